Context: an optimization exercise on an open-source flow, tuned for small area. The choices shown serve that exercise and are no tape-out recipe. RTL that was checked went through simulation tests only; none was proved equivalent to the original. The runs stand in the order in which they began. Some may have run side by side, so a run need not build on the results above it, and the first need not be the original design. The series may have gaps, and a smaller design here may also do less where the tests do not look. Function not checked in runs 2 to 6 and 10: the RTL went through the layout flow alone. Power and IR drop assume default switching activity.

[flow/config.mk]
export PLATFORM = sky130hd
export DESIGN_NAME = ldiv
export DESIGN_NICKNAME = ldiv
export VERILOG_FILES = /design/flow/design.v
export SDC_FILE = /design/flow/constraint.sdc
export NUM_CORES = 4
export LEC_CHECK = 0
export CAP_MARGIN = 20
export CORE_MARGIN = 2
export CORE_UTILIZATION = 45
export PLACE_DENSITY = 0.6
export SLEW_MARGIN = 20
[flow/constraint.sdc]
create_clock -name core_clock -period 7.0 [get_ports {clk}]
set_input_delay 1.4000 -clock core_clock [delete_from_list [all_inputs] [get_ports {clk}]]
set_output_delay 1.4000 -clock core_clock [all_outputs]
set_load 0.01 [all_outputs]
[flow/design.v]
module ldiv #
  (
   parameter 	NUMERATOR_WIDTH = 32,
   parameter 	DENOMINATOR_WIDTH = 32,
   parameter 	QUOTIENT_WIDTH = 32 
   )
   (
    input 				      clk,
    input 				      reset,
    input signed [NUMERATOR_WIDTH - 1:0]      numerator_in,
    input [DENOMINATOR_WIDTH - 1:0] 	      denominator_in,
    input 				      valid_in,
    output signed [QUOTIENT_WIDTH - 1:0]      quotient_out,
    output signed [NUMERATOR_WIDTH - 1:0]     remainder_out,
    output 				      valid_out,
    output signed [NUMERATOR_WIDTH - 1 + 1:0] numerator_out,
    output [DENOMINATOR_WIDTH - 1:0] 	      denominator_out
    );
   localparam LATENCY = NUMERATOR_WIDTH;
   reg signed [LATENCY - 1 + 1:0] 	      numerator [LATENCY - 1:0];
   reg [DENOMINATOR_WIDTH - 1:0] 	      denominator [LATENCY - 1:0];
   reg [QUOTIENT_WIDTH - 1:0] 		      quotient [LATENCY - 1:0];
   reg [NUMERATOR_WIDTH - 1:0] 		      remainder [LATENCY - 1:0];
   reg 					      valid [LATENCY - 1:0];
   reg [LATENCY - 1:0] 			      numerator_negative;
   wire [LATENCY - 1:0] 		      remainder_next [LATENCY - 1:0];
   assign quotient_out = numerator_negative[LATENCY - 1] ? -quotient[LATENCY - 1] : quotient[LATENCY - 1];
   assign remainder_out = numerator_negative[LATENCY - 1] ? -remainder[LATENCY - 1] : remainder[LATENCY - 1];
   assign valid_out = valid[LATENCY - 1];
   assign numerator_out = numerator_negative[LATENCY - 1] ? -numerator[LATENCY - 1] : numerator[LATENCY - 1];
   assign denominator_out = denominator[LATENCY - 1];
   genvar 				      i;
   generate
      for (i = 0; i < LATENCY; i = i + 1)
	begin
	   assign remainder_next[i] = i > 0 ? (remainder[i - 1] << 1) | numerator[i - 1][LATENCY - i - 1] : 0;
	   always @(posedge clk)
	     if (i == 0)
	       begin
		  quotient[i] <= 0;
		  remainder[i] <= 0;
		  denominator[i] <= denominator_in;
		  numerator[i] <= numerator_in < 0 ? -numerator_in : numerator_in;
		  numerator_negative[i] <= numerator_in < 0;
		  valid[i] <= reset ? 1'b0 : valid_in;
	       end
	     else
	       begin
		  if (remainder_next[i] >= denominator[i - 1])
		    begin
		       remainder[i] <= remainder_next[i] - denominator[i - 1];
		       quotient[i] <= quotient[i - 1] | (1 << LATENCY - i - 1);
		    end
		  else
		    begin
		       remainder[i] <= remainder_next[i];
		       quotient[i] <= quotient[i - 1];
		    end
		  denominator[i] <= denominator[i - 1];
		  numerator[i] <= numerator[i - 1];
		  numerator_negative[i] <= numerator_negative[i - 1];
		  valid[i] <= reset ? 1'b0 : valid[i - 1];
	       end
	end
   endgenerate
endmodule
[flow/run.sh]
#!/bin/bash
# synth_recipe.tcl (not shown) runs the flow's synth.tcl, then flattens the netlist and writes it again
# the make line also repeats each setting of config.mk as NAME=value (left out here)
make -C /OpenROAD-flow-scripts/flow DESIGN_CONFIG=/design/flow/config.mk WORK_HOME=/design/flow/orfs CLKGATE_MAP_FILE= SYNTH_SCRIPT=/design/flow/synth_recipe.tcl finish
==> impl_metrics.json, run 1 <==
{
  "fin_skew_ns": 0.0462,
  "worstSetupStartpointType": "flop",
  "cts_num_sinks": 3602,
  "ios": 197,
  "final.period_utilization": 0.918,
  "crit_type": "reg2out",
  "final-hold-violation-count": 0,
  "ys_dominant_reg_cell": "dfxtp_1",
  "synth_most_common_cell": "dfxtp_1",
  "tightestPinTransition_ns": 1.25,
  "row_count": 201,
  "critical_path_required_time_ns": 5.60,
  "synth.cells.most_frequent": "dfxtp_1 (3,602), inv_1 (1,214), a21oi_1 (1,087), ha_1 (966), nand2_1 (850)",
  "vdd.ir_drop.worst_uv": 234,
  "grt_pass1_vias": 86500,
  "synthesis.area_per_instance_um2": 10.1,
  "global_route_congestion_overflow_total": 0,
  "globalRouteTotalUtil": 0.194,
  "vias_per_cell": 5.05,
  "ant_nets": 0,
  "cts_tree": "yes",
  "cts.root.buffer_cell": "clkbuf_16",
  "arrival_ns": 5.02,
  "yosys.area.top_type": "dfxtp_1",
  "die_area_um2": 305000,
  "ys_seq_elements": 3602,
  "cts_made_buffers": 358,
  "fin_setup_tns_ns": 0,
  "netlist_instances": 13400,
  "synth.cell_area_um2": 135000,
  "syn_nets": 14400,
  "fmaxAchievable_mhz": 156,
  "max-cap-violations": 0,
  "cts_resized": 0,
  "slew_headroom": 0.153,
  "power.density_cell_area_nw_per_um2": 329,
  "status": "timing/DRC/antenna clean",
  "final_critical_delay_including_setup_and_external_delays_ns": 6.42,
  "maximum_net_fanout_on_the_critical_path": 4,
  "synth.yosys.seq_area_share": 0.534,
  "number_of_buffers_inserted_for_hold_repair_after_clock_tree_synthesis": 0,
  "holdCritPathClass": "reg2reg",
  "io_buffers": 196,
  "worstSkewPairLatency_ns": 0.91,
  "drt_iter0_markers": 5838,
  "grt_setup_unrepaired": "false",
  "crit_path_end_kind": "output pin",
  "antenna_found_initial": 20,
  "initial_core_util": 0.452,
  "cts.path.max_buffers": 4,
  "detail_route.wirelength_um": 305000,
  "total_leakage_power_nw": 70.7,
  "layout-drive-gt1-share": 0.0731,
  "drt-pass1-iter-count": 6,
  "synthToLayoutAreaGrowth_pct": 14.1,
  "synth_top_area_frac": 0.534,
  "slew_viol_final": 0,
  "htree_num_levels": 5,
  "wire_per_inst_um": 17.0,
  "grt_pass1_wl_um": 477000,
  "yosys.cell_types.count": 86,
  "fillerInstances": 27100,
  "dp_hpwl_um": 236000,
  "die_h_um": 552,
  "yosys-top-cells-area": "dfxtp_1 (53%), ha_1 (8.9%), a21oi_1 (4.0%)",
  "gpl.final_weighted_congestion": 0.884,
  "async_flop_share": 0,
  "routed-via-count": 90800,
  "grt_max_degree": 77,
  "fp.coreArea_um2": 299000,
  "p_total_mw": 50.8,
  "setup_violations": 0,
  "die_width_um": 552,
  "post-cts-setup-buffers": 0,
  "detail_route.drc_violations": 0,
  "synth_enable_flop_cells": 0,
  "finalNetCount": 14700,
  "clk_transition_reported_paths_ns": 0.06,
  "place_worst_setup_slack_ns": 1.29,
  "finalWorstSetupSlack_ns": 0.575,
  "synth-warning-count": 6
}
layout make-up:
| class | instances | area [µm²] | area share |
|---|---|---|---|
| clock buffers | 498 | 10300 | 0.0668 |
| clock inverters | 156 | 2230 | 0.0145 |
| diodes | 47 | 118 | 0.000763 |
| multi-input cells | 8239 | 57600 | 0.374 |
| inverters | 1216 | 4560 | 0.0296 |
| repair buffers | 241 | 2310 | 0.0150 |
| well taps | 3958 | 4950 | 0.0321 |
| flip-flops and latches | 3602 | 72100 | 0.468 |
path summary, 6_finish.rpt:
check,cells past startpoint,slack (ns),endpoint,from
worst min-delay path,0,0.30,quotient[27][15],quotient[26][15]
worst max-delay path,11,0.58,numerator_out[32],numerator[31][7]
worst max register to register,13,2.35,remainder[19][3],numerator[18][12]
worst min register to register,0,0.30,quotient[27][15],quotient[26][15]
state kept, by name, indices dropped and copies added, names as in the netlist:
name / cells
numerator_negative: 32
quotient: 496
remainder: 962
valid: 32
denominator: 1024
numerator: 1056
cells in the final DEF, fill, tap and decap left out, types with 37 or more instances in the layout:
cell type / netlist / routed
and2_1: 49 / 49
bufinv_16: 0 / 37
o21a_1: 122 / 122
xor2_1: 354 / 354
a21o_1: 487 / 487
inv_1: 1214 / 1214
xnor2_1: 567 / 567
nor4_1: 46 / 45
a21boi_0: 56 / 55
or4_1: 37 / 37
dfxtp_1: 3602 / 3601
clkbuf_8: 0 / 79
o31ai_1: 93 / 92
clkinv_2: 0 / 51
o211ai_1: 44 / 44
mux2_2: 253 / 253
a211oi_1: 59 / 59
o21bai_1: 118 / 118
buf_4: 3 / 44
nand2b_1: 128 / 128
a21oi_1: 1087 / 1086
clkbuf_1: 266 / 60
nor3_1: 120 / 118
or3_1: 42 / 42
or2_2: 41 / 41
ha_1: 966 / 966
and3_1: 90 / 90
nand4_1: 149 / 149
clkdlybuf4s50_1: 0 / 194
diode_2: 0 / 47
nor2b_1: 143 / 143
nor2_1: 741 / 740
o21ai_0: 792 / 791
clkbuf_16: 0 / 359
a31oi_1: 116 / 113
nand2_1: 850 / 848
nand3_1: 200 / 199
power breakdown:
group | internal, mW | switching [mW]
combinational | 3.49 | 4.37
sequential | 22.1 | 0.967
clock | 11.8 | 8.09
total | 37.3 | 13.4
critical path, cell delays in order, from the launching register on:
cell and delay (ns):
dfxtp_1 0.34, or4_1 0.54, nor2_1 0.17, nand3_1 0.11, or4_1 0.48, or4_4 0.50
inv_1 0.13, nand2_1 0.10, or4_4 0.45, o31ai_1 0.49, xnor2_1 0.18, clkdlybuf4s50_1 0.61
through the flow:
stage / instance area, µm² / hold WS [ns] / util / instances
after floorplan: 135000 / 0.310 / - / 13400
after global placement: 142000 / 0.309 / 0.473 / 17300
after detailed placement: 142000 / 0.312 / 0.473 / 17300
after CTS: 154000 / 0.287 / 0.515 / 17900
after global routing: 154000 / 0.303 / 0.515 / 18000
final: 154000 / 0.298 / 0.515 / 18000
cell families (layout without fill, tap and decap cells):
kind of cell               count (synthesis)  in the layout  synth area share
DFF                                     3602           3602             0.534
AOI/OAI and AO/OA                       3324           3324             0.152
and+or+nand+nor                         2725           2725            0.0957
buffers and inverters                   1513           2111            0.0422
adders and majority gates                996            996            0.0939
xor gates and xnor gates                 921            921            0.0597
muxes                                    272            272            0.0225
other                                      1             48         0.0000277
metal layers:
layer / wire length, µm / track usage / part of all wire
met4: 8800 / 0.0582 / 0.029
met3: 14900 / 0.0301 / 0.049
met1: 143000 / 0.263 / 0.47
met2: 138000 / 0.317 / 0.45
met5: 0 / 0 / 0
==> run 2: too many edits to list; what changed since run 1 <==
flow/design.v: 66 -> 2946 lines; modules unchanged: 0
  ldiv: edited, 66 -> 2946 lines, shown in part
==> module ldiv, changes in run 2, first 42 of 2983 lines <==
@@ -3,5 +3,5 @@
    parameter 	NUMERATOR_WIDTH = 32,
    parameter 	DENOMINATOR_WIDTH = 32,
-   parameter 	QUOTIENT_WIDTH = 32 
+   parameter 	QUOTIENT_WIDTH = 32
    )
    (
@@ -17,50 +17,2930 @@
     output [DENOMINATOR_WIDTH - 1:0] 	      denominator_out
     );
-   localparam LATENCY = NUMERATOR_WIDTH;
-   reg signed [LATENCY - 1 + 1:0] 	      numerator [LATENCY - 1:0];
-   reg [DENOMINATOR_WIDTH - 1:0] 	      denominator [LATENCY - 1:0];
-   reg [QUOTIENT_WIDTH - 1:0] 		      quotient [LATENCY - 1:0];
-   reg [NUMERATOR_WIDTH - 1:0] 		      remainder [LATENCY - 1:0];
-   reg 					      valid [LATENCY - 1:0];
-   reg [LATENCY - 1:0] 			      numerator_negative;
-   wire [LATENCY - 1:0] 		      remainder_next [LATENCY - 1:0];
-   assign quotient_out = numerator_negative[LATENCY - 1] ? -quotient[LATENCY - 1] : quotient[LATENCY - 1];
-   assign remainder_out = numerator_negative[LATENCY - 1] ? -remainder[LATENCY - 1] : remainder[LATENCY - 1];
-   assign valid_out = valid[LATENCY - 1];
-   assign numerator_out = numerator_negative[LATENCY - 1] ? -numerator[LATENCY - 1] : numerator[LATENCY - 1];
-   assign denominator_out = denominator[LATENCY - 1];
-   genvar 				      i;
+   wire [31:0] n0 = numerator_in;
+   wire [31:0] d0 = denominator_in;
+   wire v0 = valid_in;
+   wire [0:0] t1 = {n0[30] ^ n0[31]};
+   wire [1:0] b1;
+   wire [0:0] x1 = t1 ^ d0[0:0];
+   assign b1[0] = 1'b0;
+   wire [0:0] b1_g0 = ~t1 & d0[0:0];
+   wire [0:0] b1_p0 = ~t1 | d0[0:0];
+   assign b1[1] = b1_g0[0];
+   wire g1 = ~b1[1] & ~(|d0[31:1]);
+   wire [0:0] r1 = t1 ^ ({1{g1}} & (d0[0:0] ^ b1[0:0]));
+   wire [0:0] q1 = g1;
+   wire [1:0] t2 = {r1, n0[29] ^ n0[31]};
+   wire [2:0] b2;
+   wire [1:0] x2 = t2 ^ d0[1:0];
+   assign b2[0] = 1'b0;
+   wire [1:0] b2_g0 = ~t2 & d0[1:0];
--- a/flow/config.mk
+++ b/flow/config.mk
@@ -9,4 +9,5 @@
 export CORE_MARGIN = 2
 export CORE_UTILIZATION = 45
+export GPL_TIMING_DRIVEN = 0
 export PLACE_DENSITY = 0.6
 export SLEW_MARGIN = 20
==> run 2 against run 1 <==
  * Now fails the layout checks on setup timing
  * Final cell count decreased by 54%
  * Global-route usage increased by 1.5 points
  * Largest cell class is now multi-input gates
  * Sequential power decreased by 65%
  * Clock power decreased by 63%
==> impl_metrics.json, run 2 <==
{
  "cts.path.max_buffers": 3,
  "p_total_mw": 19.5,
  "crit_chain": "nor4_4, nand2_2, or4_4, or4_4, or4_4, nor2_4, xor2_1, nor2_1, a21oi_2, a21oi_2, nand4_1, or2_4, ha_4, nand3_2, or4_4, or3_4, or4_4, or4_4, nand2_2, xnor2_2, buf_2",
  "vias_per_cell": 5.29,
  "final_critical_delay_including_setup_and_external_delays_ns": 7.44,
  "yosys.area.top_type": "dfxtp_1",
  "crit_path_end_kind": "output pin",
  "cts_made_buffers": 134,
  "finish.cell_count_without_fillers": 8217,
  "finalWorstSetupSlack_ns": -0.443,
  "most_common_cell_after_layout_fill_and_taps_aside": "dfxtp_1",
  "ant_nets": 0,
  "synth.cell_area_um2": 55500,
  "worstHoldPathCells": 0,
  "synth_most_common_cell": "dfxtp_1",
  "grt_pass1_wl_um": 216000,
  "critPathMaxStageDelay_ns": 0.49,
  "detail_route.wirelength_um": 135000,
  "die_area_um2": 126000,
  "ys_seq_elements": 1240,
  "worstSetupStartpointType": "flop",
  "tightestPinTransition_ns": 1.01,
  "synth.yosys.seq_area_share": 0.448,
  "globalRouteTotalUtil": 0.208,
  "clk_transition_reported_paths_ns": 0.06,
  "row_count": 128,
  "worst_path_most_repeated_cell": "or4_4",
  "global_route_congestion_overflow_total": 0,
  "so.violations": "setup timing",
  "cts.root.buffer_cell": "clkbuf_16",
  "ys_dominant_reg_cell": "dfxtp_1",
  "setup_violations": 5,
  "slew_viol_final": 0,
  "place_worst_setup_slack_ns": -1.60,
  "worst-r2r-cell-count": 25,
  "ios": 197,
  "crit_type": "reg2out",
  "worstPathBufferInverterCount": 1,
  "detail_route.drc_violations": 0,
  "crit_cells": 21,
  "post_dp_cell_area_um2": 59500,
  "routed-via-count": 43500,
  "synth_enable_flop_cells": 0,
  "grt_max_degree": 17,
  "maximum_net_fanout_on_the_critical_path": 6,
  "fmaxAchievable_mhz": 134,
  "status": "finished with violations",
  "synth_top_area_frac": 0.448,
  "vdd.ir_drop.worst_uv": 271,
  "die_width_um": 355,
  "syn_nets": 6164,
  "total_leakage_power_nw": 25.0,
  "timing.critical_path.max_delay_family": "simple AND/OR/NAND/NOR gates",
  "drt_iter0_markers": 2429,
  "fp.coreArea_um2": 122000,
  "grt_setup_unrepaired": "true",
  "htree_num_levels": 4,
  "arrival_ns": 6.04,
  "final.period_utilization": 1.06,
  "cts_tree": "yes",
  "design_area_um2": 66900,
  "fin_setup_tns_ns": -1.69,
  "grt_pass1_vias": 41400,
  "fillerInstances": 11100,
  "wire_per_inst_um": 16.4,
  "fin_skew_ns": 0.0626,
  "synthToLayoutAreaGrowth_pct": 20.5,
  "drt-pass1-iter-count": 5,
  "synth.cells.most_frequent": "dfxtp_1 (1,240), xnor2_1 (663), nand2_1 (535), nor2_1 (467), inv_1 (277)",
  "synth-warning-count": 1,
  "yosys.cell_types.count": 111,
  "cts_num_sinks": 1240,
  "gpl.final_weighted_congestion": 0.893,
  "power.density_cell_area_nw_per_um2": 292,
  "dp_hpwl_um": 102000,
  "layout-drive-gt1-share": 0.124,
  "antenna_found_initial": 2,
  "slew_headroom": 0.325,
  "async_flop_share": 0,
  "final-hold-violation-count": 0,
  "io_buffers": 196,
  "synthesis.area_per_instance_um2": 9.11,
  "holdCritPathClass": "reg2reg",
  "critical_path_required_time_ns": 5.60,
  "number_of_buffers_inserted_for_hold_repair_after_clock_tree_synthesis": 0,
  "worstSkewPairLatency_ns": 0.77,
  "yosys-top-cells-area": "dfxtp_1 (45%), xnor2_1 (10%), xor2_1 (4.2%)",
  "die_h_um": 355,
  "netlist_instances": 6090,
  "max-cap-violations": 0,
  "dpl.cell_count": 7912,
  "initial_core_util": 0.454,
  "most-common-layout-cells": "dfxtp_1 (1,221), xnor2_1 (626), nand2_1 (523)",
  "finalNetCount": 6563,
  "crit_slowest_cell": "or4_4"
}
-- run 2: cell type report --
type / count / area [µm²] / area share
repair buffers: 282 / 2570 / 0.0384
clock buffers: 161 / 3600 / 0.0538
inverters: 292 / 1110 / 0.0167
multi-input cells: 4331 / 30600 / 0.458
well taps: 1625 / 2030 / 0.0304
clock inverters: 77 / 1090 / 0.0163
diodes: 1 / 2.50 / 0.0000374
flip-flops and latches: 1240 / 24900 / 0.372
plain buffers: 208 / 965 / 0.0144
-- run 2: through the flow --
stage | utilization | hold slack [ns]
2_1_floorplan | - | 0.310
3_5_place_dp | 0.487 | 0.312
4_1_cts | 0.535 | 0.293
3_3_place_gp | 0.487 | 0.310
5_1_grt | 0.548 | 0.308
6_report | 0.548 | 0.299
-- run 2: repair_timing --
item                                    in CTS  in global routing
gates cloned                                 0                  2
pin swaps                                   37                 85
resized for setup                          293                309
setup buffers                               35                 50
endpoints found under the setup margin     291                290
-- run 2: cell families after synthesis --
| kind of cell | count (synthesis) | share of synthesized area |
|---|---|---|
| AO/OA/AOI/OAI | 1211 | 0.149 |
| XOR/XNOR | 929 | 0.147 |
| adder cells (fa/ha/maj) | 217 | 0.0397 |
| buffers and inverters | 520 | 0.0363 |
| flip-flops | 1240 | 0.448 |
| multiplexers | 68 | 0.0125 |
| AND/OR/NAND/NOR | 1905 | 0.167 |
-- run 2: final timing paths --
check / start / endpoint / slack [ns]
max: d12[2] / quotient_out[30] / -0.44
min reg2reg: Q11[1] / Q12[3] / 0.30
max reg2reg: d7[12] / R8[22] / 0.19
min: Q11[1] / Q12[3] / 0.30
-- run 2: worst register-to-register path, cell delays in order, from the launching register on --
cell	delay, ns
dfxtp_1	0.34
clkbuf_1	0.23
nor2b_1	0.20
maj3_1	0.35
maj3_1	0.44
or3_1	0.41
o41ai_2	0.10
a211oi_2	0.12
buf_4	0.17
o31a_1	0.27
maj3_1	0.51
a211oi_1	0.36
o211ai_1	0.20
a21boi_1	0.17
o2bb2ai_1	0.17
a211oi_2	0.32
o21ai_1	0.14
a21oi_2	0.29
o21ai_1	0.18
a311oi_2	0.28
o2111ai_2	0.28
a31oi_4	0.28
a41oi_4	0.23
buf_4	0.21
a311o_1	0.33
nor3_1	0.13
-- run 2: where the power goes --
part | total [mW] | internal [mW] | switching, mW
clock network | 7.30 | 4.30 | 2.99
logic | 4.22 | 1.92 | 2.31
registers | 8.00 | 7.54 | 0.458
-- run 2: metal layers --
metal  routed length [µm]  part of all wire  global-route usage  vias up
met4                 3470             0.026              0.0631        0
met2                65500              0.48               0.364      856
met1                60400              0.45               0.264    20500
met5                    0                 0                   0        -
met3                 5700             0.042              0.0317      230
li1                     -                 -                   -    21900
==> run 3, diff against run 2 <==
--- a/flow/config.mk
+++ b/flow/config.mk
@@ -9,5 +9,4 @@
 export CORE_MARGIN = 2
 export CORE_UTILIZATION = 45
-export GPL_TIMING_DRIVEN = 0
 export PLACE_DENSITY = 0.6
 export SLEW_MARGIN = 20
==> run 3 against run 2 <==
  * Flip-flop and latch count unchanged
  * Critical path type unchanged
  * Routed wire length down 4.3%
  * Core utilization down 0.32 points
  * Non-clock buffer count up 61
  * Clock power down 3.2%
  * Largest power group unchanged
  * The layout still fails its checks (setup timing)
==> impl_metrics.json, run 3 <==
{
  "cts.path.max_buffers": 3,
  "detail_route.drc_violations": 0,
  "async_flop_share": 0,
  "globalRouteTotalUtil": 0.202,
  "post_synth_mux_area_share": 0.0125,
  "setup_slack_of_the_worst_register_to_register_path_ns": 0.26,
  "worst_path_most_repeated_cell": "or4_4",
  "area.sequential_um2": 24800,
  "synthesis.area_per_instance_um2": 9.11,
  "synth_fa_ha_area_frac": 0.0397,
  "power_switching_mw": 5.51,
  "power.density_cell_area_nw_per_um2": 288,
  "finish.cell_count_without_fillers": 8268,
  "die_h_um": 355,
  "design_area_um2": 66500,
  "fmaxAchievable_mhz": 138,
  "io_buffers": 196,
  "vdd.ir_drop.worst_uv": 245,
  "so.violations": "setup timing",
  "drt_iter0_markers": 2468,
  "final-hold-violation-count": 0,
  "most-common-layout-cells": "dfxtp_1 (1,225), xnor2_1 (652), nand2_1 (533)",
  "cts.root.buffer_cell": "clkbuf_16",
  "switching_share": 0.288,
  "fp.coreArea_um2": 122000,
  "post_synth_and_or_nand_nor_area_fraction": 0.167,
  "crit_chain": "nor4_4, nand2_1, or4_4, or4_4, or4_4, buf_6, nor3_4, xnor2_1, nand3_1, nor4_2, nand4_1, or2_4, ha_4, nand3_2, or4_4, or3_4, or4_4, or4_4, nand2_2, xnor2_2, buf_2",
  "status": "finished with violations",
  "yosys.cell_types.count": 111,
  "synthXorXnorAreaFrac": 0.147,
  "antenna_found_initial": 2,
  "global_route_congestion_overflow_total": 0,
  "ys_dominant_reg_cell": "dfxtp_1",
  "setup_violations": 5,
  "finalWorstSetupSlack_ns": -0.235,
  "post_dp_cell_area_um2": 61200,
  "share_seq_of_total_power": 0.421,
  "worstSkewPairLatency_ns": 0.76,
  "crit_type": "reg2out",
  "internal-power_mw": 13.7,
  "cts_tree": "yes",
  "final_critical_delay_including_setup_and_external_delays_ns": 7.23,
  "row_count": 128,
  "holdCritPathClass": "reg2reg",
  "synth_most_common_cell": "dfxtp_1",
  "synthToLayoutAreaGrowth_pct": 19.8,
  "synth.cell_area_um2": 55500,
  "p_total_mw": 19.2,
  "die_width_um": 355,
  "netlist_instances": 6090,
  "syn_nets": 6164,
  "most_common_cell_after_layout_fill_and_taps_aside": "dfxtp_1",
  "finalNetCount": 6620,
  "vias_per_cell": 5.28,
  "worstSetupStartpointType": "flop",
  "multi_input_area_um2": 29200,
  "synth-warning-count": 1,
  "slew_viol_final": 0,
  "yosys-top-cells-area": "dfxtp_1 (45%), xnor2_1 (10%), xor2_1 (4.2%)",
  "die_area_um2": 126000,
  "gpl.final_weighted_congestion": 0.893,
  "ant_nets": 0,
  "number_of_inserted_diodes": 0,
  "grt_pass1_wl_um": 213000,
  "grt_setup_unrepaired": "true",
  "crit_slowest_cell": "or4_4",
  "wire_per_inst_um": 15.6,
  "initial_core_util": 0.454,
  "clk_transition_reported_paths_ns": 0.06,
  "total_leakage_power_nw": 25.7,
  "dpl.cell_count": 8028,
  "synth_top_family_by_area": "simple AND/OR/NAND/NOR gates",
  "maximum_net_fanout_on_the_critical_path": 3,
  "cts_num_sinks": 1240,
  "synth_enable_flop_cells": 0,
  "critPathMaxStageDelay_ns": 0.48,
  "grt_pass1_vias": 41700,
  "utilization": 0.545,
  "critical_path_required_time_ns": 5.60,
  "htree_num_levels": 4,
  "synth-compound-area-share": 0.149,
  "layout-drive-gt1-share": 0.120,
  "arrival_ns": 5.83,
  "cts_made_buffers": 131,
  "ios": 197,
  "detail_route.wirelength_um": 129000,
  "synth.cells.most_frequent": "dfxtp_1 (1,240), xnor2_1 (663), nand2_1 (535), nor2_1 (467), inv_1 (277)",
  "slew_headroom": 0.323,
  "whs_ns": 0.316,
  "synth.yosys.seq_area_share": 0.448,
  "grt_max_degree": 48,
  "tightestPinTransition_ns": 1.01,
  "fin_skew_ns": 0.0309,
  "crit_path_end_kind": "output pin",
  "fillerInstances": 11100,
  "ys_seq_elements": 1240,
  "routed-via-count": 43600,
  "drt-pass1-iter-count": 5,
  "max-cap-violations": 0,
  "yosys.area.top_type": "dfxtp_1",
  "final.period_utilization": 1.03,
  "clock_network_power_share": 0.369,
  "p_comb_frac": 0.211,
  "dp_hpwl_um": 98600,
  "synth_top_area_frac": 0.448
}
## run 3: cell counts after synthesis
No cell type changed its count.
## run 3: path summary, 6_finish.rpt
kind / startpoint / to / cells after the start
max: d12[4] / quotient_out[30] / 21
min: n7[3] / n8[3] / 0
max reg2reg: R6[15] / R7[1] / 24
min reg2reg: n7[3] / n8[3] / 0
## run 3: critical path: cells and delay by family (launching register included)
kind,cells,cell delay [ns]
flip-flops,1,0.34
XOR/XNOR,2,0.19
AND/OR/NAND/NOR,16,4.13
buffers and inverters,2,0.30
adder cells (fa/ha/maj),1,0.14
## run 3: timing repair
action	4_1_cts	5_1_grt
endpoints found under the setup margin	40	229
buffers inserted	4	6
endpoints found under the hold margin	0	0
hold buffers	0	0
gates resized for setup	46	128
pin swaps	4	16
## run 3: area by class of cell
class,count,area share
timing repair buffer,551,0.0717
sequential,1240,0.374
clock inverter,62,0.0137
multi-input combinational,4330,0.439
inverter,292,0.0165
tap,1625,0.0306
clock buffer,168,0.0546
## run 3: through the flow
step                      TNS (ns)  setup WS [ns]
after floorplan                  0          0.167
after global placement      -0.921         -0.213
after detailed placement     -1.48         -0.291
after CTS                    -1.60         -0.256
after global routing         -1.94         -0.434
final                       -0.829         -0.235
## run 3: routing by layer
metal	vias up	global-route usage	wire (µm)
met3	178	0.0323	5420
met4	0	0.0553	2620
met5	-	0	0
met1	20600	0.260	58900
li1	22000	-	-
met2	816	0.351	62200
## run 3: cell families (layout without fill, tap and decap cells)
family | Yosys count | count (layout)
XOR/XNOR | 929 | 929
multiplexers | 68 | 68
AO/OA/AOI/OAI | 1211 | 1211
buffers and inverters | 520 | 1073
flip-flops | 1240 | 1240
AND/OR/NAND/NOR | 1905 | 1905
adder cells (fa/ha/maj) | 217 | 217
## run 3: power by group through the flow
stage	registers, mW	clock network, mW	logic (mW)
final	8.06	7.07	4.04
after floorplan	7.98	0	2.94
after detailed placement	8.22	0	3.93
after global routing	8.14	7.60	4.47
after CTS	8.07	7.30	3.98
after global placement	8.21	0	3.88
==> run 4, diff against run 3 <==
--- a/flow/design.v
+++ b/flow/design.v
@@ -2911,4 +2911,9 @@
    wire [30:0] r31 = t31 ^ ({31{g31}} & (d11[30:0] ^ b31[30:0]));
    wire [30:0] q31 = {q30, g31};
+   wire [31:0] dm1_12 = d11 - 32'd1;
+   wire e1 = t31[0] & ({2'b00, t31[30:1]} == dm1_12);
+   wire e0 = ({1'b0, t31} == dm1_12);
+   wire eq31 = g31 ? e1 : e0;
+   reg E12;
    reg [31:0] n12;
    reg [31:0] d12;
@@ -2921,4 +2926,5 @@
       Q12 <= q31;
       R12 <= r31;
+      E12 <= eq31;
       v12 <= reset ? 1'b0 : v11;
    end
@@ -2926,6 +2932,5 @@
    wire [31:0] Qx = {1'b0, Q12};
    wire [31:0] Rx = {1'b0, R12};
-   wire [31:0] dm1 = d12 - 32'd1;
-   wire eq = (Rx == dm1);       
+   wire eq = E12;
    wire [31:0] qo;              
    assign qo[1:0] = 2'b00;
==> run 4 against run 3 <==
  * Still fails the layout checks on setup timing
  * Routed wire length is 1.6% higher
  * Worst hold slack worse by 0.045 ns
  * Die area is 3.0% lower
  * Area after synthesis is 3.0% lower
  * Non-clock buffer count is 712 higher
  * Sequential power is 2% lower
  * Maximum frequency is 5.7% lower
  * Critical endpoint is now R8[2]
  * Highest routed layer unchanged
==> impl_metrics.json, run 4 <==
{
  "finalWorstSetupSlack_ns": -0.675,
  "max-cap-violations": 0,
  "maximum_net_fanout_on_the_critical_path": 5,
  "yosys-top-cells-area": "dfxtp_1 (46%), xnor2_1 (12%), xor2_1 (4.7%)",
  "die_h_um": 350,
  "critPathMaxStageDelay_ns": 0.55,
  "final_critical_delay_including_setup_and_external_delays_ns": 7.67,
  "syn_nets": 5822,
  "worstSetupStartpointType": "flop",
  "ant_nets": 0,
  "ys_seq_elements": 1241,
  "dpl.cell_count": 8151,
  "place_worst_setup_slack_ns": -0.744,
  "final-hold-violation-count": 0,
  "synth_enable_flop_cells": 0,
  "vias_per_cell": 5.01,
  "row_count": 126,
  "critical_path_required_time_ns": 7.60,
  "cts_tree": "yes",
  "io_buffers": 196,
  "yosys.area.top_type": "dfxtp_1",
  "area.sequential_um2": 24900,
  "grt_max_degree": 56,
  "power.density_cell_area_nw_per_um2": 269,
  "drt_iter0_markers": 2086,
  "post_dp_cell_area_um2": 64000,
  "synth.cell_area_um2": 53800,
  "slew_headroom": 0.397,
  "met3_usage": 0.0365,
  "fillerInstances": 9941,
  "fin_setup_tns_ns": -19.12,
  "grt_pass1_wl_um": 209000,
  "design_area_um2": 72400,
  "status": "finished with violations",
  "final.period_utilization": 1.10,
  "grt_setup_unrepaired": "true",
  "routed-via-count": 42800,
  "finalNetCount": 6984,
  "synth.yosys.seq_area_share": 0.462,
  "fp.coreArea_um2": 118000,
  "fin_skew_ns": 0.0855,
  "worst_path_most_repeated_cell": "maj3_2",
  "holdCritPathClass": "reg2reg",
  "cts.path.max_buffers": 3,
  "timing.critical_path.max_delay_family": "adder cells",
  "synth.cells.most_frequent": "dfxtp_1 (1,241), xnor2_1 (730), nand2_1 (502), nor2_1 (475), xor2_1 (289)",
  "clk_transition_reported_paths_ns": 0.06,
  "p_total_mw": 19.5,
  "ios": 197,
  "synthToLayoutAreaGrowth_pct": 34.7,
  "synth_most_common_cell": "dfxtp_1",
  "cts_made_buffers": 120,
  "total_leakage_power_nw": 28.9,
  "vdd.ir_drop.worst_uv": 263,
  "worstPathBufferInverterCount": 1,
  "setup_slack_of_the_worst_register_to_register_path_ns": -0.67,
  "grt_pass1_vias": 41400,
  "gpl.final_weighted_congestion": 0.911,
  "detail_route.drc_violations": 0,
  "ys_dominant_reg_cell": "dfxtp_1",
  "slew_viol_final": 0,
  "utilization": 0.613,
  "synth-warning-count": 1,
  "finish.cell_count_without_fillers": 8549,
  "cts_num_sinks": 1241,
  "layout-drive-gt1-share": 0.269,
  "fmaxAchievable_mhz": 130,
  "synthesis.area_per_instance_um2": 9.36,
  "most-common-layout-cells": "dfxtp_1 (1,216), buf_4 (1,001), xnor2_1 (699)",
  "dp_hpwl_um": 97600,
  "tightestPinTransition_ns": 0.894,
  "drt-pass1-iter-count": 5,
  "arrival_ns": 8.27,
  "met2_usage": 0.366,
  "so.violations": "setup timing",
  "global_route_congestion_overflow_total": 0,
  "wire_per_inst_um": 15.3,
  "async_flop_share": 0,
  "yosys.cell_types.count": 122,
  "whs_ns": 0.271,
  "setup_violations": 49,
  "crit_path_end_kind": "flop",
  "htree_num_levels": 3,
  "number_of_buffers_inserted_for_hold_repair_after_clock_tree_synthesis": 0,
  "die_width_um": 350,
  "globalRouteTotalUtil": 0.207,
  "synth_top_area_frac": 0.462,
  "most_common_cell_after_layout_fill_and_taps_aside": "dfxtp_1",
  "die_area_um2": 122000,
  "grt_busiest_layer": "met2",
  "initial_core_util": 0.455,
  "antenna_found_initial": 0,
  "detail_route.wirelength_um": 131000,
  "multi_input_area_um2": 29800,
  "crit_slowest_cell": "or4_4",
  "crit_type": "reg2reg",
  "use_met1": 0.253,
  "worstSkewPairLatency_ns": 0.76,
  "netlist_instances": 5747,
  "cts.root.buffer_cell": "clkbuf_16"
}
## run 4: worst reg2reg max path, delay by kind of cell (launching register included)
kind / cells / cell delay, ns
fa+ha+maj: 11 / 3.56
compound gates: 11 / 2.25
simple gates: 5 / 1.09
flops: 1 / 0.32
buf+inv: 1 / 0.18
xor+xnor: 1 / 0.14
## run 4: cells by family (layout without fill, tap and decap cells)
kind of cell	after synthesis	in the layout	synth area share
fa+ha+maj	252	252	0.0481
simple gates	1720	1721	0.154
xor+xnor	1022	1022	0.167
compound gates	958	960	0.121
buf+inv	505	1767	0.0389
flops	1241	1241	0.462
mux	49	49	0.00919
other cells	0	1	0
## run 4: final timing paths
path	startpoint	to	cells after the start
max	d7[6]	R8[2]	29
min	n6[2]	n7[2]	0
max reg2reg	d7[6]	R8[2]	29
min reg2reg	n6[2]	n7[2]	0
## run 4: timing repair
| action | CTS | global route |
|---|---|---|
| gates cloned | 3 | 4 |
| pin swaps | 122 | 302 |
| resized for setup | 162 | 434 |
| endpoints found under the setup margin | 217 | 238 |
| buffers inserted | 78 | 95 |
## run 4: final cells by class
class,count,share of cell area
timing repair buffer,1263,0.144
inverter,279,0.0147
clock buffer,166,0.0483
sequential,1241,0.344
antenna,1,0.0000345
multi-input combinational,4004,0.412
clock inverter,59,0.0115
tap,1536,0.0265
## run 4: report_power, final
group	internal, mW	switching (mW)
combinational	2.51	2.34
clock	3.98	2.80
sequential	7.54	0.339
total	14.0	5.48
## run 4: layer usage
layer  up-vias  routed length [µm]
li1      21800                   -
met2       702               64900
met1     20100               57600
met5         -                   0
met3       202                5100
met4         0                3610
==> run 5, diff against run 4 <==
--- a/flow/config.mk
+++ b/flow/config.mk
@@ -9,4 +9,6 @@
 export CORE_MARGIN = 2
 export CORE_UTILIZATION = 45
+export CTS_BUF_LIST = sky130_fd_sc_hd__clkbuf_8
+export CTS_CLUSTER_SIZE = 20
 export PLACE_DENSITY = 0.6
 export SLEW_MARGIN = 20
==> run 5 against run 4 <==
  * Still fails the layout checks on setup timing
  * First-iteration DRC count shrank 7.7%
  * Register-to-register slack better by 0.03 ns
  * Via count grew 0.92%
  * Non-clock buffer count stayed put
  * Die area unchanged
  * Clock skew down 0.012 ns
  * Critical endpoint is now R8[7]
==> impl_metrics.json, run 5 <==
{
  "crit_slowest_cell": "or4_4",
  "detail_route.wirelength_um": 132000,
  "utilization": 0.615,
  "async_flop_share": 0,
  "globalRouteTotalUtil": 0.209,
  "cts_made_buffers": 194,
  "area.sequential_um2": 24900,
  "worstSkewPairLatency_ns": 0.91,
  "fin_skew_ns": 0.0738,
  "synth.cells.most_frequent": "dfxtp_1 (1,241), xnor2_1 (730), nand2_1 (502), nor2_1 (475), xor2_1 (289)",
  "antenna_found_initial": 2,
  "power.density_cell_area_nw_per_um2": 265,
  "die_h_um": 350,
  "grt_pass1_wl_um": 210000,
  "slew_viol_final": 0,
  "synth_enable_flop_cells": 0,
  "layout-drive-gt1-share": 0.280,
  "final-hold-violation-count": 0,
  "synth_top_area_frac": 0.462,
  "grt_setup_unrepaired": "true",
  "worst_path_most_repeated_cell": "maj3_2",
  "wire_per_inst_um": 15.2,
  "synth_most_common_cell": "dfxtp_1",
  "synthToLayoutAreaGrowth_pct": 35.2,
  "slew_headroom": 0.165,
  "fp.coreArea_um2": 118000,
  "total_leakage_power_nw": 29.3,
  "internal-power_mw": 13.7,
  "final_critical_delay_including_setup_and_external_delays_ns": 7.64,
  "cp-startpoint": "d7[6]",
  "most_common_cell_after_layout_fill_and_taps_aside": "dfxtp_1",
  "whs_ns": 0.291,
  "drt_iter0_markers": 1926,
  "share_seq_of_total_power": 0.408,
  "global_route_congestion_overflow_total": 0,
  "yosys-top-cells-area": "dfxtp_1 (46%), xnor2_1 (12%), xor2_1 (4.7%)",
  "grt_max_degree": 56,
  "ys_seq_elements": 1241,
  "synth-warning-count": 1,
  "io_buffers": 196,
  "setup_violations": 56,
  "design_area_um2": 72700,
  "crit_type": "reg2reg",
  "yosys.area.top_type": "dfxtp_1",
  "fmaxAchievable_mhz": 131,
  "htree_num_levels": 4,
  "ys_dominant_reg_cell": "dfxtp_1",
  "critical_path.reg2reg.startpoint": "d7[6]",
  "cts_tree": "yes",
  "gpl.final_weighted_congestion": 0.911,
  "final.period_utilization": 1.09,
  "critical_path_required_time_ns": 7.82,
  "fillerInstances": 9963,
  "dp_hpwl_um": 97600,
  "row_count": 126,
  "ios": 197,
  "finalNetCount": 7058,
  "routed-via-count": 43200,
  "synth.cell_area_um2": 53800,
  "critPathMaxStageDelay_ns": 0.56,
  "vias_per_cell": 4.98,
  "so.violations": "setup timing",
  "crit_path_end_kind": "flop",
  "clock_network_power_share": 0.339,
  "cts_num_sinks": 1241,
  "min_from": "n5[15]",
  "detail_route.drc_violations": 0,
  "number_of_buffers_inserted_for_hold_repair_after_clock_tree_synthesis": 0,
  "die_area_um2": 122000,
  "switching_share": 0.289,
  "p_comb_frac": 0.253,
  "worstSetupStartpointType": "flop",
  "cts.path.max_buffers": 3,
  "clk_transition_reported_paths_ns": 0.06,
  "netlist_instances": 5747,
  "cts.root.buffer_cell": "clkbuf_8",
  "die_width_um": 350,
  "synthesis.area_per_instance_um2": 9.36,
  "arrival_ns": 8.46,
  "yosys.cell_types.count": 122,
  "holdCritPathClass": "reg2reg",
  "synth.yosys.seq_area_share": 0.462,
  "initial_core_util": 0.455,
  "syn_nets": 5822,
  "ant_nets": 0,
  "p_total_mw": 19.3,
  "max-cap-violations": 0,
  "grt_pass1_vias": 42300,
  "status": "finished with violations",
  "fin_setup_tns_ns": -18.17,
  "setup_slack_of_the_worst_register_to_register_path_ns": -0.64,
  "vdd.ir_drop.worst_uv": 213,
  "drt-pass1-iter-count": 5,
  "multi_input_area_um2": 30100,
  "power_switching_mw": 5.57,
  "post_dp_cell_area_um2": 64000,
  "maximum_net_fanout_on_the_critical_path": 6,
  "tightestPinTransition_ns": 1.24,
  "finalWorstSetupSlack_ns": -0.643,
  "most-common-layout-cells": "dfxtp_1 (1,217), buf_4 (1,003), xnor2_1 (689)"
}
run 5: cell counts after synthesis:
Identical to the previous run, type by type.
run 5: repair_timing:
action / 4_1_cts / 5_1_grt
setup endpoints to repair: 216 / 240
gates cloned: 2 / 5
buffers inserted: 92 / 83
pin swaps: 153 / 306
resized for setup: 180 / 443
run 5: worst paths after layout:
kind | endpoint | cells after the start
setup reg to reg | R8[7] | 30
hold reg to reg | n6[15] | 0
setup / recovery | R8[7] | 30
hold / removal | n6[15] | 0
run 5: power by group through the flow:
stage / clock (mW) / combinational (mW) / sequential [mW]
floorplan: 0 / 2.81 / 7.93
global placement: 0 / 4.30 / 8.02
detailed placement: 0 / 4.35 / 8.03
CTS: 6.78 / 4.56 / 7.88
global route: 7.11 / 5.31 / 7.94
finish: 6.54 / 4.88 / 7.88
run 5: critical path, delay by kind of cell (launching register included):
kind / cells / cell delay [ns]
adder cells (fa/ha/maj): 11 / 3.54
AO/OA/AOI/OAI: 11 / 2.26
AND/OR/NAND/NOR: 5 / 1.04
flip-flops: 1 / 0.32
buffers and inverters: 2 / 0.29
XOR/XNOR: 1 / 0.12
run 5: through the flow:
step,worst slack (ns),instances
after floorplan,-0.282,5747
after CTS,-0.663,8587
after global placement,-0.577,8151
after global routing,-0.898,8669
final,-0.643,8670
after detailed placement,-0.744,8151
run 5: per-layer routing:
metal	track usage	part of all wire	up-vias
met5	0	0	-
met4	0.0752	0.026	0
met3	0.0415	0.040	239
met2	0.370	0.50	746
met1	0.250	0.44	20300
li1	-	-	22000
run 5: cell families after synthesis:
kind of cell,Yosys count,synth area share
xor gates and xnor gates,1022,0.167
adders and majority gates,252,0.0481
DFF,1241,0.462
and+or+nand+nor,1720,0.154
muxes,49,0.00919
buffers and inverters,505,0.0389
AOI/OAI and AO/OA,958,0.121
run 5: final cells by class:
class / instances / share of cell area
clock buffer: 234 / 0.0443
antenna: 4 / 0.000138
timing repair buffer: 1263 / 0.143
tap: 1536 / 0.0264
multi-input combinational: 4004 / 0.413
sequential: 1241 / 0.342
clock inverter: 109 / 0.0162
inverter: 279 / 0.0147
--- run 6: outline of the changes from run 5 ---
flow/design.v: 2951 -> 2993 lines; modules unchanged: 0
  ldiv: edited, 2951 -> 212 lines
  ldiv_rows_1_5: new, 83 lines
  ldiv_rows_6_8: new, 105 lines
  ldiv_rows_9_11: new, 148 lines
  ldiv_rows_12_14: new, 201 lines
  ldiv_rows_15_17: new, 262 lines, not shown
  ldiv_rows_18_19: new, 201 lines, not shown
  ldiv_rows_20_21: new, 225 lines, not shown
  ldiv_rows_22_23: new, 251 lines, not shown
  ldiv_rows_24_25: new, 281 lines, not shown
  ldiv_rows_26_27: new, 307 lines, not shown
  ldiv_rows_28_29: new, 339 lines, not shown
  ldiv_rows_30_31: new, 378 lines, shown in part
==> module ldiv as of run 6 <==
module ldiv #
  (
   parameter 	NUMERATOR_WIDTH = 32,
   parameter 	DENOMINATOR_WIDTH = 32,
   parameter 	QUOTIENT_WIDTH = 32
   )
   (
    input 				      clk,
    input 				      reset,
    input signed [NUMERATOR_WIDTH - 1:0]      numerator_in,
    input [DENOMINATOR_WIDTH - 1:0] 	      denominator_in,
    input 				      valid_in,
    output signed [QUOTIENT_WIDTH - 1:0]      quotient_out,
    output signed [NUMERATOR_WIDTH - 1:0]     remainder_out,
    output 				      valid_out,
    output signed [NUMERATOR_WIDTH - 1 + 1:0] numerator_out,
    output [DENOMINATOR_WIDTH - 1:0] 	      denominator_out
    );
   wire [31:0] n0 = numerator_in;
   wire [31:0] d0 = denominator_in;
   wire v0 = valid_in;
   wire [4:0] q5, r5;
   ldiv_rows_1_5 u_rows_1 (.n(n0), .d(d0), .qo(q5), .ro(r5));
   reg [31:0] n1;
   reg [31:0] d1;
   reg v1;
   reg [4:0] Q1;
   reg [4:0] R1;
   always @(posedge clk) begin
      n1 <= n0;
      d1 <= d0;
      Q1 <= q5;
      R1 <= r5;
      v1 <= reset ? 1'b0 : v0;
   end
   wire [7:0] q8, r8;
   ldiv_rows_6_8 u_rows_2 (.n(n1), .d(d1), .qi(Q1), .ri(R1), .qo(q8), .ro(r8));
   reg [31:0] n2;
   reg [31:0] d2;
   reg v2;
   reg [7:0] Q2;
   reg [7:0] R2;
   always @(posedge clk) begin
      n2 <= n1;
      d2 <= d1;
      Q2 <= q8;
      R2 <= r8;
      v2 <= reset ? 1'b0 : v1;
   end
   wire [10:0] q11, r11;
   ldiv_rows_9_11 u_rows_3 (.n(n2), .d(d2), .qi(Q2), .ri(R2), .qo(q11), .ro(r11));
   reg [31:0] n3;
   reg [31:0] d3;
   reg v3;
   reg [10:0] Q3;
   reg [10:0] R3;
   always @(posedge clk) begin
      n3 <= n2;
      d3 <= d2;
      Q3 <= q11;
      R3 <= r11;
      v3 <= reset ? 1'b0 : v2;
   end
   wire [13:0] q14, r14;
   ldiv_rows_12_14 u_rows_4 (.n(n3), .d(d3), .qi(Q3), .ri(R3), .qo(q14), .ro(r14));
   reg [31:0] n4;
   reg [31:0] d4;
   reg v4;
   reg [13:0] Q4;
   reg [13:0] R4;
   always @(posedge clk) begin
      n4 <= n3;
      d4 <= d3;
      Q4 <= q14;
      R4 <= r14;
      v4 <= reset ? 1'b0 : v3;
   end
   wire [16:0] q17, r17;
   ldiv_rows_15_17 u_rows_5 (.n(n4), .d(d4), .qi(Q4), .ri(R4), .qo(q17), .ro(r17));
   reg [31:0] n5;
   reg [31:0] d5;
   reg v5;
   reg [16:0] Q5;
   reg [16:0] R5;
   always @(posedge clk) begin
      n5 <= n4;
      d5 <= d4;
      Q5 <= q17;
      R5 <= r17;
      v5 <= reset ? 1'b0 : v4;
   end
   wire [18:0] q19, r19;
   ldiv_rows_18_19 u_rows_6 (.n(n5), .d(d5), .qi(Q5), .ri(R5), .qo(q19), .ro(r19));
   reg [31:0] n6;
   reg [31:0] d6;
   reg v6;
   reg [18:0] Q6;
   reg [18:0] R6;
   always @(posedge clk) begin
      n6 <= n5;
      d6 <= d5;
      Q6 <= q19;
      R6 <= r19;
      v6 <= reset ? 1'b0 : v5;
   end
   wire [20:0] q21, r21;
   ldiv_rows_20_21 u_rows_7 (.n(n6), .d(d6), .qi(Q6), .ri(R6), .qo(q21), .ro(r21));
   reg [31:0] n7;
   reg [31:0] d7;
   reg v7;
   reg [20:0] Q7;
   reg [20:0] R7;
   always @(posedge clk) begin
      n7 <= n6;
      d7 <= d6;
      Q7 <= q21;
      R7 <= r21;
      v7 <= reset ? 1'b0 : v6;
   end
   wire [22:0] q23, r23;
   ldiv_rows_22_23 u_rows_8 (.n(n7), .d(d7), .qi(Q7), .ri(R7), .qo(q23), .ro(r23));
   reg [31:0] n8;
   reg [31:0] d8;
   reg v8;
   reg [22:0] Q8;
   reg [22:0] R8;
   always @(posedge clk) begin
      n8 <= n7;
      d8 <= d7;
      Q8 <= q23;
      R8 <= r23;
      v8 <= reset ? 1'b0 : v7;
   end
   wire [24:0] q25, r25;
   ldiv_rows_24_25 u_rows_9 (.n(n8), .d(d8), .qi(Q8), .ri(R8), .qo(q25), .ro(r25));
   reg [31:0] n9;
   reg [31:0] d9;
   reg v9;
   reg [24:0] Q9;
   reg [24:0] R9;
   always @(posedge clk) begin
      n9 <= n8;
      d9 <= d8;
      Q9 <= q25;
      R9 <= r25;
      v9 <= reset ? 1'b0 : v8;
   end
   wire [26:0] q27, r27;
   ldiv_rows_26_27 u_rows_10 (.n(n9), .d(d9), .qi(Q9), .ri(R9), .qo(q27), .ro(r27));
   reg [31:0] n10;
   reg [31:0] d10;
   reg v10;
   reg [26:0] Q10;
   reg [26:0] R10;
   always @(posedge clk) begin
      n10 <= n9;
      d10 <= d9;
      Q10 <= q27;
      R10 <= r27;
      v10 <= reset ? 1'b0 : v9;
   end
   wire [28:0] q29, r29;
   ldiv_rows_28_29 u_rows_11 (.n(n10), .d(d10), .qi(Q10), .ri(R10), .qo(q29), .ro(r29));
   reg [31:0] n11;
   reg [31:0] d11;
   reg v11;
   reg [28:0] Q11;
   reg [28:0] R11;
   always @(posedge clk) begin
      n11 <= n10;
      d11 <= d10;
      Q11 <= q29;
      R11 <= r29;
      v11 <= reset ? 1'b0 : v10;
   end
   wire [30:0] q31, r31;
   wire eq;
   ldiv_rows_30_31 u_rows_12 (.n(n11), .d(d11), .qi(Q11), .ri(R11), .qo(q31), .ro(r31), .eqo(eq));
   reg [31:0] n12;
   reg [31:0] d12;
   reg v12;
   reg [30:0] Q12;
   reg [30:0] R12;
   reg E12;
   always @(posedge clk) begin
      n12 <= n11;
      d12 <= d11;
      Q12 <= q31;
      R12 <= r31;
      E12 <= eq;
      v12 <= reset ? 1'b0 : v11;
   end
   wire s = n12[31];
   wire [31:0] Qx = {1'b0, Q12};
   wire [31:0] Rx = {1'b0, R12};
   wire eqr = E12;
   wire [31:0] qo;              
   assign qo[1:0] = 2'b00;
   genvar k;
   generate
      for (k = 2; k < 32; k = k + 1) begin : qor
         assign qo[k] = |Qx[k-1:1];
      end
   endgenerate
   wire [31:0] nq = Qx ^ qo;    
   wire sel = eqr | Qx[0];
   assign quotient_out = s ? {sel ? ~Qx[31:1] : nq[31:1], Qx[0] ^ eqr} : Qx;
   assign remainder_out = s ? (eqr ? 32'd0 : ~Rx) : Rx;
   assign numerator_out = {n12[31], n12};
   assign denominator_out = d12;
   assign valid_out = v12;
endmodule
==> module ldiv_rows_1_5 as of run 6 <==
module ldiv_rows_1_5 (input [31:0] n, input [31:0] d, output [4:0] qo, output [4:0] ro);
   wire [0:0] t1 = {n[30] ^ n[31]};
   wire [0:0] b1_g = ~t1 & d[0:0];
   wire [0:0] b1_p = ~t1 | d[0:0];
   wire [1:0] b1;
   assign b1[0] = 1'b0;
   assign b1[1] = b1_g[0];
   wire g1 = ~b1[1] & ~(|d[31:1]);
   wire [0:0] r1 = t1 ^ ({1{g1}} & (d[0:0] ^ b1[0:0]));
   wire [0:0] q1 = g1;
   wire [1:0] t2 = {r1, n[29] ^ n[31]};
   wire [1:0] b2_g = ~t2 & d[1:0];
   wire [1:0] b2_p = ~t2 | d[1:0];
   wire b2_G0 = b2_g[1] | (b2_p[1] & b2_g[0]);
   wire b2_P0 = b2_p[1] & b2_p[0];
   wire [2:0] b2;
   assign b2[0] = 1'b0;
   assign b2[1] = b2_g[0];
   assign b2[2] = b2_G0;
   wire g2 = ~b2[2] & ~(|d[31:2]);
   wire [1:0] r2 = t2 ^ ({2{g2}} & (d[1:0] ^ b2[1:0]));
   wire [1:0] q2 = {q1, g2};
   wire [2:0] t3 = {r2, n[28] ^ n[31]};
   wire [2:0] b3_g = ~t3 & d[2:0];
   wire [2:0] b3_p = ~t3 | d[2:0];
   wire b3_G0 = b3_g[1] | (b3_p[1] & b3_g[0]);
   wire b3_P0 = b3_p[1] & b3_p[0];
   wire b3_G1 = b3_g[2] | (b3_p[2] & b3_G0);
   wire b3_P1 = b3_p[2] & b3_P0;
   wire [3:0] b3;
   assign b3[0] = 1'b0;
   assign b3[1] = b3_g[0];
   assign b3[2] = b3_G0;
   assign b3[3] = b3_G1;
   wire g3 = ~b3[3] & ~(|d[31:3]);
   wire [2:0] r3 = t3 ^ ({3{g3}} & (d[2:0] ^ b3[2:0]));
   wire [2:0] q3 = {q2, g3};
   wire [3:0] t4 = {r3, n[27] ^ n[31]};
   wire [3:0] b4_g = ~t4 & d[3:0];
   wire [3:0] b4_p = ~t4 | d[3:0];
   wire b4_G0 = b4_g[1] | (b4_p[1] & b4_g[0]);
   wire b4_P0 = b4_p[1] & b4_p[0];
   wire b4_G1 = b4_g[3] | (b4_p[3] & b4_g[2]);
   wire b4_P1 = b4_p[3] & b4_p[2];
   wire b4_G2 = b4_g[2] | (b4_p[2] & b4_G0);
   wire b4_P2 = b4_p[2] & b4_P0;
   wire b4_G3 = b4_G1 | (b4_P1 & b4_G0);
   wire b4_P3 = b4_P1 & b4_P0;
   wire [4:0] b4;
   assign b4[0] = 1'b0;
   assign b4[1] = b4_g[0];
   assign b4[2] = b4_G0;
   assign b4[3] = b4_G2;
   assign b4[4] = b4_G3;
   wire g4 = ~b4[4] & ~(|d[31:4]);
   wire [3:0] r4 = t4 ^ ({4{g4}} & (d[3:0] ^ b4[3:0]));
   wire [3:0] q4 = {q3, g4};
   wire [4:0] t5 = {r4, n[26] ^ n[31]};
   wire [4:0] b5_g = ~t5 & d[4:0];
   wire [4:0] b5_p = ~t5 | d[4:0];
   wire b5_G0 = b5_g[1] | (b5_p[1] & b5_g[0]);
   wire b5_P0 = b5_p[1] & b5_p[0];
   wire b5_G1 = b5_g[3] | (b5_p[3] & b5_g[2]);
   wire b5_P1 = b5_p[3] & b5_p[2];
   wire b5_G2 = b5_g[2] | (b5_p[2] & b5_G0);
   wire b5_P2 = b5_p[2] & b5_P0;
   wire b5_G3 = b5_G1 | (b5_P1 & b5_G0);
   wire b5_P3 = b5_P1 & b5_P0;
   wire b5_G4 = b5_g[4] | (b5_p[4] & b5_G3);
   wire b5_P4 = b5_p[4] & b5_P3;
   wire [5:0] b5;
   assign b5[0] = 1'b0;
   assign b5[1] = b5_g[0];
   assign b5[2] = b5_G0;
   assign b5[3] = b5_G2;
   assign b5[4] = b5_G3;
   assign b5[5] = b5_G4;
   wire g5 = ~b5[5] & ~(|d[31:5]);
   wire [4:0] r5 = t5 ^ ({5{g5}} & (d[4:0] ^ b5[4:0]));
   wire [4:0] q5 = {q4, g5};
   assign qo = q5;
   assign ro = r5;
endmodule
==> module ldiv_rows_6_8 as of run 6 <==
module ldiv_rows_6_8 (input [31:0] n, input [31:0] d, input [4:0] qi, input [4:0] ri, output [7:0] qo, output [7:0] ro);
   wire [5:0] t6 = {ri, n[25] ^ n[31]};
   wire [5:0] b6_g = ~t6 & d[5:0];
   wire [5:0] b6_p = ~t6 | d[5:0];
   wire b6_G0 = b6_g[1] | (b6_p[1] & b6_g[0]);
   wire b6_P0 = b6_p[1] & b6_p[0];
   wire b6_G1 = b6_g[3] | (b6_p[3] & b6_g[2]);
   wire b6_P1 = b6_p[3] & b6_p[2];
   wire b6_G2 = b6_g[5] | (b6_p[5] & b6_g[4]);
   wire b6_P2 = b6_p[5] & b6_p[4];
   wire b6_G3 = b6_g[2] | (b6_p[2] & b6_G0);
   wire b6_P3 = b6_p[2] & b6_P0;
   wire b6_G4 = b6_G1 | (b6_P1 & b6_G0);
   wire b6_P4 = b6_P1 & b6_P0;
   wire b6_G5 = b6_g[4] | (b6_p[4] & b6_G4);
   wire b6_P5 = b6_p[4] & b6_P4;
   wire b6_G6 = b6_G2 | (b6_P2 & b6_G4);
   wire b6_P6 = b6_P2 & b6_P4;
   wire [6:0] b6;
   assign b6[0] = 1'b0;
   assign b6[1] = b6_g[0];
   assign b6[2] = b6_G0;
   assign b6[3] = b6_G3;
   assign b6[4] = b6_G4;
   assign b6[5] = b6_G5;
   assign b6[6] = b6_G6;
   wire g6 = ~b6[6] & ~(|d[31:6]);
   wire [5:0] r6 = t6 ^ ({6{g6}} & (d[5:0] ^ b6[5:0]));
   wire [5:0] q6 = {qi, g6};
   wire [6:0] t7 = {r6, n[24] ^ n[31]};
   wire [6:0] b7_g = ~t7 & d[6:0];
   wire [6:0] b7_p = ~t7 | d[6:0];
   wire b7_G0 = b7_g[1] | (b7_p[1] & b7_g[0]);
   wire b7_P0 = b7_p[1] & b7_p[0];
   wire b7_G1 = b7_g[3] | (b7_p[3] & b7_g[2]);
   wire b7_P1 = b7_p[3] & b7_p[2];
   wire b7_G2 = b7_g[5] | (b7_p[5] & b7_g[4]);
   wire b7_P2 = b7_p[5] & b7_p[4];
   wire b7_G3 = b7_g[2] | (b7_p[2] & b7_G0);
   wire b7_P3 = b7_p[2] & b7_P0;
   wire b7_G4 = b7_G1 | (b7_P1 & b7_G0);
   wire b7_P4 = b7_P1 & b7_P0;
   wire b7_G5 = b7_g[6] | (b7_p[6] & b7_G2);
   wire b7_P5 = b7_p[6] & b7_P2;
   wire b7_G6 = b7_g[4] | (b7_p[4] & b7_G4);
   wire b7_P6 = b7_p[4] & b7_P4;
   wire b7_G7 = b7_G2 | (b7_P2 & b7_G4);
   wire b7_P7 = b7_P2 & b7_P4;
   wire b7_G8 = b7_G5 | (b7_P5 & b7_G4);
   wire b7_P8 = b7_P5 & b7_P4;
   wire [7:0] b7;
   assign b7[0] = 1'b0;
   assign b7[1] = b7_g[0];
   assign b7[2] = b7_G0;
   assign b7[3] = b7_G3;
   assign b7[4] = b7_G4;
   assign b7[5] = b7_G6;
   assign b7[6] = b7_G7;
   assign b7[7] = b7_G8;
   wire g7 = ~b7[7] & ~(|d[31:7]);
   wire [6:0] r7 = t7 ^ ({7{g7}} & (d[6:0] ^ b7[6:0]));
   wire [6:0] q7 = {q6, g7};
   wire [7:0] t8 = {r7, n[23] ^ n[31]};
   wire [7:0] b8_g = ~t8 & d[7:0];
   wire [7:0] b8_p = ~t8 | d[7:0];
   wire b8_G0 = b8_g[1] | (b8_p[1] & b8_g[0]);
   wire b8_P0 = b8_p[1] & b8_p[0];
   wire b8_G1 = b8_g[3] | (b8_p[3] & b8_g[2]);
   wire b8_P1 = b8_p[3] & b8_p[2];
   wire b8_G2 = b8_g[5] | (b8_p[5] & b8_g[4]);
   wire b8_P2 = b8_p[5] & b8_p[4];
   wire b8_G3 = b8_g[7] | (b8_p[7] & b8_g[6]);
   wire b8_P3 = b8_p[7] & b8_p[6];
   wire b8_G4 = b8_g[2] | (b8_p[2] & b8_G0);
   wire b8_P4 = b8_p[2] & b8_P0;
   wire b8_G5 = b8_G1 | (b8_P1 & b8_G0);
   wire b8_P5 = b8_P1 & b8_P0;
   wire b8_G6 = b8_g[6] | (b8_p[6] & b8_G2);
   wire b8_P6 = b8_p[6] & b8_P2;
   wire b8_G7 = b8_G3 | (b8_P3 & b8_G2);
   wire b8_P7 = b8_P3 & b8_P2;
   wire b8_G8 = b8_g[4] | (b8_p[4] & b8_G5);
   wire b8_P8 = b8_p[4] & b8_P5;
   wire b8_G9 = b8_G2 | (b8_P2 & b8_G5);
   wire b8_P9 = b8_P2 & b8_P5;
   wire b8_G10 = b8_G6 | (b8_P6 & b8_G5);
   wire b8_P10 = b8_P6 & b8_P5;
   wire b8_G11 = b8_G7 | (b8_P7 & b8_G5);
   wire b8_P11 = b8_P7 & b8_P5;
   wire [8:0] b8;
   assign b8[0] = 1'b0;
   assign b8[1] = b8_g[0];
   assign b8[2] = b8_G0;
   assign b8[3] = b8_G4;
   assign b8[4] = b8_G5;
   assign b8[5] = b8_G8;
   assign b8[6] = b8_G9;
   assign b8[7] = b8_G10;
   assign b8[8] = b8_G11;
   wire g8 = ~b8[8] & ~(|d[31:8]);
   wire [7:0] r8 = t8 ^ ({8{g8}} & (d[7:0] ^ b8[7:0]));
   wire [7:0] q8 = {q7, g8};
   assign qo = q8;
   assign ro = r8;
endmodule
==> module ldiv_rows_9_11 as of run 6 <==
module ldiv_rows_9_11 (input [31:0] n, input [31:0] d, input [7:0] qi, input [7:0] ri, output [10:0] qo, output [10:0] ro);
   wire [8:0] t9 = {ri, n[22] ^ n[31]};
   wire [8:0] b9_g = ~t9 & d[8:0];
   wire [8:0] b9_p = ~t9 | d[8:0];
   wire b9_G0 = b9_g[1] | (b9_p[1] & b9_g[0]);
   wire b9_P0 = b9_p[1] & b9_p[0];
   wire b9_G1 = b9_g[3] | (b9_p[3] & b9_g[2]);
   wire b9_P1 = b9_p[3] & b9_p[2];
   wire b9_G2 = b9_g[5] | (b9_p[5] & b9_g[4]);
   wire b9_P2 = b9_p[5] & b9_p[4];
   wire b9_G3 = b9_g[7] | (b9_p[7] & b9_g[6]);
   wire b9_P3 = b9_p[7] & b9_p[6];
   wire b9_G4 = b9_g[2] | (b9_p[2] & b9_G0);
   wire b9_P4 = b9_p[2] & b9_P0;
   wire b9_G5 = b9_G1 | (b9_P1 & b9_G0);
   wire b9_P5 = b9_P1 & b9_P0;
   wire b9_G6 = b9_g[6] | (b9_p[6] & b9_G2);
   wire b9_P6 = b9_p[6] & b9_P2;
   wire b9_G7 = b9_G3 | (b9_P3 & b9_G2);
   wire b9_P7 = b9_P3 & b9_P2;
   wire b9_G8 = b9_g[4] | (b9_p[4] & b9_G5);
   wire b9_P8 = b9_p[4] & b9_P5;
   wire b9_G9 = b9_G2 | (b9_P2 & b9_G5);
   wire b9_P9 = b9_P2 & b9_P5;
   wire b9_G10 = b9_G6 | (b9_P6 & b9_G5);
   wire b9_P10 = b9_P6 & b9_P5;
   wire b9_G11 = b9_G7 | (b9_P7 & b9_G5);
   wire b9_P11 = b9_P7 & b9_P5;
   wire b9_G12 = b9_g[8] | (b9_p[8] & b9_G11);
   wire b9_P12 = b9_p[8] & b9_P11;
   wire [9:0] b9;
   assign b9[0] = 1'b0;
   assign b9[1] = b9_g[0];
   assign b9[2] = b9_G0;
   assign b9[3] = b9_G4;
   assign b9[4] = b9_G5;
   assign b9[5] = b9_G8;
   assign b9[6] = b9_G9;
   assign b9[7] = b9_G10;
   assign b9[8] = b9_G11;
   assign b9[9] = b9_G12;
   wire g9 = ~b9[9] & ~(|d[31:9]);
   wire [8:0] r9 = t9 ^ ({9{g9}} & (d[8:0] ^ b9[8:0]));
   wire [8:0] q9 = {qi, g9};
   wire [9:0] t10 = {r9, n[21] ^ n[31]};
   wire [9:0] b10_g = ~t10 & d[9:0];
   wire [9:0] b10_p = ~t10 | d[9:0];
   wire b10_G0 = b10_g[1] | (b10_p[1] & b10_g[0]);
   wire b10_P0 = b10_p[1] & b10_p[0];
   wire b10_G1 = b10_g[3] | (b10_p[3] & b10_g[2]);
   wire b10_P1 = b10_p[3] & b10_p[2];
   wire b10_G2 = b10_g[5] | (b10_p[5] & b10_g[4]);
   wire b10_P2 = b10_p[5] & b10_p[4];
   wire b10_G3 = b10_g[7] | (b10_p[7] & b10_g[6]);
   wire b10_P3 = b10_p[7] & b10_p[6];
   wire b10_G4 = b10_g[9] | (b10_p[9] & b10_g[8]);
   wire b10_P4 = b10_p[9] & b10_p[8];
   wire b10_G5 = b10_g[2] | (b10_p[2] & b10_G0);
   wire b10_P5 = b10_p[2] & b10_P0;
   wire b10_G6 = b10_G1 | (b10_P1 & b10_G0);
   wire b10_P6 = b10_P1 & b10_P0;
   wire b10_G7 = b10_g[6] | (b10_p[6] & b10_G2);
   wire b10_P7 = b10_p[6] & b10_P2;
   wire b10_G8 = b10_G3 | (b10_P3 & b10_G2);
   wire b10_P8 = b10_P3 & b10_P2;
   wire b10_G9 = b10_g[4] | (b10_p[4] & b10_G6);
   wire b10_P9 = b10_p[4] & b10_P6;
   wire b10_G10 = b10_G2 | (b10_P2 & b10_G6);
   wire b10_P10 = b10_P2 & b10_P6;
   wire b10_G11 = b10_G7 | (b10_P7 & b10_G6);
   wire b10_P11 = b10_P7 & b10_P6;
   wire b10_G12 = b10_G8 | (b10_P8 & b10_G6);
   wire b10_P12 = b10_P8 & b10_P6;
   wire b10_G13 = b10_g[8] | (b10_p[8] & b10_G12);
   wire b10_P13 = b10_p[8] & b10_P12;
   wire b10_G14 = b10_G4 | (b10_P4 & b10_G12);
   wire b10_P14 = b10_P4 & b10_P12;
   wire [10:0] b10;
   assign b10[0] = 1'b0;
   assign b10[1] = b10_g[0];
   assign b10[2] = b10_G0;
   assign b10[3] = b10_G5;
   assign b10[4] = b10_G6;
   assign b10[5] = b10_G9;
   assign b10[6] = b10_G10;
   assign b10[7] = b10_G11;
   assign b10[8] = b10_G12;
   assign b10[9] = b10_G13;
   assign b10[10] = b10_G14;
   wire g10 = ~b10[10] & ~(|d[31:10]);
   wire [9:0] r10 = t10 ^ ({10{g10}} & (d[9:0] ^ b10[9:0]));
   wire [9:0] q10 = {q9, g10};
   wire [10:0] t11 = {r10, n[20] ^ n[31]};
   wire [10:0] b11_g = ~t11 & d[10:0];
   wire [10:0] b11_p = ~t11 | d[10:0];
   wire b11_G0 = b11_g[1] | (b11_p[1] & b11_g[0]);
   wire b11_P0 = b11_p[1] & b11_p[0];
   wire b11_G1 = b11_g[3] | (b11_p[3] & b11_g[2]);
   wire b11_P1 = b11_p[3] & b11_p[2];
   wire b11_G2 = b11_g[5] | (b11_p[5] & b11_g[4]);
   wire b11_P2 = b11_p[5] & b11_p[4];
   wire b11_G3 = b11_g[7] | (b11_p[7] & b11_g[6]);
   wire b11_P3 = b11_p[7] & b11_p[6];
   wire b11_G4 = b11_g[9] | (b11_p[9] & b11_g[8]);
   wire b11_P4 = b11_p[9] & b11_p[8];
   wire b11_G5 = b11_g[2] | (b11_p[2] & b11_G0);
   wire b11_P5 = b11_p[2] & b11_P0;
   wire b11_G6 = b11_G1 | (b11_P1 & b11_G0);
   wire b11_P6 = b11_P1 & b11_P0;
   wire b11_G7 = b11_g[6] | (b11_p[6] & b11_G2);
   wire b11_P7 = b11_p[6] & b11_P2;
   wire b11_G8 = b11_G3 | (b11_P3 & b11_G2);
   wire b11_P8 = b11_P3 & b11_P2;
   wire b11_G9 = b11_g[10] | (b11_p[10] & b11_G4);
   wire b11_P9 = b11_p[10] & b11_P4;
   wire b11_G10 = b11_g[4] | (b11_p[4] & b11_G6);
   wire b11_P10 = b11_p[4] & b11_P6;
   wire b11_G11 = b11_G2 | (b11_P2 & b11_G6);
   wire b11_P11 = b11_P2 & b11_P6;
   wire b11_G12 = b11_G7 | (b11_P7 & b11_G6);
   wire b11_P12 = b11_P7 & b11_P6;
   wire b11_G13 = b11_G8 | (b11_P8 & b11_G6);
   wire b11_P13 = b11_P8 & b11_P6;
   wire b11_G14 = b11_g[8] | (b11_p[8] & b11_G13);
   wire b11_P14 = b11_p[8] & b11_P13;
   wire b11_G15 = b11_G4 | (b11_P4 & b11_G13);
   wire b11_P15 = b11_P4 & b11_P13;
   wire b11_G16 = b11_G9 | (b11_P9 & b11_G13);
   wire b11_P16 = b11_P9 & b11_P13;
   wire [11:0] b11;
   assign b11[0] = 1'b0;
   assign b11[1] = b11_g[0];
   assign b11[2] = b11_G0;
   assign b11[3] = b11_G5;
   assign b11[4] = b11_G6;
   assign b11[5] = b11_G10;
   assign b11[6] = b11_G11;
   assign b11[7] = b11_G12;
   assign b11[8] = b11_G13;
   assign b11[9] = b11_G14;
   assign b11[10] = b11_G15;
   assign b11[11] = b11_G16;
   wire g11 = ~b11[11] & ~(|d[31:11]);
   wire [10:0] r11 = t11 ^ ({11{g11}} & (d[10:0] ^ b11[10:0]));
   wire [10:0] q11 = {q10, g11};
   assign qo = q11;
   assign ro = r11;
endmodule
==> module ldiv_rows_12_14 as of run 6 <==
module ldiv_rows_12_14 (input [31:0] n, input [31:0] d, input [10:0] qi, input [10:0] ri, output [13:0] qo, output [13:0] ro);
   wire [11:0] t12 = {ri, n[19] ^ n[31]};
   wire [11:0] b12_g = ~t12 & d[11:0];
   wire [11:0] b12_p = ~t12 | d[11:0];
   wire b12_G0 = b12_g[1] | (b12_p[1] & b12_g[0]);
   wire b12_P0 = b12_p[1] & b12_p[0];
   wire b12_G1 = b12_g[3] | (b12_p[3] & b12_g[2]);
   wire b12_P1 = b12_p[3] & b12_p[2];
   wire b12_G2 = b12_g[5] | (b12_p[5] & b12_g[4]);
   wire b12_P2 = b12_p[5] & b12_p[4];
   wire b12_G3 = b12_g[7] | (b12_p[7] & b12_g[6]);
   wire b12_P3 = b12_p[7] & b12_p[6];
   wire b12_G4 = b12_g[9] | (b12_p[9] & b12_g[8]);
   wire b12_P4 = b12_p[9] & b12_p[8];
   wire b12_G5 = b12_g[11] | (b12_p[11] & b12_g[10]);
   wire b12_P5 = b12_p[11] & b12_p[10];
   wire b12_G6 = b12_g[2] | (b12_p[2] & b12_G0);
   wire b12_P6 = b12_p[2] & b12_P0;
   wire b12_G7 = b12_G1 | (b12_P1 & b12_G0);
   wire b12_P7 = b12_P1 & b12_P0;
   wire b12_G8 = b12_g[6] | (b12_p[6] & b12_G2);
   wire b12_P8 = b12_p[6] & b12_P2;
   wire b12_G9 = b12_G3 | (b12_P3 & b12_G2);
   wire b12_P9 = b12_P3 & b12_P2;
   wire b12_G10 = b12_g[10] | (b12_p[10] & b12_G4);
   wire b12_P10 = b12_p[10] & b12_P4;
   wire b12_G11 = b12_G5 | (b12_P5 & b12_G4);
   wire b12_P11 = b12_P5 & b12_P4;
   wire b12_G12 = b12_g[4] | (b12_p[4] & b12_G7);
   wire b12_P12 = b12_p[4] & b12_P7;
   wire b12_G13 = b12_G2 | (b12_P2 & b12_G7);
   wire b12_P13 = b12_P2 & b12_P7;
   wire b12_G14 = b12_G8 | (b12_P8 & b12_G7);
   wire b12_P14 = b12_P8 & b12_P7;
   wire b12_G15 = b12_G9 | (b12_P9 & b12_G7);
   wire b12_P15 = b12_P9 & b12_P7;
   wire b12_G16 = b12_g[8] | (b12_p[8] & b12_G15);
   wire b12_P16 = b12_p[8] & b12_P15;
   wire b12_G17 = b12_G4 | (b12_P4 & b12_G15);
   wire b12_P17 = b12_P4 & b12_P15;
   wire b12_G18 = b12_G10 | (b12_P10 & b12_G15);
   wire b12_P18 = b12_P10 & b12_P15;
   wire b12_G19 = b12_G11 | (b12_P11 & b12_G15);
   wire b12_P19 = b12_P11 & b12_P15;
   wire [12:0] b12;
   assign b12[0] = 1'b0;
   assign b12[1] = b12_g[0];
   assign b12[2] = b12_G0;
   assign b12[3] = b12_G6;
   assign b12[4] = b12_G7;
   assign b12[5] = b12_G12;
   assign b12[6] = b12_G13;
   assign b12[7] = b12_G14;
   assign b12[8] = b12_G15;
   assign b12[9] = b12_G16;
   assign b12[10] = b12_G17;
   assign b12[11] = b12_G18;
   assign b12[12] = b12_G19;
   wire g12 = ~b12[12] & ~(|d[31:12]);
   wire [11:0] r12 = t12 ^ ({12{g12}} & (d[11:0] ^ b12[11:0]));
   wire [11:0] q12 = {qi, g12};
   wire [12:0] t13 = {r12, n[18] ^ n[31]};
   wire [12:0] b13_g = ~t13 & d[12:0];
   wire [12:0] b13_p = ~t13 | d[12:0];
   wire b13_G0 = b13_g[1] | (b13_p[1] & b13_g[0]);
   wire b13_P0 = b13_p[1] & b13_p[0];
   wire b13_G1 = b13_g[3] | (b13_p[3] & b13_g[2]);
   wire b13_P1 = b13_p[3] & b13_p[2];
   wire b13_G2 = b13_g[5] | (b13_p[5] & b13_g[4]);
   wire b13_P2 = b13_p[5] & b13_p[4];
   wire b13_G3 = b13_g[7] | (b13_p[7] & b13_g[6]);
   wire b13_P3 = b13_p[7] & b13_p[6];
   wire b13_G4 = b13_g[9] | (b13_p[9] & b13_g[8]);
   wire b13_P4 = b13_p[9] & b13_p[8];
   wire b13_G5 = b13_g[11] | (b13_p[11] & b13_g[10]);
   wire b13_P5 = b13_p[11] & b13_p[10];
   wire b13_G6 = b13_g[2] | (b13_p[2] & b13_G0);
   wire b13_P6 = b13_p[2] & b13_P0;
   wire b13_G7 = b13_G1 | (b13_P1 & b13_G0);
   wire b13_P7 = b13_P1 & b13_P0;
   wire b13_G8 = b13_g[6] | (b13_p[6] & b13_G2);
   wire b13_P8 = b13_p[6] & b13_P2;
   wire b13_G9 = b13_G3 | (b13_P3 & b13_G2);
   wire b13_P9 = b13_P3 & b13_P2;
   wire b13_G10 = b13_g[10] | (b13_p[10] & b13_G4);
   wire b13_P10 = b13_p[10] & b13_P4;
   wire b13_G11 = b13_G5 | (b13_P5 & b13_G4);
   wire b13_P11 = b13_P5 & b13_P4;
   wire b13_G12 = b13_g[4] | (b13_p[4] & b13_G7);
   wire b13_P12 = b13_p[4] & b13_P7;
   wire b13_G13 = b13_G2 | (b13_P2 & b13_G7);
   wire b13_P13 = b13_P2 & b13_P7;
   wire b13_G14 = b13_G8 | (b13_P8 & b13_G7);
   wire b13_P14 = b13_P8 & b13_P7;
   wire b13_G15 = b13_G9 | (b13_P9 & b13_G7);
   wire b13_P15 = b13_P9 & b13_P7;
   wire b13_G16 = b13_g[12] | (b13_p[12] & b13_G11);
   wire b13_P16 = b13_p[12] & b13_P11;
   wire b13_G17 = b13_g[8] | (b13_p[8] & b13_G15);
   wire b13_P17 = b13_p[8] & b13_P15;
   wire b13_G18 = b13_G4 | (b13_P4 & b13_G15);
   wire b13_P18 = b13_P4 & b13_P15;
   wire b13_G19 = b13_G10 | (b13_P10 & b13_G15);
   wire b13_P19 = b13_P10 & b13_P15;
   wire b13_G20 = b13_G11 | (b13_P11 & b13_G15);
   wire b13_P20 = b13_P11 & b13_P15;
   wire b13_G21 = b13_G16 | (b13_P16 & b13_G15);
   wire b13_P21 = b13_P16 & b13_P15;
   wire [13:0] b13;
   assign b13[0] = 1'b0;
   assign b13[1] = b13_g[0];
   assign b13[2] = b13_G0;
   assign b13[3] = b13_G6;
   assign b13[4] = b13_G7;
   assign b13[5] = b13_G12;
   assign b13[6] = b13_G13;
   assign b13[7] = b13_G14;
   assign b13[8] = b13_G15;
   assign b13[9] = b13_G17;
   assign b13[10] = b13_G18;
   assign b13[11] = b13_G19;
   assign b13[12] = b13_G20;
   assign b13[13] = b13_G21;
   wire g13 = ~b13[13] & ~(|d[31:13]);
   wire [12:0] r13 = t13 ^ ({13{g13}} & (d[12:0] ^ b13[12:0]));
   wire [12:0] q13 = {q12, g13};
   wire [13:0] t14 = {r13, n[17] ^ n[31]};
   wire [13:0] b14_g = ~t14 & d[13:0];
   wire [13:0] b14_p = ~t14 | d[13:0];
   wire b14_G0 = b14_g[1] | (b14_p[1] & b14_g[0]);
   wire b14_P0 = b14_p[1] & b14_p[0];
   wire b14_G1 = b14_g[3] | (b14_p[3] & b14_g[2]);
   wire b14_P1 = b14_p[3] & b14_p[2];
   wire b14_G2 = b14_g[5] | (b14_p[5] & b14_g[4]);
   wire b14_P2 = b14_p[5] & b14_p[4];
   wire b14_G3 = b14_g[7] | (b14_p[7] & b14_g[6]);
   wire b14_P3 = b14_p[7] & b14_p[6];
   wire b14_G4 = b14_g[9] | (b14_p[9] & b14_g[8]);
   wire b14_P4 = b14_p[9] & b14_p[8];
   wire b14_G5 = b14_g[11] | (b14_p[11] & b14_g[10]);
   wire b14_P5 = b14_p[11] & b14_p[10];
   wire b14_G6 = b14_g[13] | (b14_p[13] & b14_g[12]);
   wire b14_P6 = b14_p[13] & b14_p[12];
   wire b14_G7 = b14_g[2] | (b14_p[2] & b14_G0);
   wire b14_P7 = b14_p[2] & b14_P0;
   wire b14_G8 = b14_G1 | (b14_P1 & b14_G0);
   wire b14_P8 = b14_P1 & b14_P0;
   wire b14_G9 = b14_g[6] | (b14_p[6] & b14_G2);
   wire b14_P9 = b14_p[6] & b14_P2;
   wire b14_G10 = b14_G3 | (b14_P3 & b14_G2);
   wire b14_P10 = b14_P3 & b14_P2;
   wire b14_G11 = b14_g[10] | (b14_p[10] & b14_G4);
   wire b14_P11 = b14_p[10] & b14_P4;
   wire b14_G12 = b14_G5 | (b14_P5 & b14_G4);
   wire b14_P12 = b14_P5 & b14_P4;
   wire b14_G13 = b14_g[4] | (b14_p[4] & b14_G8);
   wire b14_P13 = b14_p[4] & b14_P8;
   wire b14_G14 = b14_G2 | (b14_P2 & b14_G8);
   wire b14_P14 = b14_P2 & b14_P8;
   wire b14_G15 = b14_G9 | (b14_P9 & b14_G8);
   wire b14_P15 = b14_P9 & b14_P8;
   wire b14_G16 = b14_G10 | (b14_P10 & b14_G8);
   wire b14_P16 = b14_P10 & b14_P8;
   wire b14_G17 = b14_g[12] | (b14_p[12] & b14_G12);
   wire b14_P17 = b14_p[12] & b14_P12;
   wire b14_G18 = b14_G6 | (b14_P6 & b14_G12);
   wire b14_P18 = b14_P6 & b14_P12;
   wire b14_G19 = b14_g[8] | (b14_p[8] & b14_G16);
   wire b14_P19 = b14_p[8] & b14_P16;
   wire b14_G20 = b14_G4 | (b14_P4 & b14_G16);
   wire b14_P20 = b14_P4 & b14_P16;
   wire b14_G21 = b14_G11 | (b14_P11 & b14_G16);
   wire b14_P21 = b14_P11 & b14_P16;
   wire b14_G22 = b14_G12 | (b14_P12 & b14_G16);
   wire b14_P22 = b14_P12 & b14_P16;
   wire b14_G23 = b14_G17 | (b14_P17 & b14_G16);
   wire b14_P23 = b14_P17 & b14_P16;
   wire b14_G24 = b14_G18 | (b14_P18 & b14_G16);
   wire b14_P24 = b14_P18 & b14_P16;
   wire [14:0] b14;
   assign b14[0] = 1'b0;
   assign b14[1] = b14_g[0];
   assign b14[2] = b14_G0;
   assign b14[3] = b14_G7;
   assign b14[4] = b14_G8;
   assign b14[5] = b14_G13;
   assign b14[6] = b14_G14;
   assign b14[7] = b14_G15;
   assign b14[8] = b14_G16;
   assign b14[9] = b14_G19;
   assign b14[10] = b14_G20;
   assign b14[11] = b14_G21;
   assign b14[12] = b14_G22;
   assign b14[13] = b14_G23;
   assign b14[14] = b14_G24;
   wire g14 = ~b14[14] & ~(|d[31:14]);
   wire [13:0] r14 = t14 ^ ({14{g14}} & (d[13:0] ^ b14[13:0]));
   wire [13:0] q14 = {q13, g14};
   assign qo = q14;
   assign ro = r14;
endmodule
==> module ldiv_rows_30_31 as of run 6, first 37 of 378 lines <==
module ldiv_rows_30_31 (input [31:0] n, input [31:0] d, input [28:0] qi, input [28:0] ri, output [30:0] qo, output [30:0] ro, output eqo);
   wire [29:0] t30 = {ri, n[1] ^ n[31]};
   wire [29:0] b30_g = ~t30 & d[29:0];
   wire [29:0] b30_p = ~t30 | d[29:0];
   wire b30_G0 = b30_g[1] | (b30_p[1] & b30_g[0]);
   wire b30_P0 = b30_p[1] & b30_p[0];
   wire b30_G1 = b30_g[3] | (b30_p[3] & b30_g[2]);
   wire b30_P1 = b30_p[3] & b30_p[2];
   wire b30_G2 = b30_g[5] | (b30_p[5] & b30_g[4]);
   wire b30_P2 = b30_p[5] & b30_p[4];
   wire b30_G3 = b30_g[7] | (b30_p[7] & b30_g[6]);
   wire b30_P3 = b30_p[7] & b30_p[6];
   wire b30_G4 = b30_g[9] | (b30_p[9] & b30_g[8]);
   wire b30_P4 = b30_p[9] & b30_p[8];
   wire b30_G5 = b30_g[11] | (b30_p[11] & b30_g[10]);
   wire b30_P5 = b30_p[11] & b30_p[10];
   wire b30_G6 = b30_g[13] | (b30_p[13] & b30_g[12]);
   wire b30_P6 = b30_p[13] & b30_p[12];
   wire b30_G7 = b30_g[15] | (b30_p[15] & b30_g[14]);
   wire b30_P7 = b30_p[15] & b30_p[14];
   wire b30_G8 = b30_g[17] | (b30_p[17] & b30_g[16]);
   wire b30_P8 = b30_p[17] & b30_p[16];
   wire b30_G9 = b30_g[19] | (b30_p[19] & b30_g[18]);
   wire b30_P9 = b30_p[19] & b30_p[18];
   wire b30_G10 = b30_g[21] | (b30_p[21] & b30_g[20]);
   wire b30_P10 = b30_p[21] & b30_p[20];
   wire b30_G11 = b30_g[23] | (b30_p[23] & b30_g[22]);
   wire b30_P11 = b30_p[23] & b30_p[22];
   wire b30_G12 = b30_g[25] | (b30_p[25] & b30_g[24]);
   wire b30_P12 = b30_p[25] & b30_p[24];
   wire b30_G13 = b30_g[27] | (b30_p[27] & b30_g[26]);
   wire b30_P13 = b30_p[27] & b30_p[26];
   wire b30_G14 = b30_g[29] | (b30_p[29] & b30_g[28]);
   wire b30_P14 = b30_p[29] & b30_p[28];
   wire b30_G15 = b30_g[2] | (b30_p[2] & b30_G0);
   wire b30_P15 = b30_p[2] & b30_P0;
   wire b30_G16 = b30_G1 | (b30_P1 & b30_G0);
--- a/flow/config.mk
+++ b/flow/config.mk
@@ -9,6 +9,5 @@
 export CORE_MARGIN = 2
 export CORE_UTILIZATION = 45
-export CTS_BUF_LIST = sky130_fd_sc_hd__clkbuf_8
-export CTS_CLUSTER_SIZE = 20
 export PLACE_DENSITY = 0.6
 export SLEW_MARGIN = 20
+export SYNTH_HIERARCHICAL = 1
==> run 6 against run 5 <==
  * The run now finishes clean
  * Register-to-register slack improved by 1.1 ns
  * Global-route usage decreased by 0.26 points
  * Sequential power increased by 2.8%
  * Maximum frequency increased by 17%
  * Area after synthesis increased by 19%
  * Clock-buffer cell count decreased by 63
  * Critical path depth decreased by 5
  * Core utilization decreased by 11 points
  * Design area decreased by 2.2%
  * Sequential share of layout area increased by 0.71 points
  * Highest routed layer unchanged
==> impl_metrics.json, run 6 <==
{
  "cts.path.max_buffers": 3,
  "syn_nets": 7083,
  "synth_most_common_cell": "dfxtp_1",
  "grt_pass1_vias": 46600,
  "global_route_congestion_overflow_total": 0,
  "netlist_instances": 7008,
  "yosys-top-cells-area": "dfxtp_1 (39%), xnor2_1 (8.5%), xor2_1 (3.9%)",
  "ant_nets": 0,
  "initial_core_util": 0.452,
  "synth_enable_flop_cells": 0,
  "fillerInstances": 13100,
  "p_comb_frac": 0.248,
  "die_h_um": 380,
  "tightestPinTransition_ns": 1.08,
  "drt-pass1-iter-count": 6,
  "yosys.cell_types.count": 182,
  "clock_network_power_share": 0.362,
  "max-cap-violations": 0,
  "detail_route.wirelength_um": 153000,
  "finalNetCount": 7049,
  "drt_iter0_markers": 3077,
  "crit_path_end_kind": "flop",
  "ys_dominant_reg_cell": "dfxtp_1",
  "wire_per_inst_um": 17.1,
  "clk_transition_reported_paths_ns": 0.06,
  "critical_path_required_time_ns": 7.63,
  "worstSkewPairLatency_ns": 0.79,
  "grt_pass1_wl_um": 248000,
  "post_dp_cell_area_um2": 66100,
  "cts_made_buffers": 133,
  "row_count": 138,
  "grt_max_degree": 54,
  "yosys.area.top_type": "dfxtp_1",
  "die_area_um2": 145000,
  "arrival_ns": 7.18,
  "fmaxAchievable_mhz": 153,
  "switching_share": 0.310,
  "slew_viol_final": 0,
  "worstSetupStartpointType": "flop",
  "synthesis.area_per_instance_um2": 9.10,
  "synth.cells.most_frequent": "dfxtp_1 (1,241), xnor2_1 (616), nand2_1 (555), nor2_1 (443), xor2_1 (283)",
  "final-hold-violation-count": 0,
  "whs_ns": 0.300,
  "most-common-layout-cells": "dfxtp_1 (1,239), xnor2_1 (613), nand2_1 (554)",
  "maximum_net_fanout_on_the_critical_path": 17,
  "total_leakage_power_nw": 26.6,
  "globalRouteTotalUtil": 0.206,
  "power.density_cell_area_nw_per_um2": 292,
  "power_switching_mw": 6.44,
  "async_flop_share": 0,
  "htree_num_levels": 4,
  "number_of_inserted_diodes": 0,
  "dp_hpwl_um": 118000,
  "number_of_buffers_inserted_for_hold_repair_after_clock_tree_synthesis": 0,
  "cts.root.buffer_cell": "clkbuf_16",
  "final.period_utilization": 0.935,
  "routed-via-count": 48800,
  "gpl.final_weighted_congestion": 0.916,
  "ys_seq_elements": 1241,
  "io_buffers": 196,
  "synth-warning-count": 7,
  "antenna_found_initial": 2,
  "p_total_mw": 20.8,
  "crit_type": "reg2reg",
  "design_area_um2": 71100,
  "detail_route.drc_violations": 0,
  "setup_violations": 0,
  "die_width_um": 380,
  "synthToLayoutAreaGrowth_pct": 11.5,
  "cts_num_sinks": 1241,
  "cts_tree": "yes",
  "layout-drive-gt1-share": 0.114,
  "holdCritPathClass": "reg2reg",
  "fp.coreArea_um2": 141000,
  "ios": 197,
  "synth_top_area_frac": 0.390,
  "vias_per_cell": 5.44,
  "slew_headroom": 0.272,
  "fin_skew_ns": 0.0597,
  "share_seq_of_total_power": 0.391,
  "vdd.ir_drop.worst_uv": 233,
  "status": "timing/DRC/antenna clean",
  "internal-power_mw": 14.3,
  "synth.cell_area_um2": 63800,
  "synth.yosys.seq_area_share": 0.390,
  "final_critical_delay_including_setup_and_external_delays_ns": 6.54,
  "most_common_cell_after_layout_fill_and_taps_aside": "dfxtp_1"
}
[run 6: per-module statistics from Yosys (local to each module, per instance), excerpt]
module           cells  flip-flops and latches  times used  area (µm²)
ldiv_rows_30_31    806                       0           1        5460
ldiv_rows_15_17    609                       0           1        3990
ldiv_rows_26_27    522                       0           1        3490
ldiv_rows_12_14    463                       0           1        3120
ldiv              1418                    1241           1       26100
ldiv_rows_6_8      252                       0           1        1750
ldiv_rows_20_21    463                       0           1        3150
ldiv_rows_22_23    480                       0           1        3240
ldiv_rows_9_11     331                       0           1        2320
[run 6: cells by family after synthesis]
group                      Yosys count  synth area share
xor gates and xnor gates           919             0.129
AOI/OAI and AO/OA                 1498             0.185
buffers and inverters              824            0.0698
adders and majority gates          184            0.0297
muxes                               77            0.0122
DFF                               1241             0.390
and+or+nand+nor                   2265             0.184
[run 6: routing by layer]
metal,up-vias,GRT usage,wire length [µm]
met5,-,0,0
met4,0,0.0620,3640
met3,227,0.0377,7780
met2,1046,0.347,71600
met1,23100,0.268,70100
li1,24500,-,-
[run 6: path summary, 6_finish.rpt]
path / from / cells past startpoint / slack (ns) / endpoint
max: R4[7] / 25 / 0.46 / R5[14]
min: n7[6] / 0 / 0.30 / n8[6]
min reg2reg: n7[6] / 0 / 0.30 / n8[6]
max reg2reg: R4[7] / 25 / 0.46 / R5[14]
[run 6: layout make-up]
class	instances	area [µm²]	area share
clock inverters	71	1180	0.0166
clock buffers	171	3710	0.0522
inverters	288	1090	0.0153
multi-input cells	4944	34700	0.487
flip-flops and latches	1241	24800	0.349
well taps	1890	2360	0.0332
repair buffers	366	3280	0.0461
[run 6: worst max-delay path, cell delays in order, from the launching register on]
cell and delay, ns:
dfxtp_1 0.40, nor2b_1 0.20, a21oi_1 0.37, and3_1 0.31, nand2b_2 0.18, o211ai_4 0.38, inv_2 0.26, a21boi_1 0.21
o211ai_1 0.10, o311a_1 0.37, o41a_1 0.52, a211oi_4 0.35, o31ai_4 0.14, inv_2 0.19, buf_4 0.19, nand3_1 0.09
xnor2_1 0.16, and2_1 0.19, or3_1 0.43, a2111oi_0 0.45, a21oi_1 0.10, a31oi_1 0.28, maj3_1 0.24, xnor2_1 0.11
nand2_1 0.08, xor2_1 0.13
[run 6: timing repair]
| item | in CTS | in global routing |
|---|---|---|
| endpoints found under the setup margin | 0 | 55 |
| buffers inserted | 0 | 1 |
| gates resized for setup | 0 | 25 |
[run 6: per-stage QoR]
step | setup WS [ns] | cells | utilization | setup TNS (ns)
3_3_place_gp | 0.345 | 8727 | 0.468 | 0
2_1_floorplan | 0.985 | 7008 | - | 0
6_report | 0.457 | 8971 | 0.504 | 0
5_1_grt | -0.000978 | 8971 | 0.504 | -0.000978
4_1_cts | 0.158 | 8969 | 0.503 | 0
3_5_place_dp | 0.219 | 8727 | 0.468 | 0
[run 6: power groups by stage]
| stage | Sequential (mW) | Combinational [mW] | Clock [mW] |
|---|---|---|---|
| 3_3_place_gp | 8.26 | 5.02 | 0 |
| 6_report | 8.10 | 5.14 | 7.51 |
| 3_5_place_dp | 8.26 | 5.07 | 0 |
| 2_1_floorplan | 7.99 | 3.95 | 0 |
| 4_1_cts | 8.11 | 5.10 | 7.76 |
| 5_1_grt | 8.18 | 5.64 | 8.05 |
==> run 7, diff against run 6 <==
--- a/flow/design.v
+++ b/flow/design.v
@@ -20,208 +20,16 @@
    wire [31:0] d0 = denominator_in;
    wire v0 = valid_in;
-   wire [4:0] q5, r5;
-   ldiv_rows_1_5 u_rows_1 (.n(n0), .d(d0), .qo(q5), .ro(r5));
-   reg [31:0] n1;
-   reg [31:0] d1;
-   reg v1;
-   reg [4:0] Q1;
-   reg [4:0] R1;
-   always @(posedge clk) begin
-      n1 <= n0;
-      d1 <= d0;
-      Q1 <= q5;
-      R1 <= r5;
-      v1 <= reset ? 1'b0 : v0;
-   end
-   wire [7:0] q8, r8;
-   ldiv_rows_6_8 u_rows_2 (.n(n1), .d(d1), .qi(Q1), .ri(R1), .qo(q8), .ro(r8));
-   reg [31:0] n2;
-   reg [31:0] d2;
-   reg v2;
-   reg [7:0] Q2;
-   reg [7:0] R2;
-   always @(posedge clk) begin
-      n2 <= n1;
-      d2 <= d1;
-      Q2 <= q8;
-      R2 <= r8;
-      v2 <= reset ? 1'b0 : v1;
-   end
-   wire [10:0] q11, r11;
-   ldiv_rows_9_11 u_rows_3 (.n(n2), .d(d2), .qi(Q2), .ri(R2), .qo(q11), .ro(r11));
-   reg [31:0] n3;
-   reg [31:0] d3;
-   reg v3;
-   reg [10:0] Q3;
-   reg [10:0] R3;
-   always @(posedge clk) begin
-      n3 <= n2;
-      d3 <= d2;
-      Q3 <= q11;
-      R3 <= r11;
-      v3 <= reset ? 1'b0 : v2;
-   end
-   wire [13:0] q14, r14;
-   ldiv_rows_12_14 u_rows_4 (.n(n3), .d(d3), .qi(Q3), .ri(R3), .qo(q14), .ro(r14));
-   reg [31:0] n4;
-   reg [31:0] d4;
-   reg v4;
-   reg [13:0] Q4;
-   reg [13:0] R4;
-   always @(posedge clk) begin
-      n4 <= n3;
-      d4 <= d3;
-      Q4 <= q14;
-      R4 <= r14;
-      v4 <= reset ? 1'b0 : v3;
-   end
-   wire [16:0] q17, r17;
-   ldiv_rows_15_17 u_rows_5 (.n(n4), .d(d4), .qi(Q4), .ri(R4), .qo(q17), .ro(r17));
-   reg [31:0] n5;
-   reg [31:0] d5;
-   reg v5;
-   reg [16:0] Q5;
-   reg [16:0] R5;
-   always @(posedge clk) begin
-      n5 <= n4;
-      d5 <= d4;
-      Q5 <= q17;
-      R5 <= r17;
-      v5 <= reset ? 1'b0 : v4;
-   end
-   wire [18:0] q19, r19;
-   ldiv_rows_18_19 u_rows_6 (.n(n5), .d(d5), .qi(Q5), .ri(R5), .qo(q19), .ro(r19));
-   reg [31:0] n6;
-   reg [31:0] d6;
-   reg v6;
-   reg [18:0] Q6;
-   reg [18:0] R6;
-   always @(posedge clk) begin
-      n6 <= n5;
-      d6 <= d5;
-      Q6 <= q19;
-      R6 <= r19;
-      v6 <= reset ? 1'b0 : v5;
-   end
-   wire [20:0] q21, r21;
-   ldiv_rows_20_21 u_rows_7 (.n(n6), .d(d6), .qi(Q6), .ri(R6), .qo(q21), .ro(r21));
-   reg [31:0] n7;
-   reg [31:0] d7;
-   reg v7;
-   reg [20:0] Q7;
-   reg [20:0] R7;
-   always @(posedge clk) begin
-      n7 <= n6;
-      d7 <= d6;
-      Q7 <= q21;
-      R7 <= r21;
-      v7 <= reset ? 1'b0 : v6;
-   end
-   wire [22:0] q23, r23;
-   ldiv_rows_22_23 u_rows_8 (.n(n7), .d(d7), .qi(Q7), .ri(R7), .qo(q23), .ro(r23));
-   reg [31:0] n8;
-   reg [31:0] d8;
-   reg v8;
-   reg [22:0] Q8;
-   reg [22:0] R8;
-   always @(posedge clk) begin
-      n8 <= n7;
-      d8 <= d7;
-      Q8 <= q23;
-      R8 <= r23;
-      v8 <= reset ? 1'b0 : v7;
-   end
-   wire [24:0] q25, r25;
-   ldiv_rows_24_25 u_rows_9 (.n(n8), .d(d8), .qi(Q8), .ri(R8), .qo(q25), .ro(r25));
-   reg [31:0] n9;
-   reg [31:0] d9;
-   reg v9;
-   reg [24:0] Q9;
-   reg [24:0] R9;
-   always @(posedge clk) begin
-      n9 <= n8;
-      d9 <= d8;
-      Q9 <= q25;
-      R9 <= r25;
-      v9 <= reset ? 1'b0 : v8;
-   end
-   wire [26:0] q27, r27;
-   ldiv_rows_26_27 u_rows_10 (.n(n9), .d(d9), .qi(Q9), .ri(R9), .qo(q27), .ro(r27));
-   reg [31:0] n10;
-   reg [31:0] d10;
-   reg v10;
-   reg [26:0] Q10;
-   reg [26:0] R10;
-   always @(posedge clk) begin
-      n10 <= n9;
-      d10 <= d9;
-      Q10 <= q27;
-      R10 <= r27;
-      v10 <= reset ? 1'b0 : v9;
-   end
-   wire [28:0] q29, r29;
-   ldiv_rows_28_29 u_rows_11 (.n(n10), .d(d10), .qi(Q10), .ri(R10), .qo(q29), .ro(r29));
-   reg [31:0] n11;
-   reg [31:0] d11;
-   reg v11;
-   reg [28:0] Q11;
-   reg [28:0] R11;
-   always @(posedge clk) begin
-      n11 <= n10;
-      d11 <= d10;
-      Q11 <= q29;
-      R11 <= r29;
-      v11 <= reset ? 1'b0 : v10;
-   end
-   wire [30:0] q31, r31;
-   wire eq;
-   ldiv_rows_30_31 u_rows_12 (.n(n11), .d(d11), .qi(Q11), .ri(R11), .qo(q31), .ro(r31), .eqo(eq));
-   reg [31:0] n12;
-   reg [31:0] d12;
-   reg v12;
-   reg [30:0] Q12;
-   reg [30:0] R12;
-   reg E12;
-   always @(posedge clk) begin
-      n12 <= n11;
-      d12 <= d11;
-      Q12 <= q31;
-      R12 <= r31;
-      E12 <= eq;
-      v12 <= reset ? 1'b0 : v11;
-   end
-   wire s = n12[31];
-   wire [31:0] Qx = {1'b0, Q12};
-   wire [31:0] Rx = {1'b0, R12};
-   wire eqr = E12;
-   wire [31:0] qo;              
-   assign qo[1:0] = 2'b00;
-   genvar k;
-   generate
-      for (k = 2; k < 32; k = k + 1) begin : qor
-         assign qo[k] = |Qx[k-1:1];
-      end
-   endgenerate
-   wire [31:0] nq = Qx ^ qo;    
-   wire sel = eqr | Qx[0];
-   assign quotient_out = s ? {sel ? ~Qx[31:1] : nq[31:1], Qx[0] ^ eqr} : Qx;
-   assign remainder_out = s ? (eqr ? 32'd0 : ~Rx) : Rx;
-   assign numerator_out = {n12[31], n12};
-   assign denominator_out = d12;
-   assign valid_out = v12;
-endmodule
-module ldiv_rows_1_5 (input [31:0] n, input [31:0] d, output [4:0] qo, output [4:0] ro);
-   wire [0:0] t1 = {n[30] ^ n[31]};
-   wire [0:0] b1_g = ~t1 & d[0:0];
-   wire [0:0] b1_p = ~t1 | d[0:0];
+   wire [0:0] t1 = {n0[30] ^ n0[31]};
+   wire [0:0] b1_g = ~t1 & d0[0:0];
+   wire [0:0] b1_p = ~t1 | d0[0:0];
    wire [1:0] b1;
    assign b1[0] = 1'b0;
    assign b1[1] = b1_g[0];
-   wire g1 = ~b1[1] & ~(|d[31:1]);
-   wire [0:0] r1 = t1 ^ ({1{g1}} & (d[0:0] ^ b1[0:0]));
+   wire g1 = ~b1[1] & ~(|d0[31:1]);
+   wire [0:0] r1 = t1 ^ ({1{g1}} & (d0[0:0] ^ b1[0:0]));
    wire [0:0] q1 = g1;
-   wire [1:0] t2 = {r1, n[29] ^ n[31]};
-   wire [1:0] b2_g = ~t2 & d[1:0];
-   wire [1:0] b2_p = ~t2 | d[1:0];
+   wire [1:0] t2 = {r1, n0[29] ^ n0[31]};
+   wire [1:0] b2_g = ~t2 & d0[1:0];
+   wire [1:0] b2_p = ~t2 | d0[1:0];
    wire b2_G0 = b2_g[1] | (b2_p[1] & b2_g[0]);
    wire b2_P0 = b2_p[1] & b2_p[0];
@@ -230,10 +38,10 @@
    assign b2[1] = b2_g[0];
    assign b2[2] = b2_G0;
-   wire g2 = ~b2[2] & ~(|d[31:2]);
-   wire [1:0] r2 = t2 ^ ({2{g2}} & (d[1:0] ^ b2[1:0]));
+   wire g2 = ~b2[2] & ~(|d0[31:2]);
+   wire [1:0] r2 = t2 ^ ({2{g2}} & (d0[1:0] ^ b2[1:0]));
    wire [1:0] q2 = {q1, g2};
-   wire [2:0] t3 = {r2, n[28] ^ n[31]};
-   wire [2:0] b3_g = ~t3 & d[2:0];
-   wire [2:0] b3_p = ~t3 | d[2:0];
+   wire [2:0] t3 = {r2, n0[28] ^ n0[31]};
+   wire [2:0] b3_g = ~t3 & d0[2:0];
+   wire [2:0] b3_p = ~t3 | d0[2:0];
    wire b3_G0 = b3_g[1] | (b3_p[1] & b3_g[0]);
    wire b3_P0 = b3_p[1] & b3_p[0];
@@ -245,10 +53,10 @@
    assign b3[2] = b3_G0;
    assign b3[3] = b3_G1;
-   wire g3 = ~b3[3] & ~(|d[31:3]);
-   wire [2:0] r3 = t3 ^ ({3{g3}} & (d[2:0] ^ b3[2:0]));
+   wire g3 = ~b3[3] & ~(|d0[31:3]);
+   wire [2:0] r3 = t3 ^ ({3{g3}} & (d0[2:0] ^ b3[2:0]));
    wire [2:0] q3 = {q2, g3};
-   wire [3:0] t4 = {r3, n[27] ^ n[31]};
-   wire [3:0] b4_g = ~t4 & d[3:0];
-   wire [3:0] b4_p = ~t4 | d[3:0];
+   wire [3:0] t4 = {r3, n0[27] ^ n0[31]};
+   wire [3:0] b4_g = ~t4 & d0[3:0];
+   wire [3:0] b4_p = ~t4 | d0[3:0];
    wire b4_G0 = b4_g[1] | (b4_p[1] & b4_g[0]);
    wire b4_P0 = b4_p[1] & b4_p[0];
@@ -265,10 +73,10 @@
    assign b4[3] = b4_G2;
    assign b4[4] = b4_G3;
-   wire g4 = ~b4[4] & ~(|d[31:4]);
-   wire [3:0] r4 = t4 ^ ({4{g4}} & (d[3:0] ^ b4[3:0]));
+   wire g4 = ~b4[4] & ~(|d0[31:4]);
+   wire [3:0] r4 = t4 ^ ({4{g4}} & (d0[3:0] ^ b4[3:0]));
    wire [3:0] q4 = {q3, g4};
-   wire [4:0] t5 = {r4, n[26] ^ n[31]};
-   wire [4:0] b5_g = ~t5 & d[4:0];
-   wire [4:0] b5_p = ~t5 | d[4:0];
+   wire [4:0] t5 = {r4, n0[26] ^ n0[31]};
+   wire [4:0] b5_g = ~t5 & d0[4:0];
+   wire [4:0] b5_p = ~t5 | d0[4:0];
    wire b5_G0 = b5_g[1] | (b5_p[1] & b5_g[0]);
    wire b5_P0 = b5_p[1] & b5_p[0];
@@ -288,14 +96,22 @@
    assign b5[4] = b5_G3;
    assign b5[5] = b5_G4;
-   wire g5 = ~b5[5] & ~(|d[31:5]);
-   wire [4:0] r5 = t5 ^ ({5{g5}} & (d[4:0] ^ b5[4:0]));
+   wire g5 = ~b5[5] & ~(|d0[31:5]);
+   wire [4:0] r5 = t5 ^ ({5{g5}} & (d0[4:0] ^ b5[4:0]));
    wire [4:0] q5 = {q4, g5};
-   assign qo = q5;
-   assign ro = r5;
-endmodule
-module ldiv_rows_6_8 (input [31:0] n, input [31:0] d, input [4:0] qi, input [4:0] ri, output [7:0] qo, output [7:0] ro);
-   wire [5:0] t6 = {ri, n[25] ^ n[31]};
-   wire [5:0] b6_g = ~t6 & d[5:0];
-   wire [5:0] b6_p = ~t6 | d[5:0];
+   reg [31:0] n1;
+   reg [31:0] d1;
+   reg v1;
+   reg [4:0] Q1;
+   reg [4:0] R1;
+   always @(posedge clk) begin
+      n1 <= n0;
+      d1 <= d0;
+      Q1 <= q5;
+      R1 <= r5;
+      v1 <= reset ? 1'b0 : v0;
+   end
+   wire [5:0] t6 = {R1, n1[25] ^ n1[31]};
+   wire [5:0] b6_g = ~t6 & d1[5:0];
+   wire [5:0] b6_p = ~t6 | d1[5:0];
    wire b6_G0 = b6_g[1] | (b6_p[1] & b6_g[0]);
    wire b6_P0 = b6_p[1] & b6_p[0];
@@ -320,10 +136,10 @@
    assign b6[5] = b6_G5;
    assign b6[6] = b6_G6;
-   wire g6 = ~b6[6] & ~(|d[31:6]);
-   wire [5:0] r6 = t6 ^ ({6{g6}} & (d[5:0] ^ b6[5:0]));
-   wire [5:0] q6 = {qi, g6};
-   wire [6:0] t7 = {r6, n[24] ^ n[31]};
-   wire [6:0] b7_g = ~t7 & d[6:0];
-   wire [6:0] b7_p = ~t7 | d[6:0];
+   wire g6 = ~b6[6] & ~(|d1[31:6]);
+   wire [5:0] r6 = t6 ^ ({6{g6}} & (d1[5:0] ^ b6[5:0]));
+   wire [5:0] q6 = {Q1, g6};
+   wire [6:0] t7 = {r6, n1[24] ^ n1[31]};
+   wire [6:0] b7_g = ~t7 & d1[6:0];
+   wire [6:0] b7_p = ~t7 | d1[6:0];
    wire b7_G0 = b7_g[1] | (b7_p[1] & b7_g[0]);
    wire b7_P0 = b7_p[1] & b7_p[0];
@@ -353,10 +169,10 @@
    assign b7[6] = b7_G7;
    assign b7[7] = b7_G8;
-   wire g7 = ~b7[7] & ~(|d[31:7]);
-   wire [6:0] r7 = t7 ^ ({7{g7}} & (d[6:0] ^ b7[6:0]));
+   wire g7 = ~b7[7] & ~(|d1[31:7]);
+   wire [6:0] r7 = t7 ^ ({7{g7}} & (d1[6:0] ^ b7[6:0]));
    wire [6:0] q7 = {q6, g7};
-   wire [7:0] t8 = {r7, n[23] ^ n[31]};
-   wire [7:0] b8_g = ~t8 & d[7:0];
-   wire [7:0] b8_p = ~t8 | d[7:0];
+   wire [7:0] t8 = {r7, n1[23] ^ n1[31]};
+   wire [7:0] b8_g = ~t8 & d1[7:0];
+   wire [7:0] b8_p = ~t8 | d1[7:0];
    wire b8_G0 = b8_g[1] | (b8_p[1] & b8_g[0]);
    wire b8_P0 = b8_p[1] & b8_p[0];
@@ -393,14 +209,22 @@
    assign b8[7] = b8_G10;
    assign b8[8] = b8_G11;
-   wire g8 = ~b8[8] & ~(|d[31:8]);
-   wire [7:0] r8 = t8 ^ ({8{g8}} & (d[7:0] ^ b8[7:0]));
+   wire g8 = ~b8[8] & ~(|d1[31:8]);
+   wire [7:0] r8 = t8 ^ ({8{g8}} & (d1[7:0] ^ b8[7:0]));
    wire [7:0] q8 = {q7, g8};
-   assign qo = q8;
-   assign ro = r8;
-endmodule
-module ldiv_rows_9_11 (input [31:0] n, input [31:0] d, input [7:0] qi, input [7:0] ri, output [10:0] qo, output [10:0] ro);
-   wire [8:0] t9 = {ri, n[22] ^ n[31]};
-   wire [8:0] b9_g = ~t9 & d[8:0];
-   wire [8:0] b9_p = ~t9 | d[8:0];
+   reg [31:0] n2;
+   reg [31:0] d2;
+   reg v2;
+   reg [7:0] Q2;
+   reg [7:0] R2;
+   always @(posedge clk) begin
+      n2 <= n1;
+      d2 <= d1;
+      Q2 <= q8;
+      R2 <= r8;
+      v2 <= reset ? 1'b0 : v1;
+   end
+   wire [8:0] t9 = {R2, n2[22] ^ n2[31]};
+   wire [8:0] b9_g = ~t9 & d2[8:0];
+   wire [8:0] b9_p = ~t9 | d2[8:0];
    wire b9_G0 = b9_g[1] | (b9_p[1] & b9_g[0]);
    wire b9_P0 = b9_p[1] & b9_p[0];
@@ -440,10 +264,10 @@
    assign b9[8] = b9_G11;
    assign b9[9] = b9_G12;
-   wire g9 = ~b9[9] & ~(|d[31:9]);
-   wire [8:0] r9 = t9 ^ ({9{g9}} & (d[8:0] ^ b9[8:0]));
-   wire [8:0] q9 = {qi, g9};
-   wire [9:0] t10 = {r9, n[21] ^ n[31]};
-   wire [9:0] b10_g = ~t10 & d[9:0];
-   wire [9:0] b10_p = ~t10 | d[9:0];
+   wire g9 = ~b9[9] & ~(|d2[31:9]);
+   wire [8:0] r9 = t9 ^ ({9{g9}} & (d2[8:0] ^ b9[8:0]));
+   wire [8:0] q9 = {Q2, g9};
+   wire [9:0] t10 = {r9, n2[21] ^ n2[31]};
+   wire [9:0] b10_g = ~t10 & d2[9:0];
+   wire [9:0] b10_p = ~t10 | d2[9:0];
    wire b10_G0 = b10_g[1] | (b10_p[1] & b10_g[0]);
    wire b10_P0 = b10_p[1] & b10_p[0];
@@ -488,10 +312,10 @@
    assign b10[9] = b10_G13;
    assign b10[10] = b10_G14;
-   wire g10 = ~b10[10] & ~(|d[31:10]);
-   wire [9:0] r10 = t10 ^ ({10{g10}} & (d[9:0] ^ b10[9:0]));
+   wire g10 = ~b10[10] & ~(|d2[31:10]);
+   wire [9:0] r10 = t10 ^ ({10{g10}} & (d2[9:0] ^ b10[9:0]));
    wire [9:0] q10 = {q9, g10};
-   wire [10:0] t11 = {r10, n[20] ^ n[31]};
-   wire [10:0] b11_g = ~t11 & d[10:0];
-   wire [10:0] b11_p = ~t11 | d[10:0];
+   wire [10:0] t11 = {r10, n2[20] ^ n2[31]};
+   wire [10:0] b11_g = ~t11 & d2[10:0];
+   wire [10:0] b11_p = ~t11 | d2[10:0];
    wire b11_G0 = b11_g[1] | (b11_p[1] & b11_g[0]);
    wire b11_P0 = b11_p[1] & b11_p[0];
@@ -541,14 +365,22 @@
    assign b11[10] = b11_G15;
    assign b11[11] = b11_G16;
-   wire g11 = ~b11[11] & ~(|d[31:11]);
-   wire [10:0] r11 = t11 ^ ({11{g11}} & (d[10:0] ^ b11[10:0]));
+   wire g11 = ~b11[11] & ~(|d2[31:11]);
+   wire [10:0] r11 = t11 ^ ({11{g11}} & (d2[10:0] ^ b11[10:0]));
    wire [10:0] q11 = {q10, g11};
-   assign qo = q11;
-   assign ro = r11;
-endmodule
-module ldiv_rows_12_14 (input [31:0] n, input [31:0] d, input [10:0] qi, input [10:0] ri, output [13:0] qo, output [13:0] ro);
-   wire [11:0] t12 = {ri, n[19] ^ n[31]};
-   wire [11:0] b12_g = ~t12 & d[11:0];
-   wire [11:0] b12_p = ~t12 | d[11:0];
+   reg [31:0] n3;
+   reg [31:0] d3;
+   reg v3;
+   reg [10:0] Q3;
+   reg [10:0] R3;
+   always @(posedge clk) begin
+      n3 <= n2;
+      d3 <= d2;
+      Q3 <= q11;
+      R3 <= r11;
+      v3 <= reset ? 1'b0 : v2;
+   end
+   wire [11:0] t12 = {R3, n3[19] ^ n3[31]};
+   wire [11:0] b12_g = ~t12 & d3[11:0];
+   wire [11:0] b12_p = ~t12 | d3[11:0];
    wire b12_G0 = b12_g[1] | (b12_p[1] & b12_g[0]);
    wire b12_P0 = b12_p[1] & b12_p[0];
@@ -605,10 +437,10 @@
    assign b12[11] = b12_G18;
    assign b12[12] = b12_G19;
-   wire g12 = ~b12[12] & ~(|d[31:12]);
-   wire [11:0] r12 = t12 ^ ({12{g12}} & (d[11:0] ^ b12[11:0]));
-   wire [11:0] q12 = {qi, g12};
-   wire [12:0] t13 = {r12, n[18] ^ n[31]};
-   wire [12:0] b13_g = ~t13 & d[12:0];
-   wire [12:0] b13_p = ~t13 | d[12:0];
+   wire g12 = ~b12[12] & ~(|d3[31:12]);
+   wire [11:0] r12 = t12 ^ ({12{g12}} & (d3[11:0] ^ b12[11:0]));
+   wire [11:0] q12 = {Q3, g12};
+   wire [12:0] t13 = {r12, n3[18] ^ n3[31]};
+   wire [12:0] b13_g = ~t13 & d3[12:0];
+   wire [12:0] b13_p = ~t13 | d3[12:0];
    wire b13_G0 = b13_g[1] | (b13_p[1] & b13_g[0]);
    wire b13_P0 = b13_p[1] & b13_p[0];
@@ -670,10 +502,10 @@
    assign b13[12] = b13_G20;
    assign b13[13] = b13_G21;
-   wire g13 = ~b13[13] & ~(|d[31:13]);
-   wire [12:0] r13 = t13 ^ ({13{g13}} & (d[12:0] ^ b13[12:0]));
+   wire g13 = ~b13[13] & ~(|d3[31:13]);
+   wire [12:0] r13 = t13 ^ ({13{g13}} & (d3[12:0] ^ b13[12:0]));
    wire [12:0] q13 = {q12, g13};
-   wire [13:0] t14 = {r13, n[17] ^ n[31]};
-   wire [13:0] b14_g = ~t14 & d[13:0];
-   wire [13:0] b14_p = ~t14 | d[13:0];
+   wire [13:0] t14 = {r13, n3[17] ^ n3[31]};
+   wire [13:0] b14_g = ~t14 & d3[13:0];
+   wire [13:0] b14_p = ~t14 | d3[13:0];
    wire b14_G0 = b14_g[1] | (b14_p[1] & b14_g[0]);
    wire b14_P0 = b14_p[1] & b14_p[0];
@@ -742,14 +574,22 @@
    assign b14[13] = b14_G23;
    assign b14[14] = b14_G24;
-   wire g14 = ~b14[14] & ~(|d[31:14]);
-   wire [13:0] r14 = t14 ^ ({14{g14}} & (d[13:0] ^ b14[13:0]));
+   wire g14 = ~b14[14] & ~(|d3[31:14]);
+   wire [13:0] r14 = t14 ^ ({14{g14}} & (d3[13:0] ^ b14[13:0]));
    wire [13:0] q14 = {q13, g14};
-   assign qo = q14;
-   assign ro = r14;
-endmodule
-module ldiv_rows_15_17 (input [31:0] n, input [31:0] d, input [13:0] qi, input [13:0] ri, output [16:0] qo, output [16:0] ro);
-   wire [14:0] t15 = {ri, n[16] ^ n[31]};
-   wire [14:0] b15_g = ~t15 & d[14:0];
-   wire [14:0] b15_p = ~t15 | d[14:0];
+   reg [31:0] n4;
+   reg [31:0] d4;
+   reg v4;
+   reg [13:0] Q4;
+   reg [13:0] R4;
+   always @(posedge clk) begin
+      n4 <= n3;
+      d4 <= d3;
+      Q4 <= q14;
+      R4 <= r14;
+      v4 <= reset ? 1'b0 : v3;
+   end
+   wire [14:0] t15 = {R4, n4[16] ^ n4[31]};
+   wire [14:0] b15_g = ~t15 & d4[14:0];
+   wire [14:0] b15_p = ~t15 | d4[14:0];
    wire b15_G0 = b15_g[1] | (b15_p[1] & b15_g[0]);
    wire b15_P0 = b15_p[1] & b15_p[0];
@@ -825,10 +665,10 @@
    assign b15[14] = b15_G26;
    assign b15[15] = b15_G27;
-   wire g15 = ~b15[15] & ~(|d[31:15]);
-   wire [14:0] r15 = t15 ^ ({15{g15}} & (d[14:0] ^ b15[14:0]));
-   wire [14:0] q15 = {qi, g15};
-   wire [15:0] t16 = {r15, n[15] ^ n[31]};
-   wire [15:0] b16_g = ~t16 & d[15:0];
-   wire [15:0] b16_p = ~t16 | d[15:0];
+   wire g15 = ~b15[15] & ~(|d4[31:15]);
+   wire [14:0] r15 = t15 ^ ({15{g15}} & (d4[14:0] ^ b15[14:0]));
+   wire [14:0] q15 = {Q4, g15};
+   wire [15:0] t16 = {r15, n4[15] ^ n4[31]};
+   wire [15:0] b16_g = ~t16 & d4[15:0];
+   wire [15:0] b16_p = ~t16 | d4[15:0];
    wire b16_G0 = b16_g[1] | (b16_p[1] & b16_g[0]);
    wire b16_P0 = b16_p[1] & b16_p[0];
@@ -913,10 +753,10 @@
    assign b16[15] = b16_G30;
    assign b16[16] = b16_G31;
-   wire g16 = ~b16[16] & ~(|d[31:16]);
-   wire [15:0] r16 = t16 ^ ({16{g16}} & (d[15:0] ^ b16[15:0]));
+   wire g16 = ~b16[16] & ~(|d4[31:16]);
+   wire [15:0] r16 = t16 ^ ({16{g16}} & (d4[15:0] ^ b16[15:0]));
    wire [15:0] q16 = {q15, g16};
-   wire [16:0] t17 = {r16, n[14] ^ n[31]};
-   wire [16:0] b17_g = ~t17 & d[16:0];
-   wire [16:0] b17_p = ~t17 | d[16:0];
+   wire [16:0] t17 = {r16, n4[14] ^ n4[31]};
+   wire [16:0] b17_g = ~t17 & d4[16:0];
+   wire [16:0] b17_p = ~t17 | d4[16:0];
    wire b17_G0 = b17_g[1] | (b17_p[1] & b17_g[0]);
    wire b17_P0 = b17_p[1] & b17_p[0];
@@ -1004,14 +844,22 @@
    assign b17[16] = b17_G31;
    assign b17[17] = b17_G32;
-   wire g17 = ~b17[17] & ~(|d[31:17]);
-   wire [16:0] r17 = t17 ^ ({17{g17}} & (d[16:0] ^ b17[16:0]));
+   wire g17 = ~b17[17] & ~(|d4[31:17]);
+   wire [16:0] r17 = t17 ^ ({17{g17}} & (d4[16:0] ^ b17[16:0]));
    wire [16:0] q17 = {q16, g17};
-   assign qo = q17;
-   assign ro = r17;
-endmodule
-module ldiv_rows_18_19 (input [31:0] n, input [31:0] d, input [16:0] qi, input [16:0] ri, output [18:0] qo, output [18:0] ro);
-   wire [17:0] t18 = {ri, n[13] ^ n[31]};
-   wire [17:0] b18_g = ~t18 & d[17:0];
-   wire [17:0] b18_p = ~t18 | d[17:0];
+   reg [31:0] n5;
+   reg [31:0] d5;
+   reg v5;
+   reg [16:0] Q5;
+   reg [16:0] R5;
+   always @(posedge clk) begin
+      n5 <= n4;
+      d5 <= d4;
+      Q5 <= q17;
+      R5 <= r17;
+      v5 <= reset ? 1'b0 : v4;
+   end
+   wire [17:0] t18 = {R5, n5[13] ^ n5[31]};
+   wire [17:0] b18_g = ~t18 & d5[17:0];
+   wire [17:0] b18_p = ~t18 | d5[17:0];
    wire b18_G0 = b18_g[1] | (b18_p[1] & b18_g[0]);
    wire b18_P0 = b18_p[1] & b18_p[0];
@@ -1104,10 +952,10 @@
    assign b18[17] = b18_G33;
    assign b18[18] = b18_G34;
-   wire g18 = ~b18[18] & ~(|d[31:18]);
-   wire [17:0] r18 = t18 ^ ({18{g18}} & (d[17:0] ^ b18[17:0]));
-   wire [17:0] q18 = {qi, g18};
-   wire [18:0] t19 = {r18, n[12] ^ n[31]};
-   wire [18:0] b19_g = ~t19 & d[18:0];
-   wire [18:0] b19_p = ~t19 | d[18:0];
+   wire g18 = ~b18[18] & ~(|d5[31:18]);
+   wire [17:0] r18 = t18 ^ ({18{g18}} & (d5[17:0] ^ b18[17:0]));
+   wire [17:0] q18 = {Q5, g18};
+   wire [18:0] t19 = {r18, n5[12] ^ n5[31]};
+   wire [18:0] b19_g = ~t19 & d5[18:0];
+   wire [18:0] b19_p = ~t19 | d5[18:0];
    wire b19_G0 = b19_g[1] | (b19_p[1] & b19_g[0]);
    wire b19_P0 = b19_p[1] & b19_p[0];
@@ -1205,14 +1053,22 @@
    assign b19[18] = b19_G35;
    assign b19[19] = b19_G36;
-   wire g19 = ~b19[19] & ~(|d[31:19]);
-   wire [18:0] r19 = t19 ^ ({19{g19}} & (d[18:0] ^ b19[18:0]));
+   wire g19 = ~b19[19] & ~(|d5[31:19]);
+   wire [18:0] r19 = t19 ^ ({19{g19}} & (d5[18:0] ^ b19[18:0]));
    wire [18:0] q19 = {q18, g19};
-   assign qo = q19;
-   assign ro = r19;
-endmodule
-module ldiv_rows_20_21 (input [31:0] n, input [31:0] d, input [18:0] qi, input [18:0] ri, output [20:0] qo, output [20:0] ro);
-   wire [19:0] t20 = {ri, n[11] ^ n[31]};
-   wire [19:0] b20_g = ~t20 & d[19:0];
-   wire [19:0] b20_p = ~t20 | d[19:0];
+   reg [31:0] n6;
+   reg [31:0] d6;
+   reg v6;
+   reg [18:0] Q6;
+   reg [18:0] R6;
+   always @(posedge clk) begin
+      n6 <= n5;
+      d6 <= d5;
+      Q6 <= q19;
+      R6 <= r19;
+      v6 <= reset ? 1'b0 : v5;
+   end
+   wire [19:0] t20 = {R6, n6[11] ^ n6[31]};
+   wire [19:0] b20_g = ~t20 & d6[19:0];
+   wire [19:0] b20_p = ~t20 | d6[19:0];
    wire b20_G0 = b20_g[1] | (b20_p[1] & b20_g[0]);
    wire b20_P0 = b20_p[1] & b20_p[0];
@@ -1317,10 +1173,10 @@
    assign b20[19] = b20_G38;
    assign b20[20] = b20_G39;
-   wire g20 = ~b20[20] & ~(|d[31:20]);
-   wire [19:0] r20 = t20 ^ ({20{g20}} & (d[19:0] ^ b20[19:0]));
-   wire [19:0] q20 = {qi, g20};
-   wire [20:0] t21 = {r20, n[10] ^ n[31]};
-   wire [20:0] b21_g = ~t21 & d[20:0];
-   wire [20:0] b21_p = ~t21 | d[20:0];
+   wire g20 = ~b20[20] & ~(|d6[31:20]);
+   wire [19:0] r20 = t20 ^ ({20{g20}} & (d6[19:0] ^ b20[19:0]));
+   wire [19:0] q20 = {Q6, g20};
+   wire [20:0] t21 = {r20, n6[10] ^ n6[31]};
+   wire [20:0] b21_g = ~t21 & d6[20:0];
+   wire [20:0] b21_p = ~t21 | d6[20:0];
    wire b21_G0 = b21_g[1] | (b21_p[1] & b21_g[0]);
    wire b21_P0 = b21_p[1] & b21_p[0];
@@ -1430,14 +1286,22 @@
    assign b21[20] = b21_G40;
    assign b21[21] = b21_G41;
-   wire g21 = ~b21[21] & ~(|d[31:21]);
-   wire [20:0] r21 = t21 ^ ({21{g21}} & (d[20:0] ^ b21[20:0]));
+   wire g21 = ~b21[21] & ~(|d6[31:21]);
+   wire [20:0] r21 = t21 ^ ({21{g21}} & (d6[20:0] ^ b21[20:0]));
    wire [20:0] q21 = {q20, g21};
-   assign qo = q21;
-   assign ro = r21;
-endmodule
-module ldiv_rows_22_23 (input [31:0] n, input [31:0] d, input [20:0] qi, input [20:0] ri, output [22:0] qo, output [22:0] ro);
-   wire [21:0] t22 = {ri, n[9] ^ n[31]};
-   wire [21:0] b22_g = ~t22 & d[21:0];
-   wire [21:0] b22_p = ~t22 | d[21:0];
+   reg [31:0] n7;
+   reg [31:0] d7;
+   reg v7;
+   reg [20:0] Q7;
+   reg [20:0] R7;
+   always @(posedge clk) begin
+      n7 <= n6;
+      d7 <= d6;
+      Q7 <= q21;
+      R7 <= r21;
+      v7 <= reset ? 1'b0 : v6;
+   end
+   wire [21:0] t22 = {R7, n7[9] ^ n7[31]};
+   wire [21:0] b22_g = ~t22 & d7[21:0];
+   wire [21:0] b22_p = ~t22 | d7[21:0];
    wire b22_G0 = b22_g[1] | (b22_p[1] & b22_g[0]);
    wire b22_P0 = b22_p[1] & b22_p[0];
@@ -1554,10 +1418,10 @@
    assign b22[21] = b22_G43;
    assign b22[22] = b22_G44;
-   wire g22 = ~b22[22] & ~(|d[31:22]);
-   wire [21:0] r22 = t22 ^ ({22{g22}} & (d[21:0] ^ b22[21:0]));
-   wire [21:0] q22 = {qi, g22};
-   wire [22:0] t23 = {r22, n[8] ^ n[31]};
-   wire [22:0] b23_g = ~t23 & d[22:0];
-   wire [22:0] b23_p = ~t23 | d[22:0];
+   wire g22 = ~b22[22] & ~(|d7[31:22]);
+   wire [21:0] r22 = t22 ^ ({22{g22}} & (d7[21:0] ^ b22[21:0]));
+   wire [21:0] q22 = {Q7, g22};
+   wire [22:0] t23 = {r22, n7[8] ^ n7[31]};
+   wire [22:0] b23_g = ~t23 & d7[22:0];
+   wire [22:0] b23_p = ~t23 | d7[22:0];
    wire b23_G0 = b23_g[1] | (b23_p[1] & b23_g[0]);
    wire b23_P0 = b23_p[1] & b23_p[0];
@@ -1681,14 +1545,22 @@
    assign b23[22] = b23_G46;
    assign b23[23] = b23_G47;
-   wire g23 = ~b23[23] & ~(|d[31:23]);
-   wire [22:0] r23 = t23 ^ ({23{g23}} & (d[22:0] ^ b23[22:0]));
+   wire g23 = ~b23[23] & ~(|d7[31:23]);
+   wire [22:0] r23 = t23 ^ ({23{g23}} & (d7[22:0] ^ b23[22:0]));
    wire [22:0] q23 = {q22, g23};
-   assign qo = q23;
-   assign ro = r23;
-endmodule
-module ldiv_rows_24_25 (input [31:0] n, input [31:0] d, input [22:0] qi, input [22:0] ri, output [24:0] qo, output [24:0] ro);
-   wire [23:0] t24 = {ri, n[7] ^ n[31]};
-   wire [23:0] b24_g = ~t24 & d[23:0];
-   wire [23:0] b24_p = ~t24 | d[23:0];
+   reg [31:0] n8;
+   reg [31:0] d8;
+   reg v8;
+   reg [22:0] Q8;
+   reg [22:0] R8;
+   always @(posedge clk) begin
+      n8 <= n7;
+      d8 <= d7;
+      Q8 <= q23;
+      R8 <= r23;
+      v8 <= reset ? 1'b0 : v7;
+   end
+   wire [23:0] t24 = {R8, n8[7] ^ n8[31]};
+   wire [23:0] b24_g = ~t24 & d8[23:0];
+   wire [23:0] b24_p = ~t24 | d8[23:0];
    wire b24_G0 = b24_g[1] | (b24_p[1] & b24_g[0]);
    wire b24_P0 = b24_p[1] & b24_p[0];
@@ -1821,10 +1693,10 @@
    assign b24[23] = b24_G50;
    assign b24[24] = b24_G51;
-   wire g24 = ~b24[24] & ~(|d[31:24]);
-   wire [23:0] r24 = t24 ^ ({24{g24}} & (d[23:0] ^ b24[23:0]));
-   wire [23:0] q24 = {qi, g24};
-   wire [24:0] t25 = {r24, n[6] ^ n[31]};
-   wire [24:0] b25_g = ~t25 & d[24:0];
-   wire [24:0] b25_p = ~t25 | d[24:0];
+   wire g24 = ~b24[24] & ~(|d8[31:24]);
+   wire [23:0] r24 = t24 ^ ({24{g24}} & (d8[23:0] ^ b24[23:0]));
+   wire [23:0] q24 = {Q8, g24};
+   wire [24:0] t25 = {r24, n8[6] ^ n8[31]};
+   wire [24:0] b25_g = ~t25 & d8[24:0];
+   wire [24:0] b25_p = ~t25 | d8[24:0];
    wire b25_G0 = b25_g[1] | (b25_p[1] & b25_g[0]);
    wire b25_P0 = b25_p[1] & b25_p[0];
@@ -1962,14 +1834,22 @@
    assign b25[24] = b25_G52;
    assign b25[25] = b25_G53;
-   wire g25 = ~b25[25] & ~(|d[31:25]);
-   wire [24:0] r25 = t25 ^ ({25{g25}} & (d[24:0] ^ b25[24:0]));
+   wire g25 = ~b25[25] & ~(|d8[31:25]);
+   wire [24:0] r25 = t25 ^ ({25{g25}} & (d8[24:0] ^ b25[24:0]));
    wire [24:0] q25 = {q24, g25};
-   assign qo = q25;
-   assign ro = r25;
-endmodule
-module ldiv_rows_26_27 (input [31:0] n, input [31:0] d, input [24:0] qi, input [24:0] ri, output [26:0] qo, output [26:0] ro);
-   wire [25:0] t26 = {ri, n[5] ^ n[31]};
-   wire [25:0] b26_g = ~t26 & d[25:0];
-   wire [25:0] b26_p = ~t26 | d[25:0];
+   reg [31:0] n9;
+   reg [31:0] d9;
+   reg v9;
+   reg [24:0] Q9;
+   reg [24:0] R9;
+   always @(posedge clk) begin
+      n9 <= n8;
+      d9 <= d8;
+      Q9 <= q25;
+      R9 <= r25;
+      v9 <= reset ? 1'b0 : v8;
+   end
+   wire [25:0] t26 = {R9, n9[5] ^ n9[31]};
+   wire [25:0] b26_g = ~t26 & d9[25:0];
+   wire [25:0] b26_p = ~t26 | d9[25:0];
    wire b26_G0 = b26_g[1] | (b26_p[1] & b26_g[0]);
    wire b26_P0 = b26_p[1] & b26_p[0];
@@ -2114,10 +1994,10 @@
    assign b26[25] = b26_G55;
    assign b26[26] = b26_G56;
-   wire g26 = ~b26[26] & ~(|d[31:26]);
-   wire [25:0] r26 = t26 ^ ({26{g26}} & (d[25:0] ^ b26[25:0]));
-   wire [25:0] q26 = {qi, g26};
-   wire [26:0] t27 = {r26, n[4] ^ n[31]};
-   wire [26:0] b27_g = ~t27 & d[26:0];
-   wire [26:0] b27_p = ~t27 | d[26:0];
+   wire g26 = ~b26[26] & ~(|d9[31:26]);
+   wire [25:0] r26 = t26 ^ ({26{g26}} & (d9[25:0] ^ b26[25:0]));
+   wire [25:0] q26 = {Q9, g26};
+   wire [26:0] t27 = {r26, n9[4] ^ n9[31]};
+   wire [26:0] b27_g = ~t27 & d9[26:0];
+   wire [26:0] b27_p = ~t27 | d9[26:0];
    wire b27_G0 = b27_g[1] | (b27_p[1] & b27_g[0]);
    wire b27_P0 = b27_p[1] & b27_p[0];
@@ -2269,14 +2149,22 @@
    assign b27[26] = b27_G58;
    assign b27[27] = b27_G59;
-   wire g27 = ~b27[27] & ~(|d[31:27]);
-   wire [26:0] r27 = t27 ^ ({27{g27}} & (d[26:0] ^ b27[26:0]));
+   wire g27 = ~b27[27] & ~(|d9[31:27]);
+   wire [26:0] r27 = t27 ^ ({27{g27}} & (d9[26:0] ^ b27[26:0]));
    wire [26:0] q27 = {q26, g27};
-   assign qo = q27;
-   assign ro = r27;
-endmodule
-module ldiv_rows_28_29 (input [31:0] n, input [31:0] d, input [26:0] qi, input [26:0] ri, output [28:0] qo, output [28:0] ro);
-   wire [27:0] t28 = {ri, n[3] ^ n[31]};
-   wire [27:0] b28_g = ~t28 & d[27:0];
-   wire [27:0] b28_p = ~t28 | d[27:0];
+   reg [31:0] n10;
+   reg [31:0] d10;
+   reg v10;
+   reg [26:0] Q10;
+   reg [26:0] R10;
+   always @(posedge clk) begin
+      n10 <= n9;
+      d10 <= d9;
+      Q10 <= q27;
+      R10 <= r27;
+      v10 <= reset ? 1'b0 : v9;
+   end
+   wire [27:0] t28 = {R10, n10[3] ^ n10[31]};
+   wire [27:0] b28_g = ~t28 & d10[27:0];
+   wire [27:0] b28_p = ~t28 | d10[27:0];
    wire b28_G0 = b28_g[1] | (b28_p[1] & b28_g[0]);
    wire b28_P0 = b28_p[1] & b28_p[0];
@@ -2437,10 +2325,10 @@
    assign b28[27] = b28_G62;
    assign b28[28] = b28_G63;
-   wire g28 = ~b28[28] & ~(|d[31:28]);
-   wire [27:0] r28 = t28 ^ ({28{g28}} & (d[27:0] ^ b28[27:0]));
-   wire [27:0] q28 = {qi, g28};
-   wire [28:0] t29 = {r28, n[2] ^ n[31]};
-   wire [28:0] b29_g = ~t29 & d[28:0];
-   wire [28:0] b29_p = ~t29 | d[28:0];
+   wire g28 = ~b28[28] & ~(|d10[31:28]);
+   wire [27:0] r28 = t28 ^ ({28{g28}} & (d10[27:0] ^ b28[27:0]));
+   wire [27:0] q28 = {Q10, g28};
+   wire [28:0] t29 = {r28, n10[2] ^ n10[31]};
+   wire [28:0] b29_g = ~t29 & d10[28:0];
+   wire [28:0] b29_p = ~t29 | d10[28:0];
    wire b29_G0 = b29_g[1] | (b29_p[1] & b29_g[0]);
    wire b29_P0 = b29_p[1] & b29_p[0];
@@ -2608,14 +2496,22 @@
    assign b29[28] = b29_G65;
    assign b29[29] = b29_G66;
-   wire g29 = ~b29[29] & ~(|d[31:29]);
-   wire [28:0] r29 = t29 ^ ({29{g29}} & (d[28:0] ^ b29[28:0]));
+   wire g29 = ~b29[29] & ~(|d10[31:29]);
+   wire [28:0] r29 = t29 ^ ({29{g29}} & (d10[28:0] ^ b29[28:0]));
    wire [28:0] q29 = {q28, g29};
-   assign qo = q29;
-   assign ro = r29;
-endmodule
-module ldiv_rows_30_31 (input [31:0] n, input [31:0] d, input [28:0] qi, input [28:0] ri, output [30:0] qo, output [30:0] ro, output eqo);
-   wire [29:0] t30 = {ri, n[1] ^ n[31]};
-   wire [29:0] b30_g = ~t30 & d[29:0];
-   wire [29:0] b30_p = ~t30 | d[29:0];
+   reg [31:0] n11;
+   reg [31:0] d11;
+   reg v11;
+   reg [28:0] Q11;
+   reg [28:0] R11;
+   always @(posedge clk) begin
+      n11 <= n10;
+      d11 <= d10;
+      Q11 <= q29;
+      R11 <= r29;
+      v11 <= reset ? 1'b0 : v10;
+   end
+   wire [29:0] t30 = {R11, n11[1] ^ n11[31]};
+   wire [29:0] b30_g = ~t30 & d11[29:0];
+   wire [29:0] b30_p = ~t30 | d11[29:0];
    wire b30_G0 = b30_g[1] | (b30_p[1] & b30_g[0]);
    wire b30_P0 = b30_p[1] & b30_p[0];
@@ -2792,10 +2688,10 @@
    assign b30[29] = b30_G69;
    assign b30[30] = b30_G70;
-   wire g30 = ~b30[30] & ~(|d[31:30]);
-   wire [29:0] r30 = t30 ^ ({30{g30}} & (d[29:0] ^ b30[29:0]));
-   wire [29:0] q30 = {qi, g30};
-   wire [30:0] t31 = {r30, n[0] ^ n[31]};
-   wire [30:0] b31_g = ~t31 & d[30:0];
-   wire [30:0] b31_p = ~t31 | d[30:0];
+   wire g30 = ~b30[30] & ~(|d11[31:30]);
+   wire [29:0] r30 = t30 ^ ({30{g30}} & (d11[29:0] ^ b30[29:0]));
+   wire [29:0] q30 = {Q11, g30};
+   wire [30:0] t31 = {r30, n11[0] ^ n11[31]};
+   wire [30:0] b31_g = ~t31 & d11[30:0];
+   wire [30:0] b31_p = ~t31 | d11[30:0];
    wire b31_G0 = b31_g[1] | (b31_p[1] & b31_g[0]);
    wire b31_P0 = b31_p[1] & b31_p[0];
@@ -2981,13 +2877,43 @@
    assign b31[30] = b31_G73;
    assign b31[31] = b31_G74;
-   wire g31 = ~b31[31] & ~(|d[31:31]);
-   wire [30:0] r31 = t31 ^ ({31{g31}} & (d[30:0] ^ b31[30:0]));
+   wire g31 = ~b31[31] & ~(|d11[31:31]);
+   wire [30:0] r31 = t31 ^ ({31{g31}} & (d11[30:0] ^ b31[30:0]));
    wire [30:0] q31 = {q30, g31};
-   wire [31:0] dm1 = d - 32'd1;
+   wire [31:0] dm1 = d11 - 32'd1;
    wire e1 = t31[0] & ({2'b00, t31[30:1]} == dm1);
    wire e0 = ({1'b0, t31} == dm1);
    wire eq = g31 ? e1 : e0;
-   assign qo = q31;
-   assign ro = r31;
-   assign eqo = eq;
+   reg [31:0] n12;
+   reg [31:0] d12;
+   reg v12;
+   reg [30:0] Q12;
+   reg [30:0] R12;
+   reg E12;
+   always @(posedge clk) begin
+      n12 <= n11;
+      d12 <= d11;
+      Q12 <= q31;
+      R12 <= r31;
+      E12 <= eq;
+      v12 <= reset ? 1'b0 : v11;
+   end
+   wire s = n12[31];
+   wire [31:0] Qx = {1'b0, Q12};
+   wire [31:0] Rx = {1'b0, R12};
+   wire eqr = E12;
+   wire [31:0] qo;              
+   assign qo[1:0] = 2'b00;
+   genvar k;
+   generate
+      for (k = 2; k < 32; k = k + 1) begin : qor
+         assign qo[k] = |Qx[k-1:1];
+      end
+   endgenerate
+   wire [31:0] nq = Qx ^ qo;    
+   wire sel = eqr | Qx[0];
+   assign quotient_out = s ? {sel ? ~Qx[31:1] : nq[31:1], Qx[0] ^ eqr} : Qx;
+   assign remainder_out = s ? (eqr ? 32'd0 : ~Rx) : Rx;
+   assign numerator_out = {n12[31], n12};
+   assign denominator_out = d12;
+   assign valid_out = v12;
 endmodule
--- a/flow/config.mk
+++ b/flow/config.mk
@@ -11,3 +11,2 @@
 export PLACE_DENSITY = 0.6
 export SLEW_MARGIN = 20
-export SYNTH_HIERARCHICAL = 1
==> run 7 against run 6 <==
  * Critical endpoint is now R5[1]
  * Maximum frequency down 5.0%
  * Largest cell class unchanged
  * Still clean on timing, DRC and antenna
  * Total power down 7.7%
  * Synthesized cell count is 15% lower
==> impl_metrics.json, run 7 <==
{
  "die_width_um": 353,
  "crit_path_end_kind": "flop",
  "drt-pass1-iter-count": 5,
  "critical_path_required_time_ns": 7.64,
  "vdd.ir_drop.worst_uv": 247,
  "yosys-top-cells-area": "dfxtp_1 (45%), xnor2_1 (11%), xor2_1 (4.9%)",
  "ys_dominant_reg_cell": "dfxtp_1",
  "synth.cell_area_um2": 54900,
  "layout-drive-gt1-share": 0.156,
  "grt_setup_unrepaired": "true",
  "fp.coreArea_um2": 121000,
  "most_common_cell_after_layout_fill_and_taps_aside": "dfxtp_1",
  "cts.root.buffer_cell": "clkbuf_16",
  "final_critical_delay_including_setup_and_external_delays_ns": 6.89,
  "async_flop_share": 0,
  "fmaxAchievable_mhz": 145,
  "finalNetCount": 6635,
  "die_area_um2": 125000,
  "crit_type": "reg2reg",
  "max-cap-violations": 0,
  "ant_nets": 0,
  "row_count": 128,
  "top_layer": "met5",
  "grt_max_degree": 55,
  "status": "timing/DRC/antenna clean",
  "met2_wirelength_um": 62200,
  "synth.yosys.seq_area_share": 0.453,
  "synthToLayoutAreaGrowth_pct": 23.1,
  "yosys.area.top_type": "dfxtp_1",
  "grt_pass1_wl_um": 207000,
  "synth.cells.most_frequent": "dfxtp_1 (1,241), xnor2_1 (668), nand2_1 (568), nor2_1 (373), xor2_1 (309)",
  "routed-via-count": 42600,
  "global_route_congestion_overflow_total": 0,
  "utilization": 0.557,
  "cts_made_buffers": 130,
  "wl_met1_um": 57200,
  "die_h_um": 353,
  "detail_route.wirelength_um": 128000,
  "htree_num_levels": 4,
  "power.density_cell_area_nw_per_um2": 283,
  "vias_per_cell": 5.14,
  "cts_tree": "yes",
  "fin_skew_ns": 0.0419,
  "total_leakage_power_nw": 26.2,
  "worstSkewPairLatency_ns": 0.77,
  "clk_transition_reported_paths_ns": 0.06,
  "cts.path.max_buffers": 3,
  "netlist_instances": 5926,
  "cts_num_sinks": 1241,
  "ys_seq_elements": 1241,
  "number_of_buffers_inserted_for_hold_repair_after_clock_tree_synthesis": 0,
  "worst_path_most_repeated_cell": "maj3_2",
  "synth_top_area_frac": 0.453,
  "initial_core_util": 0.452,
  "worstSetupStartpointType": "flop",
  "drt_iter0_markers": 2171,
  "yosys.cell_types.count": 108,
  "arrival_ns": 7.53,
  "dp_hpwl_um": 97800,
  "slew_headroom": 0.361,
  "ios": 197,
  "fin_setup_tns_ns": 0,
  "wire_per_inst_um": 15.4,
  "final-hold-violation-count": 0,
  "synth_enable_flop_cells": 0,
  "slew_viol_final": 0,
  "gpl.final_weighted_congestion": 0.920,
  "holdCritPathClass": "reg2reg",
  "globalRouteTotalUtil": 0.199,
  "synth_most_common_cell": "dfxtp_1",
  "tightestPinTransition_ns": 0.947,
  "maximum_net_fanout_on_the_critical_path": 6,
  "setup_violations": 0,
  "wire_length_on_met3_um": 5490,
  "detail_route.drc_violations": 0,
  "synth-warning-count": 1,
  "syn_nets": 6001,
  "io_buffers": 196,
  "grt_pass1_vias": 41000,
  "synthesis.area_per_instance_um2": 9.26,
  "final.period_utilization": 0.984,
  "antenna_found_initial": 8,
  "crit_slowest_cell": "maj3_2",
  "critPathMaxStageDelay_ns": 0.38,
  "most-common-layout-cells": "dfxtp_1 (1,225), xnor2_1 (660), nand2_1 (556)"
}
run 7: changes by cell type in the layout (fill, tap and decap cells not counted), moves of 47 or more:
cell | previous run | this run
nor3_1 | 166 | 109
buf_4 | 167 | 518
nand2b_1 | 171 | 106
maj3_1 | 149 | 237
nand3_1 | 209 | 96
nor2_1 | 442 | 369
xnor2_1 | 613 | 660
run 7: kinds of logic after synthesis:
logic type      after synthesis  synth area share
buf+inv                     537            0.0379
fa+ha+maj                   269            0.0497
xor+xnor                    978             0.156
flops                      1241             0.453
simple gates               1795             0.160
compound gates             1050             0.133
mux                          56            0.0104
run 7: through the flow:
step / hold slack, ns / cells / cell area, µm² / setup slack, ns / power (mW)
global placement: 0.310 / 8019 / 61800 / -0.167 / 12.2
finish: 0.286 / 8284 / 67600 / 0.114 / 19.1
detailed placement: 0.312 / 8019 / 61800 / -0.205 / 12.2
CTS: 0.283 / 8248 / 66400 / 0.00158 / 19.2
floorplan: 0.310 / 5926 / 54900 / 0.248 / 10.9
global route: 0.296 / 8282 / 67600 / -0.221 / 20.2
run 7: critical path, delay by kind of cell, from the launching register on:
family,cells,cell delay [ns]
buf+inv,2,0.35
flops,1,0.32
fa+ha+maj,6,1.98
simple gates,5,1.20
compound gates,11,2.59
xor+xnor,2,0.29
run 7: final cells by class:
| cell class | instances | area (µm²) |
|---|---|---|
| diodes | 2 | 5.00 |
| clock buffers | 167 | 3590 |
| clock inverters | 62 | 883 |
| fillers | 10900 | 53800 |
| inverters | 303 | 1140 |
| multi-input cells | 4148 | 28900 |
| flip-flops and latches | 1241 | 24900 |
| well taps | 1625 | 2030 |
| repair buffers | 736 | 6230 |
run 7: power breakdown:
part	leakage [nW]	switching [mW]	internal, mW	total (mW)
logic	13.7	2.18	2.10	4.28
registers	10.4	0.394	7.56	7.95
clock network	2.13	2.91	4.00	6.91
run 7: routing by layer:
| layer | up-vias | track usage |
|---|---|---|
| met2 | 750 | 0.351 |
| li1 | 21600 | - |
| met1 | 20000 | 0.246 |
| met5 | - | 0 |
| met3 | 186 | 0.0375 |
| met4 | 6 | 0.0599 |
run 7: final timing paths:
path,startpoint,end,slack (ns),depth (start not counted)
setup / recovery,d4[18],R5[1],0.11,26
hold / removal,n6[9],n7[9],0.29,0
hold reg to reg,n6[9],n7[9],0.29,0
setup reg to reg,d4[18],R5[1],0.11,26
run 7: repair_timing:
item                       in CTS  in global routing
pin swaps                       6                 68
setup endpoints to repair      74                219
resized for setup              19                204
setup buffers                   0                 30
gates cloned                    0                  5
==> run 8, diff against run 7 <==
--- a/flow/config.mk
+++ b/flow/config.mk
@@ -9,4 +9,5 @@
 export CORE_MARGIN = 2
 export CORE_UTILIZATION = 45
+export CTS_BUF_LIST = sky130_fd_sc_hd__clkbuf_4
 export PLACE_DENSITY = 0.6
 export SLEW_MARGIN = 20
==> run 8 against run 7 <==
  * Still clean
  * Sequential power about the same
  * Flip-flop and latch count unchanged
  * Clock-buffer cell count increased by 284
  * Core utilization decreased by 0.48 points
  * Die area unchanged
  * Routed wire length increased by 1.7%
  * Final cell count increased by 3.8%
  * Design area decreased by 0.85%
  * Clock power decreased by 14%
  * Worst hold slack improved by 0.017 ns
  * First-iteration DRC count decreased by 2.4%
  * Area after synthesis unchanged
  * Largest cell class unchanged
==> impl_metrics.json, run 8 <==
{
  "die_h_um": 353,
  "slew_viol_final": 0,
  "worst-r2r-cell-count": 25,
  "final_critical_delay_including_setup_and_external_delays_ns": 6.90,
  "layout-drive-gt1-share": 0.188,
  "synthToLayoutAreaGrowth_pct": 22.1,
  "vias_per_cell": 5.09,
  "grt_pass1_vias": 42700,
  "netlist_instances": 5926,
  "maximum_net_fanout_on_the_critical_path": 9,
  "detail_route.drc_violations": 0,
  "most-common-layout-cells": "dfxtp_1 (1,224), xnor2_1 (663), nand2_1 (566)",
  "synth-warning-count": 1,
  "antenna_found_initial": 11,
  "fin_setup_tns_ns": 0,
  "timing.critical_path.max_delay_family": "compound AO/OA/AOI/OAI gates",
  "critPathMaxStageDelay_ns": 0.37,
  "ys_seq_elements": 1241,
  "tightestPinTransition_ns": 0.962,
  "fp.coreArea_um2": 121000,
  "grt_setup_unrepaired": "true",
  "min_to": "Q12[13]",
  "detail_route.wirelength_um": 130000,
  "yosys.cell_types.count": 108,
  "worstSetupStartpointType": "flop",
  "worstPathBufferInverterCount": 1,
  "critical_path_required_time_ns": 8.05,
  "arrival_ns": 7.94,
  "worstSkewPairLatency_ns": 1.24,
  "finalNetCount": 6838,
  "synth.yosys.seq_area_share": 0.453,
  "crit_slowest_cell": "or3_1",
  "holdCritPathClass": "reg2reg",
  "synth.cell_area_um2": 54900,
  "status": "timing/DRC/antenna clean",
  "drt_iter0_markers": 2119,
  "area.sequential_um2": 24900,
  "critical_path.reg2reg.startpoint": "d4[23]",
  "globalRouteTotalUtil": 0.203,
  "fin_skew_ns": 0.0970,
  "syn_nets": 6001,
  "ant_nets": 0,
  "worst_r2r_endpoint": "R5[1]",
  "yosys-top-cells-area": "dfxtp_1 (45%), xnor2_1 (11%), xor2_1 (4.9%)",
  "synthesis.area_per_instance_um2": 9.26,
  "synth_enable_flop_cells": 0,
  "worstHoldPathCells": 0,
  "yosys.area.top_type": "dfxtp_1",
  "cts_tree": "yes",
  "dp_hpwl_um": 97800,
  "grt_max_degree": 55,
  "power.density_cell_area_nw_per_um2": 271,
  "global_route_congestion_overflow_total": 0,
  "setup_violations": 0,
  "whs_ns": 0.303,
  "fillerInstances": 11300,
  "max-cap-violations": 0,
  "finish.cell_count_without_fillers": 8602,
  "gpl.final_weighted_congestion": 0.920,
  "worst_path_most_repeated_cell": "maj3_2",
  "min_from": "Q11[11]",
  "synth_top_area_frac": 0.453,
  "routed-via-count": 43800,
  "htree_num_levels": 5,
  "p_total_mw": 18.2,
  "io_buffers": 196,
  "ys_dominant_reg_cell": "dfxtp_1",
  "fmaxAchievable_mhz": 145,
  "crit_path_end_kind": "flop",
  "most_common_cell_after_layout_fill_and_taps_aside": "dfxtp_1",
  "final-hold-violation-count": 0,
  "cts_num_sinks": 1241,
  "multi_input_area_um2": 28800,
  "die_area_um2": 125000,
  "total_leakage_power_nw": 26.4,
  "crit_type": "reg2reg",
  "vdd.ir_drop.worst_uv": 189,
  "drt-pass1-iter-count": 7,
  "synth_most_common_cell": "dfxtp_1",
  "die_width_um": 353,
  "cts_made_buffers": 329,
  "number_of_buffers_inserted_for_hold_repair_after_clock_tree_synthesis": 0,
  "ios": 197,
  "cp-startpoint": "d4[23]",
  "cts.root.buffer_cell": "clkbuf_4",
  "async_flop_share": 0,
  "row_count": 128,
  "dpl.cell_count": 8019,
  "final.period_utilization": 0.985,
  "clk_transition_reported_paths_ns": 0.06,
  "cts.path.max_buffers": 4,
  "synth.cells.most_frequent": "dfxtp_1 (1,241), xnor2_1 (668), nand2_1 (568), nor2_1 (373), xor2_1 (309)",
  "setup_slack_of_the_worst_register_to_register_path_ns": 0.10,
  "grt_pass1_wl_um": 211000,
  "initial_core_util": 0.452,
  "wire_per_inst_um": 15.1,
  "slew_headroom": 0.351
}
run 8: cell counts after synthesis:
No cell type changed its count.
run 8: worst max-delay path by stage:
stage / endpoint / slack [ns] / cells after the start
2_1_floorplan: R3[9] / 0.25 / 27
3_3_place_gp: R8[1] / -0.17 / 25
3_5_place_dp: R8[1] / -0.20 / 25
4_1_cts: R5[1] / 0.01 / 25
5_1_grt: R5[1] / -0.18 / 26
6_report: R5[1] / 0.10 / 25
run 8: layout make-up:
cell class	instances	area share
clock buffers	451	0.0505
well taps	1625	0.0303
repair buffers	740	0.0932
clock inverters	88	0.00736
inverters	303	0.0170
flip-flops and latches	1241	0.371
multi-input cells	4148	0.430
diodes	6	0.000224
run 8: cell families after synthesis:
logic type / count (synthesis) / synth area share
AOI/OAI and AO/OA: 1050 / 0.133
xor gates and xnor gates: 978 / 0.156
adders and majority gates: 269 / 0.0497
buffers and inverters: 537 / 0.0379
DFF: 1241 / 0.453
muxes: 56 / 0.0104
and+or+nand+nor: 1795 / 0.160
run 8: timing repair:
item | 4_1_cts | 5_1_grt
gates resized for setup | 27 | 180
pin swaps | 12 | 76
endpoints found under the hold margin | 0 | 0
cloned | 0 | 5
setup endpoints to repair | 82 | 219
setup buffers | 6 | 27
run 8: layer usage:
layer / track usage / wire [µm]
met5: 0 / 27
met4: 0.0787 / 3390
met1: 0.244 / 57300
met3: 0.0427 / 5880
met2: 0.354 / 63100
run 8: metrics by stage:
stage | instance area (µm²) | worst slack [ns] | utilization
floorplan | 54900 | 0.248 | -
global placement | 61800 | -0.167 | 0.509
detailed placement | 61800 | -0.205 | 0.509
CTS | 65900 | 0.0101 | 0.543
global route | 67000 | -0.185 | 0.552
finish | 67000 | 0.105 | 0.552
run 8: power breakdown:
| group | switching [mW] | internal (mW) | leakage, nW | total [mW] |
|---|---|---|---|---|
| clock network | 2.77 | 3.15 | 2.33 | 5.92 |
| logic | 2.18 | 2.11 | 13.7 | 4.30 |
| registers | 0.395 | 7.56 | 10.4 | 7.95 |
| total | 5.35 | 12.8 | 26.4 | 18.2 |
==> run 9, diff against run 8 <==
--- a/flow/config.mk
+++ b/flow/config.mk
@@ -8,6 +8,7 @@
 export CAP_MARGIN = 20
 export CORE_MARGIN = 2
-export CORE_UTILIZATION = 45
+export CORE_UTILIZATION = 60
 export CTS_BUF_LIST = sky130_fd_sc_hd__clkbuf_4
-export PLACE_DENSITY = 0.6
+export GPL_TIMING_DRIVEN = 0
+export PLACE_DENSITY = 0.75
 export SLEW_MARGIN = 20
==> run 9 against run 8 <==
  * The layout now fails its checks (setup timing)
  * Highest routed layer is now met4
  * First-iteration DRC count up 16%
  * Largest cell class unchanged
  * Via count about the same
  * Largest power group unchanged
  * Combinational power down 3%
  * Total power down 2.4%
  * Clock power down 5.6%
  * Clock-buffer cell count down 23
  * Global-route usage up 6.7 points
  * Critical endpoint unchanged
  * Register-to-register slack worse by 0.29 ns
==> impl_metrics.json, run 9 <==
{
  "fin_skew_ns": 0.163,
  "cts_made_buffers": 311,
  "cts_num_sinks": 1241,
  "netlist_instances": 5926,
  "yosys-top-cells-area": "dfxtp_1 (45%), xnor2_1 (11%), xor2_1 (4.9%)",
  "dpl.cell_count": 7301,
  "synth.cell_area_um2": 54900,
  "cts.path.max_buffers": 4,
  "synth_top_area_frac": 0.453,
  "slew_headroom": 0.341,
  "so.violations": "setup timing",
  "detail_route.drc_violations": 0,
  "antenna_found_initial": 2,
  "die_area_um2": 93900,
  "worstPathBufferInverterCount": 3,
  "worstSkewPairLatency_ns": 1.21,
  "most-common-layout-cells": "dfxtp_1 (1,202), xnor2_1 (644), nand2_1 (553)",
  "setup_slack_of_the_worst_register_to_register_path_ns": -0.18,
  "gpl.final_weighted_congestion": 0.909,
  "initial_core_util": 0.608,
  "io_buffers": 196,
  "grt_pass1_vias": 42700,
  "worstSetupStartpointType": "flop",
  "cp-startpoint": "d4[8]",
  "met2_wirelength_um": 66600,
  "finish.cell_count_without_fillers": 7935,
  "routed-via-count": 43800,
  "critical_path_required_time_ns": 8.03,
  "die_h_um": 306,
  "grt_max_degree": 20,
  "fmaxAchievable_mhz": 139,
  "critPathMaxStageDelay_ns": 0.52,
  "most_common_cell_after_layout_fill_and_taps_aside": "dfxtp_1",
  "cts.root.buffer_cell": "clkbuf_4",
  "setup_violations": 14,
  "async_flop_share": 0,
  "vias_per_cell": 5.52,
  "grt_setup_unrepaired": "true",
  "dp_hpwl_um": 95500,
  "ant_nets": 0,
  "total_leakage_power_nw": 25.1,
  "ios": 197,
  "worst-r2r-cell-count": 27,
  "synthToLayoutAreaGrowth_pct": 19.1,
  "vdd.ir_drop.worst_uv": 228,
  "synth.yosys.seq_area_share": 0.453,
  "status": "finished with violations",
  "utilization": 0.724,
  "wire_length_on_met3_um": 5160,
  "crit_path_end_kind": "flop",
  "fin_setup_tns_ns": -1.01,
  "synthesis.area_per_instance_um2": 9.26,
  "ys_seq_elements": 1241,
  "layout-drive-gt1-share": 0.166,
  "maximum_net_fanout_on_the_critical_path": 7,
  "holdCritPathClass": "reg2reg",
  "syn_nets": 6001,
  "min_from": "Q3[1]",
  "synth.cells.most_frequent": "dfxtp_1 (1,241), xnor2_1 (668), nand2_1 (568), nor2_1 (373), xor2_1 (309)",
  "wire_per_inst_um": 16.5,
  "die_width_um": 306,
  "global_route_congestion_overflow_total": 0,
  "crit_slowest_cell": "a2111o_1",
  "row_count": 110,
  "ys_dominant_reg_cell": "dfxtp_1",
  "final-hold-violation-count": 0,
  "drt-pass1-iter-count": 5,
  "synth_enable_flop_cells": 0,
  "yosys.area.top_type": "dfxtp_1",
  "crit_cells": 27,
  "max-cap-violations": 0,
  "wl_met1_um": 53400,
  "top_layer": "met4",
  "detail_route.wirelength_um": 131000,
  "clk_transition_reported_paths_ns": 0.07,
  "finalNetCount": 6634,
  "final.period_utilization": 1.03,
  "yosys.cell_types.count": 108,
  "power.density_cell_area_nw_per_um2": 271,
  "finalWorstSetupSlack_ns": -0.182,
  "synth-warning-count": 1,
  "grt_pass1_wl_um": 209000,
  "tightestPinTransition_ns": 0.988,
  "slew_viol_final": 0,
  "htree_num_levels": 5,
  "drt_iter0_markers": 2464,
  "globalRouteTotalUtil": 0.270,
  "crit_type": "reg2reg",
  "critical_path.reg2reg.startpoint": "d4[8]",
  "cts_tree": "yes",
  "timing.critical_path.max_delay_family": "compound AO/OA/AOI/OAI gates",
  "synth_most_common_cell": "dfxtp_1",
  "arrival_ns": 8.22,
  "worstHoldPathCells": 0,
  "final_critical_delay_including_setup_and_external_delays_ns": 7.18,
  "fp.coreArea_um2": 90300
}
-- run 9: cell counts after synthesis --
Identical to the previous run, type by type.
-- run 9: final timing paths --
path,endpoint
worst max-delay path,R5[1]
worst min-delay path,Q4[4]
worst max register to register,R5[1]
worst min register to register,Q4[4]
-- run 9: cell families (layout without fill, tap and decap cells) --
family,after synthesis,after routing,share of synthesized area
and+or+nand+nor,1795,1795,0.160
other,0,2,0
AOI/OAI and AO/OA,1050,1050,0.133
xor gates and xnor gates,978,978,0.156
adders and majority gates,269,269,0.0497
buffers and inverters,537,1368,0.0379
muxes,56,56,0.0104
DFF,1241,1241,0.453
-- run 9: power by group --
part | total, mW | internal (mW) | switching [mW] | leakage (nW)
clock | 5.59 | 2.93 | 2.66 | 2.19
combinational | 4.18 | 1.93 | 2.26 | 12.5
sequential | 7.95 | 7.55 | 0.400 | 10.4
total | 17.7 | 12.4 | 5.32 | 25.1
-- run 9: through the flow --
stage | hold slack (ns) | power [mW] | cell area [µm²] | setup slack [ns]
after CTS | 0.209 | 17.7 | 63700 | -0.0619
final | 0.239 | 17.7 | 65400 | -0.182
after global placement | 0.310 | 11.7 | 58300 | -1.74
after floorplan | 0.310 | 10.9 | 54900 | 0.248
after global routing | 0.219 | 18.7 | 65400 | -0.421
after detailed placement | 0.312 | 11.8 | 58300 | -1.81
-- run 9: metal layers --
metal / vias up / global-route usage
met2: 1110 / 0.490
met3: 308 / 0.0414
met5: - / 0
met1: 20600 / 0.303
met4: 0 / 0.144
li1: 21800 / -
-- run 9: area by class of cell --
class                   instances  area, µm²
flip-flops and latches       1241      24900
clock inverters                83        417
clock buffers                 428       3210
diodes                          2       5.00
plain buffers                 218       1140
well taps                    1176       1470
fillers                      6853      24900
multi-input cells            4148      30000
repair buffers                336       3080
inverters                     303       1160
-- run 9: timing repair --
item	4_1_cts	5_1_grt
gates cloned	0	4
endpoints found under the hold margin	0	0
resized for setup	291	331
setup endpoints to repair	236	230
buffers inserted	71	62
pin swaps	74	111
hold buffers	0	0
==> run 10, diff against run 9 <==
--- a/flow/design.v
+++ b/flow/design.v
@@ -20,16 +20,180 @@
    wire [31:0] d0 = denominator_in;
    wire v0 = valid_in;
-   wire [0:0] t1 = {n0[30] ^ n0[31]};
-   wire [0:0] b1_g = ~t1 & d0[0:0];
-   wire [0:0] b1_p = ~t1 | d0[0:0];
+   wire [5:0] q6, r6;
+   ldiv_rows_1_6 u_rows_1 (.n(n0), .d(d0), .qo(q6), .ro(r6));
+   reg [31:0] n1;
+   reg [31:0] d1;
+   reg v1;
+   reg [5:0] Q1;
+   reg [5:0] R1;
+   always @(posedge clk) begin
+      n1 <= n0;
+      d1 <= d0;
+      Q1 <= q6;
+      R1 <= r6;
+      v1 <= reset ? 1'b0 : v0;
+   end
+   wire [8:0] q9, r9;
+   ldiv_rows_7_9 u_rows_2 (.n(n1), .d(d1), .qi(Q1), .ri(R1), .qo(q9), .ro(r9));
+   reg [31:0] n2;
+   reg [31:0] d2;
+   reg v2;
+   reg [8:0] Q2;
+   reg [8:0] R2;
+   always @(posedge clk) begin
+      n2 <= n1;
+      d2 <= d1;
+      Q2 <= q9;
+      R2 <= r9;
+      v2 <= reset ? 1'b0 : v1;
+   end
+   wire [11:0] q12, r12;
+   ldiv_rows_10_12 u_rows_3 (.n(n2), .d(d2), .qi(Q2), .ri(R2), .qo(q12), .ro(r12));
+   reg [31:0] n3;
+   reg [31:0] d3;
+   reg v3;
+   reg [11:0] Q3;
+   reg [11:0] R3;
+   always @(posedge clk) begin
+      n3 <= n2;
+      d3 <= d2;
+      Q3 <= q12;
+      R3 <= r12;
+      v3 <= reset ? 1'b0 : v2;
+   end
+   wire [14:0] q15, r15;
+   ldiv_rows_13_15 u_rows_4 (.n(n3), .d(d3), .qi(Q3), .ri(R3), .qo(q15), .ro(r15));
+   reg [31:0] n4;
+   reg [31:0] d4;
+   reg v4;
+   reg [14:0] Q4;
+   reg [14:0] R4;
+   always @(posedge clk) begin
+      n4 <= n3;
+      d4 <= d3;
+      Q4 <= q15;
+      R4 <= r15;
+      v4 <= reset ? 1'b0 : v3;
+   end
+   wire [17:0] q18, r18;
+   ldiv_rows_16_18 u_rows_5 (.n(n4), .d(d4), .qi(Q4), .ri(R4), .qo(q18), .ro(r18));
+   reg [31:0] n5;
+   reg [31:0] d5;
+   reg v5;
+   reg [17:0] Q5;
+   reg [17:0] R5;
+   always @(posedge clk) begin
+      n5 <= n4;
+      d5 <= d4;
+      Q5 <= q18;
+      R5 <= r18;
+      v5 <= reset ? 1'b0 : v4;
+   end
+   wire [20:0] q21, r21;
+   ldiv_rows_19_21 u_rows_6 (.n(n5), .d(d5), .qi(Q5), .ri(R5), .qo(q21), .ro(r21));
+   reg [31:0] n6;
+   reg [31:0] d6;
+   reg v6;
+   reg [20:0] Q6;
+   reg [20:0] R6;
+   always @(posedge clk) begin
+      n6 <= n5;
+      d6 <= d5;
+      Q6 <= q21;
+      R6 <= r21;
+      v6 <= reset ? 1'b0 : v5;
+   end
+   wire [23:0] q24, r24;
+   ldiv_rows_22_24 u_rows_7 (.n(n6), .d(d6), .qi(Q6), .ri(R6), .qo(q24), .ro(r24));
+   reg [31:0] n7;
+   reg [31:0] d7;
+   reg v7;
+   reg [23:0] Q7;
+   reg [23:0] R7;
+   always @(posedge clk) begin
+      n7 <= n6;
+      d7 <= d6;
+      Q7 <= q24;
+      R7 <= r24;
+      v7 <= reset ? 1'b0 : v6;
+   end
+   wire [26:0] q27, r27;
+   ldiv_rows_25_27 u_rows_8 (.n(n7), .d(d7), .qi(Q7), .ri(R7), .qo(q27), .ro(r27));
+   reg [31:0] n8;
+   reg [31:0] d8;
+   reg v8;
+   reg [26:0] Q8;
+   reg [26:0] R8;
+   always @(posedge clk) begin
+      n8 <= n7;
+      d8 <= d7;
+      Q8 <= q27;
+      R8 <= r27;
+      v8 <= reset ? 1'b0 : v7;
+   end
+   wire [28:0] q29, r29;
+   ldiv_rows_28_29 u_rows_9 (.n(n8), .d(d8), .qi(Q8), .ri(R8), .qo(q29), .ro(r29));
+   reg [31:0] n9;
+   reg [31:0] d9;
+   reg v9;
+   reg [28:0] Q9;
+   reg [28:0] R9;
+   always @(posedge clk) begin
+      n9 <= n8;
+      d9 <= d8;
+      Q9 <= q29;
+      R9 <= r29;
+      v9 <= reset ? 1'b0 : v8;
+   end
+   wire [30:0] q31, r31;
+   wire eq;
+   ldiv_rows_30_31 u_rows_10 (.n(n9), .d(d9), .qi(Q9), .ri(R9), .qo(q31), .ro(r31), .eqo(eq));
+   reg [31:0] n10;
+   reg [31:0] d10;
+   reg v10;
+   reg [30:0] Q10;
+   reg [30:0] R10;
+   reg E10;
+   always @(posedge clk) begin
+      n10 <= n9;
+      d10 <= d9;
+      Q10 <= q31;
+      R10 <= r31;
+      E10 <= eq;
+      v10 <= reset ? 1'b0 : v9;
+   end
+   wire s = n10[31];
+   wire [31:0] Qx = {1'b0, Q10};
+   wire [31:0] Rx = {1'b0, R10};
+   wire eqr = E10;
+   wire [31:0] qo;              
+   assign qo[1:0] = 2'b00;
+   genvar k;
+   generate
+      for (k = 2; k < 32; k = k + 1) begin : qor
+         assign qo[k] = |Qx[k-1:1];
+      end
+   endgenerate
+   wire [31:0] nq = Qx ^ qo;    
+   wire sel = eqr | Qx[0];
+   assign quotient_out = s ? {sel ? ~Qx[31:1] : nq[31:1], Qx[0] ^ eqr} : Qx;
+   assign remainder_out = s ? (eqr ? 32'd0 : ~Rx) : Rx;
+   assign numerator_out = {n10[31], n10};
+   assign denominator_out = d10;
+   assign valid_out = v10;
+endmodule
+module ldiv_rows_1_6 (input [31:0] n, input [31:0] d, output [5:0] qo, output [5:0] ro);
+   wire [0:0] t1 = {n[30] ^ n[31]};
+   wire [0:0] b1_g = ~t1 & d[0:0];
+   wire [0:0] b1_p = ~t1 | d[0:0];
    wire [1:0] b1;
    assign b1[0] = 1'b0;
    assign b1[1] = b1_g[0];
-   wire g1 = ~b1[1] & ~(|d0[31:1]);
-   wire [0:0] r1 = t1 ^ ({1{g1}} & (d0[0:0] ^ b1[0:0]));
+   wire g1 = ~b1[1] & ~(|d[31:1]);
+   wire [0:0] r1 = t1 ^ ({1{g1}} & (d[0:0] ^ b1[0:0]));
    wire [0:0] q1 = g1;
-   wire [1:0] t2 = {r1, n0[29] ^ n0[31]};
-   wire [1:0] b2_g = ~t2 & d0[1:0];
-   wire [1:0] b2_p = ~t2 | d0[1:0];
+   wire [1:0] t2 = {r1, n[29] ^ n[31]};
+   wire [1:0] b2_g = ~t2 & d[1:0];
+   wire [1:0] b2_p = ~t2 | d[1:0];
    wire b2_G0 = b2_g[1] | (b2_p[1] & b2_g[0]);
    wire b2_P0 = b2_p[1] & b2_p[0];
@@ -38,10 +202,10 @@
    assign b2[1] = b2_g[0];
    assign b2[2] = b2_G0;
-   wire g2 = ~b2[2] & ~(|d0[31:2]);
-   wire [1:0] r2 = t2 ^ ({2{g2}} & (d0[1:0] ^ b2[1:0]));
+   wire g2 = ~b2[2] & ~(|d[31:2]);
+   wire [1:0] r2 = t2 ^ ({2{g2}} & (d[1:0] ^ b2[1:0]));
    wire [1:0] q2 = {q1, g2};
-   wire [2:0] t3 = {r2, n0[28] ^ n0[31]};
-   wire [2:0] b3_g = ~t3 & d0[2:0];
-   wire [2:0] b3_p = ~t3 | d0[2:0];
+   wire [2:0] t3 = {r2, n[28] ^ n[31]};
+   wire [2:0] b3_g = ~t3 & d[2:0];
+   wire [2:0] b3_p = ~t3 | d[2:0];
    wire b3_G0 = b3_g[1] | (b3_p[1] & b3_g[0]);
    wire b3_P0 = b3_p[1] & b3_p[0];
@@ -53,10 +217,10 @@
    assign b3[2] = b3_G0;
    assign b3[3] = b3_G1;
-   wire g3 = ~b3[3] & ~(|d0[31:3]);
-   wire [2:0] r3 = t3 ^ ({3{g3}} & (d0[2:0] ^ b3[2:0]));
+   wire g3 = ~b3[3] & ~(|d[31:3]);
+   wire [2:0] r3 = t3 ^ ({3{g3}} & (d[2:0] ^ b3[2:0]));
    wire [2:0] q3 = {q2, g3};
-   wire [3:0] t4 = {r3, n0[27] ^ n0[31]};
-   wire [3:0] b4_g = ~t4 & d0[3:0];
-   wire [3:0] b4_p = ~t4 | d0[3:0];
+   wire [3:0] t4 = {r3, n[27] ^ n[31]};
+   wire [3:0] b4_g = ~t4 & d[3:0];
+   wire [3:0] b4_p = ~t4 | d[3:0];
    wire b4_G0 = b4_g[1] | (b4_p[1] & b4_g[0]);
    wire b4_P0 = b4_p[1] & b4_p[0];
@@ -73,10 +237,10 @@
    assign b4[3] = b4_G2;
    assign b4[4] = b4_G3;
-   wire g4 = ~b4[4] & ~(|d0[31:4]);
-   wire [3:0] r4 = t4 ^ ({4{g4}} & (d0[3:0] ^ b4[3:0]));
+   wire g4 = ~b4[4] & ~(|d[31:4]);
+   wire [3:0] r4 = t4 ^ ({4{g4}} & (d[3:0] ^ b4[3:0]));
    wire [3:0] q4 = {q3, g4};
-   wire [4:0] t5 = {r4, n0[26] ^ n0[31]};
-   wire [4:0] b5_g = ~t5 & d0[4:0];
-   wire [4:0] b5_p = ~t5 | d0[4:0];
+   wire [4:0] t5 = {r4, n[26] ^ n[31]};
+   wire [4:0] b5_g = ~t5 & d[4:0];
+   wire [4:0] b5_p = ~t5 | d[4:0];
    wire b5_G0 = b5_g[1] | (b5_p[1] & b5_g[0]);
    wire b5_P0 = b5_p[1] & b5_p[0];
@@ -96,22 +260,10 @@
    assign b5[4] = b5_G3;
    assign b5[5] = b5_G4;
-   wire g5 = ~b5[5] & ~(|d0[31:5]);
-   wire [4:0] r5 = t5 ^ ({5{g5}} & (d0[4:0] ^ b5[4:0]));
+   wire g5 = ~b5[5] & ~(|d[31:5]);
+   wire [4:0] r5 = t5 ^ ({5{g5}} & (d[4:0] ^ b5[4:0]));
    wire [4:0] q5 = {q4, g5};
-   reg [31:0] n1;
-   reg [31:0] d1;
-   reg v1;
-   reg [4:0] Q1;
-   reg [4:0] R1;
-   always @(posedge clk) begin
-      n1 <= n0;
-      d1 <= d0;
-      Q1 <= q5;
-      R1 <= r5;
-      v1 <= reset ? 1'b0 : v0;
-   end
-   wire [5:0] t6 = {R1, n1[25] ^ n1[31]};
-   wire [5:0] b6_g = ~t6 & d1[5:0];
-   wire [5:0] b6_p = ~t6 | d1[5:0];
+   wire [5:0] t6 = {r5, n[25] ^ n[31]};
+   wire [5:0] b6_g = ~t6 & d[5:0];
+   wire [5:0] b6_p = ~t6 | d[5:0];
    wire b6_G0 = b6_g[1] | (b6_p[1] & b6_g[0]);
    wire b6_P0 = b6_p[1] & b6_p[0];
@@ -136,10 +288,14 @@
    assign b6[5] = b6_G5;
    assign b6[6] = b6_G6;
-   wire g6 = ~b6[6] & ~(|d1[31:6]);
-   wire [5:0] r6 = t6 ^ ({6{g6}} & (d1[5:0] ^ b6[5:0]));
-   wire [5:0] q6 = {Q1, g6};
-   wire [6:0] t7 = {r6, n1[24] ^ n1[31]};
-   wire [6:0] b7_g = ~t7 & d1[6:0];
-   wire [6:0] b7_p = ~t7 | d1[6:0];
+   wire g6 = ~b6[6] & ~(|d[31:6]);
+   wire [5:0] r6 = t6 ^ ({6{g6}} & (d[5:0] ^ b6[5:0]));
+   wire [5:0] q6 = {q5, g6};
+   assign qo = q6;
+   assign ro = r6;
+endmodule
+module ldiv_rows_7_9 (input [31:0] n, input [31:0] d, input [5:0] qi, input [5:0] ri, output [8:0] qo, output [8:0] ro);
+   wire [6:0] t7 = {ri, n[24] ^ n[31]};
+   wire [6:0] b7_g = ~t7 & d[6:0];
+   wire [6:0] b7_p = ~t7 | d[6:0];
    wire b7_G0 = b7_g[1] | (b7_p[1] & b7_g[0]);
    wire b7_P0 = b7_p[1] & b7_p[0];
@@ -169,10 +325,10 @@
    assign b7[6] = b7_G7;
    assign b7[7] = b7_G8;
-   wire g7 = ~b7[7] & ~(|d1[31:7]);
-   wire [6:0] r7 = t7 ^ ({7{g7}} & (d1[6:0] ^ b7[6:0]));
-   wire [6:0] q7 = {q6, g7};
-   wire [7:0] t8 = {r7, n1[23] ^ n1[31]};
-   wire [7:0] b8_g = ~t8 & d1[7:0];
-   wire [7:0] b8_p = ~t8 | d1[7:0];
+   wire g7 = ~b7[7] & ~(|d[31:7]);
+   wire [6:0] r7 = t7 ^ ({7{g7}} & (d[6:0] ^ b7[6:0]));
+   wire [6:0] q7 = {qi, g7};
+   wire [7:0] t8 = {r7, n[23] ^ n[31]};
+   wire [7:0] b8_g = ~t8 & d[7:0];
+   wire [7:0] b8_p = ~t8 | d[7:0];
    wire b8_G0 = b8_g[1] | (b8_p[1] & b8_g[0]);
    wire b8_P0 = b8_p[1] & b8_p[0];
@@ -209,22 +365,10 @@
    assign b8[7] = b8_G10;
    assign b8[8] = b8_G11;
-   wire g8 = ~b8[8] & ~(|d1[31:8]);
-   wire [7:0] r8 = t8 ^ ({8{g8}} & (d1[7:0] ^ b8[7:0]));
+   wire g8 = ~b8[8] & ~(|d[31:8]);
+   wire [7:0] r8 = t8 ^ ({8{g8}} & (d[7:0] ^ b8[7:0]));
    wire [7:0] q8 = {q7, g8};
-   reg [31:0] n2;
-   reg [31:0] d2;
-   reg v2;
-   reg [7:0] Q2;
-   reg [7:0] R2;
-   always @(posedge clk) begin
-      n2 <= n1;
-      d2 <= d1;
-      Q2 <= q8;
-      R2 <= r8;
-      v2 <= reset ? 1'b0 : v1;
-   end
-   wire [8:0] t9 = {R2, n2[22] ^ n2[31]};
-   wire [8:0] b9_g = ~t9 & d2[8:0];
-   wire [8:0] b9_p = ~t9 | d2[8:0];
+   wire [8:0] t9 = {r8, n[22] ^ n[31]};
+   wire [8:0] b9_g = ~t9 & d[8:0];
+   wire [8:0] b9_p = ~t9 | d[8:0];
    wire b9_G0 = b9_g[1] | (b9_p[1] & b9_g[0]);
    wire b9_P0 = b9_p[1] & b9_p[0];
@@ -264,10 +408,14 @@
    assign b9[8] = b9_G11;
    assign b9[9] = b9_G12;
-   wire g9 = ~b9[9] & ~(|d2[31:9]);
-   wire [8:0] r9 = t9 ^ ({9{g9}} & (d2[8:0] ^ b9[8:0]));
-   wire [8:0] q9 = {Q2, g9};
-   wire [9:0] t10 = {r9, n2[21] ^ n2[31]};
-   wire [9:0] b10_g = ~t10 & d2[9:0];
-   wire [9:0] b10_p = ~t10 | d2[9:0];
+   wire g9 = ~b9[9] & ~(|d[31:9]);
+   wire [8:0] r9 = t9 ^ ({9{g9}} & (d[8:0] ^ b9[8:0]));
+   wire [8:0] q9 = {q8, g9};
+   assign qo = q9;
+   assign ro = r9;
+endmodule
+module ldiv_rows_10_12 (input [31:0] n, input [31:0] d, input [8:0] qi, input [8:0] ri, output [11:0] qo, output [11:0] ro);
+   wire [9:0] t10 = {ri, n[21] ^ n[31]};
+   wire [9:0] b10_g = ~t10 & d[9:0];
+   wire [9:0] b10_p = ~t10 | d[9:0];
    wire b10_G0 = b10_g[1] | (b10_p[1] & b10_g[0]);
    wire b10_P0 = b10_p[1] & b10_p[0];
@@ -312,10 +460,10 @@
    assign b10[9] = b10_G13;
    assign b10[10] = b10_G14;
-   wire g10 = ~b10[10] & ~(|d2[31:10]);
-   wire [9:0] r10 = t10 ^ ({10{g10}} & (d2[9:0] ^ b10[9:0]));
-   wire [9:0] q10 = {q9, g10};
-   wire [10:0] t11 = {r10, n2[20] ^ n2[31]};
-   wire [10:0] b11_g = ~t11 & d2[10:0];
-   wire [10:0] b11_p = ~t11 | d2[10:0];
+   wire g10 = ~b10[10] & ~(|d[31:10]);
+   wire [9:0] r10 = t10 ^ ({10{g10}} & (d[9:0] ^ b10[9:0]));
+   wire [9:0] q10 = {qi, g10};
+   wire [10:0] t11 = {r10, n[20] ^ n[31]};
+   wire [10:0] b11_g = ~t11 & d[10:0];
+   wire [10:0] b11_p = ~t11 | d[10:0];
    wire b11_G0 = b11_g[1] | (b11_p[1] & b11_g[0]);
    wire b11_P0 = b11_p[1] & b11_p[0];
@@ -365,22 +513,10 @@
    assign b11[10] = b11_G15;
    assign b11[11] = b11_G16;
-   wire g11 = ~b11[11] & ~(|d2[31:11]);
-   wire [10:0] r11 = t11 ^ ({11{g11}} & (d2[10:0] ^ b11[10:0]));
+   wire g11 = ~b11[11] & ~(|d[31:11]);
+   wire [10:0] r11 = t11 ^ ({11{g11}} & (d[10:0] ^ b11[10:0]));
    wire [10:0] q11 = {q10, g11};
-   reg [31:0] n3;
-   reg [31:0] d3;
-   reg v3;
-   reg [10:0] Q3;
-   reg [10:0] R3;
-   always @(posedge clk) begin
-      n3 <= n2;
-      d3 <= d2;
-      Q3 <= q11;
-      R3 <= r11;
-      v3 <= reset ? 1'b0 : v2;
-   end
-   wire [11:0] t12 = {R3, n3[19] ^ n3[31]};
-   wire [11:0] b12_g = ~t12 & d3[11:0];
-   wire [11:0] b12_p = ~t12 | d3[11:0];
+   wire [11:0] t12 = {r11, n[19] ^ n[31]};
+   wire [11:0] b12_g = ~t12 & d[11:0];
+   wire [11:0] b12_p = ~t12 | d[11:0];
    wire b12_G0 = b12_g[1] | (b12_p[1] & b12_g[0]);
    wire b12_P0 = b12_p[1] & b12_p[0];
@@ -437,10 +573,14 @@
    assign b12[11] = b12_G18;
    assign b12[12] = b12_G19;
-   wire g12 = ~b12[12] & ~(|d3[31:12]);
-   wire [11:0] r12 = t12 ^ ({12{g12}} & (d3[11:0] ^ b12[11:0]));
-   wire [11:0] q12 = {Q3, g12};
-   wire [12:0] t13 = {r12, n3[18] ^ n3[31]};
-   wire [12:0] b13_g = ~t13 & d3[12:0];
-   wire [12:0] b13_p = ~t13 | d3[12:0];
+   wire g12 = ~b12[12] & ~(|d[31:12]);
+   wire [11:0] r12 = t12 ^ ({12{g12}} & (d[11:0] ^ b12[11:0]));
+   wire [11:0] q12 = {q11, g12};
+   assign qo = q12;
+   assign ro = r12;
+endmodule
+module ldiv_rows_13_15 (input [31:0] n, input [31:0] d, input [11:0] qi, input [11:0] ri, output [14:0] qo, output [14:0] ro);
+   wire [12:0] t13 = {ri, n[18] ^ n[31]};
+   wire [12:0] b13_g = ~t13 & d[12:0];
+   wire [12:0] b13_p = ~t13 | d[12:0];
    wire b13_G0 = b13_g[1] | (b13_p[1] & b13_g[0]);
    wire b13_P0 = b13_p[1] & b13_p[0];
@@ -502,10 +642,10 @@
    assign b13[12] = b13_G20;
    assign b13[13] = b13_G21;
-   wire g13 = ~b13[13] & ~(|d3[31:13]);
-   wire [12:0] r13 = t13 ^ ({13{g13}} & (d3[12:0] ^ b13[12:0]));
-   wire [12:0] q13 = {q12, g13};
-   wire [13:0] t14 = {r13, n3[17] ^ n3[31]};
-   wire [13:0] b14_g = ~t14 & d3[13:0];
-   wire [13:0] b14_p = ~t14 | d3[13:0];
+   wire g13 = ~b13[13] & ~(|d[31:13]);
+   wire [12:0] r13 = t13 ^ ({13{g13}} & (d[12:0] ^ b13[12:0]));
+   wire [12:0] q13 = {qi, g13};
+   wire [13:0] t14 = {r13, n[17] ^ n[31]};
+   wire [13:0] b14_g = ~t14 & d[13:0];
+   wire [13:0] b14_p = ~t14 | d[13:0];
    wire b14_G0 = b14_g[1] | (b14_p[1] & b14_g[0]);
    wire b14_P0 = b14_p[1] & b14_p[0];
@@ -574,22 +714,10 @@
    assign b14[13] = b14_G23;
    assign b14[14] = b14_G24;
-   wire g14 = ~b14[14] & ~(|d3[31:14]);
-   wire [13:0] r14 = t14 ^ ({14{g14}} & (d3[13:0] ^ b14[13:0]));
+   wire g14 = ~b14[14] & ~(|d[31:14]);
+   wire [13:0] r14 = t14 ^ ({14{g14}} & (d[13:0] ^ b14[13:0]));
    wire [13:0] q14 = {q13, g14};
-   reg [31:0] n4;
-   reg [31:0] d4;
-   reg v4;
-   reg [13:0] Q4;
-   reg [13:0] R4;
-   always @(posedge clk) begin
-      n4 <= n3;
-      d4 <= d3;
-      Q4 <= q14;
-      R4 <= r14;
-      v4 <= reset ? 1'b0 : v3;
-   end
-   wire [14:0] t15 = {R4, n4[16] ^ n4[31]};
-   wire [14:0] b15_g = ~t15 & d4[14:0];
-   wire [14:0] b15_p = ~t15 | d4[14:0];
+   wire [14:0] t15 = {r14, n[16] ^ n[31]};
+   wire [14:0] b15_g = ~t15 & d[14:0];
+   wire [14:0] b15_p = ~t15 | d[14:0];
    wire b15_G0 = b15_g[1] | (b15_p[1] & b15_g[0]);
    wire b15_P0 = b15_p[1] & b15_p[0];
@@ -665,10 +793,14 @@
    assign b15[14] = b15_G26;
    assign b15[15] = b15_G27;
-   wire g15 = ~b15[15] & ~(|d4[31:15]);
-   wire [14:0] r15 = t15 ^ ({15{g15}} & (d4[14:0] ^ b15[14:0]));
-   wire [14:0] q15 = {Q4, g15};
-   wire [15:0] t16 = {r15, n4[15] ^ n4[31]};
-   wire [15:0] b16_g = ~t16 & d4[15:0];
-   wire [15:0] b16_p = ~t16 | d4[15:0];
+   wire g15 = ~b15[15] & ~(|d[31:15]);
+   wire [14:0] r15 = t15 ^ ({15{g15}} & (d[14:0] ^ b15[14:0]));
+   wire [14:0] q15 = {q14, g15};
+   assign qo = q15;
+   assign ro = r15;
+endmodule
+module ldiv_rows_16_18 (input [31:0] n, input [31:0] d, input [14:0] qi, input [14:0] ri, output [17:0] qo, output [17:0] ro);
+   wire [15:0] t16 = {ri, n[15] ^ n[31]};
+   wire [15:0] b16_g = ~t16 & d[15:0];
+   wire [15:0] b16_p = ~t16 | d[15:0];
    wire b16_G0 = b16_g[1] | (b16_p[1] & b16_g[0]);
    wire b16_P0 = b16_p[1] & b16_p[0];
@@ -753,10 +885,10 @@
    assign b16[15] = b16_G30;
    assign b16[16] = b16_G31;
-   wire g16 = ~b16[16] & ~(|d4[31:16]);
-   wire [15:0] r16 = t16 ^ ({16{g16}} & (d4[15:0] ^ b16[15:0]));
-   wire [15:0] q16 = {q15, g16};
-   wire [16:0] t17 = {r16, n4[14] ^ n4[31]};
-   wire [16:0] b17_g = ~t17 & d4[16:0];
-   wire [16:0] b17_p = ~t17 | d4[16:0];
+   wire g16 = ~b16[16] & ~(|d[31:16]);
+   wire [15:0] r16 = t16 ^ ({16{g16}} & (d[15:0] ^ b16[15:0]));
+   wire [15:0] q16 = {qi, g16};
+   wire [16:0] t17 = {r16, n[14] ^ n[31]};
+   wire [16:0] b17_g = ~t17 & d[16:0];
+   wire [16:0] b17_p = ~t17 | d[16:0];
    wire b17_G0 = b17_g[1] | (b17_p[1] & b17_g[0]);
    wire b17_P0 = b17_p[1] & b17_p[0];
@@ -844,22 +976,10 @@
    assign b17[16] = b17_G31;
    assign b17[17] = b17_G32;
-   wire g17 = ~b17[17] & ~(|d4[31:17]);
-   wire [16:0] r17 = t17 ^ ({17{g17}} & (d4[16:0] ^ b17[16:0]));
+   wire g17 = ~b17[17] & ~(|d[31:17]);
+   wire [16:0] r17 = t17 ^ ({17{g17}} & (d[16:0] ^ b17[16:0]));
    wire [16:0] q17 = {q16, g17};
-   reg [31:0] n5;
-   reg [31:0] d5;
-   reg v5;
-   reg [16:0] Q5;
-   reg [16:0] R5;
-   always @(posedge clk) begin
-      n5 <= n4;
-      d5 <= d4;
-      Q5 <= q17;
-      R5 <= r17;
-      v5 <= reset ? 1'b0 : v4;
-   end
-   wire [17:0] t18 = {R5, n5[13] ^ n5[31]};
-   wire [17:0] b18_g = ~t18 & d5[17:0];
-   wire [17:0] b18_p = ~t18 | d5[17:0];
+   wire [17:0] t18 = {r17, n[13] ^ n[31]};
+   wire [17:0] b18_g = ~t18 & d[17:0];
+   wire [17:0] b18_p = ~t18 | d[17:0];
    wire b18_G0 = b18_g[1] | (b18_p[1] & b18_g[0]);
    wire b18_P0 = b18_p[1] & b18_p[0];
@@ -952,10 +1072,14 @@
    assign b18[17] = b18_G33;
    assign b18[18] = b18_G34;
-   wire g18 = ~b18[18] & ~(|d5[31:18]);
-   wire [17:0] r18 = t18 ^ ({18{g18}} & (d5[17:0] ^ b18[17:0]));
-   wire [17:0] q18 = {Q5, g18};
-   wire [18:0] t19 = {r18, n5[12] ^ n5[31]};
-   wire [18:0] b19_g = ~t19 & d5[18:0];
-   wire [18:0] b19_p = ~t19 | d5[18:0];
+   wire g18 = ~b18[18] & ~(|d[31:18]);
+   wire [17:0] r18 = t18 ^ ({18{g18}} & (d[17:0] ^ b18[17:0]));
+   wire [17:0] q18 = {q17, g18};
+   assign qo = q18;
+   assign ro = r18;
+endmodule
+module ldiv_rows_19_21 (input [31:0] n, input [31:0] d, input [17:0] qi, input [17:0] ri, output [20:0] qo, output [20:0] ro);
+   wire [18:0] t19 = {ri, n[12] ^ n[31]};
+   wire [18:0] b19_g = ~t19 & d[18:0];
+   wire [18:0] b19_p = ~t19 | d[18:0];
    wire b19_G0 = b19_g[1] | (b19_p[1] & b19_g[0]);
    wire b19_P0 = b19_p[1] & b19_p[0];
@@ -1053,22 +1177,10 @@
    assign b19[18] = b19_G35;
    assign b19[19] = b19_G36;
-   wire g19 = ~b19[19] & ~(|d5[31:19]);
-   wire [18:0] r19 = t19 ^ ({19{g19}} & (d5[18:0] ^ b19[18:0]));
-   wire [18:0] q19 = {q18, g19};
-   reg [31:0] n6;
-   reg [31:0] d6;
-   reg v6;
-   reg [18:0] Q6;
-   reg [18:0] R6;
-   always @(posedge clk) begin
-      n6 <= n5;
-      d6 <= d5;
-      Q6 <= q19;
-      R6 <= r19;
-      v6 <= reset ? 1'b0 : v5;
-   end
-   wire [19:0] t20 = {R6, n6[11] ^ n6[31]};
-   wire [19:0] b20_g = ~t20 & d6[19:0];
-   wire [19:0] b20_p = ~t20 | d6[19:0];
+   wire g19 = ~b19[19] & ~(|d[31:19]);
+   wire [18:0] r19 = t19 ^ ({19{g19}} & (d[18:0] ^ b19[18:0]));
+   wire [18:0] q19 = {qi, g19};
+   wire [19:0] t20 = {r19, n[11] ^ n[31]};
+   wire [19:0] b20_g = ~t20 & d[19:0];
+   wire [19:0] b20_p = ~t20 | d[19:0];
    wire b20_G0 = b20_g[1] | (b20_p[1] & b20_g[0]);
    wire b20_P0 = b20_p[1] & b20_p[0];
@@ -1173,10 +1285,10 @@
    assign b20[19] = b20_G38;
    assign b20[20] = b20_G39;
-   wire g20 = ~b20[20] & ~(|d6[31:20]);
-   wire [19:0] r20 = t20 ^ ({20{g20}} & (d6[19:0] ^ b20[19:0]));
-   wire [19:0] q20 = {Q6, g20};
-   wire [20:0] t21 = {r20, n6[10] ^ n6[31]};
-   wire [20:0] b21_g = ~t21 & d6[20:0];
-   wire [20:0] b21_p = ~t21 | d6[20:0];
+   wire g20 = ~b20[20] & ~(|d[31:20]);
+   wire [19:0] r20 = t20 ^ ({20{g20}} & (d[19:0] ^ b20[19:0]));
+   wire [19:0] q20 = {q19, g20};
+   wire [20:0] t21 = {r20, n[10] ^ n[31]};
+   wire [20:0] b21_g = ~t21 & d[20:0];
+   wire [20:0] b21_p = ~t21 | d[20:0];
    wire b21_G0 = b21_g[1] | (b21_p[1] & b21_g[0]);
    wire b21_P0 = b21_p[1] & b21_p[0];
@@ -1286,22 +1398,14 @@
    assign b21[20] = b21_G40;
    assign b21[21] = b21_G41;
-   wire g21 = ~b21[21] & ~(|d6[31:21]);
-   wire [20:0] r21 = t21 ^ ({21{g21}} & (d6[20:0] ^ b21[20:0]));
+   wire g21 = ~b21[21] & ~(|d[31:21]);
+   wire [20:0] r21 = t21 ^ ({21{g21}} & (d[20:0] ^ b21[20:0]));
    wire [20:0] q21 = {q20, g21};
-   reg [31:0] n7;
-   reg [31:0] d7;
-   reg v7;
-   reg [20:0] Q7;
-   reg [20:0] R7;
-   always @(posedge clk) begin
-      n7 <= n6;
-      d7 <= d6;
-      Q7 <= q21;
-      R7 <= r21;
-      v7 <= reset ? 1'b0 : v6;
-   end
-   wire [21:0] t22 = {R7, n7[9] ^ n7[31]};
-   wire [21:0] b22_g = ~t22 & d7[21:0];
-   wire [21:0] b22_p = ~t22 | d7[21:0];
+   assign qo = q21;
+   assign ro = r21;
+endmodule
+module ldiv_rows_22_24 (input [31:0] n, input [31:0] d, input [20:0] qi, input [20:0] ri, output [23:0] qo, output [23:0] ro);
+   wire [21:0] t22 = {ri, n[9] ^ n[31]};
+   wire [21:0] b22_g = ~t22 & d[21:0];
+   wire [21:0] b22_p = ~t22 | d[21:0];
    wire b22_G0 = b22_g[1] | (b22_p[1] & b22_g[0]);
    wire b22_P0 = b22_p[1] & b22_p[0];
@@ -1418,10 +1522,10 @@
    assign b22[21] = b22_G43;
    assign b22[22] = b22_G44;
-   wire g22 = ~b22[22] & ~(|d7[31:22]);
-   wire [21:0] r22 = t22 ^ ({22{g22}} & (d7[21:0] ^ b22[21:0]));
-   wire [21:0] q22 = {Q7, g22};
-   wire [22:0] t23 = {r22, n7[8] ^ n7[31]};
-   wire [22:0] b23_g = ~t23 & d7[22:0];
-   wire [22:0] b23_p = ~t23 | d7[22:0];
+   wire g22 = ~b22[22] & ~(|d[31:22]);
+   wire [21:0] r22 = t22 ^ ({22{g22}} & (d[21:0] ^ b22[21:0]));
+   wire [21:0] q22 = {qi, g22};
+   wire [22:0] t23 = {r22, n[8] ^ n[31]};
+   wire [22:0] b23_g = ~t23 & d[22:0];
+   wire [22:0] b23_p = ~t23 | d[22:0];
    wire b23_G0 = b23_g[1] | (b23_p[1] & b23_g[0]);
    wire b23_P0 = b23_p[1] & b23_p[0];
@@ -1545,22 +1649,10 @@
    assign b23[22] = b23_G46;
    assign b23[23] = b23_G47;
-   wire g23 = ~b23[23] & ~(|d7[31:23]);
-   wire [22:0] r23 = t23 ^ ({23{g23}} & (d7[22:0] ^ b23[22:0]));
+   wire g23 = ~b23[23] & ~(|d[31:23]);
+   wire [22:0] r23 = t23 ^ ({23{g23}} & (d[22:0] ^ b23[22:0]));
    wire [22:0] q23 = {q22, g23};
-   reg [31:0] n8;
-   reg [31:0] d8;
-   reg v8;
-   reg [22:0] Q8;
-   reg [22:0] R8;
-   always @(posedge clk) begin
-      n8 <= n7;
-      d8 <= d7;
-      Q8 <= q23;
-      R8 <= r23;
-      v8 <= reset ? 1'b0 : v7;
-   end
-   wire [23:0] t24 = {R8, n8[7] ^ n8[31]};
-   wire [23:0] b24_g = ~t24 & d8[23:0];
-   wire [23:0] b24_p = ~t24 | d8[23:0];
+   wire [23:0] t24 = {r23, n[7] ^ n[31]};
+   wire [23:0] b24_g = ~t24 & d[23:0];
+   wire [23:0] b24_p = ~t24 | d[23:0];
    wire b24_G0 = b24_g[1] | (b24_p[1] & b24_g[0]);
    wire b24_P0 = b24_p[1] & b24_p[0];
@@ -1693,10 +1785,14 @@
    assign b24[23] = b24_G50;
    assign b24[24] = b24_G51;
-   wire g24 = ~b24[24] & ~(|d8[31:24]);
-   wire [23:0] r24 = t24 ^ ({24{g24}} & (d8[23:0] ^ b24[23:0]));
-   wire [23:0] q24 = {Q8, g24};
-   wire [24:0] t25 = {r24, n8[6] ^ n8[31]};
-   wire [24:0] b25_g = ~t25 & d8[24:0];
-   wire [24:0] b25_p = ~t25 | d8[24:0];
+   wire g24 = ~b24[24] & ~(|d[31:24]);
+   wire [23:0] r24 = t24 ^ ({24{g24}} & (d[23:0] ^ b24[23:0]));
+   wire [23:0] q24 = {q23, g24};
+   assign qo = q24;
+   assign ro = r24;
+endmodule
+module ldiv_rows_25_27 (input [31:0] n, input [31:0] d, input [23:0] qi, input [23:0] ri, output [26:0] qo, output [26:0] ro);
+   wire [24:0] t25 = {ri, n[6] ^ n[31]};
+   wire [24:0] b25_g = ~t25 & d[24:0];
+   wire [24:0] b25_p = ~t25 | d[24:0];
    wire b25_G0 = b25_g[1] | (b25_p[1] & b25_g[0]);
    wire b25_P0 = b25_p[1] & b25_p[0];
@@ -1834,22 +1930,10 @@
    assign b25[24] = b25_G52;
    assign b25[25] = b25_G53;
-   wire g25 = ~b25[25] & ~(|d8[31:25]);
-   wire [24:0] r25 = t25 ^ ({25{g25}} & (d8[24:0] ^ b25[24:0]));
-   wire [24:0] q25 = {q24, g25};
-   reg [31:0] n9;
-   reg [31:0] d9;
-   reg v9;
-   reg [24:0] Q9;
-   reg [24:0] R9;
-   always @(posedge clk) begin
-      n9 <= n8;
-      d9 <= d8;
-      Q9 <= q25;
-      R9 <= r25;
-      v9 <= reset ? 1'b0 : v8;
-   end
-   wire [25:0] t26 = {R9, n9[5] ^ n9[31]};
-   wire [25:0] b26_g = ~t26 & d9[25:0];
-   wire [25:0] b26_p = ~t26 | d9[25:0];
+   wire g25 = ~b25[25] & ~(|d[31:25]);
+   wire [24:0] r25 = t25 ^ ({25{g25}} & (d[24:0] ^ b25[24:0]));
+   wire [24:0] q25 = {qi, g25};
+   wire [25:0] t26 = {r25, n[5] ^ n[31]};
+   wire [25:0] b26_g = ~t26 & d[25:0];
+   wire [25:0] b26_p = ~t26 | d[25:0];
    wire b26_G0 = b26_g[1] | (b26_p[1] & b26_g[0]);
    wire b26_P0 = b26_p[1] & b26_p[0];
@@ -1994,10 +2078,10 @@
    assign b26[25] = b26_G55;
    assign b26[26] = b26_G56;
-   wire g26 = ~b26[26] & ~(|d9[31:26]);
-   wire [25:0] r26 = t26 ^ ({26{g26}} & (d9[25:0] ^ b26[25:0]));
-   wire [25:0] q26 = {Q9, g26};
-   wire [26:0] t27 = {r26, n9[4] ^ n9[31]};
-   wire [26:0] b27_g = ~t27 & d9[26:0];
-   wire [26:0] b27_p = ~t27 | d9[26:0];
+   wire g26 = ~b26[26] & ~(|d[31:26]);
+   wire [25:0] r26 = t26 ^ ({26{g26}} & (d[25:0] ^ b26[25:0]));
+   wire [25:0] q26 = {q25, g26};
+   wire [26:0] t27 = {r26, n[4] ^ n[31]};
+   wire [26:0] b27_g = ~t27 & d[26:0];
+   wire [26:0] b27_p = ~t27 | d[26:0];
    wire b27_G0 = b27_g[1] | (b27_p[1] & b27_g[0]);
    wire b27_P0 = b27_p[1] & b27_p[0];
@@ -2149,22 +2233,14 @@
    assign b27[26] = b27_G58;
    assign b27[27] = b27_G59;
-   wire g27 = ~b27[27] & ~(|d9[31:27]);
-   wire [26:0] r27 = t27 ^ ({27{g27}} & (d9[26:0] ^ b27[26:0]));
+   wire g27 = ~b27[27] & ~(|d[31:27]);
+   wire [26:0] r27 = t27 ^ ({27{g27}} & (d[26:0] ^ b27[26:0]));
    wire [26:0] q27 = {q26, g27};
-   reg [31:0] n10;
-   reg [31:0] d10;
-   reg v10;
-   reg [26:0] Q10;
-   reg [26:0] R10;
-   always @(posedge clk) begin
-      n10 <= n9;
-      d10 <= d9;
-      Q10 <= q27;
-      R10 <= r27;
-      v10 <= reset ? 1'b0 : v9;
-   end
-   wire [27:0] t28 = {R10, n10[3] ^ n10[31]};
-   wire [27:0] b28_g = ~t28 & d10[27:0];
-   wire [27:0] b28_p = ~t28 | d10[27:0];
+   assign qo = q27;
+   assign ro = r27;
+endmodule
+module ldiv_rows_28_29 (input [31:0] n, input [31:0] d, input [26:0] qi, input [26:0] ri, output [28:0] qo, output [28:0] ro);
+   wire [27:0] t28 = {ri, n[3] ^ n[31]};
+   wire [27:0] b28_g = ~t28 & d[27:0];
+   wire [27:0] b28_p = ~t28 | d[27:0];
    wire b28_G0 = b28_g[1] | (b28_p[1] & b28_g[0]);
    wire b28_P0 = b28_p[1] & b28_p[0];
@@ -2325,10 +2401,10 @@
    assign b28[27] = b28_G62;
    assign b28[28] = b28_G63;
-   wire g28 = ~b28[28] & ~(|d10[31:28]);
-   wire [27:0] r28 = t28 ^ ({28{g28}} & (d10[27:0] ^ b28[27:0]));
-   wire [27:0] q28 = {Q10, g28};
-   wire [28:0] t29 = {r28, n10[2] ^ n10[31]};
-   wire [28:0] b29_g = ~t29 & d10[28:0];
-   wire [28:0] b29_p = ~t29 | d10[28:0];
+   wire g28 = ~b28[28] & ~(|d[31:28]);
+   wire [27:0] r28 = t28 ^ ({28{g28}} & (d[27:0] ^ b28[27:0]));
+   wire [27:0] q28 = {qi, g28};
+   wire [28:0] t29 = {r28, n[2] ^ n[31]};
+   wire [28:0] b29_g = ~t29 & d[28:0];
+   wire [28:0] b29_p = ~t29 | d[28:0];
    wire b29_G0 = b29_g[1] | (b29_p[1] & b29_g[0]);
    wire b29_P0 = b29_p[1] & b29_p[0];
@@ -2496,22 +2572,14 @@
    assign b29[28] = b29_G65;
    assign b29[29] = b29_G66;
-   wire g29 = ~b29[29] & ~(|d10[31:29]);
-   wire [28:0] r29 = t29 ^ ({29{g29}} & (d10[28:0] ^ b29[28:0]));
+   wire g29 = ~b29[29] & ~(|d[31:29]);
+   wire [28:0] r29 = t29 ^ ({29{g29}} & (d[28:0] ^ b29[28:0]));
    wire [28:0] q29 = {q28, g29};
-   reg [31:0] n11;
-   reg [31:0] d11;
-   reg v11;
-   reg [28:0] Q11;
-   reg [28:0] R11;
-   always @(posedge clk) begin
-      n11 <= n10;
-      d11 <= d10;
-      Q11 <= q29;
-      R11 <= r29;
-      v11 <= reset ? 1'b0 : v10;
-   end
-   wire [29:0] t30 = {R11, n11[1] ^ n11[31]};
-   wire [29:0] b30_g = ~t30 & d11[29:0];
-   wire [29:0] b30_p = ~t30 | d11[29:0];
+   assign qo = q29;
+   assign ro = r29;
+endmodule
+module ldiv_rows_30_31 (input [31:0] n, input [31:0] d, input [28:0] qi, input [28:0] ri, output [30:0] qo, output [30:0] ro, output eqo);
+   wire [29:0] t30 = {ri, n[1] ^ n[31]};
+   wire [29:0] b30_g = ~t30 & d[29:0];
+   wire [29:0] b30_p = ~t30 | d[29:0];
    wire b30_G0 = b30_g[1] | (b30_p[1] & b30_g[0]);
    wire b30_P0 = b30_p[1] & b30_p[0];
@@ -2688,10 +2756,10 @@
    assign b30[29] = b30_G69;
    assign b30[30] = b30_G70;
-   wire g30 = ~b30[30] & ~(|d11[31:30]);
-   wire [29:0] r30 = t30 ^ ({30{g30}} & (d11[29:0] ^ b30[29:0]));
-   wire [29:0] q30 = {Q11, g30};
-   wire [30:0] t31 = {r30, n11[0] ^ n11[31]};
-   wire [30:0] b31_g = ~t31 & d11[30:0];
-   wire [30:0] b31_p = ~t31 | d11[30:0];
+   wire g30 = ~b30[30] & ~(|d[31:30]);
+   wire [29:0] r30 = t30 ^ ({30{g30}} & (d[29:0] ^ b30[29:0]));
+   wire [29:0] q30 = {qi, g30};
+   wire [30:0] t31 = {r30, n[0] ^ n[31]};
+   wire [30:0] b31_g = ~t31 & d[30:0];
+   wire [30:0] b31_p = ~t31 | d[30:0];
    wire b31_G0 = b31_g[1] | (b31_p[1] & b31_g[0]);
    wire b31_P0 = b31_p[1] & b31_p[0];
@@ -2877,43 +2945,13 @@
    assign b31[30] = b31_G73;
    assign b31[31] = b31_G74;
-   wire g31 = ~b31[31] & ~(|d11[31:31]);
-   wire [30:0] r31 = t31 ^ ({31{g31}} & (d11[30:0] ^ b31[30:0]));
+   wire g31 = ~b31[31] & ~(|d[31:31]);
+   wire [30:0] r31 = t31 ^ ({31{g31}} & (d[30:0] ^ b31[30:0]));
    wire [30:0] q31 = {q30, g31};
-   wire [31:0] dm1 = d11 - 32'd1;
+   wire [31:0] dm1 = d - 32'd1;
    wire e1 = t31[0] & ({2'b00, t31[30:1]} == dm1);
    wire e0 = ({1'b0, t31} == dm1);
    wire eq = g31 ? e1 : e0;
-   reg [31:0] n12;
-   reg [31:0] d12;
-   reg v12;
-   reg [30:0] Q12;
-   reg [30:0] R12;
-   reg E12;
-   always @(posedge clk) begin
-      n12 <= n11;
-      d12 <= d11;
-      Q12 <= q31;
-      R12 <= r31;
-      E12 <= eq;
-      v12 <= reset ? 1'b0 : v11;
-   end
-   wire s = n12[31];
-   wire [31:0] Qx = {1'b0, Q12};
-   wire [31:0] Rx = {1'b0, R12};
-   wire eqr = E12;
-   wire [31:0] qo;              
-   assign qo[1:0] = 2'b00;
-   genvar k;
-   generate
-      for (k = 2; k < 32; k = k + 1) begin : qor
-         assign qo[k] = |Qx[k-1:1];
-      end
-   endgenerate
-   wire [31:0] nq = Qx ^ qo;    
-   wire sel = eqr | Qx[0];
-   assign quotient_out = s ? {sel ? ~Qx[31:1] : nq[31:1], Qx[0] ^ eqr} : Qx;
-   assign remainder_out = s ? (eqr ? 32'd0 : ~Rx) : Rx;
-   assign numerator_out = {n12[31], n12};
-   assign denominator_out = d12;
-   assign valid_out = v12;
+   assign qo = q31;
+   assign ro = r31;
+   assign eqo = eq;
 endmodule
--- a/flow/config.mk
+++ b/flow/config.mk
@@ -10,5 +10,5 @@
 export CORE_UTILIZATION = 60
 export CTS_BUF_LIST = sky130_fd_sc_hd__clkbuf_4
-export GPL_TIMING_DRIVEN = 0
 export PLACE_DENSITY = 0.75
 export SLEW_MARGIN = 20
+export SYNTH_HIERARCHICAL = 1
==> run 10 against run 9 <==
  * Still fails the layout checks on setup timing
  * Non-clock buffer count increased by 704
  * Die area is 9.3% higher
  * Design area rose by 14%
  * Critical endpoint is now R6[1]
  * Largest cell class unchanged
  * Largest power group unchanged
==> impl_metrics.json, run 10 <==
{
  "vdd.ir_drop.worst_uv": 229,
  "globalRouteTotalUtil": 0.322,
  "slew_headroom": 0.125,
  "worstPathBufferInverterCount": 4,
  "synth.cell_area_um2": 60100,
  "setup_violations": 37,
  "layout-drive-gt1-share": 0.268,
  "worstHoldPathCells": 0,
  "critical_path_required_time_ns": 7.95,
  "finalWorstSetupSlack_ns": -0.324,
  "synth-warning-count": 7,
  "max-cap-violations": 0,
  "cts.path.max_buffers": 4,
  "yosys.area.top_type": "dfxtp_1",
  "grt_setup_unrepaired": "true",
  "critical_path.reg2reg.startpoint": "R5[0]",
  "min_to": "n9[9]",
  "fillerInstances": 7097,
  "routed-via-count": 56600,
  "dpl.cell_count": 8836,
  "row_count": 116,
  "critPathMaxStageDelay_ns": 0.55,
  "gpl.final_weighted_congestion": 0.985,
  "yosys-top-cells-area": "dfxtp_1 (34%), xnor2_1 (8.8%), xor2_1 (3.8%)",
  "slew_viol_final": 0,
  "crit_path_end_kind": "flop",
  "initial_core_util": 0.603,
  "grt_max_degree": 73,
  "synthToLayoutAreaGrowth_pct": 24.5,
  "synth_most_common_cell": "dfxtp_1",
  "synth.cells.most_frequent": "dfxtp_1 (1,035), xnor2_1 (606), nand2_1 (553), nor2_1 (475), a21oi_1 (265)",
  "cts_num_sinks": 1035,
  "syn_nets": 6989,
  "yosys.cell_types.count": 172,
  "timing.critical_path.max_delay_family": "compound AO/OA/AOI/OAI gates",
  "worst_r2r_endpoint": "R6[1]",
  "detail_route.drc_violations": 0,
  "crit_type": "reg2reg",
  "setup_slack_of_the_worst_register_to_register_path_ns": -0.32,
  "status": "finished with violations",
  "grt_pass1_vias": 53300,
  "grt_pass1_wl_um": 271000,
  "final.period_utilization": 1.05,
  "drt-pass1-iter-count": 6,
  "worstSetupStartpointType": "flop",
  "htree_num_levels": 5,
  "arrival_ns": 8.28,
  "die_width_um": 320,
  "ys_seq_elements": 1035,
  "holdCritPathClass": "reg2reg",
  "post_dp_cell_area_um2": 67700,
  "dp_hpwl_um": 130000,
  "ys_dominant_reg_cell": "dfxtp_1",
  "so.violations": "setup timing",
  "worstSkewPairLatency_ns": 1.18,
  "design_area_um2": 74800,
  "die_area_um2": 103000,
  "vias_per_cell": 6.00,
  "most-common-layout-cells": "dfxtp_1 (1,013), buf_4 (998), xnor2_1 (569)",
  "ant_nets": 0,
  "fin_skew_ns": 0.0931,
  "wire_per_inst_um": 18.8,
  "finalNetCount": 8026,
  "final-hold-violation-count": 0,
  "place_worst_setup_slack_ns": -0.464,
  "drt_iter0_markers": 4901,
  "ios": 197,
  "async_flop_share": 0,
  "worst-r2r-cell-count": 30,
  "maximum_net_fanout_on_the_critical_path": 6,
  "fp.coreArea_um2": 99700,
  "cts_made_buffers": 276,
  "synth_enable_flop_cells": 0,
  "detail_route.wirelength_um": 177000,
  "min_from": "n8[9]",
  "finish.cell_count_without_fillers": 9429,
  "total_leakage_power_nw": 29.7,
  "fmaxAchievable_mhz": 137,
  "synth_top_area_frac": 0.345,
  "tightestPinTransition_ns": 1.30,
  "io_buffers": 196,
  "clk_transition_reported_paths_ns": 0.07,
  "final_critical_delay_including_setup_and_external_delays_ns": 7.32,
  "cts.root.buffer_cell": "clkbuf_4",
  "worst_path_most_repeated_cell": "buf_4",
  "power.density_cell_area_nw_per_um2": 248,
  "netlist_instances": 6914,
  "whs_ns": 0.246,
  "synthesis.area_per_instance_um2": 8.69,
  "die_h_um": 320,
  "crit_slowest_cell": "or4_1",
  "fin_setup_tns_ns": -4.98,
  "cts_tree": "yes",
  "synth.yosys.seq_area_share": 0.345,
  "antenna_found_initial": 6,
  "global_route_congestion_overflow_total": 0,
  "most_common_cell_after_layout_fill_and_taps_aside": "dfxtp_1"
}
==> run 10: layout make-up <==
type / count / area, µm² / area share
repair buffers: 1258 / 10300 / 0.138
clock inverters: 70 / 551 / 0.00736
diodes: 4 / 10.0 / 0.000134
clock buffers: 384 / 2880 / 0.0385
flip-flops and latches: 1035 / 20800 / 0.277
well taps: 1298 / 1620 / 0.0217
inverters: 276 / 1050 / 0.0141
multi-input cells: 5104 / 37600 / 0.503
==> run 10: modules after synthesis (local to each module, per instance), a selection <==
module | flops+latches | cell area (µm²) | times used
ldiv_rows_10_12 | 0 | 2860 | 1
ldiv_rows_22_24 | 0 | 4710 | 1
ldiv_rows_25_27 | 0 | 6060 | 1
ldiv_rows_1_6 | 0 | 2140 | 1
ldiv_rows_7_9 | 0 | 1750 | 1
ldiv_rows_13_15 | 0 | 3480 | 1
ldiv_rows_16_18 | 0 | 3590 | 1
ldiv_rows_28_29 | 0 | 3740 | 1
==> run 10: how the worst max path moves through the flow <==
stage                       from      to  slack (ns)  depth (start not counted)
after global routing      R5[13]   R6[1]       -0.69                         30
after global placement    d6[24]  R7[22]       -0.44                         30
after CTS                 d6[28]   R7[0]       -0.05                         33
after detailed placement  d5[28]  R6[15]       -0.46                         30
final                      R5[0]   R6[1]       -0.32                         30
after floorplan           n6[31]  R7[13]        0.01                         31
==> run 10: routing by layer <==
layer / global-route usage / routed length, µm / up-vias
met4: 0.161 / 8630 / 6
met3: 0.0545 / 12000 / 592
met2: 0.554 / 86000 / 2352
met1: 0.386 / 70800 / 26800
li1: - / - / 26900
met5: 0 / 44 / -
==> run 10: stage by stage <==
step	utilization	power, mW
after global placement	0.679	12.6
final	0.750	18.6
after detailed placement	0.679	12.8
after CTS	0.724	18.2
after floorplan	-	10.7
after global routing	0.750	19.6
==> run 10: cells by family (layout without fill, tap and decap cells) <==
group,after synthesis,count (layout),synth area share
xor gates and xnor gates,880,880,0.130
adders and majority gates,174,174,0.0299
other,0,4,0
and+or+nand+nor,2341,2341,0.204
DFF,1035,1035,0.345
muxes,77,77,0.0129
buffers and inverters,776,1988,0.0679
AOI/OAI and AO/OA,1631,1632,0.210
==> run 10: power breakdown <==
group,leakage (nW),switching [mW],internal (mW),total [mW]
clock,2.06,2.41,2.89,5.31
sequential,8.66,0.405,6.33,6.73
combinational,19.0,3.48,3.04,6.52
==> run 10: timing repair <==
action | in CTS | in global routing
setup buffers | 41 | 96
endpoints found under the setup margin | 74 | 114
pin swaps | 86 | 192
resized for setup | 137 | 387
cloned | 5 | 4
hold buffers | 0 | 0
==> run 11, diff against run 10 <==
==> flow/design.v: back to that of run 7 <==
--- a/flow/config.mk
+++ b/flow/config.mk
@@ -9,6 +9,9 @@
 export CORE_MARGIN = 2
 export CORE_UTILIZATION = 60
-export CTS_BUF_LIST = sky130_fd_sc_hd__clkbuf_4
+export CTS_BUF_LIST = sky130_fd_sc_hd__clkbuf_16
+export CTS_CLUSTER_DIAMETER = 120
+export CTS_CLUSTER_SIZE = 30
+export GPL_TIMING_DRIVEN = 0
 export PLACE_DENSITY = 0.75
+export SETUP_SLACK_MARGIN = 0.2
 export SLEW_MARGIN = 20
-export SYNTH_HIERARCHICAL = 1
==> run 11 against run 10 <==
  * Non-clock buffer count shrank 637
  * Routed wire length down 27%
  * Still fails the layout checks on setup timing
  * Largest power group unchanged
  * Combinational power is 33% lower
  * Design area fell by 14%
  * Sequential power increased by 18%
  * Worst setup slack better by 0.071 ns
  * Final cell count fell by 20%
  * Maximum frequency increased by 0.98%
==> impl_metrics.json, run 11 <==
{
  "status": "finished with violations",
  "so.violations": "setup timing",
  "tightestPinTransition_ns": 0.966,
  "fin_skew_ns": 0.0454,
  "synth.yosys.seq_area_share": 0.453,
  "post_synth_mux_area_share": 0.0104,
  "drt-pass1-iter-count": 6,
  "max-cap-violations": 0,
  "whs_ns": 0.307,
  "timing.critical_path.max_delay_family": "compound AO/OA/AOI/OAI gates",
  "worst_setup_path_endpoint": "R5[1]",
  "ant_nets": 0,
  "most-common-layout-cells": "dfxtp_1 (1,206), xnor2_1 (632), nand2_1 (539)",
  "synth.cells.most_frequent": "dfxtp_1 (1,241), xnor2_1 (668), nand2_1 (568), nor2_1 (373), xor2_1 (309)",
  "worstSkewPairLatency_ns": 0.67,
  "cts.path.max_buffers": 3,
  "dpl.cell_count": 7301,
  "async_flop_share": 0,
  "syn_nets": 6001,
  "synth_fa_ha_area_frac": 0.0497,
  "synth_top_area_frac": 0.453,
  "grt_pass1_wl_um": 204000,
  "io_buffers": 196,
  "synth.cell_area_um2": 54900,
  "die_area_um2": 93900,
  "synth_most_common_cell": "dfxtp_1",
  "synth-warning-count": 1,
  "post_synth_and_or_nand_nor_area_fraction": 0.160,
  "ios": 197,
  "synth_top_family_by_area": "simple AND/OR/NAND/NOR gates",
  "crit_type": "reg2reg",
  "slew_headroom": 0.356,
  "setup_slack_of_the_worst_register_to_register_path_ns": -0.25,
  "die_h_um": 306,
  "ys_dominant_reg_cell": "dfxtp_1",
  "fmaxAchievable_mhz": 138,
  "detail_route.drc_violations": 0,
  "clk_transition_reported_paths_ns": 0.10,
  "crit_slowest_cell": "or4_1",
  "critical_path_required_time_ns": 7.57,
  "worstPathBufferInverterCount": 3,
  "gpl.final_weighted_congestion": 0.909,
  "worst_r2r_endpoint": "R5[1]",
  "min_from": "n8[13]",
  "slew_viol_final": 0,
  "holdCritPathClass": "reg2reg",
  "routed-via-count": 42500,
  "fp.coreArea_um2": 90300,
  "final.period_utilization": 1.04,
  "globalRouteTotalUtil": 0.262,
  "vdd.ir_drop.worst_uv": 227,
  "p_total_mw": 15.6,
  "finalWorstSetupSlack_ns": -0.253,
  "synthToLayoutAreaGrowth_pct": 17.2,
  "grt_max_degree": 31,
  "crit_path_end_kind": "flop",
  "drt_iter0_markers": 2740,
  "maximum_net_fanout_on_the_critical_path": 10,
  "synth-compound-area-share": 0.133,
  "finalNetCount": 6437,
  "worst-r2r-cell-count": 27,
  "yosys-top-cells-area": "dfxtp_1 (45%), xnor2_1 (11%), xor2_1 (4.9%)",
  "cts.root.buffer_cell": "clkbuf_16",
  "synthesis.area_per_instance_um2": 9.26,
  "initial_core_util": 0.608,
  "critical_path.reg2reg.startpoint": "d4[9]",
  "power.density_cell_area_nw_per_um2": 243,
  "ys_seq_elements": 1241,
  "final-hold-violation-count": 0,
  "number_of_buffers_inserted_for_hold_repair_after_clock_tree_synthesis": 0,
  "layout-drive-gt1-share": 0.139,
  "vias_per_cell": 5.64,
  "wire_per_inst_um": 17.1,
  "post_dp_cell_area_um2": 58300,
  "total_leakage_power_nw": 24.2,
  "arrival_ns": 7.82,
  "fin_setup_tns_ns": -2.03,
  "worstSetupStartpointType": "flop",
  "synthXorXnorAreaFrac": 0.156,
  "grt_pass1_vias": 40400,
  "dp_hpwl_um": 95500,
  "most_common_cell_after_layout_fill_and_taps_aside": "dfxtp_1",
  "setup_violations": 21,
  "cp-startpoint": "d4[9]",
  "design_area_um2": 64300,
  "final_critical_delay_including_setup_and_external_delays_ns": 7.25,
  "cts_num_sinks": 1241,
  "die_width_um": 306,
  "synth_enable_flop_cells": 0,
  "finish.cell_count_without_fillers": 7544,
  "critPathMaxStageDelay_ns": 0.53,
  "antenna_found_initial": 1,
  "worst_path_most_repeated_cell": "maj3_2",
  "global_route_congestion_overflow_total": 0,
  "htree_num_levels": 2,
  "grt_setup_unrepaired": "true",
  "yosys.area.top_type": "dfxtp_1",
  "netlist_instances": 5926,
  "crit_cells": 27,
  "detail_route.wirelength_um": 129000,
  "cts_tree": "yes",
  "yosys.cell_types.count": 108,
  "cts_made_buffers": 47,
  "row_count": 110
}
==> run 11: timing repair <==
action	4_1_cts	5_1_grt
gates cloned	3	5
setup endpoints to repair	242	237
setup buffers	88	92
gates resized for setup	398	404
pin swaps	105	170
==> run 11: cell families after synthesis <==
kind of cell    after synthesis
fa+ha+maj                   269
xor+xnor                    978
mux                          56
compound gates             1050
buf+inv                     537
flops                      1241
simple gates               1795
==> run 11: routing by layer <==
metal | track usage | up-vias | part of all wire
li1 | - | 21100 | -
met3 | 0.0243 | 263 | 0.035
met4 | 0.0971 | 0 | 0.040
met1 | 0.310 | 20100 | 0.42
met2 | 0.488 | 999 | 0.51
met5 | 0 | - | 0
==> run 11: layout make-up <==
type | count | area, µm²
sequential | 1241 | 24900
tap | 1176 | 1470
clock inverter | 6 | 140
multi-input combinational | 4148 | 30600
timing repair buffer | 387 | 3570
fill | 6866 | 26000
antenna | 2 | 5.00
inverter | 303 | 1160
buffer | 234 | 1310
clock buffer | 47 | 1180
==> run 11: metrics by stage <==
stage	util	setup WS (ns)
3_3_place_gp	0.646	-1.74
2_1_floorplan	-	0.248
3_5_place_dp	0.646	-1.81
4_1_cts	0.688	-0.189
6_report	0.713	-0.253
5_1_grt	0.713	-0.458
==> run 11: how the worst min path moves through the flow <==
stage                         end  slack [ns]  cells after the start
after CTS                  n9[13]        0.30                      0
final                      n9[13]        0.31                      0
after detailed placement    n9[4]        0.31                      0
after global placement    Q12[29]        0.31                      0
after global routing       n7[12]        0.32                      0
after floorplan           Q10[10]        0.31                      0
==> run 11: power breakdown <==
| group | total [mW] | switching (mW) | leakage [nW] | internal, mW |
|---|---|---|---|---|
| clock network | 3.31 | 2.03 | 0.638 | 1.28 |
| registers | 7.94 | 0.392 | 10.4 | 7.55 |
| logic | 4.36 | 2.34 | 13.2 | 2.02 |
| total | 15.6 | 4.77 | 24.2 | 10.8 |
==> run 11: worst register-to-register path: cells and delay by family, from the launching register on <==
family,cells,cell delay [ns]
XOR/XNOR,1,0.14
AND/OR/NAND/NOR,4,1.29
buffers and inverters,3,0.48
AO/OA/AOI/OAI,14,3.14
adder cells (fa/ha/maj),5,1.80
flip-flops,1,0.34
==> run 12, diff against run 11 <==
==> flow/config.mk (replaced) <==
export PLATFORM = sky130hd
export DESIGN_NAME = ldiv
export DESIGN_NICKNAME = ldiv
export VERILOG_FILES = /design/flow/design.v
export SDC_FILE = /design/flow/constraint.sdc
export NUM_CORES = 4
export LEC_CHECK = 0
export CAP_MARGIN = 20
export CORE_MARGIN = 2
export CORE_UTILIZATION = 60
export CTS_BUF_LIST = sky130_fd_sc_hd__clkbuf_4
export PLACE_DENSITY = 0.75
export SLEW_MARGIN = 20
==> run 12 against run 11 <==
  * Now clean on timing, DRC and antenna
  * Area after synthesis did not move
  * Largest power group unchanged
  * Non-clock buffer count rose by 77
  * Maximum frequency rose by 5.8%
  * Critical path depth did not move
  * Clock power rose by 73%
  * Critical path type unchanged
  * Sequential power barely moved
  * Clock-buffer cell count rose by 381
  * Largest cell class unchanged
==> impl_metrics.json, run 12 <==
{
  "status": "timing/DRC/antenna clean",
  "fp.coreArea_um2": 90300,
  "power.density_cell_area_nw_per_um2": 272,
  "dp_hpwl_um": 94200,
  "ys_seq_elements": 1241,
  "initial_core_util": 0.608,
  "detail_route.drc_violations": 0,
  "wire_per_inst_um": 15.8,
  "synth_top_area_frac": 0.453,
  "power_switching_mw": 5.31,
  "worst_r2r_endpoint": "R5[1]",
  "detail_route.wirelength_um": 127000,
  "netlist_instances": 5926,
  "ys_dominant_reg_cell": "dfxtp_1",
  "worstPathBufferInverterCount": 3,
  "crit_path_end_kind": "flop",
  "global_route_congestion_overflow_total": 0,
  "row_count": 110,
  "die_area_um2": 93900,
  "share_seq_of_total_power": 0.443,
  "internal-power_mw": 12.6,
  "worstSkewPairLatency_ns": 1.22,
  "antenna_found_initial": 3,
  "crit_cells": 27,
  "arrival_ns": 7.83,
  "synth.cell_area_um2": 54900,
  "maximum_net_fanout_on_the_critical_path": 7,
  "io_buffers": 196,
  "ant_nets": 0,
  "synth.cells.most_frequent": "dfxtp_1 (1,241), xnor2_1 (668), nand2_1 (568), nor2_1 (373), xor2_1 (309)",
  "globalRouteTotalUtil": 0.263,
  "synth-warning-count": 1,
  "yosys.area.top_type": "dfxtp_1",
  "place_worst_setup_slack_ns": -0.227,
  "p_comb_frac": 0.238,
  "grt_pass1_vias": 42800,
  "routed-via-count": 44000,
  "total_leakage_power_nw": 26.1,
  "drt-pass1-iter-count": 6,
  "htree_num_levels": 5,
  "setup_violations": 0,
  "switching_share": 0.296,
  "synthToLayoutAreaGrowth_pct": 20.3,
  "clock_network_power_share": 0.319,
  "cp-startpoint": "d4[24]",
  "holdCritPathClass": "reg2reg",
  "crit_slowest_cell": "maj3_2",
  "p_total_mw": 17.9,
  "cts_num_sinks": 1241,
  "die_h_um": 306,
  "worst_path_most_repeated_cell": "maj3_2",
  "dpl.cell_count": 7538,
  "vdd.ir_drop.worst_uv": 268,
  "die_width_um": 306,
  "worstSetupStartpointType": "flop",
  "timing.critical_path.max_delay_family": "compound AO/OA/AOI/OAI gates",
  "worst-r2r-cell-count": 27,
  "layout-drive-gt1-share": 0.181,
  "gpl.final_weighted_congestion": 0.923,
  "critical_path_required_time_ns": 7.97,
  "synth.yosys.seq_area_share": 0.453,
  "critical_path.reg2reg.startpoint": "d4[24]",
  "cts_made_buffers": 318,
  "critPathMaxStageDelay_ns": 0.38,
  "synth_enable_flop_cells": 0,
  "crit_type": "reg2reg",
  "max-cap-violations": 0,
  "yosys-top-cells-area": "dfxtp_1 (45%), xnor2_1 (11%), xor2_1 (4.9%)",
  "worst_setup_path_endpoint": "R5[1]",
  "fin_setup_tns_ns": 0,
  "cts_tree": "yes",
  "fin_skew_ns": 0.192,
  "drt_iter0_markers": 2795,
  "synth_most_common_cell": "dfxtp_1",
  "finalWorstSetupSlack_ns": 0.146,
  "tightestPinTransition_ns": 0.994,
  "fmaxAchievable_mhz": 146,
  "most-common-layout-cells": "dfxtp_1 (1,224), xnor2_1 (661), nand2_1 (566)",
  "slew_headroom": 0.335,
  "final.period_utilization": 0.979,
  "syn_nets": 6001,
  "synthesis.area_per_instance_um2": 9.26,
  "cts.root.buffer_cell": "clkbuf_4",
  "async_flop_share": 0,
  "cts.path.max_buffers": 4,
  "most_common_cell_after_layout_fill_and_taps_aside": "dfxtp_1",
  "slew_viol_final": 0,
  "yosys.cell_types.count": 108,
  "finalNetCount": 6786,
  "grt_max_degree": 45,
  "vias_per_cell": 5.44,
  "setup_slack_of_the_worst_register_to_register_path_ns": 0.15,
  "final_critical_delay_including_setup_and_external_delays_ns": 6.85,
  "finish.cell_count_without_fillers": 8082,
  "grt_setup_unrepaired": "true",
  "final-hold-violation-count": 0,
  "grt_pass1_wl_um": 206000,
  "ios": 197,
  "clk_transition_reported_paths_ns": 0.07
}
## run 12: area by class of cell
| class | count | area (µm²) |
|---|---|---|
| Inverter | 303 | 1140 |
| Clock buffer | 428 | 3210 |
| Fill cell | 6758 | 24200 |
| Clock inverter | 79 | 472 |
| Timing Repair Buffer | 698 | 5880 |
| Antenna cell | 8 | 20.0 |
| Sequential cell | 1241 | 24900 |
| Tap cell | 1176 | 1470 |
| Multi-Input combinational cell | 4149 | 29000 |
## run 12: what timing repair did
item / 4_1_cts / 5_1_grt
setup buffers: 2 / 25
hold buffers: 0 / 0
gates cloned: 0 / 3
gates resized for setup: 27 / 186
endpoints found under the setup margin: 44 / 209
pin swaps: 4 / 69
## run 12: cells by family after synthesis
| kind of cell | synth area share |
|---|---|
| buf+inv | 0.0379 |
| simple gates | 0.160 |
| fa+ha+maj | 0.0497 |
| compound gates | 0.133 |
| mux | 0.0104 |
| xor+xnor | 0.156 |
| flops | 0.453 |
## run 12: power by group through the flow
stage	logic, mW	registers (mW)	clock network [mW]
final	4.27	7.95	5.72
after global placement	3.99	8.09	0
after CTS	4.10	7.94	5.94
after detailed placement	4.06	8.10	0
after global routing	4.68	8.01	6.31
after floorplan	2.90	7.95	0
## run 12: how the worst min path moves through the flow
stage | start | to | depth (start not counted) | slack [ns]
floorplan | Q9[8] | Q10[10] | 0 | 0.31
global placement | n10[14] | n11[14] | 0 | 0.31
detailed placement | n5[23] | n6[23] | 0 | 0.31
CTS | Q7[2] | Q8[4] | 0 | 0.18
global route | Q7[2] | Q8[4] | 0 | 0.20
finish | Q7[2] | Q8[4] | 0 | 0.22
## run 12: metal layers
metal / GRT usage / share of wire / up-vias
li1: - / - / 22100
met1: 0.315 / 0.43 / 20600
met2: 0.472 / 0.50 / 1077
met3: 0.0414 / 0.047 / 231
met4: 0.104 / 0.024 / 0
met5: 0 / 0 / -
## run 12: stage by stage
step,area (µm²),utilization,hold WS (ns)
global placement,61000,0.676,0.309
CTS,64800,0.718,0.179
global route,66000,0.732,0.205
floorplan,54900,-,0.310
finish,66000,0.732,0.216
detailed placement,61000,0.676,0.312
==> run 13, diff against run 12 <==
--- a/flow/design.v
+++ b/flow/design.v
@@ -111,105 +111,5 @@
       v1 <= reset ? 1'b0 : v0;
    end
-   wire [5:0] t6 = {R1, n1[25] ^ n1[31]};
-   wire [5:0] b6_g = ~t6 & d1[5:0];
-   wire [5:0] b6_p = ~t6 | d1[5:0];
-   wire b6_G0 = b6_g[1] | (b6_p[1] & b6_g[0]);
-   wire b6_P0 = b6_p[1] & b6_p[0];
-   wire b6_G1 = b6_g[3] | (b6_p[3] & b6_g[2]);
-   wire b6_P1 = b6_p[3] & b6_p[2];
-   wire b6_G2 = b6_g[5] | (b6_p[5] & b6_g[4]);
-   wire b6_P2 = b6_p[5] & b6_p[4];
-   wire b6_G3 = b6_g[2] | (b6_p[2] & b6_G0);
-   wire b6_P3 = b6_p[2] & b6_P0;
-   wire b6_G4 = b6_G1 | (b6_P1 & b6_G0);
-   wire b6_P4 = b6_P1 & b6_P0;
-   wire b6_G5 = b6_g[4] | (b6_p[4] & b6_G4);
-   wire b6_P5 = b6_p[4] & b6_P4;
-   wire b6_G6 = b6_G2 | (b6_P2 & b6_G4);
-   wire b6_P6 = b6_P2 & b6_P4;
-   wire [6:0] b6;
-   assign b6[0] = 1'b0;
-   assign b6[1] = b6_g[0];
-   assign b6[2] = b6_G0;
-   assign b6[3] = b6_G3;
-   assign b6[4] = b6_G4;
-   assign b6[5] = b6_G5;
-   assign b6[6] = b6_G6;
-   wire g6 = ~b6[6] & ~(|d1[31:6]);
-   wire [5:0] r6 = t6 ^ ({6{g6}} & (d1[5:0] ^ b6[5:0]));
-   wire [5:0] q6 = {Q1, g6};
-   wire [6:0] t7 = {r6, n1[24] ^ n1[31]};
-   wire [6:0] b7_g = ~t7 & d1[6:0];
-   wire [6:0] b7_p = ~t7 | d1[6:0];
-   wire b7_G0 = b7_g[1] | (b7_p[1] & b7_g[0]);
-   wire b7_P0 = b7_p[1] & b7_p[0];
-   wire b7_G1 = b7_g[3] | (b7_p[3] & b7_g[2]);
-   wire b7_P1 = b7_p[3] & b7_p[2];
-   wire b7_G2 = b7_g[5] | (b7_p[5] & b7_g[4]);
-   wire b7_P2 = b7_p[5] & b7_p[4];
-   wire b7_G3 = b7_g[2] | (b7_p[2] & b7_G0);
-   wire b7_P3 = b7_p[2] & b7_P0;
-   wire b7_G4 = b7_G1 | (b7_P1 & b7_G0);
-   wire b7_P4 = b7_P1 & b7_P0;
-   wire b7_G5 = b7_g[6] | (b7_p[6] & b7_G2);
-   wire b7_P5 = b7_p[6] & b7_P2;
-   wire b7_G6 = b7_g[4] | (b7_p[4] & b7_G4);
-   wire b7_P6 = b7_p[4] & b7_P4;
-   wire b7_G7 = b7_G2 | (b7_P2 & b7_G4);
-   wire b7_P7 = b7_P2 & b7_P4;
-   wire b7_G8 = b7_G5 | (b7_P5 & b7_G4);
-   wire b7_P8 = b7_P5 & b7_P4;
-   wire [7:0] b7;
-   assign b7[0] = 1'b0;
-   assign b7[1] = b7_g[0];
-   assign b7[2] = b7_G0;
-   assign b7[3] = b7_G3;
-   assign b7[4] = b7_G4;
-   assign b7[5] = b7_G6;
-   assign b7[6] = b7_G7;
-   assign b7[7] = b7_G8;
-   wire g7 = ~b7[7] & ~(|d1[31:7]);
-   wire [6:0] r7 = t7 ^ ({7{g7}} & (d1[6:0] ^ b7[6:0]));
-   wire [6:0] q7 = {q6, g7};
-   wire [7:0] t8 = {r7, n1[23] ^ n1[31]};
-   wire [7:0] b8_g = ~t8 & d1[7:0];
-   wire [7:0] b8_p = ~t8 | d1[7:0];
-   wire b8_G0 = b8_g[1] | (b8_p[1] & b8_g[0]);
-   wire b8_P0 = b8_p[1] & b8_p[0];
-   wire b8_G1 = b8_g[3] | (b8_p[3] & b8_g[2]);
-   wire b8_P1 = b8_p[3] & b8_p[2];
-   wire b8_G2 = b8_g[5] | (b8_p[5] & b8_g[4]);
-   wire b8_P2 = b8_p[5] & b8_p[4];
-   wire b8_G3 = b8_g[7] | (b8_p[7] & b8_g[6]);
-   wire b8_P3 = b8_p[7] & b8_p[6];
-   wire b8_G4 = b8_g[2] | (b8_p[2] & b8_G0);
-   wire b8_P4 = b8_p[2] & b8_P0;
-   wire b8_G5 = b8_G1 | (b8_P1 & b8_G0);
-   wire b8_P5 = b8_P1 & b8_P0;
-   wire b8_G6 = b8_g[6] | (b8_p[6] & b8_G2);
-   wire b8_P6 = b8_p[6] & b8_P2;
-   wire b8_G7 = b8_G3 | (b8_P3 & b8_G2);
-   wire b8_P7 = b8_P3 & b8_P2;
-   wire b8_G8 = b8_g[4] | (b8_p[4] & b8_G5);
-   wire b8_P8 = b8_p[4] & b8_P5;
-   wire b8_G9 = b8_G2 | (b8_P2 & b8_G5);
-   wire b8_P9 = b8_P2 & b8_P5;
-   wire b8_G10 = b8_G6 | (b8_P6 & b8_G5);
-   wire b8_P10 = b8_P6 & b8_P5;
-   wire b8_G11 = b8_G7 | (b8_P7 & b8_G5);
-   wire b8_P11 = b8_P7 & b8_P5;
-   wire [8:0] b8;
-   assign b8[0] = 1'b0;
-   assign b8[1] = b8_g[0];
-   assign b8[2] = b8_G0;
-   assign b8[3] = b8_G4;
-   assign b8[4] = b8_G5;
-   assign b8[5] = b8_G8;
-   assign b8[6] = b8_G9;
-   assign b8[7] = b8_G10;
-   assign b8[8] = b8_G11;
-   wire g8 = ~b8[8] & ~(|d1[31:8]);
-   wire [7:0] r8 = t8 ^ ({8{g8}} & (d1[7:0] ^ b8[7:0]));
-   wire [7:0] q8 = {q7, g8};
+   wire [7:0] q8, r8;
    reg [31:0] n2;
    reg [31:0] d2;
@@ -224,148 +124,5 @@
       v2 <= reset ? 1'b0 : v1;
    end
-   wire [8:0] t9 = {R2, n2[22] ^ n2[31]};
-   wire [8:0] b9_g = ~t9 & d2[8:0];
-   wire [8:0] b9_p = ~t9 | d2[8:0];
-   wire b9_G0 = b9_g[1] | (b9_p[1] & b9_g[0]);
-   wire b9_P0 = b9_p[1] & b9_p[0];
-   wire b9_G1 = b9_g[3] | (b9_p[3] & b9_g[2]);
-   wire b9_P1 = b9_p[3] & b9_p[2];
-   wire b9_G2 = b9_g[5] | (b9_p[5] & b9_g[4]);
-   wire b9_P2 = b9_p[5] & b9_p[4];
-   wire b9_G3 = b9_g[7] | (b9_p[7] & b9_g[6]);
-   wire b9_P3 = b9_p[7] & b9_p[6];
-   wire b9_G4 = b9_g[2] | (b9_p[2] & b9_G0);
-   wire b9_P4 = b9_p[2] & b9_P0;
-   wire b9_G5 = b9_G1 | (b9_P1 & b9_G0);
-   wire b9_P5 = b9_P1 & b9_P0;
-   wire b9_G6 = b9_g[6] | (b9_p[6] & b9_G2);
-   wire b9_P6 = b9_p[6] & b9_P2;
-   wire b9_G7 = b9_G3 | (b9_P3 & b9_G2);
-   wire b9_P7 = b9_P3 & b9_P2;
-   wire b9_G8 = b9_g[4] | (b9_p[4] & b9_G5);
-   wire b9_P8 = b9_p[4] & b9_P5;
-   wire b9_G9 = b9_G2 | (b9_P2 & b9_G5);
-   wire b9_P9 = b9_P2 & b9_P5;
-   wire b9_G10 = b9_G6 | (b9_P6 & b9_G5);
-   wire b9_P10 = b9_P6 & b9_P5;
-   wire b9_G11 = b9_G7 | (b9_P7 & b9_G5);
-   wire b9_P11 = b9_P7 & b9_P5;
-   wire b9_G12 = b9_g[8] | (b9_p[8] & b9_G11);
-   wire b9_P12 = b9_p[8] & b9_P11;
-   wire [9:0] b9;
-   assign b9[0] = 1'b0;
-   assign b9[1] = b9_g[0];
-   assign b9[2] = b9_G0;
-   assign b9[3] = b9_G4;
-   assign b9[4] = b9_G5;
-   assign b9[5] = b9_G8;
-   assign b9[6] = b9_G9;
-   assign b9[7] = b9_G10;
-   assign b9[8] = b9_G11;
-   assign b9[9] = b9_G12;
-   wire g9 = ~b9[9] & ~(|d2[31:9]);
-   wire [8:0] r9 = t9 ^ ({9{g9}} & (d2[8:0] ^ b9[8:0]));
-   wire [8:0] q9 = {Q2, g9};
-   wire [9:0] t10 = {r9, n2[21] ^ n2[31]};
-   wire [9:0] b10_g = ~t10 & d2[9:0];
-   wire [9:0] b10_p = ~t10 | d2[9:0];
-   wire b10_G0 = b10_g[1] | (b10_p[1] & b10_g[0]);
-   wire b10_P0 = b10_p[1] & b10_p[0];
-   wire b10_G1 = b10_g[3] | (b10_p[3] & b10_g[2]);
-   wire b10_P1 = b10_p[3] & b10_p[2];
-   wire b10_G2 = b10_g[5] | (b10_p[5] & b10_g[4]);
-   wire b10_P2 = b10_p[5] & b10_p[4];
-   wire b10_G3 = b10_g[7] | (b10_p[7] & b10_g[6]);
-   wire b10_P3 = b10_p[7] & b10_p[6];
-   wire b10_G4 = b10_g[9] | (b10_p[9] & b10_g[8]);
-   wire b10_P4 = b10_p[9] & b10_p[8];
-   wire b10_G5 = b10_g[2] | (b10_p[2] & b10_G0);
-   wire b10_P5 = b10_p[2] & b10_P0;
-   wire b10_G6 = b10_G1 | (b10_P1 & b10_G0);
-   wire b10_P6 = b10_P1 & b10_P0;
-   wire b10_G7 = b10_g[6] | (b10_p[6] & b10_G2);
-   wire b10_P7 = b10_p[6] & b10_P2;
-   wire b10_G8 = b10_G3 | (b10_P3 & b10_G2);
-   wire b10_P8 = b10_P3 & b10_P2;
-   wire b10_G9 = b10_g[4] | (b10_p[4] & b10_G6);
-   wire b10_P9 = b10_p[4] & b10_P6;
-   wire b10_G10 = b10_G2 | (b10_P2 & b10_G6);
-   wire b10_P10 = b10_P2 & b10_P6;
-   wire b10_G11 = b10_G7 | (b10_P7 & b10_G6);
-   wire b10_P11 = b10_P7 & b10_P6;
-   wire b10_G12 = b10_G8 | (b10_P8 & b10_G6);
-   wire b10_P12 = b10_P8 & b10_P6;
-   wire b10_G13 = b10_g[8] | (b10_p[8] & b10_G12);
-   wire b10_P13 = b10_p[8] & b10_P12;
-   wire b10_G14 = b10_G4 | (b10_P4 & b10_G12);
-   wire b10_P14 = b10_P4 & b10_P12;
-   wire [10:0] b10;
-   assign b10[0] = 1'b0;
-   assign b10[1] = b10_g[0];
-   assign b10[2] = b10_G0;
-   assign b10[3] = b10_G5;
-   assign b10[4] = b10_G6;
-   assign b10[5] = b10_G9;
-   assign b10[6] = b10_G10;
-   assign b10[7] = b10_G11;
-   assign b10[8] = b10_G12;
-   assign b10[9] = b10_G13;
-   assign b10[10] = b10_G14;
-   wire g10 = ~b10[10] & ~(|d2[31:10]);
-   wire [9:0] r10 = t10 ^ ({10{g10}} & (d2[9:0] ^ b10[9:0]));
-   wire [9:0] q10 = {q9, g10};
-   wire [10:0] t11 = {r10, n2[20] ^ n2[31]};
-   wire [10:0] b11_g = ~t11 & d2[10:0];
-   wire [10:0] b11_p = ~t11 | d2[10:0];
-   wire b11_G0 = b11_g[1] | (b11_p[1] & b11_g[0]);
-   wire b11_P0 = b11_p[1] & b11_p[0];
-   wire b11_G1 = b11_g[3] | (b11_p[3] & b11_g[2]);
-   wire b11_P1 = b11_p[3] & b11_p[2];
-   wire b11_G2 = b11_g[5] | (b11_p[5] & b11_g[4]);
-   wire b11_P2 = b11_p[5] & b11_p[4];
-   wire b11_G3 = b11_g[7] | (b11_p[7] & b11_g[6]);
-   wire b11_P3 = b11_p[7] & b11_p[6];
-   wire b11_G4 = b11_g[9] | (b11_p[9] & b11_g[8]);
-   wire b11_P4 = b11_p[9] & b11_p[8];
-   wire b11_G5 = b11_g[2] | (b11_p[2] & b11_G0);
-   wire b11_P5 = b11_p[2] & b11_P0;
-   wire b11_G6 = b11_G1 | (b11_P1 & b11_G0);
-   wire b11_P6 = b11_P1 & b11_P0;
-   wire b11_G7 = b11_g[6] | (b11_p[6] & b11_G2);
-   wire b11_P7 = b11_p[6] & b11_P2;
-   wire b11_G8 = b11_G3 | (b11_P3 & b11_G2);
-   wire b11_P8 = b11_P3 & b11_P2;
-   wire b11_G9 = b11_g[10] | (b11_p[10] & b11_G4);
-   wire b11_P9 = b11_p[10] & b11_P4;
-   wire b11_G10 = b11_g[4] | (b11_p[4] & b11_G6);
-   wire b11_P10 = b11_p[4] & b11_P6;
-   wire b11_G11 = b11_G2 | (b11_P2 & b11_G6);
-   wire b11_P11 = b11_P2 & b11_P6;
-   wire b11_G12 = b11_G7 | (b11_P7 & b11_G6);
-   wire b11_P12 = b11_P7 & b11_P6;
-   wire b11_G13 = b11_G8 | (b11_P8 & b11_G6);
-   wire b11_P13 = b11_P8 & b11_P6;
-   wire b11_G14 = b11_g[8] | (b11_p[8] & b11_G13);
-   wire b11_P14 = b11_p[8] & b11_P13;
-   wire b11_G15 = b11_G4 | (b11_P4 & b11_G13);
-   wire b11_P15 = b11_P4 & b11_P13;
-   wire b11_G16 = b11_G9 | (b11_P9 & b11_G13);
-   wire b11_P16 = b11_P9 & b11_P13;
-   wire [11:0] b11;
-   assign b11[0] = 1'b0;
-   assign b11[1] = b11_g[0];
-   assign b11[2] = b11_G0;
-   assign b11[3] = b11_G5;
-   assign b11[4] = b11_G6;
-   assign b11[5] = b11_G10;
-   assign b11[6] = b11_G11;
-   assign b11[7] = b11_G12;
-   assign b11[8] = b11_G13;
-   assign b11[9] = b11_G14;
-   assign b11[10] = b11_G15;
-   assign b11[11] = b11_G16;
-   wire g11 = ~b11[11] & ~(|d2[31:11]);
-   wire [10:0] r11 = t11 ^ ({11{g11}} & (d2[10:0] ^ b11[10:0]));
-   wire [10:0] q11 = {q10, g11};
+   wire [10:0] q11, r11;
    reg [31:0] n3;
    reg [31:0] d3;
@@ -380,201 +137,5 @@
       v3 <= reset ? 1'b0 : v2;
    end
-   wire [11:0] t12 = {R3, n3[19] ^ n3[31]};
-   wire [11:0] b12_g = ~t12 & d3[11:0];
-   wire [11:0] b12_p = ~t12 | d3[11:0];
-   wire b12_G0 = b12_g[1] | (b12_p[1] & b12_g[0]);
-   wire b12_P0 = b12_p[1] & b12_p[0];
-   wire b12_G1 = b12_g[3] | (b12_p[3] & b12_g[2]);
-   wire b12_P1 = b12_p[3] & b12_p[2];
-   wire b12_G2 = b12_g[5] | (b12_p[5] & b12_g[4]);
-   wire b12_P2 = b12_p[5] & b12_p[4];
-   wire b12_G3 = b12_g[7] | (b12_p[7] & b12_g[6]);
-   wire b12_P3 = b12_p[7] & b12_p[6];
-   wire b12_G4 = b12_g[9] | (b12_p[9] & b12_g[8]);
-   wire b12_P4 = b12_p[9] & b12_p[8];
-   wire b12_G5 = b12_g[11] | (b12_p[11] & b12_g[10]);
-   wire b12_P5 = b12_p[11] & b12_p[10];
-   wire b12_G6 = b12_g[2] | (b12_p[2] & b12_G0);
-   wire b12_P6 = b12_p[2] & b12_P0;
-   wire b12_G7 = b12_G1 | (b12_P1 & b12_G0);
-   wire b12_P7 = b12_P1 & b12_P0;
-   wire b12_G8 = b12_g[6] | (b12_p[6] & b12_G2);
-   wire b12_P8 = b12_p[6] & b12_P2;
-   wire b12_G9 = b12_G3 | (b12_P3 & b12_G2);
-   wire b12_P9 = b12_P3 & b12_P2;
-   wire b12_G10 = b12_g[10] | (b12_p[10] & b12_G4);
-   wire b12_P10 = b12_p[10] & b12_P4;
-   wire b12_G11 = b12_G5 | (b12_P5 & b12_G4);
-   wire b12_P11 = b12_P5 & b12_P4;
-   wire b12_G12 = b12_g[4] | (b12_p[4] & b12_G7);
-   wire b12_P12 = b12_p[4] & b12_P7;
-   wire b12_G13 = b12_G2 | (b12_P2 & b12_G7);
-   wire b12_P13 = b12_P2 & b12_P7;
-   wire b12_G14 = b12_G8 | (b12_P8 & b12_G7);
-   wire b12_P14 = b12_P8 & b12_P7;
-   wire b12_G15 = b12_G9 | (b12_P9 & b12_G7);
-   wire b12_P15 = b12_P9 & b12_P7;
-   wire b12_G16 = b12_g[8] | (b12_p[8] & b12_G15);
-   wire b12_P16 = b12_p[8] & b12_P15;
-   wire b12_G17 = b12_G4 | (b12_P4 & b12_G15);
-   wire b12_P17 = b12_P4 & b12_P15;
-   wire b12_G18 = b12_G10 | (b12_P10 & b12_G15);
-   wire b12_P18 = b12_P10 & b12_P15;
-   wire b12_G19 = b12_G11 | (b12_P11 & b12_G15);
-   wire b12_P19 = b12_P11 & b12_P15;
-   wire [12:0] b12;
-   assign b12[0] = 1'b0;
-   assign b12[1] = b12_g[0];
-   assign b12[2] = b12_G0;
-   assign b12[3] = b12_G6;
-   assign b12[4] = b12_G7;
-   assign b12[5] = b12_G12;
-   assign b12[6] = b12_G13;
-   assign b12[7] = b12_G14;
-   assign b12[8] = b12_G15;
-   assign b12[9] = b12_G16;
-   assign b12[10] = b12_G17;
-   assign b12[11] = b12_G18;
-   assign b12[12] = b12_G19;
-   wire g12 = ~b12[12] & ~(|d3[31:12]);
-   wire [11:0] r12 = t12 ^ ({12{g12}} & (d3[11:0] ^ b12[11:0]));
-   wire [11:0] q12 = {Q3, g12};
-   wire [12:0] t13 = {r12, n3[18] ^ n3[31]};
-   wire [12:0] b13_g = ~t13 & d3[12:0];
-   wire [12:0] b13_p = ~t13 | d3[12:0];
-   wire b13_G0 = b13_g[1] | (b13_p[1] & b13_g[0]);
-   wire b13_P0 = b13_p[1] & b13_p[0];
-   wire b13_G1 = b13_g[3] | (b13_p[3] & b13_g[2]);
-   wire b13_P1 = b13_p[3] & b13_p[2];
-   wire b13_G2 = b13_g[5] | (b13_p[5] & b13_g[4]);
-   wire b13_P2 = b13_p[5] & b13_p[4];
-   wire b13_G3 = b13_g[7] | (b13_p[7] & b13_g[6]);
-   wire b13_P3 = b13_p[7] & b13_p[6];
-   wire b13_G4 = b13_g[9] | (b13_p[9] & b13_g[8]);
-   wire b13_P4 = b13_p[9] & b13_p[8];
-   wire b13_G5 = b13_g[11] | (b13_p[11] & b13_g[10]);
-   wire b13_P5 = b13_p[11] & b13_p[10];
-   wire b13_G6 = b13_g[2] | (b13_p[2] & b13_G0);
-   wire b13_P6 = b13_p[2] & b13_P0;
-   wire b13_G7 = b13_G1 | (b13_P1 & b13_G0);
-   wire b13_P7 = b13_P1 & b13_P0;
-   wire b13_G8 = b13_g[6] | (b13_p[6] & b13_G2);
-   wire b13_P8 = b13_p[6] & b13_P2;
-   wire b13_G9 = b13_G3 | (b13_P3 & b13_G2);
-   wire b13_P9 = b13_P3 & b13_P2;
-   wire b13_G10 = b13_g[10] | (b13_p[10] & b13_G4);
-   wire b13_P10 = b13_p[10] & b13_P4;
-   wire b13_G11 = b13_G5 | (b13_P5 & b13_G4);
-   wire b13_P11 = b13_P5 & b13_P4;
-   wire b13_G12 = b13_g[4] | (b13_p[4] & b13_G7);
-   wire b13_P12 = b13_p[4] & b13_P7;
-   wire b13_G13 = b13_G2 | (b13_P2 & b13_G7);
-   wire b13_P13 = b13_P2 & b13_P7;
-   wire b13_G14 = b13_G8 | (b13_P8 & b13_G7);
-   wire b13_P14 = b13_P8 & b13_P7;
-   wire b13_G15 = b13_G9 | (b13_P9 & b13_G7);
-   wire b13_P15 = b13_P9 & b13_P7;
-   wire b13_G16 = b13_g[12] | (b13_p[12] & b13_G11);
-   wire b13_P16 = b13_p[12] & b13_P11;
-   wire b13_G17 = b13_g[8] | (b13_p[8] & b13_G15);
-   wire b13_P17 = b13_p[8] & b13_P15;
-   wire b13_G18 = b13_G4 | (b13_P4 & b13_G15);
-   wire b13_P18 = b13_P4 & b13_P15;
-   wire b13_G19 = b13_G10 | (b13_P10 & b13_G15);
-   wire b13_P19 = b13_P10 & b13_P15;
-   wire b13_G20 = b13_G11 | (b13_P11 & b13_G15);
-   wire b13_P20 = b13_P11 & b13_P15;
-   wire b13_G21 = b13_G16 | (b13_P16 & b13_G15);
-   wire b13_P21 = b13_P16 & b13_P15;
-   wire [13:0] b13;
-   assign b13[0] = 1'b0;
-   assign b13[1] = b13_g[0];
-   assign b13[2] = b13_G0;
-   assign b13[3] = b13_G6;
-   assign b13[4] = b13_G7;
-   assign b13[5] = b13_G12;
-   assign b13[6] = b13_G13;
-   assign b13[7] = b13_G14;
-   assign b13[8] = b13_G15;
-   assign b13[9] = b13_G17;
-   assign b13[10] = b13_G18;
-   assign b13[11] = b13_G19;
-   assign b13[12] = b13_G20;
-   assign b13[13] = b13_G21;
-   wire g13 = ~b13[13] & ~(|d3[31:13]);
-   wire [12:0] r13 = t13 ^ ({13{g13}} & (d3[12:0] ^ b13[12:0]));
-   wire [12:0] q13 = {q12, g13};
-   wire [13:0] t14 = {r13, n3[17] ^ n3[31]};
-   wire [13:0] b14_g = ~t14 & d3[13:0];
-   wire [13:0] b14_p = ~t14 | d3[13:0];
-   wire b14_G0 = b14_g[1] | (b14_p[1] & b14_g[0]);
-   wire b14_P0 = b14_p[1] & b14_p[0];
-   wire b14_G1 = b14_g[3] | (b14_p[3] & b14_g[2]);
-   wire b14_P1 = b14_p[3] & b14_p[2];
-   wire b14_G2 = b14_g[5] | (b14_p[5] & b14_g[4]);
-   wire b14_P2 = b14_p[5] & b14_p[4];
-   wire b14_G3 = b14_g[7] | (b14_p[7] & b14_g[6]);
-   wire b14_P3 = b14_p[7] & b14_p[6];
-   wire b14_G4 = b14_g[9] | (b14_p[9] & b14_g[8]);
-   wire b14_P4 = b14_p[9] & b14_p[8];
-   wire b14_G5 = b14_g[11] | (b14_p[11] & b14_g[10]);
-   wire b14_P5 = b14_p[11] & b14_p[10];
-   wire b14_G6 = b14_g[13] | (b14_p[13] & b14_g[12]);
-   wire b14_P6 = b14_p[13] & b14_p[12];
-   wire b14_G7 = b14_g[2] | (b14_p[2] & b14_G0);
-   wire b14_P7 = b14_p[2] & b14_P0;
-   wire b14_G8 = b14_G1 | (b14_P1 & b14_G0);
-   wire b14_P8 = b14_P1 & b14_P0;
-   wire b14_G9 = b14_g[6] | (b14_p[6] & b14_G2);
-   wire b14_P9 = b14_p[6] & b14_P2;
-   wire b14_G10 = b14_G3 | (b14_P3 & b14_G2);
-   wire b14_P10 = b14_P3 & b14_P2;
-   wire b14_G11 = b14_g[10] | (b14_p[10] & b14_G4);
-   wire b14_P11 = b14_p[10] & b14_P4;
-   wire b14_G12 = b14_G5 | (b14_P5 & b14_G4);
-   wire b14_P12 = b14_P5 & b14_P4;
-   wire b14_G13 = b14_g[4] | (b14_p[4] & b14_G8);
-   wire b14_P13 = b14_p[4] & b14_P8;
-   wire b14_G14 = b14_G2 | (b14_P2 & b14_G8);
-   wire b14_P14 = b14_P2 & b14_P8;
-   wire b14_G15 = b14_G9 | (b14_P9 & b14_G8);
-   wire b14_P15 = b14_P9 & b14_P8;
-   wire b14_G16 = b14_G10 | (b14_P10 & b14_G8);
-   wire b14_P16 = b14_P10 & b14_P8;
-   wire b14_G17 = b14_g[12] | (b14_p[12] & b14_G12);
-   wire b14_P17 = b14_p[12] & b14_P12;
-   wire b14_G18 = b14_G6 | (b14_P6 & b14_G12);
-   wire b14_P18 = b14_P6 & b14_P12;
-   wire b14_G19 = b14_g[8] | (b14_p[8] & b14_G16);
-   wire b14_P19 = b14_p[8] & b14_P16;
-   wire b14_G20 = b14_G4 | (b14_P4 & b14_G16);
-   wire b14_P20 = b14_P4 & b14_P16;
-   wire b14_G21 = b14_G11 | (b14_P11 & b14_G16);
-   wire b14_P21 = b14_P11 & b14_P16;
-   wire b14_G22 = b14_G12 | (b14_P12 & b14_G16);
-   wire b14_P22 = b14_P12 & b14_P16;
-   wire b14_G23 = b14_G17 | (b14_P17 & b14_G16);
-   wire b14_P23 = b14_P17 & b14_P16;
-   wire b14_G24 = b14_G18 | (b14_P18 & b14_G16);
-   wire b14_P24 = b14_P18 & b14_P16;
-   wire [14:0] b14;
-   assign b14[0] = 1'b0;
-   assign b14[1] = b14_g[0];
-   assign b14[2] = b14_G0;
-   assign b14[3] = b14_G7;
-   assign b14[4] = b14_G8;
-   assign b14[5] = b14_G13;
-   assign b14[6] = b14_G14;
-   assign b14[7] = b14_G15;
-   assign b14[8] = b14_G16;
-   assign b14[9] = b14_G19;
-   assign b14[10] = b14_G20;
-   assign b14[11] = b14_G21;
-   assign b14[12] = b14_G22;
-   assign b14[13] = b14_G23;
-   assign b14[14] = b14_G24;
-   wire g14 = ~b14[14] & ~(|d3[31:14]);
-   wire [13:0] r14 = t14 ^ ({14{g14}} & (d3[13:0] ^ b14[13:0]));
-   wire [13:0] q14 = {q13, g14};
+   wire [13:0] q14, r14;
    reg [31:0] n4;
    reg [31:0] d4;
@@ -589,262 +150,5 @@
       v4 <= reset ? 1'b0 : v3;
    end
-   wire [14:0] t15 = {R4, n4[16] ^ n4[31]};
-   wire [14:0] b15_g = ~t15 & d4[14:0];
-   wire [14:0] b15_p = ~t15 | d4[14:0];
-   wire b15_G0 = b15_g[1] | (b15_p[1] & b15_g[0]);
-   wire b15_P0 = b15_p[1] & b15_p[0];
-   wire b15_G1 = b15_g[3] | (b15_p[3] & b15_g[2]);
-   wire b15_P1 = b15_p[3] & b15_p[2];
-   wire b15_G2 = b15_g[5] | (b15_p[5] & b15_g[4]);
-   wire b15_P2 = b15_p[5] & b15_p[4];
-   wire b15_G3 = b15_g[7] | (b15_p[7] & b15_g[6]);
-   wire b15_P3 = b15_p[7] & b15_p[6];
-   wire b15_G4 = b15_g[9] | (b15_p[9] & b15_g[8]);
-   wire b15_P4 = b15_p[9] & b15_p[8];
-   wire b15_G5 = b15_g[11] | (b15_p[11] & b15_g[10]);
-   wire b15_P5 = b15_p[11] & b15_p[10];
-   wire b15_G6 = b15_g[13] | (b15_p[13] & b15_g[12]);
-   wire b15_P6 = b15_p[13] & b15_p[12];
-   wire b15_G7 = b15_g[2] | (b15_p[2] & b15_G0);
-   wire b15_P7 = b15_p[2] & b15_P0;
-   wire b15_G8 = b15_G1 | (b15_P1 & b15_G0);
-   wire b15_P8 = b15_P1 & b15_P0;
-   wire b15_G9 = b15_g[6] | (b15_p[6] & b15_G2);
-   wire b15_P9 = b15_p[6] & b15_P2;
-   wire b15_G10 = b15_G3 | (b15_P3 & b15_G2);
-   wire b15_P10 = b15_P3 & b15_P2;
-   wire b15_G11 = b15_g[10] | (b15_p[10] & b15_G4);
-   wire b15_P11 = b15_p[10] & b15_P4;
-   wire b15_G12 = b15_G5 | (b15_P5 & b15_G4);
-   wire b15_P12 = b15_P5 & b15_P4;
-   wire b15_G13 = b15_g[14] | (b15_p[14] & b15_G6);
-   wire b15_P13 = b15_p[14] & b15_P6;
-   wire b15_G14 = b15_g[4] | (b15_p[4] & b15_G8);
-   wire b15_P14 = b15_p[4] & b15_P8;
-   wire b15_G15 = b15_G2 | (b15_P2 & b15_G8);
-   wire b15_P15 = b15_P2 & b15_P8;
-   wire b15_G16 = b15_G9 | (b15_P9 & b15_G8);
-   wire b15_P16 = b15_P9 & b15_P8;
-   wire b15_G17 = b15_G10 | (b15_P10 & b15_G8);
-   wire b15_P17 = b15_P10 & b15_P8;
-   wire b15_G18 = b15_g[12] | (b15_p[12] & b15_G12);
-   wire b15_P18 = b15_p[12] & b15_P12;
-   wire b15_G19 = b15_G6 | (b15_P6 & b15_G12);
-   wire b15_P19 = b15_P6 & b15_P12;
-   wire b15_G20 = b15_G13 | (b15_P13 & b15_G12);
-   wire b15_P20 = b15_P13 & b15_P12;
-   wire b15_G21 = b15_g[8] | (b15_p[8] & b15_G17);
-   wire b15_P21 = b15_p[8] & b15_P17;
-   wire b15_G22 = b15_G4 | (b15_P4 & b15_G17);
-   wire b15_P22 = b15_P4 & b15_P17;
-   wire b15_G23 = b15_G11 | (b15_P11 & b15_G17);
-   wire b15_P23 = b15_P11 & b15_P17;
-   wire b15_G24 = b15_G12 | (b15_P12 & b15_G17);
-   wire b15_P24 = b15_P12 & b15_P17;
-   wire b15_G25 = b15_G18 | (b15_P18 & b15_G17);
-   wire b15_P25 = b15_P18 & b15_P17;
-   wire b15_G26 = b15_G19 | (b15_P19 & b15_G17);
-   wire b15_P26 = b15_P19 & b15_P17;
-   wire b15_G27 = b15_G20 | (b15_P20 & b15_G17);
-   wire b15_P27 = b15_P20 & b15_P17;
-   wire [15:0] b15;
-   assign b15[0] = 1'b0;
-   assign b15[1] = b15_g[0];
-   assign b15[2] = b15_G0;
-   assign b15[3] = b15_G7;
-   assign b15[4] = b15_G8;
-   assign b15[5] = b15_G14;
-   assign b15[6] = b15_G15;
-   assign b15[7] = b15_G16;
-   assign b15[8] = b15_G17;
-   assign b15[9] = b15_G21;
-   assign b15[10] = b15_G22;
-   assign b15[11] = b15_G23;
-   assign b15[12] = b15_G24;
-   assign b15[13] = b15_G25;
-   assign b15[14] = b15_G26;
-   assign b15[15] = b15_G27;
-   wire g15 = ~b15[15] & ~(|d4[31:15]);
-   wire [14:0] r15 = t15 ^ ({15{g15}} & (d4[14:0] ^ b15[14:0]));
-   wire [14:0] q15 = {Q4, g15};
-   wire [15:0] t16 = {r15, n4[15] ^ n4[31]};
-   wire [15:0] b16_g = ~t16 & d4[15:0];
-   wire [15:0] b16_p = ~t16 | d4[15:0];
-   wire b16_G0 = b16_g[1] | (b16_p[1] & b16_g[0]);
-   wire b16_P0 = b16_p[1] & b16_p[0];
-   wire b16_G1 = b16_g[3] | (b16_p[3] & b16_g[2]);
-   wire b16_P1 = b16_p[3] & b16_p[2];
-   wire b16_G2 = b16_g[5] | (b16_p[5] & b16_g[4]);
-   wire b16_P2 = b16_p[5] & b16_p[4];
-   wire b16_G3 = b16_g[7] | (b16_p[7] & b16_g[6]);
-   wire b16_P3 = b16_p[7] & b16_p[6];
-   wire b16_G4 = b16_g[9] | (b16_p[9] & b16_g[8]);
-   wire b16_P4 = b16_p[9] & b16_p[8];
-   wire b16_G5 = b16_g[11] | (b16_p[11] & b16_g[10]);
-   wire b16_P5 = b16_p[11] & b16_p[10];
-   wire b16_G6 = b16_g[13] | (b16_p[13] & b16_g[12]);
-   wire b16_P6 = b16_p[13] & b16_p[12];
-   wire b16_G7 = b16_g[15] | (b16_p[15] & b16_g[14]);
-   wire b16_P7 = b16_p[15] & b16_p[14];
-   wire b16_G8 = b16_g[2] | (b16_p[2] & b16_G0);
-   wire b16_P8 = b16_p[2] & b16_P0;
-   wire b16_G9 = b16_G1 | (b16_P1 & b16_G0);
-   wire b16_P9 = b16_P1 & b16_P0;
-   wire b16_G10 = b16_g[6] | (b16_p[6] & b16_G2);
-   wire b16_P10 = b16_p[6] & b16_P2;
-   wire b16_G11 = b16_G3 | (b16_P3 & b16_G2);
-   wire b16_P11 = b16_P3 & b16_P2;
-   wire b16_G12 = b16_g[10] | (b16_p[10] & b16_G4);
-   wire b16_P12 = b16_p[10] & b16_P4;
-   wire b16_G13 = b16_G5 | (b16_P5 & b16_G4);
-   wire b16_P13 = b16_P5 & b16_P4;
-   wire b16_G14 = b16_g[14] | (b16_p[14] & b16_G6);
-   wire b16_P14 = b16_p[14] & b16_P6;
-   wire b16_G15 = b16_G7 | (b16_P7 & b16_G6);
-   wire b16_P15 = b16_P7 & b16_P6;
-   wire b16_G16 = b16_g[4] | (b16_p[4] & b16_G9);
-   wire b16_P16 = b16_p[4] & b16_P9;
-   wire b16_G17 = b16_G2 | (b16_P2 & b16_G9);
-   wire b16_P17 = b16_P2 & b16_P9;
-   wire b16_G18 = b16_G10 | (b16_P10 & b16_G9);
-   wire b16_P18 = b16_P10 & b16_P9;
-   wire b16_G19 = b16_G11 | (b16_P11 & b16_G9);
-   wire b16_P19 = b16_P11 & b16_P9;
-   wire b16_G20 = b16_g[12] | (b16_p[12] & b16_G13);
-   wire b16_P20 = b16_p[12] & b16_P13;
-   wire b16_G21 = b16_G6 | (b16_P6 & b16_G13);
-   wire b16_P21 = b16_P6 & b16_P13;
-   wire b16_G22 = b16_G14 | (b16_P14 & b16_G13);
-   wire b16_P22 = b16_P14 & b16_P13;
-   wire b16_G23 = b16_G15 | (b16_P15 & b16_G13);
-   wire b16_P23 = b16_P15 & b16_P13;
-   wire b16_G24 = b16_g[8] | (b16_p[8] & b16_G19);
-   wire b16_P24 = b16_p[8] & b16_P19;
-   wire b16_G25 = b16_G4 | (b16_P4 & b16_G19);
-   wire b16_P25 = b16_P4 & b16_P19;
-   wire b16_G26 = b16_G12 | (b16_P12 & b16_G19);
-   wire b16_P26 = b16_P12 & b16_P19;
-   wire b16_G27 = b16_G13 | (b16_P13 & b16_G19);
-   wire b16_P27 = b16_P13 & b16_P19;
-   wire b16_G28 = b16_G20 | (b16_P20 & b16_G19);
-   wire b16_P28 = b16_P20 & b16_P19;
-   wire b16_G29 = b16_G21 | (b16_P21 & b16_G19);
-   wire b16_P29 = b16_P21 & b16_P19;
-   wire b16_G30 = b16_G22 | (b16_P22 & b16_G19);
-   wire b16_P30 = b16_P22 & b16_P19;
-   wire b16_G31 = b16_G23 | (b16_P23 & b16_G19);
-   wire b16_P31 = b16_P23 & b16_P19;
-   wire [16:0] b16;
-   assign b16[0] = 1'b0;
-   assign b16[1] = b16_g[0];
-   assign b16[2] = b16_G0;
-   assign b16[3] = b16_G8;
-   assign b16[4] = b16_G9;
-   assign b16[5] = b16_G16;
-   assign b16[6] = b16_G17;
-   assign b16[7] = b16_G18;
-   assign b16[8] = b16_G19;
-   assign b16[9] = b16_G24;
-   assign b16[10] = b16_G25;
-   assign b16[11] = b16_G26;
-   assign b16[12] = b16_G27;
-   assign b16[13] = b16_G28;
-   assign b16[14] = b16_G29;
-   assign b16[15] = b16_G30;
-   assign b16[16] = b16_G31;
-   wire g16 = ~b16[16] & ~(|d4[31:16]);
-   wire [15:0] r16 = t16 ^ ({16{g16}} & (d4[15:0] ^ b16[15:0]));
-   wire [15:0] q16 = {q15, g16};
-   wire [16:0] t17 = {r16, n4[14] ^ n4[31]};
-   wire [16:0] b17_g = ~t17 & d4[16:0];
-   wire [16:0] b17_p = ~t17 | d4[16:0];
-   wire b17_G0 = b17_g[1] | (b17_p[1] & b17_g[0]);
-   wire b17_P0 = b17_p[1] & b17_p[0];
-   wire b17_G1 = b17_g[3] | (b17_p[3] & b17_g[2]);
-   wire b17_P1 = b17_p[3] & b17_p[2];
-   wire b17_G2 = b17_g[5] | (b17_p[5] & b17_g[4]);
-   wire b17_P2 = b17_p[5] & b17_p[4];
-   wire b17_G3 = b17_g[7] | (b17_p[7] & b17_g[6]);
-   wire b17_P3 = b17_p[7] & b17_p[6];
-   wire b17_G4 = b17_g[9] | (b17_p[9] & b17_g[8]);
-   wire b17_P4 = b17_p[9] & b17_p[8];
-   wire b17_G5 = b17_g[11] | (b17_p[11] & b17_g[10]);
-   wire b17_P5 = b17_p[11] & b17_p[10];
-   wire b17_G6 = b17_g[13] | (b17_p[13] & b17_g[12]);
-   wire b17_P6 = b17_p[13] & b17_p[12];
-   wire b17_G7 = b17_g[15] | (b17_p[15] & b17_g[14]);
-   wire b17_P7 = b17_p[15] & b17_p[14];
-   wire b17_G8 = b17_g[2] | (b17_p[2] & b17_G0);
-   wire b17_P8 = b17_p[2] & b17_P0;
-   wire b17_G9 = b17_G1 | (b17_P1 & b17_G0);
-   wire b17_P9 = b17_P1 & b17_P0;
-   wire b17_G10 = b17_g[6] | (b17_p[6] & b17_G2);
-   wire b17_P10 = b17_p[6] & b17_P2;
-   wire b17_G11 = b17_G3 | (b17_P3 & b17_G2);
-   wire b17_P11 = b17_P3 & b17_P2;
-   wire b17_G12 = b17_g[10] | (b17_p[10] & b17_G4);
-   wire b17_P12 = b17_p[10] & b17_P4;
-   wire b17_G13 = b17_G5 | (b17_P5 & b17_G4);
-   wire b17_P13 = b17_P5 & b17_P4;
-   wire b17_G14 = b17_g[14] | (b17_p[14] & b17_G6);
-   wire b17_P14 = b17_p[14] & b17_P6;
-   wire b17_G15 = b17_G7 | (b17_P7 & b17_G6);
-   wire b17_P15 = b17_P7 & b17_P6;
-   wire b17_G16 = b17_g[4] | (b17_p[4] & b17_G9);
-   wire b17_P16 = b17_p[4] & b17_P9;
-   wire b17_G17 = b17_G2 | (b17_P2 & b17_G9);
-   wire b17_P17 = b17_P2 & b17_P9;
-   wire b17_G18 = b17_G10 | (b17_P10 & b17_G9);
-   wire b17_P18 = b17_P10 & b17_P9;
-   wire b17_G19 = b17_G11 | (b17_P11 & b17_G9);
-   wire b17_P19 = b17_P11 & b17_P9;
-   wire b17_G20 = b17_g[12] | (b17_p[12] & b17_G13);
-   wire b17_P20 = b17_p[12] & b17_P13;
-   wire b17_G21 = b17_G6 | (b17_P6 & b17_G13);
-   wire b17_P21 = b17_P6 & b17_P13;
-   wire b17_G22 = b17_G14 | (b17_P14 & b17_G13);
-   wire b17_P22 = b17_P14 & b17_P13;
-   wire b17_G23 = b17_G15 | (b17_P15 & b17_G13);
-   wire b17_P23 = b17_P15 & b17_P13;
-   wire b17_G24 = b17_g[8] | (b17_p[8] & b17_G19);
-   wire b17_P24 = b17_p[8] & b17_P19;
-   wire b17_G25 = b17_G4 | (b17_P4 & b17_G19);
-   wire b17_P25 = b17_P4 & b17_P19;
-   wire b17_G26 = b17_G12 | (b17_P12 & b17_G19);
-   wire b17_P26 = b17_P12 & b17_P19;
-   wire b17_G27 = b17_G13 | (b17_P13 & b17_G19);
-   wire b17_P27 = b17_P13 & b17_P19;
-   wire b17_G28 = b17_G20 | (b17_P20 & b17_G19);
-   wire b17_P28 = b17_P20 & b17_P19;
-   wire b17_G29 = b17_G21 | (b17_P21 & b17_G19);
-   wire b17_P29 = b17_P21 & b17_P19;
-   wire b17_G30 = b17_G22 | (b17_P22 & b17_G19);
-   wire b17_P30 = b17_P22 & b17_P19;
-   wire b17_G31 = b17_G23 | (b17_P23 & b17_G19);
-   wire b17_P31 = b17_P23 & b17_P19;
-   wire b17_G32 = b17_g[16] | (b17_p[16] & b17_G31);
-   wire b17_P32 = b17_p[16] & b17_P31;
-   wire [17:0] b17;
-   assign b17[0] = 1'b0;
-   assign b17[1] = b17_g[0];
-   assign b17[2] = b17_G0;
-   assign b17[3] = b17_G8;
-   assign b17[4] = b17_G9;
-   assign b17[5] = b17_G16;
-   assign b17[6] = b17_G17;
-   assign b17[7] = b17_G18;
-   assign b17[8] = b17_G19;
-   assign b17[9] = b17_G24;
-   assign b17[10] = b17_G25;
-   assign b17[11] = b17_G26;
-   assign b17[12] = b17_G27;
-   assign b17[13] = b17_G28;
-   assign b17[14] = b17_G29;
-   assign b17[15] = b17_G30;
-   assign b17[16] = b17_G31;
-   assign b17[17] = b17_G32;
-   wire g17 = ~b17[17] & ~(|d4[31:17]);
-   wire [16:0] r17 = t17 ^ ({17{g17}} & (d4[16:0] ^ b17[16:0]));
-   wire [16:0] q17 = {q16, g17};
+   wire [16:0] q17, r17;
    reg [31:0] n5;
    reg [31:0] d5;
@@ -2898,4 +2202,5 @@
       v12 <= reset ? 1'b0 : v11;
    end
+   ldiv_group_0 u_group_0 (.n_2(n1), .d_2(d1), .qi_2(Q1), .ri_2(R1), .qo_2(q8), .ro_2(r8), .n_3(n2), .d_3(d2), .qi_3(Q2), .ri_3(R2), .qo_3(q11), .ro_3(r11), .n_4(n3), .d_4(d3), .qi_4(Q3), .ri_4(R3), .qo_4(q14), .ro_4(r14), .n_5(n4), .d_5(d4), .qi_5(Q4), .ri_5(R4), .qo_5(q17), .ro_5(r17));
    wire s = n12[31];
    wire [31:0] Qx = {1'b0, Q12};
@@ -2918,2 +2223,712 @@
    assign valid_out = v12;
 endmodule
+module ldiv_group_0 (input [31:0] n_2, input [31:0] d_2, input [4:0] qi_2, input [4:0] ri_2, output [7:0] qo_2, output [7:0] ro_2, input [31:0] n_3, input [31:0] d_3, input [7:0] qi_3, input [7:0] ri_3, output [10:0] qo_3, output [10:0] ro_3, input [31:0] n_4, input [31:0] d_4, input [10:0] qi_4, input [10:0] ri_4, output [13:0] qo_4, output [13:0] ro_4, input [31:0] n_5, input [31:0] d_5, input [13:0] qi_5, input [13:0] ri_5, output [16:0] qo_5, output [16:0] ro_5);
+   wire [5:0] t6 = {ri_2, n_2[25] ^ n_2[31]};
+   wire [5:0] b6_g = ~t6 & d_2[5:0];
+   wire [5:0] b6_p = ~t6 | d_2[5:0];
+   wire b6_G0 = b6_g[1] | (b6_p[1] & b6_g[0]);
+   wire b6_P0 = b6_p[1] & b6_p[0];
+   wire b6_G1 = b6_g[3] | (b6_p[3] & b6_g[2]);
+   wire b6_P1 = b6_p[3] & b6_p[2];
+   wire b6_G2 = b6_g[5] | (b6_p[5] & b6_g[4]);
+   wire b6_P2 = b6_p[5] & b6_p[4];
+   wire b6_G3 = b6_g[2] | (b6_p[2] & b6_G0);
+   wire b6_P3 = b6_p[2] & b6_P0;
+   wire b6_G4 = b6_G1 | (b6_P1 & b6_G0);
+   wire b6_P4 = b6_P1 & b6_P0;
+   wire b6_G5 = b6_g[4] | (b6_p[4] & b6_G4);
+   wire b6_P5 = b6_p[4] & b6_P4;
+   wire b6_G6 = b6_G2 | (b6_P2 & b6_G4);
+   wire b6_P6 = b6_P2 & b6_P4;
+   wire [6:0] b6;
+   assign b6[0] = 1'b0;
+   assign b6[1] = b6_g[0];
+   assign b6[2] = b6_G0;
+   assign b6[3] = b6_G3;
+   assign b6[4] = b6_G4;
+   assign b6[5] = b6_G5;
+   assign b6[6] = b6_G6;
+   wire g6 = ~b6[6] & ~(|d_2[31:6]);
+   wire [5:0] r6 = t6 ^ ({6{g6}} & (d_2[5:0] ^ b6[5:0]));
+   wire [5:0] q6 = {qi_2, g6};
+   wire [6:0] t7 = {r6, n_2[24] ^ n_2[31]};
+   wire [6:0] b7_g = ~t7 & d_2[6:0];
+   wire [6:0] b7_p = ~t7 | d_2[6:0];
+   wire b7_G0 = b7_g[1] | (b7_p[1] & b7_g[0]);
+   wire b7_P0 = b7_p[1] & b7_p[0];
+   wire b7_G1 = b7_g[3] | (b7_p[3] & b7_g[2]);
+   wire b7_P1 = b7_p[3] & b7_p[2];
+   wire b7_G2 = b7_g[5] | (b7_p[5] & b7_g[4]);
+   wire b7_P2 = b7_p[5] & b7_p[4];
+   wire b7_G3 = b7_g[2] | (b7_p[2] & b7_G0);
+   wire b7_P3 = b7_p[2] & b7_P0;
+   wire b7_G4 = b7_G1 | (b7_P1 & b7_G0);
+   wire b7_P4 = b7_P1 & b7_P0;
+   wire b7_G5 = b7_g[6] | (b7_p[6] & b7_G2);
+   wire b7_P5 = b7_p[6] & b7_P2;
+   wire b7_G6 = b7_g[4] | (b7_p[4] & b7_G4);
+   wire b7_P6 = b7_p[4] & b7_P4;
+   wire b7_G7 = b7_G2 | (b7_P2 & b7_G4);
+   wire b7_P7 = b7_P2 & b7_P4;
+   wire b7_G8 = b7_G5 | (b7_P5 & b7_G4);
+   wire b7_P8 = b7_P5 & b7_P4;
+   wire [7:0] b7;
+   assign b7[0] = 1'b0;
+   assign b7[1] = b7_g[0];
+   assign b7[2] = b7_G0;
+   assign b7[3] = b7_G3;
+   assign b7[4] = b7_G4;
+   assign b7[5] = b7_G6;
+   assign b7[6] = b7_G7;
+   assign b7[7] = b7_G8;
+   wire g7 = ~b7[7] & ~(|d_2[31:7]);
+   wire [6:0] r7 = t7 ^ ({7{g7}} & (d_2[6:0] ^ b7[6:0]));
+   wire [6:0] q7 = {q6, g7};
+   wire [7:0] t8 = {r7, n_2[23] ^ n_2[31]};
+   wire [7:0] b8_g = ~t8 & d_2[7:0];
+   wire [7:0] b8_p = ~t8 | d_2[7:0];
+   wire b8_G0 = b8_g[1] | (b8_p[1] & b8_g[0]);
+   wire b8_P0 = b8_p[1] & b8_p[0];
+   wire b8_G1 = b8_g[3] | (b8_p[3] & b8_g[2]);
+   wire b8_P1 = b8_p[3] & b8_p[2];
+   wire b8_G2 = b8_g[5] | (b8_p[5] & b8_g[4]);
+   wire b8_P2 = b8_p[5] & b8_p[4];
+   wire b8_G3 = b8_g[7] | (b8_p[7] & b8_g[6]);
+   wire b8_P3 = b8_p[7] & b8_p[6];
+   wire b8_G4 = b8_g[2] | (b8_p[2] & b8_G0);
+   wire b8_P4 = b8_p[2] & b8_P0;
+   wire b8_G5 = b8_G1 | (b8_P1 & b8_G0);
+   wire b8_P5 = b8_P1 & b8_P0;
+   wire b8_G6 = b8_g[6] | (b8_p[6] & b8_G2);
+   wire b8_P6 = b8_p[6] & b8_P2;
+   wire b8_G7 = b8_G3 | (b8_P3 & b8_G2);
+   wire b8_P7 = b8_P3 & b8_P2;
+   wire b8_G8 = b8_g[4] | (b8_p[4] & b8_G5);
+   wire b8_P8 = b8_p[4] & b8_P5;
+   wire b8_G9 = b8_G2 | (b8_P2 & b8_G5);
+   wire b8_P9 = b8_P2 & b8_P5;
+   wire b8_G10 = b8_G6 | (b8_P6 & b8_G5);
+   wire b8_P10 = b8_P6 & b8_P5;
+   wire b8_G11 = b8_G7 | (b8_P7 & b8_G5);
+   wire b8_P11 = b8_P7 & b8_P5;
+   wire [8:0] b8;
+   assign b8[0] = 1'b0;
+   assign b8[1] = b8_g[0];
+   assign b8[2] = b8_G0;
+   assign b8[3] = b8_G4;
+   assign b8[4] = b8_G5;
+   assign b8[5] = b8_G8;
+   assign b8[6] = b8_G9;
+   assign b8[7] = b8_G10;
+   assign b8[8] = b8_G11;
+   wire g8 = ~b8[8] & ~(|d_2[31:8]);
+   wire [7:0] r8 = t8 ^ ({8{g8}} & (d_2[7:0] ^ b8[7:0]));
+   wire [7:0] q8 = {q7, g8};
+   assign qo_2 = q8;
+   assign ro_2 = r8;
+   wire [8:0] t9 = {ri_3, n_3[22] ^ n_3[31]};
+   wire [8:0] b9_g = ~t9 & d_3[8:0];
+   wire [8:0] b9_p = ~t9 | d_3[8:0];
+   wire b9_G0 = b9_g[1] | (b9_p[1] & b9_g[0]);
+   wire b9_P0 = b9_p[1] & b9_p[0];
+   wire b9_G1 = b9_g[3] | (b9_p[3] & b9_g[2]);
+   wire b9_P1 = b9_p[3] & b9_p[2];
+   wire b9_G2 = b9_g[5] | (b9_p[5] & b9_g[4]);
+   wire b9_P2 = b9_p[5] & b9_p[4];
+   wire b9_G3 = b9_g[7] | (b9_p[7] & b9_g[6]);
+   wire b9_P3 = b9_p[7] & b9_p[6];
+   wire b9_G4 = b9_g[2] | (b9_p[2] & b9_G0);
+   wire b9_P4 = b9_p[2] & b9_P0;
+   wire b9_G5 = b9_G1 | (b9_P1 & b9_G0);
+   wire b9_P5 = b9_P1 & b9_P0;
+   wire b9_G6 = b9_g[6] | (b9_p[6] & b9_G2);
+   wire b9_P6 = b9_p[6] & b9_P2;
+   wire b9_G7 = b9_G3 | (b9_P3 & b9_G2);
+   wire b9_P7 = b9_P3 & b9_P2;
+   wire b9_G8 = b9_g[4] | (b9_p[4] & b9_G5);
+   wire b9_P8 = b9_p[4] & b9_P5;
+   wire b9_G9 = b9_G2 | (b9_P2 & b9_G5);
+   wire b9_P9 = b9_P2 & b9_P5;
+   wire b9_G10 = b9_G6 | (b9_P6 & b9_G5);
+   wire b9_P10 = b9_P6 & b9_P5;
+   wire b9_G11 = b9_G7 | (b9_P7 & b9_G5);
+   wire b9_P11 = b9_P7 & b9_P5;
+   wire b9_G12 = b9_g[8] | (b9_p[8] & b9_G11);
+   wire b9_P12 = b9_p[8] & b9_P11;
+   wire [9:0] b9;
+   assign b9[0] = 1'b0;
+   assign b9[1] = b9_g[0];
+   assign b9[2] = b9_G0;
+   assign b9[3] = b9_G4;
+   assign b9[4] = b9_G5;
+   assign b9[5] = b9_G8;
+   assign b9[6] = b9_G9;
+   assign b9[7] = b9_G10;
+   assign b9[8] = b9_G11;
+   assign b9[9] = b9_G12;
+   wire g9 = ~b9[9] & ~(|d_3[31:9]);
+   wire [8:0] r9 = t9 ^ ({9{g9}} & (d_3[8:0] ^ b9[8:0]));
+   wire [8:0] q9 = {qi_3, g9};
+   wire [9:0] t10 = {r9, n_3[21] ^ n_3[31]};
+   wire [9:0] b10_g = ~t10 & d_3[9:0];
+   wire [9:0] b10_p = ~t10 | d_3[9:0];
+   wire b10_G0 = b10_g[1] | (b10_p[1] & b10_g[0]);
+   wire b10_P0 = b10_p[1] & b10_p[0];
+   wire b10_G1 = b10_g[3] | (b10_p[3] & b10_g[2]);
+   wire b10_P1 = b10_p[3] & b10_p[2];
+   wire b10_G2 = b10_g[5] | (b10_p[5] & b10_g[4]);
+   wire b10_P2 = b10_p[5] & b10_p[4];
+   wire b10_G3 = b10_g[7] | (b10_p[7] & b10_g[6]);
+   wire b10_P3 = b10_p[7] & b10_p[6];
+   wire b10_G4 = b10_g[9] | (b10_p[9] & b10_g[8]);
+   wire b10_P4 = b10_p[9] & b10_p[8];
+   wire b10_G5 = b10_g[2] | (b10_p[2] & b10_G0);
+   wire b10_P5 = b10_p[2] & b10_P0;
+   wire b10_G6 = b10_G1 | (b10_P1 & b10_G0);
+   wire b10_P6 = b10_P1 & b10_P0;
+   wire b10_G7 = b10_g[6] | (b10_p[6] & b10_G2);
+   wire b10_P7 = b10_p[6] & b10_P2;
+   wire b10_G8 = b10_G3 | (b10_P3 & b10_G2);
+   wire b10_P8 = b10_P3 & b10_P2;
+   wire b10_G9 = b10_g[4] | (b10_p[4] & b10_G6);
+   wire b10_P9 = b10_p[4] & b10_P6;
+   wire b10_G10 = b10_G2 | (b10_P2 & b10_G6);
+   wire b10_P10 = b10_P2 & b10_P6;
+   wire b10_G11 = b10_G7 | (b10_P7 & b10_G6);
+   wire b10_P11 = b10_P7 & b10_P6;
+   wire b10_G12 = b10_G8 | (b10_P8 & b10_G6);
+   wire b10_P12 = b10_P8 & b10_P6;
+   wire b10_G13 = b10_g[8] | (b10_p[8] & b10_G12);
+   wire b10_P13 = b10_p[8] & b10_P12;
+   wire b10_G14 = b10_G4 | (b10_P4 & b10_G12);
+   wire b10_P14 = b10_P4 & b10_P12;
+   wire [10:0] b10;
+   assign b10[0] = 1'b0;
+   assign b10[1] = b10_g[0];
+   assign b10[2] = b10_G0;
+   assign b10[3] = b10_G5;
+   assign b10[4] = b10_G6;
+   assign b10[5] = b10_G9;
+   assign b10[6] = b10_G10;
+   assign b10[7] = b10_G11;
+   assign b10[8] = b10_G12;
+   assign b10[9] = b10_G13;
+   assign b10[10] = b10_G14;
+   wire g10 = ~b10[10] & ~(|d_3[31:10]);
+   wire [9:0] r10 = t10 ^ ({10{g10}} & (d_3[9:0] ^ b10[9:0]));
+   wire [9:0] q10 = {q9, g10};
+   wire [10:0] t11 = {r10, n_3[20] ^ n_3[31]};
+   wire [10:0] b11_g = ~t11 & d_3[10:0];
+   wire [10:0] b11_p = ~t11 | d_3[10:0];
+   wire b11_G0 = b11_g[1] | (b11_p[1] & b11_g[0]);
+   wire b11_P0 = b11_p[1] & b11_p[0];
+   wire b11_G1 = b11_g[3] | (b11_p[3] & b11_g[2]);
+   wire b11_P1 = b11_p[3] & b11_p[2];
+   wire b11_G2 = b11_g[5] | (b11_p[5] & b11_g[4]);
+   wire b11_P2 = b11_p[5] & b11_p[4];
+   wire b11_G3 = b11_g[7] | (b11_p[7] & b11_g[6]);
+   wire b11_P3 = b11_p[7] & b11_p[6];
+   wire b11_G4 = b11_g[9] | (b11_p[9] & b11_g[8]);
+   wire b11_P4 = b11_p[9] & b11_p[8];
+   wire b11_G5 = b11_g[2] | (b11_p[2] & b11_G0);
+   wire b11_P5 = b11_p[2] & b11_P0;
+   wire b11_G6 = b11_G1 | (b11_P1 & b11_G0);
+   wire b11_P6 = b11_P1 & b11_P0;
+   wire b11_G7 = b11_g[6] | (b11_p[6] & b11_G2);
+   wire b11_P7 = b11_p[6] & b11_P2;
+   wire b11_G8 = b11_G3 | (b11_P3 & b11_G2);
+   wire b11_P8 = b11_P3 & b11_P2;
+   wire b11_G9 = b11_g[10] | (b11_p[10] & b11_G4);
+   wire b11_P9 = b11_p[10] & b11_P4;
+   wire b11_G10 = b11_g[4] | (b11_p[4] & b11_G6);
+   wire b11_P10 = b11_p[4] & b11_P6;
+   wire b11_G11 = b11_G2 | (b11_P2 & b11_G6);
+   wire b11_P11 = b11_P2 & b11_P6;
+   wire b11_G12 = b11_G7 | (b11_P7 & b11_G6);
+   wire b11_P12 = b11_P7 & b11_P6;
+   wire b11_G13 = b11_G8 | (b11_P8 & b11_G6);
+   wire b11_P13 = b11_P8 & b11_P6;
+   wire b11_G14 = b11_g[8] | (b11_p[8] & b11_G13);
+   wire b11_P14 = b11_p[8] & b11_P13;
+   wire b11_G15 = b11_G4 | (b11_P4 & b11_G13);
+   wire b11_P15 = b11_P4 & b11_P13;
+   wire b11_G16 = b11_G9 | (b11_P9 & b11_G13);
+   wire b11_P16 = b11_P9 & b11_P13;
+   wire [11:0] b11;
+   assign b11[0] = 1'b0;
+   assign b11[1] = b11_g[0];
+   assign b11[2] = b11_G0;
+   assign b11[3] = b11_G5;
+   assign b11[4] = b11_G6;
+   assign b11[5] = b11_G10;
+   assign b11[6] = b11_G11;
+   assign b11[7] = b11_G12;
+   assign b11[8] = b11_G13;
+   assign b11[9] = b11_G14;
+   assign b11[10] = b11_G15;
+   assign b11[11] = b11_G16;
+   wire g11 = ~b11[11] & ~(|d_3[31:11]);
+   wire [10:0] r11 = t11 ^ ({11{g11}} & (d_3[10:0] ^ b11[10:0]));
+   wire [10:0] q11 = {q10, g11};
+   assign qo_3 = q11;
+   assign ro_3 = r11;
+   wire [11:0] t12 = {ri_4, n_4[19] ^ n_4[31]};
+   wire [11:0] b12_g = ~t12 & d_4[11:0];
+   wire [11:0] b12_p = ~t12 | d_4[11:0];
+   wire b12_G0 = b12_g[1] | (b12_p[1] & b12_g[0]);
+   wire b12_P0 = b12_p[1] & b12_p[0];
+   wire b12_G1 = b12_g[3] | (b12_p[3] & b12_g[2]);
+   wire b12_P1 = b12_p[3] & b12_p[2];
+   wire b12_G2 = b12_g[5] | (b12_p[5] & b12_g[4]);
+   wire b12_P2 = b12_p[5] & b12_p[4];
+   wire b12_G3 = b12_g[7] | (b12_p[7] & b12_g[6]);
+   wire b12_P3 = b12_p[7] & b12_p[6];
+   wire b12_G4 = b12_g[9] | (b12_p[9] & b12_g[8]);
+   wire b12_P4 = b12_p[9] & b12_p[8];
+   wire b12_G5 = b12_g[11] | (b12_p[11] & b12_g[10]);
+   wire b12_P5 = b12_p[11] & b12_p[10];
+   wire b12_G6 = b12_g[2] | (b12_p[2] & b12_G0);
+   wire b12_P6 = b12_p[2] & b12_P0;
+   wire b12_G7 = b12_G1 | (b12_P1 & b12_G0);
+   wire b12_P7 = b12_P1 & b12_P0;
+   wire b12_G8 = b12_g[6] | (b12_p[6] & b12_G2);
+   wire b12_P8 = b12_p[6] & b12_P2;
+   wire b12_G9 = b12_G3 | (b12_P3 & b12_G2);
+   wire b12_P9 = b12_P3 & b12_P2;
+   wire b12_G10 = b12_g[10] | (b12_p[10] & b12_G4);
+   wire b12_P10 = b12_p[10] & b12_P4;
+   wire b12_G11 = b12_G5 | (b12_P5 & b12_G4);
+   wire b12_P11 = b12_P5 & b12_P4;
+   wire b12_G12 = b12_g[4] | (b12_p[4] & b12_G7);
+   wire b12_P12 = b12_p[4] & b12_P7;
+   wire b12_G13 = b12_G2 | (b12_P2 & b12_G7);
+   wire b12_P13 = b12_P2 & b12_P7;
+   wire b12_G14 = b12_G8 | (b12_P8 & b12_G7);
+   wire b12_P14 = b12_P8 & b12_P7;
+   wire b12_G15 = b12_G9 | (b12_P9 & b12_G7);
+   wire b12_P15 = b12_P9 & b12_P7;
+   wire b12_G16 = b12_g[8] | (b12_p[8] & b12_G15);
+   wire b12_P16 = b12_p[8] & b12_P15;
+   wire b12_G17 = b12_G4 | (b12_P4 & b12_G15);
+   wire b12_P17 = b12_P4 & b12_P15;
+   wire b12_G18 = b12_G10 | (b12_P10 & b12_G15);
+   wire b12_P18 = b12_P10 & b12_P15;
+   wire b12_G19 = b12_G11 | (b12_P11 & b12_G15);
+   wire b12_P19 = b12_P11 & b12_P15;
+   wire [12:0] b12;
+   assign b12[0] = 1'b0;
+   assign b12[1] = b12_g[0];
+   assign b12[2] = b12_G0;
+   assign b12[3] = b12_G6;
+   assign b12[4] = b12_G7;
+   assign b12[5] = b12_G12;
+   assign b12[6] = b12_G13;
+   assign b12[7] = b12_G14;
+   assign b12[8] = b12_G15;
+   assign b12[9] = b12_G16;
+   assign b12[10] = b12_G17;
+   assign b12[11] = b12_G18;
+   assign b12[12] = b12_G19;
+   wire g12 = ~b12[12] & ~(|d_4[31:12]);
+   wire [11:0] r12 = t12 ^ ({12{g12}} & (d_4[11:0] ^ b12[11:0]));
+   wire [11:0] q12 = {qi_4, g12};
+   wire [12:0] t13 = {r12, n_4[18] ^ n_4[31]};
+   wire [12:0] b13_g = ~t13 & d_4[12:0];
+   wire [12:0] b13_p = ~t13 | d_4[12:0];
+   wire b13_G0 = b13_g[1] | (b13_p[1] & b13_g[0]);
+   wire b13_P0 = b13_p[1] & b13_p[0];
+   wire b13_G1 = b13_g[3] | (b13_p[3] & b13_g[2]);
+   wire b13_P1 = b13_p[3] & b13_p[2];
+   wire b13_G2 = b13_g[5] | (b13_p[5] & b13_g[4]);
+   wire b13_P2 = b13_p[5] & b13_p[4];
+   wire b13_G3 = b13_g[7] | (b13_p[7] & b13_g[6]);
+   wire b13_P3 = b13_p[7] & b13_p[6];
+   wire b13_G4 = b13_g[9] | (b13_p[9] & b13_g[8]);
+   wire b13_P4 = b13_p[9] & b13_p[8];
+   wire b13_G5 = b13_g[11] | (b13_p[11] & b13_g[10]);
+   wire b13_P5 = b13_p[11] & b13_p[10];
+   wire b13_G6 = b13_g[2] | (b13_p[2] & b13_G0);
+   wire b13_P6 = b13_p[2] & b13_P0;
+   wire b13_G7 = b13_G1 | (b13_P1 & b13_G0);
+   wire b13_P7 = b13_P1 & b13_P0;
+   wire b13_G8 = b13_g[6] | (b13_p[6] & b13_G2);
+   wire b13_P8 = b13_p[6] & b13_P2;
+   wire b13_G9 = b13_G3 | (b13_P3 & b13_G2);
+   wire b13_P9 = b13_P3 & b13_P2;
+   wire b13_G10 = b13_g[10] | (b13_p[10] & b13_G4);
+   wire b13_P10 = b13_p[10] & b13_P4;
+   wire b13_G11 = b13_G5 | (b13_P5 & b13_G4);
+   wire b13_P11 = b13_P5 & b13_P4;
+   wire b13_G12 = b13_g[4] | (b13_p[4] & b13_G7);
+   wire b13_P12 = b13_p[4] & b13_P7;
+   wire b13_G13 = b13_G2 | (b13_P2 & b13_G7);
+   wire b13_P13 = b13_P2 & b13_P7;
+   wire b13_G14 = b13_G8 | (b13_P8 & b13_G7);
+   wire b13_P14 = b13_P8 & b13_P7;
+   wire b13_G15 = b13_G9 | (b13_P9 & b13_G7);
+   wire b13_P15 = b13_P9 & b13_P7;
+   wire b13_G16 = b13_g[12] | (b13_p[12] & b13_G11);
+   wire b13_P16 = b13_p[12] & b13_P11;
+   wire b13_G17 = b13_g[8] | (b13_p[8] & b13_G15);
+   wire b13_P17 = b13_p[8] & b13_P15;
+   wire b13_G18 = b13_G4 | (b13_P4 & b13_G15);
+   wire b13_P18 = b13_P4 & b13_P15;
+   wire b13_G19 = b13_G10 | (b13_P10 & b13_G15);
+   wire b13_P19 = b13_P10 & b13_P15;
+   wire b13_G20 = b13_G11 | (b13_P11 & b13_G15);
+   wire b13_P20 = b13_P11 & b13_P15;
+   wire b13_G21 = b13_G16 | (b13_P16 & b13_G15);
+   wire b13_P21 = b13_P16 & b13_P15;
+   wire [13:0] b13;
+   assign b13[0] = 1'b0;
+   assign b13[1] = b13_g[0];
+   assign b13[2] = b13_G0;
+   assign b13[3] = b13_G6;
+   assign b13[4] = b13_G7;
+   assign b13[5] = b13_G12;
+   assign b13[6] = b13_G13;
+   assign b13[7] = b13_G14;
+   assign b13[8] = b13_G15;
+   assign b13[9] = b13_G17;
+   assign b13[10] = b13_G18;
+   assign b13[11] = b13_G19;
+   assign b13[12] = b13_G20;
+   assign b13[13] = b13_G21;
+   wire g13 = ~b13[13] & ~(|d_4[31:13]);
+   wire [12:0] r13 = t13 ^ ({13{g13}} & (d_4[12:0] ^ b13[12:0]));
+   wire [12:0] q13 = {q12, g13};
+   wire [13:0] t14 = {r13, n_4[17] ^ n_4[31]};
+   wire [13:0] b14_g = ~t14 & d_4[13:0];
+   wire [13:0] b14_p = ~t14 | d_4[13:0];
+   wire b14_G0 = b14_g[1] | (b14_p[1] & b14_g[0]);
+   wire b14_P0 = b14_p[1] & b14_p[0];
+   wire b14_G1 = b14_g[3] | (b14_p[3] & b14_g[2]);
+   wire b14_P1 = b14_p[3] & b14_p[2];
+   wire b14_G2 = b14_g[5] | (b14_p[5] & b14_g[4]);
+   wire b14_P2 = b14_p[5] & b14_p[4];
+   wire b14_G3 = b14_g[7] | (b14_p[7] & b14_g[6]);
+   wire b14_P3 = b14_p[7] & b14_p[6];
+   wire b14_G4 = b14_g[9] | (b14_p[9] & b14_g[8]);
+   wire b14_P4 = b14_p[9] & b14_p[8];
+   wire b14_G5 = b14_g[11] | (b14_p[11] & b14_g[10]);
+   wire b14_P5 = b14_p[11] & b14_p[10];
+   wire b14_G6 = b14_g[13] | (b14_p[13] & b14_g[12]);
+   wire b14_P6 = b14_p[13] & b14_p[12];
+   wire b14_G7 = b14_g[2] | (b14_p[2] & b14_G0);
+   wire b14_P7 = b14_p[2] & b14_P0;
+   wire b14_G8 = b14_G1 | (b14_P1 & b14_G0);
+   wire b14_P8 = b14_P1 & b14_P0;
+   wire b14_G9 = b14_g[6] | (b14_p[6] & b14_G2);
+   wire b14_P9 = b14_p[6] & b14_P2;
+   wire b14_G10 = b14_G3 | (b14_P3 & b14_G2);
+   wire b14_P10 = b14_P3 & b14_P2;
+   wire b14_G11 = b14_g[10] | (b14_p[10] & b14_G4);
+   wire b14_P11 = b14_p[10] & b14_P4;
+   wire b14_G12 = b14_G5 | (b14_P5 & b14_G4);
+   wire b14_P12 = b14_P5 & b14_P4;
+   wire b14_G13 = b14_g[4] | (b14_p[4] & b14_G8);
+   wire b14_P13 = b14_p[4] & b14_P8;
+   wire b14_G14 = b14_G2 | (b14_P2 & b14_G8);
+   wire b14_P14 = b14_P2 & b14_P8;
+   wire b14_G15 = b14_G9 | (b14_P9 & b14_G8);
+   wire b14_P15 = b14_P9 & b14_P8;
+   wire b14_G16 = b14_G10 | (b14_P10 & b14_G8);
+   wire b14_P16 = b14_P10 & b14_P8;
+   wire b14_G17 = b14_g[12] | (b14_p[12] & b14_G12);
+   wire b14_P17 = b14_p[12] & b14_P12;
+   wire b14_G18 = b14_G6 | (b14_P6 & b14_G12);
+   wire b14_P18 = b14_P6 & b14_P12;
+   wire b14_G19 = b14_g[8] | (b14_p[8] & b14_G16);
+   wire b14_P19 = b14_p[8] & b14_P16;
+   wire b14_G20 = b14_G4 | (b14_P4 & b14_G16);
+   wire b14_P20 = b14_P4 & b14_P16;
+   wire b14_G21 = b14_G11 | (b14_P11 & b14_G16);
+   wire b14_P21 = b14_P11 & b14_P16;
+   wire b14_G22 = b14_G12 | (b14_P12 & b14_G16);
+   wire b14_P22 = b14_P12 & b14_P16;
+   wire b14_G23 = b14_G17 | (b14_P17 & b14_G16);
+   wire b14_P23 = b14_P17 & b14_P16;
+   wire b14_G24 = b14_G18 | (b14_P18 & b14_G16);
+   wire b14_P24 = b14_P18 & b14_P16;
+   wire [14:0] b14;
+   assign b14[0] = 1'b0;
+   assign b14[1] = b14_g[0];
+   assign b14[2] = b14_G0;
+   assign b14[3] = b14_G7;
+   assign b14[4] = b14_G8;
+   assign b14[5] = b14_G13;
+   assign b14[6] = b14_G14;
+   assign b14[7] = b14_G15;
+   assign b14[8] = b14_G16;
+   assign b14[9] = b14_G19;
+   assign b14[10] = b14_G20;
+   assign b14[11] = b14_G21;
+   assign b14[12] = b14_G22;
+   assign b14[13] = b14_G23;
+   assign b14[14] = b14_G24;
+   wire g14 = ~b14[14] & ~(|d_4[31:14]);
+   wire [13:0] r14 = t14 ^ ({14{g14}} & (d_4[13:0] ^ b14[13:0]));
+   wire [13:0] q14 = {q13, g14};
+   assign qo_4 = q14;
+   assign ro_4 = r14;
+   wire [14:0] t15 = {ri_5, n_5[16] ^ n_5[31]};
+   wire [14:0] b15_g = ~t15 & d_5[14:0];
+   wire [14:0] b15_p = ~t15 | d_5[14:0];
+   wire b15_G0 = b15_g[1] | (b15_p[1] & b15_g[0]);
+   wire b15_P0 = b15_p[1] & b15_p[0];
+   wire b15_G1 = b15_g[3] | (b15_p[3] & b15_g[2]);
+   wire b15_P1 = b15_p[3] & b15_p[2];
+   wire b15_G2 = b15_g[5] | (b15_p[5] & b15_g[4]);
+   wire b15_P2 = b15_p[5] & b15_p[4];
+   wire b15_G3 = b15_g[7] | (b15_p[7] & b15_g[6]);
+   wire b15_P3 = b15_p[7] & b15_p[6];
+   wire b15_G4 = b15_g[9] | (b15_p[9] & b15_g[8]);
+   wire b15_P4 = b15_p[9] & b15_p[8];
+   wire b15_G5 = b15_g[11] | (b15_p[11] & b15_g[10]);
+   wire b15_P5 = b15_p[11] & b15_p[10];
+   wire b15_G6 = b15_g[13] | (b15_p[13] & b15_g[12]);
+   wire b15_P6 = b15_p[13] & b15_p[12];
+   wire b15_G7 = b15_g[2] | (b15_p[2] & b15_G0);
+   wire b15_P7 = b15_p[2] & b15_P0;
+   wire b15_G8 = b15_G1 | (b15_P1 & b15_G0);
+   wire b15_P8 = b15_P1 & b15_P0;
+   wire b15_G9 = b15_g[6] | (b15_p[6] & b15_G2);
+   wire b15_P9 = b15_p[6] & b15_P2;
+   wire b15_G10 = b15_G3 | (b15_P3 & b15_G2);
+   wire b15_P10 = b15_P3 & b15_P2;
+   wire b15_G11 = b15_g[10] | (b15_p[10] & b15_G4);
+   wire b15_P11 = b15_p[10] & b15_P4;
+   wire b15_G12 = b15_G5 | (b15_P5 & b15_G4);
+   wire b15_P12 = b15_P5 & b15_P4;
+   wire b15_G13 = b15_g[14] | (b15_p[14] & b15_G6);
+   wire b15_P13 = b15_p[14] & b15_P6;
+   wire b15_G14 = b15_g[4] | (b15_p[4] & b15_G8);
+   wire b15_P14 = b15_p[4] & b15_P8;
+   wire b15_G15 = b15_G2 | (b15_P2 & b15_G8);
+   wire b15_P15 = b15_P2 & b15_P8;
+   wire b15_G16 = b15_G9 | (b15_P9 & b15_G8);
+   wire b15_P16 = b15_P9 & b15_P8;
+   wire b15_G17 = b15_G10 | (b15_P10 & b15_G8);
+   wire b15_P17 = b15_P10 & b15_P8;
+   wire b15_G18 = b15_g[12] | (b15_p[12] & b15_G12);
+   wire b15_P18 = b15_p[12] & b15_P12;
+   wire b15_G19 = b15_G6 | (b15_P6 & b15_G12);
+   wire b15_P19 = b15_P6 & b15_P12;
+   wire b15_G20 = b15_G13 | (b15_P13 & b15_G12);
+   wire b15_P20 = b15_P13 & b15_P12;
+   wire b15_G21 = b15_g[8] | (b15_p[8] & b15_G17);
+   wire b15_P21 = b15_p[8] & b15_P17;
+   wire b15_G22 = b15_G4 | (b15_P4 & b15_G17);
+   wire b15_P22 = b15_P4 & b15_P17;
+   wire b15_G23 = b15_G11 | (b15_P11 & b15_G17);
+   wire b15_P23 = b15_P11 & b15_P17;
+   wire b15_G24 = b15_G12 | (b15_P12 & b15_G17);
+   wire b15_P24 = b15_P12 & b15_P17;
+   wire b15_G25 = b15_G18 | (b15_P18 & b15_G17);
+   wire b15_P25 = b15_P18 & b15_P17;
+   wire b15_G26 = b15_G19 | (b15_P19 & b15_G17);
+   wire b15_P26 = b15_P19 & b15_P17;
+   wire b15_G27 = b15_G20 | (b15_P20 & b15_G17);
+   wire b15_P27 = b15_P20 & b15_P17;
+   wire [15:0] b15;
+   assign b15[0] = 1'b0;
+   assign b15[1] = b15_g[0];
+   assign b15[2] = b15_G0;
+   assign b15[3] = b15_G7;
+   assign b15[4] = b15_G8;
+   assign b15[5] = b15_G14;
+   assign b15[6] = b15_G15;
+   assign b15[7] = b15_G16;
+   assign b15[8] = b15_G17;
+   assign b15[9] = b15_G21;
+   assign b15[10] = b15_G22;
+   assign b15[11] = b15_G23;
+   assign b15[12] = b15_G24;
+   assign b15[13] = b15_G25;
+   assign b15[14] = b15_G26;
+   assign b15[15] = b15_G27;
+   wire g15 = ~b15[15] & ~(|d_5[31:15]);
+   wire [14:0] r15 = t15 ^ ({15{g15}} & (d_5[14:0] ^ b15[14:0]));
+   wire [14:0] q15 = {qi_5, g15};
+   wire [15:0] t16 = {r15, n_5[15] ^ n_5[31]};
+   wire [15:0] b16_g = ~t16 & d_5[15:0];
+   wire [15:0] b16_p = ~t16 | d_5[15:0];
+   wire b16_G0 = b16_g[1] | (b16_p[1] & b16_g[0]);
+   wire b16_P0 = b16_p[1] & b16_p[0];
+   wire b16_G1 = b16_g[3] | (b16_p[3] & b16_g[2]);
+   wire b16_P1 = b16_p[3] & b16_p[2];
+   wire b16_G2 = b16_g[5] | (b16_p[5] & b16_g[4]);
+   wire b16_P2 = b16_p[5] & b16_p[4];
+   wire b16_G3 = b16_g[7] | (b16_p[7] & b16_g[6]);
+   wire b16_P3 = b16_p[7] & b16_p[6];
+   wire b16_G4 = b16_g[9] | (b16_p[9] & b16_g[8]);
+   wire b16_P4 = b16_p[9] & b16_p[8];
+   wire b16_G5 = b16_g[11] | (b16_p[11] & b16_g[10]);
+   wire b16_P5 = b16_p[11] & b16_p[10];
+   wire b16_G6 = b16_g[13] | (b16_p[13] & b16_g[12]);
+   wire b16_P6 = b16_p[13] & b16_p[12];
+   wire b16_G7 = b16_g[15] | (b16_p[15] & b16_g[14]);
+   wire b16_P7 = b16_p[15] & b16_p[14];
+   wire b16_G8 = b16_g[2] | (b16_p[2] & b16_G0);
+   wire b16_P8 = b16_p[2] & b16_P0;
+   wire b16_G9 = b16_G1 | (b16_P1 & b16_G0);
+   wire b16_P9 = b16_P1 & b16_P0;
+   wire b16_G10 = b16_g[6] | (b16_p[6] & b16_G2);
+   wire b16_P10 = b16_p[6] & b16_P2;
+   wire b16_G11 = b16_G3 | (b16_P3 & b16_G2);
+   wire b16_P11 = b16_P3 & b16_P2;
+   wire b16_G12 = b16_g[10] | (b16_p[10] & b16_G4);
+   wire b16_P12 = b16_p[10] & b16_P4;
+   wire b16_G13 = b16_G5 | (b16_P5 & b16_G4);
+   wire b16_P13 = b16_P5 & b16_P4;
+   wire b16_G14 = b16_g[14] | (b16_p[14] & b16_G6);
+   wire b16_P14 = b16_p[14] & b16_P6;
+   wire b16_G15 = b16_G7 | (b16_P7 & b16_G6);
+   wire b16_P15 = b16_P7 & b16_P6;
+   wire b16_G16 = b16_g[4] | (b16_p[4] & b16_G9);
+   wire b16_P16 = b16_p[4] & b16_P9;
+   wire b16_G17 = b16_G2 | (b16_P2 & b16_G9);
+   wire b16_P17 = b16_P2 & b16_P9;
+   wire b16_G18 = b16_G10 | (b16_P10 & b16_G9);
+   wire b16_P18 = b16_P10 & b16_P9;
+   wire b16_G19 = b16_G11 | (b16_P11 & b16_G9);
+   wire b16_P19 = b16_P11 & b16_P9;
+   wire b16_G20 = b16_g[12] | (b16_p[12] & b16_G13);
+   wire b16_P20 = b16_p[12] & b16_P13;
+   wire b16_G21 = b16_G6 | (b16_P6 & b16_G13);
+   wire b16_P21 = b16_P6 & b16_P13;
+   wire b16_G22 = b16_G14 | (b16_P14 & b16_G13);
+   wire b16_P22 = b16_P14 & b16_P13;
+   wire b16_G23 = b16_G15 | (b16_P15 & b16_G13);
+   wire b16_P23 = b16_P15 & b16_P13;
+   wire b16_G24 = b16_g[8] | (b16_p[8] & b16_G19);
+   wire b16_P24 = b16_p[8] & b16_P19;
+   wire b16_G25 = b16_G4 | (b16_P4 & b16_G19);
+   wire b16_P25 = b16_P4 & b16_P19;
+   wire b16_G26 = b16_G12 | (b16_P12 & b16_G19);
+   wire b16_P26 = b16_P12 & b16_P19;
+   wire b16_G27 = b16_G13 | (b16_P13 & b16_G19);
+   wire b16_P27 = b16_P13 & b16_P19;
+   wire b16_G28 = b16_G20 | (b16_P20 & b16_G19);
+   wire b16_P28 = b16_P20 & b16_P19;
+   wire b16_G29 = b16_G21 | (b16_P21 & b16_G19);
+   wire b16_P29 = b16_P21 & b16_P19;
+   wire b16_G30 = b16_G22 | (b16_P22 & b16_G19);
+   wire b16_P30 = b16_P22 & b16_P19;
+   wire b16_G31 = b16_G23 | (b16_P23 & b16_G19);
+   wire b16_P31 = b16_P23 & b16_P19;
+   wire [16:0] b16;
+   assign b16[0] = 1'b0;
+   assign b16[1] = b16_g[0];
+   assign b16[2] = b16_G0;
+   assign b16[3] = b16_G8;
+   assign b16[4] = b16_G9;
+   assign b16[5] = b16_G16;
+   assign b16[6] = b16_G17;
+   assign b16[7] = b16_G18;
+   assign b16[8] = b16_G19;
+   assign b16[9] = b16_G24;
+   assign b16[10] = b16_G25;
+   assign b16[11] = b16_G26;
+   assign b16[12] = b16_G27;
+   assign b16[13] = b16_G28;
+   assign b16[14] = b16_G29;
+   assign b16[15] = b16_G30;
+   assign b16[16] = b16_G31;
+   wire g16 = ~b16[16] & ~(|d_5[31:16]);
+   wire [15:0] r16 = t16 ^ ({16{g16}} & (d_5[15:0] ^ b16[15:0]));
+   wire [15:0] q16 = {q15, g16};
+   wire [16:0] t17 = {r16, n_5[14] ^ n_5[31]};
+   wire [16:0] b17_g = ~t17 & d_5[16:0];
+   wire [16:0] b17_p = ~t17 | d_5[16:0];
+   wire b17_G0 = b17_g[1] | (b17_p[1] & b17_g[0]);
+   wire b17_P0 = b17_p[1] & b17_p[0];
+   wire b17_G1 = b17_g[3] | (b17_p[3] & b17_g[2]);
+   wire b17_P1 = b17_p[3] & b17_p[2];
+   wire b17_G2 = b17_g[5] | (b17_p[5] & b17_g[4]);
+   wire b17_P2 = b17_p[5] & b17_p[4];
+   wire b17_G3 = b17_g[7] | (b17_p[7] & b17_g[6]);
+   wire b17_P3 = b17_p[7] & b17_p[6];
+   wire b17_G4 = b17_g[9] | (b17_p[9] & b17_g[8]);
+   wire b17_P4 = b17_p[9] & b17_p[8];
+   wire b17_G5 = b17_g[11] | (b17_p[11] & b17_g[10]);
+   wire b17_P5 = b17_p[11] & b17_p[10];
+   wire b17_G6 = b17_g[13] | (b17_p[13] & b17_g[12]);
+   wire b17_P6 = b17_p[13] & b17_p[12];
+   wire b17_G7 = b17_g[15] | (b17_p[15] & b17_g[14]);
+   wire b17_P7 = b17_p[15] & b17_p[14];
+   wire b17_G8 = b17_g[2] | (b17_p[2] & b17_G0);
+   wire b17_P8 = b17_p[2] & b17_P0;
+   wire b17_G9 = b17_G1 | (b17_P1 & b17_G0);
+   wire b17_P9 = b17_P1 & b17_P0;
+   wire b17_G10 = b17_g[6] | (b17_p[6] & b17_G2);
+   wire b17_P10 = b17_p[6] & b17_P2;
+   wire b17_G11 = b17_G3 | (b17_P3 & b17_G2);
+   wire b17_P11 = b17_P3 & b17_P2;
+   wire b17_G12 = b17_g[10] | (b17_p[10] & b17_G4);
+   wire b17_P12 = b17_p[10] & b17_P4;
+   wire b17_G13 = b17_G5 | (b17_P5 & b17_G4);
+   wire b17_P13 = b17_P5 & b17_P4;
+   wire b17_G14 = b17_g[14] | (b17_p[14] & b17_G6);
+   wire b17_P14 = b17_p[14] & b17_P6;
+   wire b17_G15 = b17_G7 | (b17_P7 & b17_G6);
+   wire b17_P15 = b17_P7 & b17_P6;
+   wire b17_G16 = b17_g[4] | (b17_p[4] & b17_G9);
+   wire b17_P16 = b17_p[4] & b17_P9;
+   wire b17_G17 = b17_G2 | (b17_P2 & b17_G9);
+   wire b17_P17 = b17_P2 & b17_P9;
+   wire b17_G18 = b17_G10 | (b17_P10 & b17_G9);
+   wire b17_P18 = b17_P10 & b17_P9;
+   wire b17_G19 = b17_G11 | (b17_P11 & b17_G9);
+   wire b17_P19 = b17_P11 & b17_P9;
+   wire b17_G20 = b17_g[12] | (b17_p[12] & b17_G13);
+   wire b17_P20 = b17_p[12] & b17_P13;
+   wire b17_G21 = b17_G6 | (b17_P6 & b17_G13);
+   wire b17_P21 = b17_P6 & b17_P13;
+   wire b17_G22 = b17_G14 | (b17_P14 & b17_G13);
+   wire b17_P22 = b17_P14 & b17_P13;
+   wire b17_G23 = b17_G15 | (b17_P15 & b17_G13);
+   wire b17_P23 = b17_P15 & b17_P13;
+   wire b17_G24 = b17_g[8] | (b17_p[8] & b17_G19);
+   wire b17_P24 = b17_p[8] & b17_P19;
+   wire b17_G25 = b17_G4 | (b17_P4 & b17_G19);
+   wire b17_P25 = b17_P4 & b17_P19;
+   wire b17_G26 = b17_G12 | (b17_P12 & b17_G19);
+   wire b17_P26 = b17_P12 & b17_P19;
+   wire b17_G27 = b17_G13 | (b17_P13 & b17_G19);
+   wire b17_P27 = b17_P13 & b17_P19;
+   wire b17_G28 = b17_G20 | (b17_P20 & b17_G19);
+   wire b17_P28 = b17_P20 & b17_P19;
+   wire b17_G29 = b17_G21 | (b17_P21 & b17_G19);
+   wire b17_P29 = b17_P21 & b17_P19;
+   wire b17_G30 = b17_G22 | (b17_P22 & b17_G19);
+   wire b17_P30 = b17_P22 & b17_P19;
+   wire b17_G31 = b17_G23 | (b17_P23 & b17_G19);
+   wire b17_P31 = b17_P23 & b17_P19;
+   wire b17_G32 = b17_g[16] | (b17_p[16] & b17_G31);
+   wire b17_P32 = b17_p[16] & b17_P31;
+   wire [17:0] b17;
+   assign b17[0] = 1'b0;
+   assign b17[1] = b17_g[0];
+   assign b17[2] = b17_G0;
+   assign b17[3] = b17_G8;
+   assign b17[4] = b17_G9;
+   assign b17[5] = b17_G16;
+   assign b17[6] = b17_G17;
+   assign b17[7] = b17_G18;
+   assign b17[8] = b17_G19;
+   assign b17[9] = b17_G24;
+   assign b17[10] = b17_G25;
+   assign b17[11] = b17_G26;
+   assign b17[12] = b17_G27;
+   assign b17[13] = b17_G28;
+   assign b17[14] = b17_G29;
+   assign b17[15] = b17_G30;
+   assign b17[16] = b17_G31;
+   assign b17[17] = b17_G32;
+   wire g17 = ~b17[17] & ~(|d_5[31:17]);
+   wire [16:0] r17 = t17 ^ ({17{g17}} & (d_5[16:0] ^ b17[16:0]));
+   wire [16:0] q17 = {q16, g17};
+   assign qo_5 = q17;
+   assign ro_5 = r17;
+endmodule
--- a/flow/config.mk
+++ b/flow/config.mk
@@ -9,5 +9,9 @@
 export CORE_MARGIN = 2
 export CORE_UTILIZATION = 60
-export CTS_BUF_LIST = sky130_fd_sc_hd__clkbuf_4
+export CTS_BUF_LIST = sky130_fd_sc_hd__clkbuf_16
+export CTS_CLUSTER_DIAMETER = 120
+export CTS_CLUSTER_SIZE = 30
+export GPL_TIMING_DRIVEN = 0
 export PLACE_DENSITY = 0.75
 export SLEW_MARGIN = 20
+export SYNTH_HIERARCHICAL = 1
==> run 13 against run 12 <==
  * Clock power is 39% lower
  * Still clean
  * Maximum frequency hardly changed
  * Design area is 2.7% lower
  * Global-route usage is 1.2 points higher
  * Flip-flop and latch count stayed put
  * Routed wire length is 11% higher
  * Largest power group unchanged
  * Largest cell class unchanged
==> impl_metrics.json, run 13 <==
{
  "design_area_um2": 64300,
  "detail_route.drc_violations": 0,
  "cts_made_buffers": 49,
  "ys_dominant_reg_cell": "dfxtp_1",
  "ys_seq_elements": 1241,
  "cts_num_sinks": 1241,
  "crit_type": "in2reg",
  "row_count": 113,
  "grt_pass1_wl_um": 221000,
  "synthToLayoutAreaGrowth_pct": 12.0,
  "final_critical_delay_including_setup_and_external_delays_ns": 6.85,
  "ios": 197,
  "finish.cell_count_without_fillers": 7863,
  "async_flop_share": 0,
  "timing.critical_path.max_delay_family": "simple AND/OR/NAND/NOR gates",
  "cts.path.max_buffers": 3,
  "routed-via-count": 45200,
  "p_total_mw": 16.1,
  "layout-drive-gt1-share": 0.0994,
  "globalRouteTotalUtil": 0.275,
  "initial_core_util": 0.605,
  "cts.root.buffer_cell": "clkbuf_16",
  "vdd.ir_drop.worst_uv": 319,
  "global_route_congestion_overflow_total": 0,
  "final.period_utilization": 0.979,
  "fp.coreArea_um2": 94900,
  "fin_skew_ns": 0.0449,
  "dpl.cell_count": 7733,
  "post_dp_cell_area_um2": 60900,
  "synth.yosys.seq_area_share": 0.433,
  "total_leakage_power_nw": 24.1,
  "synthesis.area_per_instance_um2": 9.15,
  "yosys.cell_types.count": 125,
  "crit_path_end_kind": "flop",
  "slew_viol_final": 0,
  "netlist_instances": 6271,
  "crit_slowest_cell": "or4_4",
  "die_width_um": 313,
  "grt_max_degree": 31,
  "die_area_um2": 98100,
  "most_common_cell_after_layout_fill_and_taps_aside": "dfxtp_1",
  "ant_nets": 0,
  "antenna_found_initial": 0,
  "slew_headroom": 0.229,
  "drt_iter0_markers": 3146,
  "arrival_ns": 7.43,
  "gpl.final_weighted_congestion": 0.957,
  "number_of_inserted_diodes": 0,
  "status": "timing/DRC/antenna clean",
  "synth_enable_flop_cells": 0,
  "dp_hpwl_um": 108000,
  "critical_path_required_time_ns": 7.57,
  "setup_violations": 0,
  "synth.cells.most_frequent": "dfxtp_1 (1,241), xnor2_1 (687), nand2_1 (562), nor2_1 (427), inv_1 (288)",
  "synth-warning-count": 7,
  "synth.cell_area_um2": 57400,
  "drt-pass1-iter-count": 6,
  "clk_transition_reported_paths_ns": 0.11,
  "die_h_um": 313,
  "whs_ns": 0.315,
  "syn_nets": 6346,
  "vias_per_cell": 5.75,
  "io_buffers": 196,
  "fmaxAchievable_mhz": 146,
  "finalNetCount": 6661,
  "most-common-layout-cells": "dfxtp_1 (1,230), xnor2_1 (661), nand2_1 (557)",
  "fillerInstances": 7656,
  "tightestPinTransition_ns": 1.15,
  "cts_tree": "yes",
  "wire_per_inst_um": 17.9,
  "synth_top_area_frac": 0.433,
  "worstSkewPairLatency_ns": 0.71,
  "htree_num_levels": 2,
  "grt_pass1_vias": 42200,
  "worstPathBufferInverterCount": 3,
  "power.density_cell_area_nw_per_um2": 250,
  "holdCritPathClass": "reg2reg",
  "yosys-top-cells-area": "dfxtp_1 (43%), xnor2_1 (10%), xor2_1 (4.0%)",
  "synth_most_common_cell": "dfxtp_1",
  "critPathMaxStageDelay_ns": 0.62,
  "final-hold-violation-count": 0,
  "max-cap-violations": 0,
  "yosys.area.top_type": "dfxtp_1",
  "detail_route.wirelength_um": 141000,
  "maximum_net_fanout_on_the_critical_path": 6,
  "worstSetupStartpointType": "input port"
}
==> run 13: cell types whose count changed after synthesis, sizes merged, moves of 26 or more <==
cell	delta
a21oi	+35
nor2	+53
o21ai	+26
a211oi	+38
maj3	-38
xor2	-43
buf	+72
==> run 13: Yosys stat by module, one instance, submodules excluded <==
module,cells,flops+latches,cell area (µm²)
ldiv,4777,1241,47600
ldiv_group_0,1494,0,9730
==> run 13: cell type report <==
| class | instances | area (µm²) | area share |
|---|---|---|---|
| timing repair buffer | 271 | 2540 | 0.0395 |
| clock inverter | 14 | 205 | 0.00319 |
| clock buffer | 49 | 1230 | 0.0191 |
| inverter | 304 | 1160 | 0.0181 |
| sequential | 1241 | 24900 | 0.387 |
| tap | 1265 | 1580 | 0.0246 |
| buffer | 302 | 1510 | 0.0235 |
| multi-input combinational | 4417 | 31200 | 0.485 |
==> run 13: through the flow <==
step | TNS [ns] | setup slack, ns | utilization
after floorplan | 0 | 0.301 | -
after global placement | -48.44 | -0.922 | 0.642
after detailed placement | -63.93 | -1.08 | 0.642
after CTS | -0.00787 | -0.00787 | 0.663
after global routing | -0.424 | -0.0739 | 0.677
final | 0 | 0.147 | 0.677
==> run 13: path summary, 6_finish.rpt <==
check                           slack, ns  depth (start not counted)                from     end
worst max-delay path                 0.15                         25  denominator_in[21]   R1[0]
worst min-delay path                 0.31                          0              n3[26]  n4[26]
worst max register to register       0.18                         23               d4[4]   R5[1]
worst min register to register       0.31                          0              n3[26]  n4[26]
==> run 13: per-layer routing <==
layer / wire, µm / part of all wire / vias up / track usage
li1: - / - / 22200 / -
met1: 59100 / 0.42 / 21400 / 0.334
met2: 69000 / 0.49 / 1220 / 0.491
met3: 6370 / 0.045 / 301 / 0.0306
met4: 6510 / 0.046 / 0 / 0.119
met5: 0 / 0 / - / 0
==> run 13: cell families (layout without fill, tap and decap cells) <==
family	Yosys count	count (layout)	share of synthesized area
flops	1241	1241	0.433
simple gates	1913	1913	0.165
buf+inv	613	940	0.0455
xor+xnor	957	957	0.147
compound gates	1253	1253	0.158
mux	63	63	0.0112
fa+ha+maj	231	231	0.0410
==> run 13: where the power goes <==
part           switching, mW  internal, mW
clock network           2.14          1.35
registers              0.423          7.56
logic                   2.56          2.02
total                   5.13          10.9
==> run 13: repair_timing <==
| item | in CTS | in global routing |
|---|---|---|
| resized for setup | 93 | 220 |
| pin swaps | 16 | 63 |
| buffers inserted | 17 | 57 |
| hold buffers | 0 | 0 |
| endpoints found under the setup margin | 177 | 237 |
==> run 14, diff against run 13 <==
--- a/flow/config.mk
+++ b/flow/config.mk
@@ -12,5 +12,4 @@
 export CTS_CLUSTER_DIAMETER = 120
 export CTS_CLUSTER_SIZE = 30
-export GPL_TIMING_DRIVEN = 0
 export PLACE_DENSITY = 0.75
 export SLEW_MARGIN = 20
==> run 14 against run 13 <==
  * Area after synthesis stayed put
  * Largest power group unchanged
  * Flip-flop and latch count stayed put
  * Design area is 1.5% lower
  * Critical endpoint unchanged
  * Highest routed layer is now met5
  * Sequential share of layout area is 0.59 points higher
  * Still clean
  * Largest cell class unchanged
  * Clock skew is 0.017 ns lower
==> impl_metrics.json, run 14 <==
{
  "status": "timing/DRC/antenna clean",
  "utilization": 0.667,
  "synth_most_common_cell": "dfxtp_1",
  "crit_path_end_kind": "flop",
  "synthToLayoutAreaGrowth_pct": 10.4,
  "final-hold-violation-count": 0,
  "number_of_inserted_diodes": 0,
  "cts_made_buffers": 49,
  "grt_setup_unrepaired": "true",
  "final_critical_delay_including_setup_and_external_delays_ns": 6.79,
  "critPathMaxStageDelay_ns": 0.51,
  "fmaxAchievable_mhz": 147,
  "grt_pass1_wl_um": 215000,
  "grt_max_degree": 72,
  "row_count": 113,
  "total_leakage_power_nw": 24.0,
  "power.density_cell_area_nw_per_um2": 252,
  "netlist_instances": 6271,
  "antenna_found_initial": 1,
  "crit_slowest_cell": "clkdlybuf4s50_1",
  "async_flop_share": 0,
  "cts_num_sinks": 1241,
  "holdCritPathClass": "reg2reg",
  "ios": 197,
  "drt-pass1-iter-count": 7,
  "p_total_mw": 15.9,
  "whs_ns": 0.316,
  "initial_core_util": 0.605,
  "cts.root.buffer_cell": "clkbuf_16",
  "synth-warning-count": 7,
  "layout-drive-gt1-share": 0.0923,
  "synth_enable_flop_cells": 0,
  "finalNetCount": 6571,
  "worst_r2r_endpoint": "R5[1]",
  "critical_path_required_time_ns": 7.56,
  "max-cap-violations": 0,
  "synth.yosys.seq_area_share": 0.433,
  "most-common-layout-cells": "dfxtp_1 (1,231), xnor2_1 (681), nand2_1 (562)",
  "dp_hpwl_um": 104000,
  "htree_num_levels": 2,
  "clk_transition_reported_paths_ns": 0.11,
  "global_route_congestion_overflow_total": 0,
  "wire_per_inst_um": 17.2,
  "drt_iter0_markers": 3119,
  "yosys.cell_types.count": 125,
  "setup_violations": 0,
  "detail_route.wirelength_um": 134000,
  "die_h_um": 313,
  "finish.cell_count_without_fillers": 7769,
  "tightestPinTransition_ns": 1.03,
  "yosys.area.top_type": "dfxtp_1",
  "yosys-top-cells-area": "dfxtp_1 (43%), xnor2_1 (10%), xor2_1 (4.0%)",
  "detail_route.drc_violations": 0,
  "arrival_ns": 7.35,
  "ant_nets": 0,
  "cp-startpoint": "denominator_in[24]",
  "die_width_um": 313,
  "number_of_buffers_inserted_for_hold_repair_after_clock_tree_synthesis": 0,
  "ys_seq_elements": 1241,
  "worst_setup_path_endpoint": "R1[0]",
  "gpl.final_weighted_congestion": 0.929,
  "crit_type": "in2reg",
  "most_common_cell_after_layout_fill_and_taps_aside": "dfxtp_1",
  "vdd.ir_drop.worst_uv": 264,
  "syn_nets": 6346,
  "slew_viol_final": 0,
  "synth.cells.most_frequent": "dfxtp_1 (1,241), xnor2_1 (687), nand2_1 (562), nor2_1 (427), inv_1 (288)",
  "synth.cell_area_um2": 57400,
  "worstSkewPairLatency_ns": 0.70,
  "final.period_utilization": 0.970,
  "synthesis.area_per_instance_um2": 9.15,
  "die_area_um2": 98100,
  "dpl.cell_count": 7708,
  "critical_path.reg2reg.startpoint": "d4[19]",
  "setup_slack_of_the_worst_register_to_register_path_ns": 0.31,
  "worstSetupStartpointType": "input port",
  "routed-via-count": 44500,
  "synth_top_area_frac": 0.433,
  "slew_headroom": 0.315,
  "io_buffers": 196,
  "maximum_net_fanout_on_the_critical_path": 7,
  "vias_per_cell": 5.73,
  "globalRouteTotalUtil": 0.265,
  "worst-r2r-cell-count": 26,
  "ys_dominant_reg_cell": "dfxtp_1",
  "cts_tree": "yes",
  "grt_pass1_vias": 41900,
  "fin_skew_ns": 0.0274,
  "fp.coreArea_um2": 94900,
  "cts.path.max_buffers": 3
}
run 14: worst min-delay path by stage:
| stage | startpoint | end | slack (ns) | depth (start not counted) |
|---|---|---|---|---|
| final | n2[16] | n3[16] | 0.32 | 0 |
| after global routing | n4[25] | n5[25] | 0.32 | 0 |
| after CTS | Q5[1] | Q6[3] | 0.32 | 0 |
| after detailed placement | n8[20] | n9[20] | 0.31 | 0 |
| after global placement | Q3[8] | Q4[11] | 0.31 | 0 |
| after floorplan | Q9[8] | Q10[10] | 0.31 | 0 |
run 14: Yosys stat by module, one instance, submodules excluded:
module | area, µm² | copies in the design | cells inside
ldiv_group_0 | 9730 | 1 | 1494
ldiv | 47600 | 1 | 4777
run 14: timing repair:
action / CTS / global route
setup endpoints to repair: 0 / 159
resized for setup: 0 / 56
setup buffers: 0 / 1
run 14: layout make-up:
cell class,instances,area (µm²)
Fill cell,7585,31600
Multi-Input combinational cell,4418,30200
Sequential cell,1241,24900
Timing Repair Buffer,482,4130
Tap cell,1265,1580
Clock buffer,49,1230
Inverter,304,1150
Clock inverter,10,178
run 14: critical path, delay by kind of cell:
kind	cells	cell delay [ns]
compound gates	9	2.20
simple gates	7	1.27
fa+ha+maj	3	1.03
buf+inv	4	0.91
mux	2	0.37
xor+xnor	1	0.14
run 14: report_power, final:
part           switching (mW)  internal [mW]
logic                    2.37           2.05
registers               0.477           7.56
clock network            2.14           1.32
run 14: cells by family after synthesis:
logic type | count (synthesis) | synth area share
buf+inv | 613 | 0.0455
compound gates | 1253 | 0.158
xor+xnor | 957 | 0.147
flops | 1241 | 0.433
fa+ha+maj | 231 | 0.0410
simple gates | 1913 | 0.165
mux | 63 | 0.0112
run 14: layer usage:
metal | wire (µm) | global-route usage | up-vias
li1 | - | - | 22100
met1 | 56300 | 0.321 | 21100
met2 | 67000 | 0.484 | 1104
met3 | 6240 | 0.0333 | 236
met4 | 4170 | 0.0858 | 2
met5 | 13 | 0 | -
run 14: stage by stage:
step	cell area (µm²)	worst slack (ns)	TNS, ns
3_5_place_dp	61600	-0.567	-2.72
2_1_floorplan	57400	0.301	0
3_3_place_gp	61600	-0.439	-1.97
5_1_grt	63300	-0.0874	-0.126
4_1_cts	63000	0.134	0
6_report	63300	0.213	0
==> run 15, diff against run 14 <==
==> flow/flow/run.sh (new file) <==
#!/bin/bash
set -euo pipefail
bash standard.sh finish "BUFFER_PORTS_ARGS=-buffer_cell sky130_fd_sc_hd__buf_1" > standard.log 2>&1
==> flow/standard.sh (new file) <==
#!/bin/bash
# synth_recipe.tcl (not shown) runs the flow's synth.tcl, then flattens the netlist and writes it again
# the make line also repeats each setting of config.mk as NAME=value (left out here)
make -C /OpenROAD-flow-scripts/flow DESIGN_CONFIG=/design/flow/config.mk WORK_HOME=/design/flow/orfs CLKGATE_MAP_FILE= SYNTH_SCRIPT=/design/flow/synth_recipe.tcl "${@:-finish}"
removed: flow/run.sh
==> run 15 against run 14 <==
  * Now fails the layout checks on antenna rules
  * Total power decreased by 1.6%
  * Clock-buffer cell count shrank 1
  * Core utilization fell by 1.5 points
  * Worst hold slack got worse by 0.0056 ns
  * Non-clock buffer count fell by 8
  * Worst setup slack improved by 0.032 ns
  * Critical path type is now reg2reg
==> impl_metrics.json, run 15 <==
{
  "synth.cells.most_frequent": "dfxtp_1 (1,241), xnor2_1 (687), nand2_1 (562), nor2_1 (427), inv_1 (288)",
  "share_seq_of_total_power": 0.513,
  "grt_pass1_vias": 42600,
  "clock_network_power_share": 0.216,
  "slew_viol_final": 0,
  "synth.yosys.seq_area_share": 0.433,
  "drt-pass1-iter-count": 6,
  "ys_dominant_reg_cell": "dfxtp_1",
  "detail_route.drc_violations": 0,
  "holdCritPathClass": "reg2reg",
  "power_switching_mw": 4.95,
  "cts.root.buffer_cell": "clkbuf_16",
  "clk_transition_reported_paths_ns": 0.11,
  "antenna_found_initial": 1,
  "critical_path_required_time_ns": 7.57,
  "io_buffers": 196,
  "vdd.ir_drop.worst_uv": 271,
  "maximum_net_fanout_on_the_critical_path": 18,
  "vias_per_cell": 5.76,
  "initial_core_util": 0.605,
  "ys_seq_elements": 1241,
  "die_h_um": 313,
  "ant_nets": 1,
  "die_width_um": 313,
  "total_leakage_power_nw": 23.4,
  "gpl.final_weighted_congestion": 0.926,
  "cts_num_sinks": 1241,
  "max-cap-violations": 0,
  "crit_type": "reg2reg",
  "synth-warning-count": 7,
  "wire_per_inst_um": 17.3,
  "post_dp_cell_area_um2": 60300,
  "finalNetCount": 6561,
  "layout-drive-gt1-share": 0.0888,
  "yosys.area.top_type": "dfxtp_1",
  "row_count": 113,
  "syn_nets": 6346,
  "detail_route.wirelength_um": 134000,
  "fmaxAchievable_mhz": 148,
  "setup_violations": 0,
  "crit_path_end_kind": "flop",
  "final.period_utilization": 0.965,
  "switching_share": 0.316,
  "die_area_um2": 98100,
  "status": "finished with violations",
  "netlist_instances": 6271,
  "cts_made_buffers": 48,
  "synthToLayoutAreaGrowth_pct": 7.90,
  "fp.coreArea_um2": 94900,
  "drt_iter0_markers": 3187,
  "synth_enable_flop_cells": 0,
  "routed-via-count": 44700,
  "async_flop_share": 0,
  "grt_max_degree": 72,
  "internal-power_mw": 10.7,
  "globalRouteTotalUtil": 0.266,
  "p_comb_frac": 0.271,
  "htree_num_levels": 2,
  "power.density_cell_area_nw_per_um2": 253,
  "final-hold-violation-count": 0,
  "worstSetupStartpointType": "flop",
  "so.violations": "antenna rules",
  "yosys.cell_types.count": 125,
  "cts_tree": "yes",
  "cts.path.max_buffers": 3,
  "design_area_um2": 61900,
  "grt_pass1_wl_um": 216000,
  "most-common-layout-cells": "dfxtp_1 (1,236), xnor2_1 (679), nand2_1 (562)",
  "ios": 197,
  "arrival_ns": 7.33,
  "fin_skew_ns": 0.0428,
  "final_critical_delay_including_setup_and_external_delays_ns": 6.75,
  "yosys-top-cells-area": "dfxtp_1 (43%), xnor2_1 (10%), xor2_1 (4.0%)",
  "worstSkewPairLatency_ns": 0.70,
  "synth.cell_area_um2": 57400,
  "fin_setup_tns_ns": 0,
  "synth_most_common_cell": "dfxtp_1",
  "global_route_congestion_overflow_total": 0,
  "synthesis.area_per_instance_um2": 9.15,
  "most_common_cell_after_layout_fill_and_taps_aside": "dfxtp_1",
  "synth_top_area_frac": 0.433,
  "slew_headroom": 0.253,
  "dp_hpwl_um": 105000,
  "tightestPinTransition_ns": 1.11
}
==> run 15: cell count changes in the layout (fill, tap and decap cells not counted), moves of 7 or more <==
cell             delta
clkdlybuf4s50_1   -196
a211oi_2            -7
buf_1             +196
buf_4               -7
==> run 15: cells by family (layout without fill, tap and decap cells) <==
logic type	Yosys count	count (layout)	synth area share
other	0	5	0
muxes	63	63	0.0112
adders and majority gates	231	231	0.0410
xor gates and xnor gates	957	957	0.147
buffers and inverters	613	837	0.0455
and+or+nand+nor	1913	1913	0.165
AOI/OAI and AO/OA	1253	1253	0.158
DFF	1241	1241	0.433
==> run 15: worst max-delay path, stage by stage (launching register included) <==
cell	delay (ns)
dfxtp_1	0.33
nor4_1	0.33
nand4_1	0.18
or3_4	0.41
a21oi_4	0.25
nand3_4	0.10
buf_4	0.23
or3_1	0.37
a211o_1	0.32
o221ai_2	0.22
a41oi_2	0.19
maj3_1	0.41
maj3_1	0.38
xnor2_1	0.17
or3_4	0.35
a21o_1	0.19
maj3_2	0.35
a221oi_2	0.29
nor4_1	0.09
buf_4	0.16
o221ai_4	0.16
a22oi_1	0.11
or3_1	0.44
buf_4	0.18
a31oi_1	0.17
o311a_1	0.20
xnor2_1	0.06
==> run 15: routing by layer <==
layer / GRT usage / vias up / wire length, µm
met2: 0.485 / 1181 / 67300
li1: - / 22100 / -
met5: 0 / - / 13
met1: 0.325 / 21200 / 56400
met4: 0.0962 / 2 / 4610
met3: 0.0237 / 258 / 5920
==> run 15: area by class of cell <==
class                   count  area [µm²]
flip-flops and latches   1241       24900
clock buffers              48        1200
multi-input cells        4417       30100
well taps                1265        1580
clock inverters            11         134
inverters                 304        1140
repair buffers            474        2840
fillers                  7784       33000
diodes                      5        12.5
==> run 15: final timing paths <==
path / endpoint / start / cells after the start / slack (ns)
max: R5[1] / d4[19] / 26 / 0.25
min: Q6[14] / Q5[12] / 0 / 0.31
max reg2reg: R5[1] / d4[19] / 26 / 0.25
min reg2reg: Q6[14] / Q5[12] / 0 / 0.31
==> run 15: Yosys stat by module, one instance, submodules excluded <==
module	cell area (µm²)	flip-flops and latches
ldiv	47600	1241
ldiv_group_0	9730	0
==> run 15: what timing repair did <==
action / CTS / global route
resized for setup: 0 / 39
setup endpoints to repair: 0 / 119
hold buffers: 0 / 0
setup buffers: 0 / 2
==> run 15: per-stage QoR <==
step                setup WS (ns)  cells  hold slack, ns  power, mW  utilization
floorplan                   0.301   6271           0.310       11.3            -
global placement          -0.0723   7699           0.310       12.2        0.636
detailed placement         -0.218   7699           0.312       12.4        0.636
CTS                        0.0874   7758           0.317       15.7        0.650
global route             -0.00239   7760           0.324       16.5        0.652
finish                      0.246   7765           0.310       15.7        0.652
==> run 15: power groups by stage <==
stage               combinational, mW  sequential [mW]  clock (mW)
global placement                 4.06             8.18           0
CTS                              4.18             8.04        3.48
detailed placement               4.15             8.20           0
finish                           4.24             8.04        3.38
floorplan                        3.30             7.97           0
global route                     4.66             8.11        3.73
==> run 16, diff against run 15 <==
==> flow/run.sh (new file) <==
#!/bin/bash
# synth_recipe.tcl (not shown) runs the flow's synth.tcl, then flattens the netlist and writes it again
# the make line also repeats each setting of config.mk as NAME=value (left out here)
make -C /OpenROAD-flow-scripts/flow DESIGN_CONFIG=/design/flow/config.mk WORK_HOME=/design/flow/orfs CLKGATE_MAP_FILE= SYNTH_SCRIPT=/design/flow/synth_recipe.tcl finish
--- a/flow/config.mk
+++ b/flow/config.mk
@@ -8,9 +8,9 @@
 export CAP_MARGIN = 20
 export CORE_MARGIN = 2
-export CORE_UTILIZATION = 60
+export CORE_UTILIZATION = 55
 export CTS_BUF_LIST = sky130_fd_sc_hd__clkbuf_16
 export CTS_CLUSTER_DIAMETER = 120
 export CTS_CLUSTER_SIZE = 30
-export PLACE_DENSITY = 0.75
+export PLACE_DENSITY = 0.7
 export SLEW_MARGIN = 20
 export SYNTH_HIERARCHICAL = 1
removed: flow/flow/run.sh
removed: flow/standard.sh
==> run 16 against run 15 <==
  * The run now finishes clean
  * Routed wire length down 0.29%
  * Critical path depth did not move
  * Global-route usage is 2.2 points lower
  * Largest cell class unchanged
  * Highest routed layer unchanged
==> impl_metrics.json, run 16 <==
{
  "grt_pass1_vias": 41700,
  "drt_iter0_markers": 2730,
  "fp.coreArea_um2": 103000,
  "worstSkewPairLatency_ns": 0.70,
  "clk_transition_reported_paths_ns": 0.11,
  "synth_most_common_cell": "dfxtp_1",
  "synth-warning-count": 7,
  "crit_type": "in2reg",
  "grt_max_degree": 72,
  "grt_setup_unrepaired": "true",
  "htree_num_levels": 2,
  "yosys-top-cells-area": "dfxtp_1 (43%), xnor2_1 (10%), xor2_1 (4.0%)",
  "die_width_um": 327,
  "status": "timing/DRC/antenna clean",
  "most_common_cell_after_layout_fill_and_taps_aside": "dfxtp_1",
  "drt-pass1-iter-count": 6,
  "routed-via-count": 44200,
  "power.density_cell_area_nw_per_um2": 249,
  "cts_num_sinks": 1241,
  "cts_tree": "yes",
  "ios": 197,
  "fin_setup_tns_ns": 0,
  "dpl.cell_count": 7874,
  "crit_slowest_cell": "or4_4",
  "synthesis.area_per_instance_um2": 9.15,
  "vias_per_cell": 5.57,
  "yosys.area.top_type": "dfxtp_1",
  "final_critical_delay_including_setup_and_external_delays_ns": 6.80,
  "global_route_congestion_overflow_total": 0,
  "tightestPinTransition_ns": 0.891,
  "number_of_buffers_inserted_for_hold_repair_after_clock_tree_synthesis": 0,
  "ys_seq_elements": 1241,
  "cts_made_buffers": 48,
  "ys_dominant_reg_cell": "dfxtp_1",
  "synth.yosys.seq_area_share": 0.433,
  "die_area_um2": 107000,
  "number_of_inserted_diodes": 0,
  "cts.root.buffer_cell": "clkbuf_16",
  "synth.cell_area_um2": 57400,
  "maximum_net_fanout_on_the_critical_path": 5,
  "worstSetupStartpointType": "input port",
  "io_buffers": 196,
  "most-common-layout-cells": "dfxtp_1 (1,238), xnor2_1 (684), nand2_1 (561)",
  "critPathMaxStageDelay_ns": 0.49,
  "synth.cells.most_frequent": "dfxtp_1 (1,241), xnor2_1 (687), nand2_1 (562), nor2_1 (427), inv_1 (288)",
  "syn_nets": 6346,
  "worst_r2r_endpoint": "R5[1]",
  "async_flop_share": 0,
  "max-cap-violations": 0,
  "design_area_um2": 63900,
  "finish.cell_count_without_fillers": 7941,
  "setup_violations": 0,
  "cts.path.max_buffers": 3,
  "row_count": 118,
  "slew_viol_final": 0,
  "critical_path.reg2reg.startpoint": "d4[19]",
  "dp_hpwl_um": 105000,
  "gpl.final_weighted_congestion": 0.925,
  "yosys.cell_types.count": 125,
  "post_dp_cell_area_um2": 62200,
  "p_total_mw": 15.9,
  "synthToLayoutAreaGrowth_pct": 11.4,
  "netlist_instances": 6271,
  "initial_core_util": 0.554,
  "synth_enable_flop_cells": 0,
  "finalNetCount": 6625,
  "critical_path_required_time_ns": 7.55,
  "globalRouteTotalUtil": 0.244,
  "setup_slack_of_the_worst_register_to_register_path_ns": 0.30,
  "die_h_um": 327,
  "antenna_found_initial": 2,
  "detail_route.wirelength_um": 134000,
  "whs_ns": 0.328,
  "worst_setup_path_endpoint": "R1[0]",
  "final.period_utilization": 0.972,
  "detail_route.drc_violations": 0,
  "wire_per_inst_um": 16.9,
  "final-hold-violation-count": 0,
  "fmaxAchievable_mhz": 147,
  "cp-startpoint": "denominator_in[30]",
  "worst-r2r-cell-count": 27,
  "total_leakage_power_nw": 24.3,
  "crit_path_end_kind": "flop",
  "layout-drive-gt1-share": 0.0985,
  "arrival_ns": 7.35,
  "ant_nets": 0,
  "slew_headroom": 0.402,
  "vdd.ir_drop.worst_uv": 301,
  "holdCritPathClass": "reg2reg",
  "synth_top_area_frac": 0.433,
  "grt_pass1_wl_um": 216000,
  "fin_skew_ns": 0.0322
}
-- run 16: cell counts after synthesis --
No cell type changed its count.
-- run 16: what timing repair did --
item | in CTS | in global routing
endpoints found under the setup margin | 4 | 133
endpoints found under the hold margin | 0 | 0
setup buffers | 0 | 6
pin swaps | 0 | 9
gates resized for setup | 1 | 44
-- run 16: logic make-up (layout without fill, tap and decap cells) --
family                   Yosys count  in the layout  synth area share
AND/OR/NAND/NOR                 1913           1913             0.165
adder cells (fa/ha/maj)          231            231            0.0410
XOR/XNOR                         957            957             0.147
multiplexers                      63             63            0.0112
flip-flops                      1241           1241             0.433
buffers and inverters            613            903            0.0455
AO/OA/AOI/OAI                   1253           1253             0.158
-- run 16: through the flow --
step	setup slack [ns]	utilization
2_1_floorplan	0.301	-
3_3_place_gp	-0.761	0.601
3_5_place_dp	-0.880	0.601
4_1_cts	0.0371	0.614
5_1_grt	-0.115	0.617
6_report	0.199	0.617
-- run 16: critical path: cells and delay by family --
kind / cells / cell delay (ns)
muxes: 2 / 0.36
and+or+nand+nor: 6 / 1.31
AOI/OAI and AO/OA: 10 / 2.27
xor gates and xnor gates: 1 / 0.14
adders and majority gates: 3 / 1.03
buffers and inverters: 4 / 0.83
-- run 16: cell type report --
class | count | area (µm²)
inverter | 304 | 1150
fill | 8929 | 39600
clock buffer | 48 | 1200
tap | 1380 | 1730
timing repair buffer | 538 | 4600
multi-input combinational | 4417 | 30100
clock inverter | 13 | 194
sequential | 1241 | 24800
-- run 16: how the worst min path moves through the flow --
stage	startpoint	endpoint	slack [ns]	cells after the start
global route	n4[27]	n5[27]	0.33	0
floorplan	Q9[8]	Q10[10]	0.31	0
finish	n9[27]	n10[27]	0.33	0
detailed placement	n11[20]	n12[20]	0.31	0
global placement	n1[10]	n2[10]	0.31	0
CTS	n10[14]	n11[14]	0.33	0
-- run 16: routing by layer --
| layer | vias to the layer above | track usage | share of wire |
|---|---|---|---|
| li1 | 22200 | - | - |
| met1 | 20900 | 0.301 | 0.43 |
| met2 | 914 | 0.443 | 0.50 |
| met3 | 217 | 0.0250 | 0.037 |
| met4 | 2 | 0.0792 | 0.031 |
| met5 | - | 0 | 0.000097 |
-- run 16: report_power, final --
part	total, mW	leakage (nW)	switching, mW	internal [mW]
registers	8.02	10.4	0.464	7.56
clock network	3.45	0.683	2.10	1.35
logic	4.46	13.2	2.38	2.08
total	15.9	24.3	4.95	11.0
-- run 16: modules after synthesis, one instance, submodules excluded --
module        cells  area (µm²)  flip-flops and latches  copies in the design
ldiv_group_0   1494        9730                       0                     1
ldiv           4777       47600                    1241                     1
==> run 17, diff against run 16 <==
==> flow/flow/run.sh (new file) <==
#!/bin/bash
set -euo pipefail
bash standard.sh finish "BUFFER_PORTS_ARGS=-buffer_cell sky130_fd_sc_hd__buf_2" > standard.log 2>&1
==> flow/standard.sh (new file) <==
#!/bin/bash
# synth_recipe.tcl (not shown) runs the flow's synth.tcl, then flattens the netlist and writes it again
# the make line also repeats each setting of config.mk as NAME=value (left out here)
make -C /OpenROAD-flow-scripts/flow DESIGN_CONFIG=/design/flow/config.mk WORK_HOME=/design/flow/orfs CLKGATE_MAP_FILE= SYNTH_SCRIPT=/design/flow/synth_recipe.tcl "${@:-finish}"
--- a/flow/config.mk
+++ b/flow/config.mk
@@ -8,9 +8,9 @@
 export CAP_MARGIN = 20
 export CORE_MARGIN = 2
-export CORE_UTILIZATION = 55
+export CORE_UTILIZATION = 60
 export CTS_BUF_LIST = sky130_fd_sc_hd__clkbuf_16
 export CTS_CLUSTER_DIAMETER = 120
 export CTS_CLUSTER_SIZE = 30
-export PLACE_DENSITY = 0.7
+export PLACE_DENSITY = 0.75
 export SLEW_MARGIN = 20
 export SYNTH_HIERARCHICAL = 1
removed: flow/run.sh
==> run 17 against run 16 <==
  * Non-clock buffer count down 87
  * Design area shrank 3.0%
  * Final cell count down 2.6%
  * Clock power fell by 2%
  * First-iteration DRC count increased by 14%
  * Clock-buffer cell count did not move
  * Maximum frequency grew 0.25%
  * Worst hold slack worse by 0.010 ns
  * Worst setup slack improved by 0.017 ns
  * Combinational power is 4.5% lower
  * Sequential share of layout area up 1.2 points
  * Area after synthesis is the same
  * Critical endpoint is now R5[3]
==> impl_metrics.json, run 17 <==
{
  "synth.yosys.seq_area_share": 0.433,
  "ant_nets": 0,
  "slew_viol_final": 0,
  "finalNetCount": 6538,
  "die_area_um2": 98100,
  "crit_path_end_kind": "flop",
  "power_switching_mw": 4.94,
  "fin_skew_ns": 0.0477,
  "routed-via-count": 44500,
  "final-hold-violation-count": 0,
  "worstHoldPathCells": 0,
  "most_common_cell_after_layout_fill_and_taps_aside": "dfxtp_1",
  "synth_most_common_cell": "dfxtp_1",
  "power.density_cell_area_nw_per_um2": 253,
  "setup_slack_of_the_worst_register_to_register_path_ns": 0.22,
  "post_synth_and_or_nand_nor_area_fraction": 0.165,
  "async_flop_share": 0,
  "status": "timing/DRC/antenna clean",
  "cp-startpoint": "d4[18]",
  "cts_num_sinks": 1241,
  "holdCritPathClass": "reg2reg",
  "drt_iter0_markers": 3108,
  "cts_made_buffers": 48,
  "finalWorstSetupSlack_ns": 0.216,
  "die_width_um": 313,
  "fmaxAchievable_mhz": 147,
  "clock_network_power_share": 0.216,
  "synthesis.area_per_instance_um2": 9.15,
  "grt_pass1_wl_um": 216000,
  "setup_violations": 0,
  "worstSetupStartpointType": "flop",
  "synth.cell_area_um2": 57400,
  "place_worst_setup_slack_ns": -0.314,
  "dp_hpwl_um": 104000,
  "netlist_instances": 6271,
  "synth_top_family_by_area": "simple AND/OR/NAND/NOR gates",
  "synth_fa_ha_area_frac": 0.0410,
  "wire_per_inst_um": 17.4,
  "synth-warning-count": 7,
  "yosys.cell_types.count": 125,
  "critical_path.reg2reg.startpoint": "d4[18]",
  "max-cap-violations": 0,
  "synthToLayoutAreaGrowth_pct": 8.06,
  "globalRouteTotalUtil": 0.265,
  "detail_route.drc_violations": 0,
  "switching_share": 0.315,
  "fp.coreArea_um2": 94900,
  "arrival_ns": 7.38,
  "design_area_um2": 62000,
  "tightestPinTransition_ns": 1.02,
  "antenna_found_initial": 1,
  "cts.path.max_buffers": 3,
  "final.period_utilization": 0.969,
  "fillerInstances": 7787,
  "die_h_um": 313,
  "initial_core_util": 0.605,
  "ys_dominant_reg_cell": "dfxtp_1",
  "row_count": 113,
  "syn_nets": 6346,
  "cts_tree": "yes",
  "synth.cells.most_frequent": "dfxtp_1 (1,241), xnor2_1 (687), nand2_1 (562), nor2_1 (427), inv_1 (288)",
  "ys_seq_elements": 1241,
  "min_to": "n8[2]",
  "detail_route.wirelength_um": 135000,
  "yosys-top-cells-area": "dfxtp_1 (43%), xnor2_1 (10%), xor2_1 (4.0%)",
  "htree_num_levels": 2,
  "vdd.ir_drop.worst_uv": 272,
  "crit_type": "reg2reg",
  "whs_ns": 0.318,
  "worst_r2r_endpoint": "R5[3]",
  "post_synth_mux_area_share": 0.0112,
  "most-common-layout-cells": "dfxtp_1 (1,234), xnor2_1 (681), nand2_1 (562)",
  "synth-compound-area-share": 0.158,
  "layout-drive-gt1-share": 0.117,
  "drt-pass1-iter-count": 5,
  "internal-power_mw": 10.7,
  "cts.root.buffer_cell": "clkbuf_16",
  "vias_per_cell": 5.75,
  "number_of_buffers_inserted_for_hold_repair_after_clock_tree_synthesis": 0,
  "synthXorXnorAreaFrac": 0.147,
  "min_from": "n7[2]",
  "critical_path_required_time_ns": 7.60,
  "final_critical_delay_including_setup_and_external_delays_ns": 6.78,
  "grt_max_degree": 72,
  "io_buffers": 196,
  "slew_headroom": 0.315,
  "post_dp_cell_area_um2": 60400,
  "clk_transition_reported_paths_ns": 0.11,
  "worst-r2r-cell-count": 25,
  "synth_top_area_frac": 0.433,
  "ios": 197,
  "grt_pass1_vias": 42100,
  "number_of_inserted_diodes": 0,
  "gpl.final_weighted_congestion": 0.956,
  "yosys.area.top_type": "dfxtp_1",
  "worstSkewPairLatency_ns": 0.72,
  "total_leakage_power_nw": 23.9,
  "share_seq_of_total_power": 0.513,
  "p_comb_frac": 0.271,
  "global_route_congestion_overflow_total": 0,
  "synth_enable_flop_cells": 0,
  "maximum_net_fanout_on_the_critical_path": 18
}
run 17: cell type report:
cell class / count / area [µm²] / share of cell area
repair buffers: 451 / 2910 / 0.0469
clock buffers: 48 / 1200 / 0.0194
clock inverters: 11 / 153 / 0.00246
multi-input cells: 4417 / 30100 / 0.486
flip-flops and latches: 1241 / 24900 / 0.401
well taps: 1265 / 1580 / 0.0255
inverters: 304 / 1150 / 0.0185
run 17: critical path, cell delays in order, from the launching register on:
cell      delay [ns]
dfxtp_1         0.33
nor4_1          0.33
nand4_1         0.19
or3_4           0.40
a21oi_4         0.29
nand3_4         0.11
buf_4           0.22
or3_1           0.37
a211o_1         0.30
o221ai_1        0.26
a41oi_1         0.23
maj3_1          0.43
maj3_1          0.38
xnor2_1         0.18
or3_4           0.36
a21o_1          0.19
maj3_2          0.34
a221oi_2        0.29
nor4_1          0.10
buf_4           0.16
o221ai_4        0.17
a22oi_1         0.12
or3_4           0.43
buf_4           0.20
and2_1          0.15
xnor2_1         0.12
run 17: worst max path at each step:
stage | end | slack (ns) | cells past startpoint
after floorplan | R1[0] | 0.30 | 23
after global placement | R1[0] | -0.02 | 24
after detailed placement | R1[1] | -0.31 | 25
after CTS | R5[3] | 0.15 | 25
after global routing | R3[6] | -0.0007 | 25
final | R5[3] | 0.22 | 25
run 17: per-module statistics from Yosys (local to each module, per instance):
module,area [µm²],flip-flops and latches,cells inside
ldiv,47600,1241,4777
ldiv_group_0,9730,0,1494
run 17: layer usage:
metal	track usage	vias up	share of wire
li1	-	22000	-
met1	0.328	21000	0.42
met2	0.480	1242	0.50
met3	0.0264	220	0.049
met4	0.0937	0	0.032
met5	0	-	0
run 17: metrics by stage:
stage                     std cells   util    TNS, ns  power [mW]
after global placement         7675  0.636    -0.0300        12.3
after detailed placement       7675  0.636      -1.05        12.4
after CTS                      7734  0.651          0        15.7
after global routing           7737  0.653  -0.000651        16.5
final                          7737  0.653          0        15.7
after floorplan                6271      -          0        11.3
run 17: kinds of logic after synthesis:
group	after synthesis
muxes	63
and+or+nand+nor	1913
DFF	1241
buffers and inverters	613
adders and majority gates	231
xor gates and xnor gates	957
AOI/OAI and AO/OA	1253
run 17: repair_timing:
item | 4_1_cts | 5_1_grt
setup buffers | 0 | 3
resized for setup | 0 | 47
setup endpoints to repair | 0 | 135
run 17: power groups by stage:
stage                     clock (mW)  sequential (mW)  combinational, mW
after floorplan                    0             7.97               3.30
after global placement             0             8.19               4.08
after detailed placement           0             8.20               4.16
after CTS                       3.50             8.04               4.19
after global routing            3.72             8.11               4.68
final                           3.39             8.05               4.26
==> run 18, diff against run 17 <==
--- a/flow/design.v
+++ b/flow/design.v
@@ -20,83 +20,6 @@
    wire [31:0] d0 = denominator_in;
    wire v0 = valid_in;
-   wire [0:0] t1 = {n0[30] ^ n0[31]};
-   wire [0:0] b1_g = ~t1 & d0[0:0];
-   wire [0:0] b1_p = ~t1 | d0[0:0];
-   wire [1:0] b1;
-   assign b1[0] = 1'b0;
-   assign b1[1] = b1_g[0];
-   wire g1 = ~b1[1] & ~(|d0[31:1]);
-   wire [0:0] r1 = t1 ^ ({1{g1}} & (d0[0:0] ^ b1[0:0]));
-   wire [0:0] q1 = g1;
-   wire [1:0] t2 = {r1, n0[29] ^ n0[31]};
-   wire [1:0] b2_g = ~t2 & d0[1:0];
-   wire [1:0] b2_p = ~t2 | d0[1:0];
-   wire b2_G0 = b2_g[1] | (b2_p[1] & b2_g[0]);
-   wire b2_P0 = b2_p[1] & b2_p[0];
-   wire [2:0] b2;
-   assign b2[0] = 1'b0;
-   assign b2[1] = b2_g[0];
-   assign b2[2] = b2_G0;
-   wire g2 = ~b2[2] & ~(|d0[31:2]);
-   wire [1:0] r2 = t2 ^ ({2{g2}} & (d0[1:0] ^ b2[1:0]));
-   wire [1:0] q2 = {q1, g2};
-   wire [2:0] t3 = {r2, n0[28] ^ n0[31]};
-   wire [2:0] b3_g = ~t3 & d0[2:0];
-   wire [2:0] b3_p = ~t3 | d0[2:0];
-   wire b3_G0 = b3_g[1] | (b3_p[1] & b3_g[0]);
-   wire b3_P0 = b3_p[1] & b3_p[0];
-   wire b3_G1 = b3_g[2] | (b3_p[2] & b3_G0);
-   wire b3_P1 = b3_p[2] & b3_P0;
-   wire [3:0] b3;
-   assign b3[0] = 1'b0;
-   assign b3[1] = b3_g[0];
-   assign b3[2] = b3_G0;
-   assign b3[3] = b3_G1;
-   wire g3 = ~b3[3] & ~(|d0[31:3]);
-   wire [2:0] r3 = t3 ^ ({3{g3}} & (d0[2:0] ^ b3[2:0]));
-   wire [2:0] q3 = {q2, g3};
-   wire [3:0] t4 = {r3, n0[27] ^ n0[31]};
-   wire [3:0] b4_g = ~t4 & d0[3:0];
-   wire [3:0] b4_p = ~t4 | d0[3:0];
-   wire b4_G0 = b4_g[1] | (b4_p[1] & b4_g[0]);
-   wire b4_P0 = b4_p[1] & b4_p[0];
-   wire b4_G1 = b4_g[3] | (b4_p[3] & b4_g[2]);
-   wire b4_P1 = b4_p[3] & b4_p[2];
-   wire b4_G2 = b4_g[2] | (b4_p[2] & b4_G0);
-   wire b4_P2 = b4_p[2] & b4_P0;
-   wire b4_G3 = b4_G1 | (b4_P1 & b4_G0);
-   wire b4_P3 = b4_P1 & b4_P0;
-   wire [4:0] b4;
-   assign b4[0] = 1'b0;
-   assign b4[1] = b4_g[0];
-   assign b4[2] = b4_G0;
-   assign b4[3] = b4_G2;
-   assign b4[4] = b4_G3;
-   wire g4 = ~b4[4] & ~(|d0[31:4]);
-   wire [3:0] r4 = t4 ^ ({4{g4}} & (d0[3:0] ^ b4[3:0]));
-   wire [3:0] q4 = {q3, g4};
-   wire [4:0] t5 = {r4, n0[26] ^ n0[31]};
-   wire [4:0] b5_g = ~t5 & d0[4:0];
-   wire [4:0] b5_p = ~t5 | d0[4:0];
-   wire b5_G0 = b5_g[1] | (b5_p[1] & b5_g[0]);
-   wire b5_P0 = b5_p[1] & b5_p[0];
-   wire b5_G1 = b5_g[3] | (b5_p[3] & b5_g[2]);
-   wire b5_P1 = b5_p[3] & b5_p[2];
-   wire b5_G2 = b5_g[2] | (b5_p[2] & b5_G0);
-   wire b5_P2 = b5_p[2] & b5_P0;
-   wire b5_G3 = b5_G1 | (b5_P1 & b5_G0);
-   wire b5_P3 = b5_P1 & b5_P0;
-   wire b5_G4 = b5_g[4] | (b5_p[4] & b5_G3);
-   wire b5_P4 = b5_p[4] & b5_P3;
-   wire [5:0] b5;
-   assign b5[0] = 1'b0;
-   assign b5[1] = b5_g[0];
-   assign b5[2] = b5_G0;
-   assign b5[3] = b5_G2;
-   assign b5[4] = b5_G3;
-   assign b5[5] = b5_G4;
-   wire g5 = ~b5[5] & ~(|d0[31:5]);
-   wire [4:0] r5 = t5 ^ ({5{g5}} & (d0[4:0] ^ b5[4:0]));
-   wire [4:0] q5 = {q4, g5};
+   wire [4:0] q5, r5;
+   ldiv_rows_1_5 u_rows_1 (.n(n0), .d(d0), .qo(q5), .ro(r5));
    reg [31:0] n1;
    reg [31:0] d1;
@@ -2223,4 +2146,87 @@
    assign valid_out = v12;
 endmodule
+module ldiv_rows_1_5 (input [31:0] n, input [31:0] d, output [4:0] qo, output [4:0] ro);
+   wire [0:0] t1 = {n[30] ^ n[31]};
+   wire [0:0] b1_g = ~t1 & d[0:0];
+   wire [0:0] b1_p = ~t1 | d[0:0];
+   wire [1:0] b1;
+   assign b1[0] = 1'b0;
+   assign b1[1] = b1_g[0];
+   wire g1 = ~b1[1] & ~(|d[31:1]);
+   wire [0:0] r1 = t1 ^ ({1{g1}} & (d[0:0] ^ b1[0:0]));
+   wire [0:0] q1 = g1;
+   wire [1:0] t2 = {r1, n[29] ^ n[31]};
+   wire [1:0] b2_g = ~t2 & d[1:0];
+   wire [1:0] b2_p = ~t2 | d[1:0];
+   wire b2_G0 = b2_g[1] | (b2_p[1] & b2_g[0]);
+   wire b2_P0 = b2_p[1] & b2_p[0];
+   wire [2:0] b2;
+   assign b2[0] = 1'b0;
+   assign b2[1] = b2_g[0];
+   assign b2[2] = b2_G0;
+   wire g2 = ~b2[2] & ~(|d[31:2]);
+   wire [1:0] r2 = t2 ^ ({2{g2}} & (d[1:0] ^ b2[1:0]));
+   wire [1:0] q2 = {q1, g2};
+   wire [2:0] t3 = {r2, n[28] ^ n[31]};
+   wire [2:0] b3_g = ~t3 & d[2:0];
+   wire [2:0] b3_p = ~t3 | d[2:0];
+   wire b3_G0 = b3_g[1] | (b3_p[1] & b3_g[0]);
+   wire b3_P0 = b3_p[1] & b3_p[0];
+   wire b3_G1 = b3_g[2] | (b3_p[2] & b3_G0);
+   wire b3_P1 = b3_p[2] & b3_P0;
+   wire [3:0] b3;
+   assign b3[0] = 1'b0;
+   assign b3[1] = b3_g[0];
+   assign b3[2] = b3_G0;
+   assign b3[3] = b3_G1;
+   wire g3 = ~b3[3] & ~(|d[31:3]);
+   wire [2:0] r3 = t3 ^ ({3{g3}} & (d[2:0] ^ b3[2:0]));
+   wire [2:0] q3 = {q2, g3};
+   wire [3:0] t4 = {r3, n[27] ^ n[31]};
+   wire [3:0] b4_g = ~t4 & d[3:0];
+   wire [3:0] b4_p = ~t4 | d[3:0];
+   wire b4_G0 = b4_g[1] | (b4_p[1] & b4_g[0]);
+   wire b4_P0 = b4_p[1] & b4_p[0];
+   wire b4_G1 = b4_g[3] | (b4_p[3] & b4_g[2]);
+   wire b4_P1 = b4_p[3] & b4_p[2];
+   wire b4_G2 = b4_g[2] | (b4_p[2] & b4_G0);
+   wire b4_P2 = b4_p[2] & b4_P0;
+   wire b4_G3 = b4_G1 | (b4_P1 & b4_G0);
+   wire b4_P3 = b4_P1 & b4_P0;
+   wire [4:0] b4;
+   assign b4[0] = 1'b0;
+   assign b4[1] = b4_g[0];
+   assign b4[2] = b4_G0;
+   assign b4[3] = b4_G2;
+   assign b4[4] = b4_G3;
+   wire g4 = ~b4[4] & ~(|d[31:4]);
+   wire [3:0] r4 = t4 ^ ({4{g4}} & (d[3:0] ^ b4[3:0]));
+   wire [3:0] q4 = {q3, g4};
+   wire [4:0] t5 = {r4, n[26] ^ n[31]};
+   wire [4:0] b5_g = ~t5 & d[4:0];
+   wire [4:0] b5_p = ~t5 | d[4:0];
+   wire b5_G0 = b5_g[1] | (b5_p[1] & b5_g[0]);
+   wire b5_P0 = b5_p[1] & b5_p[0];
+   wire b5_G1 = b5_g[3] | (b5_p[3] & b5_g[2]);
+   wire b5_P1 = b5_p[3] & b5_p[2];
+   wire b5_G2 = b5_g[2] | (b5_p[2] & b5_G0);
+   wire b5_P2 = b5_p[2] & b5_P0;
+   wire b5_G3 = b5_G1 | (b5_P1 & b5_G0);
+   wire b5_P3 = b5_P1 & b5_P0;
+   wire b5_G4 = b5_g[4] | (b5_p[4] & b5_G3);
+   wire b5_P4 = b5_p[4] & b5_P3;
+   wire [5:0] b5;
+   assign b5[0] = 1'b0;
+   assign b5[1] = b5_g[0];
+   assign b5[2] = b5_G0;
+   assign b5[3] = b5_G2;
+   assign b5[4] = b5_G3;
+   assign b5[5] = b5_G4;
+   wire g5 = ~b5[5] & ~(|d[31:5]);
+   wire [4:0] r5 = t5 ^ ({5{g5}} & (d[4:0] ^ b5[4:0]));
+   wire [4:0] q5 = {q4, g5};
+   assign qo = q5;
+   assign ro = r5;
+endmodule
 module ldiv_group_0 (input [31:0] n_2, input [31:0] d_2, input [4:0] qi_2, input [4:0] ri_2, output [7:0] qo_2, output [7:0] ro_2, input [31:0] n_3, input [31:0] d_3, input [7:0] qi_3, input [7:0] ri_3, output [10:0] qo_3, output [10:0] ro_3, input [31:0] n_4, input [31:0] d_4, input [10:0] qi_4, input [10:0] ri_4, output [13:0] qo_4, output [13:0] ro_4, input [31:0] n_5, input [31:0] d_5, input [13:0] qi_5, input [13:0] ri_5, output [16:0] qo_5, output [16:0] ro_5);
    wire [5:0] t6 = {ri_2, n_2[25] ^ n_2[31]};
==> flow/flow/run.sh (replaced) <==
#!/bin/bash
set -euo pipefail
bash standard.sh finish "BUFFER_PORTS_ARGS=-buffer_cell sky130_fd_sc_hd__buf_1" > standard.log 2>&1
==> run 18 against run 17 <==
  * Sequential share of layout area shrank 0.061 points
  * Clock-buffer cell count is the same
  * Critical path depth grew 1
  * Final cell count is essentially flat
  * Maximum frequency grew 2.2%
  * Flip-flop and latch count is the same
  * Area after synthesis grew 2.0%
  * Die area grew 2.0%
  * Combinational power grew 14%
  * Routed wire length shrank 0.68%
  * Critical path type unchanged
  * Synthesized cell count grew 1.5%
  * Sequential power grew 1%
==> impl_metrics.json, run 18 <==
{
  "worstPathBufferInverterCount": 3,
  "synth_most_common_cell": "dfxtp_1",
  "post_dp_cell_area_um2": 60500,
  "total_leakage_power_nw": 23.2,
  "worstSkewPairLatency_ns": 0.71,
  "globalRouteTotalUtil": 0.261,
  "grt_setup_unrepaired": "true",
  "ys_seq_elements": 1241,
  "status": "timing/DRC/antenna clean",
  "wire_per_inst_um": 17.3,
  "global_route_congestion_overflow_total": 0,
  "design_area_um2": 62100,
  "synth_top_family_by_area": "simple AND/OR/NAND/NOR gates",
  "whs_ns": 0.316,
  "synth.cells.most_frequent": "dfxtp_1 (1,241), xnor2_1 (672), nand2_1 (496), nor2_1 (443), inv_1 (280)",
  "detail_route.drc_violations": 0,
  "grt_max_degree": 72,
  "antenna_found_initial": 1,
  "met3_usage": 0.0226,
  "synthXorXnorAreaFrac": 0.144,
  "grt_pass1_wl_um": 215000,
  "power.density_cell_area_nw_per_um2": 264,
  "ant_nets": 0,
  "crit_slowest_cell": "a211oi_1",
  "ios": 197,
  "clk_transition_reported_paths_ns": 0.10,
  "setup_violations": 0,
  "finalWorstSetupSlack_ns": 0.361,
  "fin_skew_ns": 0.0415,
  "post_synth_mux_area_share": 0.0112,
  "synth.cell_area_um2": 58500,
  "layout-drive-gt1-share": 0.0778,
  "yosys.cell_types.count": 145,
  "post_synth_and_or_nand_nor_area_fraction": 0.166,
  "area.sequential_um2": 24900,
  "dp_hpwl_um": 104000,
  "dpl.cell_count": 7682,
  "cts_tree": "yes",
  "syn_nets": 6438,
  "cts_num_sinks": 1241,
  "fp.coreArea_um2": 96700,
  "ys_dominant_reg_cell": "dfxtp_1",
  "worstSetupStartpointType": "flop",
  "timing.critical_path.max_delay_family": "compound AO/OA/AOI/OAI gates",
  "yosys-top-cells-area": "dfxtp_1 (42%), xnor2_1 (10%), xor2_1 (4.0%)",
  "netlist_instances": 6363,
  "detail_route.wirelength_um": 134000,
  "cts_made_buffers": 48,
  "drt_iter0_markers": 3175,
  "critical_path_required_time_ns": 7.63,
  "holdCritPathClass": "reg2reg",
  "grt_busiest_layer": "met2",
  "arrival_ns": 7.27,
  "synth_enable_flop_cells": 0,
  "critPathMaxStageDelay_ns": 0.41,
  "slew_headroom": 0.316,
  "row_count": 114,
  "final_critical_delay_including_setup_and_external_delays_ns": 6.64,
  "cts.root.buffer_cell": "clkbuf_16",
  "fillerInstances": 8060,
  "synth_top_area_frac": 0.425,
  "synth-compound-area-share": 0.165,
  "vias_per_cell": 5.78,
  "gpl.final_weighted_congestion": 0.939,
  "initial_core_util": 0.605,
  "drt-pass1-iter-count": 6,
  "met2_usage": 0.475,
  "routed-via-count": 44700,
  "slew_viol_final": 0,
  "maximum_net_fanout_on_the_critical_path": 11,
  "most_common_cell_after_layout_fill_and_taps_aside": "dfxtp_1",
  "io_buffers": 196,
  "final.period_utilization": 0.948,
  "crit_path_end_kind": "flop",
  "max-cap-violations": 0,
  "grt_pass1_vias": 42200,
  "place_worst_setup_slack_ns": 0.0208,
  "number_of_buffers_inserted_for_hold_repair_after_clock_tree_synthesis": 0,
  "htree_num_levels": 2,
  "tightestPinTransition_ns": 1.02,
  "synthToLayoutAreaGrowth_pct": 6.12,
  "fmaxAchievable_mhz": 151,
  "finish.cell_count_without_fillers": 7744,
  "crit_type": "reg2reg",
  "yosys.area.top_type": "dfxtp_1",
  "synth.yosys.seq_area_share": 0.425,
  "die_area_um2": 100000,
  "use_met1": 0.315,
  "multi_input_area_um2": 31000,
  "fin_setup_tns_ns": 0,
  "async_flop_share": 0,
  "synth-warning-count": 7,
  "finalNetCount": 6535,
  "die_width_um": 316,
  "vdd.ir_drop.worst_uv": 239,
  "synth_fa_ha_area_frac": 0.0403,
  "most-common-layout-cells": "dfxtp_1 (1,234), xnor2_1 (670), nand2_1 (496)",
  "die_h_um": 316,
  "synthesis.area_per_instance_um2": 9.19,
  "cts.path.max_buffers": 3,
  "final-hold-violation-count": 0
}
-- run 18: changes by cell type after synthesis, sizes merged, moves of 16 or more --
cell    delta
or3       -16
nor2      +16
buf       +25
o211ai    +19
a211oi    -19
nand2     -64
nor2b     +19
nand3     +42
-- run 18: repair_timing --
item | in CTS | in global routing
endpoints found under the setup margin | 1 | 108
gates resized for setup | 1 | 37
pin swaps | 0 | 5
buffers inserted | 0 | 4
-- run 18: worst paths after layout --
path | end | cells after the start | from | slack (ns)
worst max register to register | R4[1] | 26 | n3[31] | 0.36
worst max-delay path | R4[1] | 26 | n3[31] | 0.36
worst min register to register | n4[28] | 0 | n3[28] | 0.32
worst min-delay path | n4[28] | 0 | n3[28] | 0.32
-- run 18: stage by stage --
step | utilization | power [mW]
6_report | 0.642 | 16.4
5_1_grt | 0.642 | 17.3
4_1_cts | 0.640 | 16.4
3_5_place_dp | 0.626 | 13.1
3_3_place_gp | 0.626 | 13.0
2_1_floorplan | - | 11.9
-- run 18: cell type report --
cell class,instances,share of cell area
diodes,1,0.0000403
repair buffers,384,0.0348
multi-input cells,4491,0.499
flip-flops and latches,1241,0.400
clock buffers,48,0.0194
clock inverters,9,0.00242
inverters,294,0.0179
well taps,1276,0.0257
-- run 18: report_power, final --
| part | switching (mW) | internal (mW) |
|---|---|---|
| Clock | 2.11 | 1.28 |
| Combinational | 2.72 | 2.12 |
| Sequential | 0.543 | 7.60 |
-- run 18: per-module statistics from Yosys, one instance, submodules excluded --
module / flip-flops and latches / copies in the design / cells
ldiv_rows_1_5: 0 / 1 / 229
ldiv_group_0: 0 / 1 / 1494
ldiv: 1241 / 1 / 4640
-- run 18: cells by family (layout without fill, tap and decap cells) --
logic type / count (synthesis) / count (layout)
compound gates: 1313 / 1313
flops: 1241 / 1241
xor+xnor: 953 / 953
buf+inv: 631 / 735
other cells: 0 / 1
simple gates: 1930 / 1930
mux: 65 / 65
fa+ha+maj: 230 / 230
-- run 18: routing by layer --
metal / up-vias / share of wire
met5: - / 0.000082
met4: 2 / 0.038
met3: 257 / 0.040
met2: 1098 / 0.50
met1: 21100 / 0.42
li1: 22300 / -
-- run 18: worst reg2reg max path: stages (launching register included) --
cell and delay (ns):
dfxtp_1 0.35, xnor2_2 0.29, a31oi_1 0.22, o21bai_1 0.39, nand4_1 0.35, nand3_2 0.33
inv_1 0.09, buf_4 0.17, o2111ai_1 0.27, a211oi_1 0.11, o21ai_2 0.27, a31oi_1 0.18
and2_1 0.24, o221a_2 0.31, o21ai_2 0.17, clkinv_1 0.23, a211oi_1 0.41, nor4_2 0.12
a211oi_2 0.33, o21ai_1 0.16, nand2_1 0.16, a311o_2 0.25, nand2_1 0.10, o31a_1 0.32
a41o_1 0.25, a221oi_1 0.33, xnor2_1 0.18
==> run 19, diff against run 18 <==
==> flow/flow/run.sh (replaced) <==
#!/bin/bash
set -euo pipefail
bash standard.sh finish "BUFFER_PORTS_ARGS=-buffer_cell sky130_fd_sc_hd__buf_2" > standard.log 2>&1
==> run 19 against run 18 <==
  * Global-route usage increased by 0.18 points
  * Critical endpoint is now R5[1]
  * Synthesized cell count stayed put
  * Maximum frequency shrank 0.62%
  * Core utilization up 0.34 points
  * Clock power hardly changed
  * Die area unchanged
  * Combinational power grew 1%
==> impl_metrics.json, run 19 <==
{
  "status": "timing/DRC/antenna clean",
  "layout-drive-gt1-share": 0.110,
  "holdCritPathClass": "reg2reg",
  "power.density_cell_area_nw_per_um2": 263,
  "dpl.cell_count": 7687,
  "detail_route.drc_violations": 0,
  "design_area_um2": 62400,
  "grt_pass1_vias": 42500,
  "maximum_net_fanout_on_the_critical_path": 14,
  "drt_iter0_markers": 2926,
  "synthesis.area_per_instance_um2": 9.19,
  "most_common_cell_after_layout_fill_and_taps_aside": "dfxtp_1",
  "antenna_found_initial": 2,
  "worstPathBufferInverterCount": 5,
  "synth.cells.most_frequent": "dfxtp_1 (1,241), xnor2_1 (672), nand2_1 (496), nor2_1 (443), inv_1 (280)",
  "crit_slowest_cell": "or3_1",
  "synth.yosys.seq_area_share": 0.425,
  "yosys.area.top_type": "dfxtp_1",
  "global_route_congestion_overflow_total": 0,
  "vias_per_cell": 5.77,
  "total_leakage_power_nw": 23.8,
  "synth.cell_area_um2": 58500,
  "worst-r2r-cell-count": 27,
  "slew_headroom": 0.317,
  "setup_violations": 0,
  "finish.cell_count_without_fillers": 7749,
  "cts.path.max_buffers": 3,
  "htree_num_levels": 2,
  "fin_setup_tns_ns": 0,
  "grt_pass1_wl_um": 216000,
  "synth-warning-count": 7,
  "synthToLayoutAreaGrowth_pct": 6.68,
  "ys_seq_elements": 1241,
  "synth_enable_flop_cells": 0,
  "wire_per_inst_um": 17.4,
  "tightestPinTransition_ns": 1.02,
  "yosys-top-cells-area": "dfxtp_1 (42%), xnor2_1 (10%), xor2_1 (4.0%)",
  "ant_nets": 0,
  "cts_num_sinks": 1241,
  "fin_skew_ns": 0.0248,
  "finalWorstSetupSlack_ns": 0.319,
  "async_flop_share": 0,
  "detail_route.wirelength_um": 135000,
  "drt-pass1-iter-count": 8,
  "gpl.final_weighted_congestion": 0.941,
  "max-cap-violations": 0,
  "io_buffers": 196,
  "number_of_buffers_inserted_for_hold_repair_after_clock_tree_synthesis": 0,
  "cts_made_buffers": 48,
  "slew_viol_final": 0,
  "fillerInstances": 8079,
  "p_total_mw": 16.4,
  "arrival_ns": 7.27,
  "setup_slack_of_the_worst_register_to_register_path_ns": 0.32,
  "final.period_utilization": 0.954,
  "vdd.ir_drop.worst_uv": 275,
  "worstSetupStartpointType": "flop",
  "critical_path_required_time_ns": 7.59,
  "die_area_um2": 100000,
  "most-common-layout-cells": "dfxtp_1 (1,235), xnor2_1 (670), nand2_1 (496)",
  "row_count": 114,
  "critPathMaxStageDelay_ns": 0.48,
  "worstHoldPathCells": 0,
  "post_dp_cell_area_um2": 60800,
  "crit_path_end_kind": "flop",
  "timing.critical_path.max_delay_family": "compound AO/OA/AOI/OAI gates",
  "worstSkewPairLatency_ns": 0.70,
  "crit_type": "reg2reg",
  "ys_dominant_reg_cell": "dfxtp_1",
  "crit_cells": 27,
  "ios": 197,
  "fp.coreArea_um2": 96700,
  "final-hold-violation-count": 0,
  "cts_tree": "yes",
  "clk_transition_reported_paths_ns": 0.10,
  "die_h_um": 316,
  "yosys.cell_types.count": 145,
  "synth_top_area_frac": 0.425,
  "fmaxAchievable_mhz": 150,
  "syn_nets": 6438,
  "cts.root.buffer_cell": "clkbuf_16",
  "final_critical_delay_including_setup_and_external_delays_ns": 6.68,
  "grt_max_degree": 72,
  "initial_core_util": 0.605,
  "netlist_instances": 6363,
  "die_width_um": 316,
  "globalRouteTotalUtil": 0.262,
  "finalNetCount": 6538,
  "place_worst_setup_slack_ns": 0.0429,
  "routed-via-count": 44800,
  "synth_most_common_cell": "dfxtp_1",
  "dp_hpwl_um": 104000
}
==> run 19: through the flow <==
stage | utilization | hold WS (ns)
2_1_floorplan | - | 0.310
3_3_place_gp | 0.629 | 0.309
5_1_grt | 0.645 | 0.302
4_1_cts | 0.643 | 0.311
3_5_place_dp | 0.629 | 0.312
6_report | 0.645 | 0.310
==> run 19: timing repair <==
action,4_1_cts,5_1_grt
setup endpoints to repair,1,94
buffers inserted,0,2
gates resized for setup,1,44
==> run 19: per-module statistics from Yosys, one instance, submodules excluded <==
module,copies in the design,flops+latches,cells,area (µm²)
ldiv,1,1241,4640,47100
ldiv_group_0,1,0,1494,9730
ldiv_rows_1_5,1,0,229,1670
==> run 19: cell families (layout without fill, tap and decap cells) <==
family	Yosys count	after routing	synth area share
DFF	1241	1241	0.425
adders and majority gates	230	230	0.0403
buffers and inverters	631	740	0.0482
xor gates and xnor gates	953	953	0.144
muxes	65	65	0.0112
AOI/OAI and AO/OA	1313	1313	0.165
and+or+nand+nor	1930	1930	0.166
other	0	1	0
==> run 19: cell type report <==
| class | count | area, µm² | share of cell area |
|---|---|---|---|
| Sequential cell | 1241 | 24900 | 0.398 |
| Inverter | 294 | 1110 | 0.0177 |
| Clock buffer | 48 | 1200 | 0.0192 |
| Clock inverter | 11 | 144 | 0.00231 |
| Antenna cell | 1 | 2.50 | 0.0000401 |
| Tap cell | 1276 | 1600 | 0.0256 |
| Timing Repair Buffer | 387 | 2440 | 0.0391 |
| Multi-Input combinational cell | 4491 | 31100 | 0.498 |
==> run 19: where the power goes <==
part           switching, mW  leakage [nW]  internal, mW
Clock                   2.10         0.659          1.27
Sequential             0.543          10.4          7.60
Combinational           2.73          12.8          2.17
==> run 19: layer usage <==
metal	track usage	up-vias	routed length, µm
met5	0	-	0
met1	0.319	21000	57100
met3	0.0277	245	5820
li1	-	22300	-
met2	0.478	1191	67100
met4	0.0943	0	4700
==> run 19: final timing paths <==
path | startpoint | endpoint
min | n10[23] | n11[23]
max | d4[23] | R5[1]
max reg2reg | d4[23] | R5[1]
min reg2reg | n10[23] | n11[23]
==> run 19: worst reg2reg max path: stages, from the launching register on <==
cell and delay (ns):
dfxtp_1 0.33, nor4_1 0.34, nand4_1 0.23, or3_4 0.43
a21oi_4 0.20, nand3_4 0.17, inv_4 0.18, a211oi_2 0.13
maj3_2 0.32, maj3_2 0.32, maj3_2 0.36, a221oi_2 0.27
buf_4 0.20, o31ai_4 0.12, buf_12 0.16, a21oi_2 0.16
xnor2_1 0.10, a222oi_1 0.45, o2111ai_1 0.22, a22oi_1 0.26
nor4_1 0.08, buf_4 0.15, o221ai_4 0.16, a22oi_1 0.11
or3_1 0.49, buf_4 0.20, o311a_1 0.30, xnor2_1 0.12
==> run 20, diff against run 19 <==
==> flow/design.v: back to that of run 13 <==
--- a/flow/config.mk
+++ b/flow/config.mk
@@ -10,6 +10,6 @@
 export CORE_UTILIZATION = 60
 export CTS_BUF_LIST = sky130_fd_sc_hd__clkbuf_16
-export CTS_CLUSTER_DIAMETER = 120
-export CTS_CLUSTER_SIZE = 30
+export CTS_CLUSTER_DIAMETER = 110
+export CTS_CLUSTER_SIZE = 34
 export PLACE_DENSITY = 0.75
 export SLEW_MARGIN = 20
==> run 20 against run 19 <==
  * Still clean on timing, DRC and antenna
  * Sequential share of layout area increased by 0.27 points
  * Global-route usage is 0.22 points higher
  * Core utilization is 0.81 points higher
  * Clock power hardly changed
  * Clock skew grew 0.0093 ns
  * Combinational power decreased by 13%
  * Worst setup slack lost 0.076 ns
  * Worst hold slack improved by 0.017 ns
  * Synthesized cell count fell by 1.4%
  * Critical endpoint is now R5[3]
  * Largest power group unchanged
==> impl_metrics.json, run 20 <==
{
  "status": "timing/DRC/antenna clean",
  "slew_headroom": 0.321,
  "fp.coreArea_um2": 94900,
  "grt_pass1_vias": 42000,
  "detail_route.wirelength_um": 134000,
  "cts_made_buffers": 45,
  "holdCritPathClass": "reg2reg",
  "total_leakage_power_nw": 23.8,
  "global_route_congestion_overflow_total": 0,
  "cts_num_sinks": 1241,
  "number_of_inserted_diodes": 0,
  "whs_ns": 0.327,
  "ys_seq_elements": 1241,
  "fmaxAchievable_mhz": 148,
  "syn_nets": 6346,
  "layout-drive-gt1-share": 0.117,
  "p_total_mw": 15.7,
  "async_flop_share": 0,
  "antenna_found_initial": 0,
  "gpl.final_weighted_congestion": 0.956,
  "synth-warning-count": 7,
  "wire_per_inst_um": 17.3,
  "ios": 197,
  "most_common_cell_after_layout_fill_and_taps_aside": "dfxtp_1",
  "clk_transition_reported_paths_ns": 0.12,
  "grt_max_degree": 72,
  "row_count": 113,
  "final-hold-violation-count": 0,
  "tightestPinTransition_ns": 1.02,
  "worstSkewPairLatency_ns": 0.69,
  "drt_iter0_markers": 3177,
  "critical_path_required_time_ns": 7.59,
  "crit_type": "reg2reg",
  "vias_per_cell": 5.75,
  "ant_nets": 0,
  "dp_hpwl_um": 104000,
  "arrival_ns": 7.34,
  "routed-via-count": 44500,
  "max-cap-violations": 0,
  "cts.path.max_buffers": 3,
  "final.period_utilization": 0.965,
  "power.density_cell_area_nw_per_um2": 253,
  "cts.root.buffer_cell": "clkbuf_16",
  "die_width_um": 313,
  "synth_enable_flop_cells": 0,
  "yosys-top-cells-area": "dfxtp_1 (43%), xnor2_1 (10%), xor2_1 (4.0%)",
  "slew_viol_final": 0,
  "die_h_um": 313,
  "synthesis.area_per_instance_um2": 9.15,
  "detail_route.drc_violations": 0,
  "initial_core_util": 0.605,
  "crit_path_end_kind": "flop",
  "synth_top_area_frac": 0.433,
  "globalRouteTotalUtil": 0.264,
  "netlist_instances": 6271,
  "worstSetupStartpointType": "flop",
  "synth.cells.most_frequent": "dfxtp_1 (1,241), xnor2_1 (687), nand2_1 (562), nor2_1 (427), inv_1 (288)",
  "worst-r2r-cell-count": 25,
  "yosys.area.top_type": "dfxtp_1",
  "grt_pass1_wl_um": 215000,
  "drt-pass1-iter-count": 6,
  "setup_violations": 0,
  "ys_dominant_reg_cell": "dfxtp_1",
  "htree_num_levels": 2,
  "synth.cell_area_um2": 57400,
  "finalNetCount": 6536,
  "synth_most_common_cell": "dfxtp_1",
  "most-common-layout-cells": "dfxtp_1 (1,232), xnor2_1 (681), nand2_1 (562)",
  "die_area_um2": 98100,
  "yosys.cell_types.count": 125,
  "fin_skew_ns": 0.0341,
  "maximum_net_fanout_on_the_critical_path": 18,
  "vdd.ir_drop.worst_uv": 228,
  "cts_tree": "yes",
  "synthToLayoutAreaGrowth_pct": 8.07,
  "worstHoldPathCells": 0,
  "number_of_buffers_inserted_for_hold_repair_after_clock_tree_synthesis": 0,
  "io_buffers": 196,
  "synth.yosys.seq_area_share": 0.433,
  "final_critical_delay_including_setup_and_external_delays_ns": 6.76
}
## run 20: final cells by class
type                       count  area (µm²)
fill                        7784       32900
multi-input combinational   4417       30100
sequential                  1241       24900
timing repair buffer         452        2920
tap                         1265        1580
inverter                     304        1150
clock buffer                  45        1130
clock inverter                16         215
## run 20: metal layers
layer | track usage | up-vias | part of all wire
met5 | 0 | - | 0
met2 | 0.478 | 1247 | 0.50
met3 | 0.0296 | 225 | 0.050
met1 | 0.326 | 21100 | 0.42
met4 | 0.0888 | 0 | 0.031
li1 | - | 22000 | -
## run 20: power breakdown
group	switching (mW)	internal, mW
Sequential	0.485	7.56
Clock	2.13	1.23
Combinational	2.35	1.90
Total	4.97	10.7
## run 20: path summary, 6_finish.rpt
check                               to  slack (ns)   start
worst max register to register   R5[3]        0.24  d4[19]
worst min register to register  Q10[9]        0.33   Q9[7]
worst max-delay path             R5[3]        0.24  d4[19]
worst min-delay path            Q10[9]        0.33   Q9[7]
## run 20: per-module statistics from Yosys (local to each module, per instance)
module        flops+latches  area (µm²)
ldiv                   1241       47600
ldiv_group_0              0        9730
## run 20: stage by stage
step / cell area (µm²) / setup TNS [ns] / cells / utilization / setup slack, ns
6_report: 62000 / 0 / 7740 / 0.653 / 0.243
4_1_cts: 61700 / 0 / 7736 / 0.651 / 0.113
5_1_grt: 62000 / -0.0318 / 7740 / 0.653 / -0.0175
3_3_place_gp: 60400 / -0.0300 / 7675 / 0.636 / -0.0173
3_5_place_dp: 60400 / -1.05 / 7675 / 0.636 / -0.314
2_1_floorplan: 57400 / 0 / 6271 / - / 0.301
## run 20: what timing repair did
| item | 4_1_cts | 5_1_grt |
|---|---|---|
| endpoints found under the setup margin | 0 | 138 |
| resized for setup | 0 | 51 |
| setup buffers | 0 | 4 |
## run 20: cell families (layout without fill, tap and decap cells)
logic type	after synthesis	in the layout	synth area share
buffers and inverters	613	817	0.0455
AND/OR/NAND/NOR	1913	1913	0.165
XOR/XNOR	957	957	0.147
adder cells (fa/ha/maj)	231	231	0.0410
AO/OA/AOI/OAI	1253	1253	0.158
multiplexers	63	63	0.0112
flip-flops	1241	1241	0.433
## run 20: worst max-delay path: stages, from the launching register on
cell,delay (ns)
dfxtp_1,0.33
nor4_1,0.31
nand4_1,0.19
or3_4,0.41
a21oi_4,0.29
nand3_4,0.11
buf_4,0.21
or3_1,0.37
a211o_1,0.30
o221ai_1,0.26
a41oi_1,0.23
maj3_1,0.43
maj3_1,0.38
xnor2_1,0.18
or3_4,0.36
a21o_1,0.19
maj3_2,0.34
a221oi_2,0.29
nor4_1,0.10
buf_4,0.16
o221ai_4,0.16
a22oi_1,0.12
or3_4,0.43
buf_4,0.20
and2_1,0.15
xnor2_1,0.12

[static timing again, ports no longer ideal]
In the flow no input, the clock included, has a driving cell. The finished layouts below were timed again as built, in two steps.
Step 1 (the two cells are an assumption about what drives the block):
set clk [get_ports {clk}]
set_driving_cell -lib_cell sky130_fd_sc_hd__clkbuf_16 $clk
set_driving_cell -lib_cell sky130_fd_sc_hd__buf_2 [delete_from_list [all_inputs] $clk]
Step 2 times the ports against the registers' clock, not the clock port: input delays grow and output delays shrink by t, the midpoint of the rising clock arrivals with the driver on.
Slacks: no drivers / after step 1 / after step 2; pairs: no drivers / after step 1.
run	t (ns)	setup WS [ns]	clock arrival spread, ns	slew at the worst register clock pin (ns)	cell pins on the clock port's net
run 1	0.994	0.575 / 0.480 / 1.474	0.072 / 0.072	0.07 / 0.07	1
run 2	0.812	-0.443 / -0.517 / -0.501	0.063 / 0.063	0.07 / 0.07	1
run 3	0.815	-0.235 / -0.304 / -0.269	0.040 / 0.041	0.07 / 0.07	1
run 4	0.793	-0.675 / -0.675 / -0.675	0.090 / 0.090	0.07 / 0.07	1
run 5	0.953	-0.643 / -0.643 / -0.643	0.107 / 0.107	0.07 / 0.07	1
run 6	0.845	0.457 / 0.457 / 0.457	0.078 / 0.078	0.07 / 0.07	1
run 7	0.830	0.114 / 0.114 / -0.012	0.060 / 0.059	0.07 / 0.07	1
run 8	1.251	0.105 / 0.105 / 0.045	0.123 / 0.124	0.08 / 0.08	1
run 9	1.190	-0.182 / -0.182 / -0.781	0.167 / 0.167	0.08 / 0.08	1
run 10	1.201	-0.324 / -0.324 / -0.324	0.098 / 0.098	0.09 / 0.09	1
run 11	0.720	-0.253 / -0.253 / -0.253	0.051 / 0.052	0.11 / 0.11	1
run 12	1.194	0.146 / 0.146 / -0.378	0.193 / 0.192	0.08 / 0.08	1
run 13	0.762	0.147 / 0.181 / -0.574	0.052 / 0.053	0.12 / 0.12	1
run 14	0.759	0.213 / 0.263 / -0.496	0.035 / 0.036	0.12 / 0.12	1
run 15	0.748	0.246 / 0.246 / -0.220	0.045 / 0.046	0.12 / 0.12	1
run 16	0.750	0.199 / 0.247 / -0.503	0.047 / 0.048	0.12 / 0.12	1
run 17	0.764	0.216 / 0.216 / -0.426	0.053 / 0.054	0.12 / 0.12	1
run 18	0.759	0.361 / 0.361 / 0.361	0.046 / 0.046	0.12 / 0.12	1
run 19	0.758	0.319 / 0.319 / 0.319	0.027 / 0.027	0.12 / 0.12	1
run 20	0.748	0.243 / 0.243 / -0.367	0.038 / 0.038	0.12 / 0.12	1
For run 13, which loses most, drivers alone change the setup slack by +0.034 ns; drivers and shift together by -0.721 ns.
